This design comes from an exercise in tuning for small area on the open sky130 flow, not from production work.
At most, simulation tests tie the RTL to the original design; equivalence was not proved.
The runs stand in the order in which they began. Some may have run side by side, so a run need not build on the results above it, and the first need not be the original design.
The series may have gaps, and a smaller design here may also do less where the tests do not look.
Only the layout flow was run in runs 8, 9 and 18; the RTL was not checked for function there.

===== config.mk =====
export PLATFORM = sky130hd
export DESIGN_NAME = top_level
export DESIGN_NICKNAME = top_level
export VERILOG_FILES = /design/flow/design.v
export SDC_FILE = /design/flow/constraint.sdc
export NUM_CORES = 4
export LEC_CHECK = 0
export CAP_MARGIN = 20
export CORE_MARGIN = 2
export CORE_UTILIZATION = 40
export SLEW_MARGIN = 20

===== constraint.sdc =====
create_clock -name core_clock -period 10.0 [get_ports {CLK100MHZ}]
set_input_delay 2.0000 -clock core_clock [delete_from_list [all_inputs] [get_ports {CLK100MHZ}]]
set_output_delay 2.0000 -clock core_clock [all_outputs]
set_load 0.01 [all_outputs]

===== design.v =====
`timescale 1ns / 1ps
module prbs9(   enable,
                o_bit,
                rst,
                clk
    );
    output  o_bit;
    input enable;
    input   clk;
    input   rst;
    parameter SEED = 9'b110101010;
    reg     [8:0]buffer;
    always@(posedge clk) begin
          if(rst) begin
             buffer <= SEED;
          end
          else begin
            if(enable)begin
                buffer <= {buffer[0]^buffer[4] , buffer[8:1]};
            end
          end
    end
    assign o_bit    = buffer[0];
endmodule
`timescale 1ns / 1ps
module tx(
            i_tx,
            enable,
            o_tx,
            clk,
            rst
    );
    localparam COEF = {8'h0, 8'hfe, 8'hff, 8'h0, 8'h2, 8'h0, 8'hfb, 8'hf5,
                       8'hf9, 8'ha, 8'h25, 8'h3e, 8'h48, 8'h3e, 8'h25, 8'ha,
                       8'hf9, 8'hf5,8'hfb, 8'h0, 8'h2, 8'h0, 8'hff, 8'hfe};
    output reg signed [7:0] o_tx;
    input   i_tx;
    input   clk;
    input   rst;
    input   enable;
    reg [23:0] buffer_in;
    reg signed [7:0] sat;
    reg [1:0] up_count;
    wire signed [7:0] coef [23:0];
    reg signed [10:0] suma; 
    integer i;
    genvar g;
    generate
        for (g=0; g<24; g=g+1) begin : g_coef
            assign coef[g] = COEF[191-(g*8) -:8];
        end
    endgenerate
    always@(posedge clk)
    begin
        if(rst)begin
            up_count <= 0;
            buffer_in <= 0;
            o_tx <= 0;
        end
        else begin
            if (enable)begin
                buffer_in <= {i_tx, buffer_in[23:1]};
                up_count <= up_count + 1;
                o_tx <= sat;
            end
            else begin
                buffer_in <= buffer_in;
                up_count <= up_count;
                o_tx <= o_tx;
            end
        end
    end
    always@*
    begin
        suma = {11{1'b0}};
        for (i=0; i<6; i=i+1)
        begin
            if(buffer_in[(i*4)+up_count] == 1'b1)begin
                suma = suma + coef[(i*4)+up_count];
            end
            else begin
                suma = suma - coef[(i*4)+up_count];
            end
        end
        if(~suma[10]&|suma[9:7])begin
            sat = 8'b01111111;
        end
        else if(suma[10] & ~&suma[9:7])begin
            sat = 8'b10000000;
         end
         else begin
            sat = suma[7:0];
         end
    end
endmodule
`timescale 1ns / 1ps
module rx(
          clk,
          rst,
          enable,
          i_rx,
          i_sw,
          o_rx
);
    input clk;
    input rst;
    input enable;
    input signed [7:0] i_rx;
    input [1:0] i_sw;
    output reg o_rx;
    localparam COEF = {8'h0, 8'hfe, 8'hff, 8'h0, 8'h2, 8'h0, 8'hfb, 8'hf5,
                           8'hf9, 8'ha, 8'h25, 8'h3e, 8'h48, 8'h3e, 8'h25, 8'ha,
                           8'hf9, 8'hf5,8'hfb, 8'h0, 8'h2, 8'h0, 8'hff, 8'hfe};
    wire signed [7:0] coef [23:0];
    wire signed [13:0] mult [23:0]; 
    reg signed [18:0] suma [23:0];  
    reg [1:0] down_counter;
    integer i;
    genvar g;
    generate
        for (g=0; g<24; g=g+1) begin : g_mult
            assign coef[g] = COEF[191-(g*8) -:8];
            assign mult[g] = coef[g]*i_rx;
        end
    endgenerate
    always@(posedge clk)begin
        if(rst)begin
            for(i=0; i<24; i=i+1) begin
                suma[i] <= {19{1'b0}};
            end
            o_rx <= 0;
            down_counter <= 0;
        end
        else begin
            if(enable) begin
                if (down_counter == 3)begin
                    down_counter <= 0;
                end
                else begin
                    down_counter <= down_counter+1;
                end
                suma[0] <= mult[23];
                for (i=1; i<24; i=i+1)begin
                    suma[i] <= mult[23-i] + suma[i-1];
                end
                if (down_counter == i_sw)begin
                    o_rx <= ~suma[23][17];
                end
            end
        end
    end
endmodule
`timescale 1ns / 1ps
module ber( clk,
            rst,
            enable,
            i_prbs,
            i_rx,
            o_err
);
input   clk;
input   rst;
input   enable;
input   i_prbs;
input   i_rx;
output  o_err;
reg [511:0] buffer_in;
reg o_error;
reg [8:0] count;
reg [31:0]error;
reg [8:0] ber_shift;
assign o_err = o_error;
always@(posedge clk)
begin
    if(rst)begin
        buffer_in <= 0;
        o_error <= 0;
        count <= 0;
        error <= 0;
        ber_shift <= 0;
    end
    else begin
        if (enable) begin
            buffer_in <= {i_rx, buffer_in[511:1]};
            error <= error + (buffer_in[511-ber_shift] ^ i_prbs);
            count <= count + 1;
            if (count == 511-ber_shift)begin
                if (error == 0) begin
                    o_error <= 1;
                end
                else begin
                    ber_shift <= ber_shift + 1;
                    error <= 0;
                    o_error <= 0;
                end
            end
        end
    end
end
endmodule
`timescale 1ns / 1ps
module top_level(
                rst,
                CLK100MHZ,
                i_switch,
                o_led,
                o_tx,
                o_rx
                );
    input       rst;
    input       CLK100MHZ;
    input [3:0] i_switch;
    output      o_led;
    output [7:0] o_tx;
    output      o_rx;
    parameter SEED   = 9'b110101010;
    wire        o_prbs;
    wire        reset;
    wire        enable_tx;
    wire        enable_rx;
    reg         enable;
    reg         enable_ber;
    reg [1:0]   clk_count;
    assign reset    = ~rst;
    assign enable_tx = i_switch[0];
    assign enable_rx = i_switch[1];
    always@(posedge CLK100MHZ)
    begin
    if(reset)begin
        clk_count <= 0;
        enable <= 0;
        enable_ber <= 0;
    end
    else begin
        clk_count <= clk_count + 1;
        if (clk_count==0)begin
            enable <= 1;
            enable_ber <= 1;
        end
        else begin
            enable <= 0;
            enable_ber <= 0;
        end
    end
    end
     prbs9
         #(
         .SEED (SEED)
         )
     prbs_r(
         .clk (CLK100MHZ),
         .enable(enable),
         .rst (reset),
         .o_bit (o_prbs)
         );
     tx
     tx_r(
         .clk (CLK100MHZ),
         .rst (reset),
         .enable (enable_tx),
         .i_tx (o_prbs),
         .o_tx (o_tx)
    );
     rx
     rx_r(
     .clk(CLK100MHZ),
     .rst(reset),
     .enable(enable_rx),
     .i_rx(o_tx),
     .i_sw(i_switch[2:1]),
     .o_rx(o_rx)
     );
     ber
     ber_r(
     .clk(CLK100MHZ),
     .rst(reset),
     .enable(enable_ber),
     .i_prbs(o_prbs),
     .i_rx(o_rx),
     .o_err(o_led)
     );
endmodule

===== run.sh =====
#!/bin/bash
# synth_recipe.tcl (not shown) runs the flow's synth.tcl, then flattens the netlist and writes it again
# the make line also repeats each setting of config.mk as NAME=value (left out here)
make -C /OpenROAD-flow-scripts/flow DESIGN_CONFIG=/design/flow/config.mk WORK_HOME=/design/flow/orfs CLKGATE_MAP_FILE= SYNTH_SCRIPT=/design/flow/synth_recipe.tcl finish

==> summary.txt, run 1 <==
Status: finished clean
Worst slew pin tran: 1090 ps
CP Capture Type: flop
Post-CTS Resized: 0
Synth top area share: 0.348
R2R depth: 32
RePlAce Congestion: 0.841
Unrepaired setup endpoints after global routing: false
XOR/XNOR share of the synthesized area: 0.0605
Port bufs: 14
Netlist cell types: 70
Critical path required time: 10580 ps
Final net count: 6420
Final hold vios: 0
Hold path depth: 1
Post-synthesis simple-gate area fraction: 0.138
Fin area: 0.0625 mm2
GRT Util Overall: 0.168
Tcrit/Tclk final: 0.780
Die Y: 382 um
Total CTS buffers: 109
Final-report max-slew violation count: 0
Synth cell count leaders: nor2_1, dfxtp_1, mux2i_1, ha_1, xnor2_1
WL/cell: 15.7 um
Core footprint: 0.142 mm2
Remaining global-route overflow: 0
Htree depth: 3
Critical Path AT: 8370 ps
Main combinational cell family by area after synthesis: multiplexers
Clock transition at the registers of the reported paths: 60 ps
First-pass DRT Iterations: 7
Synth top area cells: dfxtp_1, mux2i_1, ha_1
Post-layout instance count excluding filler cells: 7867
Slew margin rel.: 0.270
Largest net degree at the start of global routing: 229
Vias in the first global route: 39600
HPWL Detailed: 83300 um
Setup TNS: 0 ps
Dpl cells: 7671
ANT nets after route: 0
Initial antenna violation count: 1
Cell with the most instances after synthesis: nor2_1
IO Count: 16
Max-cap violations: 0
Worst setup margin: 2200 ps
Routed WL: 123000 um
First-pass GRT wire length: 205000 um
Postcts setup bufs: 0
Syn Inst Count: 6010
Main synth FF type: dfxtp_1
Clock skew: 60.7 ps
Asr flop ratio synth: 0
Area leader, netlist: dfxtp_1
CP startpoint kind: flop
Adder-Cell Fraction of Synth Area: 0.123
Post-synthesis sequential area ratio: 0.348
Compound-cell area share of the yosys netlist: 0.0818
Number of vias per cell: 5.22
Setup WS pre-CTS: 2160 ps
Drt drc: 0
Routed via count: 41000
Post-synth EDFFs: 0
Clock sink total: 993
Die Footprint: 0.146 mm2
Clock Root Buffer: clkbuf_16
Initial DRC Count: 2092
Syn avg cell area: 9.50 um2
Die width: 382 um
Worst min-delay path category: flop to flop
Mapped cell area: 0.0571 mm2
Clock latency (worst-skew pair): 740 ps
Layout cell share with drive strength beyond 1: 0.0698
Seq cells post-synth: 993
CP peak stage delay: 740 ps
CP max stage cell: dfxtp_1
WS Path Type: flop to flop
Post-layout min period: 7800 ps
Final setup vio count: 0
Area growth syn-to-layout: 9.49%
Syn_nets: 6537
YS warnings: 6
Row cnt: 138
Max Fclk: 0.128 GHz
Clock Path Buffers: 3
Multiplexer share of the synthesized area: 0.214
Ant diodes: 0
Starting Density: 0.403
Hold Buf Count CTS: 0
Critical Path Fanout Max: 13
Placed cell area: 0.0589 mm2
R2R setup slack: 2200 ps
CTS tree: built
[path summary, 6_finish.rpt]
check                                startpoint                         to
setup / recovery  tx_r.up_count[0]$_SDFFE_PN0P_  tx_r.o_tx[1]$_SDFFE_PN0P_
hold / removal          clk_count[0]$_SDFF_PN0_    clk_count[0]$_SDFF_PN0_
setup reg to reg  tx_r.up_count[0]$_SDFFE_PN0P_  tx_r.o_tx[1]$_SDFFE_PN0P_
hold reg to reg         clk_count[0]$_SDFF_PN0_    clk_count[0]$_SDFF_PN0_
[cells by family (layout without fill, tap and decap cells)]
kind of cell               count (synthesis)  after routing
muxes                                   1001           1001
xor gates and xnor gates                 392            392
AOI/OAI and AO/OA                        749            749
buffers and inverters                    511            478
and+or+nand+nor                         1842           1842
adders and majority gates                522            522
DFF                                      993            993
[critical path: cells and delay by family, from the launching register on]
family / cells / cell delay, ps
AO/OA/AOI/OAI: 10 / 1570
XOR/XNOR: 6 / 1190
adder cells (fa/ha/maj): 6 / 2110
buffers and inverters: 2 / 370
flip-flops: 1 / 740
AND/OR/NAND/NOR: 8 / 1700
[cell type report]
type | instances | area [um2]
multi-input cells | 4506 | 35300
inverters | 227 | 862
fillers | 13700 | 79000
clock inverters | 34 | 462
well taps | 1890 | 2360
repair buffers | 56 | 523
clock buffers | 161 | 3150
flip-flops and latches | 993 | 19900
[flip-flops by register name, indices dropped and copies added, names as in the netlist]
signal and cells:
ber_r.ber_shift 9, ber_r.buffer_in 512, ber_r.count 9, ber_r.error 32, ber_r.o_error 1, clk_count 2, enable_ber 1, prbs_r.buffer 9
rx_r.down_counter 2, rx_r.o_rx 1, rx_r.suma 381, tx_r.buffer_in 24, tx_r.o_tx 8, tx_r.up_count 2
[stage by stage]
stage / hold slack [ps] / util
after floorplan: 393 / -
after global placement: 402 / 0.416
after detailed placement: 405 / 0.416
after CTS: 414 / 0.442
after global routing: 445 / 0.442
final: 410 / 0.442
[metal layers]
metal / global-route usage / vias to the layer above / part of all wire
li1: - / 20800 / -
met1: 0.227 / 19600 / 0.48
met2: 0.280 / 466 / 0.46
met3: 0.0235 / 173 / 0.030
met4: 0.0444 / 0 / 0.023
met5: 0 / - / 0
[cell usage in the layout (no fill, tap or decap), types with 13 or more instances in the layout]
cell type | netlist | routed
clkbuf_1 | 175 | 29
o31a_1 | 13 | 13
clkinv_2 | 0 | 19
clkbuf_8 | 0 | 23
or3_1 | 31 | 31
mux2i_1 | 822 | 822
nor4_1 | 16 | 16
o211ai_1 | 26 | 26
nor2_1 | 1171 | 1171
o41ai_1 | 13 | 13
a21o_1 | 78 | 78
ha_1 | 455 | 455
o21ai_0 | 156 | 156
nor2b_1 | 58 | 58
a21oi_1 | 254 | 254
nand2_1 | 202 | 201
inv_1 | 225 | 224
mux4_2 | 171 | 171
buf_4 | 2 | 35
nand2b_1 | 24 | 24
dfxtp_1 | 993 | 987
a211oi_1 | 28 | 28
xnor2_1 | 269 | 269
o21bai_1 | 31 | 31
clkbuf_16 | 0 | 109
nand3_1 | 86 | 86
o21a_1 | 25 | 25
fa_1 | 66 | 66
a31oi_1 | 31 | 31
and3_1 | 37 | 37
xor2_1 | 121 | 121
nor3_1 | 135 | 135
a21boi_0 | 16 | 16
nand4_1 | 23 | 23
a41oi_1 | 16 | 16
Power of run 1 is not shown: the default activity estimate is doubtful for this run.
==> run 2: changes to the inputs <==
==> design.v (replaced) <==
`timescale 1ns / 1ps
module prbs9(enable, o_bit, rst, clk);
    output  o_bit;
    input   enable;
    input   clk;
    input   rst;
    parameter SEED = 9'b110101010;
    reg [8:0] buffer;
    always @(posedge clk) begin
        if (rst)
            buffer <= SEED;
        else if (enable)
            buffer <= {buffer[0] ^ buffer[4], buffer[8:1]};
    end
    assign o_bit = buffer[0];
endmodule
`timescale 1ns / 1ps
module tx(i_tx, enable, o_tx, clk, rst);
    output [7:0] o_tx;
    input   i_tx;
    input   clk;
    input   rst;
    input   enable;
    reg [23:0] buffer_in;
    reg [1:0]  phase;
    reg        zero;
    reg signed [7:0] s;
    always @(posedge clk) begin
        if (rst) begin
            buffer_in <= 24'd0;
            phase     <= 2'd3;
            zero      <= 1'b1;
        end else if (enable) begin
            buffer_in <= {i_tx, buffer_in[23:1]};
            phase     <= phase + 2'd1;
            zero      <= 1'b0;
        end
    end
    function signed [7:0] pm;
        input b;
        input signed [7:0] c;
        pm = b ? c : -c;
    endfunction
    always @* begin
        case (phase)
        2'd0: s = pm(buffer_in[3], 8'sd2) + pm(buffer_in[7], -8'sd7) + pm(buffer_in[11], 8'sd72)
                + pm(buffer_in[15], -8'sd7) + pm(buffer_in[19], 8'sd2);
        2'd1: s = pm(buffer_in[0], -8'sd2) + pm(buffer_in[8], 8'sd10) + pm(buffer_in[12], 8'sd62)
                + pm(buffer_in[16], -8'sd11);
        2'd2: s = pm(buffer_in[1], -8'sd1) + pm(buffer_in[5], -8'sd5) + pm(buffer_in[9], 8'sd37)
                + pm(buffer_in[13], 8'sd37) + pm(buffer_in[17], -8'sd5) + pm(buffer_in[21], -8'sd1);
        default: s = pm(buffer_in[6], -8'sd11) + pm(buffer_in[10], 8'sd62) + pm(buffer_in[14], 8'sd10)
                + pm(buffer_in[22], -8'sd2);
        endcase
    end
    assign o_tx = zero ? 8'd0 : s;
endmodule
`timescale 1ns / 1ps
module rx(clk, rst, enable, i_rx, i_sw, o_rx);
    input clk;
    input rst;
    input enable;
    input signed [7:0] i_rx;
    input [1:0] i_sw;
    output reg o_rx;
    reg signed [7:0] h [1:23];
    reg [1:0] down_counter;
    reg sgn;
    integer i;
    wire signed [15:0] acc =
          -16'sd2  * (h[1]  + h[23])
        -            (h[2]  + h[22])
        +  16'sd2  * (h[4]  + h[20])
        -  16'sd5  * (h[6]  + h[18])
        -  16'sd11 * (h[7]  + h[17])
        -  16'sd7  * (h[8]  + h[16])
        +  16'sd10 * (h[9]  + h[15])
        +  16'sd37 * (h[10] + h[14])
        +  16'sd62 * (h[11] + h[13])
        +  16'sd72 *  h[12];
    always @(posedge clk) begin
        if (rst) begin
            for (i = 1; i < 24; i = i + 1)
                h[i] <= 8'd0;
            sgn <= 1'b0;
            o_rx <= 1'b0;
            down_counter <= 2'd0;
        end else if (enable) begin
            h[1] <= i_rx;
            for (i = 2; i < 24; i = i + 1)
                h[i] <= h[i-1];
            sgn <= acc[15];
            down_counter <= down_counter + 2'd1;
            if (down_counter == i_sw)
                o_rx <= ~sgn;
        end
    end
endmodule
`timescale 1ns / 1ps
module ber(clk, rst, enable, clk_count, i_prbs, i_rx, o_err);
    input  clk;
    input  rst;
    input  enable;
    input  [1:0] clk_count;
    input  i_prbs;
    input  i_rx;
    output o_err;
    reg [512:0] ring;
    reg       cap;
    reg       o_error;
    reg [8:0] count;
    reg       full;
    reg       error;
    reg [8:0] ber_shift;
    assign o_err = o_error;
    wire [127:0] taps;
    genvar g;
    generate
        for (g = 0; g < 128; g = g + 1) begin : g_tap
            assign taps[g] = ring[4*g];
        end
    endgenerate
    wire tap   = taps[ber_shift[6:0]];
    wire late  = (ber_shift[8:7] == 2'd3);
    wire hist  = late ? tap : cap;
    wire valid = full | (ber_shift < count);
    wire miss  = (valid & hist) ^ i_prbs;
    wire last  = (ber_shift == ~count);
    always @(posedge clk) begin
        ring <= {ring[511:0], enable ? i_rx : ring[512]};
        if (clk_count == {~ber_shift[8], ber_shift[7]})
            cap <= tap;
    end
    always @(posedge clk) begin
        if (rst) begin
            o_error   <= 1'b0;
            count     <= 9'd0;
            full      <= 1'b0;
            error     <= 1'b0;
            ber_shift <= 9'd0;
        end else if (enable) begin
            count <= count + 9'd1;
            if (count == 9'd511)
                full <= 1'b1;
            error <= error | miss;
            if (last) begin
                if (!error) begin
                    o_error <= 1'b1;
                    error   <= miss;
                end else begin
                    ber_shift <= ber_shift + 9'd1;
                    error     <= 1'b0;
                    o_error   <= 1'b0;
                end
            end
        end
    end
endmodule
`timescale 1ns / 1ps
module top_level(
                rst,
                CLK100MHZ,
                i_switch,
                o_led,
                o_tx,
                o_rx
                );
    input       rst;
    input       CLK100MHZ;
    input [3:0] i_switch;
    output      o_led;
    output [7:0] o_tx;
    output      o_rx;
    parameter SEED   = 9'b110101010;
    wire        o_prbs;
    wire        reset;
    reg [1:0]   clk_count;
    wire        enable;
    assign reset  = ~rst;
    assign enable = (clk_count == 2'd1);
    always @(posedge CLK100MHZ) begin
        if (reset)
            clk_count <= 2'd0;
        else
            clk_count <= clk_count + 2'd1;
    end
    prbs9 #(.SEED(SEED)) prbs_r(
        .clk   (CLK100MHZ),
        .enable(enable),
        .rst   (reset),
        .o_bit (o_prbs)
    );
    tx tx_r(
        .clk   (CLK100MHZ),
        .rst   (reset),
        .enable(i_switch[0]),
        .i_tx  (o_prbs),
        .o_tx  (o_tx)
    );
    rx rx_r(
        .clk   (CLK100MHZ),
        .rst   (reset),
        .enable(i_switch[1]),
        .i_rx  (o_tx),
        .i_sw  (i_switch[2:1]),
        .o_rx  (o_rx)
    );
    ber ber_r(
        .clk      (CLK100MHZ),
        .rst      (reset),
        .enable   (enable),
        .clk_count(clk_count),
        .i_prbs   (o_prbs),
        .i_rx     (o_rx),
        .o_err    (o_led)
    );
endmodule
==> run 2 against run 1 <==
Now fails the layout checks on setup timing. First-iteration DRC count fell by 72%. Clock-buffer cell count decreased by 53. Utilization grew 1.7 points. Register-to-register slack worse by 2600 ps. Worst hold slack got worse by 100 ps. Critical path depth increased by 11. Cell area down 39%. Largest cell class unchanged.
==> summary.txt, run 2 <==
Hold path depth: 0 (was 1)
Max Fclk: 0.0959 GHz (was 0.128 GHz)
Mapped cell area: 0.0336 mm2 (was 0.0571 mm2)
Status: failed layout checks (was finished clean)
Ant diodes: 0 (unchanged)
Area leader, netlist: dfxtp_1 (unchanged)
Syn avg cell area: 12.0 um2 (was 9.50 um2)
CP most frequent cell: fa_1
Slew margin rel.: 0.329 (was 0.270)
Syn_nets: 3334 (was 6537)
Max-cap violations: 0 (unchanged)
SO Faults: setup timing
R2R depth: 43 (was 32)
Max reg flops: 513 (was 512)
Worst min-delay path category: flop to flop (unchanged)
Seq cells post-synth: 761 (was 993)
Clock sink total: 761 (was 993)
Area growth syn-to-layout: 13.8% (was 9.49%)
Starting Density: 0.403 (about the same)
Main synth FF type: dfxtp_1 (unchanged)
Syn Inst Count: 2809 (was 6010)
Worst path top cell family by delay: adder cells (unchanged)
Htree depth: 3 (unchanged)
Critical path required time: 10450 ps (was 10580 ps)
Cell with the most instances after synthesis: dfxtp_1 (was nor2_1)
Initial DRC Count: 590 (was 2092)
Commonest cells after routing, fill and taps aside: dfxtp_1, inv_1, ha_1 (was nor2_1, dfxtp_1, mux2i_1)
FF-to-FF Start: rx_r.h[11][1]$_SDFFE_PN0P_ (was tx_r.up_count[0]$_SDFFE_PN0P_)
Final hold vios: 0 (unchanged)
WL/cell: 14.9 um (was 15.7 um)
Initial antenna violation count: 0 (was 1)
Hold wc startpoint: ber_r.ring[133]$_DFF_P_ (was clk_count[0]$_SDFF_PN0_)
Largest net degree at the start of global routing: 130 (was 229)
Die width: 294 um (was 382 um)
Top reg by flops: ber_r.ring (was ber_r.buffer_in)
First-pass DRT Iterations: 6 (was 7)
Synth top area share: 0.453 (was 0.348)
First-pass GRT wire length: 102000 um (was 205000 um)
R2R setup slack: -430 ps (was 2200 ps)
CP max stage cell: fa_1 (was dfxtp_1)
Filler cell count: 7553 (was 13700)
Vias in the first global route: 20000 (was 39600)
Hold endpoint: ber_r.ring[134]$_DFF_P_ (was clk_count[0]$_SDFF_PN0_)
Post-layout min period: 10430 ps (was 7800 ps)
Clock Path Buffers: 3 (unchanged)
Biggest regs: ber_r.ring: 513 flops, rx_r.h: 184 flops, tx_r.buffer_in: 24 flops (was ber_r.buffer_in: 512 flops, rx_r.suma: 381 flops, ber_r.error: 32 flops)
Unrepaired setup endpoints after global routing: true (was false)
Worst slew pin tran: 1010 ps (was 1090 ps)
Clock transition at the registers of the reported paths: 70 ps (was 60 ps)
Synth cell count leaders: dfxtp_1, inv_1, ha_1, fa_1, nor2b_1 (was nor2_1, dfxtp_1, mux2i_1, ha_1, xnor2_1)
Synth top area cells: dfxtp_1, fa_1, ha_1 (was dfxtp_1, mux2i_1, ha_1)
Total CTS buffers: 75 (was 109)
Routed via count: 18400 (was 41000)
CTS tree: built (unchanged)
Critical Path Fanout Max: 4 (was 13)
Post-synthesis sequential area ratio: 0.453 (was 0.348)
Number of vias per cell: 4.55 (was 5.22)
Critical Path AT: 10880 ps (was 8370 ps)
Remaining global-route overflow: 0 (unchanged)
WS Path Type: flop to flop (unchanged)
Die Footprint: 0.0864 mm2 (was 0.146 mm2)
Final net count: 3437 (was 6420)
Row cnt: 106 (was 138)
Routed WL: 60500 um (was 123000 um)
Layout cell share with drive strength beyond 1: 0.0993 (was 0.0698)
Critical path depth: 43 (was 32)
Buf/Inv on CP: 7 (was 2)
Netlist cell types: 54 (was 70)
Drt drc: 0 (unchanged)
Asr flop ratio synth: 0 (unchanged)
Final-report max-slew violation count: 0 (unchanged)
Clock skew: 36.6 ps (was 60.7 ps)
Register area: 0.0153 mm2 (was 0.0199 mm2)
Setup TNS: -426 ps (was 0 ps)
Die Y: 294 um (was 382 um)
RePlAce Congestion: 0.836 (was 0.841)
Post-synth EDFFs: 1 (was 0)
ANT nets after route: 0 (unchanged)
CP peak stage delay: 510 ps (was 740 ps)
CP Capture Type: flop (unchanged)
Final setup vio count: 1 (was 0)
IO Count: 16 (unchanged)
Clock latency (worst-skew pair): 640 ps (was 740 ps)
Area of the multi-input gates: 0.0167 mm2 (was 0.0353 mm2)
GRT Util Overall: 0.147 (was 0.168)
Tcrit/Tclk final: 1.04 (was 0.780)
Port bufs: 14 (unchanged)
HPWL Detailed: 44800 um (was 83300 um)
CP startpoint kind: flop (unchanged)
Core footprint: 0.0834 mm2 (was 0.142 mm2)
R2r endpoint: rx_r.sgn$_SDFFE_PN0P_ (was tx_r.o_tx[1]$_SDFFE_PN0P_)
Commonest non-fill, non-tap cell in the layout: dfxtp_1 (was nor2_1)
Clock Root Buffer: clkbuf_16 (unchanged)
YS warnings: 6 (unchanged)
Worst setup margin: -426 ps (was 2200 ps)
[run 2: changes by cell type after synthesis, moves of 173 or more]
cell and delta:
nor2b_1 +174, dfxtp_1 -233, nor2_1 -1132, inv_1 +200, mux2i_1 -597, a21oi_1 -173
[run 2: area by class of cell]
type / instances / share of cell area
Clock buffer: 108 / 0.0557
Clock inverter: 28 / 0.0128
Inverter: 425 / 0.0417
Multi-Input combinational cell: 1555 / 0.436
Sequential cell: 761 / 0.399
Tap cell: 1080 / 0.0353
Timing Repair Buffer: 94 / 0.0195
[run 2: cells by family (layout without fill, tap and decap cells)]
family	after synthesis	in the layout	synth area share
fa+ha+maj	519	519	0.245
mux	274	274	0.0971
simple gates	384	384	0.0656
flops	761	761	0.453
buf+inv	493	655	0.0556
xor+xnor	163	163	0.0429
compound gates	215	215	0.0403
[run 2: through the flow]
stage | hold WS (ps) | cell area, um2 | cells | setup WS [ps] | util
floorplan | 310 | 33700 | 2809 | 11.9 | -
global placement | 310 | 35500 | 3908 | -664 | 0.425
detailed placement | 312 | 35500 | 3908 | -737 | 0.425
CTS | 307 | 38200 | 4048 | -567 | 0.458
global route | 318 | 38300 | 4051 | -954 | 0.459
finish | 307 | 38300 | 4051 | -426 | 0.459
[run 2: per-layer routing]
layer  vias up  track usage  share of wire
met3       117       0.0252          0.031
li1       9231            -              -
met1      8881        0.187           0.46
met4         0       0.0557          0.035
met2       192        0.247           0.48
met5         -            0              0
[run 2: how the worst max path moves through the flow]
stage                                          start                     to  slack, ps
after floorplan           rx_r.h[11][0]$_SDFFE_PN0P_  rx_r.sgn$_SDFFE_PN0P_         10
after global placement    rx_r.h[13][1]$_SDFFE_PN0P_  rx_r.sgn$_SDFFE_PN0P_       -660
after detailed placement  rx_r.h[13][1]$_SDFFE_PN0P_  rx_r.sgn$_SDFFE_PN0P_       -740
after CTS                 rx_r.h[11][1]$_SDFFE_PN0P_  rx_r.sgn$_SDFFE_PN0P_       -570
after global routing      rx_r.h[13][1]$_SDFFE_PN0P_  rx_r.sgn$_SDFFE_PN0P_       -950
final                     rx_r.h[11][1]$_SDFFE_PN0P_  rx_r.sgn$_SDFFE_PN0P_       -430
[run 2: worst reg2reg max path, delay by kind of cell (launching register included)]
kind,cells,cell delay [ps]
AOI/OAI and AO/OA,10,1400
buffers and inverters,7,540
xor gates and xnor gates,11,1900
adders and majority gates,13,5580
and+or+nand+nor,2,530
DFF,1,320
[run 2: repair_timing]
action                                  CTS  global route
pin swaps                                23            15
hold buffers                              0             0
setup buffers                             4             3
endpoints found under the setup margin    1             1
gates resized for setup                  18            12
Power of run 2 is not shown: the default activity estimate is doubtful for this run.
==> run 3: changes to the inputs <==
--- a/design.v
+++ b/design.v
@@ -63,33 +63,617 @@
     input signed [7:0] i_rx;
     input [1:0] i_sw;
     output reg o_rx;
-    reg signed [7:0] h [1:23];
     reg [1:0] down_counter;
     reg sgn;
-    integer i;
-    wire signed [15:0] acc =
-          -16'sd2  * (h[1]  + h[23])
-        -            (h[2]  + h[22])
-        +  16'sd2  * (h[4]  + h[20])
-        -  16'sd5  * (h[6]  + h[18])
-        -  16'sd11 * (h[7]  + h[17])
-        -  16'sd7  * (h[8]  + h[16])
-        +  16'sd10 * (h[9]  + h[15])
-        +  16'sd37 * (h[10] + h[14])
-        +  16'sd62 * (h[11] + h[13])
-        +  16'sd72 *  h[12];
+    reg [7:0] h1;
+    reg [7:0] h2;
+    reg [7:0] h3;
+    reg [7:0] h4;
+    reg [7:0] h5;
+    reg [7:0] h6;
+    reg [7:0] h7;
+    reg [7:0] h8;
+    reg [7:0] h9;
+    reg [7:0] h10;
+    reg [7:0] h11;
+    reg [7:0] h12;
+    reg [7:0] h13;
+    reg [7:0] h14;
+    reg [7:0] h15;
+    reg [7:0] h16;
+    reg [7:0] h17;
+    reg [7:0] h18;
+    reg [7:0] h19;
+    reg [7:0] h20;
+    reg [7:0] h21;
+    reg [7:0] h22;
+    reg [7:0] h23;
+    wire n1 = h6[0] ^ h18[0];
+    wire n2 = h6[0] & h18[0];
+    wire n3 = h6[1] ^ h18[1] ^ n2;
+    wire n4 = (h6[1] & h18[1]) | (h6[1] & n2) | (h18[1] & n2);
+    wire n5 = h6[2] ^ h18[2] ^ n4;
+    wire n6 = (h6[2] & h18[2]) | (h6[2] & n4) | (h18[2] & n4);
+    wire n7 = h6[3] ^ h18[3] ^ n6;
+    wire n8 = (h6[3] & h18[3]) | (h6[3] & n6) | (h18[3] & n6);
+    wire n9 = h6[4] ^ h18[4] ^ n8;
+    wire n10 = (h6[4] & h18[4]) | (h6[4] & n8) | (h18[4] & n8);
+    wire n11 = h6[5] ^ h18[5] ^ n10;
+    wire n12 = (h6[5] & h18[5]) | (h6[5] & n10) | (h18[5] & n10);
+    wire n13 = h6[6] ^ h18[6] ^ n12;
+    wire n14 = (h6[6] & h18[6]) | (h6[6] & n12) | (h18[6] & n12);
+    wire n15 = ~n14;
+    wire n16 = h6[7] ^ h18[7] ^ n15;
+    wire n17 = (h6[7] & h18[7]) | (h6[7] & n15) | (h18[7] & n15);
+    wire n18 = h7[0] ^ h17[0];
+    wire n19 = h7[0] & h17[0];
+    wire n20 = h7[1] ^ h17[1] ^ n19;
+    wire n21 = (h7[1] & h17[1]) | (h7[1] & n19) | (h17[1] & n19);
+    wire n22 = h7[2] ^ h17[2] ^ n21;
+    wire n23 = (h7[2] & h17[2]) | (h7[2] & n21) | (h17[2] & n21);
+    wire n24 = h7[3] ^ h17[3] ^ n23;
+    wire n25 = (h7[3] & h17[3]) | (h7[3] & n23) | (h17[3] & n23);
+    wire n26 = h7[4] ^ h17[4] ^ n25;
+    wire n27 = (h7[4] & h17[4]) | (h7[4] & n25) | (h17[4] & n25);
+    wire n28 = h7[5] ^ h17[5] ^ n27;
+    wire n29 = (h7[5] & h17[5]) | (h7[5] & n27) | (h17[5] & n27);
+    wire n30 = h7[6] ^ h17[6] ^ n29;
+    wire n31 = (h7[6] & h17[6]) | (h7[6] & n29) | (h17[6] & n29);
+    wire n32 = ~n31;
+    wire n33 = h7[7] ^ h17[7] ^ n32;
+    wire n34 = (h7[7] & h17[7]) | (h7[7] & n32) | (h17[7] & n32);
+    wire n35 = h8[0] ^ h16[0];
+    wire n36 = h8[0] & h16[0];
+    wire n37 = h8[1] ^ h16[1] ^ n36;
+    wire n38 = (h8[1] & h16[1]) | (h8[1] & n36) | (h16[1] & n36);
+    wire n39 = h8[2] ^ h16[2] ^ n38;
+    wire n40 = (h8[2] & h16[2]) | (h8[2] & n38) | (h16[2] & n38);
+    wire n41 = h8[3] ^ h16[3] ^ n40;
+    wire n42 = (h8[3] & h16[3]) | (h8[3] & n40) | (h16[3] & n40);
+    wire n43 = h8[4] ^ h16[4] ^ n42;
+    wire n44 = (h8[4] & h16[4]) | (h8[4] & n42) | (h16[4] & n42);
+    wire n45 = h8[5] ^ h16[5] ^ n44;
+    wire n46 = (h8[5] & h16[5]) | (h8[5] & n44) | (h16[5] & n44);
+    wire n47 = h8[6] ^ h16[6] ^ n46;
+    wire n48 = (h8[6] & h16[6]) | (h8[6] & n46) | (h16[6] & n46);
+    wire n49 = ~n48;
+    wire n50 = h8[7] ^ h16[7] ^ n49;
+    wire n51 = (h8[7] & h16[7]) | (h8[7] & n49) | (h16[7] & n49);
+    wire n52 = h9[0] ^ h15[0];
+    wire n53 = h9[0] & h15[0];
+    wire n54 = h9[1] ^ h15[1] ^ n53;
+    wire n55 = (h9[1] & h15[1]) | (h9[1] & n53) | (h15[1] & n53);
+    wire n56 = h9[2] ^ h15[2] ^ n55;
+    wire n57 = (h9[2] & h15[2]) | (h9[2] & n55) | (h15[2] & n55);
+    wire n58 = h9[3] ^ h15[3] ^ n57;
+    wire n59 = (h9[3] & h15[3]) | (h9[3] & n57) | (h15[3] & n57);
+    wire n60 = h9[4] ^ h15[4] ^ n59;
+    wire n61 = (h9[4] & h15[4]) | (h9[4] & n59) | (h15[4] & n59);
+    wire n62 = h9[5] ^ h15[5] ^ n61;
+    wire n63 = (h9[5] & h15[5]) | (h9[5] & n61) | (h15[5] & n61);
+    wire n64 = h9[6] ^ h15[6] ^ n63;
+    wire n65 = (h9[6] & h15[6]) | (h9[6] & n63) | (h15[6] & n63);
+    wire n66 = ~n65;
+    wire n67 = h9[7] ^ h15[7] ^ n66;
+    wire n68 = (h9[7] & h15[7]) | (h9[7] & n66) | (h15[7] & n66);
+    wire n69 = h10[0] ^ h14[0];
+    wire n70 = h10[0] & h14[0];
+    wire n71 = h10[1] ^ h14[1] ^ n70;
+    wire n72 = (h10[1] & h14[1]) | (h10[1] & n70) | (h14[1] & n70);
+    wire n73 = h10[2] ^ h14[2] ^ n72;
+    wire n74 = (h10[2] & h14[2]) | (h10[2] & n72) | (h14[2] & n72);
+    wire n75 = h10[3] ^ h14[3] ^ n74;
+    wire n76 = (h10[3] & h14[3]) | (h10[3] & n74) | (h14[3] & n74);
+    wire n77 = h10[4] ^ h14[4] ^ n76;
+    wire n78 = (h10[4] & h14[4]) | (h10[4] & n76) | (h14[4] & n76);
+    wire n79 = h10[5] ^ h14[5] ^ n78;
+    wire n80 = (h10[5] & h14[5]) | (h10[5] & n78) | (h14[5] & n78);
+    wire n81 = h10[6] ^ h14[6] ^ n80;
+    wire n82 = (h10[6] & h14[6]) | (h10[6] & n80) | (h14[6] & n80);
+    wire n83 = ~n82;
+    wire n84 = h10[7] ^ h14[7] ^ n83;
+    wire n85 = (h10[7] & h14[7]) | (h10[7] & n83) | (h14[7] & n83);
+    wire n86 = h11[0] ^ h13[0];
+    wire n87 = h11[0] & h13[0];
+    wire n88 = h11[1] ^ h13[1] ^ n87;
+    wire n89 = (h11[1] & h13[1]) | (h11[1] & n87) | (h13[1] & n87);
+    wire n90 = h11[2] ^ h13[2] ^ n89;
+    wire n91 = (h11[2] & h13[2]) | (h11[2] & n89) | (h13[2] & n89);
+    wire n92 = h11[3] ^ h13[3] ^ n91;
+    wire n93 = (h11[3] & h13[3]) | (h11[3] & n91) | (h13[3] & n91);
+    wire n94 = h11[4] ^ h13[4] ^ n93;
+    wire n95 = (h11[4] & h13[4]) | (h11[4] & n93) | (h13[4] & n93);
+    wire n96 = h11[5] ^ h13[5] ^ n95;
+    wire n97 = (h11[5] & h13[5]) | (h11[5] & n95) | (h13[5] & n95);
+    wire n98 = h11[6] ^ h13[6] ^ n97;
+    wire n99 = (h11[6] & h13[6]) | (h11[6] & n97) | (h13[6] & n97);
+    wire n100 = ~n99;
+    wire n101 = h11[7] ^ h13[7] ^ n100;
+    wire n102 = (h11[7] & h13[7]) | (h11[7] & n100) | (h13[7] & n100);
+    wire n103 = h4[4] ^ h20[4] ^ n28;
+    wire n104 = (h4[4] & h20[4]) | (h4[4] & n28) | (h20[4] & n28);
+    wire n105 = h4[5] ^ h20[5] ^ n30;
+    wire n106 = (h4[5] & h20[5]) | (h4[5] & n30) | (h20[5] & n30);
+    wire n107 = n26 ^ n47 ^ n62;
+    wire n108 = (n26 & n47) | (n26 & n62) | (n47 & n62);
+    wire n109 = h2[7] ^ h22[7] ^ h4[6];
+    wire n110 = (h2[7] & h22[7]) | (h2[7] & h4[6]) | (h22[7] & h4[6]);
+    wire n111 = h20[6] ^ n16 ^ n28;
+    wire n112 = (h20[6] & n16) | (h20[6] & n28) | (n16 & n28);
+    wire n113 = h1[6] ^ h23[6];
+    wire n114 = h1[6] | h23[6];
+    wire n115 = h1[7] ^ h23[7] ^ n17;
+    wire n116 = (h1[7] & h23[7]) | (h1[7] & n17) | (h23[7] & n17);
+    wire n117 = h4[7] ^ h20[7];
+    wire n118 = ~h4[7] | ~h20[7];
+    wire n119 = n30 ^ n62;
+    wire n120 = n30 & n62;
+    wire n121 = h4[1] ^ h20[1] ^ n22;
+    wire n122 = (h4[1] & h20[1]) | (h4[1] & n22) | (h20[1] & n22);
+    wire n123 = h4[2] ^ h20[2] ^ n24;
+    wire n124 = (h4[2] & h20[2]) | (h4[2] & n24) | (h20[2] & n24);
+    wire n125 = h1[2] ^ h23[2] ^ h2[3];
+    wire n126 = (h1[2] & h23[2]) | (h1[2] & h2[3]) | (h23[2] & h2[3]);
+    wire n127 = n20 ^ n41 ^ n56;
+    wire n128 = (n20 & n41) | (n20 & n56) | (n41 & n56);
+    wire n129 = h22[3] ^ n7;
+    wire n130 = h22[3] | n7;
+    wire n131 = h4[3] ^ h20[3] ^ n26;
+    wire n132 = (h4[3] & h20[3]) | (h4[3] & n26) | (h20[3] & n26);
+    wire n133 = h1[3] ^ h23[3] ^ h2[4];
+    wire n134 = (h1[3] & h23[3]) | (h1[3] & h2[4]) | (h23[3] & h2[4]);
+    wire n135 = n22 ^ n43 ^ n58;
+    wire n136 = (n22 & n43) | (n22 & n58) | (n43 & n58);
+    wire n137 = h22[4] ^ n9 ^ n5;
+    wire n138 = (h22[4] & n9) | (h22[4] & n5) | (n9 & n5);
+    wire n139 = n54 ^ n77 ^ n73;
+    wire n140 = (n54 & n77) | (n54 & n73) | (n77 & n73);
+    wire n141 = h1[4] ^ h23[4];
+    wire n142 = ~h1[4] | ~h23[4];
+    wire n143 = n103 ^ n24 ^ n45;
+    wire n144 = (n103 & n24) | (n103 & n45) | (n24 & n45);
+    wire n145 = h2[5] ^ h22[5] ^ n11;
+    wire n146 = (h2[5] & h22[5]) | (h2[5] & n11) | (h22[5] & n11);
+    wire n147 = n60 ^ n56 ^ n79;
+    wire n148 = (n60 & n56) | (n60 & n79) | (n56 & n79);
+    wire n149 = n7 ^ n20 ^ n39;
+    wire n150 = (n7 & n20) | (n7 & n39) | (n20 & n39);
+    wire n151 = n75 ^ n69;
+    wire n152 = n75 & n69;
+    wire n153 = n104 ^ n105 ^ n107;
+    wire n154 = (n104 & n105) | (n104 & n107) | (n105 & n107);
+    wire n155 = h1[5] ^ h23[5] ^ h2[6];
+    wire n156 = (h1[5] & h23[5]) | (h1[5] & h2[6]) | (h23[5] & h2[6]);
+    wire n157 = n58 ^ n81 ^ n77;
+    wire n158 = (n58 & n81) | (n58 & n77) | (n81 & n77);
+    wire n159 = h22[6] ^ n13 ^ n9;
+    wire n160 = (h22[6] & n13) | (h22[6] & n9) | (n13 & n9);
+    wire n161 = n71 ^ n86 ^ h12[3];
+    wire n162 = (n71 & n86) | (n71 & h12[3]) | (n86 & h12[3]);
+    wire n163 = n22 ^ n41 ^ n96;
+    wire n164 = (n22 & n41) | (n22 & n96) | (n41 & n96);
+    wire n165 = n106 ^ n108 ^ n109;
+    wire n166 = (n106 & n108) | (n106 & n109) | (n108 & n109);
+    wire n167 = n111 ^ n113 ^ n64;
+    wire n168 = (n111 & n113) | (n111 & n64) | (n113 & n64);
+    wire n169 = n11 ^ n33 ^ n24;
+    wire n170 = (n11 & n33) | (n11 & n24) | (n33 & n24);
+    wire n171 = n60 ^ n79 ^ n73;
+    wire n172 = (n60 & n79) | (n60 & n73) | (n79 & n73);
+    wire n173 = n50 ^ n43 ^ n84;
+    wire n174 = (n50 & n43) | (n50 & n84) | (n43 & n84);
+    wire n175 = n88 ^ h12[4] ^ h12[1];
+    wire n176 = (n88 & h12[4]) | (n88 & h12[1]) | (h12[4] & h12[1]);
+    wire n177 = n110 ^ n112 ^ n115;
+    wire n178 = (n110 & n112) | (n110 & n115) | (n112 & n115);
+    wire n179 = n114 ^ n117 ^ n13;
+    wire n180 = (n114 & n117) | (n114 & n13) | (n117 & n13);
+    wire n181 = n119 ^ n81 ^ n75;
+    wire n182 = (n119 & n81) | (n119 & n75) | (n81 & n75);
+    wire n183 = n34 ^ n26 ^ n51;
+    wire n184 = (n34 & n26) | (n34 & n51) | (n26 & n51);
+    wire n185 = n101 ^ n90 ^ h12[5];
+    wire n186 = (n101 & n90) | (n101 & h12[5]) | (n90 & h12[5]);
+    wire n187 = n45 ^ n67 ^ n85;
+    wire n188 = (n45 & n67) | (n45 & n85) | (n67 & n85);
+    wire n189 = n116 ^ n118 ^ n120;
+    wire n190 = (n116 & n118) | (n116 & n120) | (n118 & n120);
+    wire n191 = n16 ^ n64 ^ n77;
+    wire n192 = (n16 & n64) | (n16 & n77) | (n64 & n77);
+    wire n193 = n33 ^ n28;
+    wire n194 = ~n33 | ~n28;
+    wire n195 = n102 ^ n92 ^ h12[6];
+    wire n196 = (n102 & n92) | (n102 & h12[6]) | (n92 & h12[6]);
+    wire n197 = n47 ^ n68;
+    wire n198 = n47 | n68;
+    wire n199 = n17 ^ n50 ^ n79;
+    wire n200 = (n17 & n50) | (n17 & n79) | (n50 & n79);
+    wire n201 = h4[0] ^ h20[0] ^ n20;
+    wire n202 = (h4[0] & h20[0]) | (h4[0] & n20) | (h20[0] & n20);
+    wire n203 = h1[0] ^ h23[0];
+    wire n204 = h1[0] | h23[0];
+    wire n205 = n121 ^ h1[1] ^ n18;
+    wire n206 = (n121 & h1[1]) | (n121 & n18) | (h1[1] & n18);
+    wire n207 = h23[1] ^ h2[2] ^ h22[2];
+    wire n208 = (h23[1] & h2[2]) | (h23[1] & h22[2]) | (h2[2] & h22[2]);
+    wire n209 = n39 ^ n54 ^ n73;
+    wire n210 = (n39 & n54) | (n39 & n73) | (n54 & n73);
+    wire n211 = n122 ^ n123 ^ n127;
+    wire n212 = (n122 & n123) | (n122 & n127) | (n123 & n127);
+    wire n213 = n129 ^ n52 ^ n75;
+    wire n214 = (n129 & n52) | (n129 & n75) | (n52 & n75);
+    wire n215 = h1[1] ^ n125 ^ n3;
+    wire n216 = (h1[1] & n125) | (h1[1] & n3) | (n125 & n3);
+    wire n217 = n71 ^ h12[0];
+    wire n218 = n71 & h12[0];
+    wire n219 = n126 ^ n130 ^ n133;
+    wire n220 = (n126 & n130) | (n126 & n133) | (n130 & n133);
+    wire n221 = n124 ^ n128 ^ n131;
+    wire n222 = (n124 & n128) | (n124 & n131) | (n128 & n131);
+    wire n223 = n137 ^ n18 ^ n37;
+    wire n224 = (n137 & n18) | (n137 & n37) | (n18 & n37);
+    wire n225 = n135 ^ n139 ^ h12[1];
+    wire n226 = (n135 & n139) | (n135 & h12[1]) | (n139 & h12[1]);
+    wire n227 = n132 ^ n136 ^ n140;
+    wire n228 = (n132 & n136) | (n132 & n140) | (n136 & n140);
+    wire n229 = n134 ^ n138 ^ n141;
+    wire n230 = (n134 & n138) | (n134 & n141) | (n138 & n141);
+    wire n231 = n143 ^ n147 ^ n151;
+    wire n232 = (n143 & n147) | (n143 & n151) | (n147 & n151);
+    wire n233 = n145 ^ n149 ^ n94;
+    wire n234 = (n145 & n149) | (n145 & n94) | (n149 & n94);
+    wire n235 = n142 ^ n144 ^ n148;
+    wire n236 = (n142 & n144) | (n142 & n148) | (n144 & n148);
+    wire n237 = n152 ^ n153 ^ n157;
+    wire n238 = (n152 & n153) | (n152 & n157) | (n153 & n157);
+    wire n239 = n146 ^ n150 ^ n155;
+    wire n240 = (n146 & n150) | (n146 & n155) | (n150 & n155);
+    wire n241 = ~n161;
+    wire n242 = n159 ^ n163 ^ n241;
+    wire n243 = (n159 & n163) | (n159 & n241) | (n163 & n241);
+    wire n244 = n154 ^ n158 ^ n162;
+    wire n245 = (n154 & n158) | (n154 & n162) | (n158 & n162);
+    wire n246 = n156 ^ n160 ^ n164;
+    wire n247 = (n156 & n160) | (n156 & n164) | (n160 & n164);
+    wire n248 = n165 ^ n167 ^ n171;
+    wire n249 = (n165 & n167) | (n165 & n171) | (n167 & n171);
+    wire n250 = n169 ^ n173 ^ n98;
+    wire n251 = (n169 & n173) | (n169 & n98) | (n173 & n98);
+    wire n252 = n166 ^ n168 ^ n172;
+    wire n253 = (n166 & n168) | (n166 & n172) | (n168 & n172);
+    wire n254 = n176 ^ n177 ^ n181;
+    wire n255 = (n176 & n177) | (n176 & n181) | (n177 & n181);
+    wire n256 = n170 ^ n174 ^ n179;
+    wire n257 = (n170 & n174) | (n170 & n179) | (n174 & n179);
+    wire n258 = ~n185;
+    wire n259 = n183 ^ n187 ^ n258;
+    wire n260 = (n183 & n187) | (n183 & n258) | (n187 & n258);
+    wire n261 = n178 ^ n182 ^ n186;
+    wire n262 = (n178 & n182) | (n178 & n186) | (n182 & n186);
+    wire n263 = n189 ^ n191 ^ n195;
+    wire n264 = (n189 & n191) | (n189 & n195) | (n191 & n195);
+    wire n265 = n180 ^ n184 ^ n188;
+    wire n266 = (n180 & n184) | (n180 & n188) | (n184 & n188);
+    wire n267 = ~n197;
+    wire n268 = n193 ^ n84 ^ n267;
+    wire n269 = (n193 & n84) | (n193 & n267) | (n84 & n267);
+    wire n270 = n190 ^ n192 ^ n194;
+    wire n271 = (n190 & n192) | (n190 & n194) | (n192 & n194);
+    wire n272 = n198 ^ n34 ^ n30;
+    wire n273 = (n198 & n34) | (n198 & n30) | (n34 & n30);
+    wire n274 = n196 ^ n199 ^ n94;
+    wire n275 = (n196 & n199) | (n196 & n94) | (n199 & n94);
+    wire n276 = n67 ^ n85 ^ h12[7];
+    wire n277 = (n67 & n85) | (n67 & h12[7]) | (n85 & h12[7]);
+    wire n278 = n200 ^ n33 ^ n51;
+    wire n279 = (n200 & n33) | (n200 & n51) | (n33 & n51);
+    wire n280 = n201 ^ n203 ^ n37;
+    wire n281 = (n201 & n203) | (n201 & n37) | (n203 & n37);
+    wire n282 = h2[1] ^ h22[1] ^ n3;
+    wire n283 = (h2[1] & h22[1]) | (h2[1] & n3) | (h22[1] & n3);
+    wire n284 = n204 ^ n207 ^ n5;
+    wire n285 = (n204 & n207) | (n204 & n5) | (n207 & n5);
+    wire n286 = n202 ^ n205 ^ n209;
+    wire n287 = (n202 & n205) | (n202 & n209) | (n205 & n209);
+    wire n288 = n1 ^ n88;
+    wire n289 = n1 | n88;
+    wire n290 = n206 ^ n210 ^ n211;
+    wire n291 = (n206 & n210) | (n206 & n211) | (n210 & n211);
+    wire n292 = n208 ^ n215 ^ n35;
+    wire n293 = (n208 & n215) | (n208 & n35) | (n215 & n35);
+    wire n294 = ~n90;
+    wire n295 = n294 ^ n213 ^ n217;
+    wire n296 = (n294 & n213) | (n294 & n217) | (n213 & n217);
+    wire n297 = n212 ^ n214 ^ n218;
+    wire n298 = (n212 & n214) | (n212 & n218) | (n214 & n218);
+    wire n299 = n216 ^ n219 ^ n223;
+    wire n300 = (n216 & n219) | (n216 & n223) | (n219 & n223);
+    wire n301 = ~n92;
+    wire n302 = n301 ^ n221 ^ n225;
+    wire n303 = (n301 & n221) | (n301 & n225) | (n221 & n225);
+    wire n304 = n222 ^ n226 ^ n227;
+    wire n305 = (n222 & n226) | (n222 & n227) | (n226 & n227);
+    wire n306 = n220 ^ n224 ^ n229;
+    wire n307 = (n220 & n224) | (n220 & n229) | (n224 & n229);
+    wire n308 = ~n233;
+    wire n309 = n308 ^ n231 ^ h12[2];
+    wire n310 = (n308 & n231) | (n308 & h12[2]) | (n231 & h12[2]);
+    wire n311 = n228 ^ n232 ^ n235;
+    wire n312 = (n228 & n232) | (n228 & n235) | (n232 & n235);
+    wire n313 = n230 ^ n234 ^ n239;
+    wire n314 = (n230 & n234) | (n230 & n239) | (n234 & n239);
+    wire n315 = ~n242;
+    wire n316 = n315 ^ n237 ^ h12[0];
+    wire n317 = (n315 & n237) | (n315 & h12[0]) | (n237 & h12[0]);
+    wire n318 = n236 ^ n238 ^ n244;
+    wire n319 = (n236 & n238) | (n236 & n244) | (n238 & n244);
+    wire n320 = n240 ^ n243 ^ n246;
+    wire n321 = (n240 & n243) | (n240 & n246) | (n243 & n246);
+    wire n322 = ~n250;
+    wire n323 = n322 ^ n248 ^ n175;
+    wire n324 = (n322 & n248) | (n322 & n175) | (n248 & n175);
+    wire n325 = n245 ^ n249 ^ n252;
+    wire n326 = (n245 & n249) | (n245 & n252) | (n249 & n252);
+    wire n327 = n247 ^ n251 ^ n256;
+    wire n328 = (n247 & n251) | (n247 & n256) | (n251 & n256);
+    wire n329 = ~n259;
+    wire n330 = n329 ^ n254 ^ h12[2];
+    wire n331 = (n329 & n254) | (n329 & h12[2]) | (n254 & h12[2]);
+    wire n332 = n253 ^ n255 ^ n261;
+    wire n333 = (n253 & n255) | (n253 & n261) | (n255 & n261);
+    wire n334 = n257 ^ n260 ^ n265;
+    wire n335 = (n257 & n260) | (n257 & n265) | (n260 & n265);
+    wire n336 = ~n268;
+    wire n337 = n336 ^ n263 ^ h12[3];
+    wire n338 = (n336 & n263) | (n336 & h12[3]) | (n263 & h12[3]);
+    wire n339 = n262 ^ n264 ^ n270;
+    wire n340 = (n262 & n264) | (n262 & n270) | (n264 & n270);
+    wire n341 = n266 ^ n269 ^ n272;
+    wire n342 = (n266 & n269) | (n266 & n272) | (n269 & n272);
+    wire n343 = ~n276;
+    wire n344 = n343 ^ n274 ^ h12[4];
+    wire n345 = (n343 & n274) | (n343 & h12[4]) | (n274 & h12[4]);
+    wire n346 = n271 ^ n275 ^ n278;
+    wire n347 = (n271 & n275) | (n271 & n278) | (n275 & n278);
+    wire n348 = n81 ^ n96 ^ h12[5];
+    wire n349 = (n81 & n96) | (n81 & h12[5]) | (n96 & h12[5]);
+    wire n350 = n273 ^ n277 ^ n68;
+    wire n351 = (n273 & n277) | (n273 & n68) | (n277 & n68);
+    wire n352 = n279 ^ n34 ^ n98;
+    wire n353 = (n279 & n34) | (n279 & n98) | (n34 & n98);
+    wire n354 = h2[0] ^ n18 ^ n35;
+    wire n355 = (h2[0] & n18) | (h2[0] & n35) | (n18 & n35);
+    wire n356 = n280 ^ n52 ^ n71;
+    wire n357 = (n280 & n52) | (n280 & n71) | (n52 & n71);
+    wire n358 = h2[0] ^ n282;
+    wire n359 = h2[0] | n282;
+    wire n360 = n281 ^ n286 ^ n288;
+    wire n361 = (n281 & n286) | (n281 & n288) | (n286 & n288);
+    wire n362 = ~n69;
+    wire n363 = n362 ^ n283 ^ n284;
+    wire n364 = (n362 & n283) | (n362 & n284) | (n283 & n284);
+    wire n365 = n287 ^ n290 ^ n295;
+    wire n366 = (n287 & n290) | (n287 & n295) | (n290 & n295);
+    wire n367 = n285 ^ n289 ^ n292;
+    wire n368 = (n285 & n289) | (n285 & n292) | (n289 & n292);
+    wire n369 = n291 ^ n296 ^ n297;
+    wire n370 = (n291 & n296) | (n291 & n297) | (n296 & n297);
+    wire n371 = ~n302;
+    wire n372 = n371 ^ n293 ^ n299;
+    wire n373 = (n371 & n293) | (n371 & n299) | (n293 & n299);
+    wire n374 = n298 ^ n303 ^ n304;
+    wire n375 = (n298 & n303) | (n298 & n304) | (n303 & n304);
+    wire n376 = ~n309;
+    wire n377 = n376 ^ n300 ^ n306;
+    wire n378 = (n376 & n300) | (n376 & n306) | (n300 & n306);
+    wire n379 = n305 ^ n310 ^ n311;
+    wire n380 = (n305 & n310) | (n305 & n311) | (n310 & n311);
+    wire n381 = ~n316;
+    wire n382 = n381 ^ n307 ^ n313;
+    wire n383 = (n381 & n307) | (n381 & n313) | (n307 & n313);
+    wire n384 = n312 ^ n317 ^ n318;
+    wire n385 = (n312 & n317) | (n312 & n318) | (n317 & n318);
+    wire n386 = ~n323;
+    wire n387 = n386 ^ n314 ^ n320;
+    wire n388 = (n386 & n314) | (n386 & n320) | (n314 & n320);
+    wire n389 = n319 ^ n324 ^ n325;
+    wire n390 = (n319 & n324) | (n319 & n325) | (n324 & n325);
+    wire n391 = ~n330;
+    wire n392 = n391 ^ n321 ^ n327;
+    wire n393 = (n391 & n321) | (n391 & n327) | (n321 & n327);
+    wire n394 = n326 ^ n331 ^ n332;
+    wire n395 = (n326 & n331) | (n326 & n332) | (n331 & n332);
+    wire n396 = ~n337;
+    wire n397 = n396 ^ n328 ^ n334;
+    wire n398 = (n396 & n328) | (n396 & n334) | (n328 & n334);
+    wire n399 = n333 ^ n338 ^ n339;
+    wire n400 = (n333 & n338) | (n333 & n339) | (n338 & n339);
+    wire n401 = ~n344;
+    wire n402 = n401 ^ n335 ^ n341;
+    wire n403 = (n401 & n335) | (n401 & n341) | (n335 & n341);
+    wire n404 = n340 ^ n345 ^ n346;
+    wire n405 = (n340 & n345) | (n340 & n346) | (n345 & n346);
+    wire n406 = ~n348;
+    wire n407 = n406 ^ n342 ^ n350;
+    wire n408 = (n406 & n342) | (n406 & n350) | (n342 & n350);
+    wire n409 = n347 ^ n349 ^ n352;
+    wire n410 = (n347 & n349) | (n347 & n352) | (n349 & n352);
+    wire n411 = ~h12[6];
+    wire n412 = n411 ^ n351 ^ n84;
+    wire n413 = (n411 & n351) | (n411 & n84) | (n351 & n84);
+    wire n414 = n85 ^ n101 ^ h12[7];
+    wire n415 = (n85 & n101) | (n85 & h12[7]) | (n101 & h12[7]);
+    wire n416 = n354 ^ n69;
+    wire n417 = n354 & n69;
+    wire n418 = n355 ^ n356 ^ n358;
+    wire n419 = (n355 & n356) | (n355 & n358) | (n356 & n358);
+    wire n420 = ~n357;
+    wire n421 = n359 ^ n363 ^ n420;
+    wire n422 = (n359 & n363) | (n359 & n420) | (n363 & n420);
+    wire n423 = ~n361;
+    wire n424 = n364 ^ n367 ^ n423;
+    wire n425 = (n364 & n367) | (n364 & n423) | (n367 & n423);
+    wire n426 = ~n366;
+    wire n427 = n368 ^ n372 ^ n426;
+    wire n428 = (n368 & n372) | (n368 & n426) | (n372 & n426);
+    wire n429 = ~n370;
+    wire n430 = n373 ^ n377 ^ n429;
+    wire n431 = (n373 & n377) | (n373 & n429) | (n377 & n429);
+    wire n432 = ~n375;
+    wire n433 = n378 ^ n382 ^ n432;
+    wire n434 = (n378 & n382) | (n378 & n432) | (n382 & n432);
+    wire n435 = ~n380;
+    wire n436 = n383 ^ n387 ^ n435;
+    wire n437 = (n383 & n387) | (n383 & n435) | (n387 & n435);
+    wire n438 = ~n385;
+    wire n439 = n388 ^ n392 ^ n438;
+    wire n440 = (n388 & n392) | (n388 & n438) | (n392 & n438);
+    wire n441 = ~n390;
+    wire n442 = n393 ^ n397 ^ n441;
+    wire n443 = (n393 & n397) | (n393 & n441) | (n397 & n441);
+    wire n444 = ~n395;
+    wire n445 = n398 ^ n402 ^ n444;
+    wire n446 = (n398 & n402) | (n398 & n444) | (n402 & n444);
+    wire n447 = ~n400;
+    wire n448 = n403 ^ n407 ^ n447;
+    wire n449 = (n403 & n407) | (n403 & n447) | (n407 & n447);
+    wire n450 = ~n405;
+    wire n451 = n408 ^ n412 ^ n450;
+    wire n452 = (n408 & n412) | (n408 & n450) | (n412 & n450);
+    wire n453 = ~n410;
+    wire n454 = n413 ^ n414 ^ n453;
+    wire n455 = (n413 & n414) | (n413 & n453) | (n414 & n453);
+    wire n456 = h22[0] ^ n1;
+    wire n457 = h22[0] | n1;
+    wire n458 = ~n86;
+    wire n459 = n458 ^ n417 ^ n418;
+    wire n460 = (n458 & n417) | (n458 & n418) | (n417 & n418);
+    wire n461 = ~n421;
+    wire n462 = n461 ^ n419 ^ n360;
+    wire n463 = (n461 & n419) | (n461 & n360) | (n419 & n360);
+    wire n464 = ~n365;
+    wire n465 = n464 ^ n422 ^ n424;
+    wire n466 = (n464 & n422) | (n464 & n424) | (n422 & n424);
+    wire n467 = ~n369;
+    wire n468 = n467 ^ n425 ^ n427;
+    wire n469 = (n467 & n425) | (n467 & n427) | (n425 & n427);
+    wire n470 = ~n374;
+    wire n471 = n470 ^ n428 ^ n430;
+    wire n472 = (n470 & n428) | (n470 & n430) | (n428 & n430);
+    wire n473 = ~n379;
+    wire n474 = n473 ^ n431 ^ n433;
+    wire n475 = (n473 & n431) | (n473 & n433) | (n431 & n433);
+    wire n476 = ~n384;
+    wire n477 = n476 ^ n434 ^ n436;
+    wire n478 = (n476 & n434) | (n476 & n436) | (n434 & n436);
+    wire n479 = ~n389;
+    wire n480 = n479 ^ n437 ^ n439;
+    wire n481 = (n479 & n437) | (n479 & n439) | (n437 & n439);
+    wire n482 = ~n394;
+    wire n483 = n482 ^ n440 ^ n442;
+    wire n484 = (n482 & n440) | (n482 & n442) | (n440 & n442);
+    wire n485 = ~n399;
+    wire n486 = n485 ^ n443 ^ n445;
+    wire n487 = (n485 & n443) | (n485 & n445) | (n443 & n445);
+    wire n488 = ~n404;
+    wire n489 = n488 ^ n446 ^ n448;
+    wire n490 = (n488 & n446) | (n488 & n448) | (n446 & n448);
+    wire n491 = ~n409;
+    wire n492 = n491 ^ n449 ^ n451;
+    wire n493 = (n491 & n449) | (n491 & n451) | (n449 & n451);
+    wire n494 = ~n353;
+    wire n495 = n494 ^ n452 ^ n454;
+    wire n496 = (n494 & n452) | (n494 & n454) | (n452 & n454);
+    wire n497 = ~n415;
+    wire n498 = n497 ^ n455 ^ n102;
+    wire n499 = (n497 & n455) | (n497 & n102) | (n455 & n102);
+    wire n500 = n456 ^ n416;
+    wire n501 = n456 & n416;
+    wire n502 = ~n457;
+    wire n503 = n502 ^ n459 ^ n501;
+    wire n504 = (n502 & n459) | (n502 & n501) | (n459 & n501);
+    wire n505 = n460 ^ n462 ^ n504;
+    wire n506 = (n460 & n462) | (n460 & n504) | (n462 & n504);
+    wire n507 = ~n465;
+    wire n508 = n463 ^ n507 ^ n506;
+    wire n509 = (n463 & n507) | (n463 & n506) | (n507 & n506);
+    wire n510 = ~n509;
+    wire n511 = n466 ^ n468 ^ n510;
+    wire n512 = (n466 & n468) | (n466 & n510) | (n468 & n510);
+    wire n513 = n469 ^ n471 ^ n512;
+    wire n514 = (n469 & n471) | (n469 & n512) | (n471 & n512);
+    wire n515 = n472 ^ n474 ^ n514;
+    wire n516 = (n472 & n474) | (n472 & n514) | (n474 & n514);
+    wire n517 = n475 ^ n477 ^ n516;
+    wire n518 = (n475 & n477) | (n475 & n516) | (n477 & n516);
+    wire n519 = n478 ^ n480 ^ n518;
+    wire n520 = (n478 & n480) | (n478 & n518) | (n480 & n518);
+    wire n521 = n481 ^ n483 ^ n520;
+    wire n522 = (n481 & n483) | (n481 & n520) | (n483 & n520);
+    wire n523 = n484 ^ n486 ^ n522;
+    wire n524 = (n484 & n486) | (n484 & n522) | (n486 & n522);
+    wire n525 = n487 ^ n489 ^ n524;
+    wire n526 = (n487 & n489) | (n487 & n524) | (n489 & n524);
+    wire n527 = n490 ^ n492 ^ n526;
+    wire n528 = (n490 & n492) | (n490 & n526) | (n492 & n526);
+    wire n529 = n493 ^ n495 ^ n528;
+    wire n530 = (n493 & n495) | (n493 & n528) | (n495 & n528);
+    wire n531 = n496 ^ n498 ^ n530;
+    wire n532 = (n496 & n498) | (n496 & n530) | (n498 & n530);
+    wire neg = ~(n415 ^ n499 ^ n532);
     always @(posedge clk) begin
         if (rst) begin
-            for (i = 1; i < 24; i = i + 1)
-                h[i] <= 8'd0;
+            h1 <= 8'd0;
+            h2 <= 8'd0;
+            h3 <= 8'd0;
+            h4 <= 8'd0;
+            h5 <= 8'd0;
+            h6 <= 8'd0;
+            h7 <= 8'd0;
+            h8 <= 8'd0;
+            h9 <= 8'd0;
+            h10 <= 8'd0;
+            h11 <= 8'd0;
+            h12 <= 8'd0;
+            h13 <= 8'd0;
+            h14 <= 8'd0;
+            h15 <= 8'd0;
+            h16 <= 8'd0;
+            h17 <= 8'd0;
+            h18 <= 8'd0;
+            h19 <= 8'd0;
+            h20 <= 8'd0;
+            h21 <= 8'd0;
+            h22 <= 8'd0;
+            h23 <= 8'd0;
             sgn <= 1'b0;
             o_rx <= 1'b0;
             down_counter <= 2'd0;
         end else if (enable) begin
-            h[1] <= i_rx;
-            for (i = 2; i < 24; i = i + 1)
-                h[i] <= h[i-1];
-            sgn <= acc[15];
+            h1 <= i_rx;
+            h2 <= h1;
+            h3 <= h2;
+            h4 <= h3;
+            h5 <= h4;
+            h6 <= h5;
+            h7 <= h6;
+            h8 <= h7;
+            h9 <= h8;
+            h10 <= h9;
+            h11 <= h10;
+            h12 <= h11;
+            h13 <= h12;
+            h14 <= h13;
+            h15 <= h14;
+            h16 <= h15;
+            h17 <= h16;
+            h18 <= h17;
+            h19 <= h18;
+            h20 <= h19;
+            h21 <= h20;
+            h22 <= h21;
+            h23 <= h22;
+            sgn <= neg;
             down_counter <= down_counter + 2'd1;
             if (down_counter == i_sw)
                 o_rx <= ~sgn;
==> run 3 against run 2 <==
The run now finishes clean. Clock-buffer cell count is 7 lower. Critical path type unchanged. Clock skew is 3.2 ps higher. Synthesized cell count shrank 19%. Non-clock buffer count down 74. Sequential share of layout area rose by 6.5 points. Largest cell class is now registers. Utilization down 0.074 points. Cell area fell by 14%. Worst hold slack lost 2.9 ps.
==> summary.txt, run 3 <==
Synth cell count leaders: dfxtp_1, inv_1, fa_1, mux2i_1, nor2b_1 (was dfxtp_1, inv_1, ha_1, fa_1, nor2b_1)
Compound-cell area share of the yosys netlist: 0.0234 (was 0.0403)
ANT nets after route: 0 (unchanged)
Clock Path Buffers: 3 (unchanged)
Critical path required time: 10450 ps (about the same)
Starting Density: 0.405 (was 0.403)
CP most frequent cell: fa_1 (unchanged)
Initial DRC Count: 698 (was 590)
Die width: 274 um (was 294 um)
Top reg by flops: ber_r.ring (unchanged)
Mapped cell area: 0.0291 mm2 (was 0.0336 mm2)
Unrepaired setup endpoints after global routing: false (was true)
Post-layout min period: 9310 ps (was 10430 ps)
Final net count: 2646 (was 3437)
Post-CTS Resized: 0 (was 18)
Number of vias per cell: 4.41 (was 4.55)
Area growth syn-to-layout: 12.9% (was 13.8%)
Routed WL: 48800 um (was 60500 um)
Port bufs: 14 (unchanged)
Worst min-delay path category: flop to flop (unchanged)
Post-synth EDFFs: 1 (unchanged)
Syn avg cell area: 12.7 um2 (was 12.0 um2)
YS warnings: 5 (was 6)
Clock skew: 39.8 ps (was 36.6 ps)
CP peak stage delay: 550 ps (was 510 ps)
Critical Path AT: 9760 ps (was 10880 ps)
Multiplexer share of the synthesized area: 0.107 (was 0.0971)
Worst slew pin tran: 1030 ps (was 1010 ps)
Core footprint: 0.0719 mm2 (was 0.0834 mm2)
Commonest cells after routing, fill and taps aside: dfxtp_1, inv_1, fa_1 (was dfxtp_1, inv_1, ha_1)
Seq cells post-synth: 761 (unchanged)
Largest net degree at the start of global routing: 158 (was 130)
Row cnt: 98 (was 106)
Biggest regs: ber_r.ring: 513 flops, tx_r.buffer_in: 24 flops (was ber_r.ring: 513 flops, rx_r.h: 184 flops, tx_r.buffer_in: 24 flops)
Max reg flops: 513 (unchanged)
Die Footprint: 0.0750 mm2 (was 0.0864 mm2)
Syn Inst Count: 2287 (was 2809)
Final hold vios: 0 (unchanged)
Drt drc: 0 (unchanged)
Max-cap violations: 0 (unchanged)
Layout cell share with drive strength beyond 1: 0.0675 (was 0.0993)
HPWL Detailed: 34200 um (was 44800 um)
Area leader, netlist: dfxtp_1 (unchanged)
Remaining global-route overflow: 0 (unchanged)
Vias in the first global route: 15800 (was 20000)
GRT Util Overall: 0.137 (was 0.147)
IO Count: 16 (unchanged)
Max Fclk: 0.107 GHz (was 0.0959 GHz)
Critical Path Fanout Max: 3 (was 4)
Asr flop ratio synth: 0 (unchanged)
Clock transition at the registers of the reported paths: 60 ps (was 70 ps)
Htree depth: 3 (unchanged)
Clock Root Buffer: clkbuf_16 (unchanged)
Die Y: 274 um (was 294 um)
First-pass DRT Iterations: 5 (was 6)
XOR/XNOR share of the synthesized area: 0.0162 (was 0.0429)
Synth top area share: 0.522 (was 0.453)
Postcts setup bufs: 0 (was 4)
CP startpoint kind: flop (unchanged)
Slew margin rel.: 0.315 (was 0.329)
Clock latency (worst-skew pair): 640 ps (about the same)
Final-report max-slew violation count: 0 (unchanged)
CTS tree: built (unchanged)
CP Capture Type: flop (unchanged)
Synth top area cells: dfxtp_1, fa_1, mux2i_1 (was dfxtp_1, fa_1, ha_1)
Post-synthesis sequential area ratio: 0.523 (was 0.453)
Core Util, Final: 0.458 (was 0.459)
Clock sink total: 761 (unchanged)
WL/cell: 14.7 um (was 14.9 um)
Main synth FF type: dfxtp_1 (unchanged)
First-pass GRT wire length: 82700 um (was 102000 um)
Total CTS buffers: 73 (was 75)
Initial antenna violation count: 0 (unchanged)
Main combinational cell family by area after synthesis: adder cells (unchanged)
Ant diodes: 0 (unchanged)
Syn_nets: 2622 (was 3334)
CP max stage cell: fa_1 (unchanged)
WS Path Type: flop to flop (unchanged)
Setup TNS: 0 ps (was -426 ps)
RePlAce Congestion: 0.828 (was 0.836)
Cell with the most instances after synthesis: dfxtp_1 (unchanged)
Hold Buf Count CTS: 0 (unchanged)
Tcrit/Tclk final: 0.931 (was 1.04)
Post-synthesis simple-gate area fraction: 0.0672 (was 0.0656)
Final setup vio count: 0 (was 1)
Commonest non-fill, non-tap cell in the layout: dfxtp_1 (unchanged)
Netlist cell types: 58 (was 54)
Status: finished clean (was failed layout checks)
Adder-Cell Fraction of Synth Area: 0.205 (was 0.245)
Routed via count: 14600 (was 18400)
run 3: kinds of logic (layout without fill, tap and decap cells):
group,count (synthesis),count (layout)
adder cells (fa/ha/maj),331,331
buffers and inverters,440,522
flip-flops,761,761
multiplexers,272,272
AO/OA/AOI/OAI,95,95
XOR/XNOR,54,54
AND/OR/NAND/NOR,334,334
run 3: final timing paths:
path | end | startpoint | slack, ps | cells past startpoint
worst max-delay path | rx_r.sgn$_SDFFE_PN0P_ | rx_r.h18[0]$_SDFFE_PN0P_ | 690 | 28
worst max register to register | rx_r.sgn$_SDFFE_PN0P_ | rx_r.h18[0]$_SDFFE_PN0P_ | 690 | 28
worst min-delay path | ber_r.ring[312]$_DFF_P_ | ber_r.ring[311]$_DFF_P_ | 300 | 0
worst min register to register | ber_r.ring[312]$_DFF_P_ | ber_r.ring[311]$_DFF_P_ | 300 | 0
run 3: metrics by stage:
| step | hold WS [ps] | instances | cell area, um2 | worst slack, ps |
|---|---|---|---|---|
| 2_1_floorplan | 310 | 2287 | 29100 | 1590 |
| 3_3_place_gp | 310 | 3186 | 30200 | 775 |
| 3_5_place_dp | 312 | 3186 | 30200 | 704 |
| 4_1_cts | 299 | 3319 | 32900 | 654 |
| 5_1_grt | 312 | 3319 | 32900 | 320 |
| 6_report | 304 | 3319 | 32900 | 689 |
run 3: worst max-delay path, delay by kind of cell (launching register included):
kind,cells,cell delay [ps]
fa+ha+maj,15,6780
compound gates,5,1360
flops,1,360
buf+inv,6,360
xor+xnor,1,170
simple gates,1,100
run 3: layer usage:
| layer | global-route usage | up-vias | part of all wire |
|---|---|---|---|
| met5 | 0 | - | 0 |
| met3 | 0.0272 | 80 | 0.030 |
| met4 | 0.0380 | 0 | 0.022 |
| met1 | 0.186 | 7176 | 0.48 |
| li1 | - | 7217 | - |
| met2 | 0.223 | 154 | 0.46 |
run 3: cell type report:
cell class / instances / area, um2
clock buffers: 101 / 2120
clock inverters: 32 / 579
fillers: 6534 / 39000
inverters: 369 / 1390
multi-input cells: 1086 / 12200
flip-flops and latches: 761 / 15200
well taps: 950 / 1190
repair buffers: 20 / 186
Power of run 3 is not shown: the default activity estimate is doubtful for this run.
==> run 4: changes to the inputs <==
--- a/config.mk
+++ b/config.mk
@@ -8,4 +8,6 @@
 export CAP_MARGIN = 20
 export CORE_MARGIN = 2
 export CORE_UTILIZATION = 40
+export CTS_BUF_LIST = sky130_fd_sc_hd__clkbuf_4
+export CTS_CLUSTER_SIZE = 20
 export SLEW_MARGIN = 20
==> run 4 against run 3 <==
Still clean. Via count is 4.9% higher. Cell count grew 5.6%. Fmax is essentially flat. Routed wire length up 1.7%. Sequential cell count unchanged. Clock-buffer cell count rose by 158. Critical endpoint unchanged. Largest cell class unchanged.
==> summary.txt, run 4 <==
Htree depth: 4 (was 3)
Die Footprint: 0.0750 mm2 (unchanged)
Postcts setup bufs: 0 (unchanged)
Port bufs: 14 (unchanged)
CP max stage cell: fa_1 (unchanged)
Seq cells post-synth: 761 (unchanged)
CP most frequent cell: fa_1 (unchanged)
Synth top area share: 0.522 (unchanged)
Netlist cell types: 58 (unchanged)
R2R depth: 28 (unchanged)
Commonest cells after routing, fill and taps aside: dfxtp_1, inv_1, clkbuf_4 (was dfxtp_1, inv_1, fa_1)
First-pass GRT wire length: 84200 um (was 82700 um)
Biggest regs: ber_r.ring: 513 flops, tx_r.buffer_in: 24 flops (unchanged)
GRT Util Overall: 0.141 (was 0.137)
Crit path from: rx_r.h18[0]$_SDFFE_PN0P_ (unchanged)
FF-to-FF Start: rx_r.h18[0]$_SDFFE_PN0P_ (unchanged)
Number of vias per cell: 4.38 (was 4.41)
Starting Density: 0.405 (unchanged)
Hold path depth: 0 (unchanged)
Routed via count: 15300 (was 14600)
Multiplexer share of the synthesized area: 0.107 (unchanged)
Clock latency (worst-skew pair): 990 ps (was 640 ps)
Max reg flops: 513 (unchanged)
Tcrit/Tclk final: 0.932 (was 0.931)
Total CTS buffers: 184 (was 73)
Syn_nets: 2622 (unchanged)
IO Count: 16 (unchanged)
Status: finished clean (unchanged)
Max-cap violations: 0 (unchanged)
Top reg by flops: ber_r.ring (unchanged)
Post-synth EDFFs: 1 (unchanged)
Critical Path Fanout Max: 3 (unchanged)
Main combinational cell family by area after synthesis: adder cells (unchanged)
Hold wc startpoint: ber_r.ring[125]$_DFF_P_ (was ber_r.ring[311]$_DFF_P_)
CP Capture Type: flop (unchanged)
Routed WL: 49600 um (was 48800 um)
Final hold vios: 0 (unchanged)
WL/cell: 14.2 um (was 14.7 um)
Setup TNS: 0 ps (unchanged)
Adder-Cell Fraction of Synth Area: 0.205 (unchanged)
WS Path Type: flop to flop (unchanged)
Post-synthesis sequential area ratio: 0.523 (unchanged)
Final net count: 2757 (was 2646)
Post-synthesis simple-gate area fraction: 0.0672 (unchanged)
Row cnt: 98 (unchanged)
Clock Root Buffer: clkbuf_4 (was clkbuf_16)
First-pass DRT Iterations: 5 (unchanged)
Largest net degree at the start of global routing: 158 (unchanged)
Mapped cell area: 0.0291 mm2 (unchanged)
Slew margin rel.: 0.332 (was 0.315)
YS warnings: 5 (unchanged)
Layout cell share with drive strength beyond 1: 0.124 (was 0.0675)
Die width: 274 um (unchanged)
Final-report max-slew violation count: 0 (unchanged)
RePlAce Congestion: 0.828 (unchanged)
Hold Buf Count CTS: 0 (unchanged)
Clock transition at the registers of the reported paths: 70 ps (was 60 ps)
Compound-cell area share of the yosys netlist: 0.0234 (unchanged)
Main synth FF type: dfxtp_1 (unchanged)
ANT nets after route: 0 (unchanged)
Max Fclk: 0.107 GHz (about the same)
Clock Path Buffers: 3 (unchanged)
R2r endpoint: rx_r.sgn$_SDFFE_PN0P_ (unchanged)
R2R setup slack: 680 ps (was 690 ps)
Post-CTS Resized: 0 (unchanged)
HPWL Detailed: 34200 um (unchanged)
Synth cell count leaders: dfxtp_1, inv_1, fa_1, mux2i_1, nor2b_1 (unchanged)
Clock skew: 67.5 ps (was 39.8 ps)
Drt drc: 0 (unchanged)
Remaining global-route overflow: 0 (unchanged)
Initial antenna violation count: 2 (was 0)
Critical path required time: 10800 ps (was 10450 ps)
Worst slew pin tran: 1000 ps (was 1030 ps)
CP startpoint kind: flop (unchanged)
Area growth syn-to-layout: 11.7% (was 12.9%)
Synth top area cells: dfxtp_1, fa_1, mux2i_1 (unchanged)
Worst hold margin: 294 ps (was 304 ps)
Unrepaired setup endpoints after global routing: false (unchanged)
Post-layout min period: 9320 ps (was 9310 ps)
Critical Path AT: 10120 ps (was 9760 ps)
Clock sink total: 761 (unchanged)
Die Y: 274 um (unchanged)
Vias in the first global route: 16700 (was 15800)
Initial DRC Count: 630 (was 698)
Commonest non-fill, non-tap cell in the layout: dfxtp_1 (unchanged)
Area leader, netlist: dfxtp_1 (unchanged)
Syn Inst Count: 2287 (unchanged)
Worst min-delay path category: flop to flop (unchanged)
Cell with the most instances after synthesis: dfxtp_1 (unchanged)
Hold endpoint: ber_r.ring[126]$_DFF_P_ (was ber_r.ring[312]$_DFF_P_)
Asr flop ratio synth: 0 (unchanged)
XOR/XNOR share of the synthesized area: 0.0162 (unchanged)
CTS tree: built (unchanged)
Syn avg cell area: 12.7 um2 (unchanged)
Core footprint: 0.0719 mm2 (unchanged)
CP peak stage delay: 550 ps (about the same)
Final setup vio count: 0 (unchanged)
-- run 4: changes by cell type in the layout (fill, tap and decap cells not counted), moves of 6 or more --
cell / change
clkbuf_4: +259
clkinv_16: -6
clkbuf_1: -10
clkinv_1: +34
clkbuf_8: -17
bufinv_16: -7
clkbuf_16: -74
-- run 4: cells by family (layout without fill, tap and decap cells) --
logic type,after synthesis,count (layout)
AO/OA/AOI/OAI,95,95
XOR/XNOR,54,54
adder cells (fa/ha/maj),331,331
buffers and inverters,440,703
flip-flops,761,761
multiplexers,272,272
other,0,4
AND/OR/NAND/NOR,334,334
-- run 4: final cells by class --
cell class | count | area, um2
antenna | 4 | 10.0
clock buffer | 259 | 1940
clock inverter | 55 | 390
fill | 6684 | 39300
inverter | 369 | 1390
multi-input combinational | 1086 | 12200
sequential | 761 | 15200
tap | 950 | 1190
timing repair buffer | 20 | 186
-- run 4: worst max-delay path by stage --
stage / to / slack, ps
finish: rx_r.sgn$_SDFFE_PN0P_ / 680
global route: rx_r.sgn$_SDFFE_PN0P_ / 310
global placement: rx_r.sgn$_SDFFE_PN0P_ / 770
floorplan: rx_r.sgn$_SDFFE_PN0P_ / 1590
detailed placement: rx_r.sgn$_SDFFE_PN0P_ / 700
CTS: rx_r.sgn$_SDFFE_PN0P_ / 670
-- run 4: worst max-delay path: cells and delay by family (launching register included) --
kind	cells	cell delay [ps]
xor gates and xnor gates	1	170
and+or+nand+nor	1	100
AOI/OAI and AO/OA	5	1400
adders and majority gates	15	6760
DFF	1	360
buffers and inverters	6	360
-- run 4: per-layer routing --
metal / up-vias / global-route usage / part of all wire
li1: 7556 / - / -
met1: 7447 / 0.183 / 0.48
met2: 239 / 0.222 / 0.46
met3: 98 / 0.0354 / 0.034
met4: 0 / 0.0614 / 0.024
met5: - / 0 / 0
-- run 4: through the flow --
stage               instances  cell area [um2]   util  worst slack (ps)
floorplan                2287            29100      -              1590
global placement         3186            30200  0.420               775
detailed placement       3186            30200  0.420               704
CTS                      3500            32500  0.453               666
global route             3504            32500  0.453               310
finish                   3504            32500  0.453               682
Power of run 4 is not shown: the default activity estimate is doubtful for this run.
==> run 5: changes to the inputs <==
==> design.v (replaced) <==
`timescale 1ns / 1ps
module prbs9(enable, o_bit, rst, clk);
    output  o_bit;
    input   enable;
    input   clk;
    input   rst;
    parameter SEED = 9'b110101010;
    reg [8:0] buffer;
    always @(posedge clk) begin
        if (rst)
            buffer <= SEED;
        else if (enable)
            buffer <= {buffer[0] ^ buffer[4], buffer[8:1]};
    end
    assign o_bit = buffer[0];
endmodule
`timescale 1ns / 1ps
module tx(i_tx, enable, o_tx, clk, rst);
    output [7:0] o_tx;
    input   i_tx;
    input   clk;
    input   rst;
    input   enable;
    reg [23:0] buffer_in;
    reg [1:0]  phase;
    reg        zero;
    always @(posedge clk) begin
        if (rst) begin
            buffer_in <= 24'd0;
            phase     <= 2'd3;
            zero      <= 1'b1;
        end else if (enable) begin
            buffer_in <= {i_tx, buffer_in[23:1]};
            phase     <= phase + 2'd1;
            zero      <= 1'b0;
        end
    end
    wire [7:0] t0 = (buffer_in[3] ? (buffer_in[7] ? (buffer_in[11] ? (buffer_in[15] ? (buffer_in[19] ? 8'h3e : 8'h3a) : (buffer_in[19] ? 8'h4c : 8'h48)) : (buffer_in[15] ? (buffer_in[19] ? 8'hae : 8'haa) : (buffer_in[19] ? 8'hbc : 8'hb8))) : (buffer_in[11] ? (buffer_in[15] ? (buffer_in[19] ? 8'h4c : 8'h48) : (buffer_in[19] ? 8'h5a : 8'h56)) : (buffer_in[15] ? (buffer_in[19] ? 8'hbc : 8'hb8) : (buffer_in[19] ? 8'hca : 8'hc6)))) : (buffer_in[7] ? (buffer_in[11] ? (buffer_in[15] ? (buffer_in[19] ? 8'h3a : 8'h36) : (buffer_in[19] ? 8'h48 : 8'h44)) : (buffer_in[15] ? (buffer_in[19] ? 8'haa : 8'ha6) : (buffer_in[19] ? 8'hb8 : 8'hb4))) : (buffer_in[11] ? (buffer_in[15] ? (buffer_in[19] ? 8'h48 : 8'h44) : (buffer_in[19] ? 8'h56 : 8'h52)) : (buffer_in[15] ? (buffer_in[19] ? 8'hb8 : 8'hb4) : (buffer_in[19] ? 8'hc6 : 8'hc2)))));
    wire [7:0] t1 = (buffer_in[0] ? (buffer_in[8] ? (buffer_in[12] ? (buffer_in[16] ? 8'h3b : 8'h51) : (buffer_in[16] ? 8'hbf : 8'hd5)) : (buffer_in[12] ? (buffer_in[16] ? 8'h27 : 8'h3d) : (buffer_in[16] ? 8'hab : 8'hc1))) : (buffer_in[8] ? (buffer_in[12] ? (buffer_in[16] ? 8'h3f : 8'h55) : (buffer_in[16] ? 8'hc3 : 8'hd9)) : (buffer_in[12] ? (buffer_in[16] ? 8'h2b : 8'h41) : (buffer_in[16] ? 8'haf : 8'hc5))));
    wire [7:0] t2 = (buffer_in[1] ? (buffer_in[5] ? (buffer_in[9] ? (buffer_in[13] ? (buffer_in[17] ? (buffer_in[21] ? 8'h3e : 8'h40) : (buffer_in[21] ? 8'h48 : 8'h4a)) : (buffer_in[17] ? (buffer_in[21] ? 8'hf4 : 8'hf6) : (buffer_in[21] ? 8'hfe : 8'h00))) : (buffer_in[13] ? (buffer_in[17] ? (buffer_in[21] ? 8'hf4 : 8'hf6) : (buffer_in[21] ? 8'hfe : 8'h00)) : (buffer_in[17] ? (buffer_in[21] ? 8'haa : 8'hac) : (buffer_in[21] ? 8'hb4 : 8'hb6)))) : (buffer_in[9] ? (buffer_in[13] ? (buffer_in[17] ? (buffer_in[21] ? 8'h48 : 8'h4a) : (buffer_in[21] ? 8'h52 : 8'h54)) : (buffer_in[17] ? (buffer_in[21] ? 8'hfe : 8'h00) : (buffer_in[21] ? 8'h08 : 8'h0a))) : (buffer_in[13] ? (buffer_in[17] ? (buffer_in[21] ? 8'hfe : 8'h00) : (buffer_in[21] ? 8'h08 : 8'h0a)) : (buffer_in[17] ? (buffer_in[21] ? 8'hb4 : 8'hb6) : (buffer_in[21] ? 8'hbe : 8'hc0))))) : (buffer_in[5] ? (buffer_in[9] ? (buffer_in[13] ? (buffer_in[17] ? (buffer_in[21] ? 8'h40 : 8'h42) : (buffer_in[21] ? 8'h4a : 8'h4c)) : (buffer_in[17] ? (buffer_in[21] ? 8'hf6 : 8'hf8) : (buffer_in[21] ? 8'h00 : 8'h02))) : (buffer_in[13] ? (buffer_in[17] ? (buffer_in[21] ? 8'hf6 : 8'hf8) : (buffer_in[21] ? 8'h00 : 8'h02)) : (buffer_in[17] ? (buffer_in[21] ? 8'hac : 8'hae) : (buffer_in[21] ? 8'hb6 : 8'hb8)))) : (buffer_in[9] ? (buffer_in[13] ? (buffer_in[17] ? (buffer_in[21] ? 8'h4a : 8'h4c) : (buffer_in[21] ? 8'h54 : 8'h56)) : (buffer_in[17] ? (buffer_in[21] ? 8'h00 : 8'h02) : (buffer_in[21] ? 8'h0a : 8'h0c))) : (buffer_in[13] ? (buffer_in[17] ? (buffer_in[21] ? 8'h00 : 8'h02) : (buffer_in[21] ? 8'h0a : 8'h0c)) : (buffer_in[17] ? (buffer_in[21] ? 8'hb6 : 8'hb8) : (buffer_in[21] ? 8'hc0 : 8'hc2))))));
    wire [7:0] t3 = (buffer_in[6] ? (buffer_in[10] ? (buffer_in[14] ? (buffer_in[22] ? 8'h3b : 8'h3f) : (buffer_in[22] ? 8'h27 : 8'h2b)) : (buffer_in[14] ? (buffer_in[22] ? 8'hbf : 8'hc3) : (buffer_in[22] ? 8'hab : 8'haf))) : (buffer_in[10] ? (buffer_in[14] ? (buffer_in[22] ? 8'h51 : 8'h55) : (buffer_in[22] ? 8'h3d : 8'h41)) : (buffer_in[14] ? (buffer_in[22] ? 8'hd5 : 8'hd9) : (buffer_in[22] ? 8'hc1 : 8'hc5))));
    wire [7:0] s = phase[1] ? (phase[0] ? t3 : t2) : (phase[0] ? t1 : t0);
    assign o_tx = zero ? 8'd0 : s;
endmodule
`timescale 1ns / 1ps
module rx(clk, rst, enable, i_rx, i_sw, o_rx);
    input clk;
    input rst;
    input enable;
    input signed [7:0] i_rx;
    input [1:0] i_sw;
    output reg o_rx;
    reg [1:0] down_counter;
    reg sgn;
    reg [7:0] h1;
    reg [7:0] h2;
    reg [7:0] h3;
    reg [7:0] h4;
    reg [7:0] h5;
    reg [7:0] h6;
    reg [7:0] h7;
    reg [7:0] h8;
    reg [7:0] h9;
    reg [7:0] h10;
    reg [7:0] h11;
    reg [7:0] h12;
    reg [7:0] h13;
    reg [7:0] h14;
    reg [7:0] h15;
    reg [7:0] h16;
    reg [7:0] h17;
    reg [7:0] h18;
    reg [7:0] h19;
    reg [7:0] h20;
    reg [7:0] h21;
    reg [7:0] h22;
    reg [7:0] h23;
    wire n1 = h6[0] ^ h18[0];
    wire n2 = h6[0] & h18[0];
    wire n3 = (h6[1] ^ h18[1]) ^ n2;
    wire n4 = (h6[1] & (h18[1] | n2)) | (h18[1] & n2);
    wire n5 = (h6[2] ^ h18[2]) ^ n4;
    wire n6 = (h6[2] & (h18[2] | n4)) | (h18[2] & n4);
    wire n7 = (h6[3] ^ h18[3]) ^ n6;
    wire n8 = (h6[3] & (h18[3] | n6)) | (h18[3] & n6);
    wire n9 = (h6[4] ^ h18[4]) ^ n8;
    wire n10 = (h6[4] & (h18[4] | n8)) | (h18[4] & n8);
    wire n11 = (h6[5] ^ h18[5]) ^ n10;
    wire n12 = (h6[5] & (h18[5] | n10)) | (h18[5] & n10);
    wire n13 = (h6[6] ^ h18[6]) ^ n12;
    wire n14 = (h6[6] & (h18[6] | n12)) | (h18[6] & n12);
    wire n15 = ~n14;
    wire n16 = (h6[7] ^ h18[7]) ^ n15;
    wire n17 = (h6[7] & (h18[7] | n15)) | (h18[7] & n15);
    wire n18 = h7[0] ^ h17[0];
    wire n19 = h7[0] & h17[0];
    wire n20 = (h7[1] ^ h17[1]) ^ n19;
    wire n21 = (h7[1] & (h17[1] | n19)) | (h17[1] & n19);
    wire n22 = (h7[2] ^ h17[2]) ^ n21;
    wire n23 = (h7[2] & (h17[2] | n21)) | (h17[2] & n21);
    wire n24 = (h7[3] ^ h17[3]) ^ n23;
    wire n25 = (h7[3] & (h17[3] | n23)) | (h17[3] & n23);
    wire n26 = (h7[4] ^ h17[4]) ^ n25;
    wire n27 = (h7[4] & (h17[4] | n25)) | (h17[4] & n25);
    wire n28 = (h7[5] ^ h17[5]) ^ n27;
    wire n29 = (h7[5] & (h17[5] | n27)) | (h17[5] & n27);
    wire n30 = (h7[6] ^ h17[6]) ^ n29;
    wire n31 = (h7[6] & (h17[6] | n29)) | (h17[6] & n29);
    wire n32 = ~n31;
    wire n33 = (h7[7] ^ h17[7]) ^ n32;
    wire n34 = (h7[7] & (h17[7] | n32)) | (h17[7] & n32);
    wire n35 = h8[0] ^ h16[0];
    wire n36 = h8[0] & h16[0];
    wire n37 = (h8[1] ^ h16[1]) ^ n36;
    wire n38 = (h8[1] & (h16[1] | n36)) | (h16[1] & n36);
    wire n39 = (h8[2] ^ h16[2]) ^ n38;
    wire n40 = (h8[2] & (h16[2] | n38)) | (h16[2] & n38);
    wire n41 = (h8[3] ^ h16[3]) ^ n40;
    wire n42 = (h8[3] & (h16[3] | n40)) | (h16[3] & n40);
    wire n43 = (h8[4] ^ h16[4]) ^ n42;
    wire n44 = (h8[4] & (h16[4] | n42)) | (h16[4] & n42);
    wire n45 = (h8[5] ^ h16[5]) ^ n44;
    wire n46 = (h8[5] & (h16[5] | n44)) | (h16[5] & n44);
    wire n47 = (h8[6] ^ h16[6]) ^ n46;
    wire n48 = (h8[6] & (h16[6] | n46)) | (h16[6] & n46);
    wire n49 = ~n48;
    wire n50 = (h8[7] ^ h16[7]) ^ n49;
    wire n51 = (h8[7] & (h16[7] | n49)) | (h16[7] & n49);
    wire n52 = h9[0] ^ h15[0];
    wire n53 = h9[0] & h15[0];
    wire n54 = (h9[1] ^ h15[1]) ^ n53;
    wire n55 = (h9[1] & (h15[1] | n53)) | (h15[1] & n53);
    wire n56 = (h9[2] ^ h15[2]) ^ n55;
    wire n57 = (h9[2] & (h15[2] | n55)) | (h15[2] & n55);
    wire n58 = (h9[3] ^ h15[3]) ^ n57;
    wire n59 = (h9[3] & (h15[3] | n57)) | (h15[3] & n57);
    wire n60 = (h9[4] ^ h15[4]) ^ n59;
    wire n61 = (h9[4] & (h15[4] | n59)) | (h15[4] & n59);
    wire n62 = (h9[5] ^ h15[5]) ^ n61;
    wire n63 = (h9[5] & (h15[5] | n61)) | (h15[5] & n61);
    wire n64 = (h9[6] ^ h15[6]) ^ n63;
    wire n65 = (h9[6] & (h15[6] | n63)) | (h15[6] & n63);
    wire n66 = ~n65;
    wire n67 = (h9[7] ^ h15[7]) ^ n66;
    wire n68 = (h9[7] & (h15[7] | n66)) | (h15[7] & n66);
    wire n69 = h10[0] ^ h14[0];
    wire n70 = h10[0] & h14[0];
    wire n71 = (h10[1] ^ h14[1]) ^ n70;
    wire n72 = (h10[1] & (h14[1] | n70)) | (h14[1] & n70);
    wire n73 = (h10[2] ^ h14[2]) ^ n72;
    wire n74 = (h10[2] & (h14[2] | n72)) | (h14[2] & n72);
    wire n75 = (h10[3] ^ h14[3]) ^ n74;
    wire n76 = (h10[3] & (h14[3] | n74)) | (h14[3] & n74);
    wire n77 = (h10[4] ^ h14[4]) ^ n76;
    wire n78 = (h10[4] & (h14[4] | n76)) | (h14[4] & n76);
    wire n79 = (h10[5] ^ h14[5]) ^ n78;
    wire n80 = (h10[5] & (h14[5] | n78)) | (h14[5] & n78);
    wire n81 = (h10[6] ^ h14[6]) ^ n80;
    wire n82 = (h10[6] & (h14[6] | n80)) | (h14[6] & n80);
    wire n83 = ~n82;
    wire n84 = (h10[7] ^ h14[7]) ^ n83;
    wire n85 = (h10[7] & (h14[7] | n83)) | (h14[7] & n83);
    wire n86 = h11[0] ^ h13[0];
    wire n87 = h11[0] & h13[0];
    wire n88 = (h11[1] ^ h13[1]) ^ n87;
    wire n89 = (h11[1] & (h13[1] | n87)) | (h13[1] & n87);
    wire n90 = (h11[2] ^ h13[2]) ^ n89;
    wire n91 = (h11[2] & (h13[2] | n89)) | (h13[2] & n89);
    wire n92 = (h11[3] ^ h13[3]) ^ n91;
    wire n93 = (h11[3] & (h13[3] | n91)) | (h13[3] & n91);
    wire n94 = (h11[4] ^ h13[4]) ^ n93;
    wire n95 = (h11[4] & (h13[4] | n93)) | (h13[4] & n93);
    wire n96 = (h11[5] ^ h13[5]) ^ n95;
    wire n97 = (h11[5] & (h13[5] | n95)) | (h13[5] & n95);
    wire n98 = (h11[6] ^ h13[6]) ^ n97;
    wire n99 = (h11[6] & (h13[6] | n97)) | (h13[6] & n97);
    wire n100 = ~n99;
    wire n101 = (h11[7] ^ h13[7]) ^ n100;
    wire n102 = (h11[7] & (h13[7] | n100)) | (h13[7] & n100);
    wire n103 = (h4[4] ^ h20[4]) ^ n28;
    wire n104 = (h4[4] & (h20[4] | n28)) | (h20[4] & n28);
    wire n105 = (h4[5] ^ h20[5]) ^ n30;
    wire n106 = (h4[5] & (h20[5] | n30)) | (h20[5] & n30);
    wire n107 = (n26 ^ n47) ^ n62;
    wire n108 = (n26 & (n47 | n62)) | (n47 & n62);
    wire n109 = (h2[7] ^ h22[7]) ^ h4[6];
    wire n110 = (h2[7] & (h22[7] | h4[6])) | (h22[7] & h4[6]);
    wire n111 = (h20[6] ^ n16) ^ n28;
    wire n112 = (h20[6] & (n16 | n28)) | (n16 & n28);
    wire n113 = h1[6] ^ h23[6];
    wire n114 = h1[6] | h23[6];
    wire n115 = (h1[7] ^ h23[7]) ^ n17;
    wire n116 = (h1[7] & (h23[7] | n17)) | (h23[7] & n17);
    wire n117 = h4[7] ^ h20[7];
    wire n118 = ~h4[7] | ~h20[7];
    wire n119 = n30 ^ n62;
    wire n120 = n30 & n62;
    wire n121 = (h4[1] ^ h20[1]) ^ n22;
    wire n122 = (h4[1] & (h20[1] | n22)) | (h20[1] & n22);
    wire n123 = (h4[2] ^ h20[2]) ^ n24;
    wire n124 = (h4[2] & (h20[2] | n24)) | (h20[2] & n24);
    wire n125 = (h1[2] ^ h23[2]) ^ h2[3];
    wire n126 = (h1[2] & (h23[2] | h2[3])) | (h23[2] & h2[3]);
    wire n127 = (n20 ^ n41) ^ n56;
    wire n128 = (n20 & (n41 | n56)) | (n41 & n56);
    wire n129 = h22[3] ^ n7;
    wire n130 = h22[3] | n7;
    wire n131 = (h4[3] ^ h20[3]) ^ n26;
    wire n132 = (h4[3] & (h20[3] | n26)) | (h20[3] & n26);
    wire n133 = (h1[3] ^ h23[3]) ^ h2[4];
    wire n134 = (h1[3] & (h23[3] | h2[4])) | (h23[3] & h2[4]);
    wire n135 = (n22 ^ n43) ^ n58;
    wire n136 = (n22 & (n43 | n58)) | (n43 & n58);
    wire n137 = (h22[4] ^ n9) ^ n5;
    wire n138 = (h22[4] & (n9 | n5)) | (n9 & n5);
    wire n139 = (n54 ^ n77) ^ n73;
    wire n140 = (n54 & (n77 | n73)) | (n77 & n73);
    wire n141 = h1[4] ^ h23[4];
    wire n142 = ~h1[4] | ~h23[4];
    wire n143 = (n103 ^ n24) ^ n45;
    wire n144 = (n103 & (n24 | n45)) | (n24 & n45);
    wire n145 = (h2[5] ^ h22[5]) ^ n11;
    wire n146 = (h2[5] & (h22[5] | n11)) | (h22[5] & n11);
    wire n147 = (n60 ^ n56) ^ n79;
    wire n148 = (n60 & (n56 | n79)) | (n56 & n79);
    wire n149 = (n7 ^ n20) ^ n39;
    wire n150 = (n7 & (n20 | n39)) | (n20 & n39);
    wire n151 = n75 ^ n69;
    wire n152 = n75 & n69;
    wire n153 = (n104 ^ n105) ^ n107;
    wire n154 = (n104 & (n105 | n107)) | (n105 & n107);
    wire n155 = (h1[5] ^ h23[5]) ^ h2[6];
    wire n156 = (h1[5] & (h23[5] | h2[6])) | (h23[5] & h2[6]);
    wire n157 = (n58 ^ n81) ^ n77;
    wire n158 = (n58 & (n81 | n77)) | (n81 & n77);
    wire n159 = (h22[6] ^ n13) ^ n9;
    wire n160 = (h22[6] & (n13 | n9)) | (n13 & n9);
    wire n161 = (n71 ^ n86) ^ h12[3];
    wire n162 = (n71 & (n86 | h12[3])) | (n86 & h12[3]);
    wire n163 = (n22 ^ n41) ^ n96;
    wire n164 = (n22 & (n41 | n96)) | (n41 & n96);
    wire n165 = (n106 ^ n108) ^ n109;
    wire n166 = (n106 & (n108 | n109)) | (n108 & n109);
    wire n167 = (n111 ^ n113) ^ n64;
    wire n168 = (n111 & (n113 | n64)) | (n113 & n64);
    wire n169 = (n11 ^ n33) ^ n24;
    wire n170 = (n11 & (n33 | n24)) | (n33 & n24);
    wire n171 = (n60 ^ n79) ^ n73;
    wire n172 = (n60 & (n79 | n73)) | (n79 & n73);
    wire n173 = (n50 ^ n43) ^ n84;
    wire n174 = (n50 & (n43 | n84)) | (n43 & n84);
    wire n175 = (n88 ^ h12[4]) ^ h12[1];
    wire n176 = (n88 & (h12[4] | h12[1])) | (h12[4] & h12[1]);
    wire n177 = (n110 ^ n112) ^ n115;
    wire n178 = (n110 & (n112 | n115)) | (n112 & n115);
    wire n179 = (n114 ^ n117) ^ n13;
    wire n180 = (n114 & (n117 | n13)) | (n117 & n13);
    wire n181 = (n119 ^ n81) ^ n75;
    wire n182 = (n119 & (n81 | n75)) | (n81 & n75);
    wire n183 = (n34 ^ n26) ^ n51;
    wire n184 = (n34 & (n26 | n51)) | (n26 & n51);
    wire n185 = (n101 ^ n90) ^ h12[5];
    wire n186 = (n101 & (n90 | h12[5])) | (n90 & h12[5]);
    wire n187 = (n45 ^ n67) ^ n85;
    wire n188 = (n45 & (n67 | n85)) | (n67 & n85);
    wire n189 = (n116 ^ n118) ^ n120;
    wire n190 = (n116 & (n118 | n120)) | (n118 & n120);
    wire n191 = (n16 ^ n64) ^ n77;
    wire n192 = (n16 & (n64 | n77)) | (n64 & n77);
    wire n193 = n33 ^ n28;
    wire n194 = ~n33 | ~n28;
    wire n195 = (n102 ^ n92) ^ h12[6];
    wire n196 = (n102 & (n92 | h12[6])) | (n92 & h12[6]);
    wire n197 = n47 ^ n68;
    wire n198 = n47 | n68;
    wire n199 = (n17 ^ n50) ^ n79;
    wire n200 = (n17 & (n50 | n79)) | (n50 & n79);
    wire n201 = (h4[0] ^ h20[0]) ^ n20;
    wire n202 = (h4[0] & (h20[0] | n20)) | (h20[0] & n20);
    wire n203 = h1[0] ^ h23[0];
    wire n204 = h1[0] | h23[0];
    wire n205 = (n121 ^ h1[1]) ^ n18;
    wire n206 = (n121 & (h1[1] | n18)) | (h1[1] & n18);
    wire n207 = (h23[1] ^ h2[2]) ^ h22[2];
    wire n208 = (h23[1] & (h2[2] | h22[2])) | (h2[2] & h22[2]);
    wire n209 = (n39 ^ n54) ^ n73;
    wire n210 = (n39 & (n54 | n73)) | (n54 & n73);
    wire n211 = (n122 ^ n123) ^ n127;
    wire n212 = (n122 & (n123 | n127)) | (n123 & n127);
    wire n213 = (n129 ^ n52) ^ n75;
    wire n214 = (n129 & (n52 | n75)) | (n52 & n75);
    wire n215 = (h1[1] ^ n125) ^ n3;
    wire n216 = (h1[1] & (n125 | n3)) | (n125 & n3);
    wire n217 = n71 ^ h12[0];
    wire n218 = n71 & h12[0];
    wire n219 = (n126 ^ n130) ^ n133;
    wire n220 = (n126 & (n130 | n133)) | (n130 & n133);
    wire n221 = (n124 ^ n128) ^ n131;
    wire n222 = (n124 & (n128 | n131)) | (n128 & n131);
    wire n223 = (n137 ^ n18) ^ n37;
    wire n224 = (n137 & (n18 | n37)) | (n18 & n37);
    wire n225 = (n135 ^ n139) ^ h12[1];
    wire n226 = (n135 & (n139 | h12[1])) | (n139 & h12[1]);
    wire n227 = (n132 ^ n136) ^ n140;
    wire n228 = (n132 & (n136 | n140)) | (n136 & n140);
    wire n229 = (n134 ^ n138) ^ n141;
    wire n230 = (n134 & (n138 | n141)) | (n138 & n141);
    wire n231 = (n143 ^ n147) ^ n151;
    wire n232 = (n143 & (n147 | n151)) | (n147 & n151);
    wire n233 = (n145 ^ n149) ^ n94;
    wire n234 = (n145 & (n149 | n94)) | (n149 & n94);
    wire n235 = (n142 ^ n144) ^ n148;
    wire n236 = (n142 & (n144 | n148)) | (n144 & n148);
    wire n237 = (n152 ^ n153) ^ n157;
    wire n238 = (n152 & (n153 | n157)) | (n153 & n157);
    wire n239 = (n146 ^ n150) ^ n155;
    wire n240 = (n146 & (n150 | n155)) | (n150 & n155);
    wire n241 = ~n161;
    wire n242 = (n159 ^ n163) ^ n241;
    wire n243 = (n159 & (n163 | n241)) | (n163 & n241);
    wire n244 = (n154 ^ n158) ^ n162;
    wire n245 = (n154 & (n158 | n162)) | (n158 & n162);
    wire n246 = (n156 ^ n160) ^ n164;
    wire n247 = (n156 & (n160 | n164)) | (n160 & n164);
    wire n248 = (n165 ^ n167) ^ n171;
    wire n249 = (n165 & (n167 | n171)) | (n167 & n171);
    wire n250 = (n169 ^ n173) ^ n98;
    wire n251 = (n169 & (n173 | n98)) | (n173 & n98);
    wire n252 = (n166 ^ n168) ^ n172;
    wire n253 = (n166 & (n168 | n172)) | (n168 & n172);
    wire n254 = (n176 ^ n177) ^ n181;
    wire n255 = (n176 & (n177 | n181)) | (n177 & n181);
    wire n256 = (n170 ^ n174) ^ n179;
    wire n257 = (n170 & (n174 | n179)) | (n174 & n179);
    wire n258 = ~n185;
    wire n259 = (n183 ^ n187) ^ n258;
    wire n260 = (n183 & (n187 | n258)) | (n187 & n258);
    wire n261 = (n178 ^ n182) ^ n186;
    wire n262 = (n178 & (n182 | n186)) | (n182 & n186);
    wire n263 = (n189 ^ n191) ^ n195;
    wire n264 = (n189 & (n191 | n195)) | (n191 & n195);
    wire n265 = (n180 ^ n184) ^ n188;
    wire n266 = (n180 & (n184 | n188)) | (n184 & n188);
    wire n267 = ~n197;
    wire n268 = (n193 ^ n84) ^ n267;
    wire n269 = (n193 & (n84 | n267)) | (n84 & n267);
    wire n270 = (n190 ^ n192) ^ n194;
    wire n271 = (n190 & (n192 | n194)) | (n192 & n194);
    wire n272 = (n198 ^ n34) ^ n30;
    wire n273 = (n198 & (n34 | n30)) | (n34 & n30);
    wire n274 = (n196 ^ n199) ^ n94;
    wire n275 = (n196 & (n199 | n94)) | (n199 & n94);
    wire n276 = (n67 ^ n85) ^ h12[7];
    wire n277 = (n67 & (n85 | h12[7])) | (n85 & h12[7]);
    wire n278 = (n200 ^ n33) ^ n51;
    wire n279 = (n200 & (n33 | n51)) | (n33 & n51);
    wire n280 = (n201 ^ n203) ^ n37;
    wire n281 = (n201 & (n203 | n37)) | (n203 & n37);
    wire n282 = (h2[1] ^ h22[1]) ^ n3;
    wire n283 = (h2[1] & (h22[1] | n3)) | (h22[1] & n3);
    wire n284 = (n204 ^ n207) ^ n5;
    wire n285 = (n204 & (n207 | n5)) | (n207 & n5);
    wire n286 = (n202 ^ n205) ^ n209;
    wire n287 = (n202 & (n205 | n209)) | (n205 & n209);
    wire n288 = n1 ^ n88;
    wire n289 = n1 | n88;
    wire n290 = (n206 ^ n210) ^ n211;
    wire n291 = (n206 & (n210 | n211)) | (n210 & n211);
    wire n292 = (n208 ^ n215) ^ n35;
    wire n293 = (n208 & (n215 | n35)) | (n215 & n35);
    wire n294 = ~n90;
    wire n295 = (n294 ^ n213) ^ n217;
    wire n296 = (n294 & (n213 | n217)) | (n213 & n217);
    wire n297 = (n212 ^ n214) ^ n218;
    wire n298 = (n212 & (n214 | n218)) | (n214 & n218);
    wire n299 = (n216 ^ n219) ^ n223;
    wire n300 = (n216 & (n219 | n223)) | (n219 & n223);
    wire n301 = ~n92;
    wire n302 = (n301 ^ n221) ^ n225;
    wire n303 = (n301 & (n221 | n225)) | (n221 & n225);
    wire n304 = (n222 ^ n226) ^ n227;
    wire n305 = (n222 & (n226 | n227)) | (n226 & n227);
    wire n306 = (n220 ^ n224) ^ n229;
    wire n307 = (n220 & (n224 | n229)) | (n224 & n229);
    wire n308 = ~n233;
    wire n309 = (n308 ^ n231) ^ h12[2];
    wire n310 = (n308 & (n231 | h12[2])) | (n231 & h12[2]);
    wire n311 = (n228 ^ n232) ^ n235;
    wire n312 = (n228 & (n232 | n235)) | (n232 & n235);
    wire n313 = (n230 ^ n234) ^ n239;
    wire n314 = (n230 & (n234 | n239)) | (n234 & n239);
    wire n315 = ~n242;
    wire n316 = (n315 ^ n237) ^ h12[0];
    wire n317 = (n315 & (n237 | h12[0])) | (n237 & h12[0]);
    wire n318 = (n236 ^ n238) ^ n244;
    wire n319 = (n236 & (n238 | n244)) | (n238 & n244);
    wire n320 = (n240 ^ n243) ^ n246;
    wire n321 = (n240 & (n243 | n246)) | (n243 & n246);
    wire n322 = ~n250;
    wire n323 = (n322 ^ n248) ^ n175;
    wire n324 = (n322 & (n248 | n175)) | (n248 & n175);
    wire n325 = (n245 ^ n249) ^ n252;
    wire n326 = (n245 & (n249 | n252)) | (n249 & n252);
    wire n327 = (n247 ^ n251) ^ n256;
    wire n328 = (n247 & (n251 | n256)) | (n251 & n256);
    wire n329 = ~n259;
    wire n330 = (n329 ^ n254) ^ h12[2];
    wire n331 = (n329 & (n254 | h12[2])) | (n254 & h12[2]);
    wire n332 = (n253 ^ n255) ^ n261;
    wire n333 = (n253 & (n255 | n261)) | (n255 & n261);
    wire n334 = (n257 ^ n260) ^ n265;
    wire n335 = (n257 & (n260 | n265)) | (n260 & n265);
    wire n336 = ~n268;
    wire n337 = (n336 ^ n263) ^ h12[3];
    wire n338 = (n336 & (n263 | h12[3])) | (n263 & h12[3]);
    wire n339 = (n262 ^ n264) ^ n270;
    wire n340 = (n262 & (n264 | n270)) | (n264 & n270);
    wire n341 = (n266 ^ n269) ^ n272;
    wire n342 = (n266 & (n269 | n272)) | (n269 & n272);
    wire n343 = ~n276;
    wire n344 = (n343 ^ n274) ^ h12[4];
    wire n345 = (n343 & (n274 | h12[4])) | (n274 & h12[4]);
    wire n346 = (n271 ^ n275) ^ n278;
    wire n347 = (n271 & (n275 | n278)) | (n275 & n278);
    wire n348 = (n81 ^ n96) ^ h12[5];
    wire n349 = (n81 & (n96 | h12[5])) | (n96 & h12[5]);
    wire n350 = (n273 ^ n277) ^ n68;
    wire n351 = (n273 & (n277 | n68)) | (n277 & n68);
    wire n352 = (n279 ^ n34) ^ n98;
    wire n353 = (n279 & (n34 | n98)) | (n34 & n98);
    wire n354 = (h2[0] ^ n18) ^ n35;
    wire n355 = (h2[0] & (n18 | n35)) | (n18 & n35);
    wire n356 = (n280 ^ n52) ^ n71;
    wire n357 = (n280 & (n52 | n71)) | (n52 & n71);
    wire n358 = h2[0] ^ n282;
    wire n359 = h2[0] | n282;
    wire n360 = (n281 ^ n286) ^ n288;
    wire n361 = (n281 & (n286 | n288)) | (n286 & n288);
    wire n362 = ~n69;
    wire n363 = (n362 ^ n283) ^ n284;
    wire n364 = (n362 & (n283 | n284)) | (n283 & n284);
    wire n365 = (n287 ^ n290) ^ n295;
    wire n366 = (n287 & (n290 | n295)) | (n290 & n295);
    wire n367 = (n285 ^ n289) ^ n292;
    wire n368 = (n285 & (n289 | n292)) | (n289 & n292);
    wire n369 = (n291 ^ n296) ^ n297;
    wire n370 = (n291 & (n296 | n297)) | (n296 & n297);
    wire n371 = ~n302;
    wire n372 = (n371 ^ n293) ^ n299;
    wire n373 = (n371 & (n293 | n299)) | (n293 & n299);
    wire n374 = (n298 ^ n303) ^ n304;
    wire n375 = (n298 & (n303 | n304)) | (n303 & n304);
    wire n376 = ~n309;
    wire n377 = (n376 ^ n300) ^ n306;
    wire n378 = (n376 & (n300 | n306)) | (n300 & n306);
    wire n379 = (n305 ^ n310) ^ n311;
    wire n380 = (n305 & (n310 | n311)) | (n310 & n311);
    wire n381 = ~n316;
    wire n382 = (n381 ^ n307) ^ n313;
    wire n383 = (n381 & (n307 | n313)) | (n307 & n313);
    wire n384 = (n312 ^ n317) ^ n318;
    wire n385 = (n312 & (n317 | n318)) | (n317 & n318);
    wire n386 = ~n323;
    wire n387 = (n386 ^ n314) ^ n320;
    wire n388 = (n386 & (n314 | n320)) | (n314 & n320);
    wire n389 = (n319 ^ n324) ^ n325;
    wire n390 = (n319 & (n324 | n325)) | (n324 & n325);
    wire n391 = ~n330;
    wire n392 = (n391 ^ n321) ^ n327;
    wire n393 = (n391 & (n321 | n327)) | (n321 & n327);
    wire n394 = (n326 ^ n331) ^ n332;
    wire n395 = (n326 & (n331 | n332)) | (n331 & n332);
    wire n396 = ~n337;
    wire n397 = (n396 ^ n328) ^ n334;
    wire n398 = (n396 & (n328 | n334)) | (n328 & n334);
    wire n399 = (n333 ^ n338) ^ n339;
    wire n400 = (n333 & (n338 | n339)) | (n338 & n339);
    wire n401 = ~n344;
    wire n402 = (n401 ^ n335) ^ n341;
    wire n403 = (n401 & (n335 | n341)) | (n335 & n341);
    wire n404 = (n340 ^ n345) ^ n346;
    wire n405 = (n340 & (n345 | n346)) | (n345 & n346);
    wire n406 = ~n348;
    wire n407 = (n406 ^ n342) ^ n350;
    wire n408 = (n406 & (n342 | n350)) | (n342 & n350);
    wire n409 = (n347 ^ n349) ^ n352;
    wire n410 = (n347 & (n349 | n352)) | (n349 & n352);
    wire n411 = ~h12[6];
    wire n412 = (n411 ^ n351) ^ n84;
    wire n413 = (n411 & (n351 | n84)) | (n351 & n84);
    wire n414 = (n85 ^ n101) ^ h12[7];
    wire n415 = (n85 & (n101 | h12[7])) | (n101 & h12[7]);
    wire n416 = n354 ^ n69;
    wire n417 = n354 & n69;
    wire n418 = (n355 ^ n356) ^ n358;
    wire n419 = (n355 & (n356 | n358)) | (n356 & n358);
    wire n420 = ~n357;
    wire n421 = (n359 ^ n363) ^ n420;
    wire n422 = (n359 & (n363 | n420)) | (n363 & n420);
    wire n423 = ~n361;
    wire n424 = (n364 ^ n367) ^ n423;
    wire n425 = (n364 & (n367 | n423)) | (n367 & n423);
    wire n426 = ~n366;
    wire n427 = (n368 ^ n372) ^ n426;
    wire n428 = (n368 & (n372 | n426)) | (n372 & n426);
    wire n429 = ~n370;
    wire n430 = (n373 ^ n377) ^ n429;
    wire n431 = (n373 & (n377 | n429)) | (n377 & n429);
    wire n432 = ~n375;
    wire n433 = (n378 ^ n382) ^ n432;
    wire n434 = (n378 & (n382 | n432)) | (n382 & n432);
    wire n435 = ~n380;
    wire n436 = (n383 ^ n387) ^ n435;
    wire n437 = (n383 & (n387 | n435)) | (n387 & n435);
    wire n438 = ~n385;
    wire n439 = (n388 ^ n392) ^ n438;
    wire n440 = (n388 & (n392 | n438)) | (n392 & n438);
    wire n441 = ~n390;
    wire n442 = (n393 ^ n397) ^ n441;
    wire n443 = (n393 & (n397 | n441)) | (n397 & n441);
    wire n444 = ~n395;
    wire n445 = (n398 ^ n402) ^ n444;
    wire n446 = (n398 & (n402 | n444)) | (n402 & n444);
    wire n447 = ~n400;
    wire n448 = (n403 ^ n407) ^ n447;
    wire n449 = (n403 & (n407 | n447)) | (n407 & n447);
    wire n450 = ~n405;
    wire n451 = (n408 ^ n412) ^ n450;
    wire n452 = (n408 & (n412 | n450)) | (n412 & n450);
    wire n453 = ~n410;
    wire n454 = (n413 ^ n414) ^ n453;
    wire n455 = (n413 & (n414 | n453)) | (n414 & n453);
    wire n456 = h22[0] ^ n1;
    wire n457 = h22[0] | n1;
    wire n458 = ~n86;
    wire n459 = (n458 ^ n417) ^ n418;
    wire n460 = (n458 & (n417 | n418)) | (n417 & n418);
    wire n461 = ~n421;
    wire n462 = (n461 ^ n419) ^ n360;
    wire n463 = (n461 & (n419 | n360)) | (n419 & n360);
    wire n464 = ~n365;
    wire n465 = (n464 ^ n422) ^ n424;
    wire n466 = (n464 & (n422 | n424)) | (n422 & n424);
    wire n467 = ~n369;
    wire n468 = (n467 ^ n425) ^ n427;
    wire n469 = (n467 & (n425 | n427)) | (n425 & n427);
    wire n470 = ~n374;
    wire n471 = (n470 ^ n428) ^ n430;
    wire n472 = (n470 & (n428 | n430)) | (n428 & n430);
    wire n473 = ~n379;
    wire n474 = (n473 ^ n431) ^ n433;
    wire n475 = (n473 & (n431 | n433)) | (n431 & n433);
    wire n476 = ~n384;
    wire n477 = (n476 ^ n434) ^ n436;
    wire n478 = (n476 & (n434 | n436)) | (n434 & n436);
    wire n479 = ~n389;
    wire n480 = (n479 ^ n437) ^ n439;
    wire n481 = (n479 & (n437 | n439)) | (n437 & n439);
    wire n482 = ~n394;
    wire n483 = (n482 ^ n440) ^ n442;
    wire n484 = (n482 & (n440 | n442)) | (n440 & n442);
    wire n485 = ~n399;
    wire n486 = (n485 ^ n443) ^ n445;
    wire n487 = (n485 & (n443 | n445)) | (n443 & n445);
    wire n488 = ~n404;
    wire n489 = (n488 ^ n446) ^ n448;
    wire n490 = (n488 & (n446 | n448)) | (n446 & n448);
    wire n491 = ~n409;
    wire n492 = (n491 ^ n449) ^ n451;
    wire n493 = (n491 & (n449 | n451)) | (n449 & n451);
    wire n494 = ~n353;
    wire n495 = (n494 ^ n452) ^ n454;
    wire n496 = (n494 & (n452 | n454)) | (n452 & n454);
    wire n497 = ~n415;
    wire n498 = (n497 ^ n455) ^ n102;
    wire n499 = (n497 & (n455 | n102)) | (n455 & n102);
    wire n500 = n456 ^ n416;
    wire n501 = n456 & n416;
    wire n502 = ~n457;
    wire n503 = (n502 ^ n459) ^ n501;
    wire n504 = (n502 & (n459 | n501)) | (n459 & n501);
    wire n505 = (n460 ^ n462) ^ n504;
    wire n506 = (n460 & (n462 | n504)) | (n462 & n504);
    wire n507 = ~n465;
    wire n508 = (n463 ^ n507) ^ n506;
    wire n509 = (n463 & (n507 | n506)) | (n507 & n506);
    wire n510 = ~n509;
    wire n511 = (n466 ^ n468) ^ n510;
    wire n512 = (n466 & (n468 | n510)) | (n468 & n510);
    wire n513 = (n469 ^ n471) ^ n512;
    wire n514 = (n469 & (n471 | n512)) | (n471 & n512);
    wire n515 = (n472 ^ n474) ^ n514;
    wire n516 = (n472 & (n474 | n514)) | (n474 & n514);
    wire n517 = (n475 ^ n477) ^ n516;
    wire n518 = (n475 & (n477 | n516)) | (n477 & n516);
    wire n519 = (n478 ^ n480) ^ n518;
    wire n520 = (n478 & (n480 | n518)) | (n480 & n518);
    wire n521 = (n481 ^ n483) ^ n520;
    wire n522 = (n481 & (n483 | n520)) | (n483 & n520);
    wire n523 = (n484 ^ n486) ^ n522;
    wire n524 = (n484 & (n486 | n522)) | (n486 & n522);
    wire n525 = (n487 ^ n489) ^ n524;
    wire n526 = (n487 & (n489 | n524)) | (n489 & n524);
    wire n527 = (n490 ^ n492) ^ n526;
    wire n528 = (n490 & (n492 | n526)) | (n492 & n526);
    wire n529 = (n493 ^ n495) ^ n528;
    wire n530 = (n493 & (n495 | n528)) | (n495 & n528);
    wire n531 = (n496 ^ n498) ^ n530;
    wire n532 = (n496 & (n498 | n530)) | (n498 & n530);
    wire neg = ~(n415 ^ n499 ^ n532);
    always @(posedge clk) begin
        if (rst) begin
            h1 <= 8'd0;
            h2 <= 8'd0;
            h3 <= 8'd0;
            h4 <= 8'd0;
            h5 <= 8'd0;
            h6 <= 8'd0;
            h7 <= 8'd0;
            h8 <= 8'd0;
            h9 <= 8'd0;
            h10 <= 8'd0;
            h11 <= 8'd0;
            h12 <= 8'd0;
            h13 <= 8'd0;
            h14 <= 8'd0;
            h15 <= 8'd0;
            h16 <= 8'd0;
            h17 <= 8'd0;
            h18 <= 8'd0;
            h19 <= 8'd0;
            h20 <= 8'd0;
            h21 <= 8'd0;
            h22 <= 8'd0;
            h23 <= 8'd0;
            sgn <= 1'b0;
            o_rx <= 1'b0;
            down_counter <= 2'd0;
        end else if (enable) begin
            h1 <= i_rx;
            h2 <= h1;
            h3 <= h2;
            h4 <= h3;
            h5 <= h4;
            h6 <= h5;
            h7 <= h6;
            h8 <= h7;
            h9 <= h8;
            h10 <= h9;
            h11 <= h10;
            h12 <= h11;
            h13 <= h12;
            h14 <= h13;
            h15 <= h14;
            h16 <= h15;
            h17 <= h16;
            h18 <= h17;
            h19 <= h18;
            h20 <= h19;
            h21 <= h20;
            h22 <= h21;
            h23 <= h22;
            sgn <= neg;
            down_counter <= down_counter + 2'd1;
            if (down_counter == i_sw)
                o_rx <= ~sgn;
        end
    end
endmodule
`timescale 1ns / 1ps
module ber(clk, rst, enable, clk_count, i_prbs, i_rx, o_err);
    input  clk;
    input  rst;
    input  enable;
    input  [1:0] clk_count;
    input  i_prbs;
    input  i_rx;
    output o_err;
    reg [512:0] ring;
    reg       cap;
    reg       o_error;
    reg [8:0] count;
    reg       full;
    reg       error;
    reg [8:0] ber_shift;
    assign o_err = o_error;
    wire [127:0] taps;
    genvar g;
    generate
        for (g = 0; g < 128; g = g + 1) begin : g_tap
            assign taps[g] = ring[4*g];
        end
    endgenerate
    wire tap   = taps[ber_shift[6:0]];
    wire late  = (ber_shift[8:7] == 2'd3);
    wire hist  = late ? tap : cap;
    wire valid = full | (ber_shift < count);
    wire miss  = (valid & hist) ^ i_prbs;
    wire last  = (ber_shift == ~count);
    always @(posedge clk) begin
        ring <= {ring[511:0], enable ? i_rx : ring[512]};
        if (clk_count == {~ber_shift[8], ber_shift[7]})
            cap <= tap;
    end
    always @(posedge clk) begin
        if (rst) begin
            o_error   <= 1'b0;
            count     <= 9'd0;
            full      <= 1'b0;
            error     <= 1'b0;
            ber_shift <= 9'd0;
        end else if (enable) begin
            count <= count + 9'd1;
            if (count == 9'd511)
                full <= 1'b1;
            error <= error | miss;
            if (last) begin
                if (!error) begin
                    o_error <= 1'b1;
                    error   <= miss;
                end else begin
                    ber_shift <= ber_shift + 9'd1;
                    error     <= 1'b0;
                    o_error   <= 1'b0;
                end
            end
        end
    end
endmodule
`timescale 1ns / 1ps
module top_level(
                rst,
                CLK100MHZ,
                i_switch,
                o_led,
                o_tx,
                o_rx
                );
    input       rst;
    input       CLK100MHZ;
    input [3:0] i_switch;
    output      o_led;
    output [7:0] o_tx;
    output      o_rx;
    parameter SEED   = 9'b110101010;
    wire        o_prbs;
    wire        reset;
    reg [1:0]   clk_count;
    reg         enable;
    assign reset  = ~rst;
    always @(posedge CLK100MHZ) begin
        if (reset) begin
            clk_count <= 2'd0;
            enable    <= 1'b0;
        end else begin
            clk_count <= clk_count + 2'd1;
            enable    <= (clk_count == 2'd0);
        end
    end
    prbs9 #(.SEED(SEED)) prbs_r(
        .clk   (CLK100MHZ),
        .enable(enable),
        .rst   (reset),
        .o_bit (o_prbs)
    );
    tx tx_r(
        .clk   (CLK100MHZ),
        .rst   (reset),
        .enable(i_switch[0]),
        .i_tx  (o_prbs),
        .o_tx  (o_tx)
    );
    rx rx_r(
        .clk   (CLK100MHZ),
        .rst   (reset),
        .enable(i_switch[1]),
        .i_rx  (o_tx),
        .i_sw  (i_switch[2:1]),
        .o_rx  (o_rx)
    );
    ber ber_r(
        .clk      (CLK100MHZ),
        .rst      (reset),
        .enable   (enable),
        .clk_count(clk_count),
        .i_prbs   (o_prbs),
        .i_rx     (o_rx),
        .o_err    (o_led)
    );
endmodule
==> flow/run.sh (new file) <==
#!/bin/bash
# Layout flow: the standard flow, except that synthesis skips the quick
# "abc -fast" pass at the end of Yosys's fine stage, so that extract_fa sees
# the full adders of the RTL as written (abc -fast restructures them and
# extract_fa then surrounds the adders it finds with inverters). Everything
# else, including the naming and flattening of synth_recipe.tcl, is unchanged.
set -euo pipefail
W=$PWD
sed 's/synth -top \$::env(DESIGN_NAME) -run fine: {\*}\$synth_full_args/synth -top $::env(DESIGN_NAME) -run fine: -noabc {*}$synth_full_args/' \
    "$FLOW_HOME/scripts/synth.tcl" > "$W/synth_noabc.tcl"
grep -q -- '-run fine: -noabc' "$W/synth_noabc.tcl" || { echo "could not patch synth.tcl" >&2; exit 1; }
sed "s#source \$::env(SCRIPTS_DIR)/synth.tcl#source $W/synth_noabc.tcl#" synth_recipe.tcl > "$W/synth_recipe_noabc.tcl"
grep -q "synth_noabc.tcl" "$W/synth_recipe_noabc.tcl" || { echo "could not patch synth_recipe.tcl" >&2; exit 1; }
bash standard.sh SYNTH_SCRIPT="$W/synth_recipe_noabc.tcl" finish > "$W/flow_make.log" 2>&1
==> standard.sh (new file) <==
#!/bin/bash
# synth_recipe.tcl (not shown) runs the flow's synth.tcl, then flattens the netlist and writes it again
# the make line also repeats each setting of config.mk as NAME=value (left out here)
make -C /OpenROAD-flow-scripts/flow DESIGN_CONFIG=/design/flow/config.mk WORK_HOME=/design/flow/orfs CLKGATE_MAP_FILE= SYNTH_SCRIPT=/design/flow/synth_recipe.tcl "${@:-finish}"
--- a/config.mk
+++ b/config.mk
@@ -5,9 +5,8 @@
 export SDC_FILE = /design/flow/constraint.sdc
 export NUM_CORES = 4
 export LEC_CHECK = 0
+export ABC_AREA = 1
 export CAP_MARGIN = 20
 export CORE_MARGIN = 2
 export CORE_UTILIZATION = 40
-export CTS_BUF_LIST = sky130_fd_sc_hd__clkbuf_4
-export CTS_CLUSTER_SIZE = 20
 export SLEW_MARGIN = 20
removed: run.sh
==> run 5 against run 4 <==
Die area fell by 9.8%. Routed wire length increased by 2.5%. Fmax increased by 4.0%. Global-route usage up 1.5 points. Non-clock buffer count increased by 3. Cell count shrank 3.6%. Register-to-register slack gained 360 ps. First-iteration DRC count increased by 73%. Clock skew fell by 49 ps. Cell area decreased by 9.0%. Utilization is 0.49 points higher. Critical path type unchanged. Critical endpoint unchanged.
==> summary.txt, run 5 <==
Number of vias per cell: 4.72 (was 4.38)
Synth cell count leaders: dfxtp_1, nor2_1, o21ai_0, fa_1, inv_1 (was dfxtp_1, inv_1, fa_1, mux2i_1, nor2b_1)
Post-CTS Resized: 0 (unchanged)
Initial DRC Count: 1093 (was 630)
Critical Path AT: 9480 ps (was 10120 ps)
Commonest non-fill, non-tap cell in the layout: dfxtp_1 (unchanged)
Ant diodes: 0 (was 4)
Largest net degree at the start of global routing: 127 (was 158)
Area growth syn-to-layout: 12.8% (was 11.7%)
First-pass DRT Iterations: 5 (unchanged)
Die Footprint: 0.0677 mm2 (was 0.0750 mm2)
Row cnt: 93 (was 98)
Tcrit/Tclk final: 0.896 (was 0.932)
Post-layout instance count excluding filler cells: 3377 (was 3504)
Setup TNS: 0 ps (unchanged)
Worst min-delay path category: flop to flop (unchanged)
Dpl cells: 3253 (was 3186)
GRT Util Overall: 0.155 (was 0.141)
Unrepaired setup endpoints after global routing: false (unchanged)
Biggest regs: ber_r.ring: 513 flops, tx_r.buffer_in: 24 flops (unchanged)
Remaining global-route overflow: 0 (unchanged)
Starting Density: 0.406 (was 0.405)
Total CTS buffers: 73 (was 184)
Drt drc: 0 (unchanged)
CTS tree: built (unchanged)
Final hold vios: 0 (unchanged)
Main synth FF type: dfxtp_1 (unchanged)
CP most frequent cell: fa_1 (unchanged)
First-pass GRT wire length: 83900 um (was 84200 um)
CP max stage cell: fa_1 (unchanged)
Mapped cell area: 0.0263 mm2 (was 0.0291 mm2)
Clock sink total: 762 (was 761)
Clock Root Buffer: clkbuf_16 (was clkbuf_4)
Routed via count: 15900 (was 15300)
Worst setup margin: 1040 ps (was 682 ps)
ANT nets after route: 0 (unchanged)
Synth top area share: 0.580 (was 0.522)
Htree depth: 3 (was 4)
Post-synth EDFFs: 1 (unchanged)
Commonest cells after routing, fill and taps aside: dfxtp_1, nor2_1, o21ai_0 (was dfxtp_1, inv_1, clkbuf_4)
Clock Path Buffers: 3 (unchanged)
RePlAce Congestion: 0.850 (was 0.828)
Max-cap violations: 0 (unchanged)
Vias in the first global route: 16100 (was 16700)
Max reg flops: 513 (unchanged)
Worst slew pin tran: 1020 ps (was 1000 ps)
Syn Inst Count: 2476 (was 2287)
Layout cell share with drive strength beyond 1: 0.0611 (was 0.124)
Max Fclk: 0.112 GHz (was 0.107 GHz)
Status: finished clean (unchanged)
Die Y: 260 um (was 274 um)
WL/cell: 15.1 um (was 14.2 um)
Buf/Inv on CP: 6 (unchanged)
Slew margin rel.: 0.315 (was 0.332)
Final-report max-slew violation count: 0 (unchanged)
Clock skew: 18.2 ps (was 67.5 ps)
Critical path required time: 10520 ps (was 10800 ps)
Post-synthesis sequential area ratio: 0.581 (was 0.523)
Routed WL: 50900 um (was 49600 um)
Syn_nets: 2718 (was 2622)
Port bufs: 14 (unchanged)
Setup WS pre-CTS: 950 ps (was 704 ps)
Clock transition at the registers of the reported paths: 60 ps (was 70 ps)
Synth top area cells: dfxtp_1, fa_1, nor2_1 (was dfxtp_1, fa_1, mux2i_1)
Syn avg cell area: 10.6 um2 (was 12.7 um2)
Netlist cell types: 40 (was 58)
Cell with the most instances after synthesis: dfxtp_1 (unchanged)
YS warnings: 5 (unchanged)
WS Path Type: flop to flop (unchanged)
Top reg by flops: ber_r.ring (unchanged)
Postcts setup bufs: 0 (unchanged)
CP startpoint kind: flop (unchanged)
Post-layout min period: 8960 ps (was 9320 ps)
Final net count: 2715 (was 2757)
Core Util, Final: 0.458 (was 0.453)
CP Capture Type: flop (unchanged)
Clock latency (worst-skew pair): 630 ps (was 990 ps)
Area leader, netlist: dfxtp_1 (unchanged)
Seq cells post-synth: 762 (was 761)
Initial antenna violation count: 0 (was 2)
Core footprint: 0.0647 mm2 (was 0.0719 mm2)
IO Count: 16 (unchanged)
CP peak stage delay: 540 ps (was 550 ps)
Worst path top cell family by delay: adder cells (unchanged)
Final setup vio count: 0 (unchanged)
Hold Buf Count CTS: 0 (unchanged)
Asr flop ratio synth: 0 (unchanged)
HPWL Detailed: 33500 um (was 34200 um)
Critical Path Fanout Max: 3 (unchanged)
Die width: 260 um (was 274 um)
[run 5: worst reg2reg max path: cells and delay by family (launching register included)]
| kind | cells | cell delay [ps] |
|---|---|---|
| AO/OA/AOI/OAI | 1 | 150 |
| adder cells (fa/ha/maj) | 15 | 7230 |
| buffers and inverters | 6 | 310 |
| flip-flops | 1 | 320 |
| AND/OR/NAND/NOR | 11 | 840 |
[run 5: cells by family after synthesis]
| family | count (synthesis) | share of synthesized area |
|---|---|---|
| xor+xnor | 9 | 0.00329 |
| compound gates | 448 | 0.0893 |
| fa+ha+maj | 236 | 0.171 |
| simple gates | 706 | 0.107 |
| buf+inv | 315 | 0.0485 |
| flops | 762 | 0.581 |
[run 5: metrics by stage]
stage / instance area [um2] / hold WS [ps]
finish: 29600 / 314
global placement: 27100 / 311
detailed placement: 27100 / 312
floorplan: 26300 / 310
CTS: 29600 / 311
global route: 29600 / 313
[run 5: area by class of cell]
class / instances / area (um2)
multi-input cells: 1399 / 9710
inverters: 214 / 806
well taps: 855 / 1070
repair buffers: 23 / 206
clock buffers: 95 / 2080
flip-flops and latches: 762 / 15300
clock inverters: 29 / 475
fillers: 6005 / 35100
[run 5: path summary, 6_finish.rpt]
| path | startpoint | to | slack [ps] | cells after the start |
|---|---|---|---|---|
| max | rx_r.h18[0]$_SDFFE_PN0P_ | rx_r.sgn$_SDFFE_PN0P_ | 1040 | 33 |
| min | ber_r.ring[3]$_DFF_P_ | ber_r.ring[4]$_DFF_P_ | 310 | 0 |
| max reg2reg | rx_r.h18[0]$_SDFFE_PN0P_ | rx_r.sgn$_SDFFE_PN0P_ | 1040 | 33 |
| min reg2reg | ber_r.ring[3]$_DFF_P_ | ber_r.ring[4]$_DFF_P_ | 310 | 0 |
[run 5: metal layers]
layer / part of all wire / track usage / wire, um / up-vias
met3: 0.038 / 0.0271 / 1930 / 86
met2: 0.45 / 0.240 / 22900 / 266
li1: - / - / - / 7829
met4: 0.023 / 0.0519 / 1170 / 0
met5: 0 / 0 / 0 / -
met1: 0.49 / 0.220 / 24900 / 7757
Power of run 5 is not shown: the default activity estimate is doubtful for this run.
==> run 6: changes to the inputs <==
--- a/config.mk
+++ b/config.mk
@@ -9,4 +9,7 @@
 export CAP_MARGIN = 20
 export CORE_MARGIN = 2
 export CORE_UTILIZATION = 40
+export CTS_BUF_LIST = sky130_fd_sc_hd__clkbuf_16
+export CTS_CLUSTER_DIAMETER = 80
+export CTS_CLUSTER_SIZE = 35
 export SLEW_MARGIN = 20
==> run 6 against run 5 <==
Sequential share of layout area rose by 2.7 points. Synthesized area did not move. First-iteration DRC count rose by 5.9%. Synthesized cell count did not move. Via count fell by 3.0%. Utilization fell by 2.3 points. Highest routed layer unchanged. Largest cell class unchanged. Non-clock buffer count did not move.
==> summary.txt, run 6 <==
Remaining global-route overflow: 0 (unchanged)
Critical Path Fanout Max: 3 (unchanged)
Post-CTS Resized: 0 (unchanged)
Slew margin rel.: 0.310 (was 0.315)
Dpl cells: 3253 (unchanged)
GRT Util Overall: 0.148 (was 0.155)
R2r endpoint: rx_r.sgn$_SDFFE_PN0P_ (unchanged)
Total CTS buffers: 31 (was 73)
Top reg by flops: ber_r.ring (unchanged)
Area growth syn-to-layout: 7.14% (was 12.8%)
Clock sink total: 762 (unchanged)
Worst slew pin tran: 1030 ps (was 1020 ps)
Synth cell count leaders: dfxtp_1, nor2_1, o21ai_0, fa_1, inv_1 (unchanged)
Asr flop ratio synth: 0 (unchanged)
Setup TNS: 0 ps (unchanged)
Clock Path Buffers: 3 (unchanged)
Worst min-delay path category: flop to flop (unchanged)
Number of vias per cell: 4.68 (was 4.72)
Critical Path AT: 9520 ps (was 9480 ps)
CP Capture Type: flop (unchanged)
Final net count: 2673 (was 2715)
Row cnt: 93 (unchanged)
HPWL Detailed: 33500 um (unchanged)
Drt drc: 0 (unchanged)
CTS tree: built (unchanged)
YS warnings: 5 (unchanged)
Commonest cells after routing, fill and taps aside: dfxtp_1, nor2_1, o21ai_0 (unchanged)
FF-to-FF Start: rx_r.h18[0]$_SDFFE_PN0P_ (unchanged)
Htree depth: 1 (was 3)
Layout cell share with drive strength beyond 1: 0.0339 (was 0.0611)
R2R setup slack: 1030 ps (was 1040 ps)
Die width: 260 um (unchanged)
Commonest non-fill, non-tap cell in the layout: dfxtp_1 (unchanged)
Critical path required time: 10550 ps (was 10520 ps)
Die Footprint: 0.0677 mm2 (unchanged)
Syn Inst Count: 2476 (unchanged)
Tcrit/Tclk final: 0.897 (was 0.896)
Netlist cell types: 40 (unchanged)
ANT nets after route: 0 (unchanged)
Post-layout min period: 8970 ps (was 8960 ps)
Max Fclk: 0.111 GHz (was 0.112 GHz)
Initial antenna violation count: 0 (unchanged)
Buf/Inv on CP: 6 (unchanged)
Area leader, netlist: dfxtp_1 (unchanged)
First-pass DRT Iterations: 5 (unchanged)
Die Y: 260 um (unchanged)
WL/cell: 14.8 um (was 15.1 um)
Clock latency (worst-skew pair): 650 ps (was 630 ps)
Clock Root Buffer: clkbuf_16 (unchanged)
Worst setup margin: 1030 ps (was 1040 ps)
Max reg flops: 513 (unchanged)
CP max stage cell: fa_1 (unchanged)
Starting Density: 0.406 (unchanged)
Clock transition at the registers of the reported paths: 120 ps (was 60 ps)
Final-report max-slew violation count: 0 (unchanged)
Core footprint: 0.0647 mm2 (unchanged)
Synth top area cells: dfxtp_1, fa_1, nor2_1 (unchanged)
Seq cells post-synth: 762 (unchanged)
Post-synthesis sequential area ratio: 0.581 (unchanged)
Post-layout instance count excluding filler cells: 3300 (was 3377)
Final setup vio count: 0 (unchanged)
R2R depth: 33 (unchanged)
Worst path top cell family by delay: adder cells (unchanged)
Ant diodes: 0 (unchanged)
Max-cap violations: 0 (unchanged)
Mapped cell area: 0.0263 mm2 (unchanged)
Unrepaired setup endpoints after global routing: false (unchanged)
Worst hold margin: 334 ps (was 314 ps)
Clock skew: 19.9 ps (was 18.2 ps)
Hold endpoint: ber_r.ring[291]$_DFF_P_ (was ber_r.ring[4]$_DFF_P_)
Routed via count: 15500 (was 15900)
Postcts setup bufs: 0 (unchanged)
Hold path depth: 0 (unchanged)
Largest net degree at the start of global routing: 127 (unchanged)
Syn avg cell area: 10.6 um2 (unchanged)
Final hold vios: 0 (unchanged)
Cell with the most instances after synthesis: dfxtp_1 (unchanged)
Vias in the first global route: 15500 (was 16100)
Setup WS pre-CTS: 950 ps (unchanged)
Main synth FF type: dfxtp_1 (unchanged)
Post-synth EDFFs: 1 (unchanged)
Hold Buf Count CTS: 0 (unchanged)
Biggest regs: ber_r.ring: 513 flops, tx_r.buffer_in: 24 flops (unchanged)
RePlAce Congestion: 0.850 (unchanged)
IO Count: 16 (unchanged)
CP startpoint kind: flop (unchanged)
Port bufs: 14 (unchanged)
Register area: 0.0153 mm2 (unchanged)
Crit path from: rx_r.h18[0]$_SDFFE_PN0P_ (unchanged)
WS Path Type: flop to flop (unchanged)
Hold wc startpoint: ber_r.ring[290]$_DFF_P_ (was ber_r.ring[3]$_DFF_P_)
CP peak stage delay: 540 ps (about the same)
Area of the multi-input gates: 0.00971 mm2 (unchanged)
Synth top area share: 0.580 (unchanged)
First-pass GRT wire length: 81100 um (was 83900 um)
Initial DRC Count: 1158 (was 1093)
Syn_nets: 2718 (unchanged)
Filler cell count: 6152 (was 6005)
CP most frequent cell: fa_1 (unchanged)
Routed WL: 49000 um (was 50900 um)
Status: finished clean (unchanged)
[run 6: cell type report]
cell class,count,share of cell area
Multi-Input combinational cell,1399,0.345
Clock inverter,16,0.0103
Inverter,214,0.0286
Tap cell,855,0.0380
Timing Repair Buffer,23,0.00734
Clock buffer,31,0.0276
Sequential cell,762,0.543
[run 6: cells by family after synthesis]
group / after synthesis / share of synthesized area
DFF: 762 / 0.581
and+or+nand+nor: 706 / 0.107
AOI/OAI and AO/OA: 448 / 0.0893
buffers and inverters: 315 / 0.0485
adders and majority gates: 236 / 0.171
xor gates and xnor gates: 9 / 0.00329
[run 6: worst max path at each step]
stage                                  to  slack (ps)  depth (start not counted)
detailed placement  rx_r.sgn$_SDFFE_PN0P_         950                         33
global route        rx_r.sgn$_SDFFE_PN0P_         570                         33
global placement    rx_r.sgn$_SDFFE_PN0P_         920                         33
floorplan           rx_r.sgn$_SDFFE_PN0P_        1650                         33
CTS                 rx_r.sgn$_SDFFE_PN0P_         940                         33
finish              rx_r.sgn$_SDFFE_PN0P_        1030                         33
[run 6: through the flow]
step                      instance area [um2]   util
final                                   28100  0.435
after global routing                    28100  0.435
after CTS                               28100  0.435
after detailed placement                27100  0.418
after global placement                  27100  0.418
after floorplan                         26300      -
[run 6: worst reg2reg max path, delay by kind of cell, from the launching register on]
kind	cells	cell delay [ps]
DFF	1	340
buffers and inverters	6	310
AOI/OAI and AO/OA	1	160
and+or+nand+nor	11	830
adders and majority gates	15	7230
[run 6: routing by layer]
metal  global-route usage  vias to the layer above  routed length, um
met5                    0                        -                  0
met4               0.0373                        0               1080
met3               0.0163                       68               1440
met2                0.231                      168              21800
met1                0.218                     7502              24700
li1                     -                     7721                  -
Power of run 6 is not shown: the default activity estimate is doubtful for this run.
==> run 7: changes to the inputs <==
--- a/config.mk
+++ b/config.mk
@@ -9,7 +9,7 @@
 export CAP_MARGIN = 20
 export CORE_MARGIN = 2
 export CORE_UTILIZATION = 40
-export CTS_BUF_LIST = sky130_fd_sc_hd__clkbuf_16
-export CTS_CLUSTER_DIAMETER = 80
-export CTS_CLUSTER_SIZE = 35
+export CTS_BUF_LIST = sky130_fd_sc_hd__clkbuf_8
+export CTS_CLUSTER_DIAMETER = 60
+export CTS_CLUSTER_SIZE = 18
 export SLEW_MARGIN = 20
==> run 7 against run 6 <==
Still clean on timing, DRC and antenna. Clock-buffer cell count rose by 23. Routed wire length rose by 1.2%. Cell area fell by 0.31%. Utilization fell by 0.13 points. Non-clock buffer count did not move. Synthesized area did not move. Largest cell class unchanged.
==> summary.txt, run 7 <==
Post-CTS Resized: 0 (unchanged)
Placed cell area: 0.0271 mm2 (unchanged)
Starting Density: 0.406 (unchanged)
Row cnt: 93 (unchanged)
Max reg flops: 513 (unchanged)
Post-layout min period: 8970 ps (about the same)
CP max stage cell: fa_1 (unchanged)
Postcts setup bufs: 0 (unchanged)
Largest net degree at the start of global routing: 127 (unchanged)
Critical path depth: 33 (unchanged)
CP most frequent cell: fa_1 (unchanged)
Seq cells post-synth: 762 (unchanged)
Critical Path AT: 9560 ps (was 9520 ps)
M1 WL: 24700 um (about the same)
Total CTS buffers: 52 (was 31)
Layout cell share with drive strength beyond 1: 0.0429 (was 0.0339)
Final net count: 2694 (was 2673)
CTS tree: built (unchanged)
Worst path top cell family by delay: adder cells (unchanged)
GRT Util Overall: 0.150 (was 0.148)
ANT nets after route: 0 (unchanged)
Die Y: 260 um (unchanged)
Post-synth EDFFs: 1 (unchanged)
Routed WL: 49600 um (was 49000 um)
Routed wl met2: 21800 um (about the same)
YS warnings: 5 (unchanged)
Core footprint: 0.0647 mm2 (unchanged)
Max-cap violations: 0 (unchanged)
Hold Buf Count CTS: 0 (unchanged)
Clock latency (worst-skew pair): 700 ps (was 650 ps)
Commonest cells after routing, fill and taps aside: dfxtp_1, nor2_1, o21ai_0 (unchanged)
CP peak stage delay: 540 ps (about the same)
Port bufs: 14 (unchanged)
Asr flop ratio synth: 0 (unchanged)
Synth top area cells: dfxtp_1, fa_1, nor2_1 (unchanged)
Synth top area share: 0.580 (unchanged)
Syn_nets: 2718 (unchanged)
Fin area: 0.0280 mm2 (was 0.0281 mm2)
Clock transition at the registers of the reported paths: 110 ps (was 120 ps)
Buf/Inv on CP: 6 (unchanged)
Die width: 260 um (unchanged)
Setup TNS: 0 ps (unchanged)
Clock Path Buffers: 3 (unchanged)
Max Fclk: 0.111 GHz (about the same)
Final-report max-slew violation count: 0 (unchanged)
Commonest non-fill, non-tap cell in the layout: dfxtp_1 (unchanged)
Final setup vio count: 0 (unchanged)
Area leader, netlist: dfxtp_1 (unchanged)
Hold path depth: 0 (unchanged)
Netlist cell types: 40 (unchanged)
CP startpoint kind: flop (unchanged)
WL met3: 1750 um (was 1440 um)
Clock Root Buffer: clkbuf_8 (was clkbuf_16)
Remaining global-route overflow: 0 (unchanged)
IO Count: 16 (unchanged)
Cell with the most instances after synthesis: dfxtp_1 (unchanged)
Area growth syn-to-layout: 6.82% (was 7.14%)
Clock skew: 31.7 ps (was 19.9 ps)
RePlAce Congestion: 0.850 (unchanged)
Post-synthesis sequential area ratio: 0.581 (unchanged)
Drt drc: 0 (unchanged)
Htree depth: 2 (was 1)
Syn avg cell area: 10.6 um2 (unchanged)
CP Capture Type: flop (unchanged)
Vias in the first global route: 15700 (was 15500)
Final hold vios: 0 (unchanged)
Worst min-delay path category: flop to flop (unchanged)
Main synth FF type: dfxtp_1 (unchanged)
Slew margin rel.: 0.319 (was 0.310)
WL/cell: 14.9 um (was 14.8 um)
Unrepaired setup endpoints after global routing: false (unchanged)
Top reg by flops: ber_r.ring (unchanged)
Number of vias per cell: 4.71 (was 4.68)
Initial DRC Count: 1052 (was 1158)
Status: finished clean (unchanged)
Syn Inst Count: 2476 (unchanged)
WS Path Type: flop to flop (unchanged)
Critical path required time: 10590 ps (was 10550 ps)
Tcrit/Tclk final: 0.897 (about the same)
Worst hold margin: 309 ps (was 334 ps)
Biggest regs: ber_r.ring: 513 flops, tx_r.buffer_in: 24 flops (unchanged)
Clock sink total: 762 (unchanged)
R2R depth: 33 (unchanged)
Filler cell count: 6183 (was 6152)
Mapped cell area: 0.0263 mm2 (unchanged)
First-pass GRT wire length: 82000 um (was 81100 um)
First-pass DRT Iterations: 5 (unchanged)
Synth cell count leaders: dfxtp_1, nor2_1, o21ai_0, fa_1, inv_1 (unchanged)
Die Footprint: 0.0677 mm2 (unchanged)
Worst slew pin tran: 1020 ps (was 1030 ps)
HPWL Detailed: 33500 um (unchanged)
Initial antenna violation count: 1 (was 0)
Routed via count: 15600 (was 15500)
Critical Path Fanout Max: 3 (unchanged)
Highest metal used: met4 (unchanged)
[run 7: cell count changes in the layout (fill, tap and decap cells not counted), sizes merged]
| cell | previous run | this run |
|---|---|---|
| bufinv | 0 | 3 |
| diode | 0 | 1 |
| clkbuf | 31 | 54 |
| clkinv | 9 | 6 |
[run 7: final cells by class]
type / instances / area, um2 / share of cell area
well taps: 855 / 1070 / 0.0381
flip-flops and latches: 762 / 15300 / 0.544
diodes: 1 / 2.50 / 0.0000892
multi-input cells: 1399 / 9710 / 0.346
clock inverters: 16 / 233 / 0.00830
clock buffers: 54 / 743 / 0.0265
repair buffers: 23 / 206 / 0.00736
inverters: 214 / 806 / 0.0287
[run 7: cell families after synthesis]
group / synth area share
compound gates: 0.0893
xor+xnor: 0.00329
fa+ha+maj: 0.171
buf+inv: 0.0485
flops: 0.581
simple gates: 0.107
[run 7: worst paths after layout]
check	start	endpoint	slack, ps
min	ber_r.ring[175]$_DFF_P_	ber_r.ring[176]$_DFF_P_	310
min reg2reg	ber_r.ring[175]$_DFF_P_	ber_r.ring[176]$_DFF_P_	310
max	rx_r.h18[0]$_SDFFE_PN0P_	rx_r.sgn$_SDFFE_PN0P_	1030
max reg2reg	rx_r.h18[0]$_SDFFE_PN0P_	rx_r.sgn$_SDFFE_PN0P_	1030
[run 7: stage by stage]
step           cells  worst slack [ps]  utilization
2_1_floorplan   2476              1650            -
3_3_place_gp    3253               917        0.418
3_5_place_dp    3253               950        0.418
4_1_cts         3323               916        0.433
5_1_grt         3324               565        0.433
6_report        3324              1030        0.433
[run 7: layer usage]
layer  up-vias  track usage
met1      7561        0.219
met4         0       0.0438
met3        84       0.0220
li1       7758            -
met5         -            0
met2       238        0.232
Power of run 7 is not shown: the default activity estimate is doubtful for this run.
==> run 8: changes to the inputs <==
--- a/design.v
+++ b/design.v
@@ -677,30 +677,32 @@
     input  i_rx;
     output o_err;
     reg [512:0] ring;
-    reg       cap;
+    reg [3:0] cap;
     reg       o_error;
     reg [8:0] count;
     reg       full;
     reg       error;
     reg [8:0] ber_shift;
     assign o_err = o_error;
-    wire [127:0] taps;
+    wire [31:0] taps;
     genvar g;
     generate
-        for (g = 0; g < 128; g = g + 1) begin : g_tap
-            assign taps[g] = ring[4*g];
+        for (g = 0; g < 32; g = g + 1) begin : g_tap
+            assign taps[g] = ring[16*g];
         end
     endgenerate
-    wire tap   = taps[ber_shift[6:0]];
-    wire late  = (ber_shift[8:7] == 2'd3);
-    wire hist  = late ? tap : cap;
-    wire valid = full | (ber_shift < count);
-    wire miss  = (valid & hist) ^ i_prbs;
-    wire last  = (ber_shift == ~count);
+    wire       tap    = taps[ber_shift[6:2]];
+    wire [1:0] wslot  = count[1:0] - 2'd1;
+    wire [1:0] rslot  = count[1:0] - ber_shift[1:0] - 2'd1;
+    wire       now    = (ber_shift[1:0] == 2'd0) & (ber_shift[8:7] == 2'd3);
+    wire       hist   = now ? tap : cap[rslot];
+    wire       valid  = full | (ber_shift < count);
+    wire       miss   = (valid & hist) ^ i_prbs;
+    wire       last   = (ber_shift == ~count);
     always @(posedge clk) begin
         ring <= {ring[511:0], enable ? i_rx : ring[512]};
         if (clk_count == {~ber_shift[8], ber_shift[7]})
-            cap <= tap;
+            cap[wslot] <= tap;
     end
     always @(posedge clk) begin
         if (rst) begin
--- a/config.mk
+++ b/config.mk
@@ -8,7 +8,7 @@
 export ABC_AREA = 1
 export CAP_MARGIN = 20
 export CORE_MARGIN = 2
-export CORE_UTILIZATION = 40
+export CORE_UTILIZATION = 65
 export CTS_BUF_LIST = sky130_fd_sc_hd__clkbuf_8
 export CTS_CLUSTER_DIAMETER = 60
 export CTS_CLUSTER_SIZE = 18
==> run 8 against run 7 <==
First-iteration DRC count down 14%. Utilization rose by 26 points. Worst hold slack better by 2.9 ps. Largest cell class unchanged.
==> summary.txt, run 8 <==
Top reg by flops: ber_r.ring (unchanged)
Mapped cell area: 0.0255 mm2 (was 0.0263 mm2)
Clock sink total: 765 (was 762)
Die width: 202 um (was 260 um)
Commonest non-fill, non-tap cell in the layout: dfxtp_1 (unchanged)
Max Fclk: 0.112 GHz (was 0.111 GHz)
Clock latency (worst-skew pair): 680 ps (was 700 ps)
Syn Inst Count: 2286 (was 2476)
Asr flop ratio synth: 0 (unchanged)
Postcts setup bufs: 0 (unchanged)
First-pass DRT Iterations: 5 (unchanged)
Max reg flops: 513 (unchanged)
Drt drc: 0 (unchanged)
Final-report max-slew violation count: 0 (unchanged)
Clock skew: 25.1 ps (was 31.7 ps)
Htree depth: 2 (unchanged)
Syn avg cell area: 11.2 um2 (was 10.6 um2)
Post-synth EDFFs: 4 (was 1)
Vias in the first global route: 14500 (was 15700)
Unrepaired setup endpoints after global routing: false (unchanged)
IO Count: 16 (unchanged)
Crit path from: rx_r.h18[0]$_SDFFE_PN0P_ (unchanged)
Clock Path Buffers: 3 (unchanged)
Biggest regs: ber_r.ring: 513 flops, tx_r.buffer_in: 24 flops (unchanged)
Max-cap violations: 0 (unchanged)
Tcrit/Tclk final: 0.891 (was 0.897)
Syn_nets: 2538 (was 2718)
Row cnt: 72 (was 93)
Initial DRC Count: 900 (was 1052)
Critical Path Fanout Max: 3 (unchanged)
Die Y: 202 um (was 260 um)
Synth top area share: 0.597 (was 0.580)
Critical path depth: 33 (unchanged)
CP startpoint kind: flop (unchanged)
Synth cell count leaders: dfxtp_1, nor2_1, o21ai_0, inv_1, fa_1 (was dfxtp_1, nor2_1, o21ai_0, fa_1, inv_1)
Commonest cells after routing, fill and taps aside: dfxtp_1, nor2_1, o21ai_0 (unchanged)
CTS tree: built (unchanged)
WS Path Type: flop to flop (unchanged)
Worst path top cell family by delay: adder cells (unchanged)
Synth top area cells: dfxtp_1, fa_1, nor2_1 (unchanged)
HPWL Detailed: 30300 um (was 33500 um)
First-pass GRT wire length: 73700 um (was 82000 um)
Final hold vios: 0 (unchanged)
Number of vias per cell: 5.11 (was 4.71)
Setup TNS: 0 ps (unchanged)
Area growth syn-to-layout: 5.40% (was 6.82%)
Post-CTS Resized: 0 (unchanged)
Routed via count: 14300 (was 15600)
Slew margin rel.: 0.356 (was 0.319)
Initial antenna violation count: 0 (was 1)
Final net count: 2524 (was 2694)
RePlAce Congestion: 0.888 (was 0.850)
Area leader, netlist: dfxtp_1 (unchanged)
CP most frequent cell: fa_1 (unchanged)
Starting Density: 0.659 (was 0.406)
Main synth FF type: dfxtp_1 (unchanged)
Status: finished clean (unchanged)
R2R depth: 33 (unchanged)
Worst slew pin tran: 963 ps (was 1020 ps)
Netlist cell types: 39 (was 40)
Routed WL: 43700 um (was 49600 um)
Core footprint: 0.0387 mm2 (was 0.0647 mm2)
Hold wc startpoint: ber_r.ring[495]$_DFF_P_ (was ber_r.ring[175]$_DFF_P_)
Critical path required time: 10590 ps (about the same)
Remaining global-route overflow: 0 (unchanged)
CP Capture Type: flop (unchanged)
Buf/Inv on CP: 6 (unchanged)
FF-to-FF Start: rx_r.h18[0]$_SDFFE_PN0P_ (unchanged)
Largest net degree at the start of global routing: 126 (was 127)
Clock Root Buffer: clkbuf_8 (unchanged)
Clock transition at the registers of the reported paths: 110 ps (about the same)
CP peak stage delay: 550 ps (was 540 ps)
Port bufs: 14 (unchanged)
GRT Util Overall: 0.226 (was 0.150)
Cell with the most instances after synthesis: dfxtp_1 (unchanged)
Final setup vio count: 0 (unchanged)
YS warnings: 5 (unchanged)
Seq cells post-synth: 765 (was 762)
Post-layout min period: 8910 ps (was 8970 ps)
CP max stage cell: fa_1 (unchanged)
Die Footprint: 0.0409 mm2 (was 0.0677 mm2)
Hold Buf Count CTS: 0 (unchanged)
Post-synthesis sequential area ratio: 0.602 (was 0.581)
WL/cell: 15.6 um (was 14.9 um)
Total CTS buffers: 51 (was 52)
ANT nets after route: 0 (unchanged)
Layout cell share with drive strength beyond 1: 0.0341 (was 0.0429)
Worst min-delay path category: flop to flop (unchanged)
Ant diodes: 0 (was 1)
Critical Path AT: 9500 ps (was 9560 ps)
Hold path depth: 0 (unchanged)
==> run 8: cell type report <==
| cell class | instances | area, um2 |
|---|---|---|
| sequential | 765 | 15400 |
| clock buffer | 54 | 743 |
| timing repair buffer | 18 | 169 |
| multi-input combinational | 1216 | 9010 |
| clock inverter | 13 | 146 |
| tap | 518 | 648 |
| inverter | 220 | 830 |
| fill | 2917 | 11800 |
==> run 8: path summary, 6_finish.rpt <==
check / to / slack (ps)
worst max-delay path: rx_r.sgn$_SDFFE_PN0P_ / 1090
worst min-delay path: ber_r.ring[496]$_DFF_P_ / 310
worst max register to register: rx_r.sgn$_SDFFE_PN0P_ / 1090
worst min register to register: ber_r.ring[496]$_DFF_P_ / 310
==> run 8: cells by family after synthesis <==
group	Yosys count	synth area share
AO/OA/AOI/OAI	414	0.0847
XOR/XNOR	10	0.00343
adder cells (fa/ha/maj)	246	0.180
buffers and inverters	305	0.0454
flip-flops	765	0.602
AND/OR/NAND/NOR	546	0.0846
==> run 8: per-stage QoR <==
stage               instances  instance area [um2]  hold slack (ps)   util  setup slack (ps)
floorplan                2286                25500              310      -              1700
global placement         2737                26000              309  0.672              1050
detailed placement       2737                26000              312  0.672              1050
CTS                      2804                26900              316  0.695              1030
global route             2804                26900              322  0.695               632
finish                   2804                26900              312  0.695              1090
==> run 8: per-layer routing <==
metal	share of wire	vias to the layer above	GRT usage
met5	0	-	0
met4	0.033	0	0.0860
met3	0.037	86	0.0339
li1	-	7148	-
met2	0.47	222	0.365
met1	0.46	6883	0.313
Power of run 8 is not shown: the default activity estimate is doubtful for this run.
==> run 9: changes to the inputs <==
==> design.v (replaced) <==
`timescale 1ns / 1ps
module prbs9(enable, o_bit, rst, clk);
    output  o_bit;
    input   enable;
    input   clk;
    input   rst;
    parameter SEED = 9'b110101010;
    reg [8:0] buffer;
    always @(posedge clk) begin
        if (rst)
            buffer <= SEED;
        else if (enable)
            buffer <= {buffer[0] ^ buffer[4], buffer[8:1]};
    end
    assign o_bit = buffer[0];
endmodule
`timescale 1ns / 1ps
module tx(i_tx, enable, o_tx, clk, rst);
    output [7:0] o_tx;
    input   i_tx;
    input   clk;
    input   rst;
    input   enable;
    reg [23:0] buffer_in;
    reg [1:0]  phase;
    reg        zero;
    always @(posedge clk) begin
        if (rst) begin
            buffer_in <= 24'd0;
            phase     <= 2'd3;
            zero      <= 1'b1;
        end else if (enable) begin
            buffer_in <= {i_tx, buffer_in[23:1]};
            phase     <= phase + 2'd1;
            zero      <= 1'b0;
        end
    end
    wire [7:0] t0 = (buffer_in[3] ? (buffer_in[7] ? (buffer_in[11] ? (buffer_in[15] ? (buffer_in[19] ? 8'h3e : 8'h3a) : (buffer_in[19] ? 8'h4c : 8'h48)) : (buffer_in[15] ? (buffer_in[19] ? 8'hae : 8'haa) : (buffer_in[19] ? 8'hbc : 8'hb8))) : (buffer_in[11] ? (buffer_in[15] ? (buffer_in[19] ? 8'h4c : 8'h48) : (buffer_in[19] ? 8'h5a : 8'h56)) : (buffer_in[15] ? (buffer_in[19] ? 8'hbc : 8'hb8) : (buffer_in[19] ? 8'hca : 8'hc6)))) : (buffer_in[7] ? (buffer_in[11] ? (buffer_in[15] ? (buffer_in[19] ? 8'h3a : 8'h36) : (buffer_in[19] ? 8'h48 : 8'h44)) : (buffer_in[15] ? (buffer_in[19] ? 8'haa : 8'ha6) : (buffer_in[19] ? 8'hb8 : 8'hb4))) : (buffer_in[11] ? (buffer_in[15] ? (buffer_in[19] ? 8'h48 : 8'h44) : (buffer_in[19] ? 8'h56 : 8'h52)) : (buffer_in[15] ? (buffer_in[19] ? 8'hb8 : 8'hb4) : (buffer_in[19] ? 8'hc6 : 8'hc2)))));
    wire [7:0] t1 = (buffer_in[0] ? (buffer_in[8] ? (buffer_in[12] ? (buffer_in[16] ? 8'h3b : 8'h51) : (buffer_in[16] ? 8'hbf : 8'hd5)) : (buffer_in[12] ? (buffer_in[16] ? 8'h27 : 8'h3d) : (buffer_in[16] ? 8'hab : 8'hc1))) : (buffer_in[8] ? (buffer_in[12] ? (buffer_in[16] ? 8'h3f : 8'h55) : (buffer_in[16] ? 8'hc3 : 8'hd9)) : (buffer_in[12] ? (buffer_in[16] ? 8'h2b : 8'h41) : (buffer_in[16] ? 8'haf : 8'hc5))));
    wire [7:0] t2 = (buffer_in[1] ? (buffer_in[5] ? (buffer_in[9] ? (buffer_in[13] ? (buffer_in[17] ? (buffer_in[21] ? 8'h3e : 8'h40) : (buffer_in[21] ? 8'h48 : 8'h4a)) : (buffer_in[17] ? (buffer_in[21] ? 8'hf4 : 8'hf6) : (buffer_in[21] ? 8'hfe : 8'h00))) : (buffer_in[13] ? (buffer_in[17] ? (buffer_in[21] ? 8'hf4 : 8'hf6) : (buffer_in[21] ? 8'hfe : 8'h00)) : (buffer_in[17] ? (buffer_in[21] ? 8'haa : 8'hac) : (buffer_in[21] ? 8'hb4 : 8'hb6)))) : (buffer_in[9] ? (buffer_in[13] ? (buffer_in[17] ? (buffer_in[21] ? 8'h48 : 8'h4a) : (buffer_in[21] ? 8'h52 : 8'h54)) : (buffer_in[17] ? (buffer_in[21] ? 8'hfe : 8'h00) : (buffer_in[21] ? 8'h08 : 8'h0a))) : (buffer_in[13] ? (buffer_in[17] ? (buffer_in[21] ? 8'hfe : 8'h00) : (buffer_in[21] ? 8'h08 : 8'h0a)) : (buffer_in[17] ? (buffer_in[21] ? 8'hb4 : 8'hb6) : (buffer_in[21] ? 8'hbe : 8'hc0))))) : (buffer_in[5] ? (buffer_in[9] ? (buffer_in[13] ? (buffer_in[17] ? (buffer_in[21] ? 8'h40 : 8'h42) : (buffer_in[21] ? 8'h4a : 8'h4c)) : (buffer_in[17] ? (buffer_in[21] ? 8'hf6 : 8'hf8) : (buffer_in[21] ? 8'h00 : 8'h02))) : (buffer_in[13] ? (buffer_in[17] ? (buffer_in[21] ? 8'hf6 : 8'hf8) : (buffer_in[21] ? 8'h00 : 8'h02)) : (buffer_in[17] ? (buffer_in[21] ? 8'hac : 8'hae) : (buffer_in[21] ? 8'hb6 : 8'hb8)))) : (buffer_in[9] ? (buffer_in[13] ? (buffer_in[17] ? (buffer_in[21] ? 8'h4a : 8'h4c) : (buffer_in[21] ? 8'h54 : 8'h56)) : (buffer_in[17] ? (buffer_in[21] ? 8'h00 : 8'h02) : (buffer_in[21] ? 8'h0a : 8'h0c))) : (buffer_in[13] ? (buffer_in[17] ? (buffer_in[21] ? 8'h00 : 8'h02) : (buffer_in[21] ? 8'h0a : 8'h0c)) : (buffer_in[17] ? (buffer_in[21] ? 8'hb6 : 8'hb8) : (buffer_in[21] ? 8'hc0 : 8'hc2))))));
    wire [7:0] t3 = (buffer_in[6] ? (buffer_in[10] ? (buffer_in[14] ? (buffer_in[22] ? 8'h3b : 8'h3f) : (buffer_in[22] ? 8'h27 : 8'h2b)) : (buffer_in[14] ? (buffer_in[22] ? 8'hbf : 8'hc3) : (buffer_in[22] ? 8'hab : 8'haf))) : (buffer_in[10] ? (buffer_in[14] ? (buffer_in[22] ? 8'h51 : 8'h55) : (buffer_in[22] ? 8'h3d : 8'h41)) : (buffer_in[14] ? (buffer_in[22] ? 8'hd5 : 8'hd9) : (buffer_in[22] ? 8'hc1 : 8'hc5))));
    wire [7:0] s = phase[1] ? (phase[0] ? t3 : t2) : (phase[0] ? t1 : t0);
    assign o_tx = zero ? 8'd0 : s;
endmodule
`timescale 1ns / 1ps
module rx(clk, rst, enable, i_rx, i_sw, o_rx);
    input clk;
    input rst;
    input enable;
    input signed [7:0] i_rx;
    input [1:0] i_sw;
    output reg o_rx;
    reg [1:0] down_counter;
    reg sgn;
    reg [7:0] s1;
    reg [7:0] s2;
    reg [7:0] s3;
    reg [7:0] s4;
    reg [7:0] s5;
    reg [7:0] s6;
    reg [7:0] s7;
    reg [7:0] s8;
    reg [7:0] s9;
    reg [7:0] s10;
    reg [7:0] s11;
    reg [7:0] s12;
    reg [7:0] s13;
    reg [7:0] s14;
    reg [7:0] s15;
    reg [7:0] s16;
    reg [7:0] s17;
    reg [7:0] s18;
    reg [7:0] s19;
    reg [7:0] s20;
    reg [7:0] s21;
    reg [7:0] s22;
    reg [7:0] s23;
    wire n1 = s6[0] ^ s18[0];
    wire n2 = s6[0] & s18[0];
    wire n3 = (s6[1] ^ s18[1]) ^ n2;
    wire n4 = (s6[1] & (s18[1] | n2)) | (s18[1] & n2);
    wire n5 = (s6[2] ^ s18[2]) ^ n4;
    wire n6 = (s6[2] & (s18[2] | n4)) | (s18[2] & n4);
    wire n7 = (s6[3] ^ s18[3]) ^ n6;
    wire n8 = (s6[3] & (s18[3] | n6)) | (s18[3] & n6);
    wire n9 = (s6[4] ^ s18[4]) ^ n8;
    wire n10 = (s6[4] & (s18[4] | n8)) | (s18[4] & n8);
    wire n11 = (s6[5] ^ s18[5]) ^ n10;
    wire n12 = (s6[5] & (s18[5] | n10)) | (s18[5] & n10);
    wire n13 = (s6[6] ^ s18[6]) ^ n12;
    wire n14 = (s6[6] & (s18[6] | n12)) | (s18[6] & n12);
    wire n15 = (s6[7] ^ s18[7]) ^ n14;
    wire n16 = (s6[7] & (s18[7] | n14)) | (s18[7] & n14);
    wire n17 = s7[0] ^ s17[0];
    wire n18 = s7[0] & s17[0];
    wire n19 = (s7[1] ^ s17[1]) ^ n18;
    wire n20 = (s7[1] & (s17[1] | n18)) | (s17[1] & n18);
    wire n21 = (s7[2] ^ s17[2]) ^ n20;
    wire n22 = (s7[2] & (s17[2] | n20)) | (s17[2] & n20);
    wire n23 = (s7[3] ^ s17[3]) ^ n22;
    wire n24 = (s7[3] & (s17[3] | n22)) | (s17[3] & n22);
    wire n25 = (s7[4] ^ s17[4]) ^ n24;
    wire n26 = (s7[4] & (s17[4] | n24)) | (s17[4] & n24);
    wire n27 = (s7[5] ^ s17[5]) ^ n26;
    wire n28 = (s7[5] & (s17[5] | n26)) | (s17[5] & n26);
    wire n29 = (s7[6] ^ s17[6]) ^ n28;
    wire n30 = (s7[6] & (s17[6] | n28)) | (s17[6] & n28);
    wire n31 = (s7[7] ^ s17[7]) ^ n30;
    wire n32 = (s7[7] & (s17[7] | n30)) | (s17[7] & n30);
    wire n33 = s8[0] ^ s16[0];
    wire n34 = s8[0] & s16[0];
    wire n35 = (s8[1] ^ s16[1]) ^ n34;
    wire n36 = (s8[1] & (s16[1] | n34)) | (s16[1] & n34);
    wire n37 = (s8[2] ^ s16[2]) ^ n36;
    wire n38 = (s8[2] & (s16[2] | n36)) | (s16[2] & n36);
    wire n39 = (s8[3] ^ s16[3]) ^ n38;
    wire n40 = (s8[3] & (s16[3] | n38)) | (s16[3] & n38);
    wire n41 = (s8[4] ^ s16[4]) ^ n40;
    wire n42 = (s8[4] & (s16[4] | n40)) | (s16[4] & n40);
    wire n43 = (s8[5] ^ s16[5]) ^ n42;
    wire n44 = (s8[5] & (s16[5] | n42)) | (s16[5] & n42);
    wire n45 = (s8[6] ^ s16[6]) ^ n44;
    wire n46 = (s8[6] & (s16[6] | n44)) | (s16[6] & n44);
    wire n47 = (s8[7] ^ s16[7]) ^ n46;
    wire n48 = (s8[7] & (s16[7] | n46)) | (s16[7] & n46);
    wire n49 = s9[0] ^ s15[0];
    wire n50 = s9[0] & s15[0];
    wire n51 = (s9[1] ^ s15[1]) ^ n50;
    wire n52 = (s9[1] & (s15[1] | n50)) | (s15[1] & n50);
    wire n53 = (s9[2] ^ s15[2]) ^ n52;
    wire n54 = (s9[2] & (s15[2] | n52)) | (s15[2] & n52);
    wire n55 = (s9[3] ^ s15[3]) ^ n54;
    wire n56 = (s9[3] & (s15[3] | n54)) | (s15[3] & n54);
    wire n57 = (s9[4] ^ s15[4]) ^ n56;
    wire n58 = (s9[4] & (s15[4] | n56)) | (s15[4] & n56);
    wire n59 = (s9[5] ^ s15[5]) ^ n58;
    wire n60 = (s9[5] & (s15[5] | n58)) | (s15[5] & n58);
    wire n61 = (s9[6] ^ s15[6]) ^ n60;
    wire n62 = (s9[6] & (s15[6] | n60)) | (s15[6] & n60);
    wire n63 = (s9[7] ^ s15[7]) ^ n62;
    wire n64 = (s9[7] & (s15[7] | n62)) | (s15[7] & n62);
    wire n65 = s10[0] ^ s14[0];
    wire n66 = s10[0] & s14[0];
    wire n67 = (s10[1] ^ s14[1]) ^ n66;
    wire n68 = (s10[1] & (s14[1] | n66)) | (s14[1] & n66);
    wire n69 = (s10[2] ^ s14[2]) ^ n68;
    wire n70 = (s10[2] & (s14[2] | n68)) | (s14[2] & n68);
    wire n71 = (s10[3] ^ s14[3]) ^ n70;
    wire n72 = (s10[3] & (s14[3] | n70)) | (s14[3] & n70);
    wire n73 = (s10[4] ^ s14[4]) ^ n72;
    wire n74 = (s10[4] & (s14[4] | n72)) | (s14[4] & n72);
    wire n75 = (s10[5] ^ s14[5]) ^ n74;
    wire n76 = (s10[5] & (s14[5] | n74)) | (s14[5] & n74);
    wire n77 = (s10[6] ^ s14[6]) ^ n76;
    wire n78 = (s10[6] & (s14[6] | n76)) | (s14[6] & n76);
    wire n79 = (s10[7] ^ s14[7]) ^ n78;
    wire n80 = (s10[7] & (s14[7] | n78)) | (s14[7] & n78);
    wire n81 = s11[0] ^ s13[0];
    wire n82 = s11[0] & s13[0];
    wire n83 = (s11[1] ^ s13[1]) ^ n82;
    wire n84 = (s11[1] & (s13[1] | n82)) | (s13[1] & n82);
    wire n85 = (s11[2] ^ s13[2]) ^ n84;
    wire n86 = (s11[2] & (s13[2] | n84)) | (s13[2] & n84);
    wire n87 = (s11[3] ^ s13[3]) ^ n86;
    wire n88 = (s11[3] & (s13[3] | n86)) | (s13[3] & n86);
    wire n89 = (s11[4] ^ s13[4]) ^ n88;
    wire n90 = (s11[4] & (s13[4] | n88)) | (s13[4] & n88);
    wire n91 = (s11[5] ^ s13[5]) ^ n90;
    wire n92 = (s11[5] & (s13[5] | n90)) | (s13[5] & n90);
    wire n93 = (s11[6] ^ s13[6]) ^ n92;
    wire n94 = (s11[6] & (s13[6] | n92)) | (s13[6] & n92);
    wire n95 = (s11[7] ^ s13[7]) ^ n94;
    wire n96 = (s11[7] & (s13[7] | n94)) | (s13[7] & n94);
    wire n97 = s1[3] ^ s23[3];
    wire n98 = s1[3] & s23[3];
    wire n99 = (s1[4] ^ s23[4]) ^ s2[5];
    wire n100 = (s1[4] & (s23[4] | s2[5])) | (s23[4] & s2[5]);
    wire n101 = s22[5] ^ s4[4];
    wire n102 = s22[5] & s4[4];
    wire n103 = (s1[5] ^ s23[5]) ^ s2[6];
    wire n104 = (s1[5] & (s23[5] | s2[6])) | (s23[5] & s2[6]);
    wire n105 = (s22[6] ^ s4[5]) ^ s20[5];
    wire n106 = (s22[6] & (s4[5] | s20[5])) | (s4[5] & s20[5]);
    wire n107 = n13 ^ n9;
    wire n108 = n13 & n9;
    wire n109 = (s1[6] ^ s23[6]) ^ s2[7];
    wire n110 = (s1[6] & (s23[6] | s2[7])) | (s23[6] & s2[7]);
    wire n111 = (s22[7] ^ s4[6]) ^ s20[6];
    wire n112 = (s22[7] & (s4[6] | s20[6])) | (s4[6] & s20[6]);
    wire n113 = (n15 ^ n11) ^ n31;
    wire n114 = (n15 & (n11 | n31)) | (n11 & n31);
    wire n115 = (s1[7] ^ s23[7]) ^ s4[7];
    wire n116 = (s1[7] & (s23[7] | s4[7])) | (s23[7] & s4[7]);
    wire n117 = (s20[7] ^ n16) ^ n13;
    wire n118 = (s20[7] & (n16 | n13)) | (n16 & n13);
    wire n119 = n32 ^ n31;
    wire n120 = n32 & n31;
    wire n121 = s1[0] ^ s23[0];
    wire n122 = s1[0] & s23[0];
    wire n123 = (s1[1] ^ s23[1]) ^ s2[2];
    wire n124 = (s1[1] & (s23[1] | s2[2])) | (s23[1] & s2[2]);
    wire n125 = (s22[2] ^ s4[1]) ^ s20[1];
    wire n126 = (s22[2] & (s4[1] | s20[1])) | (s4[1] & s20[1]);
    wire n127 = (s1[2] ^ s23[2]) ^ s2[3];
    wire n128 = (s1[2] & (s23[2] | s2[3])) | (s23[2] & s2[3]);
    wire n129 = (s22[3] ^ s4[2]) ^ s20[2];
    wire n130 = (s22[3] & (s4[2] | s20[2])) | (s4[2] & s20[2]);
    wire n131 = (n7 ^ n3) ^ n23;
    wire n132 = (n7 & (n3 | n23)) | (n3 & n23);
    wire n133 = (n21 ^ n17) ^ n33;
    wire n134 = (n21 & (n17 | n33)) | (n17 & n33);
    wire n135 = (n97 ^ s2[4]) ^ s22[4];
    wire n136 = (n97 & (s2[4] | s22[4])) | (s2[4] & s22[4]);
    wire n137 = (s4[3] ^ s20[3]) ^ n9;
    wire n138 = (s4[3] & (s20[3] | n9)) | (s20[3] & n9);
    wire n139 = (n5 ^ n25) ^ n23;
    wire n140 = (n5 & (n25 | n23)) | (n25 & n23);
    wire n141 = (n19 ^ n35) ^ n55;
    wire n142 = (n19 & (n35 | n55)) | (n35 & n55);
    wire n143 = (n51 ^ n73) ^ n69;
    wire n144 = (n51 & (n73 | n69)) | (n73 & n69);
    wire n145 = (n98 ^ n99) ^ n101;
    wire n146 = (n98 & (n99 | n101)) | (n99 & n101);
    wire n147 = (s20[4] ^ n11) ^ n7;
    wire n148 = (s20[4] & (n11 | n7)) | (n11 & n7);
    wire n149 = (n27 ^ n25) ^ n21;
    wire n150 = (n27 & (n25 | n21)) | (n25 & n21);
    wire n151 = (n37 ^ n57) ^ n53;
    wire n152 = (n37 & (n57 | n53)) | (n57 & n53);
    wire n153 = (n75 ^ n71) ^ n65;
    wire n154 = (n75 & (n71 | n65)) | (n71 & n65);
    wire n155 = (n100 ^ n102) ^ n103;
    wire n156 = (n100 & (n102 | n103)) | (n102 & n103);
    wire n157 = (n105 ^ n107) ^ n29;
    wire n158 = (n105 & (n107 | n29)) | (n107 & n29);
    wire n159 = (n27 ^ n23) ^ n39;
    wire n160 = (n27 & (n23 | n39)) | (n23 & n39);
    wire n161 = (n59 ^ n55) ^ n77;
    wire n162 = (n59 & (n55 | n77)) | (n55 & n77);
    wire n163 = (n73 ^ n67) ^ n81;
    wire n164 = (n73 & (n67 | n81)) | (n67 & n81);
    wire n165 = ~s12[3];
    wire n166 = (n45 ^ n91) ^ n165;
    wire n167 = (n45 & (n91 | n165)) | (n91 & n165);
    wire n168 = (n104 ^ n106) ^ n108;
    wire n169 = (n104 & (n106 | n108)) | (n106 & n108);
    wire n170 = (n109 ^ n111) ^ n113;
    wire n171 = (n109 & (n111 | n113)) | (n111 & n113);
    wire n172 = (n29 ^ n25) ^ n41;
    wire n173 = (n29 & (n25 | n41)) | (n25 & n41);
    wire n174 = (n61 ^ n57) ^ n79;
    wire n175 = (n61 & (n57 | n79)) | (n57 & n79);
    wire n176 = (n75 ^ n69) ^ n83;
    wire n177 = (n75 & (n69 | n83)) | (n69 & n83);
    wire n178 = ~s12[4];
    wire n179 = (n47 ^ n93) ^ n178;
    wire n180 = (n47 & (n93 | n178)) | (n93 & n178);
    wire n181 = (n110 ^ n112) ^ n114;
    wire n182 = (n110 & (n112 | n114)) | (n112 & n114);
    wire n183 = (n115 ^ n117) ^ n119;
    wire n184 = (n115 & (n117 | n119)) | (n117 & n119);
    wire n185 = (n27 ^ n43) ^ n63;
    wire n186 = (n27 & (n43 | n63)) | (n43 & n63);
    wire n187 = (n59 ^ n80) ^ n77;
    wire n188 = (n59 & (n80 | n77)) | (n80 & n77);
    wire n189 = (n71 ^ n85) ^ s12[5];
    wire n190 = (n71 & (n85 | s12[5])) | (n85 & s12[5]);
    wire n191 = n48 ^ n95;
    wire n192 = ~n48 | ~n95;
    wire n193 = (n116 ^ n118) ^ n120;
    wire n194 = (n116 & (n118 | n120)) | (n118 & n120);
    wire n195 = (n15 ^ n32) ^ n29;
    wire n196 = (n15 & (n32 | n29)) | (n32 & n29);
    wire n197 = (n45 ^ n64) ^ n61;
    wire n198 = (n45 & (n64 | n61)) | (n64 & n61);
    wire n199 = (n79 ^ n73) ^ n87;
    wire n200 = (n79 & (n73 | n87)) | (n73 & n87);
    wire n201 = n16 ^ n31;
    wire n202 = n16 & n31;
    wire n203 = (n121 ^ s2[1]) ^ s22[1];
    wire n204 = (n121 & (s2[1] | s22[1])) | (s2[1] & s22[1]);
    wire n205 = (s4[0] ^ s20[0]) ^ n3;
    wire n206 = (s4[0] & (s20[0] | n3)) | (s20[0] & n3);
    wire n207 = (n122 ^ n123) ^ n125;
    wire n208 = (n122 & (n123 | n125)) | (n123 & n125);
    wire n209 = (n5 ^ n1) ^ n21;
    wire n210 = (n5 & (n1 | n21)) | (n1 & n21);
    wire n211 = (n19 ^ n51) ^ n69;
    wire n212 = (n19 & (n51 | n69)) | (n51 & n69);
    wire n213 = (n124 ^ n126) ^ n127;
    wire n214 = (n124 & (n126 | n127)) | (n126 & n127);
    wire n215 = (n129 ^ n131) ^ n133;
    wire n216 = (n129 & (n131 | n133)) | (n131 & n133);
    wire n217 = (n53 ^ n49) ^ n71;
    wire n218 = (n53 & (n49 | n71)) | (n49 & n71);
    wire n219 = n67 ^ s12[0];
    wire n220 = n67 & s12[0];
    wire n221 = (n128 ^ n130) ^ n132;
    wire n222 = (n128 & (n130 | n132)) | (n130 & n132);
    wire n223 = (n134 ^ n135) ^ n137;
    wire n224 = (n134 & (n135 | n137)) | (n135 & n137);
    wire n225 = (n139 ^ n141) ^ n143;
    wire n226 = (n139 & (n141 | n143)) | (n141 & n143);
    wire n227 = n41 ^ n87;
    wire n228 = ~n41 | ~n87;
    wire n229 = (n136 ^ n138) ^ n140;
    wire n230 = (n136 & (n138 | n140)) | (n138 & n140);
    wire n231 = (n142 ^ n144) ^ n145;
    wire n232 = (n142 & (n144 | n145)) | (n144 & n145);
    wire n233 = (n147 ^ n149) ^ n151;
    wire n234 = (n147 & (n149 | n151)) | (n149 & n151);
    wire n235 = (n153 ^ n43) ^ s12[2];
    wire n236 = (n153 & (n43 | s12[2])) | (n43 & s12[2]);
    wire n237 = (n146 ^ n148) ^ n150;
    wire n238 = (n146 & (n148 | n150)) | (n148 & n150);
    wire n239 = (n152 ^ n154) ^ n155;
    wire n240 = (n152 & (n154 | n155)) | (n154 & n155);
    wire n241 = (n157 ^ n159) ^ n161;
    wire n242 = (n157 & (n159 | n161)) | (n159 & n161);
    wire n243 = ~n163;
    wire n244 = (n43 ^ n166) ^ n243;
    wire n245 = (n43 & (n166 | n243)) | (n166 & n243);
    wire n246 = (n156 ^ n158) ^ n160;
    wire n247 = (n156 & (n158 | n160)) | (n158 & n160);
    wire n248 = (n162 ^ n164) ^ n168;
    wire n249 = (n162 & (n164 | n168)) | (n164 & n168);
    wire n250 = (n170 ^ n172) ^ n174;
    wire n251 = (n170 & (n172 | n174)) | (n172 & n174);
    wire n252 = ~n176;
    wire n253 = (n167 ^ n179) ^ n252;
    wire n254 = (n167 & (n179 | n252)) | (n179 & n252);
    wire n255 = (n169 ^ n171) ^ n173;
    wire n256 = (n169 & (n171 | n173)) | (n171 & n173);
    wire n257 = (n175 ^ n177) ^ n181;
    wire n258 = (n175 & (n177 | n181)) | (n177 & n181);
    wire n259 = (n183 ^ n185) ^ n187;
    wire n260 = (n183 & (n185 | n187)) | (n185 & n187);
    wire n261 = ~n189;
    wire n262 = (n180 ^ n191) ^ n261;
    wire n263 = (n180 & (n191 | n261)) | (n191 & n261);
    wire n264 = (n182 ^ n184) ^ n186;
    wire n265 = (n182 & (n184 | n186)) | (n184 & n186);
    wire n266 = (n188 ^ n190) ^ n192;
    wire n267 = (n188 & (n190 | n192)) | (n190 & n192);
    wire n268 = (n193 ^ n195) ^ n197;
    wire n269 = (n193 & (n195 | n197)) | (n195 & n197);
    wire n270 = (n199 ^ s12[6]) ^ s12[3];
    wire n271 = (n199 & (s12[6] | s12[3])) | (s12[6] & s12[3]);
    wire n272 = (n194 ^ n196) ^ n198;
    wire n273 = (n194 & (n196 | n198)) | (n196 & n198);
    wire n274 = (n200 ^ n201) ^ n47;
    wire n275 = (n200 & (n201 | n47)) | (n201 & n47);
    wire n276 = (n63 ^ n80) ^ n75;
    wire n277 = (n63 & (n80 | n75)) | (n80 & n75);
    wire n278 = (n89 ^ s12[7]) ^ s12[4];
    wire n279 = (n89 & (s12[7] | s12[4])) | (s12[7] & s12[4]);
    wire n280 = (n202 ^ n32) ^ n48;
    wire n281 = (n202 & (n32 | n48)) | (n32 & n48);
    wire n282 = n64 ^ n77;
    wire n283 = n64 & n77;
    wire n284 = s2[0] ^ s22[0];
    wire n285 = s2[0] & s22[0];
    wire n286 = (n203 ^ n205) ^ n19;
    wire n287 = (n203 & (n205 | n19)) | (n205 & n19);
    wire n288 = (n17 ^ n49) ^ n67;
    wire n289 = (n17 & (n49 | n67)) | (n49 & n67);
    wire n290 = (n204 ^ n206) ^ n207;
    wire n291 = (n204 & (n206 | n207)) | (n206 & n207);
    wire n292 = (n209 ^ n211) ^ n65;
    wire n293 = (n209 & (n211 | n65)) | (n211 & n65);
    wire n294 = (n208 ^ n210) ^ n212;
    wire n295 = (n208 & (n210 | n212)) | (n210 & n212);
    wire n296 = (n213 ^ n215) ^ n217;
    wire n297 = (n213 & (n215 | n217)) | (n215 & n217);
    wire n298 = ~n219;
    wire n299 = (n298 ^ n39) ^ n85;
    wire n300 = (n298 & (n39 | n85)) | (n39 & n85);
    wire n301 = (n214 ^ n216) ^ n218;
    wire n302 = (n214 & (n216 | n218)) | (n216 & n218);
    wire n303 = (n220 ^ n221) ^ n223;
    wire n304 = (n220 & (n221 | n223)) | (n221 & n223);
    wire n305 = ~n227;
    wire n306 = (n305 ^ n225) ^ s12[1];
    wire n307 = (n305 & (n225 | s12[1])) | (n225 & s12[1]);
    wire n308 = (n222 ^ n224) ^ n226;
    wire n309 = (n222 & (n224 | n226)) | (n224 & n226);
    wire n310 = (n228 ^ n229) ^ n231;
    wire n311 = (n228 & (n229 | n231)) | (n229 & n231);
    wire n312 = ~n89;
    wire n313 = (n312 ^ n233) ^ n235;
    wire n314 = (n312 & (n233 | n235)) | (n233 & n235);
    wire n315 = (n230 ^ n232) ^ n234;
    wire n316 = (n230 & (n232 | n234)) | (n232 & n234);
    wire n317 = (n236 ^ n237) ^ n239;
    wire n318 = (n236 & (n237 | n239)) | (n237 & n239);
    wire n319 = ~n244;
    wire n320 = (n319 ^ n241) ^ s12[0];
    wire n321 = (n319 & (n241 | s12[0])) | (n241 & s12[0]);
    wire n322 = (n238 ^ n240) ^ n242;
    wire n323 = (n238 & (n240 | n242)) | (n240 & n242);
    wire n324 = (n246 ^ n248) ^ n250;
    wire n325 = (n246 & (n248 | n250)) | (n248 & n250);
    wire n326 = ~s12[1];
    wire n327 = (n326 ^ n245) ^ n253;
    wire n328 = (n326 & (n245 | n253)) | (n245 & n253);
    wire n329 = (n247 ^ n249) ^ n251;
    wire n330 = (n247 & (n249 | n251)) | (n249 & n251);
    wire n331 = (n255 ^ n257) ^ n259;
    wire n332 = (n255 & (n257 | n259)) | (n257 & n259);
    wire n333 = ~s12[2];
    wire n334 = (n333 ^ n254) ^ n262;
    wire n335 = (n333 & (n254 | n262)) | (n254 & n262);
    wire n336 = (n256 ^ n258) ^ n260;
    wire n337 = (n256 & (n258 | n260)) | (n258 & n260);
    wire n338 = (n264 ^ n266) ^ n268;
    wire n339 = (n264 & (n266 | n268)) | (n266 & n268);
    wire n340 = ~n270;
    wire n341 = (n340 ^ n263) ^ n96;
    wire n342 = (n340 & (n263 | n96)) | (n263 & n96);
    wire n343 = (n265 ^ n267) ^ n269;
    wire n344 = (n265 & (n267 | n269)) | (n267 & n269);
    wire n345 = (n271 ^ n272) ^ n274;
    wire n346 = (n271 & (n272 | n274)) | (n272 & n274);
    wire n347 = n276 ^ n278;
    wire n348 = n276 | n278;
    wire n349 = (n273 ^ n275) ^ n277;
    wire n350 = (n273 & (n275 | n277)) | (n275 & n277);
    wire n351 = (n279 ^ n280) ^ n282;
    wire n352 = (n279 & (n280 | n282)) | (n280 & n282);
    wire n353 = n91 ^ s12[5];
    wire n354 = n91 | s12[5];
    wire n355 = (n281 ^ n283) ^ n79;
    wire n356 = (n281 & (n283 | n79)) | (n283 & n79);
    wire n357 = (n284 ^ n1) ^ n17;
    wire n358 = (n284 & (n1 | n17)) | (n1 & n17);
    wire n359 = (n285 ^ n286) ^ n288;
    wire n360 = (n285 & (n286 | n288)) | (n286 & n288);
    wire n361 = (n287 ^ n289) ^ n290;
    wire n362 = (n287 & (n289 | n290)) | (n289 & n290);
    wire n363 = ~n83;
    wire n364 = (n363 ^ n292) ^ n37;
    wire n365 = (n363 & (n292 | n37)) | (n292 & n37);
    wire n366 = (n291 ^ n293) ^ n294;
    wire n367 = (n291 & (n293 | n294)) | (n293 & n294);
    wire n368 = ~n296;
    wire n369 = (n368 ^ n37) ^ n299;
    wire n370 = (n368 & (n37 | n299)) | (n37 & n299);
    wire n371 = (n295 ^ n297) ^ n301;
    wire n372 = (n295 & (n297 | n301)) | (n297 & n301);
    wire n373 = ~n300;
    wire n374 = (n373 ^ n303) ^ n306;
    wire n375 = (n373 & (n303 | n306)) | (n303 & n306);
    wire n376 = (n302 ^ n304) ^ n307;
    wire n377 = (n302 & (n304 | n307)) | (n304 & n307);
    wire n378 = (n308 ^ n310) ^ n313;
    wire n379 = (n308 & (n310 | n313)) | (n310 & n313);
    wire n380 = (n309 ^ n311) ^ n314;
    wire n381 = (n309 & (n311 | n314)) | (n311 & n314);
    wire n382 = (n315 ^ n317) ^ n320;
    wire n383 = (n315 & (n317 | n320)) | (n317 & n320);
    wire n384 = (n316 ^ n318) ^ n321;
    wire n385 = (n316 & (n318 | n321)) | (n318 & n321);
    wire n386 = ~n327;
    wire n387 = (n386 ^ n322) ^ n324;
    wire n388 = (n386 & (n322 | n324)) | (n322 & n324);
    wire n389 = (n323 ^ n325) ^ n329;
    wire n390 = (n323 & (n325 | n329)) | (n325 & n329);
    wire n391 = ~n331;
    wire n392 = (n391 ^ n328) ^ n334;
    wire n393 = (n391 & (n328 | n334)) | (n328 & n334);
    wire n394 = (n330 ^ n332) ^ n336;
    wire n395 = (n330 & (n332 | n336)) | (n332 & n336);
    wire n396 = ~n338;
    wire n397 = (n396 ^ n335) ^ n341;
    wire n398 = (n396 & (n335 | n341)) | (n335 & n341);
    wire n399 = (n337 ^ n339) ^ n343;
    wire n400 = (n337 & (n339 | n343)) | (n339 & n343);
    wire n401 = ~n345;
    wire n402 = (n401 ^ n342) ^ n347;
    wire n403 = (n401 & (n342 | n347)) | (n342 & n347);
    wire n404 = (n344 ^ n346) ^ n348;
    wire n405 = (n344 & (n346 | n348)) | (n346 & n348);
    wire n406 = ~n353;
    wire n407 = (n406 ^ n349) ^ n351;
    wire n408 = (n406 & (n349 | n351)) | (n349 & n351);
    wire n409 = (n350 ^ n352) ^ n354;
    wire n410 = (n350 & (n352 | n354)) | (n352 & n354);
    wire n411 = (n355 ^ n93) ^ s12[6];
    wire n412 = (n355 & (n93 | s12[6])) | (n93 & s12[6]);
    wire n413 = (n356 ^ n80) ^ n95;
    wire n414 = (n356 & (n80 | n95)) | (n80 & n95);
    wire n415 = n357 ^ n65;
    wire n416 = n357 & n65;
    wire n417 = (n358 ^ n359) ^ n35;
    wire n418 = (n358 & (n359 | n35)) | (n359 & n35);
    wire n419 = (n360 ^ n361) ^ n364;
    wire n420 = (n360 & (n361 | n364)) | (n361 & n364);
    wire n421 = (n362 ^ n365) ^ n366;
    wire n422 = (n362 & (n365 | n366)) | (n365 & n366);
    wire n423 = (n367 ^ n371) ^ n374;
    wire n424 = (n367 & (n371 | n374)) | (n371 & n374);
    wire n425 = (n372 ^ n375) ^ n376;
    wire n426 = (n372 & (n375 | n376)) | (n375 & n376);
    wire n427 = (n377 ^ n379) ^ n380;
    wire n428 = (n377 & (n379 | n380)) | (n379 & n380);
    wire n429 = (n381 ^ n383) ^ n384;
    wire n430 = (n381 & (n383 | n384)) | (n383 & n384);
    wire n431 = (n385 ^ n388) ^ n389;
    wire n432 = (n385 & (n388 | n389)) | (n388 & n389);
    wire n433 = ~n390;
    wire n434 = (n393 ^ n397) ^ n433;
    wire n435 = (n393 & (n397 | n433)) | (n397 & n433);
    wire n436 = ~n395;
    wire n437 = (n398 ^ n402) ^ n436;
    wire n438 = (n398 & (n402 | n436)) | (n402 & n436);
    wire n439 = (n400 ^ n404) ^ n407;
    wire n440 = (n400 & (n404 | n407)) | (n404 & n407);
    wire n441 = (n405 ^ n408) ^ n409;
    wire n442 = (n405 & (n408 | n409)) | (n408 & n409);
    wire n443 = (n410 ^ n412) ^ n413;
    wire n444 = (n410 & (n412 | n413)) | (n412 & n413);
    wire n445 = n414 ^ n96;
    wire n446 = n414 & n96;
    wire n447 = ~n81;
    wire n448 = (n447 ^ n416) ^ n417;
    wire n449 = (n447 & (n416 | n417)) | (n416 & n417);
    wire n450 = ~n35;
    wire n451 = (n450 ^ n418) ^ n419;
    wire n452 = (n450 & (n418 | n419)) | (n418 & n419);
    wire n453 = ~n369;
    wire n454 = (n453 ^ n420) ^ n421;
    wire n455 = (n453 & (n420 | n421)) | (n420 & n421);
    wire n456 = ~n370;
    wire n457 = (n456 ^ n422) ^ n423;
    wire n458 = (n456 & (n422 | n423)) | (n422 & n423);
    wire n459 = (n424 ^ n425) ^ n378;
    wire n460 = (n424 & (n425 | n378)) | (n425 & n378);
    wire n461 = (n426 ^ n427) ^ n382;
    wire n462 = (n426 & (n427 | n382)) | (n427 & n382);
    wire n463 = (n428 ^ n429) ^ n387;
    wire n464 = (n428 & (n429 | n387)) | (n429 & n387);
    wire n465 = ~n392;
    wire n466 = (n465 ^ n430) ^ n431;
    wire n467 = (n465 & (n430 | n431)) | (n430 & n431);
    wire n468 = ~n434;
    wire n469 = (n468 ^ n432) ^ n394;
    wire n470 = (n468 & (n432 | n394)) | (n432 & n394);
    wire n471 = ~n399;
    wire n472 = (n471 ^ n435) ^ n437;
    wire n473 = (n471 & (n435 | n437)) | (n435 & n437);
    wire n474 = ~n439;
    wire n475 = (n474 ^ n438) ^ n403;
    wire n476 = (n474 & (n438 | n403)) | (n438 & n403);
    wire n477 = (n440 ^ n441) ^ n411;
    wire n478 = (n440 & (n441 | n411)) | (n441 & n411);
    wire n479 = (n442 ^ n443) ^ s12[7];
    wire n480 = (n442 & (n443 | s12[7])) | (n443 & s12[7]);
    wire n481 = n444 ^ n445;
    wire n482 = n444 | n445;
    wire n483 = n33 ^ n415;
    wire n484 = n33 & n415;
    wire n485 = ~n33;
    wire n486 = (n485 ^ n448) ^ n484;
    wire n487 = (n485 & (n448 | n484)) | (n448 & n484);
    wire n488 = (n449 ^ n451) ^ n487;
    wire n489 = (n449 & (n451 | n487)) | (n451 & n487);
    wire n490 = (n452 ^ n454) ^ n489;
    wire n491 = (n452 & (n454 | n489)) | (n454 & n489);
    wire n492 = (n455 ^ n457) ^ n491;
    wire n493 = (n455 & (n457 | n491)) | (n457 & n491);
    wire n494 = (n458 ^ n459) ^ n493;
    wire n495 = (n458 & (n459 | n493)) | (n459 & n493);
    wire n496 = (n460 ^ n461) ^ n495;
    wire n497 = (n460 & (n461 | n495)) | (n461 & n495);
    wire n498 = (n462 ^ n463) ^ n497;
    wire n499 = (n462 & (n463 | n497)) | (n463 & n497);
    wire n500 = (n464 ^ n466) ^ n499;
    wire n501 = (n464 & (n466 | n499)) | (n466 & n499);
    wire n502 = (n467 ^ n469) ^ n501;
    wire n503 = (n467 & (n469 | n501)) | (n469 & n501);
    wire n504 = ~n472;
    wire n505 = (n470 ^ n504) ^ n503;
    wire n506 = (n470 & (n504 | n503)) | (n504 & n503);
    wire n507 = ~n506;
    wire n508 = (n473 ^ n475) ^ n507;
    wire n509 = (n473 & (n475 | n507)) | (n475 & n507);
    wire n510 = ~n477;
    wire n511 = (n476 ^ n510) ^ n509;
    wire n512 = (n476 & (n510 | n509)) | (n510 & n509);
    wire n513 = ~n512;
    wire n514 = (n478 ^ n479) ^ n513;
    wire n515 = (n478 & (n479 | n513)) | (n479 & n513);
    wire n516 = ~n481;
    wire n517 = (n480 ^ n516) ^ n515;
    wire n518 = (n480 & (n516 | n515)) | (n516 & n515);
    wire neg = n446 ^ n482 ^ n518;
    always @(posedge clk) begin
        if (rst) begin
            s1 <= 8'h7f;
            s2 <= 8'h7f;
            s3 <= 8'h7f;
            s4 <= 8'h80;
            s5 <= 8'h80;
            s6 <= 8'h7f;
            s7 <= 8'h7f;
            s8 <= 8'h7f;
            s9 <= 8'h80;
            s10 <= 8'h80;
            s11 <= 8'h80;
            s12 <= 8'h80;
            s13 <= 8'h80;
            s14 <= 8'h80;
            s15 <= 8'h80;
            s16 <= 8'h7f;
            s17 <= 8'h7f;
            s18 <= 8'h7f;
            s19 <= 8'h7f;
            s20 <= 8'h80;
            s21 <= 8'h80;
            s22 <= 8'h7f;
            s23 <= 8'h7f;
            sgn <= 1'b0;
            o_rx <= 1'b0;
            down_counter <= 2'd0;
        end else if (enable) begin
            s1 <= i_rx ^ 8'h7f;
            s2 <= s1;
            s3 <= s2;
            s4 <= s3 ^ 8'hff;
            s5 <= s4;
            s6 <= s5 ^ 8'hff;
            s7 <= s6;
            s8 <= s7;
            s9 <= s8 ^ 8'hff;
            s10 <= s9;
            s11 <= s10;
            s12 <= s11;
            s13 <= s12;
            s14 <= s13;
            s15 <= s14;
            s16 <= s15 ^ 8'hff;
            s17 <= s16;
            s18 <= s17;
            s19 <= s18;
            s20 <= s19 ^ 8'hff;
            s21 <= s20;
            s22 <= s21 ^ 8'hff;
            s23 <= s22;
            sgn <= neg;
            down_counter <= down_counter + 2'd1;
            if (down_counter == i_sw)
                o_rx <= ~sgn;
        end
    end
endmodule
`timescale 1ns / 1ps
module ber(clk, rst, enable, clk_count, i_prbs, i_rx, o_err);
    input  clk;
    input  rst;
    input  enable;
    input  [1:0] clk_count;
    input  i_prbs;
    input  i_rx;
    output o_err;
    reg [512:0] ring;
    reg [3:0] cap;
    reg       o_error;
    reg [8:0] count;
    reg       full;
    reg       error;
    reg [8:0] ber_shift;
    assign o_err = o_error;
    wire [31:0] taps;
    genvar g;
    generate
        for (g = 0; g < 32; g = g + 1) begin : g_tap
            assign taps[g] = ring[16*g];
        end
    endgenerate
    wire       tap    = taps[ber_shift[6:2]];
    wire [1:0] wslot  = count[1:0] - 2'd1;
    wire [1:0] rslot  = count[1:0] - ber_shift[1:0] - 2'd1;
    wire       now    = (ber_shift[1:0] == 2'd0) & (ber_shift[8:7] == 2'd3);
    wire       hist   = now ? tap : cap[rslot];
    wire       valid  = full | (ber_shift < count);
    wire       miss   = (valid & hist) ^ i_prbs;
    wire       last   = (ber_shift == ~count);
    always @(posedge clk) begin
        ring <= {ring[511:0], enable ? i_rx : ring[512]};
        if (clk_count == {~ber_shift[8], ber_shift[7]})
            cap[wslot] <= tap;
    end
    always @(posedge clk) begin
        if (rst) begin
            o_error   <= 1'b0;
            count     <= 9'd0;
            full      <= 1'b0;
            error     <= 1'b0;
            ber_shift <= 9'd0;
        end else if (enable) begin
            count <= count + 9'd1;
            if (count == 9'd511)
                full <= 1'b1;
            error <= error | miss;
            if (last) begin
                if (!error) begin
                    o_error <= 1'b1;
                    error   <= miss;
                end else begin
                    ber_shift <= ber_shift + 9'd1;
                    error     <= 1'b0;
                    o_error   <= 1'b0;
                end
            end
        end
    end
endmodule
`timescale 1ns / 1ps
module top_level(
                rst,
                CLK100MHZ,
                i_switch,
                o_led,
                o_tx,
                o_rx
                );
    input       rst;
    input       CLK100MHZ;
    input [3:0] i_switch;
    output      o_led;
    output [7:0] o_tx;
    output      o_rx;
    parameter SEED   = 9'b110101010;
    wire        o_prbs;
    wire        reset;
    reg [1:0]   clk_count;
    reg         enable;
    assign reset  = ~rst;
    always @(posedge CLK100MHZ) begin
        if (reset) begin
            clk_count <= 2'd0;
            enable    <= 1'b0;
        end else begin
            clk_count <= clk_count + 2'd1;
            enable    <= (clk_count == 2'd0);
        end
    end
    prbs9 #(.SEED(SEED)) prbs_r(
        .clk   (CLK100MHZ),
        .enable(enable),
        .rst   (reset),
        .o_bit (o_prbs)
    );
    tx tx_r(
        .clk   (CLK100MHZ),
        .rst   (reset),
        .enable(i_switch[0]),
        .i_tx  (o_prbs),
        .o_tx  (o_tx)
    );
    rx rx_r(
        .clk   (CLK100MHZ),
        .rst   (reset),
        .enable(i_switch[1]),
        .i_rx  (o_tx),
        .i_sw  (i_switch[2:1]),
        .o_rx  (o_rx)
    );
    ber ber_r(
        .clk      (CLK100MHZ),
        .rst      (reset),
        .enable   (enable),
        .clk_count(clk_count),
        .i_prbs   (o_prbs),
        .i_rx     (o_rx),
        .o_err    (o_led)
    );
endmodule
--- a/config.mk
+++ b/config.mk
@@ -8,7 +8,7 @@
 export ABC_AREA = 1
 export CAP_MARGIN = 20
 export CORE_MARGIN = 2
-export CORE_UTILIZATION = 65
+export CORE_UTILIZATION = 75
 export CTS_BUF_LIST = sky130_fd_sc_hd__clkbuf_8
 export CTS_CLUSTER_DIAMETER = 60
 export CTS_CLUSTER_SIZE = 18
==> run 9 against run 8 <==
Still clean. Non-clock buffer count rose by 3. Clock skew shrank 0.66 ps. Cell area shrank 1.4%. Via count up 2.2%. Sequential share of layout area up 0.82 points. Synthesized cell count shrank 3.5%. Setup slack better by 230 ps. Sequential cell count stayed put. Fmax rose by 2.6%. Routed wire length rose by 4.1%. Synthesized area is 0.80% lower. Critical path type unchanged.
==> summary.txt, run 9 <==
CP max stage cell: fa_1 (unchanged)
Clock latency (worst-skew pair): 660 ps (was 680 ps)
R2R depth: 29 (was 33)
CTS tree: built (unchanged)
YS warnings: 5 (unchanged)
Synth top area share: 0.602 (was 0.597)
XOR/XNOR share of the synthesized area: 0.00311 (was 0.00343)
Commonest cells after routing, fill and taps aside: dfxtp_1, nand2_1, fa_1 (was dfxtp_1, nor2_1, o21ai_0)
Initial antenna violation count: 1 (was 0)
Commonest non-fill, non-tap cell in the layout: dfxtp_1 (unchanged)
Synth top area cells: dfxtp_1, fa_1, nand2_1 (was dfxtp_1, fa_1, nor2_1)
Port bufs: 14 (unchanged)
Status: finished clean (unchanged)
Slew margin rel.: 0.278 (was 0.356)
Asr flop ratio synth: 0 (unchanged)
Die Y: 188 um (was 202 um)
First-pass GRT wire length: 75100 um (was 73700 um)
FF-to-FF Start: rx_r.s7[0]$_SDFFE_PN1P_ (was rx_r.h18[0]$_SDFFE_PN0P_)
Critical Path Fanout Max: 3 (unchanged)
Layout cell share with drive strength beyond 1: 0.0431 (was 0.0341)
Vias in the first global route: 15000 (was 14500)
Tcrit/Tclk final: 0.868 (was 0.891)
Final-report max-slew violation count: 0 (unchanged)
Post-synthesis simple-gate area fraction: 0.0954 (was 0.0846)
CP startpoint kind: flop (unchanged)
CP Capture Type: flop (unchanged)
Largest net degree at the start of global routing: 108 (was 126)
HPWL Detailed: 32100 um (was 30300 um)
Hold Buf Count CTS: 0 (unchanged)
IO Count: 16 (unchanged)
Hold wc startpoint: ber_r.ring[409]$_DFF_P_ (was ber_r.ring[495]$_DFF_P_)
Cell with the most instances after synthesis: dfxtp_1 (unchanged)
Unrepaired setup endpoints after global routing: false (unchanged)
Adder-Cell Fraction of Synth Area: 0.184 (was 0.180)
Filler cell count: 1934 (was 2917)
Hold endpoint: ber_r.ring[410]$_DFF_P_ (was ber_r.ring[496]$_DFF_P_)
Main synth FF type: dfxtp_1 (unchanged)
Mapped cell area: 0.0253 mm2 (was 0.0255 mm2)
Compound-cell area share of the yosys netlist: 0.0745 (was 0.0847)
Max Fclk: 0.115 GHz (was 0.112 GHz)
CP peak stage delay: 580 ps (was 550 ps)
Max reg flops: 513 (unchanged)
Row cnt: 67 (was 72)
First-pass DRT Iterations: 7 (was 5)
Die Footprint: 0.0353 mm2 (was 0.0409 mm2)
Syn Inst Count: 2206 (was 2286)
Worst slew pin tran: 1080 ps (was 963 ps)
Drt drc: 0 (unchanged)
Top reg by flops: ber_r.ring (unchanged)
Clock Root Buffer: clkbuf_8 (unchanged)
R2R setup slack: 1320 ps (was 1090 ps)
WS Path Type: flop to flop (unchanged)
Routed WL: 45500 um (was 43700 um)
Hold path depth: 0 (unchanged)
Initial DRC Count: 1038 (was 900)
Final hold vios: 0 (unchanged)
Multiplexer share of the synthesized area: 0 (unchanged)
Setup TNS: 0 ps (unchanged)
Total CTS buffers: 50 (was 51)
Post-synthesis sequential area ratio: 0.606 (was 0.602)
ANT nets after route: 0 (unchanged)
Syn avg cell area: 11.5 um2 (was 11.2 um2)
WL/cell: 17.1 um (was 15.6 um)
Remaining global-route overflow: 0 (unchanged)
Final net count: 2452 (was 2524)
Routed via count: 14700 (was 14300)
Core footprint: 0.0334 mm2 (was 0.0387 mm2)
Clock sink total: 765 (unchanged)
Post-layout instance count excluding filler cells: 2655 (was 2804)
Htree depth: 2 (unchanged)
Area leader, netlist: dfxtp_1 (unchanged)
Post-layout min period: 8680 ps (was 8910 ps)
Final setup vio count: 0 (unchanged)
Max-cap violations: 0 (unchanged)
Netlist cell types: 40 (was 39)
Clock Path Buffers: 3 (unchanged)
CP most frequent cell: fa_1 (unchanged)
Clock skew: 24.5 ps (was 25.1 ps)
Main combinational cell family by area after synthesis: adder cells (unchanged)
Worst min-delay path category: flop to flop (unchanged)
Postcts setup bufs: 0 (unchanged)
Seq cells post-synth: 765 (unchanged)
Biggest regs: ber_r.ring: 513 flops, tx_r.buffer_in: 24 flops (unchanged)
Starting Density: 0.759 (was 0.659)
Post-CTS Resized: 0 (unchanged)
Number of vias per cell: 5.52 (was 5.11)
GRT Util Overall: 0.270 (was 0.226)
Clock transition at the registers of the reported paths: 100 ps (was 110 ps)
Critical path required time: 10560 ps (was 10590 ps)
Post-synth EDFFs: 4 (unchanged)
Critical Path AT: 9240 ps (was 9500 ps)
Area growth syn-to-layout: 4.73% (was 5.40%)
Synth cell count leaders: dfxtp_1, nand2_1, fa_1, nor2_1, o21ai_0 (was dfxtp_1, nor2_1, o21ai_0, inv_1, fa_1)
RePlAce Congestion: 0.884 (was 0.888)
Die width: 188 um (was 202 um)
Syn_nets: 2461 (was 2538)
R2r endpoint: rx_r.sgn$_SDFFE_PN0P_ (unchanged)
Dpl cells: 2593 (was 2737)
run 9: changes by cell type after synthesis, sizes merged, moves of 3 or more:
cell	change
nor3	+3
clkbuf	-3
inv	-62
nand3	+68
a21oi	+21
o21ai	-75
nor2	-176
o22ai	-4
nand2	+145
o32ai	-3
run 9: critical path: cells and delay by family (launching register included):
family / cells / cell delay, ps
AOI/OAI and AO/OA: 1 / 110
and+or+nand+nor: 12 / 840
adders and majority gates: 15 / 7230
buffers and inverters: 1 / 60
DFF: 1 / 350
run 9: worst max path at each step:
stage,cells past startpoint,end,slack [ps],start
6_report,29,rx_r.sgn$_SDFFE_PN0P_,1320,rx_r.s7[0]$_SDFFE_PN1P_
2_1_floorplan,29,rx_r.sgn$_SDFFE_PN0P_,1850,rx_r.s17[0]$_SDFFE_PN1P_
5_1_grt,29,rx_r.sgn$_SDFFE_PN0P_,930,rx_r.s17[0]$_SDFFE_PN1P_
4_1_cts,29,rx_r.sgn$_SDFFE_PN0P_,1310,rx_r.s17[0]$_SDFFE_PN1P_
3_3_place_gp,29,rx_r.sgn$_SDFFE_PN0P_,1360,rx_r.s17[0]$_SDFFE_PN1P_
3_5_place_dp,29,rx_r.sgn$_SDFFE_PN0P_,1330,rx_r.s17[0]$_SDFFE_PN1P_
run 9: per-layer routing:
layer / up-vias / track usage / share of wire
met4: 0 / 0.117 / 0.037
met5: - / 0 / 0
met1: 7145 / 0.361 / 0.43
li1: 7006 / - / -
met2: 389 / 0.443 / 0.49
met3: 119 / 0.0427 / 0.045
run 9: area by class of cell:
| cell class | instances | area (um2) | area share |
|---|---|---|---|
| Antenna cell | 1 | 2.50 | 0.0000944 |
| Clock buffer | 50 | 688 | 0.0259 |
| Clock inverter | 11 | 95.1 | 0.00359 |
| Inverter | 159 | 604 | 0.0228 |
| Multi-Input combinational cell | 1200 | 9030 | 0.340 |
| Sequential cell | 765 | 15400 | 0.579 |
| Tap cell | 448 | 561 | 0.0211 |
| Timing Repair Buffer | 21 | 188 | 0.00708 |
run 9: metrics by stage:
stage               hold WS (ps)  utilization  cell area, um2  setup slack, ps
detailed placement           312        0.771           25700             1330
CTS                          328        0.795           26500             1310
finish                       324        0.795           26500             1320
global placement             309        0.771           25700             1360
floorplan                    310            -           25300             1850
global route                 332        0.795           26500              926
run 9: cells by family (layout without fill, tap and decap cells):
family          after synthesis  count (layout)
other cells                   0               1
simple gates                586             586
flops                       765             765
xor+xnor                      9               9
compound gates              356             356
buf+inv                     241             241
fa+ha+maj                   249             249
Power of run 9 is not shown: the default activity estimate is doubtful for this run.
==> run 10: changes to the inputs <==
--- a/design.v
+++ b/design.v
@@ -666,7 +666,7 @@
     reg [3:0] cap;
     reg       o_error;
     reg [8:0] count;
-    reg       full;
+    reg       started;
     reg       error;
     reg [8:0] ber_shift;
     assign o_err = o_error;
@@ -682,7 +682,7 @@
     wire [1:0] rslot  = count[1:0] - ber_shift[1:0] - 2'd1;
     wire       now    = (ber_shift[1:0] == 2'd0) & (ber_shift[8:7] == 2'd3);
     wire       hist   = now ? tap : cap[rslot];
-    wire       valid  = full | (ber_shift < count);
+    wire       valid  = started;
     wire       miss   = (valid & hist) ^ i_prbs;
     wire       last   = (ber_shift == ~count);
     always @(posedge clk) begin
@@ -694,13 +694,12 @@
         if (rst) begin
             o_error   <= 1'b0;
             count     <= 9'd0;
-            full      <= 1'b0;
+            started   <= 1'b0;
             error     <= 1'b0;
             ber_shift <= 9'd0;
         end else if (enable) begin
             count <= count + 9'd1;
-            if (count == 9'd511)
-                full <= 1'b1;
+            started <= 1'b1;
             error <= error | miss;
             if (last) begin
                 if (!error) begin
==> flow/run.sh (replaced) <==
#!/bin/bash
# Layout flow: the standard flow with two changes to synthesis:
# - the quick "abc -fast" pass at the end of Yosys's fine stage is skipped, so
#   that extract_fa sees the full adders of the RTL as written (abc -fast
#   restructures them and extract_fa then surrounds the adders it finds with
#   inverters);
# - the final technology mapping uses flow/abc_map.script, an area-oriented
#   ABC script, instead of ORFS's abc_area.script.
# Everything else, including the naming and flattening of synth_recipe.tcl and
# all steps after synthesis, is the standard flow.
set -euo pipefail
W=$PWD
ABC_SCRIPT="$W/flow/abc_map.script"
sed -e 's/synth -top \$::env(DESIGN_NAME) -run fine: {\*}\$synth_full_args/synth -top $::env(DESIGN_NAME) -run fine: -noabc {*}$synth_full_args/' \
    -e "s#^source \$::env(SCRIPTS_DIR)/synth_preamble.tcl\$#&\nset my_i [expr {[lsearch \$abc_args -script] + 1}]\nset abc_args [lreplace \$abc_args \$my_i \$my_i $ABC_SCRIPT]#" \
    "$FLOW_HOME/scripts/synth.tcl" > "$W/synth_custom.tcl"
grep -q -- '-run fine: -noabc' "$W/synth_custom.tcl" || { echo "could not patch synth.tcl (abc -fast)" >&2; exit 1; }
grep -q -- "$ABC_SCRIPT" "$W/synth_custom.tcl" || { echo "could not patch synth.tcl (abc script)" >&2; exit 1; }
sed "s#source \$::env(SCRIPTS_DIR)/synth.tcl#source $W/synth_custom.tcl#" synth_recipe.tcl > "$W/synth_recipe_custom.tcl"
grep -q "synth_custom.tcl" "$W/synth_recipe_custom.tcl" || { echo "could not patch synth_recipe.tcl" >&2; exit 1; }
bash standard.sh SYNTH_SCRIPT="$W/synth_recipe_custom.tcl" finish > "$W/flow_make.log" 2>&1
==> flow/abc_map.script (new file) <==
strash
dc2
dch -f
map -a
topo
stime -c
==> run 10 against run 9 <==
Highest routed layer is now met5. Setup slack worse by 410 ps. Fmax is 4.5% lower. Sequential cell count stayed put. Still clean. Worst hold slack worse by 1.2 ps. Clock-buffer cell count is 3 higher. Global-route usage is 2.9 points higher.
==> summary.txt, run 10 <==
Area growth syn-to-layout: 6.58% (was 4.73%)
Seq cells post-synth: 765 (unchanged)
Final hold vios: 0 (unchanged)
Max-cap violations: 0 (unchanged)
RePlAce Congestion: 0.888 (was 0.884)
Row cnt: 66 (was 67)
Biggest regs: ber_r.ring: 513 flops, tx_r.buffer_in: 24 flops (unchanged)
Clock Root Buffer: clkbuf_8 (unchanged)
Netlist cell types: 37 (was 40)
Final-report max-slew violation count: 0 (unchanged)
Clock Path Buffers: 3 (unchanged)
Mapped cell area: 0.0246 mm2 (was 0.0253 mm2)
Die Y: 185 um (was 188 um)
Syn Inst Count: 2040 (was 2206)
Starting Density: 0.759 (about the same)
Highest metal used: met5 (was met4)
Unrepaired setup endpoints after global routing: false (unchanged)
Critical Path Fanout Max: 3 (unchanged)
WS Path Type: flop to flop (unchanged)
Post-synth EDFFs: 4 (unchanged)
Synth cell count leaders: dfxtp_1, nand2_1, fa_1, a21oi_1, clkinv_1 (was dfxtp_1, nand2_1, fa_1, nor2_1, o21ai_0)
Post-synthesis sequential area ratio: 0.624 (was 0.606)
Setup TNS: 0 ps (unchanged)
Largest net degree at the start of global routing: 114 (was 108)
CP max stage cell: fa_1 (unchanged)
R2R setup slack: 910 ps (was 1320 ps)
Commonest non-fill, non-tap cell in the layout: dfxtp_1 (unchanged)
Post-layout min period: 9090 ps (was 8680 ps)
Final net count: 2357 (was 2452)
CP Capture Type: flop (unchanged)
Post-CTS Resized: 0 (unchanged)
Core footprint: 0.0325 mm2 (was 0.0334 mm2)
Drt drc: 0 (unchanged)
Main synth FF type: dfxtp_1 (unchanged)
Commonest cells after routing, fill and taps aside: dfxtp_1, nand2_1, fa_1 (unchanged)
Syn avg cell area: 12.1 um2 (was 11.5 um2)
Status: finished clean (unchanged)
Clock skew: 23.5 ps (was 24.5 ps)
ANT nets after route: 0 (unchanged)
Die width: 185 um (was 188 um)
Clock transition at the registers of the reported paths: 110 ps (was 100 ps)
Area leader, netlist: dfxtp_1 (unchanged)
Tcrit/Tclk final: 0.909 (was 0.868)
CP startpoint kind: flop (unchanged)
First-pass GRT wire length: 78300 um (was 75100 um)
Asr flop ratio synth: 0 (unchanged)
Worst min-delay path category: flop to flop (unchanged)
WL met3: 2460 um (was 2060 um)
Port bufs: 14 (unchanged)
Hold Buf Count CTS: 0 (unchanged)
Synth top area share: 0.619 (was 0.602)
First-pass DRT Iterations: 5 (was 7)
Top reg by flops: ber_r.ring (unchanged)
Routed via count: 14600 (was 14700)
IO Count: 16 (unchanged)
Cell with the most instances after synthesis: dfxtp_1 (unchanged)
Slew margin rel.: 0.274 (was 0.278)
Layout cell share with drive strength beyond 1: 0.0376 (was 0.0431)
Clock sink total: 765 (unchanged)
Worst slew pin tran: 1090 ps (was 1080 ps)
Remaining global-route overflow: 0 (unchanged)
Clock latency (worst-skew pair): 660 ps (about the same)
Synth top area cells: dfxtp_1, fa_1, nand2_1 (unchanged)
Total CTS buffers: 52 (was 50)
M1 WL: 19800 um (was 19600 um)
Initial DRC Count: 910 (was 1038)
CP most frequent cell: fa_1 (unchanged)
Critical path required time: 10590 ps (was 10560 ps)
WL/cell: 18.9 um (was 17.1 um)
HPWL Detailed: 32300 um (was 32100 um)
Vias in the first global route: 15200 (was 15000)
Initial antenna violation count: 2 (was 1)
Final setup vio count: 0 (unchanged)
Htree depth: 2 (unchanged)
Syn_nets: 2283 (was 2461)
Postcts setup bufs: 0 (unchanged)
Routed WL: 48500 um (was 45500 um)
Critical Path AT: 9680 ps (was 9240 ps)
Max Fclk: 0.110 GHz (was 0.115 GHz)
YS warnings: 5 (unchanged)
CTS tree: built (unchanged)
CP peak stage delay: 580 ps (about the same)
Routed wl met2: 24200 um (was 22100 um)
Number of vias per cell: 5.70 (was 5.52)
GRT Util Overall: 0.299 (was 0.270)
Die Footprint: 0.0343 mm2 (was 0.0353 mm2)
Max reg flops: 513 (unchanged)
==> run 10: cell types whose count changed after synthesis, sizes merged, moves of 14 or more <==
cell | before | now
a211oi | 0 | 14
a21oi | 121 | 169
clkbuf | 73 | 0
clkinv | 3 | 141
inv | 156 | 0
nand2 | 250 | 341
nand3 | 98 | 79
nor2 | 204 | 93
o211ai | 14 | 28
o21ai | 198 | 95
==> run 10: cells by family (layout without fill, tap and decap cells) <==
family | after synthesis | count (layout) | synth area share
compound gates | 352 | 352 | 0.0813
xor+xnor | 10 | 10 | 0.00356
simple gates | 535 | 535 | 0.0874
other cells | 0 | 1 | 0
fa+ha+maj | 237 | 237 | 0.183
buf+inv | 141 | 226 | 0.0215
flops | 765 | 765 | 0.624
==> run 10: critical path, delay by kind of cell, from the launching register on <==
| kind | cells | cell delay (ps) |
|---|---|---|
| flip-flops | 1 | 350 |
| AND/OR/NAND/NOR | 2 | 130 |
| adder cells (fa/ha/maj) | 15 | 7230 |
| AO/OA/AOI/OAI | 8 | 1060 |
| buffers and inverters | 3 | 250 |
==> run 10: final timing paths <==
path                                               start                       to  cells after the start
worst min-delay path             ber_r.ring[370]$_DFF_P_  ber_r.ring[371]$_DFF_P_                      0
worst max-delay path            rx_r.s17[0]$_SDFFE_PN1P_    rx_r.sgn$_SDFFE_PN0P_                     28
worst max register to register  rx_r.s17[0]$_SDFFE_PN1P_    rx_r.sgn$_SDFFE_PN0P_                     28
worst min register to register   ber_r.ring[370]$_DFF_P_  ber_r.ring[371]$_DFF_P_                      0
==> run 10: cell type report <==
cell class                 count  area (um2)
timing repair buffer          20         184
sequential                   765       15400
clock inverter                12         149
inverter                     141         532
fill                        1781        6210
antenna                        1        2.50
multi-input combinational   1134        8740
clock buffer                  53         729
tap                          442         553
==> run 10: metrics by stage <==
stage	setup WS [ps]	cells	utilization	hold slack, ps	instance area (um2)
after global placement	1070	2502	0.781	310	25400
after floorplan	1390	2040	-	310	24600
after detailed placement	949	2502	0.781	312	25400
final	914	2568	0.809	323	26200
after CTS	913	2567	0.808	320	26200
after global routing	438	2567	0.809	334	26200
==> run 10: routing by layer <==
layer  up-vias  global-route usage
li1       6805                   -
met1      7214               0.379
met2       451               0.510
met3       156              0.0523
met4         2               0.128
met5         -                   0
Power of run 10 is not shown: the default activity estimate is doubtful for this run.
==> run 11: changes to the inputs <==
==> flow/abc_map.script (replaced) <==
strash
&get -n
&deepsyn -T 30
&put
dch -f
map -a
topo
stime -c
==> run 11 against run 10 <==
Critical endpoint unchanged. Still clean on timing, DRC and antenna. Worst hold slack lost 1.4 ps. Non-clock buffer count shrank 2. Register-to-register slack gained 140 ps. Cell area shrank 2.4%.
==> summary.txt, run 11 <==
FF-to-FF Start: rx_r.s17[0]$_SDFFE_PN1P_ (unchanged)
Synth top area cells: dfxtp_1, fa_1, clkinv_1 (was dfxtp_1, fa_1, nand2_1)
Buf/Inv on CP: 1 (was 3)
Final setup vio count: 0 (unchanged)
Routed wl met2: 22700 um (was 24200 um)
Die width: 183 um (was 185 um)
Synth top area share: 0.636 (was 0.619)
Post-layout min period: 8950 ps (was 9090 ps)
CP most frequent cell: fa_1 (unchanged)
Hold Buf Count CTS: 0 (unchanged)
GRT Util Overall: 0.284 (was 0.299)
Core Util, Final: 0.814 (was 0.809)
CP max stage cell: fa_1 (unchanged)
Critical Path Fanout Max: 3 (unchanged)
Post-synth EDFFs: 4 (unchanged)
Max Fclk: 0.112 GHz (was 0.110 GHz)
Setup TNS: 0 ps (unchanged)
Initial antenna violation count: 1 (was 2)
Final hold vios: 0 (unchanged)
WL met3: 1830 um (was 2460 um)
Hold wc startpoint: ber_r.ring[403]$_DFF_P_ (was ber_r.ring[370]$_DFF_P_)
Die Footprint: 0.0334 mm2 (was 0.0343 mm2)
Seq cells post-synth: 765 (unchanged)
Max-cap violations: 0 (unchanged)
Commonest cells after routing, fill and taps aside: dfxtp_1, clkinv_1, fa_1 (was dfxtp_1, nand2_1, fa_1)
Routed via count: 13200 (was 14600)
Remaining global-route overflow: 0 (unchanged)
Mapped cell area: 0.0240 mm2 (was 0.0246 mm2)
RePlAce Congestion: 0.897 (was 0.888)
Clock Path Buffers: 3 (unchanged)
Vias in the first global route: 14100 (was 15200)
Worst slew pin tran: 1030 ps (was 1090 ps)
Critical path required time: 10550 ps (was 10590 ps)
Routed WL: 45300 um (was 48500 um)
Row cnt: 65 (was 66)
M1 WL: 19100 um (was 19800 um)
WS Path Type: flop to flop (unchanged)
Asr flop ratio synth: 0 (unchanged)
Drt drc: 0 (unchanged)
Clock skew: 30.0 ps (was 23.5 ps)
Postcts setup bufs: 0 (unchanged)
YS warnings: 5 (unchanged)
Syn avg cell area: 13.0 um2 (was 12.1 um2)
Largest net degree at the start of global routing: 99 (was 114)
Syn_nets: 2093 (was 2283)
Clock transition at the registers of the reported paths: 100 ps (was 110 ps)
Top reg by flops: ber_r.ring (unchanged)
Worst min-delay path category: flop to flop (unchanged)
Syn Inst Count: 1850 (was 2040)
Core footprint: 0.0315 mm2 (was 0.0325 mm2)
Biggest regs: ber_r.ring: 513 flops, tx_r.buffer_in: 24 flops (unchanged)
WL/cell: 19.4 um (was 18.9 um)
Post-synthesis sequential area ratio: 0.641 (was 0.624)
Main synth FF type: dfxtp_1 (unchanged)
Crit path from: rx_r.s17[0]$_SDFFE_PN1P_ (unchanged)
Final-report max-slew violation count: 0 (unchanged)
Max reg flops: 513 (unchanged)
Final net count: 2165 (was 2357)
Port bufs: 14 (unchanged)
Starting Density: 0.762 (was 0.759)
Clock latency (worst-skew pair): 660 ps (about the same)
Tcrit/Tclk final: 0.895 (was 0.909)
Highest metal used: met4 (was met5)
Slew margin rel.: 0.297 (was 0.274)
Synth cell count leaders: dfxtp_1, clkinv_1, fa_1, nor2_1, o22ai_1 (was dfxtp_1, nand2_1, fa_1, a21oi_1, clkinv_1)
First-pass DRT Iterations: 5 (unchanged)
Initial DRC Count: 999 (was 910)
HPWL Detailed: 30900 um (was 32300 um)
Worst path top cell family by delay: adder cells (unchanged)
Cell with the most instances after synthesis: dfxtp_1 (unchanged)
Filler cell count: 1689 (was 1781)
Die Y: 183 um (was 185 um)
CP peak stage delay: 580 ps (about the same)
CP Capture Type: flop (unchanged)
CTS tree: built (unchanged)
CP startpoint kind: flop (unchanged)
Layout cell share with drive strength beyond 1: 0.0429 (was 0.0376)
Area growth syn-to-layout: 6.85% (was 6.58%)
Status: finished clean (unchanged)
Area leader, netlist: dfxtp_1 (unchanged)
Netlist cell types: 37 (unchanged)
Htree depth: 2 (unchanged)
Clock sink total: 765 (unchanged)
Total CTS buffers: 52 (unchanged)
Clock Root Buffer: clkbuf_8 (unchanged)
Commonest non-fill, non-tap cell in the layout: dfxtp_1 (unchanged)
Post-CTS Resized: 0 (unchanged)
Number of vias per cell: 5.65 (was 5.70)
Critical Path AT: 9500 ps (was 9680 ps)
First-pass GRT wire length: 73200 um (was 78300 um)
Unrepaired setup endpoints after global routing: false (unchanged)
IO Count: 16 (unchanged)
ANT nets after route: 0 (unchanged)
==> run 11: cell count changes after synthesis, moves of 25 or more <==
cell	delta
o22ai_1	+90
o211ai_1	-25
a22oi_1	+78
nand2_1	-265
a21oi_1	-95
clkinv_1	+143
nand3_1	-58
o21ai_0	-41
==> run 11: layout make-up <==
type	instances	area (um2)	share of cell area
repair buffers	18	170	0.00664
inverters	284	1070	0.0416
multi-input cells	801	7570	0.296
diodes	2	5.00	0.000195
flip-flops and latches	765	15400	0.600
well taps	402	503	0.0196
clock inverters	14	199	0.00777
clock buffers	54	743	0.0290
==> run 11: kinds of logic after synthesis <==
| kind of cell | Yosys count | share of synthesized area |
|---|---|---|
| fa+ha+maj | 237 | 0.188 |
| buf+inv | 284 | 0.0445 |
| compound gates | 333 | 0.0866 |
| simple gates | 225 | 0.0385 |
| xor+xnor | 6 | 0.00219 |
| flops | 765 | 0.641 |
==> run 11: worst register-to-register path, stage by stage (launching register included) <==
cell	delay, ps
dfxtp_1	330
ha_1	220
fa_1	460
fa_1	480
fa_1	480
fa_1	490
fa_1	470
fa_1	480
fa_1	580
fa_1	530
fa_1	580
fa_1	450
fa_1	460
fa_1	490
fa_1	550
clkinv_1	80
fa_1	500
a21oi_1	170
a21oi_1	90
o22ai_1	160
o211ai_1	130
a21oi_1	180
a211oi_1	80
a21oi_1	190
nand2_1	80
nand2_1	60
o21ai_0	80
==> run 11: per-layer routing <==
metal	vias up	global-route usage
met5	-	0
met1	6557	0.372
met4	0	0.104
met3	141	0.0363
met2	380	0.491
li1	6150	-
==> run 11: path summary, 6_finish.rpt <==
| check | cells past startpoint | to | slack (ps) |
|---|---|---|---|
| worst min-delay path | 0 | ber_r.ring[404]$_DFF_P_ | 320 |
| worst min register to register | 0 | ber_r.ring[404]$_DFF_P_ | 320 |
| worst max-delay path | 26 | rx_r.sgn$_SDFFE_PN0P_ | 1050 |
| worst max register to register | 26 | rx_r.sgn$_SDFFE_PN0P_ | 1050 |
==> run 11: stage by stage <==
stage	instances	setup slack (ps)	instance area [um2]	hold WS, ps
floorplan	1850	1300	24000	310
global placement	2270	1170	24700	310
detailed placement	2270	1030	24700	312
CTS	2338	1050	25600	319
global route	2338	588	25600	322
finish	2340	1050	25600	322
Power of run 11 is not shown: the default activity estimate is doubtful for this run.
==> run 12: changes to the inputs <==
--- a/design.v
+++ b/design.v
@@ -309,291 +309,293 @@
     wire n232 = (n142 & (n144 | n145)) | (n144 & n145);
     wire n233 = (n147 ^ n149) ^ n151;
     wire n234 = (n147 & (n149 | n151)) | (n149 & n151);
-    wire n235 = (n153 ^ n43) ^ s12[2];
-    wire n236 = (n153 & (n43 | s12[2])) | (n43 & s12[2]);
+    wire n235 = (s12[2] ^ n43) ^ n89;
+    wire n236 = (s12[2] & (n43 | n89)) | (n43 & n89);
     wire n237 = (n146 ^ n148) ^ n150;
     wire n238 = (n146 & (n148 | n150)) | (n148 & n150);
-    wire n239 = (n152 ^ n154) ^ n155;
-    wire n240 = (n152 & (n154 | n155)) | (n154 & n155);
-    wire n241 = (n157 ^ n159) ^ n161;
-    wire n242 = (n157 & (n159 | n161)) | (n159 & n161);
-    wire n243 = ~n163;
-    wire n244 = (n43 ^ n166) ^ n243;
-    wire n245 = (n43 & (n166 | n243)) | (n166 & n243);
-    wire n246 = (n156 ^ n158) ^ n160;
-    wire n247 = (n156 & (n158 | n160)) | (n158 & n160);
-    wire n248 = (n162 ^ n164) ^ n168;
-    wire n249 = (n162 & (n164 | n168)) | (n164 & n168);
-    wire n250 = (n170 ^ n172) ^ n174;
-    wire n251 = (n170 & (n172 | n174)) | (n172 & n174);
-    wire n252 = ~n176;
-    wire n253 = (n167 ^ n179) ^ n252;
-    wire n254 = (n167 & (n179 | n252)) | (n179 & n252);
-    wire n255 = (n169 ^ n171) ^ n173;
-    wire n256 = (n169 & (n171 | n173)) | (n171 & n173);
-    wire n257 = (n175 ^ n177) ^ n181;
-    wire n258 = (n175 & (n177 | n181)) | (n177 & n181);
-    wire n259 = (n183 ^ n185) ^ n187;
-    wire n260 = (n183 & (n185 | n187)) | (n185 & n187);
-    wire n261 = ~n189;
-    wire n262 = (n180 ^ n191) ^ n261;
-    wire n263 = (n180 & (n191 | n261)) | (n191 & n261);
-    wire n264 = (n182 ^ n184) ^ n186;
-    wire n265 = (n182 & (n184 | n186)) | (n184 & n186);
-    wire n266 = (n188 ^ n190) ^ n192;
-    wire n267 = (n188 & (n190 | n192)) | (n190 & n192);
-    wire n268 = (n193 ^ n195) ^ n197;
-    wire n269 = (n193 & (n195 | n197)) | (n195 & n197);
-    wire n270 = (n199 ^ s12[6]) ^ s12[3];
-    wire n271 = (n199 & (s12[6] | s12[3])) | (s12[6] & s12[3]);
-    wire n272 = (n194 ^ n196) ^ n198;
-    wire n273 = (n194 & (n196 | n198)) | (n196 & n198);
-    wire n274 = (n200 ^ n201) ^ n47;
-    wire n275 = (n200 & (n201 | n47)) | (n201 & n47);
-    wire n276 = (n63 ^ n80) ^ n75;
-    wire n277 = (n63 & (n80 | n75)) | (n80 & n75);
-    wire n278 = (n89 ^ s12[7]) ^ s12[4];
-    wire n279 = (n89 & (s12[7] | s12[4])) | (s12[7] & s12[4]);
-    wire n280 = (n202 ^ n32) ^ n48;
-    wire n281 = (n202 & (n32 | n48)) | (n32 & n48);
-    wire n282 = n64 ^ n77;
-    wire n283 = n64 & n77;
-    wire n284 = s2[0] ^ s22[0];
-    wire n285 = s2[0] & s22[0];
-    wire n286 = (n203 ^ n205) ^ n19;
-    wire n287 = (n203 & (n205 | n19)) | (n205 & n19);
-    wire n288 = (n17 ^ n49) ^ n67;
-    wire n289 = (n17 & (n49 | n67)) | (n49 & n67);
-    wire n290 = (n204 ^ n206) ^ n207;
-    wire n291 = (n204 & (n206 | n207)) | (n206 & n207);
-    wire n292 = (n209 ^ n211) ^ n65;
-    wire n293 = (n209 & (n211 | n65)) | (n211 & n65);
-    wire n294 = (n208 ^ n210) ^ n212;
-    wire n295 = (n208 & (n210 | n212)) | (n210 & n212);
-    wire n296 = (n213 ^ n215) ^ n217;
-    wire n297 = (n213 & (n215 | n217)) | (n215 & n217);
-    wire n298 = ~n219;
-    wire n299 = (n298 ^ n39) ^ n85;
-    wire n300 = (n298 & (n39 | n85)) | (n39 & n85);
-    wire n301 = (n214 ^ n216) ^ n218;
-    wire n302 = (n214 & (n216 | n218)) | (n216 & n218);
-    wire n303 = (n220 ^ n221) ^ n223;
-    wire n304 = (n220 & (n221 | n223)) | (n221 & n223);
-    wire n305 = ~n227;
-    wire n306 = (n305 ^ n225) ^ s12[1];
-    wire n307 = (n305 & (n225 | s12[1])) | (n225 & s12[1]);
-    wire n308 = (n222 ^ n224) ^ n226;
-    wire n309 = (n222 & (n224 | n226)) | (n224 & n226);
-    wire n310 = (n228 ^ n229) ^ n231;
-    wire n311 = (n228 & (n229 | n231)) | (n229 & n231);
-    wire n312 = ~n89;
-    wire n313 = (n312 ^ n233) ^ n235;
-    wire n314 = (n312 & (n233 | n235)) | (n233 & n235);
-    wire n315 = (n230 ^ n232) ^ n234;
-    wire n316 = (n230 & (n232 | n234)) | (n232 & n234);
-    wire n317 = (n236 ^ n237) ^ n239;
-    wire n318 = (n236 & (n237 | n239)) | (n237 & n239);
-    wire n319 = ~n244;
-    wire n320 = (n319 ^ n241) ^ s12[0];
-    wire n321 = (n319 & (n241 | s12[0])) | (n241 & s12[0]);
-    wire n322 = (n238 ^ n240) ^ n242;
-    wire n323 = (n238 & (n240 | n242)) | (n240 & n242);
-    wire n324 = (n246 ^ n248) ^ n250;
-    wire n325 = (n246 & (n248 | n250)) | (n248 & n250);
-    wire n326 = ~s12[1];
-    wire n327 = (n326 ^ n245) ^ n253;
-    wire n328 = (n326 & (n245 | n253)) | (n245 & n253);
-    wire n329 = (n247 ^ n249) ^ n251;
-    wire n330 = (n247 & (n249 | n251)) | (n249 & n251);
-    wire n331 = (n255 ^ n257) ^ n259;
-    wire n332 = (n255 & (n257 | n259)) | (n257 & n259);
-    wire n333 = ~s12[2];
-    wire n334 = (n333 ^ n254) ^ n262;
-    wire n335 = (n333 & (n254 | n262)) | (n254 & n262);
-    wire n336 = (n256 ^ n258) ^ n260;
-    wire n337 = (n256 & (n258 | n260)) | (n258 & n260);
-    wire n338 = (n264 ^ n266) ^ n268;
-    wire n339 = (n264 & (n266 | n268)) | (n266 & n268);
-    wire n340 = ~n270;
-    wire n341 = (n340 ^ n263) ^ n96;
-    wire n342 = (n340 & (n263 | n96)) | (n263 & n96);
-    wire n343 = (n265 ^ n267) ^ n269;
-    wire n344 = (n265 & (n267 | n269)) | (n267 & n269);
-    wire n345 = (n271 ^ n272) ^ n274;
-    wire n346 = (n271 & (n272 | n274)) | (n272 & n274);
-    wire n347 = n276 ^ n278;
-    wire n348 = n276 | n278;
-    wire n349 = (n273 ^ n275) ^ n277;
-    wire n350 = (n273 & (n275 | n277)) | (n275 & n277);
-    wire n351 = (n279 ^ n280) ^ n282;
-    wire n352 = (n279 & (n280 | n282)) | (n280 & n282);
-    wire n353 = n91 ^ s12[5];
-    wire n354 = n91 | s12[5];
-    wire n355 = (n281 ^ n283) ^ n79;
-    wire n356 = (n281 & (n283 | n79)) | (n283 & n79);
-    wire n357 = (n284 ^ n1) ^ n17;
-    wire n358 = (n284 & (n1 | n17)) | (n1 & n17);
-    wire n359 = (n285 ^ n286) ^ n288;
-    wire n360 = (n285 & (n286 | n288)) | (n286 & n288);
-    wire n361 = (n287 ^ n289) ^ n290;
-    wire n362 = (n287 & (n289 | n290)) | (n289 & n290);
-    wire n363 = ~n83;
-    wire n364 = (n363 ^ n292) ^ n37;
-    wire n365 = (n363 & (n292 | n37)) | (n292 & n37);
-    wire n366 = (n291 ^ n293) ^ n294;
-    wire n367 = (n291 & (n293 | n294)) | (n293 & n294);
-    wire n368 = ~n296;
-    wire n369 = (n368 ^ n37) ^ n299;
-    wire n370 = (n368 & (n37 | n299)) | (n37 & n299);
-    wire n371 = (n295 ^ n297) ^ n301;
-    wire n372 = (n295 & (n297 | n301)) | (n297 & n301);
-    wire n373 = ~n300;
-    wire n374 = (n373 ^ n303) ^ n306;
-    wire n375 = (n373 & (n303 | n306)) | (n303 & n306);
-    wire n376 = (n302 ^ n304) ^ n307;
-    wire n377 = (n302 & (n304 | n307)) | (n304 & n307);
-    wire n378 = (n308 ^ n310) ^ n313;
-    wire n379 = (n308 & (n310 | n313)) | (n310 & n313);
+    wire n239 = (n152 ^ n154) ^ s12[2];
+    wire n240 = (n152 & (n154 | s12[2])) | (n154 & s12[2]);
+    wire n241 = (n155 ^ n157) ^ n159;
+    wire n242 = (n155 & (n157 | n159)) | (n157 & n159);
+    wire n243 = (n161 ^ n163) ^ s12[0];
+    wire n244 = (n161 & (n163 | s12[0])) | (n163 & s12[0]);
+    wire n245 = (n156 ^ n158) ^ n160;
+    wire n246 = (n156 & (n158 | n160)) | (n158 & n160);
+    wire n247 = (n162 ^ n164) ^ n168;
+    wire n248 = (n162 & (n164 | n168)) | (n164 & n168);
+    wire n249 = (n170 ^ n172) ^ n174;
+    wire n250 = (n170 & (n172 | n174)) | (n172 & n174);
+    wire n251 = ~n176;
+    wire n252 = (n167 ^ n179) ^ n251;
+    wire n253 = (n167 & (n179 | n251)) | (n179 & n251);
+    wire n254 = (n169 ^ n171) ^ n173;
+    wire n255 = (n169 & (n171 | n173)) | (n171 & n173);
+    wire n256 = (n175 ^ n177) ^ n181;
+    wire n257 = (n175 & (n177 | n181)) | (n177 & n181);
+    wire n258 = (n183 ^ n185) ^ n187;
+    wire n259 = (n183 & (n185 | n187)) | (n185 & n187);
+    wire n260 = ~n189;
+    wire n261 = (n180 ^ n191) ^ n260;
+    wire n262 = (n180 & (n191 | n260)) | (n191 & n260);
+    wire n263 = (n182 ^ n184) ^ n186;
+    wire n264 = (n182 & (n184 | n186)) | (n184 & n186);
+    wire n265 = (n188 ^ n190) ^ n192;
+    wire n266 = (n188 & (n190 | n192)) | (n190 & n192);
+    wire n267 = (n193 ^ n195) ^ n197;
+    wire n268 = (n193 & (n195 | n197)) | (n195 & n197);
+    wire n269 = (n199 ^ s12[6]) ^ s12[3];
+    wire n270 = (n199 & (s12[6] | s12[3])) | (s12[6] & s12[3]);
+    wire n271 = (n194 ^ n196) ^ n198;
+    wire n272 = (n194 & (n196 | n198)) | (n196 & n198);
+    wire n273 = (n200 ^ n201) ^ n47;
+    wire n274 = (n200 & (n201 | n47)) | (n201 & n47);
+    wire n275 = (n63 ^ n80) ^ n75;
+    wire n276 = (n63 & (n80 | n75)) | (n80 & n75);
+    wire n277 = (n89 ^ s12[7]) ^ s12[4];
+    wire n278 = (n89 & (s12[7] | s12[4])) | (s12[7] & s12[4]);
+    wire n279 = (n202 ^ n32) ^ n48;
+    wire n280 = (n202 & (n32 | n48)) | (n32 & n48);
+    wire n281 = n64 ^ n77;
+    wire n282 = n64 & n77;
+    wire n283 = s2[0] ^ s22[0];
+    wire n284 = s2[0] & s22[0];
+    wire n285 = (n203 ^ n205) ^ n19;
+    wire n286 = (n203 & (n205 | n19)) | (n205 & n19);
+    wire n287 = (n17 ^ n49) ^ n67;
+    wire n288 = (n17 & (n49 | n67)) | (n49 & n67);
+    wire n289 = (n204 ^ n206) ^ n207;
+    wire n290 = (n204 & (n206 | n207)) | (n206 & n207);
+    wire n291 = (n209 ^ n211) ^ n65;
+    wire n292 = (n209 & (n211 | n65)) | (n211 & n65);
+    wire n293 = n37 ^ n83;
+    wire n294 = n37 | n83;
+    wire n295 = (n208 ^ n210) ^ n212;
+    wire n296 = (n208 & (n210 | n212)) | (n210 & n212);
+    wire n297 = (n213 ^ n215) ^ n217;
+    wire n298 = (n213 & (n215 | n217)) | (n215 & n217);
+    wire n299 = ~n219;
+    wire n300 = (n299 ^ n39) ^ n85;
+    wire n301 = (n299 & (n39 | n85)) | (n39 & n85);
+    wire n302 = (n214 ^ n216) ^ n218;
+    wire n303 = (n214 & (n216 | n218)) | (n216 & n218);
+    wire n304 = (n220 ^ n221) ^ n223;
+    wire n305 = (n220 & (n221 | n223)) | (n221 & n223);
+    wire n306 = ~n227;
+    wire n307 = (n306 ^ n225) ^ s12[1];
+    wire n308 = (n306 & (n225 | s12[1])) | (n225 & s12[1]);
+    wire n309 = (n222 ^ n224) ^ n226;
+    wire n310 = (n222 & (n224 | n226)) | (n224 & n226);
+    wire n311 = (n228 ^ n229) ^ n231;
+    wire n312 = (n228 & (n229 | n231)) | (n229 & n231);
+    wire n313 = ~n235;
+    wire n314 = (n313 ^ n233) ^ n153;
+    wire n315 = (n313 & (n233 | n153)) | (n233 & n153);
+    wire n316 = (n230 ^ n232) ^ n234;
+    wire n317 = (n230 & (n232 | n234)) | (n232 & n234);
+    wire n318 = (n237 ^ n239) ^ n241;
+    wire n319 = (n237 & (n239 | n241)) | (n239 & n241);
+    wire n320 = ~n243;
+    wire n321 = (n320 ^ n236) ^ n166;
+    wire n322 = (n320 & (n236 | n166)) | (n236 & n166);
+    wire n323 = (n238 ^ n240) ^ n242;
+    wire n324 = (n238 & (n240 | n242)) | (n240 & n242);
+    wire n325 = (n244 ^ n245) ^ n247;
+    wire n326 = (n244 & (n245 | n247)) | (n245 & n247);
+    wire n327 = ~n252;
+    wire n328 = (n327 ^ n249) ^ s12[1];
+    wire n329 = (n327 & (n249 | s12[1])) | (n249 & s12[1]);
+    wire n330 = (n246 ^ n248) ^ n250;
+    wire n331 = (n246 & (n248 | n250)) | (n248 & n250);
+    wire n332 = (n254 ^ n256) ^ n258;
+    wire n333 = (n254 & (n256 | n258)) | (n256 & n258);
+    wire n334 = ~s12[2];
+    wire n335 = (n334 ^ n253) ^ n261;
+    wire n336 = (n334 & (n253 | n261)) | (n253 & n261);
+    wire n337 = (n255 ^ n257) ^ n259;
+    wire n338 = (n255 & (n257 | n259)) | (n257 & n259);
+    wire n339 = (n263 ^ n265) ^ n267;
+    wire n340 = (n263 & (n265 | n267)) | (n265 & n267);
+    wire n341 = ~n269;
+    wire n342 = (n341 ^ n262) ^ n96;
+    wire n343 = (n341 & (n262 | n96)) | (n262 & n96);
+    wire n344 = (n264 ^ n266) ^ n268;
+    wire n345 = (n264 & (n266 | n268)) | (n266 & n268);
+    wire n346 = (n270 ^ n271) ^ n273;
+    wire n347 = (n270 & (n271 | n273)) | (n271 & n273);
+    wire n348 = n275 ^ n277;
+    wire n349 = n275 | n277;
+    wire n350 = (n272 ^ n274) ^ n276;
+    wire n351 = (n272 & (n274 | n276)) | (n274 & n276);
+    wire n352 = (n278 ^ n279) ^ n281;
+    wire n353 = (n278 & (n279 | n281)) | (n279 & n281);
+    wire n354 = n91 ^ s12[5];
+    wire n355 = n91 | s12[5];
+    wire n356 = (n280 ^ n282) ^ n79;
+    wire n357 = (n280 & (n282 | n79)) | (n282 & n79);
+    wire n358 = (n283 ^ n1) ^ n17;
+    wire n359 = (n283 & (n1 | n17)) | (n1 & n17);
+    wire n360 = (n284 ^ n285) ^ n287;
+    wire n361 = (n284 & (n285 | n287)) | (n285 & n287);
+    wire n362 = n35 ^ n81;
+    wire n363 = n35 | n81;
+    wire n364 = (n286 ^ n288) ^ n289;
+    wire n365 = (n286 & (n288 | n289)) | (n288 & n289);
+    wire n366 = n291 ^ n293;
+    wire n367 = n291 | n293;
+    wire n368 = (n290 ^ n292) ^ n295;
+    wire n369 = (n290 & (n292 | n295)) | (n292 & n295);
+    wire n370 = ~n297;
+    wire n371 = (n370 ^ n294) ^ n300;
+    wire n372 = (n370 & (n294 | n300)) | (n294 & n300);
+    wire n373 = (n296 ^ n298) ^ n302;
+    wire n374 = (n296 & (n298 | n302)) | (n298 & n302);
+    wire n375 = ~n301;
+    wire n376 = (n375 ^ n304) ^ n307;
+    wire n377 = (n375 & (n304 | n307)) | (n304 & n307);
+    wire n378 = (n303 ^ n305) ^ n308;
+    wire n379 = (n303 & (n305 | n308)) | (n305 & n308);
     wire n380 = (n309 ^ n311) ^ n314;
     wire n381 = (n309 & (n311 | n314)) | (n311 & n314);
-    wire n382 = (n315 ^ n317) ^ n320;
-    wire n383 = (n315 & (n317 | n320)) | (n317 & n320);
-    wire n384 = (n316 ^ n318) ^ n321;
-    wire n385 = (n316 & (n318 | n321)) | (n318 & n321);
-    wire n386 = ~n327;
-    wire n387 = (n386 ^ n322) ^ n324;
-    wire n388 = (n386 & (n322 | n324)) | (n322 & n324);
-    wire n389 = (n323 ^ n325) ^ n329;
-    wire n390 = (n323 & (n325 | n329)) | (n325 & n329);
-    wire n391 = ~n331;
-    wire n392 = (n391 ^ n328) ^ n334;
-    wire n393 = (n391 & (n328 | n334)) | (n328 & n334);
-    wire n394 = (n330 ^ n332) ^ n336;
-    wire n395 = (n330 & (n332 | n336)) | (n332 & n336);
-    wire n396 = ~n338;
-    wire n397 = (n396 ^ n335) ^ n341;
-    wire n398 = (n396 & (n335 | n341)) | (n335 & n341);
-    wire n399 = (n337 ^ n339) ^ n343;
-    wire n400 = (n337 & (n339 | n343)) | (n339 & n343);
-    wire n401 = ~n345;
-    wire n402 = (n401 ^ n342) ^ n347;
-    wire n403 = (n401 & (n342 | n347)) | (n342 & n347);
-    wire n404 = (n344 ^ n346) ^ n348;
-    wire n405 = (n344 & (n346 | n348)) | (n346 & n348);
-    wire n406 = ~n353;
-    wire n407 = (n406 ^ n349) ^ n351;
-    wire n408 = (n406 & (n349 | n351)) | (n349 & n351);
-    wire n409 = (n350 ^ n352) ^ n354;
-    wire n410 = (n350 & (n352 | n354)) | (n352 & n354);
-    wire n411 = (n355 ^ n93) ^ s12[6];
-    wire n412 = (n355 & (n93 | s12[6])) | (n93 & s12[6]);
-    wire n413 = (n356 ^ n80) ^ n95;
-    wire n414 = (n356 & (n80 | n95)) | (n80 & n95);
-    wire n415 = n357 ^ n65;
-    wire n416 = n357 & n65;
-    wire n417 = (n358 ^ n359) ^ n35;
-    wire n418 = (n358 & (n359 | n35)) | (n359 & n35);
-    wire n419 = (n360 ^ n361) ^ n364;
-    wire n420 = (n360 & (n361 | n364)) | (n361 & n364);
-    wire n421 = (n362 ^ n365) ^ n366;
-    wire n422 = (n362 & (n365 | n366)) | (n365 & n366);
-    wire n423 = (n367 ^ n371) ^ n374;
-    wire n424 = (n367 & (n371 | n374)) | (n371 & n374);
-    wire n425 = (n372 ^ n375) ^ n376;
-    wire n426 = (n372 & (n375 | n376)) | (n375 & n376);
-    wire n427 = (n377 ^ n379) ^ n380;
-    wire n428 = (n377 & (n379 | n380)) | (n379 & n380);
-    wire n429 = (n381 ^ n383) ^ n384;
-    wire n430 = (n381 & (n383 | n384)) | (n383 & n384);
-    wire n431 = (n385 ^ n388) ^ n389;
-    wire n432 = (n385 & (n388 | n389)) | (n388 & n389);
-    wire n433 = ~n390;
-    wire n434 = (n393 ^ n397) ^ n433;
-    wire n435 = (n393 & (n397 | n433)) | (n397 & n433);
-    wire n436 = ~n395;
-    wire n437 = (n398 ^ n402) ^ n436;
-    wire n438 = (n398 & (n402 | n436)) | (n402 & n436);
-    wire n439 = (n400 ^ n404) ^ n407;
-    wire n440 = (n400 & (n404 | n407)) | (n404 & n407);
-    wire n441 = (n405 ^ n408) ^ n409;
-    wire n442 = (n405 & (n408 | n409)) | (n408 & n409);
-    wire n443 = (n410 ^ n412) ^ n413;
-    wire n444 = (n410 & (n412 | n413)) | (n412 & n413);
-    wire n445 = n414 ^ n96;
-    wire n446 = n414 & n96;
-    wire n447 = ~n81;
-    wire n448 = (n447 ^ n416) ^ n417;
-    wire n449 = (n447 & (n416 | n417)) | (n416 & n417);
-    wire n450 = ~n35;
-    wire n451 = (n450 ^ n418) ^ n419;
-    wire n452 = (n450 & (n418 | n419)) | (n418 & n419);
-    wire n453 = ~n369;
-    wire n454 = (n453 ^ n420) ^ n421;
-    wire n455 = (n453 & (n420 | n421)) | (n420 & n421);
-    wire n456 = ~n370;
-    wire n457 = (n456 ^ n422) ^ n423;
-    wire n458 = (n456 & (n422 | n423)) | (n422 & n423);
-    wire n459 = (n424 ^ n425) ^ n378;
-    wire n460 = (n424 & (n425 | n378)) | (n425 & n378);
-    wire n461 = (n426 ^ n427) ^ n382;
-    wire n462 = (n426 & (n427 | n382)) | (n427 & n382);
-    wire n463 = (n428 ^ n429) ^ n387;
-    wire n464 = (n428 & (n429 | n387)) | (n429 & n387);
-    wire n465 = ~n392;
-    wire n466 = (n465 ^ n430) ^ n431;
-    wire n467 = (n465 & (n430 | n431)) | (n430 & n431);
-    wire n468 = ~n434;
-    wire n469 = (n468 ^ n432) ^ n394;
-    wire n470 = (n468 & (n432 | n394)) | (n432 & n394);
-    wire n471 = ~n399;
-    wire n472 = (n471 ^ n435) ^ n437;
-    wire n473 = (n471 & (n435 | n437)) | (n435 & n437);
-    wire n474 = ~n439;
-    wire n475 = (n474 ^ n438) ^ n403;
-    wire n476 = (n474 & (n438 | n403)) | (n438 & n403);
-    wire n477 = (n440 ^ n441) ^ n411;
-    wire n478 = (n440 & (n441 | n411)) | (n441 & n411);
-    wire n479 = (n442 ^ n443) ^ s12[7];
-    wire n480 = (n442 & (n443 | s12[7])) | (n443 & s12[7]);
-    wire n481 = n444 ^ n445;
-    wire n482 = n444 | n445;
-    wire n483 = n33 ^ n415;
-    wire n484 = n33 & n415;
-    wire n485 = ~n33;
-    wire n486 = (n485 ^ n448) ^ n484;
-    wire n487 = (n485 & (n448 | n484)) | (n448 & n484);
-    wire n488 = (n449 ^ n451) ^ n487;
-    wire n489 = (n449 & (n451 | n487)) | (n451 & n487);
-    wire n490 = (n452 ^ n454) ^ n489;
-    wire n491 = (n452 & (n454 | n489)) | (n454 & n489);
-    wire n492 = (n455 ^ n457) ^ n491;
-    wire n493 = (n455 & (n457 | n491)) | (n457 & n491);
-    wire n494 = (n458 ^ n459) ^ n493;
-    wire n495 = (n458 & (n459 | n493)) | (n459 & n493);
-    wire n496 = (n460 ^ n461) ^ n495;
-    wire n497 = (n460 & (n461 | n495)) | (n461 & n495);
-    wire n498 = (n462 ^ n463) ^ n497;
-    wire n499 = (n462 & (n463 | n497)) | (n463 & n497);
-    wire n500 = (n464 ^ n466) ^ n499;
-    wire n501 = (n464 & (n466 | n499)) | (n466 & n499);
-    wire n502 = (n467 ^ n469) ^ n501;
-    wire n503 = (n467 & (n469 | n501)) | (n469 & n501);
-    wire n504 = ~n472;
-    wire n505 = (n470 ^ n504) ^ n503;
-    wire n506 = (n470 & (n504 | n503)) | (n504 & n503);
-    wire n507 = ~n506;
-    wire n508 = (n473 ^ n475) ^ n507;
-    wire n509 = (n473 & (n475 | n507)) | (n475 & n507);
-    wire n510 = ~n477;
-    wire n511 = (n476 ^ n510) ^ n509;
-    wire n512 = (n476 & (n510 | n509)) | (n510 & n509);
-    wire n513 = ~n512;
-    wire n514 = (n478 ^ n479) ^ n513;
-    wire n515 = (n478 & (n479 | n513)) | (n479 & n513);
-    wire n516 = ~n481;
-    wire n517 = (n480 ^ n516) ^ n515;
-    wire n518 = (n480 & (n516 | n515)) | (n516 & n515);
-    wire neg = n446 ^ n482 ^ n518;
+    wire n382 = (n310 ^ n312) ^ n315;
+    wire n383 = (n310 & (n312 | n315)) | (n312 & n315);
+    wire n384 = ~n321;
+    wire n385 = (n384 ^ n316) ^ n318;
+    wire n386 = (n384 & (n316 | n318)) | (n316 & n318);
+    wire n387 = (n317 ^ n319) ^ n323;
+    wire n388 = (n317 & (n319 | n323)) | (n319 & n323);
+    wire n389 = ~n322;
+    wire n390 = (n389 ^ n325) ^ n328;
+    wire n391 = (n389 & (n325 | n328)) | (n325 & n328);
+    wire n392 = (n324 ^ n326) ^ n329;
+    wire n393 = (n324 & (n326 | n329)) | (n326 & n329);
+    wire n394 = ~n335;
+    wire n395 = (n394 ^ n330) ^ n332;
+    wire n396 = (n394 & (n330 | n332)) | (n330 & n332);
+    wire n397 = (n331 ^ n333) ^ n337;
+    wire n398 = (n331 & (n333 | n337)) | (n333 & n337);
+    wire n399 = ~n339;
+    wire n400 = (n399 ^ n336) ^ n342;
+    wire n401 = (n399 & (n336 | n342)) | (n336 & n342);
+    wire n402 = (n338 ^ n340) ^ n344;
+    wire n403 = (n338 & (n340 | n344)) | (n340 & n344);
+    wire n404 = ~n346;
+    wire n405 = (n404 ^ n343) ^ n348;
+    wire n406 = (n404 & (n343 | n348)) | (n343 & n348);
+    wire n407 = (n345 ^ n347) ^ n349;
+    wire n408 = (n345 & (n347 | n349)) | (n347 & n349);
+    wire n409 = ~n354;
+    wire n410 = (n409 ^ n350) ^ n352;
+    wire n411 = (n409 & (n350 | n352)) | (n350 & n352);
+    wire n412 = (n351 ^ n353) ^ n355;
+    wire n413 = (n351 & (n353 | n355)) | (n353 & n355);
+    wire n414 = (n356 ^ n93) ^ s12[6];
+    wire n415 = (n356 & (n93 | s12[6])) | (n93 & s12[6]);
+    wire n416 = (n357 ^ n80) ^ n95;
+    wire n417 = (n357 & (n80 | n95)) | (n80 & n95);
+    wire n418 = n358 ^ n65;
+    wire n419 = n358 & n65;
+    wire n420 = (n359 ^ n360) ^ n362;
+    wire n421 = (n359 & (n360 | n362)) | (n360 & n362);
+    wire n422 = ~n361;
+    wire n423 = (n363 ^ n366) ^ n422;
+    wire n424 = (n363 & (n366 | n422)) | (n366 & n422);
+    wire n425 = (n365 ^ n367) ^ n368;
+    wire n426 = (n365 & (n367 | n368)) | (n367 & n368);
+    wire n427 = (n369 ^ n373) ^ n376;
+    wire n428 = (n369 & (n373 | n376)) | (n373 & n376);
+    wire n429 = (n374 ^ n377) ^ n378;
+    wire n430 = (n374 & (n377 | n378)) | (n377 & n378);
+    wire n431 = (n379 ^ n381) ^ n382;
+    wire n432 = (n379 & (n381 | n382)) | (n381 & n382);
+    wire n433 = (n383 ^ n386) ^ n387;
+    wire n434 = (n383 & (n386 | n387)) | (n386 & n387);
+    wire n435 = (n388 ^ n391) ^ n392;
+    wire n436 = (n388 & (n391 | n392)) | (n391 & n392);
+    wire n437 = (n393 ^ n396) ^ n397;
+    wire n438 = (n393 & (n396 | n397)) | (n396 & n397);
+    wire n439 = ~n398;
+    wire n440 = (n401 ^ n405) ^ n439;
+    wire n441 = (n401 & (n405 | n439)) | (n405 & n439);
+    wire n442 = (n403 ^ n407) ^ n410;
+    wire n443 = (n403 & (n407 | n410)) | (n407 & n410);
+    wire n444 = (n408 ^ n411) ^ n412;
+    wire n445 = (n408 & (n411 | n412)) | (n411 & n412);
+    wire n446 = (n413 ^ n415) ^ n416;
+    wire n447 = (n413 & (n415 | n416)) | (n415 & n416);
+    wire n448 = n417 ^ n96;
+    wire n449 = n417 & n96;
+    wire n450 = n419 ^ n420;
+    wire n451 = n419 | n420;
+    wire n452 = ~n423;
+    wire n453 = (n452 ^ n421) ^ n364;
+    wire n454 = (n452 & (n421 | n364)) | (n421 & n364);
+    wire n455 = ~n425;
+    wire n456 = (n455 ^ n424) ^ n371;
+    wire n457 = (n455 & (n424 | n371)) | (n424 & n371);
+    wire n458 = ~n372;
+    wire n459 = (n458 ^ n426) ^ n427;
+    wire n460 = (n458 & (n426 | n427)) | (n426 & n427);
+    wire n461 = (n428 ^ n429) ^ n380;
+    wire n462 = (n428 & (n429 | n380)) | (n429 & n380);
+    wire n463 = (n430 ^ n431) ^ n385;
+    wire n464 = (n430 & (n431 | n385)) | (n431 & n385);
+    wire n465 = (n432 ^ n433) ^ n390;
+    wire n466 = (n432 & (n433 | n390)) | (n433 & n390);
+    wire n467 = (n434 ^ n435) ^ n395;
+    wire n468 = (n434 & (n435 | n395)) | (n435 & n395);
+    wire n469 = ~n400;
+    wire n470 = (n469 ^ n436) ^ n437;
+    wire n471 = (n469 & (n436 | n437)) | (n436 & n437);
+    wire n472 = ~n440;
+    wire n473 = (n472 ^ n438) ^ n402;
+    wire n474 = (n472 & (n438 | n402)) | (n438 & n402);
+    wire n475 = ~n442;
+    wire n476 = (n475 ^ n441) ^ n406;
+    wire n477 = (n475 & (n441 | n406)) | (n441 & n406);
+    wire n478 = (n443 ^ n444) ^ n414;
+    wire n479 = (n443 & (n444 | n414)) | (n444 & n414);
+    wire n480 = (n445 ^ n446) ^ s12[7];
+    wire n481 = (n445 & (n446 | s12[7])) | (n446 & s12[7]);
+    wire n482 = n447 ^ n448;
+    wire n483 = n447 | n448;
+    wire n484 = n418 ^ n33;
+    wire n485 = n418 | n33;
+    wire n486 = ~n418;
+    wire n487 = (n486 ^ n450) ^ n485;
+    wire n488 = (n486 & (n450 | n485)) | (n450 & n485);
+    wire n489 = ~n488;
+    wire n490 = (n451 ^ n453) ^ n489;
+    wire n491 = (n451 & (n453 | n489)) | (n453 & n489);
+    wire n492 = ~n456;
+    wire n493 = (n454 ^ n492) ^ n491;
+    wire n494 = (n454 & (n492 | n491)) | (n492 & n491);
+    wire n495 = ~n457;
+    wire n496 = (n495 ^ n459) ^ n494;
+    wire n497 = (n495 & (n459 | n494)) | (n459 & n494);
+    wire n498 = (n460 ^ n461) ^ n497;
+    wire n499 = (n460 & (n461 | n497)) | (n461 & n497);
+    wire n500 = (n462 ^ n463) ^ n499;
+    wire n501 = (n462 & (n463 | n499)) | (n463 & n499);
+    wire n502 = (n464 ^ n465) ^ n501;
+    wire n503 = (n464 & (n465 | n501)) | (n465 & n501);
+    wire n504 = (n466 ^ n467) ^ n503;
+    wire n505 = (n466 & (n467 | n503)) | (n467 & n503);
+    wire n506 = (n468 ^ n470) ^ n505;
+    wire n507 = (n468 & (n470 | n505)) | (n470 & n505);
+    wire n508 = (n471 ^ n473) ^ n507;
+    wire n509 = (n471 & (n473 | n507)) | (n473 & n507);
+    wire n510 = ~n476;
+    wire n511 = (n474 ^ n510) ^ n509;
+    wire n512 = (n474 & (n510 | n509)) | (n510 & n509);
+    wire n513 = ~n477;
+    wire n514 = (n513 ^ n478) ^ n512;
+    wire n515 = (n513 & (n478 | n512)) | (n478 & n512);
+    wire n516 = (n479 ^ n480) ^ n515;
+    wire n517 = (n479 & (n480 | n515)) | (n480 & n515);
+    wire n518 = ~n482;
+    wire n519 = (n481 ^ n518) ^ n517;
+    wire n520 = (n481 & (n518 | n517)) | (n518 & n517);
+    wire neg = n449 ^ n483 ^ n520;
     always @(posedge clk) begin
         if (rst) begin
             s1 <= 8'h7f;
==> flow/abc_map.script (replaced) <==
strash
&get -n
&deepsyn -T 30
&nf -R 1000 -p -F 10 -C 32
&put
topo
stime -c
==> run 12 against run 11 <==
Sequential share of layout area is 0.48 points higher. Cell count decreased by 8.3%. Via count decreased by 7.0%. Setup slack got worse by 660 ps. Global-route usage fell by 1.1 points. Non-clock buffer count rose by 6. Cell area fell by 0.80%. Clock skew grew 4.2 ps. Clock-buffer cell count down 2. Critical path type unchanged. Critical endpoint unchanged. Highest routed layer unchanged.
==> summary.txt, run 12 <==
Status: finished clean (unchanged)
CP startpoint kind: flop (unchanged)
Post-layout min period: 9610 ps (was 8950 ps)
Cell with the most instances after synthesis: dfxtp_1 (unchanged)
Max Fclk: 0.104 GHz (was 0.112 GHz)
Area growth syn-to-layout: 7.01% (was 6.85%)
Clock skew: 34.3 ps (was 30.0 ps)
IO Count: 16 (unchanged)
YS warnings: 5 (unchanged)
Remaining global-route overflow: 0 (unchanged)
Critical path required time: 10570 ps (was 10550 ps)
Port bufs: 14 (unchanged)
Mapped cell area: 0.0237 mm2 (was 0.0240 mm2)
Syn_nets: 1899 (was 2093)
Die Footprint: 0.0331 mm2 (was 0.0334 mm2)
Largest net degree at the start of global routing: 99 (unchanged)
Clock sink total: 765 (unchanged)
Max reg flops: 513 (unchanged)
Worst hold margin: 314 ps (was 322 ps)
Layout cell share with drive strength beyond 1: 0.0551 (was 0.0429)
Critical Path AT: 10180 ps (was 9500 ps)
Main synth FF type: dfxtp_1 (unchanged)
Drt drc: 0 (unchanged)
Routed via count: 12300 (was 13200)
Row cnt: 65 (unchanged)
Area leader, netlist: dfxtp_1 (unchanged)
Syn Inst Count: 1654 (was 1850)
Dpl cells: 2076 (was 2270)
Initial antenna violation count: 1 (unchanged)
HPWL Detailed: 30100 um (was 30900 um)
Tcrit/Tclk final: 0.961 (was 0.895)
Top reg by flops: ber_r.ring (unchanged)
CP peak stage delay: 630 ps (was 580 ps)
CTS tree: built (unchanged)
Post-layout instance count excluding filler cells: 2145 (was 2340)
Post-synth EDFFs: 4 (unchanged)
Syn avg cell area: 14.4 um2 (was 13.0 um2)
M1 WL: 18000 um (was 19100 um)
Commonest non-fill, non-tap cell in the layout: dfxtp_1 (unchanged)
Biggest regs: ber_r.ring: 513 flops, tx_r.buffer_in: 24 flops (unchanged)
Final net count: 1975 (was 2165)
Die Y: 182 um (was 183 um)
Synth cell count leaders: dfxtp_1, fa_1, clkinv_1, a22o_1, nor2_1 (was dfxtp_1, clkinv_1, fa_1, nor2_1, o22ai_1)
Seq cells post-synth: 765 (unchanged)
Htree depth: 2 (unchanged)
Final hold vios: 0 (unchanged)
ANT nets after route: 0 (unchanged)
RePlAce Congestion: 0.862 (was 0.897)
Initial DRC Count: 770 (was 999)
CP Capture Type: flop (unchanged)
Synth top area cells: dfxtp_1, fa_1, a22o_1 (was dfxtp_1, fa_1, clkinv_1)
Critical Path Fanout Max: 3 (unchanged)
First-pass DRT Iterations: 8 (was 5)
Setup TNS: 0 ps (unchanged)
Unrepaired setup endpoints after global routing: false (unchanged)
Netlist cell types: 47 (was 37)
Worst min-delay path category: flop to flop (unchanged)
Clock Root Buffer: clkbuf_8 (unchanged)
WL/cell: 19.9 um (was 19.4 um)
Asr flop ratio synth: 0 (unchanged)
CP max stage cell: fa_2 (was fa_1)
Clock transition at the registers of the reported paths: 120 ps (was 100 ps)
Clock Path Buffers: 3 (unchanged)
Max-cap violations: 0 (unchanged)
Hold Buf Count CTS: 0 (unchanged)
WL met3: 1780 um (was 1830 um)
WS Path Type: flop to flop (unchanged)
Clock latency (worst-skew pair): 630 ps (was 660 ps)
Core Util, Final: 0.809 (was 0.814)
Final-report max-slew violation count: 0 (unchanged)
Commonest cells after routing, fill and taps aside: dfxtp_1, fa_1, clkinv_1 (was dfxtp_1, clkinv_1, fa_1)
GRT Util Overall: 0.273 (was 0.284)
Worst slew pin tran: 1010 ps (was 1030 ps)
First-pass GRT wire length: 69700 um (was 73200 um)
Routed wl met2: 21200 um (was 22700 um)
Vias in the first global route: 13200 (was 14100)
Highest metal used: met4 (unchanged)
Routed WL: 42600 um (was 45300 um)
Synth top area share: 0.642 (was 0.636)
Final setup vio count: 0 (unchanged)
Number of vias per cell: 5.73 (was 5.65)
Core footprint: 0.0314 mm2 (was 0.0315 mm2)
Starting Density: 0.756 (was 0.762)
Slew margin rel.: 0.325 (was 0.297)
Total CTS buffers: 50 (was 52)
Post-synthesis sequential area ratio: 0.647 (was 0.641)
Die width: 182 um (was 183 um)
-- run 12: cell types whose count changed after synthesis, moves of 8 or more --
cell      change
a22oi_1      -80
nor2_1       -30
o22ai_1      -97
o22a_1       +67
a22o_1       +88
and2_0        +8
clkinv_1    -184
nand2_1      -13
and3_1        +8
nor2b_1      +10
-- run 12: area by class of cell --
cell class	instances	area, um2
Clock inverter	12	140
Sequential cell	765	15400
Multi-Input combinational cell	789	8080
Inverter	100	375
Fill cell	1645	5980
Antenna cell	1	2.50
Tap cell	402	503
Timing Repair Buffer	24	235
Clock buffer	52	716
-- run 12: cells by family (layout without fill, tap and decap cells) --
group                      count (synthesis)  count (layout)  synth area share
DFF                                      765             765             0.647
AOI/OAI and AO/OA                        318             318            0.0973
adders and majority gates                246             246             0.193
and+or+nand+nor                          201             201            0.0376
buffers and inverters                    100             188            0.0158
xor gates and xnor gates                  19              19           0.00701
muxes                                      5               5           0.00274
other                                      0               1                 0
-- run 12: final timing paths --
| kind | slack [ps] | depth (start not counted) | to | from |
|---|---|---|---|---|
| max | 390 | 31 | rx_r.sgn$_SDFFE_PN0P_ | rx_r.s17[0]$_SDFFE_PN1P_ |
| min | 310 | 0 | ber_r.ring[114]$_DFF_P_ | ber_r.ring[113]$_DFF_P_ |
| max reg2reg | 390 | 31 | rx_r.sgn$_SDFFE_PN0P_ | rx_r.s17[0]$_SDFFE_PN1P_ |
| min reg2reg | 310 | 0 | ber_r.ring[114]$_DFF_P_ | ber_r.ring[113]$_DFF_P_ |
-- run 12: routing by layer --
metal / vias up / GRT usage
met4: 0 / 0.0981
met3: 125 / 0.0357
met5: - / 0
met1: 6126 / 0.366
li1: 5715 / -
met2: 331 / 0.465
-- run 12: timing repair --
item,CTS,global route
pin swaps,4,10
gates resized for setup,8,13
endpoints found under the setup margin,1,1
buffers inserted,1,2
hold endpoints to repair,0,0
-- run 12: metrics by stage --
stage	setup WS, ps	instance area, um2
global route	23.4	25400
detailed placement	-143	24400
floorplan	446	23700
CTS	7.04	25300
finish	394	25400
global placement	78.8	24400
-- run 12: critical path: cells and delay by family, from the launching register on --
family / cells / cell delay (ps)
fa+ha+maj: 19 / 8120
simple gates: 3 / 290
flops: 1 / 340
buf+inv: 2 / 160
compound gates: 7 / 630
Power of run 12 is not shown: the default activity estimate is doubtful for this run.
==> run 13: changes to the inputs <==
--- a/config.mk
+++ b/config.mk
@@ -9,7 +9,7 @@
 export CAP_MARGIN = 20
 export CORE_MARGIN = 2
 export CORE_UTILIZATION = 75
-export CTS_BUF_LIST = sky130_fd_sc_hd__clkbuf_8
+export CTS_BUF_LIST = sky130_fd_sc_hd__clkbuf_4 sky130_fd_sc_hd__clkbuf_8
 export CTS_CLUSTER_DIAMETER = 60
 export CTS_CLUSTER_SIZE = 18
 export SLEW_MARGIN = 20
==> run 13 against run 12 <==
Still clean on timing, DRC and antenna. Synthesized area is the same. Utilization is essentially flat. Clock-buffer cell count grew 3. Setup slack gained 2.4 ps. Worst hold slack gained 1.6 ps. Cell area is essentially flat. Non-clock buffer count is the same. Sequential share of layout area is essentially flat. Global-route usage is essentially flat. Synthesized cell count is the same. Cell count is the same. Sequential cell count is the same.
==> summary.txt, run 13 <==
CP peak stage delay: 630 ps (about the same)
Synth top area share: 0.642 (unchanged)
FF-to-FF Start: rx_r.s17[0]$_SDFFE_PN1P_ (unchanged)
Seq cells post-synth: 765 (unchanged)
CP max stage cell: fa_2 (unchanged)
Commonest cells after routing, fill and taps aside: dfxtp_1, fa_1, clkinv_1 (unchanged)
Die width: 182 um (unchanged)
Routed WL: 42700 um (was 42600 um)
R2r endpoint: rx_r.sgn$_SDFFE_PN0P_ (unchanged)
Routed via count: 12300 (about the same)
Register area: 0.0154 mm2 (unchanged)
RePlAce Congestion: 0.862 (unchanged)
Die Footprint: 0.0331 mm2 (unchanged)
Setup TNS: 0 ps (unchanged)
Initial DRC Count: 787 (was 770)
First-pass GRT wire length: 69700 um (about the same)
Clock Root Buffer: clkbuf_8 (unchanged)
Clock transition at the registers of the reported paths: 120 ps (about the same)
Asr flop ratio synth: 0 (unchanged)
Clock sink total: 765 (unchanged)
YS warnings: 5 (unchanged)
GRT Util Overall: 0.273 (about the same)
Vias in the first global route: 13200 (unchanged)
Clock latency (worst-skew pair): 630 ps (about the same)
Main synth FF type: dfxtp_1 (unchanged)
Post-synth EDFFs: 4 (unchanged)
Clock Path Buffers: 3 (unchanged)
Slew margin rel.: 0.329 (was 0.325)
Final net count: 1975 (unchanged)
Core Util, Final: 0.810 (was 0.809)
Synth cell count leaders: dfxtp_1, fa_1, clkinv_1, a22o_1, nor2_1 (unchanged)
R2R setup slack: 400 ps (was 390 ps)
Max Fclk: 0.104 GHz (about the same)
Starting Density: 0.756 (unchanged)
Final hold vios: 0 (unchanged)
Port bufs: 14 (unchanged)
CP Capture Type: flop (unchanged)
Filler cell count: 1639 (was 1645)
Unrepaired setup endpoints after global routing: false (unchanged)
CTS tree: built (unchanged)
WS Path Type: flop to flop (unchanged)
Post-layout min period: 9600 ps (was 9610 ps)
Final setup vio count: 0 (unchanged)
Worst min-delay path category: flop to flop (unchanged)
Biggest regs: ber_r.ring: 513 flops, tx_r.buffer_in: 24 flops (unchanged)
Top reg by flops: ber_r.ring (unchanged)
HPWL Detailed: 30100 um (unchanged)
Mapped cell area: 0.0237 mm2 (unchanged)
Syn Inst Count: 1654 (unchanged)
ANT nets after route: 0 (unchanged)
Cell with the most instances after synthesis: dfxtp_1 (unchanged)
Area leader, netlist: dfxtp_1 (unchanged)
CP startpoint kind: flop (unchanged)
Initial antenna violation count: 1 (unchanged)
Die Y: 182 um (unchanged)
Tcrit/Tclk final: 0.960 (was 0.961)
Area of the multi-input gates: 0.00808 mm2 (unchanged)
Syn_nets: 1899 (unchanged)
Post-synthesis sequential area ratio: 0.647 (unchanged)
WL/cell: 19.9 um (about the same)
Htree depth: 2 (unchanged)
Commonest non-fill, non-tap cell in the layout: dfxtp_1 (unchanged)
Netlist cell types: 47 (unchanged)
Area growth syn-to-layout: 7.06% (was 7.01%)
Core footprint: 0.0314 mm2 (unchanged)
Hold path depth: 0 (unchanged)
Syn avg cell area: 14.4 um2 (unchanged)
Critical Path Fanout Max: 3 (unchanged)
Worst slew pin tran: 1010 ps (about the same)
R2R depth: 31 (unchanged)
Drt drc: 0 (unchanged)
Status: finished clean (unchanged)
Hold endpoint: ber_r.ring[114]$_DFF_P_ (unchanged)
Row cnt: 65 (unchanged)
Remaining global-route overflow: 0 (unchanged)
IO Count: 16 (unchanged)
Hold wc startpoint: ber_r.ring[113]$_DFF_P_ (unchanged)
Largest net degree at the start of global routing: 99 (unchanged)
Synth top area cells: dfxtp_1, fa_1, a22o_1 (unchanged)
Number of vias per cell: 5.73 (about the same)
Max-cap violations: 0 (unchanged)
Clock skew: 34.5 ps (was 34.3 ps)
Final-report max-slew violation count: 0 (unchanged)
Critical path required time: 10570 ps (about the same)
First-pass DRT Iterations: 7 (was 8)
Dpl cells: 2076 (unchanged)
Critical Path AT: 10170 ps (was 10180 ps)
Max reg flops: 513 (unchanged)
Layout cell share with drive strength beyond 1: 0.0568 (was 0.0551)
Post-layout instance count excluding filler cells: 2145 (unchanged)
Total CTS buffers: 50 (unchanged)
[run 13: cells by family (layout without fill, tap and decap cells)]
family | after synthesis | count (layout) | share of synthesized area
compound gates | 318 | 318 | 0.0973
xor+xnor | 19 | 19 | 0.00701
fa+ha+maj | 246 | 246 | 0.193
buf+inv | 100 | 188 | 0.0158
flops | 765 | 765 | 0.647
mux | 5 | 5 | 0.00274
other cells | 0 | 1 | 0
simple gates | 201 | 201 | 0.0376
[run 13: what timing repair did]
action                     CTS  global route
gates resized for setup      8            13
pin swaps                    4            10
hold buffers                 0             0
hold endpoints to repair     0             0
setup buffers                1             2
setup endpoints to repair    1             1
[run 13: layout make-up]
type / count / area share
sequential: 765 / 0.604
multi-input combinational: 789 / 0.318
clock buffer: 55 / 0.0290
tap: 402 / 0.0198
inverter: 100 / 0.0148
timing repair buffer: 24 / 0.00925
clock inverter: 9 / 0.00507
antenna: 1 / 0.0000984
[run 13: worst max path at each step]
stage / from / end / slack (ps) / depth (start not counted)
3_3_place_gp: rx_r.s17[0]$_SDFFE_PN1P_ / rx_r.sgn$_SDFFE_PN0P_ / 80 / 31
2_1_floorplan: rx_r.s17[0]$_SDFFE_PN1P_ / rx_r.sgn$_SDFFE_PN0P_ / 450 / 31
3_5_place_dp: rx_r.s17[0]$_SDFFE_PN1P_ / rx_r.sgn$_SDFFE_PN0P_ / -140 / 31
6_report: rx_r.s17[0]$_SDFFE_PN1P_ / rx_r.sgn$_SDFFE_PN0P_ / 400 / 31
4_1_cts: rx_r.s17[0]$_SDFFE_PN1P_ / rx_r.sgn$_SDFFE_PN0P_ / 7 / 31
5_1_grt: rx_r.s18[0]$_SDFFE_PN1P_ / rx_r.sgn$_SDFFE_PN0P_ / 20 / 31
[run 13: metrics by stage]
step	cell area [um2]	setup WS [ps]	hold slack, ps
after floorplan	23700	446	310
after global placement	24400	78.8	310
after detailed placement	24400	-143	312
after CTS	25300	7.04	318
after global routing	25400	23.4	321
final	25400	396	316
[run 13: metal layers]
metal,vias up,part of all wire,track usage
met1,6129,0.42,0.365
met3,129,0.042,0.0355
li1,5708,-,-
met5,-,0,0
met4,0,0.039,0.100
met2,332,0.50,0.463
[run 13: critical path, delay by kind of cell (launching register included)]
kind | cells | cell delay (ps)
AOI/OAI and AO/OA | 7 | 630
adders and majority gates | 19 | 8120
buffers and inverters | 2 | 160
DFF | 1 | 340
and+or+nand+nor | 3 | 290
Power of run 13 is not shown: the default activity estimate is doubtful for this run.
==> run 14: changes to the inputs <==
--- a/config.mk
+++ b/config.mk
@@ -9,7 +9,7 @@
 export CAP_MARGIN = 20
 export CORE_MARGIN = 2
 export CORE_UTILIZATION = 75
-export CTS_BUF_LIST = sky130_fd_sc_hd__clkbuf_4 sky130_fd_sc_hd__clkbuf_8
-export CTS_CLUSTER_DIAMETER = 60
-export CTS_CLUSTER_SIZE = 18
+export CTS_BUF_LIST = sky130_fd_sc_hd__clkbuf_8
+export CTS_CLUSTER_DIAMETER = 80
+export CTS_CLUSTER_SIZE = 16
 export SLEW_MARGIN = 20
==> run 14 against run 13 <==
Cell count fell by 0.28%. Sequential cell count stayed put. Utilization is 0.26 points lower. Routed wire length fell by 0.39%. Critical endpoint unchanged.
==> summary.txt, run 14 <==
Status: finished clean (unchanged)
Synth top area share: 0.642 (unchanged)
WL/cell: 19.9 um (about the same)
HPWL Detailed: 30100 um (unchanged)
Post-layout min period: 9620 ps (was 9600 ps)
Row cnt: 65 (unchanged)
RePlAce Congestion: 0.862 (unchanged)
Drt drc: 0 (unchanged)
Cell with the most instances after synthesis: dfxtp_1 (unchanged)
Commonest non-fill, non-tap cell in the layout: dfxtp_1 (unchanged)
Clock skew: 37.0 ps (was 34.5 ps)
Total CTS buffers: 53 (was 50)
Post-synth EDFFs: 4 (unchanged)
Adder-Cell Fraction of Synth Area: 0.193 (unchanged)
Syn avg cell area: 14.4 um2 (unchanged)
Unrepaired setup endpoints after global routing: false (unchanged)
Synth cell count leaders: dfxtp_1, fa_1, clkinv_1, a22o_1, nor2_1 (unchanged)
First-pass GRT wire length: 69400 um (was 69700 um)
Tcrit/Tclk final: 0.962 (was 0.960)
Multiplexer share of the synthesized area: 0.00274 (unchanged)
Netlist cell types: 47 (unchanged)
Main combinational cell family by area after synthesis: adder cells (unchanged)
Commonest cells after routing, fill and taps aside: dfxtp_1, fa_1, clkinv_1 (unchanged)
CP max stage cell: fa_2 (unchanged)
YS warnings: 5 (unchanged)
CP Capture Type: flop (unchanged)
Die width: 182 um (unchanged)
Core Util, Final: 0.807 (was 0.810)
Clock latency (worst-skew pair): 640 ps (was 630 ps)
Critical Path AT: 10190 ps (was 10170 ps)
Post-synthesis simple-gate area fraction: 0.0376 (unchanged)
Layout cell share with drive strength beyond 1: 0.0535 (was 0.0568)
GRT Util Overall: 0.271 (was 0.273)
Syn_nets: 1899 (unchanged)
Area leader, netlist: dfxtp_1 (unchanged)
Port bufs: 14 (unchanged)
Worst slew pin tran: 1050 ps (was 1010 ps)
Clock sink total: 765 (unchanged)
Top reg by flops: ber_r.ring (unchanged)
Htree depth: 2 (unchanged)
Clock Root Buffer: clkbuf_8 (unchanged)
R2R setup slack: 380 ps (was 400 ps)
CTS tree: built (unchanged)
CP peak stage delay: 630 ps (about the same)
First-pass DRT Iterations: 7 (unchanged)
Largest net degree at the start of global routing: 99 (unchanged)
IO Count: 16 (unchanged)
Critical Path Fanout Max: 3 (unchanged)
Area growth syn-to-layout: 6.72% (was 7.06%)
Final net count: 1978 (was 1975)
Final-report max-slew violation count: 0 (unchanged)
Syn Inst Count: 1654 (unchanged)
FF-to-FF Start: rx_r.s14[0]$_SDFFE_PN0P_ (was rx_r.s17[0]$_SDFFE_PN1P_)
Biggest regs: ber_r.ring: 513 flops, tx_r.buffer_in: 24 flops (unchanged)
Synth top area cells: dfxtp_1, fa_1, a22o_1 (unchanged)
XOR/XNOR share of the synthesized area: 0.00701 (unchanged)
Remaining global-route overflow: 0 (unchanged)
Asr flop ratio synth: 0 (unchanged)
Routed WL: 42500 um (was 42700 um)
Slew margin rel.: 0.293 (was 0.329)
Die Y: 182 um (unchanged)
ANT nets after route: 0 (unchanged)
Initial antenna violation count: 1 (unchanged)
Core footprint: 0.0314 mm2 (unchanged)
Clock Path Buffers: 3 (unchanged)
Clock transition at the registers of the reported paths: 100 ps (was 120 ps)
Max Fclk: 0.104 GHz (about the same)
WS Path Type: flop to flop (unchanged)
Number of vias per cell: 5.74 (was 5.73)
Final setup vio count: 0 (unchanged)
Ant diodes: 0 (was 1)
Mapped cell area: 0.0237 mm2 (unchanged)
Hold wc startpoint: ber_r.ring[306]$_DFF_P_ (was ber_r.ring[113]$_DFF_P_)
Post-synthesis sequential area ratio: 0.647 (unchanged)
Routed via count: 12300 (about the same)
CP most frequent cell: fa_1
Initial DRC Count: 754 (was 787)
Worst min-delay path category: flop to flop (unchanged)
CP startpoint kind: flop (unchanged)
Starting Density: 0.756 (unchanged)
Critical path required time: 10570 ps (about the same)
Max reg flops: 513 (unchanged)
Crit path from: rx_r.s14[0]$_SDFFE_PN0P_ (was rx_r.s17[0]$_SDFFE_PN1P_)
Seq cells post-synth: 765 (unchanged)
Vias in the first global route: 13200 (about the same)
Main synth FF type: dfxtp_1 (unchanged)
Die Footprint: 0.0331 mm2 (unchanged)
Final hold vios: 0 (unchanged)
Max-cap violations: 0 (unchanged)
Compound-cell area share of the yosys netlist: 0.0973 (unchanged)
run 14: cell counts after synthesis:
No cell type changed its count.
run 14: area by class of cell:
cell class	instances	area, um2
sequential	765	15400
multi-input combinational	789	8080
fill	1639	6050
clock buffer	53	729
tap	402	503
inverter	100	375
timing repair buffer	24	235
clock inverter	6	57.6
run 14: critical path: cells and delay by family (launching register included):
family | cells | cell delay (ps)
and+or+nand+nor | 3 | 330
DFF | 1 | 340
AOI/OAI and AO/OA | 7 | 620
buffers and inverters | 2 | 160
adders and majority gates | 18 | 8120
run 14: layer usage:
| metal | vias up | routed length, um | global-route usage |
|---|---|---|---|
| met5 | - | 0 | 0 |
| met2 | 314 | 21200 | 0.463 |
| met3 | 122 | 1710 | 0.0389 |
| li1 | 5703 | - | - |
| met4 | 0 | 1700 | 0.103 |
| met1 | 6143 | 17900 | 0.359 |
run 14: final timing paths:
path                                           endpoint  cells past startpoint
worst min-delay path            ber_r.ring[307]$_DFF_P_                      0
worst max register to register    rx_r.sgn$_SDFFE_PN0P_                     30
worst min register to register  ber_r.ring[307]$_DFF_P_                      0
worst max-delay path              rx_r.sgn$_SDFFE_PN0P_                     30
run 14: metrics by stage:
step           instance area, um2  hold WS, ps  worst slack, ps  TNS (ps)  instances
2_1_floorplan               23700          310              446         0       1654
6_report                    25300          302              382         0       2139
3_5_place_dp                24400          312             -143      -143       2076
5_1_grt                     25300          315             37.2         0       2139
3_3_place_gp                24400          310             78.8         0       2076
4_1_cts                     25300          308             25.7         0       2137
run 14: timing repair:
item / 4_1_cts / 5_1_grt
setup buffers: 2 / 1
hold buffers: 0 / 0
setup endpoints to repair: 1 / 1
pin swaps: 4 / 9
resized for setup: 11 / 11
run 14: logic make-up after synthesis:
| group | count (synthesis) |
|---|---|
| DFF | 765 |
| AOI/OAI and AO/OA | 318 |
| adders and majority gates | 246 |
| and+or+nand+nor | 201 |
| buffers and inverters | 100 |
| xor gates and xnor gates | 19 |
| muxes | 5 |
Power of run 14 is not shown: the default activity estimate is doubtful for this run.
==> run 15: changes to the inputs <==
==> flow/run.sh (replaced) <==
#!/bin/bash
# Layout flow: the standard flow with these changes:
# - synthesis skips the quick "abc -fast" pass at the end of Yosys's fine
#   stage, so that extract_fa sees the full adders of the RTL as written
#   (abc -fast restructures them and extract_fa then surrounds the adders it
#   finds with inverters);
# - the final technology mapping uses flow/abc_map.script, an area-oriented
#   ABC script, instead of ORFS's abc_area.script;
# - after synthesis, flow/bubble.py moves inverters across full-adder cells
#   (a full adder is self-dual), which removes some inverters; registers and
#   all other cells are untouched;
# - ports are buffered with sky130_fd_sc_hd__buf_1 instead of the delay
#   buffer buffer_ports picks by default.
# Everything else, including the naming and flattening of synth_recipe.tcl and
# all steps after synthesis, is the standard flow.
set -euo pipefail
W=$PWD
ABC_SCRIPT="$W/flow/abc_map.script"
R="$W/orfs/results/$FLOW_PLATFORM/top_level/base"
sed -e 's/synth -top \$::env(DESIGN_NAME) -run fine: {\*}\$synth_full_args/synth -top $::env(DESIGN_NAME) -run fine: -noabc {*}$synth_full_args/' \
    -e "s#^source \$::env(SCRIPTS_DIR)/synth_preamble.tcl\$#&\nset my_i [expr {[lsearch \$abc_args -script] + 1}]\nset abc_args [lreplace \$abc_args \$my_i \$my_i $ABC_SCRIPT]#" \
    "$FLOW_HOME/scripts/synth.tcl" > "$W/synth_custom.tcl"
grep -q -- '-run fine: -noabc' "$W/synth_custom.tcl" || { echo "could not patch synth.tcl (abc -fast)" >&2; exit 1; }
grep -q -- "$ABC_SCRIPT" "$W/synth_custom.tcl" || { echo "could not patch synth.tcl (abc script)" >&2; exit 1; }
sed "s#source \$::env(SCRIPTS_DIR)/synth.tcl#source $W/synth_custom.tcl#" synth_recipe.tcl > "$W/synth_recipe_custom.tcl"
grep -q "synth_custom.tcl" "$W/synth_recipe_custom.tcl" || { echo "could not patch synth_recipe.tcl" >&2; exit 1; }
MAKEVARS=(SYNTH_SCRIPT="$W/synth_recipe_custom.tcl" BUFFER_PORTS_ARGS="-buffer_cell sky130_fd_sc_hd__buf_1")
bash standard.sh "${MAKEVARS[@]}" "$R/1_2_yosys.v" > "$W/flow_synth.log" 2>&1
cp "$R/1_2_yosys.v" "$W/1_2_yosys_before_bubble.v"
python3 "$W/flow/bubble.py" "$W/1_2_yosys_before_bubble.v" "$R/1_2_yosys.v" > "$W/bubble.log" 2>&1
bash standard.sh "${MAKEVARS[@]}" finish > "$W/flow_make.log" 2>&1
==> flow/bubble.py (new file) <==
#!/usr/bin/env python3
"""Push inverters through full-adder cells of a mapped netlist.

A full adder is self-dual: FA(~a,~b,~c) = (~s, ~co). Flipping an adder
cell (complementing all its inputs and outputs) can remove inverters between
adders. The netlist keeps the same function; only inverter cells and the
connections of adder pins change. Every other cell keeps its connections.
usage: bubble.py in.v out.v"""
import re, sys, collections

src = open(sys.argv[1]).read()
FA = re.compile(r'sky130_fd_sc_hd__fa_\d+$')
INV = re.compile(r'sky130_fd_sc_hd__(clk)?inv_\d+$')

m = re.search(r'\bmodule\s+(\S+)\s*\((.*?)\);', src, re.S)
body_start = m.end()
end = src.rindex('endmodule')
body = src[body_start:end]

# split body into statements
stmts = [s.strip() for s in body.split(';')]
cells = []      # (type, name, [(pin, net)], raw)
others = []
for s in stmts:
    if not s:
        continue
    cm = re.match(r'(sky130_fd_sc_hd__\w+)\s+(\S+)\s*\((.*)\)\s*$', s, re.S)
    if cm:
        pins = re.findall(r'\.(\w+)\(\s*([^()]*?)\s*\)', cm.group(3))
        cells.append([cm.group(1), cm.group(2), pins])
    else:
        others.append(s)

OUTP = {'X', 'Y', 'Q', 'Q_N', 'SUM', 'COUT'}
drv = {}
for i, (t, n, pins) in enumerate(cells):
    for p, net in pins:
        if p in OUTP:
            drv[net] = (i, p)

def root(net):
    """follow inverters back: returns (root net, polarity)"""
    pol = 0
    seen = 0
    while net in drv and INV.match(cells[drv[net][0]][0]):
        i = drv[net][0]
        net = dict(cells[i][2])['A']
        pol ^= 1
        seen += 1
        if seen > 50:
            break
    return net, pol

fa_idx = [i for i, c in enumerate(cells) if FA.match(c[0])]
flip = {i: 0 for i in fa_idx}
# loads: list of (cell index, pin, root, required polarity wrt root before flips)
loads = []
for i, (t, n, pins) in enumerate(cells):
    if INV.match(t):
        continue
    for p, net in pins:
        if p in OUTP:
            continue
        r, pol = root(net)
        loads.append((i, p, r, pol))
# port / assign loads: nets used in 'assign' statements or module outputs
port_nets = set()
for s in others:
    if s.startswith('assign'):
        for tok in re.findall(r'[\\]?[\w\[\]\.$]+', s.split('=', 1)[1]):
            port_nets.add(tok)
hdr_outputs = set()
for s in others:
    om = re.match(r'output\s+(\[[^\]]*\]\s*)?(\S+)', s)
    if om:
        hdr_outputs.add(om.group(2))
fixed_need = collections.defaultdict(set)   # root -> set of polarities needed by fixed loads
for net in list(port_nets) + list(hdr_outputs):
    if net in drv:
        r, pol = root(net)
        fixed_need[r].add(pol)

by_root = collections.defaultdict(list)
for k, (i, p, r, pol) in enumerate(loads):
    by_root[r].append(k)
fa_out_root = {}
for i in fa_idx:
    for p, net in cells[i][2]:
        if p in ('SUM', 'COUT'):
            fa_out_root[net] = i

def phys(r):
    i = fa_out_root.get(r)
    return flip[i] if i is not None else 0

def need(k):
    i, p, r, pol = loads[k]
    if i in flip:
        return pol ^ flip[i]
    return pol

def root_cost(r):
    ph = phys(r)
    pols = {need(k) for k in by_root[r]} | fixed_need.get(r, set())
    return 1 if any(q != ph for q in pols) else 0

def fa_roots(i):
    rs = set()
    for p, net in cells[i][2]:
        if p in OUTP:
            rs.add(net)
        else:
            rs.add(root(net)[0])
    return rs

roots_of = {i: fa_roots(i) for i in fa_idx}
before = sum(root_cost(r) for r in set(by_root) | set(fixed_need))
improved = True
passes = 0
while improved and passes < 50:
    improved = False
    passes += 1
    for i in fa_idx:
        rs = roots_of[i]
        c0 = sum(root_cost(r) for r in rs)
        flip[i] ^= 1
        c1 = sum(root_cost(r) for r in rs)
        if c1 < c0:
            improved = True
        else:
            flip[i] ^= 1
after = sum(root_cost(r) for r in set(by_root) | set(fixed_need))
sys.stderr.write('inverter roots needed: %d -> %d, flipped %d of %d adders\n'
                 % (before, after, sum(flip.values()), len(fa_idx)))

# rebuild: remove all inverters whose outputs are only used via roots; create
# one inverter per root that needs one. Inverters driving fixed loads
# (ports/assigns) are rebuilt too.
new_cells = []
inv_net = {}
cnt = [0]
def inv_of(r):
    if r not in inv_net:
        cnt[0] += 1
        n = '_bp_n%d_' % cnt[0]
        inv_net[r] = n
        new_cells.append(['sky130_fd_sc_hd__inv_1', '_bp_inv%d_' % cnt[0], [('A', r), ('Y', n)]])
    return inv_net[r]

kept = []
for i, (t, n, pins) in enumerate(cells):
    if INV.match(t):
        continue
    newpins = []
    for p, net in pins:
        if p in OUTP:
            newpins.append((p, net))
            continue
        r, pol = root(net)
        q = pol ^ (flip[i] if i in flip else 0)
        newpins.append((p, r if q == phys(r) else inv_of(r)))
    kept.append([t, n, newpins])
# fixed loads on nets: those nets were driven by inverters; re-drive them.
extra = []
for s in others:
    pass
decl_wires = []
fixed_nets = {}
for net in list(port_nets) + list(hdr_outputs):
    if net in drv and INV.match(cells[drv[net][0]][0]):
        r, pol = root(net)
        src_net = r if pol == phys(r) else None
        if src_net is None:
            cnt[0] += 1
            extra.append(['sky130_fd_sc_hd__inv_1', '_bp_inv%d_' % cnt[0], [('A', r), ('Y', net)]])
        else:
            cnt[0] += 1
            extra.append(['sky130_fd_sc_hd__buf_1', '_bp_buf%d_' % cnt[0], [('A', r), ('X', net)]])
# nets that were driven by old inverters and still referenced only by
# non-cell statements are handled above. Wires for new nets:
for r, n in inv_net.items():
    decl_wires.append('wire %s' % n)

out = [src[:body_start]]
for s in others:
    out.append('  %s ;\n' % s)
for w in decl_wires:
    out.append('  %s ;\n' % w)
for t, n, pins in kept + new_cells + extra:
    out.append('  %s %s (%s);\n' % (t, n, ', '.join('.%s(%s )' % pp for pp in pins)))
out.append('endmodule\n')
open(sys.argv[2], 'w').write(''.join(out))
--- a/config.mk
+++ b/config.mk
@@ -11,5 +11,5 @@
 export CORE_UTILIZATION = 75
 export CTS_BUF_LIST = sky130_fd_sc_hd__clkbuf_8
 export CTS_CLUSTER_DIAMETER = 80
-export CTS_CLUSTER_SIZE = 16
+export CTS_CLUSTER_SIZE = 14
 export SLEW_MARGIN = 20
==> run 15 against run 14 <==
Cell area shrank 0.28%. Setup slack lost 67 ps. Critical endpoint unchanged. Synthesized cell count shrank 2.3%.
==> summary.txt, run 15 <==
CP Capture Type: flop (unchanged)
Initial DRC Count: 944 (was 754)
Syn Inst Count: 1616 (was 1654)
Die Y: 181 um (was 182 um)
Post-layout instance count excluding filler cells: 2107 (was 2139)
Routed WL: 46400 um (was 42500 um)
Largest net degree at the start of global routing: 99 (unchanged)
YS warnings: 5 (unchanged)
Fin area: 0.0253 mm2 (about the same)
Critical Path Fanout Max: 3 (unchanged)
Syn avg cell area: 14.6 um2 (was 14.4 um2)
HPWL Detailed: 30300 um (was 30100 um)
Initial antenna violation count: 0 (was 1)
CP peak stage delay: 590 ps (was 630 ps)
Top reg by flops: ber_r.ring (unchanged)
Status: finished clean (unchanged)
Critical Path AT: 10280 ps (was 10190 ps)
Post-layout min period: 9690 ps (was 9620 ps)
R2r endpoint: rx_r.sgn$_SDFFE_PN0P_ (unchanged)
Starting Density: 0.767 (was 0.756)
Remaining global-route overflow: 0 (unchanged)
Dpl cells: 2032 (was 2076)
Layout cell share with drive strength beyond 1: 0.0626 (was 0.0535)
Hold path depth: 0 (unchanged)
Worst min-delay path category: flop to flop (unchanged)
Port bufs: 14 (unchanged)
Commonest cells after routing, fill and taps aside: dfxtp_1, fa_1, a22o_1 (was dfxtp_1, fa_1, clkinv_1)
Final net count: 1950 (was 1978)
Commonest non-fill, non-tap cell in the layout: dfxtp_1 (unchanged)
Mapped cell area: 0.0236 mm2 (was 0.0237 mm2)
Max Fclk: 0.103 GHz (was 0.104 GHz)
RePlAce Congestion: 0.896 (was 0.862)
Number of vias per cell: 5.93 (was 5.74)
FF-to-FF Start: rx_r.s17[0]$_SDFFE_PN1P_ (was rx_r.s14[0]$_SDFFE_PN0P_)
Critical path required time: 10590 ps (was 10570 ps)
Max reg flops: 513 (unchanged)
Total CTS buffers: 60 (was 53)
ANT nets after route: 0 (unchanged)
Final-report max-slew violation count: 0 (unchanged)
CP max stage cell: fa_2 (unchanged)
Placed cell area: 0.0242 mm2 (was 0.0244 mm2)
Final setup vio count: 0 (unchanged)
R2R depth: 29 (was 30)
Hold endpoint: ber_r.ring[11]$_DFF_P_ (was ber_r.ring[307]$_DFF_P_)
Die width: 181 um (was 182 um)
Htree depth: 2 (unchanged)
Slew margin rel.: 0.293 (about the same)
Clock sink total: 765 (unchanged)
WL/cell: 22.0 um (was 19.9 um)
Vias in the first global route: 13500 (was 13200)
Routed via count: 12500 (was 12300)
Clock latency (worst-skew pair): 660 ps (was 640 ps)
First-pass DRT Iterations: 5 (was 7)
WS Path Type: flop to flop (unchanged)
CP startpoint kind: flop (unchanged)
Core footprint: 0.0307 mm2 (was 0.0314 mm2)
Row cnt: 64 (was 65)
Syn_nets: 1861 (was 1899)
Core Util, Final: 0.822 (was 0.807)
Max-cap violations: 0 (unchanged)
Tcrit/Tclk final: 0.969 (was 0.962)
Clock skew: 31.0 ps (was 37.0 ps)
IO Count: 16 (unchanged)
Filler cell count: 1479 (was 1639)
Clock Path Buffers: 3 (unchanged)
Hold wc startpoint: ber_r.ring[10]$_DFF_P_ (was ber_r.ring[306]$_DFF_P_)
Area growth syn-to-layout: 7.07% (was 6.72%)
Hold Buf Count CTS: 0 (unchanged)
Die Footprint: 0.0329 mm2 (was 0.0331 mm2)
Drt drc: 0 (unchanged)
Final hold vios: 0 (unchanged)
CTS tree: built (unchanged)
R2R setup slack: 310 ps (was 380 ps)
GRT Util Overall: 0.293 (was 0.271)
First-pass GRT wire length: 74200 um (was 69400 um)
Clock Root Buffer: clkbuf_8 (unchanged)
Biggest regs: ber_r.ring: 513 flops, tx_r.buffer_in: 24 flops (unchanged)
Clock transition at the registers of the reported paths: 90 ps (was 100 ps)
Worst slew pin tran: 1060 ps (was 1050 ps)
-- run 15: worst max-delay path, delay by kind of cell (launching register included) --
| family | cells | cell delay, ps |
|---|---|---|
| flops | 1 | 330 |
| simple gates | 3 | 390 |
| compound gates | 7 | 720 |
| fa+ha+maj | 19 | 8180 |
-- run 15: routing by layer --
layer	wire length [um]	global-route usage	share of wire
met1	18700	0.376	0.40
met2	23500	0.504	0.51
met3	2280	0.0497	0.049
met4	1870	0.116	0.040
met5	0	0	0
-- run 15: area by class of cell --
| type | instances | area, um2 | share of cell area |
|---|---|---|---|
| diodes | 1 | 2.50 | 0.0000990 |
| clock buffers | 60 | 826 | 0.0327 |
| clock inverters | 7 | 98.8 | 0.00391 |
| inverters | 62 | 233 | 0.00921 |
| multi-input cells | 789 | 8100 | 0.320 |
| flip-flops and latches | 765 | 15400 | 0.608 |
| well taps | 396 | 495 | 0.0196 |
| repair buffers | 27 | 163 | 0.00644 |
-- run 15: how the worst max path moves through the flow --
stage / startpoint / to / slack, ps / cells after the start
floorplan: rx_r.s17[0]$_SDFFE_PN1P_ / rx_r.sgn$_SDFFE_PN0P_ / 470 / 29
CTS: rx_r.s17[0]$_SDFFE_PN1P_ / rx_r.sgn$_SDFFE_PN0P_ / 10 / 29
global route: rx_r.s17[0]$_SDFFE_PN1P_ / rx_r.sgn$_SDFFE_PN0P_ / -20 / 29
finish: rx_r.s17[0]$_SDFFE_PN1P_ / rx_r.sgn$_SDFFE_PN0P_ / 310 / 29
detailed placement: rx_r.s17[0]$_SDFFE_PN1P_ / rx_r.sgn$_SDFFE_PN0P_ / -200 / 29
global placement: rx_r.s17[0]$_SDFFE_PN1P_ / rx_r.sgn$_SDFFE_PN0P_ / 110 / 29
-- run 15: through the flow --
step | setup slack [ps] | setup TNS [ps] | hold slack (ps)
after floorplan | 471 | 0 | 310
after global placement | 106 | 0 | 310
after detailed placement | -201 | -201 | 312
after CTS | 11.7 | 0 | 324
after global routing | -20.4 | -20.4 | 329
final | 314 | 0 | 311
-- run 15: timing repair --
item                                    in CTS  in global routing
endpoints found under the setup margin       1                  1
setup buffers                                2                  4
pin swaps                                    2                 15
gates resized for setup                     12                 14
Power of run 15 is not shown: the default activity estimate is doubtful for this run.
==> run 16: changes to the inputs <==
--- a/config.mk
+++ b/config.mk
@@ -10,6 +10,6 @@
 export CORE_MARGIN = 2
 export CORE_UTILIZATION = 75
 export CTS_BUF_LIST = sky130_fd_sc_hd__clkbuf_8
-export CTS_CLUSTER_DIAMETER = 80
-export CTS_CLUSTER_SIZE = 14
+export CTS_CLUSTER_DIAMETER = 60
+export CTS_CLUSTER_SIZE = 18
 export SLEW_MARGIN = 20
==> run 16 against run 15 <==
Sequential cell count is the same. Critical endpoint unchanged. Register-to-register slack gained 30 ps. Die area is the same. Sequential share of layout area grew 0.39 points. Clock skew shrank 4.7 ps. Worst hold slack gained 15 ps. Utilization shrank 0.52 points. Cell count shrank 0.47%. Critical path depth shrank 1. Synthesized area is the same. Non-clock buffer count shrank 4. Global-route usage grew 0.25 points.
==> summary.txt, run 16 <==
Final setup vio count: 0 (unchanged)
Clock transition at the registers of the reported paths: 110 ps (was 90 ps)
CP startpoint kind: flop (unchanged)
Die Footprint: 0.0329 mm2 (unchanged)
Remaining global-route overflow: 0 (unchanged)
HPWL Detailed: 30300 um (unchanged)
WL/cell: 22.2 um (was 22.0 um)
Worst min-delay path category: flop to flop (unchanged)
Final net count: 1936 (was 1950)
Syn_nets: 1861 (unchanged)
Max Fclk: 0.104 GHz (was 0.103 GHz)
Vias in the first global route: 13500 (about the same)
Tcrit/Tclk final: 0.966 (was 0.969)
Port bufs: 14 (unchanged)
Core footprint: 0.0307 mm2 (unchanged)
First-pass DRT Iterations: 5 (unchanged)
Hold Buf Count CTS: 0 (unchanged)
Routed via count: 12500 (about the same)
IO Count: 16 (unchanged)
Filler cell count: 1499 (was 1479)
CTS tree: built (unchanged)
Critical Path AT: 10260 ps (was 10280 ps)
Clock Path Buffers: 3 (unchanged)
WS Path Type: flop to flop (unchanged)
Clock skew: 26.3 ps (was 31.0 ps)
Setup WS pre-CTS: -201 ps (unchanged)
Slew margin rel.: 0.307 (was 0.293)
CP most frequent cell: fa_1
Critical path required time: 10600 ps (was 10590 ps)
Die width: 181 um (unchanged)
First-pass GRT wire length: 74600 um (was 74200 um)
Worst hold margin: 326 ps (was 311 ps)
Clock Root Buffer: clkbuf_8 (unchanged)
Syn avg cell area: 14.6 um2 (unchanged)
Worst setup margin: 340 ps (was 314 ps)
Final hold vios: 0 (unchanged)
GRT Util Overall: 0.295 (was 0.293)
Max-cap violations: 0 (unchanged)
Status: finished clean (unchanged)
Layout cell share with drive strength beyond 1: 0.0553 (was 0.0626)
Number of vias per cell: 5.95 (was 5.93)
Die Y: 181 um (unchanged)
CP peak stage delay: 660 ps (was 590 ps)
CP Capture Type: flop (unchanged)
Unrepaired setup endpoints after global routing: false
Drt drc: 0 (unchanged)
Clock latency (worst-skew pair): 640 ps (was 660 ps)
Htree depth: 2 (unchanged)
RePlAce Congestion: 0.896 (unchanged)
Worst slew pin tran: 1030 ps (was 1060 ps)
YS warnings: 5 (unchanged)
Commonest cells after routing, fill and taps aside: dfxtp_1, fa_1, a22o_1 (unchanged)
Top reg by flops: ber_r.ring (unchanged)
Critical Path Fanout Max: 3 (unchanged)
Placed cell area: 0.0242 mm2 (unchanged)
Syn Inst Count: 1616 (unchanged)
Max reg flops: 513 (unchanged)
Row cnt: 64 (unchanged)
CP max stage cell: fa_2 (unchanged)
Biggest regs: ber_r.ring: 513 flops, tx_r.buffer_in: 24 flops (unchanged)
Total CTS buffers: 50 (was 60)
Routed WL: 46500 um (was 46400 um)
Largest net degree at the start of global routing: 99 (unchanged)
Starting Density: 0.767 (unchanged)
Ant diodes: 0 (was 1)
Post-layout min period: 9660 ps (was 9690 ps)
Final-report max-slew violation count: 0 (unchanged)
Fin area: 0.0251 mm2 (was 0.0253 mm2)
Initial antenna violation count: 2 (was 0)
Mapped cell area: 0.0236 mm2 (unchanged)
Commonest non-fill, non-tap cell in the layout: dfxtp_1 (unchanged)
Clock sink total: 765 (unchanged)
Area growth syn-to-layout: 6.39% (was 7.07%)
ANT nets after route: 0 (unchanged)
Initial DRC Count: 1035 (was 944)
==> run 16: critical path: cells and delay by family, from the launching register on <==
kind | cells | cell delay (ps)
and+or+nand+nor | 3 | 340
AOI/OAI and AO/OA | 7 | 700
adders and majority gates | 18 | 8260
DFF | 1 | 350
==> run 16: area by class of cell <==
class | instances | area (um2) | share of cell area
flip-flops and latches | 765 | 15400 | 0.612
repair buffers | 23 | 133 | 0.00528
clock inverters | 11 | 108 | 0.00429
clock buffers | 51 | 702 | 0.0280
inverters | 62 | 233 | 0.00927
well taps | 396 | 495 | 0.0197
multi-input cells | 789 | 8080 | 0.322
==> run 16: worst paths after layout <==
path	from	end	slack (ps)	cells past startpoint
setup / recovery	rx_r.s14[0]$_SDFFE_PN0P_	rx_r.sgn$_SDFFE_PN0P_	340	28
hold / removal	ber_r.ring[414]$_DFF_P_	ber_r.ring[415]$_DFF_P_	330	0
setup reg to reg	rx_r.s14[0]$_SDFFE_PN0P_	rx_r.sgn$_SDFFE_PN0P_	340	28
hold reg to reg	ber_r.ring[414]$_DFF_P_	ber_r.ring[415]$_DFF_P_	330	0
==> run 16: what timing repair did <==
action	4_1_cts	5_1_grt
gates resized for setup	13	9
pin swaps	5	13
gates cloned	0	0
setup endpoints to repair	1	1
buffers inserted	1	1
==> run 16: stage by stage <==
step	cells	TNS (ps)	util
2_1_floorplan	1616	0	-
3_3_place_gp	2032	0	0.787
3_5_place_dp	2032	-201	0.787
4_1_cts	2095	0	0.815
5_1_grt	2097	0	0.817
6_report	2097	0	0.817
==> run 16: per-layer routing <==
metal	up-vias	wire length, um	global-route usage
met2	390	23500	0.505
met1	6355	19000	0.381
li1	5618	-	-
met5	-	13	0
met3	122	2170	0.0509
met4	2	1860	0.116
Power of run 16 is not shown: the default activity estimate is doubtful for this run.
==> run 17: changes to the inputs <==
--- a/config.mk
+++ b/config.mk
@@ -8,7 +8,7 @@
 export ABC_AREA = 1
 export CAP_MARGIN = 20
 export CORE_MARGIN = 2
-export CORE_UTILIZATION = 75
+export CORE_UTILIZATION = 85
 export CTS_BUF_LIST = sky130_fd_sc_hd__clkbuf_8
 export CTS_CLUSTER_DIAMETER = 60
 export CTS_CLUSTER_SIZE = 18
==> run 17 against run 16 <==
The flow now stops in 4_1_cts. Synthesized area is the same. Synthesized cell count is the same.
==> summary.txt, run 17 <==
Hold Buf Count CTS: 0 (unchanged)
Starting Density: 0.871 (was 0.767)
Dpl cells: 2008 (was 2032)
Syn Inst Count: 1616 (unchanged)
Postcts setup bufs: 4 (was 1)
Clock Root Buffer: clkbuf_8 (unchanged)
RePlAce Congestion: 0.871 (was 0.896)
YS warnings: 5 (unchanged)
Syn avg cell area: 14.6 um2 (unchanged)
Die Y: 171 um (was 181 um)
Row cnt: 60 (was 64)
HPWL Detailed: 39000 um (was 30300 um)
Post-CTS Resized: 19 (was 13)
Port bufs: 14 (unchanged)
Htree depth: 2 (unchanged)
Die width: 171 um (was 181 um)
Clock Path Buffers: 3 (unchanged)
Failing step: 4_1_cts
IO Count: 16 (unchanged)
Setup WS pre-CTS: -441 ps (was -201 ps)
Error: [ERROR DPL-0033] detailed placement checks failed during check placement.
Status: stopped before the end (was finished clean)
Syn_nets: 1861 (unchanged)
Total CTS buffers: 50 (unchanged)
Clock sink total: 765 (unchanged)
Mapped cell area: 0.0236 mm2 (unchanged)
run 17: how the worst min path moves through the flow:
stage | slack [ps] | end
floorplan | 310 | ber_r.ring[100]$_DFF_P_
global placement | 310 | ber_r.ring[251]$_DFF_P_
detailed placement | 310 | ber_r.ring[104]$_DFF_P_
run 17: stage by stage:
step	util	cell area (um2)
2_1_floorplan	-	23600
3_5_place_dp	0.892	24200
3_3_place_gp	0.892	24200
==> run 18: changes to the inputs <==
==> design.v (replaced) <==
`timescale 1ns / 1ps
module prbs9(enable, o_bit, rst, clk);
    output  o_bit;
    input   enable;
    input   clk;
    input   rst;
    parameter SEED = 9'b110101010;
    reg [8:0] buffer;
    always @(posedge clk) begin
        if (rst)
            buffer <= SEED;
        else if (enable)
            buffer <= {buffer[0] ^ buffer[4], buffer[8:1]};
    end
    assign o_bit = buffer[0];
endmodule
`timescale 1ns / 1ps
module tx(i_tx, enable, o_tx, clk, rst);
    output [7:0] o_tx;
    input   i_tx;
    input   clk;
    input   rst;
    input   enable;
    reg [23:0] buffer_in;
    reg [1:0]  phase;
    reg        zero;
    always @(posedge clk) begin
        if (rst) begin
            buffer_in <= 24'd0;
            phase     <= 2'd3;
            zero      <= 1'b1;
        end else if (enable) begin
            buffer_in <= {i_tx, buffer_in[23:1]};
            phase     <= phase + 2'd1;
            zero      <= 1'b0;
        end
    end
    wire [7:0] t0 = (buffer_in[3] ? (buffer_in[7] ? (buffer_in[11] ? (buffer_in[15] ? (buffer_in[19] ? 8'h3e : 8'h3a) : (buffer_in[19] ? 8'h4c : 8'h48)) : (buffer_in[15] ? (buffer_in[19] ? 8'hae : 8'haa) : (buffer_in[19] ? 8'hbc : 8'hb8))) : (buffer_in[11] ? (buffer_in[15] ? (buffer_in[19] ? 8'h4c : 8'h48) : (buffer_in[19] ? 8'h5a : 8'h56)) : (buffer_in[15] ? (buffer_in[19] ? 8'hbc : 8'hb8) : (buffer_in[19] ? 8'hca : 8'hc6)))) : (buffer_in[7] ? (buffer_in[11] ? (buffer_in[15] ? (buffer_in[19] ? 8'h3a : 8'h36) : (buffer_in[19] ? 8'h48 : 8'h44)) : (buffer_in[15] ? (buffer_in[19] ? 8'haa : 8'ha6) : (buffer_in[19] ? 8'hb8 : 8'hb4))) : (buffer_in[11] ? (buffer_in[15] ? (buffer_in[19] ? 8'h48 : 8'h44) : (buffer_in[19] ? 8'h56 : 8'h52)) : (buffer_in[15] ? (buffer_in[19] ? 8'hb8 : 8'hb4) : (buffer_in[19] ? 8'hc6 : 8'hc2)))));
    wire [7:0] t1 = (buffer_in[0] ? (buffer_in[8] ? (buffer_in[12] ? (buffer_in[16] ? 8'h3b : 8'h51) : (buffer_in[16] ? 8'hbf : 8'hd5)) : (buffer_in[12] ? (buffer_in[16] ? 8'h27 : 8'h3d) : (buffer_in[16] ? 8'hab : 8'hc1))) : (buffer_in[8] ? (buffer_in[12] ? (buffer_in[16] ? 8'h3f : 8'h55) : (buffer_in[16] ? 8'hc3 : 8'hd9)) : (buffer_in[12] ? (buffer_in[16] ? 8'h2b : 8'h41) : (buffer_in[16] ? 8'haf : 8'hc5))));
    wire [7:0] t2 = (buffer_in[1] ? (buffer_in[5] ? (buffer_in[9] ? (buffer_in[13] ? (buffer_in[17] ? (buffer_in[21] ? 8'h3e : 8'h40) : (buffer_in[21] ? 8'h48 : 8'h4a)) : (buffer_in[17] ? (buffer_in[21] ? 8'hf4 : 8'hf6) : (buffer_in[21] ? 8'hfe : 8'h00))) : (buffer_in[13] ? (buffer_in[17] ? (buffer_in[21] ? 8'hf4 : 8'hf6) : (buffer_in[21] ? 8'hfe : 8'h00)) : (buffer_in[17] ? (buffer_in[21] ? 8'haa : 8'hac) : (buffer_in[21] ? 8'hb4 : 8'hb6)))) : (buffer_in[9] ? (buffer_in[13] ? (buffer_in[17] ? (buffer_in[21] ? 8'h48 : 8'h4a) : (buffer_in[21] ? 8'h52 : 8'h54)) : (buffer_in[17] ? (buffer_in[21] ? 8'hfe : 8'h00) : (buffer_in[21] ? 8'h08 : 8'h0a))) : (buffer_in[13] ? (buffer_in[17] ? (buffer_in[21] ? 8'hfe : 8'h00) : (buffer_in[21] ? 8'h08 : 8'h0a)) : (buffer_in[17] ? (buffer_in[21] ? 8'hb4 : 8'hb6) : (buffer_in[21] ? 8'hbe : 8'hc0))))) : (buffer_in[5] ? (buffer_in[9] ? (buffer_in[13] ? (buffer_in[17] ? (buffer_in[21] ? 8'h40 : 8'h42) : (buffer_in[21] ? 8'h4a : 8'h4c)) : (buffer_in[17] ? (buffer_in[21] ? 8'hf6 : 8'hf8) : (buffer_in[21] ? 8'h00 : 8'h02))) : (buffer_in[13] ? (buffer_in[17] ? (buffer_in[21] ? 8'hf6 : 8'hf8) : (buffer_in[21] ? 8'h00 : 8'h02)) : (buffer_in[17] ? (buffer_in[21] ? 8'hac : 8'hae) : (buffer_in[21] ? 8'hb6 : 8'hb8)))) : (buffer_in[9] ? (buffer_in[13] ? (buffer_in[17] ? (buffer_in[21] ? 8'h4a : 8'h4c) : (buffer_in[21] ? 8'h54 : 8'h56)) : (buffer_in[17] ? (buffer_in[21] ? 8'h00 : 8'h02) : (buffer_in[21] ? 8'h0a : 8'h0c))) : (buffer_in[13] ? (buffer_in[17] ? (buffer_in[21] ? 8'h00 : 8'h02) : (buffer_in[21] ? 8'h0a : 8'h0c)) : (buffer_in[17] ? (buffer_in[21] ? 8'hb6 : 8'hb8) : (buffer_in[21] ? 8'hc0 : 8'hc2))))));
    wire [7:0] t3 = (buffer_in[6] ? (buffer_in[10] ? (buffer_in[14] ? (buffer_in[22] ? 8'h3b : 8'h3f) : (buffer_in[22] ? 8'h27 : 8'h2b)) : (buffer_in[14] ? (buffer_in[22] ? 8'hbf : 8'hc3) : (buffer_in[22] ? 8'hab : 8'haf))) : (buffer_in[10] ? (buffer_in[14] ? (buffer_in[22] ? 8'h51 : 8'h55) : (buffer_in[22] ? 8'h3d : 8'h41)) : (buffer_in[14] ? (buffer_in[22] ? 8'hd5 : 8'hd9) : (buffer_in[22] ? 8'hc1 : 8'hc5))));
    wire [7:0] s = phase[1] ? (phase[0] ? t3 : t2) : (phase[0] ? t1 : t0);
    assign o_tx = zero ? 8'd0 : s;
endmodule
`timescale 1ns / 1ps
module rx(clk, rst, enable, i_rx, i_sw, o_rx);
    input clk;
    input rst;
    input enable;
    input signed [7:0] i_rx;
    input [1:0] i_sw;
    output reg o_rx;
    reg [1:0] down_counter;
    reg sgn;
    reg [7:0] s1;
    reg [7:0] s2;
    reg [7:0] s3;
    reg [7:0] s4;
    reg [7:0] s5;
    reg [7:0] s6;
    reg [7:0] s7;
    reg [7:0] s8;
    reg [7:0] s9;
    reg [7:0] s10;
    reg [7:0] s11;
    reg [7:0] s12;
    reg [7:0] s13;
    reg [7:0] s14;
    reg [7:0] s15;
    reg [7:0] s16;
    reg [7:0] s17;
    reg [7:0] s18;
    reg [7:0] s19;
    reg [7:0] s20;
    reg [7:0] s21;
    reg [7:0] s22;
    reg [7:0] s23;
    wire n1 = s6[0] ^ s18[0];
    wire n2 = s6[0] & s18[0];
    wire n3 = (s6[1] ^ s18[1]) ^ n2;
    wire n4 = (s6[1] & (s18[1] | n2)) | (s18[1] & n2);
    wire n5 = (s6[2] ^ s18[2]) ^ n4;
    wire n6 = (s6[2] & (s18[2] | n4)) | (s18[2] & n4);
    wire n7 = (s6[3] ^ s18[3]) ^ n6;
    wire n8 = (s6[3] & (s18[3] | n6)) | (s18[3] & n6);
    wire n9 = (s6[4] ^ s18[4]) ^ n8;
    wire n10 = (s6[4] & (s18[4] | n8)) | (s18[4] & n8);
    wire n11 = (s6[5] ^ s18[5]) ^ n10;
    wire n12 = (s6[5] & (s18[5] | n10)) | (s18[5] & n10);
    wire n13 = (s6[6] ^ s18[6]) ^ n12;
    wire n14 = (s6[6] & (s18[6] | n12)) | (s18[6] & n12);
    wire n15 = (s6[7] ^ s18[7]) ^ n14;
    wire n16 = (s6[7] & (s18[7] | n14)) | (s18[7] & n14);
    wire n17 = s7[0] ^ s17[0];
    wire n18 = s7[0] & s17[0];
    wire n19 = (s7[1] ^ s17[1]) ^ n18;
    wire n20 = (s7[1] & (s17[1] | n18)) | (s17[1] & n18);
    wire n21 = (s7[2] ^ s17[2]) ^ n20;
    wire n22 = (s7[2] & (s17[2] | n20)) | (s17[2] & n20);
    wire n23 = (s7[3] ^ s17[3]) ^ n22;
    wire n24 = (s7[3] & (s17[3] | n22)) | (s17[3] & n22);
    wire n25 = (s7[4] ^ s17[4]) ^ n24;
    wire n26 = (s7[4] & (s17[4] | n24)) | (s17[4] & n24);
    wire n27 = (s7[5] ^ s17[5]) ^ n26;
    wire n28 = (s7[5] & (s17[5] | n26)) | (s17[5] & n26);
    wire n29 = (s7[6] ^ s17[6]) ^ n28;
    wire n30 = (s7[6] & (s17[6] | n28)) | (s17[6] & n28);
    wire n31 = (s7[7] ^ s17[7]) ^ n30;
    wire n32 = (s7[7] & (s17[7] | n30)) | (s17[7] & n30);
    wire n33 = s8[0] ^ s16[0];
    wire n34 = s8[0] & s16[0];
    wire n35 = (s8[1] ^ s16[1]) ^ n34;
    wire n36 = (s8[1] & (s16[1] | n34)) | (s16[1] & n34);
    wire n37 = (s8[2] ^ s16[2]) ^ n36;
    wire n38 = (s8[2] & (s16[2] | n36)) | (s16[2] & n36);
    wire n39 = (s8[3] ^ s16[3]) ^ n38;
    wire n40 = (s8[3] & (s16[3] | n38)) | (s16[3] & n38);
    wire n41 = (s8[4] ^ s16[4]) ^ n40;
    wire n42 = (s8[4] & (s16[4] | n40)) | (s16[4] & n40);
    wire n43 = (s8[5] ^ s16[5]) ^ n42;
    wire n44 = (s8[5] & (s16[5] | n42)) | (s16[5] & n42);
    wire n45 = (s8[6] ^ s16[6]) ^ n44;
    wire n46 = (s8[6] & (s16[6] | n44)) | (s16[6] & n44);
    wire n47 = (s8[7] ^ s16[7]) ^ n46;
    wire n48 = (s8[7] & (s16[7] | n46)) | (s16[7] & n46);
    wire n49 = s9[0] ^ s15[0];
    wire n50 = s9[0] & s15[0];
    wire n51 = (s9[1] ^ s15[1]) ^ n50;
    wire n52 = (s9[1] & (s15[1] | n50)) | (s15[1] & n50);
    wire n53 = (s9[2] ^ s15[2]) ^ n52;
    wire n54 = (s9[2] & (s15[2] | n52)) | (s15[2] & n52);
    wire n55 = (s9[3] ^ s15[3]) ^ n54;
    wire n56 = (s9[3] & (s15[3] | n54)) | (s15[3] & n54);
    wire n57 = (s9[4] ^ s15[4]) ^ n56;
    wire n58 = (s9[4] & (s15[4] | n56)) | (s15[4] & n56);
    wire n59 = (s9[5] ^ s15[5]) ^ n58;
    wire n60 = (s9[5] & (s15[5] | n58)) | (s15[5] & n58);
    wire n61 = (s9[6] ^ s15[6]) ^ n60;
    wire n62 = (s9[6] & (s15[6] | n60)) | (s15[6] & n60);
    wire n63 = (s9[7] ^ s15[7]) ^ n62;
    wire n64 = (s9[7] & (s15[7] | n62)) | (s15[7] & n62);
    wire n65 = s10[0] ^ s14[0];
    wire n66 = s10[0] & s14[0];
    wire n67 = (s10[1] ^ s14[1]) ^ n66;
    wire n68 = (s10[1] & (s14[1] | n66)) | (s14[1] & n66);
    wire n69 = (s10[2] ^ s14[2]) ^ n68;
    wire n70 = (s10[2] & (s14[2] | n68)) | (s14[2] & n68);
    wire n71 = (s10[3] ^ s14[3]) ^ n70;
    wire n72 = (s10[3] & (s14[3] | n70)) | (s14[3] & n70);
    wire n73 = (s10[4] ^ s14[4]) ^ n72;
    wire n74 = (s10[4] & (s14[4] | n72)) | (s14[4] & n72);
    wire n75 = (s10[5] ^ s14[5]) ^ n74;
    wire n76 = (s10[5] & (s14[5] | n74)) | (s14[5] & n74);
    wire n77 = (s10[6] ^ s14[6]) ^ n76;
    wire n78 = (s10[6] & (s14[6] | n76)) | (s14[6] & n76);
    wire n79 = (s10[7] ^ s14[7]) ^ n78;
    wire n80 = (s10[7] & (s14[7] | n78)) | (s14[7] & n78);
    wire n81 = s11[0] ^ s13[0];
    wire n82 = s11[0] & s13[0];
    wire n83 = (s11[1] ^ s13[1]) ^ n82;
    wire n84 = (s11[1] & (s13[1] | n82)) | (s13[1] & n82);
    wire n85 = (s11[2] ^ s13[2]) ^ n84;
    wire n86 = (s11[2] & (s13[2] | n84)) | (s13[2] & n84);
    wire n87 = (s11[3] ^ s13[3]) ^ n86;
    wire n88 = (s11[3] & (s13[3] | n86)) | (s13[3] & n86);
    wire n89 = (s11[4] ^ s13[4]) ^ n88;
    wire n90 = (s11[4] & (s13[4] | n88)) | (s13[4] & n88);
    wire n91 = (s11[5] ^ s13[5]) ^ n90;
    wire n92 = (s11[5] & (s13[5] | n90)) | (s13[5] & n90);
    wire n93 = (s11[6] ^ s13[6]) ^ n92;
    wire n94 = (s11[6] & (s13[6] | n92)) | (s13[6] & n92);
    wire n95 = (s11[7] ^ s13[7]) ^ n94;
    wire n96 = (s11[7] & (s13[7] | n94)) | (s13[7] & n94);
    wire n97 = s1[3] ^ s23[3];
    wire n98 = s1[3] & s23[3];
    wire n99 = (s1[4] ^ s23[4]) ^ s2[5];
    wire n100 = (s1[4] & (s23[4] | s2[5])) | (s23[4] & s2[5]);
    wire n101 = s22[5] ^ s4[4];
    wire n102 = s22[5] & s4[4];
    wire n103 = (s1[5] ^ s23[5]) ^ s2[6];
    wire n104 = (s1[5] & (s23[5] | s2[6])) | (s23[5] & s2[6]);
    wire n105 = (s22[6] ^ s4[5]) ^ s20[5];
    wire n106 = (s22[6] & (s4[5] | s20[5])) | (s4[5] & s20[5]);
    wire n107 = n13 ^ n9;
    wire n108 = n13 & n9;
    wire n109 = (s1[6] ^ s23[6]) ^ s2[7];
    wire n110 = (s1[6] & (s23[6] | s2[7])) | (s23[6] & s2[7]);
    wire n111 = (s22[7] ^ s4[6]) ^ s20[6];
    wire n112 = (s22[7] & (s4[6] | s20[6])) | (s4[6] & s20[6]);
    wire n113 = (n15 ^ n11) ^ n31;
    wire n114 = (n15 & (n11 | n31)) | (n11 & n31);
    wire n115 = (s1[7] ^ s23[7]) ^ s4[7];
    wire n116 = (s1[7] & (s23[7] | s4[7])) | (s23[7] & s4[7]);
    wire n117 = (s20[7] ^ n16) ^ n13;
    wire n118 = (s20[7] & (n16 | n13)) | (n16 & n13);
    wire n119 = n32 ^ n31;
    wire n120 = n32 & n31;
    wire n121 = s1[0] ^ s23[0];
    wire n122 = s1[0] & s23[0];
    wire n123 = (s1[1] ^ s23[1]) ^ s2[2];
    wire n124 = (s1[1] & (s23[1] | s2[2])) | (s23[1] & s2[2]);
    wire n125 = (s22[2] ^ s4[1]) ^ s20[1];
    wire n126 = (s22[2] & (s4[1] | s20[1])) | (s4[1] & s20[1]);
    wire n127 = (s1[2] ^ s23[2]) ^ s2[3];
    wire n128 = (s1[2] & (s23[2] | s2[3])) | (s23[2] & s2[3]);
    wire n129 = (s22[3] ^ s4[2]) ^ s20[2];
    wire n130 = (s22[3] & (s4[2] | s20[2])) | (s4[2] & s20[2]);
    wire n131 = (n7 ^ n3) ^ n23;
    wire n132 = (n7 & (n3 | n23)) | (n3 & n23);
    wire n133 = (n21 ^ n17) ^ n33;
    wire n134 = (n21 & (n17 | n33)) | (n17 & n33);
    wire n135 = (n97 ^ s2[4]) ^ s22[4];
    wire n136 = (n97 & (s2[4] | s22[4])) | (s2[4] & s22[4]);
    wire n137 = (s4[3] ^ s20[3]) ^ n9;
    wire n138 = (s4[3] & (s20[3] | n9)) | (s20[3] & n9);
    wire n139 = (n5 ^ n25) ^ n23;
    wire n140 = (n5 & (n25 | n23)) | (n25 & n23);
    wire n141 = (n19 ^ n35) ^ n55;
    wire n142 = (n19 & (n35 | n55)) | (n35 & n55);
    wire n143 = (n51 ^ n73) ^ n69;
    wire n144 = (n51 & (n73 | n69)) | (n73 & n69);
    wire n145 = (n99 ^ n101) ^ s20[4];
    wire n146 = (n99 & (n101 | s20[4])) | (n101 & s20[4]);
    wire n147 = (n11 ^ n7) ^ n27;
    wire n148 = (n11 & (n7 | n27)) | (n7 & n27);
    wire n149 = (n25 ^ n21) ^ n37;
    wire n150 = (n25 & (n21 | n37)) | (n21 & n37);
    wire n151 = (n57 ^ n53) ^ n75;
    wire n152 = (n57 & (n53 | n75)) | (n53 & n75);
    wire n153 = (n71 ^ n65) ^ s12[2];
    wire n154 = (n71 & (n65 | s12[2])) | (n65 & s12[2]);
    wire n155 = n98 ^ n136;
    wire n156 = n98 & n136;
    wire n157 = (n103 ^ n105) ^ n107;
    wire n158 = (n103 & (n105 | n107)) | (n105 & n107);
    wire n159 = (n29 ^ n27) ^ n23;
    wire n160 = (n29 & (n27 | n23)) | (n27 & n23);
    wire n161 = (n39 ^ n59) ^ n55;
    wire n162 = (n39 & (n59 | n55)) | (n59 & n55);
    wire n163 = (n77 ^ n73) ^ n67;
    wire n164 = (n77 & (n73 | n67)) | (n73 & n67);
    wire n165 = (n81 ^ s12[3]) ^ s12[0];
    wire n166 = (n81 & (s12[3] | s12[0])) | (s12[3] & s12[0]);
    wire n167 = (n100 ^ n102) ^ n146;
    wire n168 = (n100 & (n102 | n146)) | (n102 & n146);
    wire n169 = (n109 ^ n111) ^ n113;
    wire n170 = (n109 & (n111 | n113)) | (n111 & n113);
    wire n171 = (n29 ^ n25) ^ n41;
    wire n172 = (n29 & (n25 | n41)) | (n25 & n41);
    wire n173 = (n61 ^ n57) ^ n79;
    wire n174 = (n61 & (n57 | n79)) | (n57 & n79);
    wire n175 = (n75 ^ n69) ^ n83;
    wire n176 = (n75 & (n69 | n83)) | (n69 & n83);
    wire n177 = (s12[4] ^ s12[1]) ^ n104;
    wire n178 = (s12[4] & (s12[1] | n104)) | (s12[1] & n104);
    wire n179 = (n106 ^ n108) ^ n158;
    wire n180 = (n106 & (n108 | n158)) | (n108 & n158);
    wire n181 = (n115 ^ n117) ^ n119;
    wire n182 = (n115 & (n117 | n119)) | (n117 & n119);
    wire n183 = (n27 ^ n43) ^ n63;
    wire n184 = (n27 & (n43 | n63)) | (n43 & n63);
    wire n185 = (n59 ^ n80) ^ n77;
    wire n186 = (n59 & (n80 | n77)) | (n80 & n77);
    wire n187 = (n71 ^ n85) ^ s12[5];
    wire n188 = (n71 & (n85 | s12[5])) | (n85 & s12[5]);
    wire n189 = (s12[2] ^ n110) ^ n112;
    wire n190 = (s12[2] & (n110 | n112)) | (n110 & n112);
    wire n191 = (n114 ^ n170) ^ n172;
    wire n192 = (n114 & (n170 | n172)) | (n170 & n172);
    wire n193 = (n15 ^ n32) ^ n29;
    wire n194 = (n15 & (n32 | n29)) | (n32 & n29);
    wire n195 = (n45 ^ n64) ^ n61;
    wire n196 = (n45 & (n64 | n61)) | (n64 & n61);
    wire n197 = (n79 ^ n73) ^ n87;
    wire n198 = (n79 & (n73 | n87)) | (n73 & n87);
    wire n199 = (s12[6] ^ s12[3]) ^ n116;
    wire n200 = (s12[6] & (s12[3] | n116)) | (s12[3] & n116);
    wire n201 = n16 ^ n31;
    wire n202 = n16 & n31;
    wire n203 = (n121 ^ s2[1]) ^ s22[1];
    wire n204 = (n121 & (s2[1] | s22[1])) | (s2[1] & s22[1]);
    wire n205 = (s4[0] ^ s20[0]) ^ n3;
    wire n206 = (s4[0] & (s20[0] | n3)) | (s20[0] & n3);
    wire n207 = (n123 ^ n125) ^ n5;
    wire n208 = (n123 & (n125 | n5)) | (n125 & n5);
    wire n209 = (n1 ^ n21) ^ n19;
    wire n210 = (n1 & (n21 | n19)) | (n21 & n19);
    wire n211 = (n51 ^ n69) ^ n65;
    wire n212 = (n51 & (n69 | n65)) | (n69 & n65);
    wire n213 = (n127 ^ n129) ^ n131;
    wire n214 = (n127 & (n129 | n131)) | (n129 & n131);
    wire n215 = (n133 ^ n53) ^ n49;
    wire n216 = (n133 & (n53 | n49)) | (n53 & n49);
    wire n217 = (n71 ^ n67) ^ s12[0];
    wire n218 = (n71 & (n67 | s12[0])) | (n67 & s12[0]);
    wire n219 = n124 ^ n126;
    wire n220 = n124 & n126;
    wire n221 = (n135 ^ n137) ^ n139;
    wire n222 = (n135 & (n137 | n139)) | (n137 & n139);
    wire n223 = (n141 ^ n143) ^ s12[1];
    wire n224 = (n141 & (n143 | s12[1])) | (n143 & s12[1]);
    wire n225 = (n128 ^ n130) ^ n132;
    wire n226 = (n128 & (n130 | n132)) | (n130 & n132);
    wire n227 = (n134 ^ n214) ^ n216;
    wire n228 = (n134 & (n214 | n216)) | (n214 & n216);
    wire n229 = (n145 ^ n147) ^ n149;
    wire n230 = (n145 & (n147 | n149)) | (n147 & n149);
    wire n231 = (n151 ^ n153) ^ n155;
    wire n232 = (n151 & (n153 | n155)) | (n153 & n155);
    wire n233 = (n138 ^ n140) ^ n142;
    wire n234 = (n138 & (n140 | n142)) | (n140 & n142);
    wire n235 = (n144 ^ n222) ^ n224;
    wire n236 = (n144 & (n222 | n224)) | (n222 & n224);
    wire n237 = (n157 ^ n159) ^ n161;
    wire n238 = (n157 & (n159 | n161)) | (n159 & n161);
    wire n239 = (n163 ^ n165) ^ n167;
    wire n240 = (n163 & (n165 | n167)) | (n165 & n167);
    wire n241 = (n148 ^ n150) ^ n152;
    wire n242 = (n148 & (n150 | n152)) | (n150 & n152);
    wire n243 = (n154 ^ n156) ^ n230;
    wire n244 = (n154 & (n156 | n230)) | (n156 & n230);
    wire n245 = (n169 ^ n171) ^ n173;
    wire n246 = (n169 & (n171 | n173)) | (n171 & n173);
    wire n247 = (n175 ^ n177) ^ n179;
    wire n248 = (n175 & (n177 | n179)) | (n177 & n179);
    wire n249 = (n160 ^ n162) ^ n164;
    wire n250 = (n160 & (n162 | n164)) | (n162 & n164);
    wire n251 = (n166 ^ n168) ^ n238;
    wire n252 = (n166 & (n168 | n238)) | (n168 & n238);
    wire n253 = (n181 ^ n183) ^ n185;
    wire n254 = (n181 & (n183 | n185)) | (n183 & n185);
    wire n255 = (n187 ^ n189) ^ n191;
    wire n256 = (n187 & (n189 | n191)) | (n189 & n191);
    wire n257 = (n174 ^ n176) ^ n178;
    wire n258 = (n174 & (n176 | n178)) | (n176 & n178);
    wire n259 = (n180 ^ n246) ^ n248;
    wire n260 = (n180 & (n246 | n248)) | (n246 & n248);
    wire n261 = (n193 ^ n195) ^ n197;
    wire n262 = (n193 & (n195 | n197)) | (n195 & n197);
    wire n263 = (n199 ^ n118) ^ n120;
    wire n264 = (n199 & (n118 | n120)) | (n118 & n120);
    wire n265 = (n182 ^ n184) ^ n186;
    wire n266 = (n182 & (n184 | n186)) | (n184 & n186);
    wire n267 = (n188 ^ n190) ^ n192;
    wire n268 = (n188 & (n190 | n192)) | (n190 & n192);
    wire n269 = (n201 ^ n47) ^ n63;
    wire n270 = (n201 & (n47 | n63)) | (n47 & n63);
    wire n271 = (n80 ^ n75) ^ n89;
    wire n272 = (n80 & (n75 | n89)) | (n75 & n89);
    wire n273 = (s12[7] ^ s12[4]) ^ n194;
    wire n274 = (s12[7] & (s12[4] | n194)) | (s12[4] & n194);
    wire n275 = (n196 ^ n198) ^ n200;
    wire n276 = (n196 & (n198 | n200)) | (n198 & n200);
    wire n277 = (n32 ^ n48) ^ n64;
    wire n278 = (n32 & (n48 | n64)) | (n48 & n64);
    wire n279 = n77 ^ n91;
    wire n280 = n77 & n91;
    wire n281 = s2[0] ^ s22[0];
    wire n282 = s2[0] & s22[0];
    wire n283 = (n203 ^ n205) ^ n19;
    wire n284 = (n203 & (n205 | n19)) | (n205 & n19);
    wire n285 = (n17 ^ n49) ^ n67;
    wire n286 = (n17 & (n49 | n67)) | (n49 & n67);
    wire n287 = (n207 ^ n209) ^ n211;
    wire n288 = (n207 & (n209 | n211)) | (n209 & n211);
    wire n289 = (n122 ^ n204) ^ n206;
    wire n290 = (n122 & (n204 | n206)) | (n204 & n206);
    wire n291 = n284 ^ n286;
    wire n292 = n284 & n286;
    wire n293 = (n213 ^ n215) ^ n217;
    wire n294 = (n213 & (n215 | n217)) | (n215 & n217);
    wire n295 = (n219 ^ n208) ^ n210;
    wire n296 = (n219 & (n208 | n210)) | (n208 & n210);
    wire n297 = (n212 ^ n288) ^ n290;
    wire n298 = (n212 & (n288 | n290)) | (n288 & n290);
    wire n299 = (n221 ^ n223) ^ n225;
    wire n300 = (n221 & (n223 | n225)) | (n223 & n225);
    wire n301 = (n227 ^ n218) ^ n220;
    wire n302 = (n227 & (n218 | n220)) | (n218 & n220);
    wire n303 = (n294 ^ n296) ^ n298;
    wire n304 = (n294 & (n296 | n298)) | (n296 & n298);
    wire n305 = (n229 ^ n231) ^ n233;
    wire n306 = (n229 & (n231 | n233)) | (n231 & n233);
    wire n307 = (n235 ^ n226) ^ n228;
    wire n308 = (n235 & (n226 | n228)) | (n226 & n228);
    wire n309 = (n300 ^ n302) ^ n304;
    wire n310 = (n300 & (n302 | n304)) | (n302 & n304);
    wire n311 = (n237 ^ n239) ^ n241;
    wire n312 = (n237 & (n239 | n241)) | (n239 & n241);
    wire n313 = (n243 ^ n232) ^ n234;
    wire n314 = (n243 & (n232 | n234)) | (n232 & n234);
    wire n315 = (n236 ^ n306) ^ n308;
    wire n316 = (n236 & (n306 | n308)) | (n306 & n308);
    wire n317 = (n245 ^ n247) ^ n249;
    wire n318 = (n245 & (n247 | n249)) | (n247 & n249);
    wire n319 = (n251 ^ n240) ^ n242;
    wire n320 = (n251 & (n240 | n242)) | (n240 & n242);
    wire n321 = (n244 ^ n312) ^ n314;
    wire n322 = (n244 & (n312 | n314)) | (n312 & n314);
    wire n323 = (n253 ^ n255) ^ n257;
    wire n324 = (n253 & (n255 | n257)) | (n255 & n257);
    wire n325 = (n259 ^ n250) ^ n252;
    wire n326 = (n259 & (n250 | n252)) | (n250 & n252);
    wire n327 = (n318 ^ n320) ^ n322;
    wire n328 = (n318 & (n320 | n322)) | (n320 & n322);
    wire n329 = (n261 ^ n263) ^ n265;
    wire n330 = (n261 & (n263 | n265)) | (n263 & n265);
    wire n331 = (n267 ^ n254) ^ n256;
    wire n332 = (n267 & (n254 | n256)) | (n254 & n256);
    wire n333 = (n258 ^ n260) ^ n324;
    wire n334 = (n258 & (n260 | n324)) | (n260 & n324);
    wire n335 = (n269 ^ n271) ^ n273;
    wire n336 = (n269 & (n271 | n273)) | (n271 & n273);
    wire n337 = (n275 ^ n262) ^ n264;
    wire n338 = (n275 & (n262 | n264)) | (n262 & n264);
    wire n339 = (n266 ^ n268) ^ n330;
    wire n340 = (n266 & (n268 | n330)) | (n268 & n330);
    wire n341 = (n277 ^ n279) ^ s12[5];
    wire n342 = (n277 & (n279 | s12[5])) | (n279 & s12[5]);
    wire n343 = (n202 ^ n270) ^ n272;
    wire n344 = (n202 & (n270 | n272)) | (n270 & n272);
    wire n345 = (n274 ^ n276) ^ n336;
    wire n346 = (n274 & (n276 | n336)) | (n276 & n336);
    wire n347 = (n79 ^ n93) ^ s12[6];
    wire n348 = (n79 & (n93 | s12[6])) | (n93 & s12[6]);
    wire n349 = (n281 ^ n1) ^ n17;
    wire n350 = (n281 & (n1 | n17)) | (n1 & n17);
    wire n351 = (n283 ^ n285) ^ n282;
    wire n352 = (n283 & (n285 | n282)) | (n285 & n282);
    wire n353 = (n287 ^ n289) ^ n291;
    wire n354 = (n287 & (n289 | n291)) | (n289 & n291);
    wire n355 = n352 ^ n350;
    wire n356 = n352 & n350;
    wire n357 = (n293 ^ n295) ^ n297;
    wire n358 = (n293 & (n295 | n297)) | (n295 & n297);
    wire n359 = (n292 ^ n354) ^ n356;
    wire n360 = (n292 & (n354 | n356)) | (n354 & n356);
    wire n361 = (n299 ^ n301) ^ n303;
    wire n362 = (n299 & (n301 | n303)) | (n301 & n303);
    wire n363 = n358 ^ n360;
    wire n364 = n358 & n360;
    wire n365 = (n305 ^ n307) ^ n309;
    wire n366 = (n305 & (n307 | n309)) | (n307 & n309);
    wire n367 = n362 ^ n364;
    wire n368 = n362 & n364;
    wire n369 = (n311 ^ n313) ^ n315;
    wire n370 = (n311 & (n313 | n315)) | (n313 & n315);
    wire n371 = (n310 ^ n366) ^ n368;
    wire n372 = (n310 & (n366 | n368)) | (n366 & n368);
    wire n373 = (n317 ^ n319) ^ n321;
    wire n374 = (n317 & (n319 | n321)) | (n319 & n321);
    wire n375 = (n316 ^ n370) ^ n372;
    wire n376 = (n316 & (n370 | n372)) | (n370 & n372);
    wire n377 = (n323 ^ n325) ^ n327;
    wire n378 = (n323 & (n325 | n327)) | (n325 & n327);
    wire n379 = n374 ^ n376;
    wire n380 = n374 & n376;
    wire n381 = (n329 ^ n331) ^ n333;
    wire n382 = (n329 & (n331 | n333)) | (n331 & n333);
    wire n383 = (n326 ^ n328) ^ n378;
    wire n384 = (n326 & (n328 | n378)) | (n328 & n378);
    wire n385 = (n335 ^ n337) ^ n339;
    wire n386 = (n335 & (n337 | n339)) | (n337 & n339);
    wire n387 = (n332 ^ n334) ^ n382;
    wire n388 = (n332 & (n334 | n382)) | (n334 & n382);
    wire n389 = (n341 ^ n343) ^ n345;
    wire n390 = (n341 & (n343 | n345)) | (n343 & n345);
    wire n391 = (n338 ^ n340) ^ n386;
    wire n392 = (n338 & (n340 | n386)) | (n340 & n386);
    wire n393 = (n347 ^ n278) ^ n280;
    wire n394 = (n347 & (n278 | n280)) | (n278 & n280);
    wire n395 = (n342 ^ n344) ^ n346;
    wire n396 = (n342 & (n344 | n346)) | (n344 & n346);
    wire n397 = (n80 ^ n95) ^ s12[7];
    wire n398 = (n80 & (n95 | s12[7])) | (n95 & s12[7]);
    wire n399 = n349 ^ n65;
    wire n400 = n349 & n65;
    wire n401 = (n350 ^ n35) ^ n81;
    wire n402 = (n350 & (n35 | n81)) | (n35 & n81);
    wire n403 = (n37 ^ n83) ^ n402;
    wire n404 = (n37 & (n83 | n402)) | (n83 & n402);
    wire n405 = n353 ^ n355;
    wire n406 = n353 & n355;
    wire n407 = (n357 ^ n359) ^ n406;
    wire n408 = (n357 & (n359 | n406)) | (n359 & n406);
    wire n409 = n39 ^ n85;
    wire n410 = n39 | n85;
    wire n411 = (n361 ^ n363) ^ n408;
    wire n412 = (n361 & (n363 | n408)) | (n363 & n408);
    wire n413 = (n41 ^ n87) ^ n410;
    wire n414 = (n41 & (n87 | n410)) | (n87 & n410);
    wire n415 = (n365 ^ n367) ^ n412;
    wire n416 = (n365 & (n367 | n412)) | (n367 & n412);
    wire n417 = (n43 ^ n89) ^ n414;
    wire n418 = (n43 & (n89 | n414)) | (n89 & n414);
    wire n419 = (n369 ^ n371) ^ n416;
    wire n420 = (n369 & (n371 | n416)) | (n371 & n416);
    wire n421 = n45 ^ n91;
    wire n422 = n45 | n91;
    wire n423 = (n373 ^ n375) ^ n420;
    wire n424 = (n373 & (n375 | n420)) | (n375 & n420);
    wire n425 = n47 ^ n93;
    wire n426 = n47 | n93;
    wire n427 = (n377 ^ n379) ^ n424;
    wire n428 = (n377 & (n379 | n424)) | (n379 & n424);
    wire n429 = (n48 ^ n95) ^ n426;
    wire n430 = (n48 & (n95 | n426)) | (n95 & n426);
    wire n431 = (n381 ^ n383) ^ n380;
    wire n432 = (n381 & (n383 | n380)) | (n383 & n380);
    wire n433 = n96 ^ n430;
    wire n434 = n96 | n430;
    wire n435 = (n385 ^ n387) ^ n384;
    wire n436 = (n385 & (n387 | n384)) | (n387 & n384);
    wire n437 = (n389 ^ n391) ^ n388;
    wire n438 = (n389 & (n391 | n388)) | (n391 & n388);
    wire n439 = n436 ^ n432;
    wire n440 = n436 & n432;
    wire n441 = (n393 ^ n395) ^ n390;
    wire n442 = (n393 & (n395 | n390)) | (n395 & n390);
    wire n443 = n392 ^ n438;
    wire n444 = n392 & n438;
    wire n445 = (n397 ^ n348) ^ n394;
    wire n446 = (n397 & (n348 | n394)) | (n348 & n394);
    wire n447 = n396 ^ n442;
    wire n448 = n396 & n442;
    wire n449 = (n96 ^ n398) ^ n446;
    wire n450 = (n96 & (n398 | n446)) | (n398 & n446);
    wire n451 = (n351 ^ n400) ^ n399;
    wire n452 = (n351 & (n400 | n399)) | (n400 & n399);
    wire n453 = n405 ^ n452;
    wire n454 = n405 | n452;
    wire n455 = (n407 ^ n409) ^ n454;
    wire n456 = (n407 & (n409 | n454)) | (n409 & n454);
    wire n457 = n411 ^ n456;
    wire n458 = n411 | n456;
    wire n459 = n415 ^ n458;
    wire n460 = n415 | n458;
    wire n461 = (n419 ^ n421) ^ n460;
    wire n462 = (n419 & (n421 | n460)) | (n421 & n460);
    wire n463 = (n423 ^ n425) ^ n462;
    wire n464 = (n423 & (n425 | n462)) | (n425 & n462);
    wire n465 = n427 ^ n464;
    wire n466 = n427 | n464;
    wire n467 = (n431 ^ n433) ^ n428;
    wire n468 = (n431 & (n433 | n428)) | (n433 & n428);
    wire n469 = ~n435;
    wire n470 = (n432 ^ n434) ^ n469;
    wire n471 = (n432 & (n434 | n469)) | (n434 & n469);
    wire n472 = n437 ^ n439;
    wire n473 = n437 | n439;
    wire n474 = (n441 ^ n443) ^ n440;
    wire n475 = (n441 & (n443 | n440)) | (n443 & n440);
    wire n476 = (n445 ^ n447) ^ n444;
    wire n477 = (n445 & (n447 | n444)) | (n447 & n444);
    wire n478 = (n449 ^ n448) ^ n477;
    wire n479 = (n449 & (n448 | n477)) | (n448 & n477);
    wire n480 = n399 ^ n33;
    wire n481 = n399 | n33;
    wire n482 = ~n451;
    wire n483 = (n482 ^ n401) ^ n481;
    wire n484 = (n482 & (n401 | n481)) | (n401 & n481);
    wire n485 = (n453 ^ n403) ^ n484;
    wire n486 = (n453 & (n403 | n484)) | (n403 & n484);
    wire n487 = ~n455;
    wire n488 = (n487 ^ n404) ^ n486;
    wire n489 = (n487 & (n404 | n486)) | (n404 & n486);
    wire n490 = (n457 ^ n413) ^ n489;
    wire n491 = (n457 & (n413 | n489)) | (n413 & n489);
    wire n492 = (n459 ^ n417) ^ n491;
    wire n493 = (n459 & (n417 | n491)) | (n417 & n491);
    wire n494 = ~n461;
    wire n495 = (n494 ^ n418) ^ n493;
    wire n496 = (n494 & (n418 | n493)) | (n418 & n493);
    wire n497 = ~n463;
    wire n498 = (n497 ^ n422) ^ n496;
    wire n499 = (n497 & (n422 | n496)) | (n422 & n496);
    wire n500 = (n465 ^ n429) ^ n499;
    wire n501 = (n465 & (n429 | n499)) | (n429 & n499);
    wire n502 = ~n501;
    wire n503 = (n467 ^ n466) ^ n502;
    wire n504 = (n467 & (n466 | n502)) | (n466 & n502);
    wire n505 = ~n470;
    wire n506 = (n505 ^ n468) ^ n504;
    wire n507 = (n505 & (n468 | n504)) | (n468 & n504);
    wire n508 = ~n507;
    wire n509 = (n472 ^ n471) ^ n508;
    wire n510 = (n472 & (n471 | n508)) | (n471 & n508);
    wire n511 = ~n510;
    wire n512 = (n474 ^ n473) ^ n511;
    wire n513 = (n474 & (n473 | n511)) | (n473 & n511);
    wire n514 = (n476 ^ n475) ^ n513;
    wire n515 = (n476 & (n475 | n513)) | (n475 & n513);
    wire n516 = n478 ^ n515;
    wire n517 = n478 | n515;
    wire neg = n450 ^ n479 ^ n517;
    always @(posedge clk) begin
        if (rst) begin
            s1 <= 8'h7f;
            s2 <= 8'h7f;
            s3 <= 8'h7f;
            s4 <= 8'h80;
            s5 <= 8'h80;
            s6 <= 8'h7f;
            s7 <= 8'h7f;
            s8 <= 8'h7f;
            s9 <= 8'h80;
            s10 <= 8'h80;
            s11 <= 8'h80;
            s12 <= 8'h80;
            s13 <= 8'h80;
            s14 <= 8'h80;
            s15 <= 8'h80;
            s16 <= 8'h7f;
            s17 <= 8'h7f;
            s18 <= 8'h7f;
            s19 <= 8'h7f;
            s20 <= 8'h80;
            s21 <= 8'h80;
            s22 <= 8'h7f;
            s23 <= 8'h7f;
            sgn <= 1'b0;
            o_rx <= 1'b0;
            down_counter <= 2'd0;
        end else if (enable) begin
            s1 <= i_rx ^ 8'h7f;
            s2 <= s1;
            s3 <= s2;
            s4 <= s3 ^ 8'hff;
            s5 <= s4;
            s6 <= s5 ^ 8'hff;
            s7 <= s6;
            s8 <= s7;
            s9 <= s8 ^ 8'hff;
            s10 <= s9;
            s11 <= s10;
            s12 <= s11;
            s13 <= s12;
            s14 <= s13;
            s15 <= s14;
            s16 <= s15 ^ 8'hff;
            s17 <= s16;
            s18 <= s17;
            s19 <= s18;
            s20 <= s19 ^ 8'hff;
            s21 <= s20;
            s22 <= s21 ^ 8'hff;
            s23 <= s22;
            sgn <= neg;
            down_counter <= down_counter + 2'd1;
            if (down_counter == i_sw)
                o_rx <= ~sgn;
        end
    end
endmodule
`timescale 1ns / 1ps
module ber(clk, rst, enable, clk_count, i_prbs, i_rx, o_err);
    input  clk;
    input  rst;
    input  enable;
    input  [1:0] clk_count;
    input  i_prbs;
    input  i_rx;
    output o_err;
    reg [512:0] ring;
    reg [3:0] cap;
    reg       o_error;
    reg [8:0] count;
    reg       started;
    reg       error;
    reg [8:0] ber_shift;
    assign o_err = o_error;
    wire [31:0] taps;
    genvar g;
    generate
        for (g = 0; g < 32; g = g + 1) begin : g_tap
            assign taps[g] = ring[16*g];
        end
    endgenerate
    wire       tap    = taps[ber_shift[6:2]];
    wire [1:0] wslot  = count[1:0] - 2'd1;
    wire [1:0] rslot  = count[1:0] - ber_shift[1:0] - 2'd1;
    wire       now    = (ber_shift[1:0] == 2'd0) & (ber_shift[8:7] == 2'd3);
    wire       hist   = now ? tap : cap[rslot];
    wire       valid  = started;
    wire       miss   = (valid & hist) ^ i_prbs;
    wire       last   = (ber_shift == ~count);
    always @(posedge clk) begin
        ring <= {ring[511:0], enable ? i_rx : ring[512]};
        if (clk_count == {~ber_shift[8], ber_shift[7]})
            cap[wslot] <= tap;
    end
    always @(posedge clk) begin
        if (rst) begin
            o_error   <= 1'b0;
            count     <= 9'd0;
            started   <= 1'b0;
            error     <= 1'b0;
            ber_shift <= 9'd0;
        end else if (enable) begin
            count <= count + 9'd1;
            started <= 1'b1;
            error <= error | miss;
            if (last) begin
                if (!error) begin
                    o_error <= 1'b1;
                    error   <= miss;
                end else begin
                    ber_shift <= ber_shift + 9'd1;
                    error     <= 1'b0;
                    o_error   <= 1'b0;
                end
            end
        end
    end
endmodule
`timescale 1ns / 1ps
module top_level(
                rst,
                CLK100MHZ,
                i_switch,
                o_led,
                o_tx,
                o_rx
                );
    input       rst;
    input       CLK100MHZ;
    input [3:0] i_switch;
    output      o_led;
    output [7:0] o_tx;
    output      o_rx;
    parameter SEED   = 9'b110101010;
    wire        o_prbs;
    wire        reset;
    reg [1:0]   clk_count;
    reg         enable;
    assign reset  = ~rst;
    always @(posedge CLK100MHZ) begin
        if (reset) begin
            clk_count <= 2'd0;
            enable    <= 1'b0;
        end else begin
            clk_count <= clk_count + 2'd1;
            enable    <= (clk_count == 2'd0);
        end
    end
    prbs9 #(.SEED(SEED)) prbs_r(
        .clk   (CLK100MHZ),
        .enable(enable),
        .rst   (reset),
        .o_bit (o_prbs)
    );
    tx tx_r(
        .clk   (CLK100MHZ),
        .rst   (reset),
        .enable(i_switch[0]),
        .i_tx  (o_prbs),
        .o_tx  (o_tx)
    );
    rx rx_r(
        .clk   (CLK100MHZ),
        .rst   (reset),
        .enable(i_switch[1]),
        .i_rx  (o_tx),
        .i_sw  (i_switch[2:1]),
        .o_rx  (o_rx)
    );
    ber ber_r(
        .clk      (CLK100MHZ),
        .rst      (reset),
        .enable   (enable),
        .clk_count(clk_count),
        .i_prbs   (o_prbs),
        .i_rx     (o_rx),
        .o_err    (o_led)
    );
endmodule
--- a/config.mk
+++ b/config.mk
@@ -8,7 +8,7 @@
 export ABC_AREA = 1
 export CAP_MARGIN = 20
 export CORE_MARGIN = 2
-export CORE_UTILIZATION = 85
+export CORE_UTILIZATION = 75
 export CTS_BUF_LIST = sky130_fd_sc_hd__clkbuf_8
 export CTS_CLUSTER_DIAMETER = 60
 export CTS_CLUSTER_SIZE = 18
==> run 18 against run 17 <==
Now clean on timing, DRC and antenna. Synthesized area increased by 0.38%. Synthesized cell count fell by 0.12%.
==> summary.txt, run 18 <==
Highest metal used: met4
Starting Density: 0.757 (was 0.871)
Slew margin rel.: 0.230
Clock sink total: 765 (unchanged)
Critical Path Fanout Max: 2
Final setup vio count: 0
WL/cell: 21.3 um
Clock Root Buffer: clkbuf_8 (unchanged)
HPWL Detailed: 30200 um (was 39000 um)
Worst slew pin tran: 1140 ps
Hold path depth: 0
Port bufs: 14 (unchanged)
IO Count: 16 (unchanged)
Clock latency (worst-skew pair): 640 ps
Unrepaired setup endpoints after global routing: false
ANT nets after route: 0
Hold wc startpoint: ber_r.ring[510]$_DFF_P_
Post-layout min period: 9660 ps
Total CTS buffers: 51 (was 50)
Final net count: 1958
Mapped cell area: 0.0237 mm2 (was 0.0236 mm2)
Clock Path Buffers: 3 (unchanged)
CTS tree: built
Syn_nets: 1871 (was 1861)
Status: finished clean (was stopped before the end)
Biggest regs: ber_r.ring: 513 flops, tx_r.buffer_in: 24 flops
FF-to-FF Start: rx_r.s17[0]$_SDFFE_PN1P_
Worst hold margin: 325 ps
M1 WL: 18700 um
Critical path required time: 10510 ps
Top reg by flops: ber_r.ring
Routed via count: 12500
R2R setup slack: 340 ps
R2R depth: 27
Initial DRC Count: 820
Clock skew: 41.3 ps
Die width: 182 um (was 171 um)
Routed WL: 45000 um
Htree depth: 2 (unchanged)
Max-cap violations: 0
Tcrit/Tclk final: 0.966
WS Path Type: flop to flop
Max reg flops: 513
Max Fclk: 0.103 GHz
Die Footprint: 0.0330 mm2
Largest net degree at the start of global routing: 99
Drt drc: 0
Syn Inst Count: 1614 (was 1616)
GRT Util Overall: 0.287
Area growth syn-to-layout: 6.88%
Commonest cells after routing, fill and taps aside: dfxtp_1, fa_1, a22o_1
First-pass GRT wire length: 72800 um
Commonest non-fill, non-tap cell in the layout: dfxtp_1
Row cnt: 65 (was 60)
R2r endpoint: rx_r.sgn$_SDFFE_PN0P_
Clock transition at the registers of the reported paths: 110 ps
Syn avg cell area: 14.7 um2 (was 14.6 um2)
Core footprint: 0.0313 mm2
Hold Buf Count CTS: 0 (unchanged)
Remaining global-route overflow: 0
Layout cell share with drive strength beyond 1: 0.0568
First-pass DRT Iterations: 5
Worst min-delay path category: flop to flop
CP Capture Type: flop
RePlAce Congestion: 0.878 (was 0.871)
WL met3: 2090 um
Routed wl met2: 22200 um
Setup TNS: 0 ps
YS warnings: 5 (unchanged)
CP startpoint kind: flop
Final hold vios: 0
Critical Path AT: 10170 ps
Vias in the first global route: 13500
Number of vias per cell: 5.92
Die Y: 182 um (was 171 um)
Hold endpoint: ber_r.ring[511]$_DFF_P_
Initial antenna violation count: 1
Final-report max-slew violation count: 0
==> run 18: through the flow <==
stage	cell area (um2)	instances	setup slack, ps	util
after global placement	24400	2046	-188	0.779
after global routing	25300	2111	19.5	0.808
final	25300	2113	335	0.809
after CTS	25300	2108	0.0320	0.807
after floorplan	23700	1614	21.3	-
after detailed placement	24400	2046	-238	0.779
==> run 18: worst max-delay path by stage <==
stage	from	end	slack, ps	depth (start not counted)
after floorplan	rx_r.s17[0]$_SDFFE_PN1P_	rx_r.sgn$_SDFFE_PN0P_	20	27
after global placement	rx_r.s17[0]$_SDFFE_PN1P_	rx_r.sgn$_SDFFE_PN0P_	-190	27
after detailed placement	rx_r.s17[0]$_SDFFE_PN1P_	rx_r.sgn$_SDFFE_PN0P_	-240	27
after CTS	rx_r.s18[0]$_SDFFE_PN1P_	rx_r.sgn$_SDFFE_PN0P_	0.03	27
after global routing	rx_r.s17[0]$_SDFFE_PN1P_	rx_r.sgn$_SDFFE_PN0P_	20	27
final	rx_r.s17[0]$_SDFFE_PN1P_	rx_r.sgn$_SDFFE_PN0P_	340	27
==> run 18: area by class of cell <==
class | instances | area, um2
repair buffers | 34 | 223
multi-input cells | 807 | 8230
diodes | 2 | 5.00
clock inverters | 10 | 146
well taps | 402 | 503
clock buffers | 51 | 702
fillers | 1609 | 5990
inverters | 42 | 158
flip-flops and latches | 765 | 15400
==> run 18: layer usage <==
layer / vias to the layer above / global-route usage
met5: - / 0
met4: 0 / 0.123
met1: 6296 / 0.374
met2: 377 / 0.483
li1: 5690 / -
met3: 156 / 0.0461
==> run 18: worst max-delay path, stage by stage, from the launching register on <==
cell and delay, ps:
dfxtp_1 330, ha_1 220, fa_1 460, fa_2 410, fa_2 410, fa_2 420
fa_2 420, fa_1 440, fa_2 570, fa_1 450, fa_1 450, fa_1 530
fa_1 440, fa_2 380, fa_1 470, fa_2 410, fa_1 560, fa_1 440
fa_1 590, o22ai_1 110, o221a_1 210, a21oi_1 120, a21oi_1 60, o21ai_1 160
xor2_1 190, buf_4 130, a21oi_1 60, a21o_1 150
==> run 18: repair_timing <==
| item | CTS | global route |
|---|---|---|
| gates resized for setup | 7 | 6 |
| buffers inserted | 1 | 2 |
| endpoints found under the setup margin | 1 | 1 |
| pin swaps | 2 | 8 |
Power of run 18 is not shown: the default activity estimate is doubtful for this run.
==> run 19: changes to the inputs <==
==> design.v: back to that of run 12 <==
--- a/config.mk
+++ b/config.mk
@@ -9,7 +9,7 @@
 export CAP_MARGIN = 20
 export CORE_MARGIN = 2
 export CORE_UTILIZATION = 75
-export CTS_BUF_LIST = sky130_fd_sc_hd__clkbuf_8
+export CTS_BUF_LIST = sky130_fd_sc_hd__clkbuf_16
 export CTS_CLUSTER_DIAMETER = 60
-export CTS_CLUSTER_SIZE = 18
+export CTS_CLUSTER_SIZE = 28
 export SLEW_MARGIN = 20
==> run 19 against run 18 <==
Worst hold slack got worse by 19 ps. Cell area increased by 1.1%. Sequential cell count unchanged. Fmax increased by 0.62%. Die area decreased by 0.36%. Clock skew increased by 1.0 ps. Routed wire length increased by 16%. Synthesized cell count increased by 0.12%. Via count increased by 3.8%. Critical endpoint unchanged. Largest cell class unchanged. Highest routed layer is now met5.
==> summary.txt, run 19 <==
Top reg by flops: ber_r.ring (unchanged)
CTS tree: built (unchanged)
R2r endpoint: rx_r.sgn$_SDFFE_PN0P_ (unchanged)
Post-layout min period: 9610 ps (was 9660 ps)
Critical Path Fanout Max: 3 (was 2)
Syn avg cell area: 14.6 um2 (was 14.7 um2)
Final-report max-slew violation count: 0 (unchanged)
GRT Util Overall: 0.317 (was 0.287)
Clock latency (worst-skew pair): 590 ps (was 640 ps)
Htree depth: 2 (unchanged)
Clock Root Buffer: clkbuf_16 (was clkbuf_8)
Commonest non-fill, non-tap cell in the layout: dfxtp_1 (unchanged)
Hold Buf Count CTS: 0 (unchanged)
Area growth syn-to-layout: 8.46% (was 6.88%)
CP startpoint kind: flop (unchanged)
Core footprint: 0.0307 mm2 (was 0.0313 mm2)
Clock skew: 42.3 ps (was 41.3 ps)
Die width: 181 um (was 182 um)
Filler cell count: 1327 (was 1609)
Die Y: 181 um (was 182 um)
Syn Inst Count: 1616 (was 1614)
Starting Density: 0.767 (was 0.757)
Critical Path AT: 10130 ps (was 10170 ps)
WL/cell: 24.9 um (was 21.3 um)
First-pass DRT Iterations: 5 (unchanged)
Crit path from: rx_r.s18[0]$_SDFFE_PN1P_ (was rx_r.s17[0]$_SDFFE_PN1P_)
IO Count: 16 (unchanged)
Critical path capture point: rx_r.sgn$_SDFFE_PN0P_ (unchanged)
Remaining global-route overflow: 0 (unchanged)
Vias in the first global route: 13700 (was 13500)
Highest metal used: met5 (was met4)
Clock Path Buffers: 3 (unchanged)
Biggest regs: ber_r.ring: 513 flops, tx_r.buffer_in: 24 flops (unchanged)
Status: finished clean (unchanged)
Routed wl met2: 25600 um (was 22200 um)
ANT nets after route: 0 (unchanged)
First-pass GRT wire length: 78900 um (was 72800 um)
CP most frequent cell: fa_2 (was fa_1)
Final hold vios: 0 (unchanged)
Initial antenna violation count: 4 (was 1)
Worst min-delay path category: flop to flop (unchanged)
CP Capture Type: flop (unchanged)
Commonest cells after routing, fill and taps aside: dfxtp_1, fa_1, a22o_1 (unchanged)
Mapped cell area: 0.0236 mm2 (was 0.0237 mm2)
M1 WL: 20100 um (was 18700 um)
Die Footprint: 0.0329 mm2 (was 0.0330 mm2)
Unrepaired setup endpoints after global routing: false (unchanged)
Number of vias per cell: 6.20 (was 5.92)
Clock transition at the registers of the reported paths: 120 ps (was 110 ps)
Max Fclk: 0.104 GHz (was 0.103 GHz)
Syn_nets: 1861 (was 1871)
YS warnings: 5 (unchanged)
Worst slew pin tran: 1100 ps (was 1140 ps)
WS Path Type: flop to flop (unchanged)
Largest net degree at the start of global routing: 99 (unchanged)
CP max stage cell: fa_2 (was fa_1)
Max reg flops: 513 (unchanged)
R2R setup slack: 390 ps (was 340 ps)
R2R depth: 29 (was 27)
Drt drc: 0 (unchanged)
CP peak stage delay: 620 ps (was 590 ps)
FF-to-FF Start: rx_r.s18[0]$_SDFFE_PN1P_ (was rx_r.s17[0]$_SDFFE_PN1P_)
RePlAce Congestion: 0.896 (was 0.878)
Max-cap violations: 0 (unchanged)
Port bufs: 14 (unchanged)
Slew margin rel.: 0.269 (was 0.230)
Row cnt: 64 (was 65)
Routed WL: 52200 um (was 45000 um)
Total CTS buffers: 38 (was 51)
Critical path required time: 10520 ps (was 10510 ps)
Routed via count: 13000 (was 12500)
HPWL Detailed: 30300 um (was 30200 um)
Layout cell share with drive strength beyond 1: 0.0565 (was 0.0568)
Tcrit/Tclk final: 0.961 (was 0.966)
Final net count: 1927 (was 1958)
Final setup vio count: 0 (unchanged)
Setup TNS: 0 ps (unchanged)
WL met3: 3530 um (was 2090 um)
Clock sink total: 765 (unchanged)
Initial DRC Count: 1291 (was 820)
[run 19: how the worst min path moves through the flow]
stage | start | end | slack (ps) | cells after the start
floorplan | ber_r.ring[99]$_DFF_P_ | ber_r.ring[100]$_DFF_P_ | 310 | 0
global route | ber_r.ring[133]$_DFF_P_ | ber_r.ring[134]$_DFF_P_ | 330 | 0
CTS | ber_r.ring[358]$_DFF_P_ | ber_r.ring[359]$_DFF_P_ | 330 | 0
finish | ber_r.ring[58]$_DFF_P_ | ber_r.ring[59]$_DFF_P_ | 310 | 0
detailed placement | ber_r.ring[356]$_DFF_P_ | ber_r.ring[357]$_DFF_P_ | 310 | 0
global placement | ber_r.ring[337]$_DFF_P_ | ber_r.ring[338]$_DFF_P_ | 310 | 0
[run 19: worst max-delay path, delay by kind of cell, from the launching register on]
| kind | cells | cell delay [ps] |
|---|---|---|
| AO/OA/AOI/OAI | 7 | 700 |
| adder cells (fa/ha/maj) | 19 | 8200 |
| flip-flops | 1 | 340 |
| AND/OR/NAND/NOR | 3 | 340 |
[run 19: cell type report]
class / instances / area, um2 / share of cell area
sequential: 765 / 15400 / 0.600
clock buffer: 38 / 951 / 0.0372
inverter: 62 / 233 / 0.00909
clock inverter: 18 / 300 / 0.0117
multi-input combinational: 789 / 8100 / 0.316
antenna: 1 / 2.50 / 0.0000978
tap: 396 / 495 / 0.0194
timing repair buffer: 26 / 163 / 0.00635
[run 19: repair_timing]
action | 4_1_cts | 5_1_grt
gates resized for setup | 11 | 14
buffers inserted | 0 | 5
gates cloned | 0 | 0
pin swaps | 5 | 14
endpoints found under the setup margin | 1 | 1
[run 19: per-layer routing]
layer	track usage	up-vias
met4	0.149	2
met1	0.405	6567
met3	0.0576	211
met2	0.534	601
li1	-	5611
met5	0	-
[run 19: metrics by stage]
| step | setup slack, ps | instances | hold slack (ps) | cell area, um2 | utilization |
|---|---|---|---|---|---|
| detailed placement | -201 | 2032 | 312 | 24200 | 0.787 |
| global placement | 106 | 2032 | 310 | 24200 | 0.787 |
| global route | 128 | 2094 | 326 | 25600 | 0.832 |
| finish | 395 | 2095 | 306 | 25600 | 0.832 |
| CTS | 31.2 | 2088 | 326 | 25500 | 0.829 |
| floorplan | 471 | 1616 | 310 | 23600 | - |
Power of run 19 is not shown: the default activity estimate is doubtful for this run.
==> run 20: changes to the inputs <==
--- a/config.mk
+++ b/config.mk
@@ -9,7 +9,7 @@
 export CAP_MARGIN = 20
 export CORE_MARGIN = 2
 export CORE_UTILIZATION = 75
-export CTS_BUF_LIST = sky130_fd_sc_hd__clkbuf_16
-export CTS_CLUSTER_DIAMETER = 60
-export CTS_CLUSTER_SIZE = 28
+export CTS_BUF_LIST = sky130_fd_sc_hd__clkbuf_8
+export CTS_CLUSTER_DIAMETER = 70
+export CTS_CLUSTER_SIZE = 20
 export SLEW_MARGIN = 20
==> run 20 against run 19 <==
Still clean. Fmax shrank 0.39%. Via count fell by 5.3%. Sequential share of layout area rose by 1.1 points. Synthesized area is the same. Sequential cell count unchanged. Cell count about the same. Critical path depth is the same. Critical path type unchanged.
==> summary.txt, run 20 <==
Hold Buf Count CTS: 0 (unchanged)
Die Y: 181 um (unchanged)
Port bufs: 14 (unchanged)
Syn_nets: 1861 (unchanged)
Post-layout instance count excluding filler cells: 2097 (was 2095)
Die width: 181 um (unchanged)
ANT nets after route: 0 (unchanged)
RePlAce Congestion: 0.896 (unchanged)
Clock Path Buffers: 3 (unchanged)
Placed cell area: 0.0242 mm2 (unchanged)
Final hold vios: 0 (unchanged)
Starting Density: 0.767 (unchanged)
Final setup vio count: 0 (unchanged)
Number of vias per cell: 5.87 (was 6.20)
Register area: 0.0154 mm2 (unchanged)
FF-to-FF Start: rx_r.s17[0]$_SDFFE_PN1P_ (was rx_r.s18[0]$_SDFFE_PN1P_)
CP startpoint kind: flop (unchanged)
First-pass GRT wire length: 69900 um (was 78900 um)
Clock sink total: 765 (unchanged)
Hold path depth: 0 (unchanged)
Remaining global-route overflow: 0 (unchanged)
Row cnt: 64 (unchanged)
Max Fclk: 0.104 GHz (about the same)
CP Capture Type: flop (unchanged)
Htree depth: 2 (unchanged)
Drt drc: 0 (unchanged)
CP most frequent cell: fa_2 (unchanged)
Biggest regs: ber_r.ring: 513 flops, tx_r.buffer_in: 24 flops (unchanged)
Filler cell count: 1521 (was 1327)
R2R depth: 29 (unchanged)
Fin area: 0.0251 mm2 (was 0.0256 mm2)
Area growth syn-to-layout: 6.49% (was 8.46%)
Max-cap violations: 0 (unchanged)
Tcrit/Tclk final: 0.964 (was 0.961)
Commonest cells after routing, fill and taps aside: dfxtp_1, fa_1, a22o_1 (unchanged)
Critical path required time: 10560 ps (was 10520 ps)
Clock transition at the registers of the reported paths: 120 ps (about the same)
Met3 Resource Use GR: 0.0433 (was 0.0576)
Ant diodes: 0 (was 1)
Largest net degree at the start of global routing: 99 (unchanged)
Vias in the first global route: 13000 (was 13700)
Mapped cell area: 0.0236 mm2 (unchanged)
Routed via count: 12300 (was 13000)
Die Footprint: 0.0329 mm2 (unchanged)
Final net count: 1935 (was 1927)
Top reg by flops: ber_r.ring (unchanged)
R2R setup slack: 360 ps (was 390 ps)
GRT Util Overall: 0.274 (was 0.317)
Critical Path Fanout Max: 3 (unchanged)
Worst min-delay path category: flop to flop (unchanged)
Slew margin rel.: 0.306 (was 0.269)
Syn avg cell area: 14.6 um2 (unchanged)
CP peak stage delay: 620 ps (about the same)
Total CTS buffers: 46 (was 38)
Initial DRC Count: 964 (was 1291)
Clock latency (worst-skew pair): 620 ps (was 590 ps)
Post-layout min period: 9640 ps (was 9610 ps)
Setup TNS: 0 ps (unchanged)
IO Count: 16 (unchanged)
Worst slew pin tran: 1040 ps (was 1100 ps)
R2r endpoint: rx_r.sgn$_SDFFE_PN0P_ (unchanged)
CTS tree: built (unchanged)
Routed WL: 43800 um (was 52200 um)
HPWL Detailed: 30300 um (unchanged)
Syn Inst Count: 1616 (unchanged)
Commonest non-fill, non-tap cell in the layout: dfxtp_1 (unchanged)
First-pass DRT Iterations: 6 (was 5)
WL/cell: 20.9 um (was 24.9 um)
Clock skew: 20.0 ps (was 42.3 ps)
Unrepaired setup endpoints after global routing: false (unchanged)
Status: finished clean (unchanged)
Area of the multi-input gates: 0.00809 mm2 (was 0.00810 mm2)
Critical path capture point: rx_r.sgn$_SDFFE_PN0P_ (unchanged)
Critical Path AT: 10200 ps (was 10130 ps)
GR Util met2: 0.467 (was 0.534)
Clock Root Buffer: clkbuf_8 (was clkbuf_16)
CP max stage cell: fa_2 (unchanged)
Met1 GRT Util: 0.364 (was 0.405)
WS Path Type: flop to flop (unchanged)
Max reg flops: 513 (unchanged)
Layout cell share with drive strength beyond 1: 0.0582 (was 0.0565)
GRT Max-Usage Layer: met2 (unchanged)
Final-report max-slew violation count: 0 (unchanged)
Initial antenna violation count: 0 (was 4)
Worst hold margin: 327 ps (was 306 ps)
Core footprint: 0.0307 mm2 (unchanged)
YS warnings: 5 (unchanged)
Dpl cells: 2032 (unchanged)
Crit path from: rx_r.s17[0]$_SDFFE_PN1P_ (was rx_r.s18[0]$_SDFFE_PN1P_)
run 20: worst min path at each step:
stage,start,end
after floorplan,ber_r.ring[99]$_DFF_P_,ber_r.ring[100]$_DFF_P_
after global placement,ber_r.ring[337]$_DFF_P_,ber_r.ring[338]$_DFF_P_
after detailed placement,ber_r.ring[356]$_DFF_P_,ber_r.ring[357]$_DFF_P_
after CTS,ber_r.ring[358]$_DFF_P_,ber_r.ring[359]$_DFF_P_
after global routing,ber_r.ring[36]$_DFF_P_,ber_r.ring[37]$_DFF_P_
final,ber_r.ring[54]$_DFF_P_,ber_r.ring[55]$_DFF_P_
run 20: repair_timing:
item                                    4_1_cts  5_1_grt
resized for setup                            14       10
setup buffers                                 1        4
cloned                                        0        0
endpoints found under the setup margin        1        1
pin swaps                                     2       11
run 20: final cells by class:
type,count,area share
inverters,62,0.00926
multi-input cells,789,0.322
well taps,396,0.0197
repair buffers,26,0.00617
clock buffers,49,0.0268
flip-flops and latches,765,0.611
clock inverters,10,0.00528
run 20: layer usage:
layer,vias up,share of wire
met5,-,0
met3,133,0.046
met1,6178,0.42
li1,5612,-
met4,0,0.038
met2,376,0.50
run 20: worst max-delay path: cells and delay by family (launching register included):
| family | cells | cell delay, ps |
|---|---|---|
| AOI/OAI and AO/OA | 7 | 660 |
| adders and majority gates | 19 | 8220 |
| DFF | 1 | 340 |
| and+or+nand+nor | 3 | 340 |
run 20: through the flow:
stage | util | worst slack (ps)
after floorplan | - | 471
after global placement | 0.787 | 106
after detailed placement | 0.787 | -201
after CTS | 0.815 | 24.1
after global routing | 0.817 | 18.1
final | 0.817 | 357
Power of run 20 is not shown: the default activity estimate is doubtful for this run.

afterwards: timing with drivers on the ports:
The flow's constraints put no driver on any port. The routed layouts listed below were extracted and timed again, unchanged, in two steps.
Step 1 (the two cells are an assumption about what drives the block):
set clk [get_ports {CLK100MHZ}]
set_driving_cell -lib_cell sky130_fd_sc_hd__clkbuf_16 $clk
set_driving_cell -lib_cell sky130_fd_sc_hd__buf_2 [delete_from_list [all_inputs] $clk]
Step 2 times the ports against the registers' clock, not the clock port: input delays grow and output delays shrink by t, the midpoint of the rising clock arrivals with the driver on.
a / b / c = ideal ports / drivers / drivers and shift; a / b = the first two.
run	shift t [ns]	setup slack, ns	hold WS [ns]	clock arrival spread, ns
run 1	0.800	2.205 / 2.205 / 2.205	0.410 / 0.410 / 0.410	0.092 / 0.093
run 2	0.685	-0.426 / -0.426 / -0.426	0.307 / 0.307 / 0.307	0.051 / 0.051
run 3	0.677	0.689 / 0.690 / 0.690	0.304 / 0.304 / 0.304	0.044 / 0.044
run 4	1.006	0.682 / 0.682 / 0.682	0.294 / 0.294 / 0.294	0.084 / 0.083
run 5	0.677	1.039 / 1.039 / 1.039	0.314 / 0.314 / 0.314	0.023 / 0.024
run 6	0.701	1.031 / 1.031 / 1.031	0.334 / 0.334 / 0.334	0.026 / 0.026
run 7	0.741	1.028 / 1.028 / 1.028	0.309 / 0.309 / 0.309	0.040 / 0.040
run 8	0.718	1.095 / 1.095 / 1.095	0.312 / 0.312 / 0.312	0.033 / 0.034
run 9	0.700	1.320 / 1.320 / 1.320	0.324 / 0.324 / 0.324	0.030 / 0.031
run 10	0.700	0.914 / 0.914 / 0.914	0.323 / 0.323 / 0.323	0.033 / 0.033
run 11	0.696	1.053 / 1.053 / 1.053	0.322 / 0.322 / 0.322	0.043 / 0.043
run 12	0.659	0.394 / 0.394 / 0.394	0.314 / 0.314 / 0.314	0.037 / 0.037
run 13	0.659	0.396 / 0.396 / 0.396	0.316 / 0.316 / 0.316	0.036 / 0.036
run 14	0.667	0.382 / 0.382 / 0.382	0.302 / 0.302 / 0.302	0.041 / 0.041
run 15	0.697	0.314 / 0.314 / 0.314	0.311 / 0.311 / 0.311	0.035 / 0.034
run 16	0.682	0.340 / 0.340 / 0.340	0.326 / 0.326 / 0.326	0.030 / 0.030
run 18	0.668	0.335 / 0.335 / 0.335	0.325 / 0.325 / 0.325	0.056 / 0.056
run 19	0.619	0.395 / 0.395 / 0.395	0.306 / 0.306 / 0.306	0.058 / 0.057
run 20	0.660	0.357 / 0.357 / 0.357	0.327 / 0.327 / 0.327	0.031 / 0.030
